This design comes from an exercise in tuning for small area, a short achievable clock period and few clock cycles on the open sky130 flow, not from production work.
At most, simulation tests tie the RTL to the original design; equivalence was not proved.
Runs are listed by start time; runs that overlapped did not see each other's results, and the first one shown may already differ from the original design.
The series may have gaps, and a smaller design here may also do less where the tests do not look.
Function not checked in runs 3, 5, 6, 11 to 13, 18, 21, 24 and 25: the RTL went through the layout flow alone.

===== design/flow/constraint.sdc =====
create_clock -name core_clock -period 12.5 [get_ports {csi_clockreset_clk}]
set_input_delay 2.5000 -clock core_clock [delete_from_list [all_inputs] [get_ports {csi_clockreset_clk}]]
set_output_delay 2.5000 -clock core_clock [all_outputs]
set_load 0.01 [all_outputs]

===== design/flow/config.mk =====
export PLATFORM = sky130hd
export DESIGN_NAME = processing_element_avalon_interface
export DESIGN_NICKNAME = processing_element_avalon_interface
export VERILOG_FILES = /design/flow/design.v
export SDC_FILE = /design/flow/constraint.sdc
export NUM_CORES = 4
export LEC_CHECK = 0
export CAP_MARGIN = 20
export CORE_MARGIN = 2
export CORE_UTILIZATION = 40
export SLEW_MARGIN = 20

===== design/flow/run.sh =====
#!/bin/bash
# synth_recipe.tcl (not shown) runs the flow's synth.tcl, then flattens the netlist and writes it again
# the make line also repeats each setting of config.mk as NAME=value (left out here)
make -C /OpenROAD-flow-scripts/flow DESIGN_CONFIG=/design/flow/config.mk WORK_HOME=/design/flow/orfs CLKGATE_MAP_FILE= SYNTH_SCRIPT=/design/flow/synth_recipe.tcl finish

===== design/flow/design.v =====
module processing_element_fsm (
    input wire clk,
    input wire rst,
    input wire start,
    input signed [7:0] image_sector_0,
    input signed [7:0] image_sector_1,
    input signed [7:0] image_sector_2,
    input signed [7:0] image_sector_3,
    input signed [7:0] image_sector_4,
    input signed [7:0] image_sector_5,
    input signed [7:0] image_sector_6,
    input signed [7:0] image_sector_7,
    input signed [7:0] image_sector_8,
    input signed [7:0] filter_value_0,
    input signed [7:0] filter_value_1,
    input signed [7:0] filter_value_2,
    input signed [7:0] filter_value_3,
    input signed [7:0] filter_value_4,
    input signed [7:0] filter_value_5,
    input signed [7:0] filter_value_6,
    input signed [7:0] filter_value_7,
    input signed [7:0] filter_value_8,
    output reg signed [31:0] result,
    output reg done
);
    wire signed [15:0] p0 = image_sector_0 * filter_value_0;
    wire signed [15:0] p1 = image_sector_1 * filter_value_1;
    wire signed [15:0] p2 = image_sector_2 * filter_value_2;
    wire signed [15:0] p3 = image_sector_3 * filter_value_3;
    wire signed [15:0] p4 = image_sector_4 * filter_value_4;
    wire signed [15:0] p5 = image_sector_5 * filter_value_5;
    wire signed [15:0] p6 = image_sector_6 * filter_value_6;
    wire signed [15:0] p7 = image_sector_7 * filter_value_7;
    wire signed [15:0] p8 = image_sector_8 * filter_value_8;
    wire signed [19:0] sum1 = p0 + p1;
    wire signed [19:0] sum2 = p2 + p3;
    wire signed [19:0] sum3 = p4 + p5;
    wire signed [19:0] sum4 = p6 + p7;
    wire signed [19:0] sum5 = sum1 + sum2;
    wire signed [19:0] sum6 = sum3 + sum4;
    wire signed [31:0] final_sum = sum5 + sum6 + p8;
    reg [1:0] state;
    parameter IDLE = 2'd0, COMPUTE = 2'd1, DONE = 2'd2;
    always @(posedge clk or posedge rst) begin
        if (rst) begin
            state <= IDLE;
            result <= 0;
            done <= 0;
        end else begin
            case (state)
                IDLE: begin
                    done <= 0;
                    if (start)
                        state <= COMPUTE;
                end
                COMPUTE: begin
                    result <= final_sum;  
                    done <= 1;
                    state <= DONE;
                end
                DONE: begin
                    done <= 1;
                    state <= IDLE;
                end
            endcase
        end
    end
endmodule
module processing_element_avalon_interface (
    input csi_clockreset_clk,
    input csi_clockreset_reset_n,
    input [7:0] avs_s1_address,
    input avs_s1_read,
    input avs_s1_write,
    input [31:0] avs_s1_writedata,
    output reg [31:0] avs_s1_readdata
);
    reg signed [7:0] img_0, img_1, img_2;
    reg signed [7:0] img_3, img_4, img_5;
    reg signed [7:0] img_6, img_7, img_8;
    reg signed [7:0] filt_0, filt_1, filt_2;
    reg signed [7:0] filt_3, filt_4, filt_5;
    reg signed [7:0] filt_6, filt_7, filt_8;
    reg start;
    wire signed [31:0] result;
    wire done;
    processing_element_fsm pe_inst (
        .clk(csi_clockreset_clk),
        .rst(~csi_clockreset_reset_n),
        .start(start),
        .image_sector_0(img_0), .image_sector_1(img_1), .image_sector_2(img_2),
        .image_sector_3(img_3), .image_sector_4(img_4), .image_sector_5(img_5),
        .image_sector_6(img_6), .image_sector_7(img_7), .image_sector_8(img_8),
        .filter_value_0(filt_0), .filter_value_1(filt_1), .filter_value_2(filt_2),
        .filter_value_3(filt_3), .filter_value_4(filt_4), .filter_value_5(filt_5),
        .filter_value_6(filt_6), .filter_value_7(filt_7), .filter_value_8(filt_8),
        .result(result),
        .done(done)
    );
    always @(posedge csi_clockreset_clk) begin
        if (!csi_clockreset_reset_n) begin
            img_0 <= 0; img_1 <= 0; img_2 <= 0;
            img_3 <= 0; img_4 <= 0; img_5 <= 0;
            img_6 <= 0; img_7 <= 0; img_8 <= 0;
            filt_0 <= 0; filt_1 <= 0; filt_2 <= 0;
            filt_3 <= 0; filt_4 <= 0; filt_5 <= 0;
            filt_6 <= 0; filt_7 <= 0; filt_8 <= 0;
            start <= 0;
        end else if (avs_s1_write) begin
            case (avs_s1_address)
                8'd0:  img_0 <= avs_s1_writedata;
                8'd1:  img_1 <= avs_s1_writedata;
                8'd2:  img_2 <= avs_s1_writedata;
                8'd3:  img_3 <= avs_s1_writedata;
                8'd4:  img_4 <= avs_s1_writedata;
                8'd5:  img_5 <= avs_s1_writedata;
                8'd6:  img_6 <= avs_s1_writedata;
                8'd7:  img_7 <= avs_s1_writedata;
                8'd8:  img_8 <= avs_s1_writedata;
                8'd9:  filt_0 <= avs_s1_writedata;
                8'd10: filt_1 <= avs_s1_writedata;
                8'd11: filt_2 <= avs_s1_writedata;
                8'd12: filt_3 <= avs_s1_writedata;
                8'd13: filt_4 <= avs_s1_writedata;
                8'd14: filt_5 <= avs_s1_writedata;
                8'd15: filt_6 <= avs_s1_writedata;
                8'd16: filt_7 <= avs_s1_writedata;
                8'd17: filt_8 <= avs_s1_writedata;
                8'd18: start  <= avs_s1_writedata[0];
            endcase
        end
    end
    always @(*) begin
        case (avs_s1_address)
            8'd30: avs_s1_readdata = result;
            8'd31: avs_s1_readdata = done;
            default: avs_s1_readdata = 32'd0;
        endcase
    end
endmodule

==> impl_metrics.env, run 1 <==
export IMPL_core_area_um2=86900
export IMPL_synth_cell_type_count=69
export IMPL_cp_top_family="adder cells"
export IMPL_min_path_type="flop to flop"
export IMPL_synth_seq_cells=180
export IMPL_htree_levels=4
export IMPL_crit_buf_inv=5
export IMPL_met1_length_um=39800
export IMPL_async_flop_share_pct=19.4
export IMPL_antenna_cells=0
export IMPL_grt_max_degree=78
export IMPL_totalWireLength_um=82600
export IMPL_worst_path_most_repeated_cell="fa_1"
export IMPL_route_met2_wl_um=39500
export IMPL_grt_pass1_wl_um=140000
export IMPL_dp_cells=4863
export IMPL_cts_buffers=17
export IMPL_cts_hold_buf=0
export IMPL_drv_slew=0
export IMPL_fmax_ghz=0.0835
export IMPL_r2r_setup_slack_ns=0.53
export IMPL_slew_headroom_pct=31.1
export IMPL_root_buffer="clkbuf_16"
export IMPL_clkLatencyLatePin_ns=0.51
export IMPL_die_width_um=301
export IMPL_hold_end="start$_SDFFE_PN0P_"
export IMPL_crit_slowest_cell="fa_1"
export IMPL_hold_start="start$_SDFFE_PN0P_"
export IMPL_globalRoute_totalOverflow=0
export IMPL_highest_layer="met4"
export IMPL_port_buffers=50
export IMPL_path_class="flop to flop"
export IMPL_via_per_inst=4.87
export IMPL_grt_usage_pct=19.6
export IMPL_min_period_over_period_pct=95.8
export IMPL_wl_per_cell_um=16.9
export IMPL_arrival_ns=12.37
export IMPL_cts_clk_slew_worst_paths_ns=0.08
export IMPL_finalCriticalPeriod_ns=11.97
export IMPL_die_y_um=301
export IMPL_syn_inst=3708
export IMPL_dp_slack_ns=0.281
export IMPL_routabilityCongestion=0.846
export IMPL_placed_cell_area_um2=37100
export IMPL_synth_area_per_cell_um2=9.48
export IMPL_synth_edff_count=0
export IMPL_setup_slack_ns=0.528
export IMPL_r2r_start="filt_6[1]$_SDFFE_PN0P_"
export IMPL_hpwlAfterDp_um=68000
export IMPL_syn_to_final_growth_pct=8.31
export IMPL_ys_seq_area_share_pct=10.7
export IMPL_cts_buffer_depth=2
export IMPL_path_max_fanout=9
export IMPL_cts_sinks=180
export IMPL_skew_ns=0.0152
export IMPL_max_cap_violations=0
export IMPL_setup_viol=0
export IMPL_finalHoldViolations=0
export IMPL_finalInstanceArea_um2=38100
export IMPL_grt_pass1_vias=25700
export IMPL_status="finished clean"
export IMPL_fp_row_count=108
export IMPL_r2r_end="pe_inst.result[23]$_DFFE_PN0N_"
export IMPL_critPathLaunchType="flop"
export IMPL_finalSetupTns_ns=0
export IMPL_regMostFlops="pe_inst.result"
export IMPL_critPathCaptureType="flop"
export IMPL_drt_iter0_markers=987
export IMPL_slowest_delay_ns=0.56
export IMPL_dieArea_um2=90300
export IMPL_yosysWarnings=2
export IMPL_first_pass_iters=5
export IMPL_vias=23900
export IMPL_fillers=8552
export IMPL_routed_wl_met3_um=2190
export IMPL_r2r_cells=42
export IMPL_ant_nets=0
export IMPL_synth_ff_type="dfxtp_1"
export IMPL_final_cells=4900
export IMPL_crit_required_ns=12.90
export IMPL_cts_tree="done"
export IMPL_start_util_pct=40.5
export IMPL_grt_antenna_before_repair=0
export IMPL_syn_cell_area_um2=35200
export IMPL_layout_drive_gt1_share_pct=5.26
export IMPL_num_io_pins=76
export IMPL_drc=0
export IMPL_min_path_cells=2
export IMPL_largest_register_ffs=32
export IMPL_tightest_slew_ns=1.03
export IMPL_nets=4777
cell families after synthesis:
group / Yosys count / synth area share [%]
muxes: 166 / 4.79
and+or+nand+nor: 965 / 14.6
xor gates and xnor gates: 161 / 4.01
adders and majority gates: 1000 / 50.0
buffers and inverters: 925 / 9.88
AOI/OAI and AO/OA: 311 / 5.99
DFF: 180 / 10.7
how the worst max path moves through the flow:
stage	to	startpoint	depth (start not counted)	slack, ns
after global routing	pe_inst.result[28]$_DFFE_PN0N_	filt_2[1]$_SDFFE_PN0P_	46	-0.03
after global placement	pe_inst.result[28]$_DFFE_PN0N_	filt_0[1]$_SDFFE_PN0P_	46	0.25
after floorplan	pe_inst.result[23]$_DFFE_PN0N_	img_7[7]$_SDFFE_PN0P_	43	0.92
final	pe_inst.result[23]$_DFFE_PN0N_	filt_6[1]$_SDFFE_PN0P_	42	0.53
after detailed placement	pe_inst.result[30]$_DFFE_PN0N_	filt_2[1]$_SDFFE_PN0P_	46	0.28
after CTS	pe_inst.result[30]$_DFFE_PN0N_	filt_2[1]$_SDFFE_PN0P_	46	0.18
placed cells by master, fill, tap and decap left out, types with 45 or more instances in the layout:
cell     netlist  routed
inv_1        819     819
fa_1         675     675
and2_1       351     349
ha_1         325     319
nand2_1      231     231
nor2b_1      156     156
mux2i_1      147     147
nor2_1       132     130
dfxtp_1      145     123
xnor2_1      117     112
a21oi_1       82      76
buf_4          0      59
o21ai_0       48      45
synth_stat cells (5+ instances only):
library cell,instances,area (µm²)
a2111oi_2,5,75.1
a211oi_1,14,105
a21o_1,36,270
a21oi_1,82,410
a31oi_1,7,43.8
and2_1,351,2200
and3_1,8,50.1
clkbuf_1,97,364
dfrtp_1,35,876
dfxtp_1,145,2900
fa_1,675,13500
ha_1,325,4070
inv_1,819,3070
mux2_2,19,214
mux2i_1,147,1470
nand2_1,231,867
nand2b_1,32,200
nand3_1,9,45.0
nand4_1,5,31.3
nor2_1,132,495
nor2b_1,156,976
nor3_1,16,80.1
nor3b_1,7,52.6
o211ai_1,11,82.6
o21a_1,34,255
o21ai_0,48,240
o21ai_1,5,25.0
o21bai_1,14,105
o31a_1,5,43.8
o31ai_1,5,37.5
o41ai_1,5,43.8
or3_1,7,43.8
xnor2_1,117,1020
xor2_1,44,385
area by class of cell:
class / instances / area, µm² / area share [%]
clock buffers: 21 / 493 / 1.29
clock inverters: 10 / 153 / 0.401
inverters: 823 / 3090 / 8.11
multi-input cells: 2603 / 28200 / 74.0
flip-flops and latches: 180 / 3810 / 10.0
well taps: 1155 / 1450 / 3.79
repair buffers: 108 / 908 / 2.38
tightest hold or removal path: cells and delay by family, from the launching register on:
kind / cells / cell delay [ns]
DFF: 1 / 0.32
AOI/OAI and AO/OA: 1 / 0.07
and+or+nand+nor: 1 / 0.05
layer usage:
| metal | vias up | GRT usage, % |
|---|---|---|
| met5 | - | 0 |
| met4 | 0 | 3.62 |
| met3 | 70 | 2.32 |
| met2 | 297 | 32.2 |
| met1 | 12200 | 27.9 |
| li1 | 11300 | - |
through the flow:
stage / utilization [%] / hold slack (ns)
2_1_floorplan: - / 0.443
3_3_place_gp: 42.7 / 0.459
3_5_place_dp: 42.7 / 0.465
4_1_cts: 43.4 / 0.479
5_1_grt: 43.8 / 0.516
6_report: 43.8 / 0.476
what timing repair did:
item | CTS | global route
endpoints found under the setup margin | 0 | 14
setup buffers | 0 | 6
resized for setup | 0 | 74
Testbench counts, summed over its fixed seeds: cycles 43,200.
Power of run 1 is not shown: the default activity estimate is doubtful for this run.
==> inputs of run 2 (changes only) <==
==> design/flow/design.v (replaced) <==
module processing_element_fsm (
    input wire clk,
    input wire rst,
    input wire [8:0] delta,    
    input wire [7:0] other,    
    output wire signed [31:0] result
);
    reg signed [8:0] d_q;
    reg signed [7:0] o_q;
    reg signed [18:0] acc;
    always @(posedge clk) begin
        d_q <= delta;
        o_q <= other;
    end
    always @(posedge clk)
        if (rst) acc <= 19'sd0;
        else acc <= acc + d_q * o_q;
    assign result = {{13{acc[18]}}, acc};
endmodule
module processing_element_avalon_interface (
    input csi_clockreset_clk,
    input csi_clockreset_reset_n,
    input [7:0] avs_s1_address,
    input avs_s1_read,
    input avs_s1_write,
    input [31:0] avs_s1_writedata,
    output reg [31:0] avs_s1_readdata
);
    wire clk = csi_clockreset_clk;
    wire rst = ~csi_clockreset_reset_n;
    wire wen = avs_s1_write & ~rst;
    wire [7:0] a = avs_s1_address;
    reg [7:0] img [0:8];
    reg [7:0] filt [0:8];
    reg start;
    wire [7:0] din = rst ? 8'd0 : avs_s1_writedata[7:0];
    wire [8:0] sel_x, sel_w;
    reg  [7:0] xs, ws;
    integer k;
    genvar i;
    generate
        for (i = 0; i < 9; i = i + 1) begin : g_op
            assign sel_x[i] = wen & (a == i);
            assign sel_w[i] = wen & (a == i + 9);
            always @(posedge clk)
                if (rst | sel_x[i]) img[i] <= din;
            always @(posedge clk)
                if (rst | sel_w[i]) filt[i] <= din;
        end
    endgenerate
    always @(*) begin
        xs = 8'd0;
        ws = 8'd0;
        for (k = 0; k < 9; k = k + 1) begin
            if (sel_x[k] | sel_w[k]) begin
                xs = xs | img[k];
                ws = ws | filt[k];
            end
        end
    end
    wire is_x = |sel_x;
    wire [7:0] old_v   = is_x ? xs : ws;
    wire [7:0] other_v = is_x ? ws : xs;
    wire [8:0] delta = {din[7], din} - {old_v[7], old_v};
    always @(posedge clk)
        if (rst) start <= 1'b0;
        else if (wen & (a == 8'd18)) start <= avs_s1_writedata[0];
    wire signed [31:0] result;
    processing_element_fsm pe_inst (
        .clk(clk),
        .rst(rst),
        .delta(delta),
        .other(other_v),
        .result(result)
    );
    always @(*) begin
        case (a)
            8'd30: avs_s1_readdata = result;
            8'd31: avs_s1_readdata = {31'd0, start};
            default: avs_s1_readdata = 32'd0;
        endcase
    end
endmodule
==> run 2 against run 1 <==
  * Clock-buffer cell count is 4 lower
  * Via count is 71% lower
  * Sequential cell count is 1 higher
  * Worst setup slack better by 4.5 ns
  * Final area is 68% lower
  * Critical endpoint is now avs_s1_readdata[24]
==> impl_metrics.env, run 2 <==
export IMPL_cts_resized=0
export IMPL_grt_pass1_vias=7093
export IMPL_synth_edff_count=144
export IMPL_grt_antenna_before_repair=0
export IMPL_grt_usage_pct=17.9
export IMPL_fmax_ghz=0.134
export IMPL_totalWireLength_um=24200
export IMPL_die_width_um=169
export IMPL_arrival_ns=4.98
export IMPL_dieArea_um2=28400
export IMPL_antenna_cells=0
export IMPL_fp_row_count=60
export IMPL_cts_sinks=181
export IMPL_critPathLaunchType="input pin"
export IMPL_core_area_um2=26800
export IMPL_crit_required_ns=10.00
export IMPL_hold_ws_ns=0.483
export IMPL_port_buffers=50
export IMPL_netlist_area_leader_share_pct=39.9
export IMPL_ys_seq_area_share_pct=46.7
export IMPL_globalRoute_totalOverflow=0
export IMPL_first_pass_iters=6
export IMPL_grt_pass1_wl_um=39100
export IMPL_ys_top_cells_by_area="edfxtp_1 40%, fa_1 12%, dfxtp_1 6.8%"
export IMPL_slew_headroom_pct=33.1
export IMPL_rsz0062_at_grt="no"
export IMPL_nets=1112
export IMPL_synth_common_cells="144 x edfxtp_1, 98 x inv_1, 69 x and2_1"
export IMPL_cts_clk_slew_worst_paths_ns=0.07
export IMPL_fillers=2422
export IMPL_min_path_cells=2
export IMPL_ant_nets=0
export IMPL_synth_top_area_cell="edfxtp_1"
export IMPL_dp_slack_ns=5.01
export IMPL_drt_iter0_markers=606
export IMPL_synth_seq_cells=181
export IMPL_tightest_slew_ns=0.997
export IMPL_cts_tree="done"
export IMPL_max_cap_violations=0
export IMPL_cts_hold_buf=0
export IMPL_hpwlAfterDp_um=16800
export IMPL_finalSetupTns_ns=0
export IMPL_start_util_pct=40.4
export IMPL_final_common_cell="edfxtp_1"
export IMPL_r2r_cells=22
export IMPL_finalCriticalPeriod_ns=7.48
export IMPL_grt_max_degree=40
export IMPL_clkLatencyLatePin_ns=0.43
export IMPL_cts_setup_buffers=0
export IMPL_die_y_um=169
export IMPL_skew_ns=0.0240
export IMPL_htree_levels=4
export IMPL_crit_chain="clkdlybuf4s50_1 -> buf_4 -> nand2_1 -> nor3_1 -> buf_4 -> and2_1 -> clkdlybuf4s50_1"
export IMPL_routabilityCongestion=0.824
export IMPL_slowest_delay_ns=0.62
export IMPL_setup_slack_ns=5.02
export IMPL_synth_ff_type="edfxtp_1"
export IMPL_path_max_fanout=34
export IMPL_status="finished clean"
export IMPL_min_period_over_period_pct=59.8
export IMPL_async_flop_share_pct=0
export IMPL_path_class="input pin to primary output"
export IMPL_syn_to_final_growth_pct=13.4
export IMPL_crit_slowest_cell="clkdlybuf4s50_1"
export IMPL_critPathCaptureType="primary output"
export IMPL_drc=0
export IMPL_cts_buffer_depth=2
export IMPL_multi_input_area_um2=5170
export IMPL_cts_buffers=17
export IMPL_reg_largest_list="filt x72, img x72, pe_inst.acc x19"
export IMPL_via_per_inst=5.34
export IMPL_root_buffer="clkbuf_16"
export IMPL_regArea_um2=5060
export IMPL_synth_cell_type_count=61
export IMPL_yosysWarnings=4
export IMPL_final_cell_mix="144 x edfxtp_1, 98 x inv_1, 69 x and2_1"
export IMPL_drv_slew=0
export IMPL_num_io_pins=76
export IMPL_min_path_type="flop to flop"
export IMPL_setup_viol=0
export IMPL_layout_drive_gt1_share_pct=9.79
export IMPL_synth_area_per_cell_um2=12.1
export IMPL_syn_inst=895
export IMPL_wl_per_cell_um=18.6
export IMPL_yosysMostFrequentCell="edfxtp_1"
export IMPL_finalHoldViolations=0
export IMPL_syn_cell_area_um2=10800
export IMPL_vias=6953
==> run 2: changes by cell type in the layout (fill, tap and decap cells not counted), sizes merged, moves of 92 or more <==
cell and delta:
fa -612, nor2 -94, dfxtp -108, edfxtp +144
ha -268, nor2b -153, nand2 -191, inv -721
and2 -282, xnor2 -92, mux2i -138
==> run 2: worst max-delay path, delay by kind of cell <==
family                 cells  cell delay, ns
and+or+nand+nor            3            0.77
buffers and inverters      4            1.68
==> run 2: logic make-up after synthesis <==
logic type	count (synthesis)	synth area share, %
AND/OR/NAND/NOR	203	10.4
flip-flops	181	46.7
AO/OA/AOI/OAI	171	11.5
buffers and inverters	138	5.60
adder cells (fa/ha/maj)	120	18.2
multiplexers	46	4.68
XOR/XNOR	36	2.91
==> run 2: per-layer routing <==
layer  global-route usage [%]  wire, µm
met5                        0         0
met4                     5.10       354
met3                     2.24       982
met2                     30.3     11700
met1                     24.2     11200
==> run 2: stage by stage <==
| stage | instances | cell area (µm²) | utilization (%) |
|---|---|---|---|
| after global routing | 1301 | 12300 | 45.9 |
| after detailed placement | 1270 | 11700 | 43.7 |
| after global placement | 1270 | 11700 | 43.7 |
| after floorplan | 895 | 10800 | - |
| after CTS | 1301 | 12300 | 45.9 |
| final | 1301 | 12300 | 45.9 |
==> run 2: final timing paths <==
check	start	to	slack [ns]
setup / recovery	avs_s1_address[2]	avs_s1_readdata[24]	5.02
hold / removal	start$_SDFFE_PN0P_	start$_SDFFE_PN0P_	0.48
setup reg to reg	pe_inst.o_q[2]$_DFF_P_	pe_inst.acc[18]$_SDFF_PN0_	6.39
hold reg to reg	start$_SDFFE_PN0P_	start$_SDFFE_PN0P_	0.48
==> run 2: area by class of cell <==
class | instances | area share [%]
multi-input cells | 576 | 42.0
flip-flops and latches | 181 | 41.2
repair buffers | 74 | 5.54
well taps | 341 | 3.47
clock buffers | 17 | 3.46
inverters | 98 | 2.99
clock inverters | 14 | 1.30
Testbench counts for the RTL of run 2, summed over its fixed seeds: cycles 36,800.
Power of run 2 is not shown: the default activity estimate is doubtful for this run.
==> inputs of run 3 (changes only) <==
--- a/design/flow/design.v
+++ b/design/flow/design.v
@@ -30,4 +30,11 @@
     wire rst = ~csi_clockreset_reset_n;
-    wire wen = avs_s1_write & ~rst;
     wire [7:0] a = avs_s1_address;
+    reg       wr_v;
+    reg [4:0] wr_a;
+    reg [7:0] wr_d;
+    always @(posedge clk) begin
+        wr_v <= ~rst & avs_s1_write & (a < 8'd18);
+        wr_a <= a[4:0];
+        wr_d <= avs_s1_writedata[7:0];
+    end
     reg [7:0] img [0:8];
@@ -35,3 +42,4 @@
     reg start;
-    wire [7:0] din = rst ? 8'd0 : avs_s1_writedata[7:0];
+    wire [7:0] din = rst ? 8'd0 : wr_d;
+    wire live = wr_v & ~rst;
     wire [8:0] sel_x, sel_w;
@@ -42,4 +50,4 @@
         for (i = 0; i < 9; i = i + 1) begin : g_op
-            assign sel_x[i] = wen & (a == i);
-            assign sel_w[i] = wen & (a == i + 9);
+            assign sel_x[i] = live & (wr_a == i);
+            assign sel_w[i] = live & (wr_a == i + 9);
             always @(posedge clk)
@@ -63,6 +71,6 @@
     wire [7:0] other_v = is_x ? ws : xs;
-    wire [8:0] delta = {din[7], din} - {old_v[7], old_v};
+    wire [8:0] delta = {wr_d[7], wr_d} - {old_v[7], old_v};
     always @(posedge clk)
         if (rst) start <= 1'b0;
-        else if (wen & (a == 8'd18)) start <= avs_s1_writedata[0];
+        else if (avs_s1_write & (a == 8'd18)) start <= avs_s1_writedata[0];
     wire signed [31:0] result;
==> design/flow/flow/run.sh (new file) <==
#!/bin/bash
# Standard ORFS layout, with repair_timing asked to leave extra setup slack so
# that the fixed input/output paths are built fast. The SDC is the standard flow's own.
set -euo pipefail
bash standard.sh SETUP_SLACK_MARGIN=7 MATCH_CELL_FOOTPRINT=0 \
  "BUFFER_PORTS_ARGS=-buffer_cell sky130_fd_sc_hd__buf_2" finish > standard_flow.log 2>&1
==> design/flow/standard.sh (new file) <==
#!/bin/bash
# synth_recipe.tcl (not shown) runs the flow's synth.tcl, then flattens the netlist and writes it again
# the make line also repeats each setting of config.mk as NAME=value (left out here)
make -C /OpenROAD-flow-scripts/flow DESIGN_CONFIG=/design/flow/config.mk WORK_HOME=/design/flow/orfs CLKGATE_MAP_FILE= SYNTH_SCRIPT=/design/flow/synth_recipe.tcl "${@:-finish}"
removed: design/flow/run.sh
==> run 3 against run 2 <==
  * Still clean
  * Register-to-register slack improved by 0.63 ns
  * Synthesized cell count rose by 11%
  * Final area rose by 9.3%
  * Largest cell class unchanged
==> impl_metrics.env, run 3 <==
export IMPL_tightest_slew_ns=0.920
export IMPL_min_path_type="flop to flop"
export IMPL_via_per_inst=5.28
export IMPL_cts_clk_slew_worst_paths_ns=0.08
export IMPL_skew_ns=0.0229
export IMPL_grt_antenna_before_repair=0
export IMPL_final_cell_mix="144 x edfxtp_1, 96 x inv_1, 67 x and2_1"
export IMPL_max_cap_violations=0
export IMPL_arrival_ns=3.70
export IMPL_first_pass_iters=6
export IMPL_critPathCaptureType="primary output"
export IMPL_min_period_over_period_pct=49.6
export IMPL_yosysMostFrequentCell="edfxtp_1"
export IMPL_path_class="input pin to primary output"
export IMPL_fp_row_count=61
export IMPL_die_y_um=173
export IMPL_finalSetupTns_ns=0
export IMPL_grt_max_degree=50
export IMPL_ys_seq_area_share_pct=46.9
export IMPL_cts_buffer_depth=2
export IMPL_routabilityCongestion=0.795
export IMPL_path_max_fanout=7
export IMPL_nets=1237
export IMPL_routed_wl_met3_um=1110
export IMPL_rsz0062_at_grt="yes"
export IMPL_setup_viol=0
export IMPL_cts_hold_buf=0
export IMPL_syn_inst=993
export IMPL_finalCriticalPeriod_ns=6.20
export IMPL_drv_slew=0
export IMPL_drc=0
export IMPL_root_buffer="clkbuf_16"
export IMPL_layout_drive_gt1_share_pct=20.4
export IMPL_fillers=2573
export IMPL_syn_cell_area_um2=11400
export IMPL_antenna_cells=0
export IMPL_grt_pass1_vias=7763
export IMPL_cts_sinks=195
export IMPL_syn_to_final_growth_pct=18.0
export IMPL_core_area_um2=27900
export IMPL_finalHoldViolations=0
export IMPL_synth_edff_count=144
export IMPL_die_width_um=173
export IMPL_synth_common_cells="144 x edfxtp_1, 98 x inv_1, 73 x and2_1"
export IMPL_ys_top_cells_by_area="edfxtp_1 38%, fa_1 11%, dfxtp_1 9.0%"
export IMPL_wl_per_cell_um=18.5
export IMPL_grt_pass1_wl_um=42300
export IMPL_cts_buffers=17
export IMPL_num_io_pins=76
export IMPL_status="finished clean"
export IMPL_port_buffers=50
export IMPL_slew_headroom_pct=38.2
export IMPL_clkLatencyLatePin_ns=0.44
export IMPL_globalRoute_totalOverflow=0
export IMPL_vias=7735
export IMPL_ant_nets=0
export IMPL_hpwlAfterDp_um=18400
export IMPL_synth_ff_type="edfxtp_1"
export IMPL_dieArea_um2=29800
export IMPL_critPathLaunchType="input pin"
export IMPL_yosysWarnings=4
export IMPL_highest_layer="met4"
export IMPL_fmax_ghz=0.161
export IMPL_synth_cell_type_count=62
export IMPL_synth_top_area_cell="edfxtp_1"
export IMPL_final_common_cell="edfxtp_1"
export IMPL_totalWireLength_um=27100
export IMPL_cts_tree="done"
export IMPL_met1_length_um=11200
export IMPL_synth_seq_cells=195
export IMPL_netlist_area_leader_share_pct=38.0
export IMPL_start_util_pct=40.8
export IMPL_reg_largest_list="filt x72, img x72, pe_inst.acc x19"
export IMPL_async_flop_share_pct=0
export IMPL_synth_area_per_cell_um2=11.5
export IMPL_crit_required_ns=10.00
export IMPL_drt_iter0_markers=580
export IMPL_route_met2_wl_um=14200
export IMPL_grt_usage_pct=18.2
export IMPL_htree_levels=4
[run 3: area by class of cell]
type                            count  area (µm²)  area share, %
Tap cell                          378         473           3.52
Multi-Input combinational cell    651        5700           42.4
Timing Repair Buffer              110         890           6.62
Inverter                           98         368           2.74
Clock buffer                       18         429           3.19
Sequential cell                   195        5380           40.0
Clock inverter                     14         195           1.45
[run 3: path summary, 6_finish.rpt]
path | from | cells after the start | to | slack [ns]
setup / recovery | avs_s1_address[7] | 7 | avs_s1_readdata[25] | 6.30
hold / removal | start$_SDFFE_PN0P_ | 2 | start$_SDFFE_PN0P_ | 0.51
setup reg to reg | pe_inst.o_q[2]$_DFF_P_ | 23 | pe_inst.acc[18]$_SDFF_PN0_ | 7.02
hold reg to reg | start$_SDFFE_PN0P_ | 2 | start$_SDFFE_PN0P_ | 0.51
[run 3: cell families (layout without fill, tap and decap cells)]
logic type | Yosys count | after routing | synth area share, %
compound gates | 205 | 205 | 13.0
xor+xnor | 35 | 35 | 2.76
fa+ha+maj | 120 | 120 | 17.3
buf+inv | 148 | 240 | 5.60
flops | 195 | 195 | 46.9
mux | 37 | 37 | 3.35
simple gates | 253 | 254 | 11.1
[run 3: worst max-delay path: stages]
cell,delay (ns)
buf_6,0.10
nor3_4,0.20
nand3_2,0.15
nor3_4,0.20
buf_12,0.17
and2_4,0.24
buf_6,0.13
[run 3: timing repair]
action | 4_1_cts | 5_1_grt
endpoints found under the setup margin | 45 | 42
pin swaps | 6 | 28
buffers inserted | 15 | 17
gates resized for setup | 37 | 75
gates cloned | 2 | 0
[run 3: per-stage QoR]
step                utilization [%]  instances  hold slack [ns]  cell area, µm²  setup WS [ns]
floorplan                         -        993            0.463           11400           6.54
global placement               43.2       1397            0.480           12100           5.75
detailed placement             43.2       1398            0.504           12100           5.73
CTS                            46.5       1447            0.524           13000           6.28
global route                   48.1       1464            0.555           13400           6.22
finish                         48.1       1464            0.510           13400           6.30
[run 3: layer usage]
layer | vias up | track usage, %
li1 | 3680 | -
met1 | 3832 | 22.2
met2 | 194 | 32.8
met3 | 29 | 3.23
met4 | 0 | 5.37
met5 | - | 0
Power of run 3 is not shown: the default activity estimate is doubtful for this run.
==> inputs of run 4 (changes only) <==
--- a/design/flow/design.v
+++ b/design/flow/design.v
@@ -7,5 +7,5 @@
 );
-    reg signed [8:0] d_q;
-    reg signed [7:0] o_q;
-    reg signed [18:0] acc;
+    reg [8:0] d_q;
+    reg [7:0] o_q;
+    reg [18:0] acc;
     always @(posedge clk) begin
@@ -14,5 +14,20 @@
     end
+    reg [18:0] row;
+    reg [18:0] sum;
+    integer i, j;
+    always @(*) begin
+        sum = acc;
+        for (j = 0; j < 8; j = j + 1) begin
+            row = 19'd0;
+            for (i = 0; i < 9; i = i + 1) begin
+                if ((i == 8) ^ (j == 7)) row[i+j] = ~(d_q[i] & o_q[j]);
+                else row[i+j] = d_q[i] & o_q[j];
+            end
+            sum = sum + row;
+        end
+    end
+    localparam [18:0] K = 19'd459136;
     always @(posedge clk)
-        if (rst) acc <= 19'sd0;
-        else acc <= acc + d_q * o_q;
+        if (rst) acc <= 19'd0;
+        else acc <= sum + K;
     assign result = {{13{acc[18]}}, acc};
@@ -43,3 +58,3 @@
     wire [7:0] din = rst ? 8'd0 : wr_d;
-    wire live = wr_v & ~rst;
+    wire live = wr_v;
     wire [8:0] sel_x, sel_w;
@@ -80,3 +95,3 @@
         .delta(delta),
-        .other(other_v),
+        .other(other_v & {8{~rst}}),
         .result(result)
--- a/design/flow/flow/run.sh
+++ b/design/flow/flow/run.sh
@@ -4,3 +4,3 @@
 set -euo pipefail
-bash standard.sh SETUP_SLACK_MARGIN=7 MATCH_CELL_FOOTPRINT=0 \
+bash standard.sh SETUP_SLACK_MARGIN=8 MATCH_CELL_FOOTPRINT=0 \
   "BUFFER_PORTS_ARGS=-buffer_cell sky130_fd_sc_hd__buf_2" finish > standard_flow.log 2>&1
==> run 4 against run 3 <==
  * Still clean on timing, DRC and antenna
  * Global-route usage down 0.52 points
  * Cell count down 15%
  * Sequential cell count did not move
  * Synthesized cell count down 17%
  * Non-clock buffer count is 12 lower
  * Sequential share of layout area is 3.4 points higher
  * Maximum frequency grew 2.1%
  * Clock-buffer cell count decreased by 1
  * Synthesized area shrank 7.4%
  * Core utilization down 0.23 points
  * Register-to-register slack gained 1.1 ns
  * Worst setup slack better by 0.13 ns
==> impl_metrics.env, run 4 <==
export IMPL_status="finished clean"
export IMPL_cp_top_family="simple AND/OR/NAND/NOR gates"
export IMPL_finalCriticalPeriod_ns=6.07
export IMPL_grt_pass1_vias=6600
export IMPL_grt_pass1_wl_um=37600
export IMPL_max_cap_violations=0
export IMPL_setup_viol=0
export IMPL_drv_slew=0
export IMPL_yosysWarnings=4
export IMPL_layout_drive_gt1_share_pct=23.2
export IMPL_slowest_delay_ns=0.21
export IMPL_crit_buf_inv=4
export IMPL_netlist_area_leader_share_pct=41.0
export IMPL_crit_required_ns=10.00
export IMPL_skew_ns=0.0168
export IMPL_r2r_start="pe_inst.d_q[5]$_DFF_P_"
export IMPL_ys_top_cells_by_area="edfxtp_1 41%, fa_1 11%, dfxtp_1 9.7%"
export IMPL_num_io_pins=76
export IMPL_fmax_ghz=0.165
export IMPL_drt_iter0_markers=497
export IMPL_multi_input_area_um2=5000
export IMPL_min_path_cells=2
export IMPL_cts_buffers=17
export IMPL_r2r_setup_slack_ns=8.07
export IMPL_die_width_um=166
export IMPL_grt_usage_pct=17.7
export IMPL_synth_area_per_cell_um2=12.8
export IMPL_finalHoldViolations=0
export IMPL_final_common_cell="edfxtp_1"
export IMPL_via_per_inst=5.42
export IMPL_final_cells=1239
export IMPL_setup_slack_ns=6.43
export IMPL_cts_hold_buf=0
export IMPL_synth_ff_type="edfxtp_1"
export IMPL_hpwlAfterDp_um=16300
export IMPL_syn_inst=823
export IMPL_reg_largest_list="filt x72, img x72, pe_inst.acc x19"
export IMPL_hold_start="start$_SDFFE_PN0P_"
export IMPL_dp_cells=1184
export IMPL_finalSetupTns_ns=0
export IMPL_wl_per_cell_um=19.8
export IMPL_arrival_ns=3.57
export IMPL_syn_cell_area_um2=10500
export IMPL_path_max_fanout=6
export IMPL_critPathCaptureType="primary output"
export IMPL_slew_headroom_pct=27.0
export IMPL_start_util_pct=40.6
export IMPL_fp_row_count=59
export IMPL_min_period_over_period_pct=48.6
export IMPL_synth_edff_count=144
export IMPL_tightest_slew_ns=1.09
export IMPL_synth_top_area_cell="edfxtp_1"
export IMPL_rsz0062_at_grt="yes"
export IMPL_cts_buffer_depth=2
export IMPL_totalWireLength_um=24600
export IMPL_r2r_cells=14
export IMPL_crit_chain="buf_6 -> nor3_4 -> nand3_4 -> nor3_4 -> buf_6 -> buf_12 -> and2_4 -> buf_6"
export IMPL_grt_antenna_before_repair=0
export IMPL_first_pass_iters=7
export IMPL_cts_clk_slew_worst_paths_ns=0.08
export IMPL_routabilityCongestion=0.755
export IMPL_hold_end="start$_SDFFE_PN0P_"
export IMPL_cts_tree="done"
export IMPL_globalRoute_totalOverflow=0
export IMPL_path_class="input pin to primary output"
export IMPL_die_y_um=166
export IMPL_htree_levels=4
export IMPL_clkLatencyLatePin_ns=0.44
export IMPL_syn_to_final_growth_pct=18.0
export IMPL_antenna_cells=0
export IMPL_regArea_um2=5400
export IMPL_dieArea_um2=27700
export IMPL_dp_slack_ns=6.06
export IMPL_critPathLaunchType="input pin"
export IMPL_synth_seq_cells=195
export IMPL_synth_common_cells="144 x edfxtp_1, 63 x ha_1, 60 x and2_1, 60 x inv_1, 58 x fa_1"
export IMPL_fillers=2343
export IMPL_final_cell_mix="144 x edfxtp_1, 58 x inv_1, 57 x ha_1"
export IMPL_root_buffer="clkbuf_16"
export IMPL_worst_path_most_repeated_cell="buf_6"
export IMPL_synth_cell_type_count=60
export IMPL_nets=1056
export IMPL_cts_sinks=195
export IMPL_core_area_um2=26000
export IMPL_async_flop_share_pct=0
export IMPL_finalInstanceArea_um2=12400
export IMPL_ys_seq_area_share_pct=50.7
export IMPL_vias=6712
export IMPL_min_path_type="flop to flop"
export IMPL_grt_max_degree=41
export IMPL_drc=0
export IMPL_ant_nets=0
export IMPL_placed_cell_area_um2=11200
export IMPL_yosysMostFrequentCell="edfxtp_1"
export IMPL_r2r_end="pe_inst.acc[16]$_SDFF_PN0_"
export IMPL_crit_slowest_cell="nor3_4"
export IMPL_port_buffers=50
## run 4: changes by cell type in the layout (fill, tap and decap cells not counted), moves of 16 or more
cell     change
mux2i_1     -25
and2_1      -21
a21oi_1     -19
and4_1      +18
nand3_1     -20
inv_1       -38
a22o_1      -17
o211a_1     +30
nor2_1      -44
and3_1      +16
## run 4: worst max path at each step
stage	startpoint	endpoint	slack, ns	cells after the start
final	avs_s1_address[7]	avs_s1_readdata[14]	6.43	8
after floorplan	avs_s1_address[5]	avs_s1_readdata[19]	6.58	5
after global routing	avs_s1_address[7]	avs_s1_readdata[14]	6.38	8
after detailed placement	avs_s1_address[5]	avs_s1_readdata[25]	6.06	6
after CTS	avs_s1_address[6]	avs_s1_readdata[14]	6.37	8
after global placement	avs_s1_address[5]	avs_s1_readdata[20]	6.09	6
## run 4: timing repair
item	in CTS	in global routing
resized for setup	45	56
gates cloned	1	0
buffers inserted	8	14
setup endpoints to repair	41	42
pin swaps	17	30
## run 4: kinds of logic (layout without fill, tap and decap cells)
logic type | count (synthesis) | in the layout | share of synthesized area, %
multiplexers | 10 | 10 | 1.07
adder cells (fa/ha/maj) | 121 | 121 | 18.5
buffers and inverters | 109 | 190 | 4.59
flip-flops | 195 | 195 | 50.7
AND/OR/NAND/NOR | 219 | 219 | 12.3
XOR/XNOR | 21 | 21 | 1.74
AO/OA/AOI/OAI | 148 | 148 | 11.1
## run 4: cell type report
class,count,share of cell area [%]
clock inverters,15,1.75
multi-input cells,519,40.2
well taps,335,3.37
repair buffers,98,6.03
clock buffers,17,3.42
flip-flops and latches,195,43.4
inverters,60,1.81
## run 4: metal layers
metal | track usage [%] | vias to the layer above | routed length (µm)
li1 | - | 3165 | -
met1 | 24.4 | 3369 | 11100
met2 | 29.1 | 164 | 12000
met3 | 3.34 | 14 | 1220
met4 | 4.01 | 0 | 261
met5 | 0 | - | 0
## run 4: per-stage QoR
stage	utilization, %	hold WS (ns)
floorplan	-	0.463
global placement	43.1	0.478
detailed placement	43.1	0.494
CTS	46.5	0.515
global route	47.9	0.573
finish	47.9	0.507
## run 4: tightest hold or removal path: cells and delay by family (launching register included)
kind / cells / cell delay [ns]
flip-flops: 1 / 0.33
AND/OR/NAND/NOR: 1 / 0.08
multiplexers: 1 / 0.07
Testbench counts for the RTL of run 4, summed over its fixed seeds: cycles 36,800.
Power of run 4 is not shown: the default activity estimate is doubtful for this run.
==> inputs of run 5 (changes only) <==
--- a/design/flow/design.v
+++ b/design/flow/design.v
@@ -14,21 +14,254 @@
     end
-    reg [18:0] row;
-    reg [18:0] sum;
-    integer i, j;
-    always @(*) begin
-        sum = acc;
-        for (j = 0; j < 8; j = j + 1) begin
-            row = 19'd0;
-            for (i = 0; i < 9; i = i + 1) begin
-                if ((i == 8) ^ (j == 7)) row[i+j] = ~(d_q[i] & o_q[j]);
-                else row[i+j] = d_q[i] & o_q[j];
-            end
-            sum = sum + row;
-        end
-    end
-    localparam [18:0] K = 19'd459136;
+    wire [18:0] sum;
+    pe_mac_tree mac (
+        .d(d_q),
+        .o(o_q),
+        .acc(acc),
+        .sum(sum)
+    );
     always @(posedge clk)
         if (rst) acc <= 19'd0;
-        else acc <= sum + K;
+        else acc <= sum;
     assign result = {{13{acc[18]}}, acc};
+endmodule
+module pe_mac_tree (
+    input  wire [8:0]  d,
+    input  wire [7:0]  o,
+    input  wire [18:0] acc,
+    output wire [18:0] sum
+);
+    wire pp_0_0 = d[0] & o[0];
+    wire pp_0_1 = d[0] & o[1];
+    wire pp_0_2 = d[0] & o[2];
+    wire pp_0_3 = d[0] & o[3];
+    wire pp_0_4 = d[0] & o[4];
+    wire pp_0_5 = d[0] & o[5];
+    wire pp_0_6 = d[0] & o[6];
+    wire pp_0_7 = ~(d[0] & o[7]);
+    wire pp_1_0 = d[1] & o[0];
+    wire pp_1_1 = d[1] & o[1];
+    wire pp_1_2 = d[1] & o[2];
+    wire pp_1_3 = d[1] & o[3];
+    wire pp_1_4 = d[1] & o[4];
+    wire pp_1_5 = d[1] & o[5];
+    wire pp_1_6 = d[1] & o[6];
+    wire pp_1_7 = ~(d[1] & o[7]);
+    wire pp_2_0 = d[2] & o[0];
+    wire pp_2_1 = d[2] & o[1];
+    wire pp_2_2 = d[2] & o[2];
+    wire pp_2_3 = d[2] & o[3];
+    wire pp_2_4 = d[2] & o[4];
+    wire pp_2_5 = d[2] & o[5];
+    wire pp_2_6 = d[2] & o[6];
+    wire pp_2_7 = ~(d[2] & o[7]);
+    wire pp_3_0 = d[3] & o[0];
+    wire pp_3_1 = d[3] & o[1];
+    wire pp_3_2 = d[3] & o[2];
+    wire pp_3_3 = d[3] & o[3];
+    wire pp_3_4 = d[3] & o[4];
+    wire pp_3_5 = d[3] & o[5];
+    wire pp_3_6 = d[3] & o[6];
+    wire pp_3_7 = ~(d[3] & o[7]);
+    wire pp_4_0 = d[4] & o[0];
+    wire pp_4_1 = d[4] & o[1];
+    wire pp_4_2 = d[4] & o[2];
+    wire pp_4_3 = d[4] & o[3];
+    wire pp_4_4 = d[4] & o[4];
+    wire pp_4_5 = d[4] & o[5];
+    wire pp_4_6 = d[4] & o[6];
+    wire pp_4_7 = ~(d[4] & o[7]);
+    wire pp_5_0 = d[5] & o[0];
+    wire pp_5_1 = d[5] & o[1];
+    wire pp_5_2 = d[5] & o[2];
+    wire pp_5_3 = d[5] & o[3];
+    wire pp_5_4 = d[5] & o[4];
+    wire pp_5_5 = d[5] & o[5];
+    wire pp_5_6 = d[5] & o[6];
+    wire pp_5_7 = ~(d[5] & o[7]);
+    wire pp_6_0 = d[6] & o[0];
+    wire pp_6_1 = d[6] & o[1];
+    wire pp_6_2 = d[6] & o[2];
+    wire pp_6_3 = d[6] & o[3];
+    wire pp_6_4 = d[6] & o[4];
+    wire pp_6_5 = d[6] & o[5];
+    wire pp_6_6 = d[6] & o[6];
+    wire pp_6_7 = ~(d[6] & o[7]);
+    wire pp_7_0 = d[7] & o[0];
+    wire pp_7_1 = d[7] & o[1];
+    wire pp_7_2 = d[7] & o[2];
+    wire pp_7_3 = d[7] & o[3];
+    wire pp_7_4 = d[7] & o[4];
+    wire pp_7_5 = d[7] & o[5];
+    wire pp_7_6 = d[7] & o[6];
+    wire pp_7_7 = ~(d[7] & o[7]);
+    wire pp_8_0 = ~(d[8] & o[0]);
+    wire pp_8_1 = ~(d[8] & o[1]);
+    wire pp_8_2 = ~(d[8] & o[2]);
+    wire pp_8_3 = ~(d[8] & o[3]);
+    wire pp_8_4 = ~(d[8] & o[4]);
+    wire pp_8_5 = ~(d[8] & o[5]);
+    wire pp_8_6 = ~(d[8] & o[6]);
+    wire pp_8_7 = d[8] & o[7];
+    wire k1 = ~acc[7];
+    wire k2 = ~acc[7];
+    wire k3 = ~acc[16];
+    wire k4 = ~acc[16];
+    wire k5 = ~acc[16];
+    wire s6, c7;
+    assign {c7, s6} = pp_1_7 + pp_2_6;
+    wire s8, c9;
+    assign {c9, s8} = pp_2_7 + pp_3_6;
+    wire s10, c11;
+    assign {c11, s10} = pp_0_5 + pp_1_4;
+    wire s12, c13;
+    assign {c13, s12} = pp_0_6 + pp_1_5 + pp_2_4;
+    wire s14, c15;
+    assign {c15, s14} = pp_3_3 + pp_4_2;
+    wire s16, c17;
+    assign {c17, s16} = pp_0_7 + pp_1_6 + pp_2_5;
+    wire s18, c19;
+    assign {c19, s18} = pp_3_4 + pp_4_3 + pp_5_2;
+    wire s20, c21;
+    assign {c21, s20} = pp_6_1 + pp_7_0;
+    wire s22, c23;
+    assign {c23, s22} = s6 + pp_3_5 + pp_4_4;
+    wire s24, c25;
+    assign {c25, s24} = pp_5_3 + pp_6_2 + pp_7_1;
+    wire s26, c27;
+    assign {c27, s26} = pp_8_0 + acc[8] + k2;
+    wire s28, c29;
+    assign {c29, s28} = s8 + pp_4_5 + pp_5_4;
+    wire s30, c31;
+    assign {c31, s30} = pp_6_3 + pp_7_2 + pp_8_1;
+    wire s32, c33;
+    assign {c33, s32} = acc[9] + acc[7] + c7;
+    wire s34, c35;
+    assign {c35, s34} = pp_3_7 + pp_4_6 + pp_5_5;
+    wire s36, c37;
+    assign {c37, s36} = pp_6_4 + pp_7_3 + pp_8_2;
+    wire s38, c39;
+    assign {c39, s38} = acc[10] + c9;
+    wire s40, c41;
+    assign {c41, s40} = pp_4_7 + pp_5_6 + pp_6_5;
+    wire s42, c43;
+    assign {c43, s42} = pp_7_4 + pp_8_3;
+    wire s44, c45;
+    assign {c45, s44} = pp_5_7 + pp_6_6;
+    wire s46, c47;
+    assign {c47, s46} = pp_0_3 + pp_1_2;
+    wire s48, c49;
+    assign {c49, s48} = pp_0_4 + pp_1_3 + pp_2_2;
+    wire s50, c51;
+    assign {c51, s50} = pp_3_1 + pp_4_0;
+    wire s52, c53;
+    assign {c53, s52} = s10 + pp_2_3 + pp_3_2;
+    wire s54, c55;
+    assign {c55, s54} = pp_4_1 + pp_5_0 + acc[5];
+    wire s56, c57;
+    assign {c57, s56} = s12 + s14 + pp_5_1;
+    wire s58, c59;
+    assign {c59, s58} = pp_6_0 + acc[6] + c11;
+    wire s60, c61;
+    assign {c61, s60} = s16 + s18 + s20;
+    wire s62, c63;
+    assign {c63, s62} = k1 + c13 + c15;
+    wire s64, c65;
+    assign {c65, s64} = s22 + s24 + s26;
+    wire s66, c67;
+    assign {c67, s66} = c17 + c19 + c21;
+    wire s68, c69;
+    assign {c69, s68} = s28 + s30 + s32;
+    wire s70, c71;
+    assign {c71, s70} = c23 + c25 + c27;
+    wire s72, c73;
+    assign {c73, s72} = s34 + s36 + s38;
+    wire s74, c75;
+    assign {c75, s74} = c29 + c31 + c33;
+    wire s76, c77;
+    assign {c77, s76} = s40 + s42 + acc[11];
+    wire s78, c79;
+    assign {c79, s78} = c35 + c37 + c39;
+    wire s80, c81;
+    assign {c81, s80} = s44 + pp_7_5 + pp_8_4;
+    wire s82, c83;
+    assign {c83, s82} = acc[12] + c41 + c43;
+    wire s84, c85;
+    assign {c85, s84} = pp_6_7 + pp_7_6 + pp_8_5;
+    wire s86, c87;
+    assign {c87, s86} = acc[13] + c45;
+    wire s88, c89;
+    assign {c89, s88} = pp_7_7 + pp_8_6;
+    wire s90, c91;
+    assign {c91, s90} = pp_0_2 + pp_1_1;
+    wire s92, c93;
+    assign {c93, s92} = s46 + pp_2_1 + pp_3_0;
+    wire s94, c95;
+    assign {c95, s94} = s48 + s50 + acc[4];
+    wire s96, c97;
+    assign {c97, s96} = s52 + s54 + c49;
+    wire s98, c99;
+    assign {c99, s98} = s56 + s58 + c53;
+    wire s100, c101;
+    assign {c101, s100} = s60 + s62 + c57;
+    wire s102, c103;
+    assign {c103, s102} = s64 + s66 + c61;
+    wire s104, c105;
+    assign {c105, s104} = s68 + s70 + c65;
+    wire s106, c107;
+    assign {c107, s106} = s72 + s74 + c69;
+    wire s108, c109;
+    assign {c109, s108} = s76 + s78 + c73;
+    wire s110, c111;
+    assign {c111, s110} = s80 + s82 + c77;
+    wire s112, c113;
+    assign {c113, s112} = s84 + s86 + c81;
+    wire s114, c115;
+    assign {c115, s114} = s88 + acc[14] + c85;
+    wire s116, c117;
+    assign {c117, s116} = pp_8_7 + acc[15];
+    wire s118, c119;
+    assign {c119, s118} = pp_0_1 + pp_1_0;
+    wire s120, c121;
+    assign {c121, s120} = s90 + pp_2_0 + acc[2];
+    wire s122, c123;
+    assign {c123, s122} = s92 + acc[3] + c91;
+    wire s124, c125;
+    assign {c125, s124} = s94 + c47 + c93;
+    wire s126, c127;
+    assign {c127, s126} = s96 + c51 + c95;
+    wire s128, c129;
+    assign {c129, s128} = s98 + c55 + c97;
+    wire s130, c131;
+    assign {c131, s130} = s100 + c59 + c99;
+    wire s132, c133;
+    assign {c133, s132} = s102 + c63 + c101;
+    wire s134, c135;
+    assign {c135, s134} = s104 + c67 + c103;
+    wire s136, c137;
+    assign {c137, s136} = s106 + c71 + c105;
+    wire s138, c139;
+    assign {c139, s138} = s108 + c75 + c107;
+    wire s140, c141;
+    assign {c141, s140} = s110 + c79 + c109;
+    wire s142, c143;
+    assign {c143, s142} = s112 + c83 + c111;
+    wire s144, c145;
+    assign {c145, s144} = s114 + c87 + c113;
+    wire s146, c147;
+    assign {c147, s146} = s116 + c89 + c115;
+    wire s148, c149;
+    assign {c149, s148} = k3 + c117;
+    wire s150, c151;
+    assign {c151, s150} = acc[17] + k4;
+    wire s152, c153;
+    assign {c153, s152} = acc[18] + k5;
+    wire [18:0] ra = {s152, s150, s148, s146, s144, s142, s140, s138, s136, s134, s132, s130, s128, s126, s124, s122, s120, s118, pp_0_0};
+    wire [18:0] rb = {c151, c149, c147, c145, c143, c141, c139, c137, c135, c133, c131, c129, c127, c125, c123, c121, c119, acc[1], acc[0]};
+    wire [4:0] rc;
+    assign rc[0] = 1'b0;
+    assign {rc[1], sum[0]} = ra[0] + rb[0] + rc[0];
+    assign {rc[2], sum[1]} = ra[1] + rb[1] + rc[1];
+    assign {rc[3], sum[2]} = ra[2] + rb[2] + rc[2];
+    assign {rc[4], sum[3]} = ra[3] + rb[3] + rc[3];
+    assign sum[18:4] = ra[18:4] + rb[18:4] + rc[4];
 endmodule
--- a/design/flow/flow/run.sh
+++ b/design/flow/flow/run.sh
@@ -4,3 +4,3 @@
 set -euo pipefail
-bash standard.sh SETUP_SLACK_MARGIN=8 MATCH_CELL_FOOTPRINT=0 \
+bash standard.sh SETUP_SLACK_MARGIN=7 MATCH_CELL_FOOTPRINT=0 \
   "BUFFER_PORTS_ARGS=-buffer_cell sky130_fd_sc_hd__buf_2" finish > standard_flow.log 2>&1
==> run 5 against run 4 <==
  * Hold slack worse by 0.0058 ns
  * Core utilization is 1.6 points lower
  * Maximum frequency is 0.82% lower
  * Register-to-register slack worse by 0.45 ns
  * Critical endpoint is now avs_s1_readdata[28]
==> impl_metrics.env, run 5 <==
export IMPL_status="finished clean"
export IMPL_num_io_pins=76
export IMPL_finalCriticalPeriod_ns=6.12
export IMPL_start_util_pct=40.8
export IMPL_fp_row_count=59
export IMPL_synth_cell_type_count=62
export IMPL_drc=0
export IMPL_ys_top_cells_by_area="edfxtp_1 41%, fa_1 12%, dfxtp_1 9.6%"
export IMPL_root_buffer="clkbuf_16"
export IMPL_layout_drive_gt1_share_pct=15.1
export IMPL_drt_iter0_markers=543
export IMPL_fillers=2368
export IMPL_wl_per_cell_um=19.7
export IMPL_min_path_type="flop to flop"
export IMPL_cts_tree="done"
export IMPL_port_buffers=50
export IMPL_grt_max_degree=50
export IMPL_cts_sinks=195
export IMPL_critPathLaunchType="input pin"
export IMPL_yosysWarnings=4
export IMPL_cts_buffers=17
export IMPL_core_area_um2=26100
export IMPL_slew_headroom_pct=29.8
export IMPL_finalSetupTns_ns=0
export IMPL_grt_pass1_vias=6953
export IMPL_path_max_fanout=7
export IMPL_critPathCaptureType="primary output"
export IMPL_hpwlAfterDp_um=16900
export IMPL_r2r_setup_slack_ns=7.62
export IMPL_setup_viol=0
export IMPL_die_width_um=167
export IMPL_multi_input_area_um2=4710
export IMPL_path_class="input pin to primary output"
export IMPL_globalRoute_totalOverflow=0
export IMPL_skew_ns=0.0148
export IMPL_synth_top_area_cell="edfxtp_1"
export IMPL_htree_levels=4
export IMPL_via_per_inst=5.46
export IMPL_max_cap_violations=0
export IMPL_first_pass_iters=5
export IMPL_synth_common_cells="144 x edfxtp_1, 95 x inv_1, 68 x and2_1"
export IMPL_ys_seq_area_share_pct=50.3
export IMPL_hold_ws_ns=0.502
export IMPL_cts_clk_slew_worst_paths_ns=0.08
export IMPL_drv_slew=0
export IMPL_synth_area_per_cell_um2=12.1
export IMPL_dieArea_um2=27900
export IMPL_syn_to_final_growth_pct=13.5
export IMPL_regArea_um2=5350
export IMPL_fmax_ghz=0.163
export IMPL_nets=1067
export IMPL_rsz0062_at_grt="yes"
export IMPL_ant_nets=0
export IMPL_grt_antenna_before_repair=0
export IMPL_synth_ff_type="edfxtp_1"
export IMPL_clkLatencyLatePin_ns=0.44
export IMPL_final_common_cell="edfxtp_1"
export IMPL_syn_inst=882
export IMPL_grt_pass1_wl_um=39600
export IMPL_cts_hold_buf=0
export IMPL_yosysMostFrequentCell="edfxtp_1"
export IMPL_synth_seq_cells=195
export IMPL_cts_buffer_depth=2
export IMPL_arrival_ns=3.62
export IMPL_antenna_cells=0
export IMPL_routabilityCongestion=0.803
export IMPL_netlist_area_leader_share_pct=40.7
export IMPL_totalWireLength_um=25000
export IMPL_reg_largest_list="filt x72, img x72, pe_inst.acc x19"
export IMPL_syn_cell_area_um2=10600
export IMPL_min_period_over_period_pct=49.0
export IMPL_synth_edff_count=144
export IMPL_die_y_um=167
export IMPL_async_flop_share_pct=0
export IMPL_crit_required_ns=10.00
export IMPL_finalHoldViolations=0
export IMPL_vias=6940
export IMPL_grt_usage_pct=18.6
export IMPL_tightest_slew_ns=1.05
export IMPL_final_cell_mix="144 x edfxtp_1, 95 x inv_1, 62 x and2_1, 62 x fa_1, 51 x dfxtp_1"
==> run 5: per-stage QoR <==
step	instance area (µm²)	utilization (%)	instances	worst slack, ns
after floorplan	10700	-	882	6.51
after global placement	11200	42.9	1230	5.86
after detailed placement	11200	42.9	1230	5.80
after CTS	11900	45.8	1268	6.32
after global routing	12100	46.3	1270	6.30
final	12100	46.3	1270	6.38
==> run 5: critical path, cell delays in order <==
cell and delay (ns):
buf_6 0.10, nor3_4 0.22, nand3_4 0.14, nor3_4 0.16, buf_6 0.16, and2_4 0.22
buf_6 0.12
==> run 5: routing by layer <==
metal  vias to the layer above  share of wire, %  wire length (µm)  global-route usage, %
li1                       3248                 -                 -                      -
met1                      3501                45             11300                   25.8
met2                       170                48             12100                   30.2
met3                        21               5.3              1320                   3.45
met4                         0               1.2               301                   4.42
met5                         -                 0                 0                      0
==> run 5: worst paths after layout <==
kind / endpoint / cells past startpoint / start
setup / recovery: avs_s1_readdata[28] / 7 / avs_s1_address[6]
hold / removal: start$_SDFFE_PN0P_ / 2 / start$_SDFFE_PN0P_
setup reg to reg: pe_inst.acc[17]$_SDFF_PN0_ / 14 / pe_inst.o_q[6]$_DFF_P_
hold reg to reg: start$_SDFFE_PN0P_ / 2 / start$_SDFFE_PN0P_
==> run 5: repair_timing <==
action,in CTS,in global routing
endpoints found under the setup margin,32,32
gates cloned,1,0
setup buffers,5,2
pin swaps,4,4
gates resized for setup,19,21
==> run 5: area by class of cell <==
| class | instances | area share (%) |
|---|---|---|
| tap | 335 | 3.47 |
| sequential | 195 | 44.3 |
| timing repair buffer | 78 | 5.10 |
| clock buffer | 17 | 3.53 |
| clock inverter | 15 | 1.60 |
| inverter | 95 | 2.96 |
| multi-input combinational | 535 | 39.1 |
==> run 5: cell families after synthesis <==
| group | Yosys count | share of synthesized area [%] |
|---|---|---|
| simple gates | 264 | 14.6 |
| flops | 195 | 50.3 |
| buf+inv | 153 | 6.47 |
| compound gates | 149 | 10.7 |
| fa+ha+maj | 101 | 16.3 |
| xor+xnor | 14 | 1.15 |
| mux | 6 | 0.565 |
Power of run 5 is not shown: the default activity estimate is doubtful for this run.
==> inputs of run 6 (changes only) <==
==> design/flow/design.v (replaced) <==
module processing_element_fsm (
    input wire clk,
    input wire rst,
    input wire [8:0] delta,    
    input wire [7:0] other,    
    output wire signed [31:0] result
);
    reg [8:0] d_q;
    reg [7:0] o_q;
    reg [18:0] acc;
    always @(posedge clk) begin
        d_q <= delta;
        o_q <= other;
    end
    reg [18:0] row;
    reg [18:0] sum;
    integer i, j;
    always @(*) begin
        sum = acc;
        for (j = 0; j < 8; j = j + 1) begin
            row = 19'd0;
            for (i = 0; i < 9; i = i + 1) begin
                if ((i == 8) ^ (j == 7)) row[i+j] = ~(d_q[i] & o_q[j]);
                else row[i+j] = d_q[i] & o_q[j];
            end
            sum = sum + row;
        end
    end
    localparam [18:0] K = 19'd459136;
    always @(posedge clk)
        if (rst) acc <= 19'd0;
        else acc <= sum + K;
    assign result = {{13{acc[18]}}, acc};
endmodule
module processing_element_avalon_interface (
    input csi_clockreset_clk,
    input csi_clockreset_reset_n,
    input [7:0] avs_s1_address,
    input avs_s1_read,
    input avs_s1_write,
    input [31:0] avs_s1_writedata,
    output reg [31:0] avs_s1_readdata
);
    wire clk = csi_clockreset_clk;
    wire rst = ~csi_clockreset_reset_n;
    wire wen = avs_s1_write & ~rst;
    wire [7:0] a = avs_s1_address;
    reg [7:0] img [0:8];
    reg [7:0] filt [0:8];
    reg start;
    wire [7:0] din = rst ? 8'd0 : avs_s1_writedata[7:0];
    wire [8:0] sel_x, sel_w;
    reg  [7:0] xs, ws;
    integer k;
    genvar i;
    generate
        for (i = 0; i < 9; i = i + 1) begin : g_op
            assign sel_x[i] = wen & (a == i);
            assign sel_w[i] = wen & (a == i + 9);
            always @(posedge clk)
                if (rst | sel_x[i]) img[i] <= din;
            always @(posedge clk)
                if (rst | sel_w[i]) filt[i] <= din;
        end
    endgenerate
    always @(*) begin
        xs = 8'd0;
        ws = 8'd0;
        for (k = 0; k < 9; k = k + 1) begin
            if (sel_x[k] | sel_w[k]) begin
                xs = xs | img[k];
                ws = ws | filt[k];
            end
        end
    end
    wire is_x = |sel_x;
    wire [7:0] old_v   = is_x ? xs : ws;
    wire [7:0] other_v = is_x ? ws : xs;
    wire [8:0] delta = {din[7], din} - {old_v[7], old_v};
    always @(posedge clk)
        if (rst) start <= 1'b0;
        else if (wen & (a == 8'd18)) start <= avs_s1_writedata[0];
    wire signed [31:0] result;
    processing_element_fsm pe_inst (
        .clk(clk),
        .rst(rst),
        .delta(delta),
        .other(other_v),
        .result(result)
    );
    always @(*) begin
        case (a)
            8'd30: avs_s1_readdata = result;
            8'd31: avs_s1_readdata = {31'd0, start};
            default: avs_s1_readdata = 32'd0;
        endcase
    end
endmodule
==> run 6 against run 5 <==
  * Non-clock buffer count increased by 15
  * Worst setup slack lost 0.14 ns
  * Wire length fell by 2.8%
  * Via count shrank 3.3%
  * Sequential cell count shrank 14
  * Cell count down 0.55%
  * Maximum frequency decreased by 2.2%
  * Die area fell by 0.87%
  * Hold slack better by 0.035 ns
  * Clock-buffer cell count did not move
  * Register-to-register slack got worse by 0.28 ns
  * Critical endpoint is now avs_s1_readdata[7]
==> impl_metrics.env, run 6 <==
export IMPL_ys_top_cells_by_area="edfxtp_1 41%, fa_1 11%, ha_1 7.5%"
export IMPL_num_io_pins=76
export IMPL_reg_largest_list="filt x72, img x72, pe_inst.acc x19"
export IMPL_hold_start="start$_SDFFE_PN0P_"
export IMPL_finalCriticalPeriod_ns=6.26
export IMPL_globalRoute_totalOverflow=0
export IMPL_cts_tree="done"
export IMPL_vias=6710
export IMPL_r2r_setup_slack_ns=7.34
export IMPL_synth_cell_type_count=55
export IMPL_min_path_type="flop to flop"
export IMPL_path_class="input pin to primary output"
export IMPL_critPathCaptureType="primary output"
export IMPL_fillers=2325
export IMPL_min_path_cells=2
export IMPL_wl_per_cell_um=19.3
export IMPL_grt_pass1_vias=6879
export IMPL_port_buffers=50
export IMPL_core_area_um2=26000
export IMPL_die_width_um=166
export IMPL_cts_buffers=17
export IMPL_syn_inst=857
export IMPL_start_util_pct=40.6
export IMPL_synth_area_per_cell_um2=12.3
export IMPL_synth_common_cells="144 x edfxtp_1, 86 x nand2_1, 63 x and2_1, 63 x ha_1, 59 x inv_1"
export IMPL_status="finished clean"
export IMPL_layout_drive_gt1_share_pct=21.3
export IMPL_grt_max_degree=49
export IMPL_r2r_end="pe_inst.acc[18]$_SDFF_PN0_"
export IMPL_finalSetupTns_ns=0
export IMPL_root_buffer="clkbuf_16"
export IMPL_synth_ff_type="edfxtp_1"
export IMPL_final_common_cell="edfxtp_1"
export IMPL_ys_seq_area_share_pct=48.1
export IMPL_grt_usage_pct=18.0
export IMPL_max_cap_violations=0
export IMPL_via_per_inst=5.31
export IMPL_routabilityCongestion=0.795
export IMPL_r2r_start="pe_inst.o_q[7]$_DFF_P_"
export IMPL_skew_ns=0.0117
export IMPL_cts_sinks=181
export IMPL_drc=0
export IMPL_final_cell_mix="144 x edfxtp_1, 86 x nand2_1, 63 x ha_1"
export IMPL_grt_pass1_wl_um=38400
export IMPL_cts_clk_slew_worst_paths_ns=0.08
export IMPL_ant_nets=0
export IMPL_syn_to_final_growth_pct=16.9
export IMPL_grt_antenna_before_repair=0
export IMPL_drt_iter0_markers=428
export IMPL_setup_viol=0
export IMPL_die_y_um=166
export IMPL_slew_headroom_pct=38.6
export IMPL_synth_seq_cells=181
export IMPL_dieArea_um2=27700
export IMPL_htree_levels=4
export IMPL_synth_top_area_cell="edfxtp_1"
export IMPL_critPathLaunchType="input pin"
export IMPL_rsz0062_at_grt="yes"
export IMPL_synth_edff_count=144
export IMPL_cts_buffer_depth=2
export IMPL_drv_slew=0
export IMPL_antenna_cells=0
export IMPL_yosysMostFrequentCell="edfxtp_1"
export IMPL_path_max_fanout=6
export IMPL_r2r_cells=17
export IMPL_finalHoldViolations=0
export IMPL_async_flop_share_pct=0
export IMPL_arrival_ns=3.76
export IMPL_tightest_slew_ns=0.920
export IMPL_syn_cell_area_um2=10500
export IMPL_crit_required_ns=10.00
export IMPL_min_period_over_period_pct=50.1
export IMPL_fp_row_count=59
export IMPL_first_pass_iters=5
export IMPL_totalWireLength_um=24300
export IMPL_netlist_area_leader_share_pct=41.0
export IMPL_nets=1080
export IMPL_yosysWarnings=4
export IMPL_hold_end="start$_SDFFE_PN0P_"
export IMPL_hpwlAfterDp_um=16500
export IMPL_clkLatencyLatePin_ns=0.44
export IMPL_fmax_ghz=0.160
## run 6: cell count changes after synthesis, moves of 9 or more
cell      previous run  this run
nand2_1             46        86
inv_1               95        59
mux2i_1              6        42
a22oi_1              5        30
nand4_1             26         1
ha_1                39        63
o211ai_1            23         2
dfxtp_1             51        37
nor4_1              16         5
a221o_1             11         1
o22ai_2              0        10
mux2_2               0         9
## run 6: layer usage
layer  global-route usage (%)  share of wire [%]  vias up
met2                     30.9                 49      160
li1                         -                  -     3183
met4                     7.27                3.9        0
met5                        0                  0        -
met1                     22.7                 43     3325
met3                     2.91                4.0       42
## run 6: per-stage QoR
step	area (µm²)	setup WS [ns]	hold WS, ns	utilization [%]	cells
CTS	12200	6.27	0.541	47.0	1259
floorplan	10600	6.38	0.482	-	857
global placement	11100	4.86	0.518	42.7	1208
detailed placement	11100	4.80	0.523	42.7	1208
finish	12300	6.24	0.537	47.4	1263
global route	12300	6.16	0.594	47.4	1263
## run 6: worst max path at each step
stage,startpoint,end,slack [ns],depth (start not counted)
2_1_floorplan,avs_s1_address[2],avs_s1_readdata[19],6.38,6
4_1_cts,avs_s1_address[6],avs_s1_readdata[15],6.27,9
6_report,avs_s1_address[6],avs_s1_readdata[7],6.24,9
3_3_place_gp,avs_s1_address[2],avs_s1_readdata[18],4.86,6
5_1_grt,avs_s1_address[6],avs_s1_readdata[15],6.16,9
3_5_place_dp,avs_s1_address[2],avs_s1_readdata[30],4.80,6
## run 6: final cells by class
class	instances	area (µm²)	share of cell area (%)
Multi-Input combinational cell	562	5110	41.5
Sequential cell	181	5060	41.1
Timing Repair Buffer	93	890	7.22
Clock buffer	17	425	3.45
Tap cell	335	419	3.40
Inverter	60	225	1.83
Clock inverter	15	183	1.48
## run 6: cell families (layout without fill, tap and decap cells)
family,Yosys count,count (layout),synth area share [%]
buffers and inverters,115,185,5.03
AOI/OAI and AO/OA,153,153,11.1
xor gates and xnor gates,20,20,1.66
adders and majority gates,121,121,18.5
DFF,181,181,48.1
muxes,51,51,4.95
and+or+nand+nor,216,217,10.7
## run 6: timing repair
action / CTS / global route
pin swaps: 8 / 2
cloned: 4 / 1
hold buffers: 0 / 0
resized for setup: 60 / 14
buffers inserted: 15 / 3
endpoints found under the setup margin: 40 / 37
## run 6: worst max-delay path: stages
cell	delay [ns]
buf_6	0.10
nor3_4	0.18
nand4_1	0.13
buf_6	0.16
nor3_4	0.17
buf_12	0.15
clkbuf_16	0.13
and2_4	0.14
buf_6	0.09
Power of run 6 is not shown: the default activity estimate is doubtful for this run.
==> inputs of run 7 (changes only) <==
--- a/design/flow/design.v
+++ b/design/flow/design.v
@@ -45,4 +45,11 @@
     wire rst = ~csi_clockreset_reset_n;
-    wire wen = avs_s1_write & ~rst;
     wire [7:0] a = avs_s1_address;
+    reg       wr_v;
+    reg [4:0] wr_a;
+    reg [7:0] wr_d;
+    always @(posedge clk) begin
+        wr_v <= ~rst & avs_s1_write & (a < 8'd18);
+        wr_a <= a[4:0];
+        wr_d <= avs_s1_writedata[7:0];
+    end
     reg [7:0] img [0:8];
@@ -50,3 +57,4 @@
     reg start;
-    wire [7:0] din = rst ? 8'd0 : avs_s1_writedata[7:0];
+    wire [7:0] din = rst ? 8'd0 : wr_d;
+    wire live = wr_v;
     wire [8:0] sel_x, sel_w;
@@ -57,4 +65,4 @@
         for (i = 0; i < 9; i = i + 1) begin : g_op
-            assign sel_x[i] = wen & (a == i);
-            assign sel_w[i] = wen & (a == i + 9);
+            assign sel_x[i] = live & (wr_a == i);
+            assign sel_w[i] = live & (wr_a == i + 9);
             always @(posedge clk)
@@ -78,6 +86,6 @@
     wire [7:0] other_v = is_x ? ws : xs;
-    wire [8:0] delta = {din[7], din} - {old_v[7], old_v};
+    wire [8:0] delta = {wr_d[7], wr_d} - {old_v[7], old_v};
     always @(posedge clk)
         if (rst) start <= 1'b0;
-        else if (wen & (a == 8'd18)) start <= avs_s1_writedata[0];
+        else if (avs_s1_write & (a == 8'd18)) start <= avs_s1_writedata[0];
     wire signed [31:0] result;
@@ -87,3 +95,3 @@
         .delta(delta),
-        .other(other_v),
+        .other(other_v & {8{~rst}}),
         .result(result)
==> run 7 against run 6 <==
  * Still clean
  * Worst setup slack better by 0.19 ns
  * Via count is 0.76% lower
  * Cell count is 3.4% lower
  * Critical path depth is 1 lower
  * Maximum frequency is 3.2% higher
  * Synthesized area hardly changed
  * Sequential share of layout area is 3.5 points higher
  * Largest cell class is now sequential cells
==> impl_metrics.env, run 7 <==
export IMPL_antenna_cells=0
export IMPL_crit_end="avs_s1_readdata[7]"
export IMPL_yosysWarnings=4
export IMPL_r2r_setup_slack_ns=7.54
export IMPL_status="finished clean"
export IMPL_r2r_end="pe_inst.acc[15]$_SDFF_PN0_"
export IMPL_path_class="input pin to primary output"
export IMPL_crit_required_ns=10.00
export IMPL_clkLatencyLatePin_ns=0.45
export IMPL_die_y_um=166
export IMPL_final_cell_mix="144 x edfxtp_1, 63 x ha_1, 60 x inv_1"
export IMPL_ys_seq_area_share_pct=50.7
export IMPL_finalCriticalPeriod_ns=6.06
export IMPL_die_width_um=166
export IMPL_cts_clk_slew_worst_paths_ns=0.07
export IMPL_r2r_cells=13
export IMPL_vias=6659
export IMPL_slew_headroom_pct=24.8
export IMPL_final_common_cell="edfxtp_1"
export IMPL_rsz0062_at_grt="yes"
export IMPL_grt_antenna_before_repair=0
export IMPL_first_pass_iters=5
export IMPL_dp_cells=1182
export IMPL_syn_to_final_growth_pct=13.7
export IMPL_arrival_ns=3.56
export IMPL_highest_layer="met4"
export IMPL_syn_inst=823
export IMPL_skew_ns=0.0208
export IMPL_finalHoldViolations=0
export IMPL_synth_top_area_cell="edfxtp_1"
export IMPL_final_cells=1220
export IMPL_max_cap_violations=0
export IMPL_fin_util_pct=46.1
export IMPL_num_io_pins=76
export IMPL_routed_wl_met3_um=1050
export IMPL_fp_row_count=59
export IMPL_ant_nets=0
export IMPL_tightest_slew_ns=1.10
export IMPL_met1_length_um=10900
export IMPL_port_buffers=50
export IMPL_cts_buffer_depth=2
export IMPL_totalWireLength_um=23900
export IMPL_synth_cell_type_count=60
export IMPL_core_area_um2=26000
export IMPL_globalRoute_totalOverflow=0
export IMPL_ys_top_cells_by_area="edfxtp_1 41%, fa_1 11%, dfxtp_1 9.7%"
export IMPL_drc=0
export IMPL_synth_seq_cells=195
export IMPL_critPathCaptureType="primary output"
export IMPL_cp_startpoint="avs_s1_address[7]"
export IMPL_drt_iter0_markers=514
export IMPL_dp_slack_ns=6.05
export IMPL_min_period_over_period_pct=48.5
export IMPL_synth_area_per_cell_um2=12.8
export IMPL_path_max_fanout=5
export IMPL_wl_per_cell_um=19.6
export IMPL_cts_buffers=17
export IMPL_cts_tree="done"
export IMPL_synth_edff_count=144
export IMPL_grt_usage_pct=17.8
export IMPL_synth_ff_type="edfxtp_1"
export IMPL_synth_common_cells="144 x edfxtp_1, 63 x ha_1, 60 x and2_1, 60 x inv_1, 58 x fa_1"
export IMPL_grt_pass1_wl_um=38400
export IMPL_setup_viol=0
export IMPL_routabilityCongestion=0.770
export IMPL_yosysMostFrequentCell="edfxtp_1"
export IMPL_drv_slew=0
export IMPL_hpwlAfterDp_um=16200
export IMPL_async_flop_share_pct=0
export IMPL_cts_hold_buf=0
export IMPL_start_util_pct=40.6
export IMPL_htree_levels=4
export IMPL_layout_drive_gt1_share_pct=16.2
export IMPL_fmax_ghz=0.165
export IMPL_nets=1037
export IMPL_min_path_type="flop to flop"
export IMPL_syn_cell_area_um2=10500
export IMPL_r2r_start="pe_inst.o_q[6]$_DFF_P_"
export IMPL_finalSetupTns_ns=0
export IMPL_setup_slack_ns=6.44
export IMPL_reg_largest_list="filt x72, img x72, pe_inst.acc x19"
export IMPL_grt_max_degree=41
export IMPL_via_per_inst=5.46
export IMPL_netlist_area_leader_share_pct=41.0
export IMPL_root_buffer="clkbuf_16"
export IMPL_route_met2_wl_um=11400
export IMPL_grt_pass1_vias=6715
export IMPL_dieArea_um2=27700
export IMPL_critPathLaunchType="input pin"
export IMPL_cts_sinks=195
[run 7: cell types whose count changed in the layout (fill, tap and decap cells not counted), moves of 17 or more]
cell	previous run	this run
mux2i_1	42	3
nand2_1	86	56
o211a_1	0	30
buf_2	17	39
buf_6	33	12
and4_1	0	18
a22o_1	17	0
[run 7: cell type report]
type | instances | area [µm²]
well taps | 335 | 419
clock inverters | 15 | 219
fillers | 2347 | 14000
clock buffers | 17 | 425
repair buffers | 79 | 571
multi-input cells | 519 | 4780
flip-flops and latches | 195 | 5350
inverters | 60 | 225
[run 7: worst min path at each step]
| stage | from | endpoint | slack (ns) | depth (start not counted) |
|---|---|---|---|---|
| 2_1_floorplan | start$_SDFFE_PN0P_ | start$_SDFFE_PN0P_ | 0.46 | 2 |
| 3_3_place_gp | start$_SDFFE_PN0P_ | start$_SDFFE_PN0P_ | 0.48 | 2 |
| 3_5_place_dp | start$_SDFFE_PN0P_ | start$_SDFFE_PN0P_ | 0.50 | 2 |
| 4_1_cts | start$_SDFFE_PN0P_ | start$_SDFFE_PN0P_ | 0.52 | 2 |
| 5_1_grt | start$_SDFFE_PN0P_ | start$_SDFFE_PN0P_ | 0.59 | 2 |
| 6_report | start$_SDFFE_PN0P_ | start$_SDFFE_PN0P_ | 0.51 | 2 |
[run 7: stage by stage]
stage	instance area, µm²	hold slack, ns
finish	12000	0.510
global placement	11200	0.476
floorplan	10600	0.463
detailed placement	11200	0.498
CTS	12000	0.517
global route	12000	0.586
[run 7: what timing repair did]
action                     CTS  global route
pin swaps                    6             3
cloned                       1             0
setup buffers                5             0
setup endpoints to repair   32            32
resized for setup           14             6
[run 7: kinds of logic (layout without fill, tap and decap cells)]
group / after synthesis / after routing / share of synthesized area, %
XOR/XNOR: 21 / 21 / 1.74
flip-flops: 195 / 195 / 50.7
adder cells (fa/ha/maj): 121 / 121 / 18.5
multiplexers: 10 / 10 / 1.07
buffers and inverters: 109 / 171 / 4.59
AND/OR/NAND/NOR: 219 / 219 / 12.3
AO/OA/AOI/OAI: 148 / 148 / 11.1
[run 7: critical path, stage by stage]
cell	delay (ns)
buf_6	0.10
nor3_4	0.22
nand3_4	0.11
nor3_4	0.13
buf_6	0.15
clkbuf_16	0.13
and2_4	0.13
buf_6	0.09
[run 7: metal layers]
metal	track usage, %	vias to the layer above
li1	-	3113
met1	24.9	3321
met2	28.8	188
met3	2.88	37
met4	4.95	0
met5	0	-
Testbench counts for the RTL of run 7, summed over its fixed seeds: cycles 36,800.
Power of run 7 is not shown: the default activity estimate is doubtful for this run.
==> inputs of run 8 (changes only) <==
--- a/design/flow/design.v
+++ b/design/flow/design.v
@@ -14,21 +14,300 @@
     end
-    reg [18:0] row;
-    reg [18:0] sum;
-    integer i, j;
-    always @(*) begin
-        sum = acc;
-        for (j = 0; j < 8; j = j + 1) begin
-            row = 19'd0;
-            for (i = 0; i < 9; i = i + 1) begin
-                if ((i == 8) ^ (j == 7)) row[i+j] = ~(d_q[i] & o_q[j]);
-                else row[i+j] = d_q[i] & o_q[j];
-            end
-            sum = sum + row;
-        end
-    end
-    localparam [18:0] K = 19'd459136;
+    wire [18:0] sum;
+    pe_mac_tree mac (
+        .d(d_q),
+        .o(o_q),
+        .acc(acc),
+        .sum(sum)
+    );
     always @(posedge clk)
         if (rst) acc <= 19'd0;
-        else acc <= sum + K;
+        else acc <= sum;
     assign result = {{13{acc[18]}}, acc};
+endmodule
+module pe_mac_tree (
+    input  wire [8:0]  d,
+    input  wire [7:0]  o,
+    input  wire [18:0] acc,
+    output wire [18:0] sum
+);
+    wire pp_0_0 = d[0] & o[0];
+    wire pp_0_1 = d[0] & o[1];
+    wire pp_0_2 = d[0] & o[2];
+    wire pp_0_3 = d[0] & o[3];
+    wire pp_0_4 = d[0] & o[4];
+    wire pp_0_5 = d[0] & o[5];
+    wire pp_0_6 = d[0] & o[6];
+    wire pp_1_0 = d[1] & o[0];
+    wire pp_1_1 = d[1] & o[1];
+    wire pp_1_2 = d[1] & o[2];
+    wire pp_1_3 = d[1] & o[3];
+    wire pp_1_4 = d[1] & o[4];
+    wire pp_1_5 = d[1] & o[5];
+    wire pp_1_6 = d[1] & o[6];
+    wire pp_2_0 = d[2] & o[0];
+    wire pp_2_1 = d[2] & o[1];
+    wire pp_2_2 = d[2] & o[2];
+    wire pp_2_3 = d[2] & o[3];
+    wire pp_2_4 = d[2] & o[4];
+    wire pp_2_5 = d[2] & o[5];
+    wire pp_2_6 = d[2] & o[6];
+    wire pp_3_0 = d[3] & o[0];
+    wire pp_3_1 = d[3] & o[1];
+    wire pp_3_2 = d[3] & o[2];
+    wire pp_3_3 = d[3] & o[3];
+    wire pp_3_4 = d[3] & o[4];
+    wire pp_3_5 = d[3] & o[5];
+    wire pp_3_6 = d[3] & o[6];
+    wire pp_4_0 = d[4] & o[0];
+    wire pp_4_1 = d[4] & o[1];
+    wire pp_4_2 = d[4] & o[2];
+    wire pp_4_3 = d[4] & o[3];
+    wire pp_4_4 = d[4] & o[4];
+    wire pp_4_5 = d[4] & o[5];
+    wire pp_4_6 = d[4] & o[6];
+    wire pp_5_0 = d[5] & o[0];
+    wire pp_5_1 = d[5] & o[1];
+    wire pp_5_2 = d[5] & o[2];
+    wire pp_5_3 = d[5] & o[3];
+    wire pp_5_4 = d[5] & o[4];
+    wire pp_5_5 = d[5] & o[5];
+    wire pp_5_6 = d[5] & o[6];
+    wire pp_6_0 = d[6] & o[0];
+    wire pp_6_1 = d[6] & o[1];
+    wire pp_6_2 = d[6] & o[2];
+    wire pp_6_3 = d[6] & o[3];
+    wire pp_6_4 = d[6] & o[4];
+    wire pp_6_5 = d[6] & o[5];
+    wire pp_6_6 = d[6] & o[6];
+    wire pp_7_0 = d[7] & o[0];
+    wire pp_7_1 = d[7] & o[1];
+    wire pp_7_2 = d[7] & o[2];
+    wire pp_7_3 = d[7] & o[3];
+    wire pp_7_4 = d[7] & o[4];
+    wire pp_7_5 = d[7] & o[5];
+    wire pp_7_6 = d[7] & o[6];
+    wire pn_0 = o[7] & ~d[0];
+    wire pn_1 = o[7] & ~d[1];
+    wire pn_2 = o[7] & ~d[2];
+    wire pn_3 = o[7] & ~d[3];
+    wire pn_4 = o[7] & ~d[4];
+    wire pn_5 = o[7] & ~d[5];
+    wire pn_6 = o[7] & ~d[6];
+    wire pn_7 = o[7] & ~d[7];
+    wire qn_0 = d[8] & ~o[0];
+    wire qn_1 = d[8] & ~o[1];
+    wire qn_2 = d[8] & ~o[2];
+    wire qn_3 = d[8] & ~o[3];
+    wire qn_4 = d[8] & ~o[4];
+    wire qn_5 = d[8] & ~o[5];
+    wire qn_6 = d[8] & ~o[6];
+    wire sgn = ~(o[7] | d[8]);
+    wire s1, c2;
+    assign {c2, s1} = pp_1_6 + pp_2_5;
+    wire s3, c4;
+    assign {c4, s3} = pp_2_6 + pp_3_5 + pp_4_4;
+    wire s5, c6;
+    assign {c6, s5} = pp_0_5 + pp_1_4;
+    wire s7, c8;
+    assign {c8, s7} = pp_0_6 + pp_1_5 + pp_2_4;
+    wire s9, c10;
+    assign {c10, s9} = pp_3_3 + pp_4_2;
+    wire s11, c12;
+    assign {c12, s11} = s1 + pp_3_4 + pp_4_3;
+    wire s13, c14;
+    assign {c14, s13} = pp_5_2 + pp_6_1 + pp_7_0;
+    wire s15, c16;
+    assign {c16, s15} = pn_0 + o[7];
+    wire s17, c18;
+    assign {c18, s17} = s3 + pp_5_3 + pp_6_2;
+    wire s19, c20;
+    assign {c20, s19} = pp_7_1 + pn_1 + qn_0;
+    wire s21, c22;
+    assign {c22, s21} = d[8] + acc[8] + c2;
+    wire s23, c24;
+    assign {c24, s23} = pp_3_6 + pp_4_5 + pp_5_4;
+    wire s25, c26;
+    assign {c26, s25} = pp_6_3 + pp_7_2 + pn_2;
+    wire s27, c28;
+    assign {c28, s27} = qn_1 + acc[9] + c4;
+    wire s29, c30;
+    assign {c30, s29} = pp_4_6 + pp_5_5 + pp_6_4;
+    wire s31, c32;
+    assign {c32, s31} = pp_7_3 + pn_3 + qn_2;
+    wire s33, c34;
+    assign {c34, s33} = pp_5_6 + pp_6_5 + pp_7_4;
+    wire s35, c36;
+    assign {c36, s35} = pp_0_3 + pp_1_2;
+    wire s37, c38;
+    assign {c38, s37} = pp_0_4 + pp_1_3 + pp_2_2;
+    wire s39, c40;
+    assign {c40, s39} = pp_3_1 + pp_4_0;
+    wire s41, c42;
+    assign {c42, s41} = s5 + pp_2_3 + pp_3_2;
+    wire s43, c44;
+    assign {c44, s43} = pp_4_1 + pp_5_0 + acc[5];
+    wire s45, c46;
+    assign {c46, s45} = s7 + s9 + pp_5_1;
+    wire s47, c48;
+    assign {c48, s47} = pp_6_0 + acc[6] + c6;
+    wire s49, c50;
+    assign {c50, s49} = s11 + s13 + s15;
+    wire s51, c52;
+    assign {c52, s51} = acc[7] + c8 + c10;
+    wire s53, c54;
+    assign {c54, s53} = s17 + s19 + s21;
+    wire s55, c56;
+    assign {c56, s55} = c12 + c14 + c16;
+    wire s57, c58;
+    assign {c58, s57} = s23 + s25 + s27;
+    wire s59, c60;
+    assign {c60, s59} = c18 + c20 + c22;
+    wire s61, c62;
+    assign {c62, s61} = s29 + s31 + acc[10];
+    wire s63, c64;
+    assign {c64, s63} = c24 + c26 + c28;
+    wire s65, c66;
+    assign {c66, s65} = s33 + pn_4 + qn_3;
+    wire s67, c68;
+    assign {c68, s67} = acc[11] + c30 + c32;
+    wire s69, c70;
+    assign {c70, s69} = pp_6_6 + pp_7_5 + pn_5;
+    wire s71, c72;
+    assign {c72, s71} = qn_4 + acc[12] + c34;
+    wire s73, c74;
+    assign {c74, s73} = pp_7_6 + pn_6 + qn_5;
+    wire s75, c76;
+    assign {c76, s75} = pp_0_2 + pp_1_1;
+    wire s77, c78;
+    assign {c78, s77} = s35 + pp_2_1 + pp_3_0;
+    wire s79, c80;
+    assign {c80, s79} = s37 + s39 + acc[4];
+    wire s81, c82;
+    assign {c82, s81} = s41 + s43 + c38;
+    wire s83, c84;
+    assign {c84, s83} = s45 + s47 + c42;
+    wire s85, c86;
+    assign {c86, s85} = s49 + s51 + c46;
+    wire s87, c88;
+    assign {c88, s87} = s53 + s55 + c50;
+    wire s89, c90;
+    assign {c90, s89} = s57 + s59 + c54;
+    wire s91, c92;
+    assign {c92, s91} = s61 + s63 + c58;
+    wire s93, c94;
+    assign {c94, s93} = s65 + s67 + c62;
+    wire s95, c96;
+    assign {c96, s95} = s69 + s71 + c66;
+    wire s97, c98;
+    assign {c98, s97} = s73 + acc[13] + c70;
+    wire s99, c100;
+    assign {c100, s99} = pn_7 + qn_6 + acc[14];
+    wire s101, c102;
+    assign {c102, s101} = sgn + acc[15];
+    wire s103, c104;
+    assign {c104, s103} = pp_0_1 + pp_1_0;
+    wire s105, c106;
+    assign {c106, s105} = s75 + pp_2_0 + acc[2];
+    wire s107, c108;
+    assign {c108, s107} = s77 + acc[3] + c76;
+    wire s109, c110;
+    assign {c110, s109} = s79 + c36 + c78;
+    wire s111, c112;
+    assign {c112, s111} = s81 + c40 + c80;
+    wire s113, c114;
+    assign {c114, s113} = s83 + c44 + c82;
+    wire s115, c116;
+    assign {c116, s115} = s85 + c48 + c84;
+    wire s117, c118;
+    assign {c118, s117} = s87 + c52 + c86;
+    wire s119, c120;
+    assign {c120, s119} = s89 + c56 + c88;
+    wire s121, c122;
+    assign {c122, s121} = s91 + c60 + c90;
+    wire s123, c124;
+    assign {c124, s123} = s93 + c64 + c92;
+    wire s125, c126;
+    assign {c126, s125} = s95 + c68 + c94;
+    wire s127, c128;
+    assign {c128, s127} = s97 + c72 + c96;
+    wire s129, c130;
+    assign {c130, s129} = s99 + c74 + c98;
+    wire s131, c132;
+    assign {c132, s131} = s101 + 1'b1 + c100;
+    wire s133, c134;
+    assign {c134, s133} = acc[16] + 1'b1 + c102;
+    wire s135, c136;
+    assign {c136, s135} = acc[17] + 1'b1;
+    wire s137, c138;
+    assign {c138, s137} = acc[18] + 1'b1;
+    wire [18:0] ra = {s137, s135, s133, s131, s129, s127, s125, s123, s121, s119, s117, s115, s113, s111, s109, s107, s105, s103, pp_0_0};
+    wire [18:0] rb = {c136, c134, c132, c130, c128, c126, c124, c122, c120, c118, c116, c114, c112, c110, c108, c106, c104, acc[1], acc[0]};
+    wire [4:0] rc;
+    assign rc[0] = 1'b0;
+    assign {rc[1], sum[0]} = ra[0] + rb[0] + rc[0];
+    assign {rc[2], sum[1]} = ra[1] + rb[1] + rc[1];
+    assign {rc[3], sum[2]} = ra[2] + rb[2] + rc[2];
+    assign {rc[4], sum[3]} = ra[3] + rb[3] + rc[3];
+    wire [14:0] g0, p0;
+    assign p0 = ra[18:4] ^ rb[18:4];
+    assign g0 = (ra[18:4] & rb[18:4]) | {14'd0, p0[0] & rc[4]};
+    wire bg1 = g0[1] | (p0[1] & g0[0]);
+    wire bp1 = p0[1] & p0[0];
+    wire bg2 = g0[3] | (p0[3] & g0[2]);
+    wire bp2 = p0[3] & p0[2];
+    wire bg3 = g0[5] | (p0[5] & g0[4]);
+    wire bp3 = p0[5] & p0[4];
+    wire bg4 = g0[7] | (p0[7] & g0[6]);
+    wire bp4 = p0[7] & p0[6];
+    wire bg5 = g0[9] | (p0[9] & g0[8]);
+    wire bp5 = p0[9] & p0[8];
+    wire bg6 = g0[11] | (p0[11] & g0[10]);
+    wire bp6 = p0[11] & p0[10];
+    wire bg7 = g0[13] | (p0[13] & g0[12]);
+    wire bp7 = p0[13] & p0[12];
+    wire bg8 = bg2 | (bp2 & bg1);
+    wire bp8 = bp2 & bp1;
+    wire bg9 = bg4 | (bp4 & bg3);
+    wire bp9 = bp4 & bp3;
+    wire bg10 = bg6 | (bp6 & bg5);
+    wire bp10 = bp6 & bp5;
+    wire bg11 = bg9 | (bp9 & bg8);
+    wire bp11 = bp9 & bp8;
+    wire bg12 = bg10 | (bp10 & bg11);
+    wire bp12 = bp10 & bp11;
+    wire bg13 = bg3 | (bp3 & bg8);
+    wire bp13 = bp3 & bp8;
+    wire bg14 = bg5 | (bp5 & bg11);
+    wire bp14 = bp5 & bp11;
+    wire bg15 = bg7 | (bp7 & bg12);
+    wire bp15 = bp7 & bp12;
+    wire bg16 = g0[2] | (p0[2] & bg1);
+    wire bp16 = p0[2] & bp1;
+    wire bg17 = g0[4] | (p0[4] & bg8);
+    wire bp17 = p0[4] & bp8;
+    wire bg18 = g0[6] | (p0[6] & bg13);
+    wire bp18 = p0[6] & bp13;
+    wire bg19 = g0[8] | (p0[8] & bg11);
+    wire bp19 = p0[8] & bp11;
+    wire bg20 = g0[10] | (p0[10] & bg14);
+    wire bp20 = p0[10] & bp14;
+    wire bg21 = g0[12] | (p0[12] & bg12);
+    wire bp21 = p0[12] & bp12;
+    wire bg22 = g0[14] | (p0[14] & bg15);
+    wire bp22 = p0[14] & bp15;
+    assign sum[4] = p0[0] ^ rc[4];
+    assign sum[5] = p0[1] ^ g0[0];
+    assign sum[6] = p0[2] ^ bg1;
+    assign sum[7] = p0[3] ^ bg16;
+    assign sum[8] = p0[4] ^ bg8;
+    assign sum[9] = p0[5] ^ bg17;
+    assign sum[10] = p0[6] ^ bg13;
+    assign sum[11] = p0[7] ^ bg18;
+    assign sum[12] = p0[8] ^ bg11;
+    assign sum[13] = p0[9] ^ bg19;
+    assign sum[14] = p0[10] ^ bg14;
+    assign sum[15] = p0[11] ^ bg20;
+    assign sum[16] = p0[12] ^ bg12;
+    assign sum[17] = p0[13] ^ bg21;
+    assign sum[18] = p0[14] ^ bg15;
 endmodule
==> design/flow/flow/run.sh (replaced) <==
#!/bin/bash
# Standard ORFS layout, with repair_timing asked to leave extra setup slack so
# that the fixed input/output paths are built fast, and a timing-driven
# resynthesis of the slowest logic cones after floorplan. The SDC is the standard flow's own.
set -euo pipefail
here=$(pwd)
bash standard.sh SETUP_SLACK_MARGIN=7 MATCH_CELL_FOOTPRINT=0 \
  "BUFFER_PORTS_ARGS=-buffer_cell sky130_fd_sc_hd__buf_2" \
  POST_FLOORPLAN_TCL=$here/flow/restructure.tcl finish > standard_flow.log 2>&1
==> design/flow/flow/restructure.tcl (new file) <==
# Timing-driven resynthesis of the logic cones on the slowest paths
set lib [lindex $::env(LIB_FILES) 0]
file mkdir $::env(OBJECTS_DIR)/rmp
restructure -liberty_file $lib -target timing -slack_threshold 6.9 -depth_threshold 2 \
  -tielo_port sky130_fd_sc_hd__conb_1/LO -tiehi_port sky130_fd_sc_hd__conb_1/HI \
  -work_dir $::env(OBJECTS_DIR)/rmp -abc_logfile $::env(OBJECTS_DIR)/rmp/abc.log
==> run 8 against run 7 <==
  * Cell count fell by 1.1%
  * First-iteration DRC count fell by 11%
  * Wire length fell by 6.0%
  * Global-route usage rose by 0.073 points
  * Synthesized area fell by 3.7%
  * Critical path depth fell by 1
  * Via count fell by 6.7%
  * Critical endpoint is now avs_s1_readdata[14]
  * Highest routed layer unchanged
==> impl_metrics.env, run 8 <==
export IMPL_status="finished clean"
export IMPL_r2r_setup_slack_ns=7.29
export IMPL_cts_sinks=195
export IMPL_wl_per_cell_um=18.6
export IMPL_crit_required_ns=10.00
export IMPL_min_path_cells=2
export IMPL_port_buffers=50
export IMPL_nets=1007
export IMPL_cp_top_family="simple AND/OR/NAND/NOR gates"
export IMPL_num_io_pins=76
export IMPL_dp_cells=1171
export IMPL_multi_input_area_um2=4350
export IMPL_layout_drive_gt1_share_pct=16.9
export IMPL_hpwlAfterDp_um=15400
export IMPL_drv_slew=0
export IMPL_drc=0
export IMPL_critPathLaunchType="input pin"
export IMPL_r2r_cells=17
export IMPL_start_util_pct=40.5
export IMPL_vias=6215
export IMPL_final_cell_mix="144 x edfxtp_1, 104 x inv_1, 74 x and2_1"
export IMPL_final_cells=1207
export IMPL_synth_edff_count=144
export IMPL_hold_end="start$_SDFFE_PN0P_"
export IMPL_max_cap_violations=0
export IMPL_cts_buffer_depth=2
export IMPL_regArea_um2=5350
export IMPL_root_buffer="clkbuf_16"
export IMPL_drt_iter0_markers=460
export IMPL_reg_largest_list="filt x72, img x72, pe_inst.acc x19"
export IMPL_slowest_delay_ns=0.23
export IMPL_hold_start="start$_SDFFE_PN0P_"
export IMPL_crit_buf_inv=3
export IMPL_globalRoute_totalOverflow=0
export IMPL_path_class="input pin to primary output"
export IMPL_placed_cell_area_um2=10900
export IMPL_first_pass_iters=5
export IMPL_fmax_ghz=0.165
export IMPL_netlist_area_leader_share_pct=42.6
export IMPL_syn_cell_area_um2=10200
export IMPL_tightest_slew_ns=0.982
export IMPL_syn_inst=806
export IMPL_path_max_fanout=8
export IMPL_worst_path_most_repeated_cell="nor3_4"
export IMPL_dieArea_um2=26700
export IMPL_grt_pass1_vias=6213
export IMPL_ys_top_cells_by_area="edfxtp_1 43%, fa_1 13%, dfxtp_1 10%"
export IMPL_synth_cell_type_count=52
export IMPL_crit_slowest_cell="nor3_4"
export IMPL_syn_to_final_growth_pct=14.8
export IMPL_synth_top_area_cell="edfxtp_1"
export IMPL_grt_antenna_before_repair=0
export IMPL_cts_hold_buf=0
export IMPL_fp_row_count=58
export IMPL_antenna_cells=0
export IMPL_htree_levels=4
export IMPL_synth_common_cells="144 x edfxtp_1, 104 x inv_1, 78 x and2_1"
export IMPL_min_period_over_period_pct=48.4
export IMPL_arrival_ns=3.55
export IMPL_yosysWarnings=4
export IMPL_slew_headroom_pct=34.3
export IMPL_r2r_end="pe_inst.acc[15]$_SDFF_PN0_"
export IMPL_die_width_um=163
export IMPL_grt_max_degree=50
export IMPL_core_area_um2=25000
export IMPL_final_common_cell="edfxtp_1"
export IMPL_rsz0062_at_grt="yes"
export IMPL_skew_ns=0.0160
export IMPL_synth_ff_type="edfxtp_1"
export IMPL_routabilityCongestion=0.799
export IMPL_async_flop_share_pct=0
export IMPL_finalCriticalPeriod_ns=6.05
export IMPL_totalWireLength_um=22500
export IMPL_cts_tree="done"
export IMPL_ys_seq_area_share_pct=52.7
export IMPL_synth_seq_cells=195
export IMPL_min_path_type="flop to flop"
export IMPL_finalHoldViolations=0
export IMPL_yosysMostFrequentCell="edfxtp_1"
export IMPL_via_per_inst=5.15
export IMPL_crit_chain="buf_6 -> nor3_4 -> nand3_4 -> nor3_4 -> buf_12 -> and2_1 -> buf_2"
export IMPL_setup_viol=0
export IMPL_finalInstanceArea_um2=11700
export IMPL_finalSetupTns_ns=0
export IMPL_die_y_um=163
export IMPL_fillers=2282
export IMPL_clkLatencyLatePin_ns=0.45
export IMPL_ant_nets=0
export IMPL_grt_usage_pct=17.9
export IMPL_grt_pass1_wl_um=35500
export IMPL_critPathCaptureType="primary output"
export IMPL_synth_area_per_cell_um2=12.6
export IMPL_r2r_start="pe_inst.d_q[3]$_DFF_P_"
export IMPL_cts_clk_slew_worst_paths_ns=0.08
export IMPL_cts_buffers=17
[run 8: area by class of cell]
type                    count  area share (%)
clock buffers              17            3.65
inverters                 106            3.41
flip-flops and latches    195            45.9
well taps                 330            3.54
multi-input cells         469            37.3
clock inverters            15            1.92
repair buffers             75            4.24
[run 8: worst min-delay path, delay by kind of cell, from the launching register on]
kind / cells / cell delay [ns]
flip-flops: 1 / 0.33
multiplexers: 1 / 0.07
AND/OR/NAND/NOR: 1 / 0.10
[run 8: cells by family after synthesis]
family | synth area share, %
compound gates | 10.0
buf+inv | 6.05
flops | 52.7
xor+xnor | 1.12
simple gates | 11.8
mux | 1.17
fa+ha+maj | 17.2
[run 8: what timing repair did]
action                                  CTS  global route
resized for setup                        12             5
endpoints found under the setup margin   33            36
setup buffers                             3             1
pin swaps                                10             1
[run 8: routing by layer]
| layer | track usage, % | up-vias | share of wire, % |
|---|---|---|---|
| met2 | 28.3 | 183 | 46 |
| met4 | 3.50 | 0 | 0.94 |
| met1 | 26.1 | 3099 | 48 |
| li1 | - | 2914 | - |
| met5 | 0 | - | 0 |
| met3 | 3.02 | 19 | 5.0 |
[run 8: metrics by stage]
step           utilization, %  setup slack (ns)  hold slack (ns)
4_1_cts                  46.5              6.47            0.539
5_1_grt                  46.5              6.36            0.576
2_1_floorplan               -              6.54            0.485
6_report                 46.5              6.45            0.530
3_5_place_dp             43.4              5.78            0.520
3_3_place_gp             43.4              5.80            0.504
[run 8: worst max-delay path by stage]
| stage | start | end | slack [ns] | cells after the start |
|---|---|---|---|---|
| 4_1_cts | avs_s1_address[6] | avs_s1_readdata[14] | 6.47 | 7 |
| 3_3_place_gp | avs_s1_address[5] | avs_s1_readdata[31] | 5.80 | 6 |
| 6_report | avs_s1_address[6] | avs_s1_readdata[14] | 6.45 | 7 |
| 5_1_grt | avs_s1_address[6] | avs_s1_readdata[15] | 6.36 | 7 |
| 2_1_floorplan | avs_s1_address[5] | avs_s1_readdata[19] | 6.54 | 5 |
| 3_5_place_dp | avs_s1_address[5] | avs_s1_readdata[21] | 5.78 | 6 |
Testbench counts for the RTL of run 8, summed over its fixed seeds: cycles 36,800.
Power of run 8 is not shown: the default activity estimate is doubtful for this run.
==> inputs of run 9 (changes only) <==
==> design/flow/flow/run.sh (replaced) <==
#!/bin/bash
# Standard ORFS layout, with repair_timing asked to leave extra setup slack so
# that the fixed input/output paths are built fast. The SDC is the standard flow's own.
set -euo pipefail
bash standard.sh SETUP_SLACK_MARGIN=7 MATCH_CELL_FOOTPRINT=0 \
  "BUFFER_PORTS_ARGS=-buffer_cell sky130_fd_sc_hd__buf_2" finish > standard_flow.log 2>&1
removed: design/flow/flow/restructure.tcl
==> run 9 against run 8 <==
  * Still clean
  * Via count did not move
  * Die area did not move
  * Non-clock buffer count did not move
  * Critical path depth did not move
  * Wire length did not move
  * Synthesized area did not move
  * Core utilization did not move
  * Critical endpoint unchanged
  * Hold slack did not move
  * Sequential cell count did not move
==> impl_metrics.env, run 9 <==
export IMPL_critPathLaunchType="input pin"
export IMPL_synth_common_cells="144 x edfxtp_1, 104 x inv_1, 78 x and2_1"
export IMPL_routabilityCongestion=0.799
export IMPL_cts_tree="done"
export IMPL_yosys_area_share_adder_pct=17.2
export IMPL_cts_clk_slew_worst_paths_ns=0.08
export IMPL_grt_max_degree=50
export IMPL_path_class="input pin to primary output"
export IMPL_r2r_start="pe_inst.d_q[3]$_DFF_P_"
export IMPL_wl_per_cell_um=18.6
export IMPL_async_flop_share_pct=0
export IMPL_status="finished clean"
export IMPL_grt_pass1_vias=6213
export IMPL_via_per_inst=5.15
export IMPL_regArea_um2=5350
export IMPL_skew_ns=0.0160
export IMPL_tightest_slew_ns=0.982
export IMPL_finalHoldViolations=0
export IMPL_synth_top_area_cell="edfxtp_1"
export IMPL_layout_drive_gt1_share_pct=16.9
export IMPL_reg_largest_list="filt x72, img x72, pe_inst.acc x19"
export IMPL_min_path_type="flop to flop"
export IMPL_crit_required_ns=10.00
export IMPL_start_util_pct=40.5
export IMPL_totalWireLength_um=22500
export IMPL_synthSimpleGateAreaFrac_pct=11.8
export IMPL_synth_seq_cells=195
export IMPL_synthMuxAreaShare_pct=1.17
export IMPL_finalSetupTns_ns=0
export IMPL_first_pass_iters=5
export IMPL_synth_ff_type="edfxtp_1"
export IMPL_nets=1007
export IMPL_path_max_fanout=8
export IMPL_yosysMostFrequentCell="edfxtp_1"
export IMPL_root_buffer="clkbuf_16"
export IMPL_grt_usage_pct=17.9
export IMPL_netlist_area_leader_share_pct=42.6
export IMPL_cp_startpoint="avs_s1_address[6]"
export IMPL_arrival_ns=3.55
export IMPL_yosysWarnings=4
export IMPL_fmax_ghz=0.165
export IMPL_fp_row_count=58
export IMPL_synth_compound_area_share_pct=10.0
export IMPL_vias=6215
export IMPL_hold_start="start$_SDFFE_PN0P_"
export IMPL_ys_top_cells_by_area="edfxtp_1 43%, fa_1 13%, dfxtp_1 10%"
export IMPL_max_cap_violations=0
export IMPL_synth_area_per_cell_um2=12.6
export IMPL_hpwlAfterDp_um=15400
export IMPL_slew_headroom_pct=34.3
export IMPL_drt_iter0_markers=460
export IMPL_synth_top_family_by_area="adder cells"
export IMPL_die_y_um=163
export IMPL_num_io_pins=76
export IMPL_grt_pass1_wl_um=35500
export IMPL_drc=0
export IMPL_cts_buffers=17
export IMPL_final_common_cell="edfxtp_1"
export IMPL_drv_slew=0
export IMPL_critPathCaptureType="primary output"
export IMPL_syn_inst=806
export IMPL_setup_viol=0
export IMPL_core_area_um2=25000
export IMPL_die_width_um=163
export IMPL_syn_to_final_growth_pct=14.8
export IMPL_synth_edff_count=144
export IMPL_dieArea_um2=26700
export IMPL_rsz0062_at_grt="yes"
export IMPL_synth_xor_area_share_pct=1.12
export IMPL_synth_cell_type_count=52
export IMPL_clkLatencyLatePin_ns=0.45
export IMPL_syn_cell_area_um2=10200
export IMPL_min_period_over_period_pct=48.4
export IMPL_antenna_cells=0
export IMPL_multi_input_area_um2=4350
export IMPL_grt_antenna_before_repair=0
export IMPL_cts_sinks=195
export IMPL_finalCriticalPeriod_ns=6.05
export IMPL_port_buffers=50
export IMPL_final_cell_mix="144 x edfxtp_1, 104 x inv_1, 74 x and2_1"
export IMPL_cts_buffer_depth=2
export IMPL_ys_seq_area_share_pct=52.7
export IMPL_globalRoute_totalOverflow=0
export IMPL_ant_nets=0
export IMPL_htree_levels=4
export IMPL_fillers=2282
[run 9: per-layer routing]
metal	GRT usage, %	vias up	wire, µm
met5	0	-	0
met4	3.50	0	211
met3	3.02	19	1130
met2	28.3	183	10400
met1	26.1	3099	10700
li1	-	2914	-
[run 9: timing repair]
item                                    4_1_cts  5_1_grt
buffers inserted                              3        1
endpoints found under the setup margin       33       36
gates resized for setup                      12        5
hold buffers                                  0        0
cloned                                        0        0
pin swaps                                    10        1
endpoints found under the hold margin         0        0
[run 9: path summary, 6_finish.rpt]
path                                 to  slack, ns  cells after the start
max                 avs_s1_readdata[14]       6.45                      7
min                  start$_SDFFE_PN0P_       0.53                      2
max reg2reg  pe_inst.acc[15]$_SDFF_PN0_       7.29                     17
min reg2reg          start$_SDFFE_PN0P_       0.53                      2
[run 9: critical path, cell delays in order]
cell and delay, ns:
buf_6 0.10, nor3_4 0.23, nand3_4 0.14, nor3_4 0.19, buf_12 0.16, and2_1 0.11, buf_2 0.13
[run 9: layout make-up]
| type | count | share of cell area (%) |
|---|---|---|
| clock buffers | 17 | 3.65 |
| clock inverters | 15 | 1.92 |
| inverters | 106 | 3.41 |
| multi-input cells | 469 | 37.3 |
| flip-flops and latches | 195 | 45.9 |
| well taps | 330 | 3.54 |
| repair buffers | 75 | 4.24 |
[run 9: cells by family after synthesis]
family	Yosys count
adder cells (fa/ha/maj)	99
multiplexers	11
XOR/XNOR	13
buffers and inverters	142
AO/OA/AOI/OAI	141
AND/OR/NAND/NOR	205
flip-flops	195
[run 9: metrics by stage]
step,cell area [µm²],instances,utilization [%],setup WS [ns],hold slack [ns]
final,11700,1207,46.5,6.45,0.530
after floorplan,10300,806,-,6.54,0.485
after global routing,11700,1207,46.5,6.36,0.576
after CTS,11600,1206,46.5,6.47,0.539
after detailed placement,10900,1171,43.4,5.78,0.520
after global placement,10900,1171,43.4,5.80,0.504
Power of run 9 is not shown: the default activity estimate is doubtful for this run.
==> inputs of run 10 (changes only) <==
--- a/design/flow/config.mk
+++ b/design/flow/config.mk
@@ -9,3 +9,3 @@
 export CORE_MARGIN = 2
-export CORE_UTILIZATION = 40
+export CORE_UTILIZATION = 65
 export SLEW_MARGIN = 20
==> run 10 against run 9 <==
  * Register-to-register slack improved by 0.06 ns
  * Highest routed layer unchanged
  * Clock-buffer cell count rose by 1
  * Critical path type unchanged
  * Die area fell by 38%
  * Synthesized cell count did not move
  * Final area fell by 2.1%
==> impl_metrics.env, run 10 <==
export IMPL_status="finished clean"
export IMPL_vias=6246
export IMPL_ant_nets=0
export IMPL_port_buffers=50
export IMPL_fmax_ghz=0.164
export IMPL_dieArea_um2=16600
export IMPL_crit_required_ns=10.00
export IMPL_worst_path_most_repeated_cell="buf_6"
export IMPL_htree_levels=4
export IMPL_hold_end="start$_SDFFE_PN0P_"
export IMPL_final_cell_mix="144 x edfxtp_1, 104 x inv_1, 76 x and2_1"
export IMPL_synth_seq_cells=195
export IMPL_crit_chain="buf_6 -> nor3_4 -> nand3_4 -> buf_6 -> nor4_4 -> buf_2"
export IMPL_synth_common_cells="144 x edfxtp_1, 104 x inv_1, 78 x and2_1"
export IMPL_min_period_over_period_pct=48.7
export IMPL_critPathLaunchType="input pin"
export IMPL_clkLatencyLatePin_ns=0.43
export IMPL_start_util_pct=66.5
export IMPL_synth_edff_count=144
export IMPL_drc=0
export IMPL_cts_buffers=17
export IMPL_syn_inst=806
export IMPL_grt_pass1_wl_um=33800
export IMPL_synth_cell_type_count=52
export IMPL_hpwlAfterDp_um=15100
export IMPL_globalRoute_totalOverflow=0
export IMPL_cts_clk_slew_worst_paths_ns=0.07
export IMPL_ys_top_cells_by_area="edfxtp_1 43%, fa_1 13%, dfxtp_1 10%"
export IMPL_grt_usage_pct=27.5
export IMPL_min_path_cells=2
export IMPL_drv_slew=0
export IMPL_synth_area_per_cell_um2=12.6
export IMPL_wl_per_cell_um=19.8
export IMPL_syn_to_final_growth_pct=12.4
export IMPL_grt_max_degree=50
export IMPL_fillers=1030
export IMPL_skew_ns=0.0149
export IMPL_multi_input_area_um2=4370
export IMPL_r2r_start="pe_inst.d_q[3]$_DFF_P_"
export IMPL_r2r_setup_slack_ns=7.35
export IMPL_synth_top_area_cell="edfxtp_1"
export IMPL_num_io_pins=76
export IMPL_min_path_type="flop to flop"
export IMPL_path_max_fanout=10
export IMPL_hold_start="start$_SDFFE_PN0P_"
export IMPL_grt_pass1_vias=6470
export IMPL_tightest_slew_ns=1.07
export IMPL_regArea_um2=5350
export IMPL_rsz0062_at_grt="yes"
export IMPL_core_area_um2=15300
export IMPL_grt_antenna_before_repair=0
export IMPL_cts_sinks=195
export IMPL_drt_iter0_markers=518
export IMPL_critPathCaptureType="primary output"
export IMPL_yosysMostFrequentCell="edfxtp_1"
export IMPL_ys_seq_area_share_pct=52.7
export IMPL_reg_largest_list="filt x72, img x72, pe_inst.acc x19"
export IMPL_synth_ff_type="edfxtp_1"
export IMPL_syn_cell_area_um2=10200
export IMPL_finalHoldViolations=0
export IMPL_final_common_cell="edfxtp_1"
export IMPL_die_width_um=129
export IMPL_root_buffer="clkbuf_16"
export IMPL_cts_hold_buf=0
export IMPL_crit_slowest_cell="nor4_4"
export IMPL_arrival_ns=3.59
export IMPL_via_per_inst=5.76
export IMPL_max_cap_violations=0
export IMPL_die_y_um=129
export IMPL_yosysWarnings=4
export IMPL_slowest_delay_ns=0.24
export IMPL_totalWireLength_um=21500
export IMPL_routabilityCongestion=0.882
export IMPL_r2r_cells=17
export IMPL_cts_tree="done"
export IMPL_async_flop_share_pct=0
export IMPL_slew_headroom_pct=28.2
export IMPL_netlist_area_leader_share_pct=42.6
export IMPL_cts_buffer_depth=2
export IMPL_r2r_end="pe_inst.acc[15]$_SDFF_PN0_"
export IMPL_antenna_cells=0
export IMPL_path_class="input pin to primary output"
export IMPL_layout_drive_gt1_share_pct=16.0
export IMPL_finalCriticalPeriod_ns=6.09
export IMPL_finalSetupTns_ns=0
export IMPL_setup_viol=0
export IMPL_nets=1004
export IMPL_first_pass_iters=5
export IMPL_fp_row_count=45
run 10: cell counts after synthesis:
Identical to the previous run, type by type.
run 10: layout make-up:
cell class              instances  area share (%)
flip-flops and latches        195            46.9
multi-input cells             470            38.3
repair buffers                 71            3.86
clock buffers                  18            3.76
inverters                     106            3.49
well taps                     211            2.31
clock inverters                14            1.39
run 10: critical path: cells and delay by family:
| family | cells | cell delay [ns] |
|---|---|---|
| AND/OR/NAND/NOR | 3 | 0.62 |
| buffers and inverters | 3 | 0.47 |
run 10: cells by family after synthesis:
family | Yosys count | share of synthesized area [%]
flip-flops | 195 | 52.7
adder cells (fa/ha/maj) | 99 | 17.2
buffers and inverters | 142 | 6.05
AO/OA/AOI/OAI | 141 | 10.0
AND/OR/NAND/NOR | 205 | 11.8
multiplexers | 11 | 1.17
XOR/XNOR | 13 | 1.12
run 10: worst max-delay path by stage:
stage                       from                  end  slack [ns]  cells past startpoint
2_1_floorplan  avs_s1_address[5]  avs_s1_readdata[19]        6.54                      5
3_3_place_gp   avs_s1_address[5]  avs_s1_readdata[31]        5.75                      6
3_5_place_dp   avs_s1_address[5]  avs_s1_readdata[29]        5.68                      6
4_1_cts        avs_s1_address[6]   avs_s1_readdata[1]        6.43                      7
5_1_grt        avs_s1_address[6]  avs_s1_readdata[30]        6.35                      7
6_report       avs_s1_address[6]  avs_s1_readdata[12]        6.41                      6
run 10: layer usage:
layer | up-vias | GRT usage, % | share of wire, %
li1 | 2909 | - | -
met5 | - | 0 | 0
met3 | 34 | 3.78 | 4.1
met4 | 0 | 8.70 | 1.9
met1 | 3139 | 34.1 | 41
met2 | 164 | 50.2 | 53
run 10: timing repair:
item | in CTS | in global routing
buffers inserted | 4 | 3
endpoints found under the setup margin | 32 | 36
resized for setup | 10 | 6
gates cloned | 0 | 1
pin swaps | 9 | 1
hold endpoints to repair | 0 | 0
run 10: metrics by stage:
stage	worst slack (ns)	utilization [%]	cell area [µm²]	std cells	hold slack, ns
4_1_cts	6.43	74.4	11400	1081	0.544
6_report	6.41	74.7	11400	1085	0.544
3_3_place_gp	5.75	70.1	10700	1045	0.509
2_1_floorplan	6.54	-	10300	806	0.485
5_1_grt	6.35	74.7	11400	1085	0.561
3_5_place_dp	5.68	70.1	10700	1045	0.530
Power of run 10 is not shown: the default activity estimate is doubtful for this run.
==> inputs of run 11 (changes only) <==
--- a/design/flow/design.v
+++ b/design/flow/design.v
@@ -105,139 +105,139 @@
     wire s1, c2;
-    assign {c2, s1} = pp_1_6 + pp_2_5;
+    pe_ha us1 (.a(pp_1_6), .b(pp_2_5), .s(s1), .co(c2));
     wire s3, c4;
-    assign {c4, s3} = pp_2_6 + pp_3_5 + pp_4_4;
+    pe_fa us3 (.a(pp_2_6), .b(pp_3_5), .c(pp_4_4), .s(s3), .co(c4));
     wire s5, c6;
-    assign {c6, s5} = pp_0_5 + pp_1_4;
+    pe_ha us5 (.a(pp_0_5), .b(pp_1_4), .s(s5), .co(c6));
     wire s7, c8;
-    assign {c8, s7} = pp_0_6 + pp_1_5 + pp_2_4;
+    pe_fa us7 (.a(pp_0_6), .b(pp_1_5), .c(pp_2_4), .s(s7), .co(c8));
     wire s9, c10;
-    assign {c10, s9} = pp_3_3 + pp_4_2;
+    pe_ha us9 (.a(pp_3_3), .b(pp_4_2), .s(s9), .co(c10));
     wire s11, c12;
-    assign {c12, s11} = s1 + pp_3_4 + pp_4_3;
+    pe_fa us11 (.a(s1), .b(pp_3_4), .c(pp_4_3), .s(s11), .co(c12));
     wire s13, c14;
-    assign {c14, s13} = pp_5_2 + pp_6_1 + pp_7_0;
+    pe_fa us13 (.a(pp_5_2), .b(pp_6_1), .c(pp_7_0), .s(s13), .co(c14));
     wire s15, c16;
-    assign {c16, s15} = pn_0 + o[7];
+    pe_ha us15 (.a(pn_0), .b(o[7]), .s(s15), .co(c16));
     wire s17, c18;
-    assign {c18, s17} = s3 + pp_5_3 + pp_6_2;
+    pe_fa us17 (.a(s3), .b(pp_5_3), .c(pp_6_2), .s(s17), .co(c18));
     wire s19, c20;
-    assign {c20, s19} = pp_7_1 + pn_1 + qn_0;
+    pe_fa us19 (.a(pp_7_1), .b(pn_1), .c(qn_0), .s(s19), .co(c20));
     wire s21, c22;
-    assign {c22, s21} = d[8] + acc[8] + c2;
+    pe_fa us21 (.a(d[8]), .b(acc[8]), .c(c2), .s(s21), .co(c22));
     wire s23, c24;
-    assign {c24, s23} = pp_3_6 + pp_4_5 + pp_5_4;
+    pe_fa us23 (.a(pp_3_6), .b(pp_4_5), .c(pp_5_4), .s(s23), .co(c24));
     wire s25, c26;
-    assign {c26, s25} = pp_6_3 + pp_7_2 + pn_2;
+    pe_fa us25 (.a(pp_6_3), .b(pp_7_2), .c(pn_2), .s(s25), .co(c26));
     wire s27, c28;
-    assign {c28, s27} = qn_1 + acc[9] + c4;
+    pe_fa us27 (.a(qn_1), .b(acc[9]), .c(c4), .s(s27), .co(c28));
     wire s29, c30;
-    assign {c30, s29} = pp_4_6 + pp_5_5 + pp_6_4;
+    pe_fa us29 (.a(pp_4_6), .b(pp_5_5), .c(pp_6_4), .s(s29), .co(c30));
     wire s31, c32;
-    assign {c32, s31} = pp_7_3 + pn_3 + qn_2;
+    pe_fa us31 (.a(pp_7_3), .b(pn_3), .c(qn_2), .s(s31), .co(c32));
     wire s33, c34;
-    assign {c34, s33} = pp_5_6 + pp_6_5 + pp_7_4;
+    pe_fa us33 (.a(pp_5_6), .b(pp_6_5), .c(pp_7_4), .s(s33), .co(c34));
     wire s35, c36;
-    assign {c36, s35} = pp_0_3 + pp_1_2;
+    pe_ha us35 (.a(pp_0_3), .b(pp_1_2), .s(s35), .co(c36));
     wire s37, c38;
-    assign {c38, s37} = pp_0_4 + pp_1_3 + pp_2_2;
+    pe_fa us37 (.a(pp_0_4), .b(pp_1_3), .c(pp_2_2), .s(s37), .co(c38));
     wire s39, c40;
-    assign {c40, s39} = pp_3_1 + pp_4_0;
+    pe_ha us39 (.a(pp_3_1), .b(pp_4_0), .s(s39), .co(c40));
     wire s41, c42;
-    assign {c42, s41} = s5 + pp_2_3 + pp_3_2;
+    pe_fa us41 (.a(s5), .b(pp_2_3), .c(pp_3_2), .s(s41), .co(c42));
     wire s43, c44;
-    assign {c44, s43} = pp_4_1 + pp_5_0 + acc[5];
+    pe_fa us43 (.a(pp_4_1), .b(pp_5_0), .c(acc[5]), .s(s43), .co(c44));
     wire s45, c46;
-    assign {c46, s45} = s7 + s9 + pp_5_1;
+    pe_fa us45 (.a(s7), .b(s9), .c(pp_5_1), .s(s45), .co(c46));
     wire s47, c48;
-    assign {c48, s47} = pp_6_0 + acc[6] + c6;
+    pe_fa us47 (.a(pp_6_0), .b(acc[6]), .c(c6), .s(s47), .co(c48));
     wire s49, c50;
-    assign {c50, s49} = s11 + s13 + s15;
+    pe_fa us49 (.a(s11), .b(s13), .c(s15), .s(s49), .co(c50));
     wire s51, c52;
-    assign {c52, s51} = acc[7] + c8 + c10;
+    pe_fa us51 (.a(acc[7]), .b(c8), .c(c10), .s(s51), .co(c52));
     wire s53, c54;
-    assign {c54, s53} = s17 + s19 + s21;
+    pe_fa us53 (.a(s17), .b(s19), .c(s21), .s(s53), .co(c54));
     wire s55, c56;
-    assign {c56, s55} = c12 + c14 + c16;
+    pe_fa us55 (.a(c12), .b(c14), .c(c16), .s(s55), .co(c56));
     wire s57, c58;
-    assign {c58, s57} = s23 + s25 + s27;
+    pe_fa us57 (.a(s23), .b(s25), .c(s27), .s(s57), .co(c58));
     wire s59, c60;
-    assign {c60, s59} = c18 + c20 + c22;
+    pe_fa us59 (.a(c18), .b(c20), .c(c22), .s(s59), .co(c60));
     wire s61, c62;
-    assign {c62, s61} = s29 + s31 + acc[10];
+    pe_fa us61 (.a(s29), .b(s31), .c(acc[10]), .s(s61), .co(c62));
     wire s63, c64;
-    assign {c64, s63} = c24 + c26 + c28;
+    pe_fa us63 (.a(c24), .b(c26), .c(c28), .s(s63), .co(c64));
     wire s65, c66;
-    assign {c66, s65} = s33 + pn_4 + qn_3;
+    pe_fa us65 (.a(s33), .b(pn_4), .c(qn_3), .s(s65), .co(c66));
     wire s67, c68;
-    assign {c68, s67} = acc[11] + c30 + c32;
+    pe_fa us67 (.a(acc[11]), .b(c30), .c(c32), .s(s67), .co(c68));
     wire s69, c70;
-    assign {c70, s69} = pp_6_6 + pp_7_5 + pn_5;
+    pe_fa us69 (.a(pp_6_6), .b(pp_7_5), .c(pn_5), .s(s69), .co(c70));
     wire s71, c72;
-    assign {c72, s71} = qn_4 + acc[12] + c34;
+    pe_fa us71 (.a(qn_4), .b(acc[12]), .c(c34), .s(s71), .co(c72));
     wire s73, c74;
-    assign {c74, s73} = pp_7_6 + pn_6 + qn_5;
+    pe_fa us73 (.a(pp_7_6), .b(pn_6), .c(qn_5), .s(s73), .co(c74));
     wire s75, c76;
-    assign {c76, s75} = pp_0_2 + pp_1_1;
+    pe_ha us75 (.a(pp_0_2), .b(pp_1_1), .s(s75), .co(c76));
     wire s77, c78;
-    assign {c78, s77} = s35 + pp_2_1 + pp_3_0;
+    pe_fa us77 (.a(s35), .b(pp_2_1), .c(pp_3_0), .s(s77), .co(c78));
     wire s79, c80;
-    assign {c80, s79} = s37 + s39 + acc[4];
+    pe_fa us79 (.a(s37), .b(s39), .c(acc[4]), .s(s79), .co(c80));
     wire s81, c82;
-    assign {c82, s81} = s41 + s43 + c38;
+    pe_fa us81 (.a(s41), .b(s43), .c(c38), .s(s81), .co(c82));
     wire s83, c84;
-    assign {c84, s83} = s45 + s47 + c42;
+    pe_fa us83 (.a(s45), .b(s47), .c(c42), .s(s83), .co(c84));
     wire s85, c86;
-    assign {c86, s85} = s49 + s51 + c46;
+    pe_fa us85 (.a(s49), .b(s51), .c(c46), .s(s85), .co(c86));
     wire s87, c88;
-    assign {c88, s87} = s53 + s55 + c50;
+    pe_fa us87 (.a(s53), .b(s55), .c(c50), .s(s87), .co(c88));
     wire s89, c90;
-    assign {c90, s89} = s57 + s59 + c54;
+    pe_fa us89 (.a(s57), .b(s59), .c(c54), .s(s89), .co(c90));
     wire s91, c92;
-    assign {c92, s91} = s61 + s63 + c58;
+    pe_fa us91 (.a(s61), .b(s63), .c(c58), .s(s91), .co(c92));
     wire s93, c94;
-    assign {c94, s93} = s65 + s67 + c62;
+    pe_fa us93 (.a(s65), .b(s67), .c(c62), .s(s93), .co(c94));
     wire s95, c96;
-    assign {c96, s95} = s69 + s71 + c66;
+    pe_fa us95 (.a(s69), .b(s71), .c(c66), .s(s95), .co(c96));
     wire s97, c98;
-    assign {c98, s97} = s73 + acc[13] + c70;
+    pe_fa us97 (.a(s73), .b(acc[13]), .c(c70), .s(s97), .co(c98));
     wire s99, c100;
-    assign {c100, s99} = pn_7 + qn_6 + acc[14];
+    pe_fa us99 (.a(pn_7), .b(qn_6), .c(acc[14]), .s(s99), .co(c100));
     wire s101, c102;
-    assign {c102, s101} = sgn + acc[15];
+    pe_ha us101 (.a(sgn), .b(acc[15]), .s(s101), .co(c102));
     wire s103, c104;
-    assign {c104, s103} = pp_0_1 + pp_1_0;
+    pe_ha us103 (.a(pp_0_1), .b(pp_1_0), .s(s103), .co(c104));
     wire s105, c106;
-    assign {c106, s105} = s75 + pp_2_0 + acc[2];
+    pe_fa us105 (.a(s75), .b(pp_2_0), .c(acc[2]), .s(s105), .co(c106));
     wire s107, c108;
-    assign {c108, s107} = s77 + acc[3] + c76;
+    pe_fa us107 (.a(s77), .b(acc[3]), .c(c76), .s(s107), .co(c108));
     wire s109, c110;
-    assign {c110, s109} = s79 + c36 + c78;
+    pe_fa us109 (.a(s79), .b(c36), .c(c78), .s(s109), .co(c110));
     wire s111, c112;
-    assign {c112, s111} = s81 + c40 + c80;
+    pe_fa us111 (.a(s81), .b(c40), .c(c80), .s(s111), .co(c112));
     wire s113, c114;
-    assign {c114, s113} = s83 + c44 + c82;
+    pe_fa us113 (.a(s83), .b(c44), .c(c82), .s(s113), .co(c114));
     wire s115, c116;
-    assign {c116, s115} = s85 + c48 + c84;
+    pe_fa us115 (.a(s85), .b(c48), .c(c84), .s(s115), .co(c116));
     wire s117, c118;
-    assign {c118, s117} = s87 + c52 + c86;
+    pe_fa us117 (.a(s87), .b(c52), .c(c86), .s(s117), .co(c118));
     wire s119, c120;
-    assign {c120, s119} = s89 + c56 + c88;
+    pe_fa us119 (.a(s89), .b(c56), .c(c88), .s(s119), .co(c120));
     wire s121, c122;
-    assign {c122, s121} = s91 + c60 + c90;
+    pe_fa us121 (.a(s91), .b(c60), .c(c90), .s(s121), .co(c122));
     wire s123, c124;
-    assign {c124, s123} = s93 + c64 + c92;
+    pe_fa us123 (.a(s93), .b(c64), .c(c92), .s(s123), .co(c124));
     wire s125, c126;
-    assign {c126, s125} = s95 + c68 + c94;
+    pe_fa us125 (.a(s95), .b(c68), .c(c94), .s(s125), .co(c126));
     wire s127, c128;
-    assign {c128, s127} = s97 + c72 + c96;
+    pe_fa us127 (.a(s97), .b(c72), .c(c96), .s(s127), .co(c128));
     wire s129, c130;
-    assign {c130, s129} = s99 + c74 + c98;
+    pe_fa us129 (.a(s99), .b(c74), .c(c98), .s(s129), .co(c130));
     wire s131, c132;
-    assign {c132, s131} = s101 + 1'b1 + c100;
+    pe_fa us131 (.a(s101), .b(1'b1), .c(c100), .s(s131), .co(c132));
     wire s133, c134;
-    assign {c134, s133} = acc[16] + 1'b1 + c102;
+    pe_fa us133 (.a(acc[16]), .b(1'b1), .c(c102), .s(s133), .co(c134));
     wire s135, c136;
-    assign {c136, s135} = acc[17] + 1'b1;
+    pe_ha us135 (.a(acc[17]), .b(1'b1), .s(s135), .co(c136));
     wire s137, c138;
-    assign {c138, s137} = acc[18] + 1'b1;
+    pe_ha us137 (.a(acc[18]), .b(1'b1), .s(s137), .co(c138));
     wire [18:0] ra = {s137, s135, s133, s131, s129, s127, s125, s123, s121, s119, s117, s115, s113, s111, s109, s107, s105, s103, pp_0_0};
@@ -313,2 +313,8 @@
 endmodule
+module pe_fa (input wire a, input wire b, input wire c, output wire s, output wire co);
+    assign {co, s} = a + b + c;
+endmodule
+module pe_ha (input wire a, input wire b, output wire s, output wire co);
+    assign {co, s} = a + b;
+endmodule
 module processing_element_avalon_interface (
--- a/design/flow/config.mk
+++ b/design/flow/config.mk
@@ -9,3 +9,5 @@
 export CORE_MARGIN = 2
-export CORE_UTILIZATION = 65
+export CORE_UTILIZATION = 40
 export SLEW_MARGIN = 20
+export SYNTH_HIERARCHICAL = 1
+export SYNTH_MINIMUM_KEEP_SIZE = 0
==> run 11 against run 10 <==
  * Die area up 62%
  * Core utilization decreased by 28 points
  * Sequential cell count unchanged
  * Final area rose by 3.1%
  * Synthesized area is 0.97% higher
==> impl_metrics.env, run 11 <==
export IMPL_status="finished clean"
export IMPL_synth_top_area_cell="edfxtp_1"
export IMPL_synth_edff_count=144
export IMPL_wl_per_cell_um=18.9
export IMPL_core_area_um2=25200
export IMPL_syn_inst=769
export IMPL_fillers=2233
export IMPL_ys_top_cells_by_area="edfxtp_1 42%, fa_1 14%, dfxtp_1 10%"
export IMPL_cts_buffers=17
export IMPL_critPathCaptureType="primary output"
export IMPL_htree_levels=4
export IMPL_cts_tree="done"
export IMPL_syn_to_final_growth_pct=14.7
export IMPL_final_common_cell="edfxtp_1"
export IMPL_hold_ws_ns=0.501
export IMPL_ys_seq_area_share_pct=52.1
export IMPL_via_per_inst=5.21
export IMPL_fp_row_count=58
export IMPL_setup_viol=0
export IMPL_drt_iter0_markers=553
export IMPL_multi_input_area_um2=4700
export IMPL_dp_slack_ns=5.58
export IMPL_reg_largest_list="filt x72, img x72, pe_inst.acc x19"
export IMPL_netlist_area_leader_share_pct=42.2
export IMPL_cts_buffer_depth=2
export IMPL_die_width_um=164
export IMPL_arrival_ns=3.61
export IMPL_slew_headroom_pct=22.4
export IMPL_synth_cell_type_count=60
export IMPL_synth_seq_cells=195
export IMPL_final_cell_mix="144 x edfxtp_1, 70 x fa_1, 63 x and2_1"
export IMPL_async_flop_share_pct=0
export IMPL_path_class="input pin to primary output"
export IMPL_drv_slew=0
export IMPL_path_max_fanout=16
export IMPL_cts_sinks=195
export IMPL_r2r_setup_slack_ns=7.48
export IMPL_cts_clk_slew_worst_paths_ns=0.08
export IMPL_crit_required_ns=10.00
export IMPL_drc=0
export IMPL_num_io_pins=76
export IMPL_finalHoldViolations=0
export IMPL_finalSetupTns_ns=0
export IMPL_critPathLaunchType="input pin"
export IMPL_start_util_pct=40.7
export IMPL_die_y_um=164
export IMPL_grt_antenna_before_repair=0
export IMPL_cts_hold_buf=0
export IMPL_grt_pass1_wl_um=35100
export IMPL_dp_cells=1137
export IMPL_rsz0062_at_grt="yes"
export IMPL_clkLatencyLatePin_ns=0.45
export IMPL_grt_pass1_vias=6007
export IMPL_yosysMostFrequentCell="edfxtp_1"
export IMPL_first_pass_iters=5
export IMPL_fmax_ghz=0.164
export IMPL_vias=6118
export IMPL_skew_ns=0.0176
export IMPL_synth_area_per_cell_um2=13.3
export IMPL_routabilityCongestion=0.787
export IMPL_dieArea_um2=26900
export IMPL_final_cells=1174
export IMPL_nets=977
export IMPL_setup_slack_ns=6.39
export IMPL_totalWireLength_um=22200
export IMPL_synth_common_cells="144 x edfxtp_1, 93 x and2_1, 70 x fa_1"
export IMPL_hpwlAfterDp_um=15400
export IMPL_min_period_over_period_pct=48.9
export IMPL_finalCriticalPeriod_ns=6.11
export IMPL_layout_drive_gt1_share_pct=20.3
export IMPL_ant_nets=0
export IMPL_synth_ff_type="edfxtp_1"
export IMPL_globalRoute_totalOverflow=0
export IMPL_port_buffers=50
export IMPL_regArea_um2=5350
export IMPL_root_buffer="clkbuf_16"
export IMPL_antenna_cells=0
export IMPL_syn_cell_area_um2=10200
export IMPL_max_cap_violations=0
export IMPL_tightest_slew_ns=1.16
export IMPL_grt_usage_pct=17.5
export IMPL_min_path_type="flop to flop"
export IMPL_grt_max_degree=35
export IMPL_yosysWarnings=10
-- run 11: worst paths after layout --
check	from	to	cells after the start
min	start$_SDFFE_PN0P_	start$_SDFFE_PN0P_	2
max reg2reg	pe_inst.o_q[5]$_DFF_P_	pe_inst.acc[17]$_SDFF_PP0_	14
max	avs_s1_address[7]	avs_s1_readdata[14]	7
min reg2reg	start$_SDFFE_PN0P_	start$_SDFFE_PN0P_	2
-- run 11: kinds of logic (layout without fill, tap and decap cells) --
group                      after synthesis  in the layout  synth area share, %
AOI/OAI and AO/OA                      108            108                 8.56
xor gates and xnor gates                15             15                 1.28
adders and majority gates              102            102                 17.6
buffers and inverters                   71            142                 3.56
DFF                                    195            195                 52.1
muxes                                   12             12                 1.31
other                                    1              4               0.0366
and+or+nand+nor                        265            266                 15.5
-- run 11: modules after synthesis (local to each module, per instance) --
module	cell area, µm²	cells
processing_element_fsm	955	69
pe_fa	20.0	1
pe_ha	12.5	1
pe_mac_tree	1140	150
processing_element_avalon_interface	6860	481
-- run 11: critical path, cell delays in order --
cell and delay [ns]:
buf_6 0.09, nor3_4 0.25, nand3_4 0.15, nor3_4 0.17, buf_12 0.17, and2_4 0.14, buf_2 0.12
-- run 11: final cells by class --
class,count,share of cell area (%)
flip-flops and latches,195,45.5
multi-input cells,507,40.0
repair buffers,76,4.42
clock buffers,17,3.62
well taps,330,3.51
clock inverters,15,1.94
inverters,34,1.09
-- run 11: metal layers --
layer  GRT usage [%]  wire [µm]
met1            25.0      10400
met2            27.9      10300
met3            2.55       1120
met4            5.02        352
met5               0          0
-- run 11: through the flow --
stage	area, µm²	utilization, %
after floorplan	10400	-
after global placement	11000	43.5
after detailed placement	11000	43.6
after CTS	11700	46.6
after global routing	11800	46.7
final	11800	46.7
-- run 11: timing repair --
action                                 CTS  global route
gates resized for setup                 12             1
buffers inserted                         3             1
endpoints found under the hold margin    0             0
cloned                                   1             0
pin swaps                                4             2
setup endpoints to repair               32            32
Power of run 11 is not shown: the default activity estimate is doubtful for this run.
==> inputs of run 12 (changes only) <==
--- a/design/flow/design.v
+++ b/design/flow/design.v
@@ -1,27 +1 @@
-module processing_element_fsm (
-    input wire clk,
-    input wire rst,
-    input wire [8:0] delta,    
-    input wire [7:0] other,    
-    output wire signed [31:0] result
-);
-    reg [8:0] d_q;
-    reg [7:0] o_q;
-    reg [18:0] acc;
-    always @(posedge clk) begin
-        d_q <= delta;
-        o_q <= other;
-    end
-    wire [18:0] sum;
-    pe_mac_tree mac (
-        .d(d_q),
-        .o(o_q),
-        .acc(acc),
-        .sum(sum)
-    );
-    always @(posedge clk)
-        if (rst) acc <= 19'd0;
-        else acc <= sum;
-    assign result = {{13{acc[18]}}, acc};
-endmodule
 module pe_mac_tree (
@@ -375,10 +349,20 @@
         else if (avs_s1_write & (a == 8'd18)) start <= avs_s1_writedata[0];
-    wire signed [31:0] result;
-    processing_element_fsm pe_inst (
-        .clk(clk),
-        .rst(rst),
-        .delta(delta),
-        .other(other_v & {8{~rst}}),
-        .result(result)
+    reg [8:0] d_q;
+    reg [7:0] o_q;
+    reg [18:0] acc;
+    wire [18:0] sum;
+    always @(posedge clk) begin
+        d_q <= delta;
+        o_q <= other_v & {8{~rst}};
+    end
+    pe_mac_tree mac (
+        .d(d_q),
+        .o(o_q),
+        .acc(acc),
+        .sum(sum)
     );
+    always @(posedge clk)
+        if (rst) acc <= 19'd0;
+        else acc <= sum;
+    wire [31:0] result = {{13{acc[18]}}, acc};
     always @(*) begin
==> run 12 against run 11 <==
  * Still clean on timing, DRC and antenna
  * First-iteration DRC count decreased by 22%
  * Worst setup slack improved by 0.014 ns
  * Clock-buffer cell count unchanged
  * Sequential cell count unchanged
  * Final area decreased by 0.13%
  * Register-to-register slack got worse by 0.03 ns
  * Die area about the same
  * Critical path type unchanged
  * Critical endpoint is now avs_s1_readdata[23]
==> impl_metrics.env, run 12 <==
export IMPL_drv_slew=0
export IMPL_cts_buffer_depth=2
export IMPL_min_path_cells=2
export IMPL_synth_edff_count=144
export IMPL_arrival_ns=3.60
export IMPL_grtUsageMet3_pct=2.88
export IMPL_synth_area_per_cell_um2=13.1
export IMPL_hpwlAfterDp_um=15200
export IMPL_slew_headroom_pct=29.4
export IMPL_grt_antenna_before_repair=0
export IMPL_nets=987
export IMPL_grt_usage_pct=17.7
export IMPL_synth_seq_cells=195
export IMPL_finalSetupTns_ns=0
export IMPL_wl_per_cell_um=19.1
export IMPL_grt_pass1_vias=6293
export IMPL_netlist_area_leader_share_pct=42.1
export IMPL_hold_end="start$_SDFFE_PN0P_"
export IMPL_path_class="input pin to primary output"
export IMPL_core_area_um2=25200
export IMPL_globalRoute_totalOverflow=0
export IMPL_hold_start="start$_SDFFE_PN0P_"
export IMPL_r2r_cells=14
export IMPL_antenna_cells=0
export IMPL_r2r_end="acc[17]$_SDFF_PN0_"
export IMPL_syn_inst=783
export IMPL_syn_to_final_growth_pct=14.4
export IMPL_critPathCaptureType="primary output"
export IMPL_grt_max_degree=47
export IMPL_dieArea_um2=26900
export IMPL_max_cap_violations=0
export IMPL_final_cell_mix="144 x edfxtp_1, 100 x and2_1, 70 x fa_1"
export IMPL_port_buffers=50
export IMPL_met2_usage_pct=29.6
export IMPL_cts_tree="done"
export IMPL_min_path_type="flop to flop"
export IMPL_grt_busiest_layer="met2"
export IMPL_min_period_over_period_pct=48.8
export IMPL_use_met1_pct=24.1
export IMPL_layout_drive_gt1_share_pct=15.3
export IMPL_synth_common_cells="144 x edfxtp_1, 101 x and2_1, 70 x fa_1"
export IMPL_fillers=2239
export IMPL_regArea_um2=5350
export IMPL_routabilityCongestion=0.767
export IMPL_critPathLaunchType="input pin"
export IMPL_totalWireLength_um=22600
export IMPL_clkLatencyLatePin_ns=0.45
export IMPL_drc=0
export IMPL_cts_hold_buf=0
export IMPL_grt_pass1_wl_um=35300
export IMPL_tightest_slew_ns=1.05
export IMPL_htree_levels=4
export IMPL_r2r_start="o_q[4]$_DFF_P_"
export IMPL_r2r_setup_slack_ns=7.45
export IMPL_ys_top_cells_by_area="edfxtp_1 42%, fa_1 14%, dfxtp_1 10%"
export IMPL_ys_seq_area_share_pct=52.1
export IMPL_async_flop_share_pct=0
export IMPL_via_per_inst=5.33
export IMPL_status="finished clean"
export IMPL_cts_sinks=195
export IMPL_cts_buffers=17
export IMPL_drt_iter0_markers=429
export IMPL_die_y_um=164
export IMPL_synth_top_area_cell="edfxtp_1"
export IMPL_crit_required_ns=10.00
export IMPL_syn_cell_area_um2=10300
export IMPL_die_width_um=164
export IMPL_finalHoldViolations=0
export IMPL_multi_input_area_um2=4560
export IMPL_vias=6307
export IMPL_fmax_ghz=0.164
export IMPL_num_io_pins=76
export IMPL_synth_cell_type_count=57
export IMPL_yosysWarnings=9
export IMPL_ant_nets=0
export IMPL_start_util_pct=40.7
export IMPL_rsz0062_at_grt="yes"
export IMPL_root_buffer="clkbuf_16"
export IMPL_finalCriticalPeriod_ns=6.10
export IMPL_yosysMostFrequentCell="edfxtp_1"
export IMPL_synth_ff_type="edfxtp_1"
export IMPL_reg_largest_list="filt x72, img x72, acc x19"
export IMPL_fp_row_count=58
export IMPL_first_pass_iters=16
export IMPL_path_max_fanout=7
export IMPL_skew_ns=0.0202
export IMPL_setup_viol=0
export IMPL_final_common_cell="edfxtp_1"
export IMPL_cts_clk_slew_worst_paths_ns=0.09
run 12: cell count changes in the layout (fill, tap and decap cells not counted), moves of 11 or more:
cell       delta
and2_1       +37
nand3_1      +31
and2_4       -28
and3_1       -23
nand2_1      -19
a221o_1      -16
nor4_1       +16
o2111ai_1    +16
o211ai_1     +16
a22o_1       +14
nor2b_1      -12
a222oi_1     -11
run 12: Yosys stat by module, one instance, submodules excluded:
module                               flops+latches  copies in the design
pe_mac_tree                                      0                     1
pe_ha                                            0                    11
pe_fa                                            0                    58
processing_element_avalon_interface            195                     1
run 12: critical path, stage by stage:
cell and delay (ns):
buf_6 0.09, nor3_4 0.19, nand3_2 0.13, nor3_4 0.19
buf_12 0.14, and2_4 0.20, buf_2 0.15
run 12: per-stage QoR:
stage	area (µm²)	worst slack, ns	std cells	util (%)	hold slack [ns]
2_1_floorplan	10300	6.43	786	-	0.463
6_report	11700	6.40	1184	46.6	0.510
5_1_grt	11700	6.31	1184	46.6	0.599
3_5_place_dp	10900	6.01	1147	43.3	0.489
4_1_cts	11700	6.40	1184	46.4	0.512
3_3_place_gp	10900	6.02	1147	43.3	0.472
run 12: per-layer routing:
metal  routed length [µm]  vias up
met5                    0        -
met4                  294        0
met3                 1130       22
met2                11000      165
met1                10100     3168
li1                     -     2952
run 12: area by class of cell:
type	instances	area share (%)
Timing Repair Buffer	80	5.21
Clock inverter	15	1.92
Inverter	42	1.34
Multi-Input combinational cell	505	38.9
Tap cell	330	3.52
Sequential cell	195	45.5
Clock buffer	17	3.62
run 12: logic make-up (layout without fill, tap and decap cells):
| kind of cell | count (synthesis) | after routing | share of synthesized area [%] |
|---|---|---|---|
| mux | 2 | 2 | 0.195 |
| compound gates | 126 | 126 | 9.55 |
| buf+inv | 87 | 154 | 3.99 |
| other cells | 1 | 4 | 0.0366 |
| xor+xnor | 16 | 16 | 1.44 |
| simple gates | 254 | 255 | 15.1 |
| flops | 195 | 195 | 52.1 |
| fa+ha+maj | 102 | 102 | 17.6 |
run 12: worst max path at each step:
stage / cells past startpoint / end / from / slack (ns)
after global placement: 6 / avs_s1_readdata[19] / avs_s1_address[5] / 6.02
after detailed placement: 6 / avs_s1_readdata[31] / avs_s1_address[5] / 6.01
after floorplan: 6 / avs_s1_readdata[19] / avs_s1_address[5] / 6.43
after CTS: 8 / avs_s1_readdata[1] / avs_s1_address[5] / 6.40
final: 7 / avs_s1_readdata[23] / avs_s1_address[5] / 6.40
after global routing: 7 / avs_s1_readdata[23] / avs_s1_address[5] / 6.31
run 12: what timing repair did:
item,in CTS,in global routing
endpoints found under the setup margin,32,32
cloned,2,0
gates resized for setup,8,10
setup buffers,3,0
pin swaps,1,0
Power of run 12 is not shown: the default activity estimate is doubtful for this run.
==> inputs of run 13 (changes only) <==
--- a/design/flow/design.v
+++ b/design/flow/design.v
@@ -293,2 +293,5 @@
 endmodule
+module pe_rd_bit (input wire [7:0] a, input wire v, output wire y);
+    assign y = v & (a == 8'd30);
+endmodule
 module processing_element_avalon_interface (
@@ -367,9 +370,12 @@
     wire [31:0] result = {{13{acc[18]}}, acc};
-    always @(*) begin
-        case (a)
-            8'd30: avs_s1_readdata = result;
-            8'd31: avs_s1_readdata = {31'd0, start};
-            default: avs_s1_readdata = 32'd0;
-        endcase
-    end
+    wire [18:0] rd_sum;
+    genvar b;
+    generate
+        for (b = 0; b < 19; b = b + 1) begin : g_rd
+            pe_rd_bit rd (.a(a), .v(acc[b]), .y(rd_sum[b]));
+        end
+    endgenerate
+    wire rd_done = (a == 8'd31) & start;
+    always @(*)
+        avs_s1_readdata = {{13{rd_sum[18]}}, rd_sum[18:1], rd_sum[0] | rd_done};
 endmodule
==> run 13 against run 12 <==
  * Largest cell class unchanged
  * Die area rose by 1.9%
  * Final area grew 2.1%
  * Register-to-register slack worse by 0.04 ns
  * Hold slack lost 0.012 ns
  * Maximum frequency up 3.4%
  * Clock-buffer cell count unchanged
  * Synthesized cell count fell by 1.8%
==> impl_metrics.env, run 13 <==
export IMPL_totalWireLength_um=23800
export IMPL_num_io_pins=76
export IMPL_synth_common_cells="144 x edfxtp_1, 82 x and2_1, 70 x fa_1"
export IMPL_min_period_over_period_pct=47.2
export IMPL_grt_pass1_wl_um=37400
export IMPL_rsz0062_at_grt="yes"
export IMPL_reg_largest_list="filt x72, img x72, acc x19"
export IMPL_path_max_fanout=7
export IMPL_min_path_type="flop to flop"
export IMPL_crit_required_ns=10.00
export IMPL_synth_seq_cells=195
export IMPL_fp_row_count=59
export IMPL_max_cap_violations=0
export IMPL_routabilityCongestion=0.792
export IMPL_finalCriticalPeriod_ns=5.90
export IMPL_clkLatencyLatePin_ns=0.44
export IMPL_grt_pass1_vias=6535
export IMPL_drt_iter0_markers=528
export IMPL_cp_top_family="simple AND/OR/NAND/NOR gates"
export IMPL_cts_tree="done"
export IMPL_port_buffers=50
export IMPL_ys_seq_area_share_pct=51.1
export IMPL_via_per_inst=5.50
export IMPL_finalHoldViolations=0
export IMPL_yosysMostFrequentCell="edfxtp_1"
export IMPL_core_area_um2=25800
export IMPL_synth_top_area_cell="edfxtp_1"
export IMPL_arrival_ns=3.40
export IMPL_slowest_delay_ns=0.32
export IMPL_tightest_slew_ns=1.04
export IMPL_synth_ff_type="edfxtp_1"
export IMPL_fmax_ghz=0.170
export IMPL_grt_antenna_before_repair=0
export IMPL_r2r_cells=14
export IMPL_wl_per_cell_um=20.4
export IMPL_nets=964
export IMPL_htree_levels=4
export IMPL_grt_max_degree=49
export IMPL_syn_to_final_growth_pct=14.6
export IMPL_status="finished clean"
export IMPL_min_path_cells=2
export IMPL_antenna_cells=0
export IMPL_syn_cell_area_um2=10500
export IMPL_setup_viol=0
export IMPL_finalInstanceArea_um2=12000
export IMPL_dieArea_um2=27500
export IMPL_ant_nets=0
export IMPL_vias=6414
export IMPL_cts_buffers=17
export IMPL_synth_area_per_cell_um2=13.6
export IMPL_synth_edff_count=144
export IMPL_skew_ns=0.0173
export IMPL_root_buffer="clkbuf_16"
export IMPL_fin_util_pct=46.4
export IMPL_syn_inst=769
export IMPL_cts_hold_buf=0
export IMPL_grt_usage_pct=17.7
export IMPL_drv_slew=0
export IMPL_layout_drive_gt1_share_pct=17.3
export IMPL_synth_cell_type_count=64
export IMPL_first_pass_iters=8
export IMPL_crit_buf_inv=2
export IMPL_crit_chain="buf_16 -> nor4bb_4 -> and4_4 -> buf_2"
export IMPL_yosysWarnings=9
export IMPL_cp_depth=4
export IMPL_final_cell_mix="144 x edfxtp_1, 82 x and2_1, 70 x fa_1"
export IMPL_finalSetupTns_ns=0
export IMPL_netlist_area_leader_share_pct=41.3
export IMPL_final_common_cell="edfxtp_1"
export IMPL_hpwlAfterDp_um=15900
export IMPL_critPathLaunchType="input pin"
export IMPL_cts_sinks=195
export IMPL_start_util_pct=40.5
export IMPL_drc=0
export IMPL_die_width_um=166
export IMPL_slew_headroom_pct=30.5
export IMPL_globalRoute_totalOverflow=0
export IMPL_critPathCaptureType="primary output"
export IMPL_path_class="input pin to primary output"
export IMPL_cts_buffer_depth=2
export IMPL_async_flop_share_pct=0
export IMPL_cts_clk_slew_worst_paths_ns=0.07
export IMPL_placed_cell_area_um2=11000
export IMPL_ys_top_cells_by_area="edfxtp_1 41%, fa_1 13%, dfxtp_1 9.8%"
export IMPL_crit_slowest_cell="and4_4"
export IMPL_die_y_um=166
## run 13: tightest hold or removal path, cell delays in order, from the launching register on
cell and delay, ns:
dfxtp_1 0.33, mux2i_1 0.06, nor2_1 0.07
## run 13: what timing repair did
item / 4_1_cts / 5_1_grt
setup endpoints to repair: 32 / 32
resized for setup: 51 / 14
setup buffers: 1 / 1
pin swaps: 10 / 12
cloned: 4 / 2
## run 13: layer usage
metal | up-vias | wire, µm | track usage (%)
met2 | 169 | 11600 | 29.7
met4 | 0 | 665 | 6.24
met5 | - | 0 | 0
met1 | 3253 | 10400 | 23.1
li1 | 2960 | - | -
met3 | 32 | 1030 | 3.27
## run 13: path summary, 6_finish.rpt
path                      startpoint                   to  slack (ns)
setup reg to reg      o_q[5]$_DFF_P_   acc[17]$_SDFF_PN0_        7.41
setup / recovery   avs_s1_address[6]  avs_s1_readdata[18]        6.60
hold / removal    start$_SDFFE_PN0P_   start$_SDFFE_PN0P_        0.50
hold reg to reg   start$_SDFFE_PN0P_   start$_SDFFE_PN0P_        0.50
## run 13: stage by stage
stage          setup WS, ns  std cells  hold WS, ns
5_1_grt                6.55       1166        0.533
3_5_place_dp           6.49       1126        0.480
3_3_place_gp           6.48       1126        0.469
2_1_floorplan          6.80        772        0.452
6_report               6.60       1166        0.498
4_1_cts                6.61       1163        0.500
## run 13: area by class of cell
class	count	area, µm²
flip-flops and latches	195	5350
repair buffers	78	687
clock buffers	17	425
fillers	2332	13900
clock inverters	15	184
inverters	26	97.6
multi-input cells	500	4830
well taps	335	419
## run 13: cell families (layout without fill, tap and decap cells)
logic type | count (synthesis) | in the layout | share of synthesized area (%)
flops | 195 | 195 | 51.1
simple gates | 245 | 246 | 16.0
mux | 4 | 4 | 0.419
buf+inv | 78 | 136 | 4.28
fa+ha+maj | 102 | 102 | 17.2
xor+xnor | 14 | 14 | 1.24
compound gates | 130 | 130 | 9.72
other cells | 1 | 4 | 0.0358
## run 13: per-module statistics from Yosys (local to each module, per instance)
module                               cells  cell area (µm²)  flip-flops and latches
pe_fa                                    1             20.0                       0
pe_mac_tree                            150             1140                       0
pe_ha                                    1             12.5                       0
processing_element_avalon_interface    493             7530                     195
pe_rd_bit                                3             26.3                       0
Power of run 13 is not shown: the default activity estimate is doubtful for this run.
==> inputs of run 14 (changes only) <==
--- a/design/flow/design.v
+++ b/design/flow/design.v
@@ -293,4 +293,28 @@
 endmodule
-module pe_rd_bit (input wire [7:0] a, input wire v, output wire y);
-    assign y = v & (a == 8'd30);
+module pe_mux9 (input wire [8:0] s, input wire [8:0] d, output wire y);
+    wire [2:0] n;
+    pe_aoi222 g0 (.a1(s[0]), .a2(d[0]), .b1(s[1]), .b2(d[1]), .c1(s[2]), .c2(d[2]), .y(n[0]));
+    pe_aoi222 g1 (.a1(s[3]), .a2(d[3]), .b1(s[4]), .b2(d[4]), .c1(s[5]), .c2(d[5]), .y(n[1]));
+    pe_aoi222 g2 (.a1(s[6]), .a2(d[6]), .b1(s[7]), .b2(d[7]), .c1(s[8]), .c2(d[8]), .y(n[2]));
+    assign y = ~&n;
+endmodule
+module pe_aoi222 (
+    input wire a1, input wire a2, input wire b1, input wire b2,
+    input wire c1, input wire c2, output wire y
+);
+    assign y = ~((a1 & a2) | (b1 & b2) | (c1 & c2));
+endmodule
+module pe_dec30 (input wire [7:0] a, output wire h1, output wire h2, output wire is31);
+    assign h1 = &a[4:1];
+    assign h2 = ~(a[7] | a[6] | a[5] | a[0]);
+    assign is31 = (a == 8'd31);
+endmodule
+module pe_and3 (input wire a, input wire b, input wire c, output wire y);
+    assign y = a & b & c;
+endmodule
+module pe_rd0 (
+    input wire a, input wire b, input wire c, input wire d, input wire e,
+    output wire y
+);
+    assign y = (a & b & c) | (d & e);
 endmodule
@@ -322,4 +346,2 @@
     wire [8:0] sel_x, sel_w;
-    reg  [7:0] xs, ws;
-    integer k;
     genvar i;
@@ -335,12 +357,20 @@
     endgenerate
-    always @(*) begin
-        xs = 8'd0;
-        ws = 8'd0;
-        for (k = 0; k < 9; k = k + 1) begin
-            if (sel_x[k] | sel_w[k]) begin
-                xs = xs | img[k];
-                ws = ws | filt[k];
-            end
+    wire [8:0] sel = sel_x | sel_w;
+    wire [7:0] xs, ws;
+    generate
+        for (i = 0; i < 8; i = i + 1) begin : g_mux
+            pe_mux9 mx (
+                .s(sel),
+                .d({img[8][i], img[7][i], img[6][i], img[5][i], img[4][i],
+                    img[3][i], img[2][i], img[1][i], img[0][i]}),
+                .y(xs[i])
+            );
+            pe_mux9 mw (
+                .s(sel),
+                .d({filt[8][i], filt[7][i], filt[6][i], filt[5][i], filt[4][i],
+                    filt[3][i], filt[2][i], filt[1][i], filt[0][i]}),
+                .y(ws[i])
+            );
         end
-    end
+    endgenerate
     wire is_x = |sel_x;
@@ -370,12 +400,13 @@
     wire [31:0] result = {{13{acc[18]}}, acc};
-    wire [18:0] rd_sum;
-    genvar b;
+    wire h1, h2, is31;
+    pe_dec30 dec (.a(a), .h1(h1), .h2(h2), .is31(is31));
+    wire [31:0] rd_bits;
+    pe_rd0 rd0 (.a(h1), .b(h2), .c(result[0]), .d(is31), .e(start), .y(rd_bits[0]));
     generate
-        for (b = 0; b < 19; b = b + 1) begin : g_rd
-            pe_rd_bit rd (.a(a), .v(acc[b]), .y(rd_sum[b]));
+        for (i = 1; i < 32; i = i + 1) begin : g_rd
+            pe_and3 rd (.a(h1), .b(h2), .c(result[i]), .y(rd_bits[i]));
         end
     endgenerate
-    wire rd_done = (a == 8'd31) & start;
     always @(*)
-        avs_s1_readdata = {{13{rd_sum[18]}}, rd_sum[18:1], rd_sum[0] | rd_done};
+        avs_s1_readdata = rd_bits;
 endmodule
==> run 14 against run 13 <==
  * Sequential cell count did not move
  * Worst setup slack got worse by 0.083 ns
  * Final area fell by 7.4%
  * Synthesized cell count fell by 11%
  * Die area fell by 6.7%
  * Synthesized area fell by 6.9%
  * Critical path depth rose by 1
  * Core utilization fell by 0.36 points
  * Wire length fell by 8.2%
  * Via count fell by 6.8%
  * Non-clock buffer count fell by 17
  * Clock skew fell by 0.0036 ns
  * Critical path type unchanged
==> impl_metrics.env, run 14 <==
export IMPL_first_pass_iters=5
export IMPL_crit_chain="buf_2 -> nor4_4 -> buf_12 -> and3_1 -> buf_2"
export IMPL_dieArea_um2=25600
export IMPL_grt_pass1_wl_um=34800
export IMPL_yosysWarnings=9
export IMPL_globalRoute_totalOverflow=0
export IMPL_fillers=2205
export IMPL_reg_largest_list="filt x72, img x72, acc x19"
export IMPL_finalSetupTns_ns=0
export IMPL_grt_usage_pct=17.8
export IMPL_die_y_um=160
export IMPL_synth_area_per_cell_um2=14.2
export IMPL_wl_per_cell_um=19.9
export IMPL_cts_sinks=195
export IMPL_min_path_type="flop to flop"
export IMPL_start_util_pct=40.4
export IMPL_die_width_um=160
export IMPL_synth_cell_type_count=51
export IMPL_synth_edff_count=144
export IMPL_nets=903
export IMPL_vias=5979
export IMPL_netlist_area_leader_share_pct=44.4
export IMPL_async_flop_share_pct=0
export IMPL_ys_top_cells_by_area="edfxtp_1 44%, fa_1 14%, dfxtp_1 10%"
export IMPL_synth_ff_type="edfxtp_1"
export IMPL_dp_slack_ns=6.44
export IMPL_critPathCaptureType="primary output"
export IMPL_totalWireLength_um=21800
export IMPL_final_common_cell="edfxtp_1"
export IMPL_drc=0
export IMPL_synth_common_cells="144 x edfxtp_1, 83 x and2_1, 70 x fa_1"
export IMPL_finalCriticalPeriod_ns=5.98
export IMPL_grt_pass1_vias=6185
export IMPL_min_period_over_period_pct=47.9
export IMPL_syn_cell_area_um2=9740
export IMPL_crit_required_ns=10.00
export IMPL_hpwlAfterDp_um=15000
export IMPL_skew_ns=0.0137
export IMPL_final_cells=1094
export IMPL_finalHoldViolations=0
export IMPL_dp_cells=1060
export IMPL_arrival_ns=3.48
export IMPL_clkLatencyLatePin_ns=0.44
export IMPL_num_io_pins=76
export IMPL_syn_to_final_growth_pct=13.9
export IMPL_antenna_cells=0
export IMPL_layout_drive_gt1_share_pct=14.3
export IMPL_grt_max_degree=56
export IMPL_worst_path_most_repeated_cell="buf_2"
export IMPL_drt_iter0_markers=586
export IMPL_ys_seq_area_share_pct=54.9
export IMPL_path_max_fanout=32
export IMPL_cts_buffers=17
export IMPL_syn_inst=684
export IMPL_rsz0062_at_grt="yes"
export IMPL_fp_row_count=57
export IMPL_cts_buffer_depth=2
export IMPL_cts_clk_slew_worst_paths_ns=0.07
export IMPL_ant_nets=0
export IMPL_synth_seq_cells=195
export IMPL_cts_tree="done"
export IMPL_fin_util_pct=46.0
export IMPL_slew_headroom_pct=32.9
export IMPL_via_per_inst=5.47
export IMPL_cp_top_family="simple AND/OR/NAND/NOR gates"
export IMPL_synth_top_area_cell="edfxtp_1"
export IMPL_yosysMostFrequentCell="edfxtp_1"
export IMPL_htree_levels=4
export IMPL_fmax_ghz=0.167
export IMPL_tightest_slew_ns=0.999
export IMPL_setup_viol=0
export IMPL_slowest_delay_ns=0.32
export IMPL_critPathLaunchType="input pin"
export IMPL_root_buffer="clkbuf_16"
export IMPL_grt_antenna_before_repair=0
export IMPL_routabilityCongestion=0.833
export IMPL_final_cell_mix="144 x edfxtp_1, 83 x and2_1, 70 x fa_1"
export IMPL_max_cap_violations=0
export IMPL_crit_slowest_cell="nor4_4"
export IMPL_path_class="input pin to primary output"
export IMPL_port_buffers=50
export IMPL_core_area_um2=24100
export IMPL_multi_input_area_um2=4310
export IMPL_status="finished clean"
export IMPL_setup_slack_ns=6.52
export IMPL_crit_buf_inv=3
export IMPL_drv_slew=0
export IMPL_regArea_um2=5350
==> run 14: cell count changes after synthesis, moves of 17 or more <==
cell	change
buf_4	-35
a222oi_1	+34
and3_1	+25
and4_1	-20
nor3b_1	-20
nor4bb_1	-19
a22o_1	-18
nand3_1	+18
mux2i_1	+17
==> run 14: final cells by class <==
type / instances / share of cell area, %
multi-input combinational: 458 / 38.8
clock inverter: 15 / 1.47
timing repair buffer: 61 / 3.22
tap: 324 / 3.65
clock buffer: 17 / 3.83
sequential: 195 / 48.2
inverter: 24 / 0.812
==> run 14: worst register-to-register path, cell delays in order, from the launching register on <==
cell and delay [ns]:
dfxtp_1 0.52, and2_1 0.20, fa_1 0.45, fa_1 0.53, fa_1 0.54, fa_1 0.52
fa_1 0.44, ha_1 0.35, a21oi_1 0.29, nor2b_2 0.21, a211o_1 0.19, nand2_1 0.11
fa_1 0.39, xor2_1 0.15, and2_1 0.15
==> run 14: path summary, 6_finish.rpt <==
check | startpoint | endpoint | slack, ns | cells after the start
max | avs_s1_address[6] | avs_s1_readdata[19] | 6.52 | 5
min | start$_SDFFE_PN0P_ | start$_SDFFE_PN0P_ | 0.55 | 2
max reg2reg | o_q[4]$_DFF_P_ | acc[17]$_SDFF_PN0_ | 7.38 | 14
min reg2reg | start$_SDFFE_PN0P_ | start$_SDFFE_PN0P_ | 0.55 | 2
==> run 14: per-stage QoR <==
stage	hold WS, ns	instance area, µm²
after CTS	0.546	11100
final	0.548	11100
after detailed placement	0.538	10500
after floorplan	0.488	9770
after global routing	0.555	11100
after global placement	0.508	10500
==> run 14: repair_timing <==
action                                  CTS  global route
pin swaps                                 1             0
endpoints found under the setup margin   32            32
cloned                                    1             0
buffers inserted                          1             0
hold buffers                              0             0
resized for setup                         2             2
==> run 14: cell families (layout without fill, tap and decap cells) <==
logic type | after synthesis | in the layout | synth area share [%]
and+or+nand+nor | 214 | 215 | 13.2
DFF | 195 | 195 | 54.9
AOI/OAI and AO/OA | 104 | 104 | 8.62
adders and majority gates | 102 | 102 | 18.5
buffers and inverters | 35 | 117 | 1.53
muxes | 20 | 20 | 2.12
xor gates and xnor gates | 13 | 13 | 1.17
other | 1 | 4 | 0.0385
==> run 14: routing by layer <==
metal,GRT usage (%),up-vias,routed length [µm],part of all wire (%)
li1,-,2744,-,-
met1,23.2,3031,9400,43
met2,29.4,175,10400,48
met3,3.58,29,1340,6.2
met4,6.67,0,616,2.8
met5,0,-,0,0
==> run 14: per-module statistics from Yosys (local to each module, per instance), a selection <==
module                               copies in the design  flops+latches  cells
processing_element_avalon_interface                     1            195    365
pe_aoi222                                              48              0      1
pe_mux9                                                16              0      1
pe_mac_tree                                             1              0    150
pe_rd0                                                  1              0      1
pe_dec30                                                1              0      4
pe_ha                                                  11              0      1
pe_fa                                                  58              0      1
Testbench counts for the RTL of run 14, summed over its fixed seeds: cycles 36,800.
Power of run 14 is not shown: the default activity estimate is doubtful for this run.
==> inputs of run 15 (changes only) <==
--- a/design/flow/design.v
+++ b/design/flow/design.v
@@ -306,16 +306,2 @@
 endmodule
-module pe_dec30 (input wire [7:0] a, output wire h1, output wire h2, output wire is31);
-    assign h1 = &a[4:1];
-    assign h2 = ~(a[7] | a[6] | a[5] | a[0]);
-    assign is31 = (a == 8'd31);
-endmodule
-module pe_and3 (input wire a, input wire b, input wire c, output wire y);
-    assign y = a & b & c;
-endmodule
-module pe_rd0 (
-    input wire a, input wire b, input wire c, input wire d, input wire e,
-    output wire y
-);
-    assign y = (a & b & c) | (d & e);
-endmodule
 module processing_element_avalon_interface (
@@ -400,13 +386,9 @@
     wire [31:0] result = {{13{acc[18]}}, acc};
-    wire h1, h2, is31;
-    pe_dec30 dec (.a(a), .h1(h1), .h2(h2), .is31(is31));
-    wire [31:0] rd_bits;
-    pe_rd0 rd0 (.a(h1), .b(h2), .c(result[0]), .d(is31), .e(start), .y(rd_bits[0]));
-    generate
-        for (i = 1; i < 32; i = i + 1) begin : g_rd
-            pe_and3 rd (.a(h1), .b(h2), .c(result[i]), .y(rd_bits[i]));
-        end
-    endgenerate
-    always @(*)
-        avs_s1_readdata = rd_bits;
+    always @(*) begin
+        case (a)
+            8'd30: avs_s1_readdata = result;
+            8'd31: avs_s1_readdata = {31'd0, start};
+            default: avs_s1_readdata = 32'd0;
+        endcase
+    end
 endmodule
==> run 15 against run 14 <==
  * Register-to-register slack better by 0.14 ns
  * Sequential cell count unchanged
  * Final area up 0.26%
  * Critical path type unchanged
  * Highest routed layer unchanged
==> impl_metrics.env, run 15 <==
export IMPL_status="finished clean"
export IMPL_drc=0
export IMPL_antenna_cells=0
export IMPL_min_path_type="flop to flop"
export IMPL_port_buffers=50
export IMPL_first_pass_iters=8
export IMPL_totalWireLength_um=21000
export IMPL_placed_cell_area_um2=10300
export IMPL_drt_iter0_markers=510
export IMPL_htree_levels=4
export IMPL_syn_to_final_growth_pct=14.2
export IMPL_met2_usage_pct=28.1
export IMPL_globalRoute_totalOverflow=0
export IMPL_cts_tree="done"
export IMPL_drv_slew=0
export IMPL_dieArea_um2=25600
export IMPL_rsz0062_at_grt="yes"
export IMPL_path_class="input pin to primary output"
export IMPL_ys_top_cells_by_area="edfxtp_1 44%, fa_1 14%, dfxtp_1 10%"
export IMPL_cts_sinks=195
export IMPL_layout_drive_gt1_share_pct=15.8
export IMPL_die_width_um=160
export IMPL_grt_pass1_wl_um=32800
export IMPL_critPathCaptureType="primary output"
export IMPL_ant_nets=0
export IMPL_max_cap_violations=0
export IMPL_synth_top_area_cell="edfxtp_1"
export IMPL_crit_buf_inv=4
export IMPL_worst_path_most_repeated_cell="nor3_4"
export IMPL_grt_busiest_layer="met2"
export IMPL_fp_row_count=57
export IMPL_num_io_pins=76
export IMPL_yosysWarnings=9
export IMPL_async_flop_share_pct=0
export IMPL_grtUsageMet3_pct=2.70
export IMPL_ys_seq_area_share_pct=54.9
export IMPL_skew_ns=0.0187
export IMPL_synth_edff_count=144
export IMPL_reg_largest_list="filt x72, img x72, acc x19"
export IMPL_arrival_ns=3.65
export IMPL_root_buffer="clkbuf_16"
export IMPL_wl_per_cell_um=19.3
export IMPL_finalCriticalPeriod_ns=6.15
export IMPL_hpwlAfterDp_um=14500
export IMPL_core_area_um2=24100
export IMPL_syn_inst=683
export IMPL_synth_area_per_cell_um2=14.3
export IMPL_synth_cell_type_count=51
export IMPL_min_period_over_period_pct=49.2
export IMPL_finalInstanceArea_um2=11100
export IMPL_syn_cell_area_um2=9740
export IMPL_crit_chain="buf_6 -> nor3_4 -> nand3_2 -> nor3_4 -> buf_4 -> buf_12 -> and2_4 -> buf_2"
export IMPL_cts_buffer_depth=2
export IMPL_via_per_inst=5.34
export IMPL_final_common_cell="edfxtp_1"
export IMPL_synth_common_cells="144 x edfxtp_1, 102 x and2_1, 70 x fa_1"
export IMPL_tightest_slew_ns=0.851
export IMPL_fin_util_pct=46.2
export IMPL_critPathLaunchType="input pin"
export IMPL_routabilityCongestion=0.811
export IMPL_fmax_ghz=0.162
export IMPL_slowest_delay_ns=0.19
export IMPL_synth_ff_type="edfxtp_1"
export IMPL_grt_antenna_before_repair=0
export IMPL_path_max_fanout=10
export IMPL_vias=5795
export IMPL_crit_required_ns=10.00
export IMPL_final_cell_mix="144 x edfxtp_1, 101 x and2_1, 70 x fa_1"
export IMPL_die_y_um=160
export IMPL_slew_headroom_pct=42.9
export IMPL_finalSetupTns_ns=0
export IMPL_grt_usage_pct=16.6
export IMPL_cts_clk_slew_worst_paths_ns=0.08
export IMPL_grt_pass1_vias=5889
export IMPL_crit_slowest_cell="nor3_4"
export IMPL_clkLatencyLatePin_ns=0.43
export IMPL_finalHoldViolations=0
export IMPL_synth_seq_cells=195
export IMPL_start_util_pct=40.4
export IMPL_yosysMostFrequentCell="edfxtp_1"
export IMPL_use_met1_pct=22.4
export IMPL_setup_viol=0
export IMPL_netlist_area_leader_share_pct=44.4
export IMPL_cp_top_family="simple AND/OR/NAND/NOR gates"
export IMPL_cts_buffers=17
export IMPL_nets=894
export IMPL_grt_max_degree=56
## run 15: changes by cell type after synthesis, sizes merged, moves of 2 or more
cell	change
and3	-32
or3	+4
o21a	-2
nand2b	+2
mux2i	-2
buf	+15
nand2	+2
or2b	-2
nor2	+2
and2	+19
nand3b	-2
## run 15: what timing repair did
action,4_1_cts,5_1_grt
gates cloned,0,2
endpoints found under the hold margin,0,0
pin swaps,2,4
hold buffers,0,0
endpoints found under the setup margin,32,32
gates resized for setup,7,1
setup buffers,5,2
## run 15: cell families (layout without fill, tap and decap cells)
logic type | after synthesis | count (layout) | share of synthesized area (%)
compound gates | 99 | 99 | 8.30
flops | 195 | 195 | 54.9
xor+xnor | 15 | 15 | 1.35
buf+inv | 50 | 124 | 2.65
other cells | 1 | 4 | 0.0385
simple gates | 203 | 204 | 12.4
fa+ha+maj | 102 | 102 | 18.5
mux | 18 | 18 | 1.88
## run 15: worst min-delay path, delay by kind of cell, from the launching register on
kind	cells	cell delay (ns)
fa+ha+maj	1	0.12
buf+inv	2	0.09
flops	1	0.32
## run 15: per-layer routing
layer / vias up / part of all wire (%)
li1: 2656 / -
met3: 18 / 4.8
met4: 0 / 1.3
met2: 189 / 50
met1: 2932 / 44
met5: - / 0
## run 15: per-module statistics from Yosys (local to each module, per instance)
module                               copies in the design  flip-flops and latches
pe_mac_tree                                             1                       0
pe_fa                                                  58                       0
pe_ha                                                  11                       0
pe_mux9                                                16                       0
pe_aoi222                                              48                       0
processing_element_avalon_interface                     1                     195
## run 15: worst paths after layout
path / cells past startpoint / slack, ns / startpoint / to
worst max-delay path: 8 / 6.35 / avs_s1_address[7] / avs_s1_readdata[23]
worst min register to register: 3 / 0.58 / wr_d[0]$_DFF_P_ / d_q[0]$_DFF_P_
worst max register to register: 14 / 7.52 / d_q[3]$_DFF_P_ / acc[17]$_SDFF_PN0_
worst min-delay path: 3 / 0.58 / wr_d[0]$_DFF_P_ / d_q[0]$_DFF_P_
## run 15: final cells by class
class / count / area (µm²)
clock buffer: 17 / 425
clock inverter: 15 / 221
fill: 2180 / 13000
inverter: 25 / 93.8
multi-input combinational: 442 / 4200
sequential: 195 / 5350
tap: 324 / 405
timing repair buffer: 67 / 435
## run 15: stage by stage
stage                     std cells  hold slack (ns)  worst slack [ns]
after floorplan                 686            0.485              6.49
after global placement         1044            0.500              6.03
after detailed placement       1044            0.548              5.95
after CTS                      1081            0.556              6.30
after global routing           1085            0.598              6.26
final                          1085            0.579              6.35
Testbench counts for the RTL of run 15, summed over its fixed seeds: cycles 36,800.
Power of run 15 is not shown: the default activity estimate is doubtful for this run.
==> inputs of run 16 (changes only) <==
--- a/design/flow/config.mk
+++ b/design/flow/config.mk
@@ -10,2 +10,4 @@
 export CORE_UTILIZATION = 40
+export CTS_CLUSTER_DIAMETER = 100
+export CTS_CLUSTER_SIZE = 30
 export SLEW_MARGIN = 20
==> run 16 against run 15 <==
  * Still clean
  * Critical path depth stayed put
  * Cell count unchanged
  * Wire length unchanged
  * Critical path type unchanged
  * Largest cell class unchanged
==> impl_metrics.env, run 16 <==
export IMPL_status="finished clean"
export IMPL_async_flop_share_pct=0
export IMPL_finalInstanceArea_um2=11100
export IMPL_netlist_area_leader_share_pct=44.4
export IMPL_port_buffers=50
export IMPL_skew_ns=0.0187
export IMPL_cts_buffer_depth=2
export IMPL_cp_top_family="simple AND/OR/NAND/NOR gates"
export IMPL_reg_largest_list="filt x72, img x72, acc x19"
export IMPL_grt_max_degree=56
export IMPL_globalRoute_totalOverflow=0
export IMPL_core_area_um2=24100
export IMPL_path_max_fanout=10
export IMPL_drc=0
export IMPL_syn_to_final_growth_pct=14.2
export IMPL_synth_area_per_cell_um2=14.3
export IMPL_slowest_delay_ns=0.19
export IMPL_final_cell_mix="144 x edfxtp_1, 101 x and2_1, 70 x fa_1"
export IMPL_r2r_cells=14
export IMPL_crit_required_ns=10.00
export IMPL_r2r_setup_slack_ns=7.52
export IMPL_grt_pass1_vias=5889
export IMPL_syn_cell_area_um2=9740
export IMPL_grt_usage_pct=16.6
export IMPL_finalHoldViolations=0
export IMPL_yosysWarnings=9
export IMPL_hold_start="wr_d[0]$_DFF_P_"
export IMPL_first_pass_iters=8
export IMPL_root_buffer="clkbuf_16"
export IMPL_synth_edff_count=144
export IMPL_drv_slew=0
export IMPL_ant_nets=0
export IMPL_num_io_pins=76
export IMPL_placed_cell_area_um2=10300
export IMPL_htree_levels=4
export IMPL_die_width_um=160
export IMPL_min_path_cells=3
export IMPL_regArea_um2=5350
export IMPL_worst_path_most_repeated_cell="nor3_4"
export IMPL_totalWireLength_um=21000
export IMPL_min_period_over_period_pct=49.2
export IMPL_grt_antenna_before_repair=0
export IMPL_die_y_um=160
export IMPL_crit_buf_inv=4
export IMPL_synth_top_area_cell="edfxtp_1"
export IMPL_cts_tree="done"
export IMPL_cp_startpoint="avs_s1_address[7]"
export IMPL_slew_headroom_pct=42.9
export IMPL_synth_ff_type="edfxtp_1"
export IMPL_crit_chain="buf_6 -> nor3_4 -> nand3_2 -> nor3_4 -> buf_4 -> buf_12 -> and2_4 -> buf_2"
export IMPL_setup_slack_ns=6.35
export IMPL_start_util_pct=40.4
export IMPL_routabilityCongestion=0.811
export IMPL_dp_slack_ns=5.95
export IMPL_synth_cell_type_count=51
export IMPL_setup_viol=0
export IMPL_yosysMostFrequentCell="edfxtp_1"
export IMPL_synth_seq_cells=195
export IMPL_tightest_slew_ns=0.851
export IMPL_nets=894
export IMPL_hold_end="d_q[0]$_DFF_P_"
export IMPL_r2r_start="d_q[3]$_DFF_P_"
export IMPL_wl_per_cell_um=19.3
export IMPL_final_cells=1085
export IMPL_critPathLaunchType="input pin"
export IMPL_synth_common_cells="144 x edfxtp_1, 102 x and2_1, 70 x fa_1"
export IMPL_fmax_ghz=0.162
export IMPL_path_class="input pin to primary output"
export IMPL_antenna_cells=0
export IMPL_r2r_end="acc[17]$_SDFF_PN0_"
export IMPL_via_per_inst=5.34
export IMPL_cts_hold_buf=0
export IMPL_min_path_type="flop to flop"
export IMPL_max_cap_violations=0
export IMPL_clkLatencyLatePin_ns=0.43
export IMPL_finalSetupTns_ns=0
export IMPL_dieArea_um2=25600
export IMPL_fp_row_count=57
export IMPL_final_common_cell="edfxtp_1"
export IMPL_ys_top_cells_by_area="edfxtp_1 44%, fa_1 14%, dfxtp_1 10%"
export IMPL_arrival_ns=3.65
export IMPL_cts_clk_slew_worst_paths_ns=0.08
export IMPL_cts_buffers=17
export IMPL_finalCriticalPeriod_ns=6.15
export IMPL_hpwlAfterDp_um=14500
export IMPL_grt_pass1_wl_um=32800
export IMPL_critPathCaptureType="primary output"
export IMPL_ys_seq_area_share_pct=54.9
export IMPL_syn_inst=683
export IMPL_fillers=2180
export IMPL_crit_slowest_cell="nor3_4"
export IMPL_cts_sinks=195
export IMPL_vias=5795
export IMPL_multi_input_area_um2=4200
export IMPL_dp_cells=1044
export IMPL_drt_iter0_markers=510
export IMPL_rsz0062_at_grt="yes"
export IMPL_layout_drive_gt1_share_pct=15.8
[run 16: cell counts after synthesis]
Identical to the previous run, type by type.
[run 16: layout make-up]
| class | instances | share of cell area [%] |
|---|---|---|
| Clock buffer | 17 | 3.82 |
| Clock inverter | 15 | 1.99 |
| Inverter | 25 | 0.843 |
| Multi-Input combinational cell | 442 | 37.7 |
| Sequential cell | 195 | 48.0 |
| Tap cell | 324 | 3.64 |
| Timing Repair Buffer | 67 | 3.91 |
[run 16: cell families (layout without fill, tap and decap cells)]
| kind of cell | after synthesis | in the layout | share of synthesized area, % |
|---|---|---|---|
| AO/OA/AOI/OAI | 99 | 99 | 8.30 |
| adder cells (fa/ha/maj) | 102 | 102 | 18.5 |
| other | 1 | 4 | 0.0385 |
| flip-flops | 195 | 195 | 54.9 |
| AND/OR/NAND/NOR | 203 | 204 | 12.4 |
| multiplexers | 18 | 18 | 1.88 |
| XOR/XNOR | 15 | 15 | 1.35 |
| buffers and inverters | 50 | 124 | 2.65 |
[run 16: worst reg2reg max path, stage by stage, from the launching register on]
cell	delay, ns
dfxtp_1	0.49
and2_1	0.20
fa_1	0.45
fa_1	0.53
fa_1	0.53
fa_1	0.52
fa_1	0.44
ha_1	0.35
a21oi_1	0.22
nor2b_2	0.19
a211o_1	0.17
nand2_1	0.10
fa_1	0.39
xor2_1	0.15
and2_1	0.15
[run 16: modules after synthesis (local to each module, per instance)]
module / flip-flops and latches / cells
pe_fa: 0 / 1
pe_mac_tree: 0 / 150
processing_element_avalon_interface: 195 / 400
pe_ha: 0 / 1
pe_aoi222: 0 / 1
pe_mux9: 0 / 1
[run 16: worst max-delay path by stage]
stage | to | slack [ns] | cells after the start
final | avs_s1_readdata[23] | 6.35 | 8
after global routing | avs_s1_readdata[27] | 6.26 | 8
after detailed placement | avs_s1_readdata[27] | 5.95 | 6
after floorplan | avs_s1_readdata[19] | 6.49 | 6
after global placement | avs_s1_readdata[18] | 6.03 | 6
after CTS | avs_s1_readdata[27] | 6.30 | 7
[run 16: through the flow]
stage | hold slack [ns] | utilization [%]
after global placement | 0.500 | 42.9
after global routing | 0.598 | 46.2
after floorplan | 0.485 | -
after detailed placement | 0.548 | 42.9
final | 0.579 | 46.2
after CTS | 0.556 | 46.0
[run 16: timing repair]
| action | in CTS | in global routing |
|---|---|---|
| setup buffers | 5 | 2 |
| gates resized for setup | 7 | 1 |
| gates cloned | 0 | 2 |
| pin swaps | 2 | 4 |
| endpoints found under the setup margin | 32 | 32 |
[run 16: layer usage]
metal,vias up,share of wire [%],global-route usage [%]
met1,2932,44,22.4
met3,18,4.8,2.70
li1,2656,-,-
met4,0,1.3,4.30
met5,-,0,0
met2,189,50,28.1
Power of run 16 is not shown: the default activity estimate is doubtful for this run.
==> inputs of run 17 (changes only) <==
--- a/design/flow/config.mk
+++ b/design/flow/config.mk
@@ -10,4 +10,4 @@
 export CORE_UTILIZATION = 40
-export CTS_CLUSTER_DIAMETER = 100
-export CTS_CLUSTER_SIZE = 30
+export CTS_BUF_LIST = sky130_fd_sc_hd__clkbuf_8
+export CTS_CLUSTER_SIZE = 10
 export SLEW_MARGIN = 20
==> run 17 against run 16 <==
  * Clock skew is 0.0064 ns higher
  * Via count decreased by 0.86%
  * Wire length is 0.14% lower
  * Synthesized area is the same
  * Sequential share of layout area grew 0.84 points
  * Sequential cell count unchanged
  * Critical path depth unchanged
  * Global-route usage rose by 0.057 points
  * First-iteration DRC count is 7.8% higher
  * Highest routed layer unchanged
==> impl_metrics.env, run 17 <==
export IMPL_status="finished clean"
export IMPL_crit_required_ns=10.00
export IMPL_ys_top_cells_by_area="edfxtp_1 44%, fa_1 14%, dfxtp_1 10%"
export IMPL_netlist_area_leader_share_pct=44.4
export IMPL_vias=5745
export IMPL_dieArea_um2=25600
export IMPL_drv_slew=0
export IMPL_slew_headroom_pct=44.3
export IMPL_grt_usage_pct=16.7
export IMPL_globalRoute_totalOverflow=0
export IMPL_hpwlAfterDp_um=14500
export IMPL_path_max_fanout=10
export IMPL_synth_ff_type="edfxtp_1"
export IMPL_critPathCaptureType="primary output"
export IMPL_synth_top_area_cell="edfxtp_1"
export IMPL_grt_pass1_wl_um=32900
export IMPL_min_path_type="flop to flop"
export IMPL_dp_slack_ns=5.95
export IMPL_via_per_inst=5.29
export IMPL_synth_seq_cells=195
export IMPL_num_io_pins=76
export IMPL_wl_per_cell_um=19.3
export IMPL_synth_cell_type_count=51
export IMPL_nets=894
export IMPL_cts_clk_slew_worst_paths_ns=0.12
export IMPL_drc=0
export IMPL_cts_buffer_depth=2
export IMPL_totalWireLength_um=21000
export IMPL_syn_inst=683
export IMPL_clkLatencyLatePin_ns=0.47
export IMPL_finalCriticalPeriod_ns=6.15
export IMPL_final_common_cell="edfxtp_1"
export IMPL_skew_ns=0.0251
export IMPL_tightest_slew_ns=0.830
export IMPL_grt_pass1_vias=5883
export IMPL_first_pass_iters=7
export IMPL_start_util_pct=40.4
export IMPL_fp_row_count=57
export IMPL_root_buffer="clkbuf_8"
export IMPL_syn_cell_area_um2=9740
export IMPL_ys_seq_area_share_pct=54.9
export IMPL_htree_levels=4
export IMPL_final_cell_mix="144 x edfxtp_1, 101 x and2_1, 70 x fa_1"
export IMPL_async_flop_share_pct=0
export IMPL_grt_antenna_before_repair=0
export IMPL_min_period_over_period_pct=49.2
export IMPL_ant_nets=0
export IMPL_yosysMostFrequentCell="edfxtp_1"
export IMPL_worst_path_most_repeated_cell="nor3_4"
export IMPL_cts_buffers=17
export IMPL_cp_top_family="simple AND/OR/NAND/NOR gates"
export IMPL_port_buffers=50
export IMPL_drt_iter0_markers=550
export IMPL_synth_area_per_cell_um2=14.3
export IMPL_arrival_ns=3.65
export IMPL_fillers=2197
export IMPL_cts_sinks=195
export IMPL_rsz0062_at_grt="yes"
export IMPL_fmax_ghz=0.162
export IMPL_die_y_um=160
export IMPL_cts_tree="done"
export IMPL_slowest_delay_ns=0.19
export IMPL_finalHoldViolations=0
export IMPL_core_area_um2=24100
export IMPL_crit_chain="buf_6 -> nor3_4 -> nand3_2 -> nor3_4 -> buf_4 -> buf_12 -> and2_4 -> buf_2"
export IMPL_yosysWarnings=9
export IMPL_setup_slack_ns=6.35
export IMPL_antenna_cells=0
export IMPL_reg_largest_list="filt x72, img x72, acc x19"
export IMPL_setup_viol=0
export IMPL_synth_common_cells="144 x edfxtp_1, 102 x and2_1, 70 x fa_1"
export IMPL_routabilityCongestion=0.811
export IMPL_crit_slowest_cell="nor3_4"
export IMPL_critPathLaunchType="input pin"
export IMPL_die_width_um=160
export IMPL_synth_edff_count=144
export IMPL_layout_drive_gt1_share_pct=15.8
export IMPL_finalSetupTns_ns=0
export IMPL_max_cap_violations=0
export IMPL_crit_buf_inv=4
export IMPL_path_class="input pin to primary output"
export IMPL_grt_max_degree=56
export IMPL_syn_to_final_growth_pct=12.2
run 17: changes by cell type in the layout (fill, tap and decap cells not counted):
cell	before	now
clkbuf_16	18	1
clkbuf_8	0	17
run 17: routing by layer:
| metal | vias up | track usage [%] | part of all wire (%) |
|---|---|---|---|
| met4 | 0 | 4.18 | 1.3 |
| li1 | 2646 | - | - |
| met3 | 18 | 2.75 | 4.9 |
| met5 | - | 0 | 0 |
| met2 | 162 | 28.3 | 50 |
| met1 | 2919 | 22.5 | 43 |
run 17: worst paths after layout:
| path | endpoint | from | slack, ns | depth (start not counted) |
|---|---|---|---|---|
| setup / recovery | avs_s1_readdata[23] | avs_s1_address[7] | 6.35 | 8 |
| hold / removal | d_q[0]$_DFF_P_ | wr_d[0]$_DFF_P_ | 0.59 | 3 |
| setup reg to reg | acc[17]$_SDFF_PN0_ | d_q[3]$_DFF_P_ | 7.51 | 14 |
| hold reg to reg | d_q[0]$_DFF_P_ | wr_d[0]$_DFF_P_ | 0.59 | 3 |
run 17: metrics by stage:
stage,hold slack (ns),util (%),instances,cell area (µm²)
floorplan,0.485,-,686,9770
global placement,0.500,42.9,1044,10300
detailed placement,0.548,42.9,1044,10300
CTS,0.561,45.2,1081,10900
global route,0.603,45.4,1085,10900
finish,0.586,45.4,1085,10900
run 17: final cells by class:
cell class | instances | area, µm² | area share (%)
clock inverters | 15 | 221 | 2.03
repair buffers | 67 | 435 | 3.98
inverters | 25 | 93.8 | 0.858
well taps | 324 | 405 | 3.71
multi-input cells | 442 | 4200 | 38.4
flip-flops and latches | 195 | 5350 | 48.9
clock buffers | 17 | 234 | 2.14
run 17: cell families after synthesis:
group           synth area share [%]
compound gates                  8.30
xor+xnor                        1.35
fa+ha+maj                       18.5
buf+inv                         2.65
flops                           54.9
mux                             1.88
other cells                   0.0385
simple gates                    12.4
run 17: repair_timing:
| action | CTS | global route |
|---|---|---|
| cloned | 0 | 2 |
| pin swaps | 2 | 4 |
| resized for setup | 7 | 1 |
| hold buffers | 0 | 0 |
| buffers inserted | 5 | 2 |
| endpoints found under the setup margin | 32 | 32 |
run 17: worst reg2reg max path: cells and delay by family, from the launching register on:
kind	cells	cell delay, ns
and+or+nand+nor	4	0.64
adders and majority gates	7	3.21
xor gates and xnor gates	1	0.15
AOI/OAI and AO/OA	2	0.39
DFF	1	0.51
run 17: per-module statistics from Yosys, one instance, submodules excluded:
module	area [µm²]	flops+latches	copies in the design
processing_element_avalon_interface	6750	195	1
pe_mac_tree	1140	0	1
pe_fa	20.0	0	58
pe_ha	12.5	0	11
pe_aoi222	10.0	0	48
pe_mux9	5.00	0	16
Power of run 17 is not shown: the default activity estimate is doubtful for this run.
==> inputs of run 18 (changes only) <==
--- a/design/flow/design.v
+++ b/design/flow/design.v
@@ -306,2 +306,16 @@
 endmodule
+module pe_dec30 (input wire [7:0] a, output wire h1, output wire h2, output wire is31);
+    assign h1 = &a[4:1];
+    assign h2 = ~(a[7] | a[6] | a[5] | a[0]);
+    assign is31 = (a == 8'd31);
+endmodule
+module pe_and3 (input wire a, input wire b, input wire c, output wire y);
+    assign y = a & b & c;
+endmodule
+module pe_rd0 (
+    input wire a, input wire b, input wire c, input wire d, input wire e,
+    output wire y
+);
+    assign y = (a & b & c) | (d & e);
+endmodule
 module processing_element_avalon_interface (
@@ -386,9 +400,17 @@
     wire [31:0] result = {{13{acc[18]}}, acc};
-    always @(*) begin
-        case (a)
-            8'd30: avs_s1_readdata = result;
-            8'd31: avs_s1_readdata = {31'd0, start};
-            default: avs_s1_readdata = 32'd0;
-        endcase
-    end
+    wire [3:0] h1, h2, is31;
+    wire [31:0] rd_bits;
+    generate
+        for (i = 0; i < 4; i = i + 1) begin : g_dec
+            pe_dec30 dec (.a(a), .h1(h1[i]), .h2(h2[i]), .is31(is31[i]));
+        end
+    endgenerate
+    pe_rd0 rd0 (.a(h1[0]), .b(h2[0]), .c(result[0]), .d(is31[0]), .e(start), .y(rd_bits[0]));
+    generate
+        for (i = 1; i < 32; i = i + 1) begin : g_rd
+            pe_and3 rd (.a(h1[i/8]), .b(h2[i/8]), .c(result[i]), .y(rd_bits[i]));
+        end
+    endgenerate
+    always @(*)
+        avs_s1_readdata = rd_bits;
 endmodule
--- a/design/flow/config.mk
+++ b/design/flow/config.mk
@@ -10,4 +10,2 @@
 export CORE_UTILIZATION = 40
-export CTS_BUF_LIST = sky130_fd_sc_hd__clkbuf_8
-export CTS_CLUSTER_SIZE = 10
 export SLEW_MARGIN = 20
==> run 18 against run 17 <==
  * Worst setup slack better by 0.30 ns
  * Sequential share of layout area shrank 2.7 points
  * Highest routed layer unchanged
  * Critical path type unchanged
  * Synthesized cell count up 1.0%
  * Clock skew is 0.0091 ns lower
  * Wire length is 8.8% higher
  * Still clean on timing, DRC and antenna
  * Clock-buffer cell count did not move
  * Critical endpoint is now avs_s1_readdata[13]
  * Synthesized area rose by 0.53%
  * Largest cell class unchanged
  * Hold slack worse by 0.033 ns
  * Non-clock buffer count up 10
==> impl_metrics.env, run 18 <==
export IMPL_slowest_delay_ns=0.27
export IMPL_max_cap_violations=0
export IMPL_syn_inst=690
export IMPL_finalCriticalPeriod_ns=5.85
export IMPL_drc=0
export IMPL_reg_largest_list="filt x72, img x72, acc x19"
export IMPL_cts_clk_slew_worst_paths_ns=0.08
export IMPL_rsz0062_at_grt="yes"
export IMPL_drv_slew=0
export IMPL_tightest_slew_ns=0.867
export IMPL_cp_top_family="simple AND/OR/NAND/NOR gates"
export IMPL_critPathCaptureType="primary output"
export IMPL_dp_cells=1078
export IMPL_finalSetupTns_ns=0
export IMPL_fp_row_count=57
export IMPL_crit_slowest_cell="nor4_4"
export IMPL_arrival_ns=3.35
export IMPL_grt_usage_pct=18.1
export IMPL_grt_max_degree=56
export IMPL_die_width_um=160
export IMPL_path_class="input pin to primary output"
export IMPL_root_buffer="clkbuf_16"
export IMPL_finalInstanceArea_um2=11600
export IMPL_critPathLaunchType="input pin"
export IMPL_ant_nets=0
export IMPL_clkLatencyLatePin_ns=0.44
export IMPL_final_cells=1115
export IMPL_hpwlAfterDp_um=16000
export IMPL_finalHoldViolations=0
export IMPL_grt_pass1_vias=6398
export IMPL_yosysWarnings=9
export IMPL_cts_buffers=17
export IMPL_num_io_pins=76
export IMPL_vias=6194
export IMPL_crit_required_ns=10.00
export IMPL_synth_area_per_cell_um2=14.2
export IMPL_min_path_type="flop to flop"
export IMPL_drt_iter0_markers=677
export IMPL_cts_hold_buf=0
export IMPL_die_y_um=160
export IMPL_min_period_over_period_pct=46.8
export IMPL_antenna_cells=0
export IMPL_htree_levels=4
export IMPL_grt_antenna_before_repair=0
export IMPL_syn_cell_area_um2=9790
export IMPL_slew_headroom_pct=42.2
export IMPL_final_cell_mix="144 x edfxtp_1, 83 x and2_1, 70 x fa_1"
export IMPL_port_buffers=50
export IMPL_path_max_fanout=8
export IMPL_globalRoute_totalOverflow=0
export IMPL_start_util_pct=40.5
export IMPL_layout_drive_gt1_share_pct=18.6
export IMPL_fmax_ghz=0.171
export IMPL_dp_slack_ns=6.34
export IMPL_setup_viol=0
export IMPL_syn_to_final_growth_pct=18.2
export IMPL_fillers=2047
export IMPL_totalWireLength_um=22800
export IMPL_skew_ns=0.0160
export IMPL_core_area_um2=24200
export IMPL_crit_buf_inv=3
export IMPL_wl_per_cell_um=20.4
export IMPL_first_pass_iters=6
export IMPL_cts_sinks=195
export IMPL_crit_chain="buf_12 -> nor4_4 -> buf_6 -> and3_4 -> buf_6"
export IMPL_cts_tree="done"
export IMPL_nets=924
export IMPL_grt_pass1_wl_um=35800
export IMPL_routabilityCongestion=0.827
export IMPL_dieArea_um2=25800
export IMPL_placed_cell_area_um2=10600
export IMPL_status="finished clean"
export IMPL_worst_path_most_repeated_cell="buf_6"
export IMPL_cts_buffer_depth=2
export IMPL_final_common_cell="edfxtp_1"
export IMPL_via_per_inst=5.56
export IMPL_setup_slack_ns=6.65
run 18: changes by cell type in the layout (fill, tap and decap cells not counted), moves of 14 or more:
cell	before	now
clkbuf_8	17	0
and3_1	3	17
buf_6	6	22
clkbuf_16	1	17
and3_4	0	17
and2_1	101	83
buf_2	48	25
buf_4	11	25
run 18: timing repair:
item | 4_1_cts | 5_1_grt
setup endpoints to repair | 32 | 32
setup buffers | 4 | 1
resized for setup | 38 | 26
endpoints found under the hold margin | 0 | 0
pin swaps | 9 | 9
run 18: metal layers:
layer	GRT usage, %	vias to the layer above	share of wire [%]
li1	-	2797	-
met2	30.8	229	49
met4	5.86	0	1.9
met3	2.61	35	5.9
met5	0	-	0
met1	24.1	3133	43
run 18: cell type report:
cell class                 count  area (µm²)  share of cell area (%)
sequential                   195        5350                    46.2
multi-input combinational    463        4470                    38.6
timing repair buffer          77         656                    5.67
clock buffer                  17         425                    3.68
tap                          324         405                    3.50
clock inverter                15         183                    1.58
inverter                      24        90.1                   0.778
run 18: worst paths after layout:
kind | startpoint | to | slack [ns] | cells past startpoint
setup / recovery | avs_s1_address[6] | avs_s1_readdata[13] | 6.65 | 5
hold / removal | start$_SDFFE_PN0P_ | start$_SDFFE_PN0P_ | 0.55 | 2
setup reg to reg | o_q[5]$_DFF_P_ | acc[17]$_SDFF_PN0_ | 7.37 | 14
hold reg to reg | start$_SDFFE_PN0P_ | start$_SDFFE_PN0P_ | 0.55 | 2
run 18: tightest hold or removal path, stage by stage (launching register included):
cell     delay [ns]
dfxtp_1        0.33
mux2i_1        0.13
nor2b_1        0.06
run 18: stage by stage:
step | hold WS, ns | util (%)
after detailed placement | 0.545 | 44.0
after global routing | 0.593 | 47.9
after CTS | 0.562 | 47.2
after floorplan | 0.488 | -
after global placement | 0.539 | 44.0
final | 0.553 | 47.9
Power of run 18 is not shown: the default activity estimate is doubtful for this run.
==> inputs of run 19 (changes only) <==
--- a/design/flow/design.v
+++ b/design/flow/design.v
@@ -400,13 +400,9 @@
     wire [31:0] result = {{13{acc[18]}}, acc};
-    wire [3:0] h1, h2, is31;
+    wire h1, h2, is31;
+    pe_dec30 dec (.a(a), .h1(h1), .h2(h2), .is31(is31));
     wire [31:0] rd_bits;
-    generate
-        for (i = 0; i < 4; i = i + 1) begin : g_dec
-            pe_dec30 dec (.a(a), .h1(h1[i]), .h2(h2[i]), .is31(is31[i]));
-        end
-    endgenerate
-    pe_rd0 rd0 (.a(h1[0]), .b(h2[0]), .c(result[0]), .d(is31[0]), .e(start), .y(rd_bits[0]));
+    pe_rd0 rd0 (.a(h1), .b(h2), .c(result[0]), .d(is31), .e(start), .y(rd_bits[0]));
     generate
         for (i = 1; i < 32; i = i + 1) begin : g_rd
-            pe_and3 rd (.a(h1[i/8]), .b(h2[i/8]), .c(result[i]), .y(rd_bits[i]));
+            pe_and3 rd (.a(h1), .b(h2), .c(result[i]), .y(rd_bits[i]));
         end
--- a/design/flow/flow/run.sh
+++ b/design/flow/flow/run.sh
@@ -4,3 +4,3 @@
 set -euo pipefail
-bash standard.sh SETUP_SLACK_MARGIN=7 MATCH_CELL_FOOTPRINT=0 \
+bash standard.sh SETUP_SLACK_MARGIN=6.5 MATCH_CELL_FOOTPRINT=0 \
   "BUFFER_PORTS_ARGS=-buffer_cell sky130_fd_sc_hd__buf_2" finish > standard_flow.log 2>&1
--- a/design/flow/config.mk
+++ b/design/flow/config.mk
@@ -10,2 +10,4 @@
 export CORE_UTILIZATION = 40
+export CTS_BUF_LIST = sky130_fd_sc_hd__clkbuf_8
+export CTS_CLUSTER_SIZE = 10
 export SLEW_MARGIN = 20
==> run 19 against run 18 <==
  * Maximum frequency fell by 3.1%
  * Core utilization fell by 1.4 points
  * Cell count fell by 0.99%
  * Hold slack improved by 0.038 ns
  * Sequential cell count did not move
  * Wire length fell by 0.18%
  * First-iteration DRC count fell by 29%
==> impl_metrics.env, run 19 <==
export IMPL_r2r_cells=14
export IMPL_path_class="input pin to primary output"
export IMPL_hold_start="wr_d[1]$_DFF_P_"
export IMPL_r2r_setup_slack_ns=7.38
export IMPL_totalWireLength_um=22800
export IMPL_synth_common_cells="144 x edfxtp_1, 83 x and2_1, 70 x fa_1"
export IMPL_yosysWarnings=9
export IMPL_synth_edff_count=144
export IMPL_yosysMostFrequentCell="edfxtp_1"
export IMPL_netlist_area_leader_share_pct=44.4
export IMPL_synth_seq_cells=195
export IMPL_die_width_um=160
export IMPL_nets=913
export IMPL_regArea_um2=5350
export IMPL_crit_required_ns=10.00
export IMPL_first_pass_iters=6
export IMPL_vias=6033
export IMPL_htree_levels=4
export IMPL_critPathLaunchType="input pin"
export IMPL_reg_largest_list="filt x72, img x72, acc x19"
export IMPL_rsz0062_at_grt="yes"
export IMPL_wl_per_cell_um=20.6
export IMPL_multi_input_area_um2=4360
export IMPL_ys_top_cells_by_area="edfxtp_1 44%, fa_1 14%, dfxtp_1 10%"
export IMPL_drv_slew=0
export IMPL_fmax_ghz=0.166
export IMPL_slew_headroom_pct=42.5
export IMPL_start_util_pct=40.4
export IMPL_grt_max_degree=56
export IMPL_num_io_pins=76
export IMPL_syn_inst=684
export IMPL_finalCriticalPeriod_ns=6.04
export IMPL_cts_sinks=195
export IMPL_max_cap_violations=0
export IMPL_hpwlAfterDp_um=15000
export IMPL_grt_usage_pct=17.8
export IMPL_r2r_end="acc[17]$_SDFF_PN0_"
export IMPL_synth_top_area_cell="edfxtp_1"
export IMPL_dieArea_um2=25600
export IMPL_min_path_type="flop to flop"
export IMPL_fillers=2166
export IMPL_path_max_fanout=8
export IMPL_cts_clk_slew_worst_paths_ns=0.11
export IMPL_arrival_ns=3.54
export IMPL_min_period_over_period_pct=48.3
export IMPL_r2r_start="o_q[5]$_DFF_P_"
export IMPL_final_common_cell="edfxtp_1"
export IMPL_drc=0
export IMPL_drt_iter0_markers=484
export IMPL_cts_tree="done"
export IMPL_syn_to_final_growth_pct=14.9
export IMPL_fp_row_count=57
export IMPL_port_buffers=50
export IMPL_async_flop_share_pct=0
export IMPL_core_area_um2=24100
export IMPL_layout_drive_gt1_share_pct=16.7
export IMPL_clkLatencyLatePin_ns=0.47
export IMPL_critPathCaptureType="primary output"
export IMPL_hold_end="d_q[1]$_DFF_P_"
export IMPL_root_buffer="clkbuf_8"
export IMPL_ant_nets=0
export IMPL_status="finished clean"
export IMPL_final_cell_mix="144 x edfxtp_1, 83 x and2_1, 70 x fa_1"
export IMPL_die_y_um=160
export IMPL_antenna_cells=0
export IMPL_min_path_cells=1
export IMPL_grt_pass1_vias=6236
export IMPL_synth_cell_type_count=51
export IMPL_synth_area_per_cell_um2=14.2
export IMPL_syn_cell_area_um2=9740
export IMPL_synth_ff_type="edfxtp_1"
export IMPL_tightest_slew_ns=0.862
export IMPL_skew_ns=0.0166
export IMPL_routabilityCongestion=0.836
export IMPL_grt_antenna_before_repair=0
export IMPL_cts_buffers=17
export IMPL_finalSetupTns_ns=0
export IMPL_grt_pass1_wl_um=34900
export IMPL_setup_viol=0
export IMPL_ys_seq_area_share_pct=54.9
export IMPL_cts_buffer_depth=2
export IMPL_via_per_inst=5.46
export IMPL_globalRoute_totalOverflow=0
export IMPL_cts_hold_buf=0
export IMPL_finalHoldViolations=0
-- run 19: cell count changes in the layout (fill, tap and decap cells not counted), moves of 3 or more --
cell	change
and3_1	+4
and3_4	-4
buf_2	+10
buf_4	-10
buf_6	-6
clkbuf_16	-15
clkbuf_8	+17
inv_12	-4
nor4_4	-3
o21ai_0	-7
o21ai_1	+7
-- run 19: cell families after synthesis --
group / Yosys count / share of synthesized area (%)
adder cells (fa/ha/maj): 102 / 18.5
buffers and inverters: 35 / 1.53
AND/OR/NAND/NOR: 214 / 13.2
AO/OA/AOI/OAI: 104 / 8.62
XOR/XNOR: 13 / 1.17
flip-flops: 195 / 54.9
other: 1 / 0.0385
multiplexers: 20 / 2.12
-- run 19: cell type report --
type	count	share of cell area, %
Tap cell	324	3.62
Clock buffer	17	2.09
Multi-Input combinational cell	458	38.9
Timing Repair Buffer	71	5.12
Inverter	24	0.805
Sequential cell	195	47.8
Clock inverter	15	1.68
-- run 19: how the worst max path moves through the flow --
stage                                  from  slack, ns  depth (start not counted)                   to
after CTS                 avs_s1_address[0]       6.49                          5  avs_s1_readdata[17]
after global routing      avs_s1_address[6]       6.43                          6  avs_s1_readdata[21]
after detailed placement  avs_s1_address[0]       6.43                          5  avs_s1_readdata[17]
final                     avs_s1_address[6]       6.46                          6   avs_s1_readdata[0]
after floorplan           avs_s1_address[0]       6.54                          2   avs_s1_readdata[0]
after global placement    avs_s1_address[0]       6.46                          5  avs_s1_readdata[17]
-- run 19: per-module statistics from Yosys, one instance, submodules excluded --
module                               times used  flops+latches  cells  cell area [µm²]
pe_and3                                      31              0      1             6.26
pe_mux9                                      16              0      1             5.00
pe_aoi222                                    48              0      1             10.0
pe_dec30                                      1              0      4             28.8
pe_mac_tree                                   1              0    150             1140
processing_element_avalon_interface           1            195    365             6510
pe_ha                                        11              0      1             12.5
pe_rd0                                        1              0      1             10.0
pe_fa                                        58              0      1             20.0
-- run 19: metrics by stage --
stage | hold slack (ns) | utilization, % | cells | worst slack [ns] | cell area (µm²)
floorplan | 0.486 | - | 687 | 6.54 | 9770
global placement | 0.501 | 43.5 | 1065 | 6.46 | 10500
detailed placement | 0.532 | 43.5 | 1065 | 6.43 | 10500
CTS | 0.554 | 45.4 | 1100 | 6.49 | 10900
global route | 0.627 | 46.4 | 1104 | 6.43 | 11200
finish | 0.591 | 46.4 | 1104 | 6.46 | 11200
-- run 19: what timing repair did --
| item | 4_1_cts | 5_1_grt |
|---|---|---|
| gates resized for setup | 2 | 35 |
| pin swaps | 1 | 2 |
| gates cloned | 1 | 3 |
| endpoints found under the setup margin | 32 | 32 |
| setup buffers | 2 | 1 |
-- run 19: routing by layer --
layer  vias up  wire, µm  track usage, %
met1      3065      9570            23.1
met5         -         0               0
li1       2757         -               -
met4         0       577            6.18
met3        30      1200            2.96
met2       181     11400            30.5
-- run 19: critical path, stage by stage --
cell and delay, ns:
buf_8 0.10, nor4_4 0.27, buf_6 0.19, clkbuf_16 0.18, a32o_1 0.16, buf_2 0.13
Testbench counts for the RTL of run 19, summed over its fixed seeds: cycles 36,800.
Power of run 19 is not shown: the default activity estimate is doubtful for this run.
==> inputs of run 20 (changes only) <==
--- a/design/flow/flow/run.sh
+++ b/design/flow/flow/run.sh
@@ -4,3 +4,3 @@
 set -euo pipefail
-bash standard.sh SETUP_SLACK_MARGIN=6.5 MATCH_CELL_FOOTPRINT=0 \
+bash standard.sh SETUP_SLACK_MARGIN=7 MATCH_CELL_FOOTPRINT=0 \
   "BUFFER_PORTS_ARGS=-buffer_cell sky130_fd_sc_hd__buf_2" finish > standard_flow.log 2>&1
==> run 20 against run 19 <==
  * Still clean on timing, DRC and antenna
  * Clock-buffer cell count stayed put
  * Clock skew is 0.0099 ns higher
  * Cell count is 0.91% lower
  * Core utilization is 1.2 points lower
  * Hold slack worse by 0.045 ns
==> impl_metrics.env, run 20 <==
export IMPL_layout_drive_gt1_share_pct=14.3
export IMPL_ant_nets=0
export IMPL_synth_ff_type="edfxtp_1"
export IMPL_r2r_setup_slack_ns=7.36
export IMPL_yosysMostFrequentCell="edfxtp_1"
export IMPL_tightest_slew_ns=0.998
export IMPL_die_width_um=160
export IMPL_dieArea_um2=25600
export IMPL_reg_largest_list="filt x72, img x72, acc x19"
export IMPL_root_buffer="clkbuf_8"
export IMPL_fp_row_count=57
export IMPL_slew_headroom_pct=33.0
export IMPL_finalSetupTns_ns=0
export IMPL_dp_cells=1060
export IMPL_cts_hold_buf=0
export IMPL_routabilityCongestion=0.833
export IMPL_synth_common_cells="144 x edfxtp_1, 83 x and2_1, 70 x fa_1"
export IMPL_hold_ws_ns=0.546
export IMPL_clkLatencyLatePin_ns=0.47
export IMPL_drt_iter0_markers=480
export IMPL_netlist_area_leader_share_pct=44.4
export IMPL_setup_slack_ns=6.52
export IMPL_port_buffers=50
export IMPL_crit_slowest_cell="nor4_4"
export IMPL_fillers=2236
export IMPL_hpwlAfterDp_um=15000
export IMPL_grt_pass1_wl_um=34800
export IMPL_grt_pass1_vias=6207
export IMPL_synth_edff_count=144
export IMPL_grt_usage_pct=17.7
export IMPL_critPathLaunchType="input pin"
export IMPL_path_class="input pin to primary output"
export IMPL_status="finished clean"
export IMPL_slowest_delay_ns=0.32
export IMPL_antenna_cells=0
export IMPL_async_flop_share_pct=0
export IMPL_vias=5945
export IMPL_finalHoldViolations=0
export IMPL_cts_tree="done"
export IMPL_cts_buffers=17
export IMPL_worst_path_most_repeated_cell="buf_2"
export IMPL_cts_clk_slew_worst_paths_ns=0.10
export IMPL_synth_top_area_cell="edfxtp_1"
export IMPL_met1_length_um=9490
export IMPL_critPathCaptureType="primary output"
export IMPL_final_cell_mix="144 x edfxtp_1, 83 x and2_1, 70 x fa_1"
export IMPL_grt_antenna_before_repair=0
export IMPL_syn_inst=684
export IMPL_cts_buffer_depth=2
export IMPL_start_util_pct=40.4
export IMPL_first_pass_iters=5
export IMPL_yosysWarnings=9
export IMPL_ys_top_cells_by_area="edfxtp_1 44%, fa_1 14%, dfxtp_1 10%"
export IMPL_totalWireLength_um=21700
export IMPL_max_cap_violations=0
export IMPL_core_area_um2=24100
export IMPL_syn_to_final_growth_pct=12.0
export IMPL_min_path_type="flop to flop"
export IMPL_drc=0
export IMPL_min_period_over_period_pct=47.9
export IMPL_htree_levels=4
export IMPL_nets=903
export IMPL_via_per_inst=5.43
export IMPL_wl_per_cell_um=19.8
export IMPL_ys_seq_area_share_pct=54.9
export IMPL_skew_ns=0.0265
export IMPL_setup_viol=0
export IMPL_drv_slew=0
export IMPL_crit_required_ns=10.00
export IMPL_num_io_pins=76
export IMPL_routed_wl_met3_um=1120
export IMPL_globalRoute_totalOverflow=0
export IMPL_path_max_fanout=32
export IMPL_die_y_um=160
export IMPL_final_cells=1094
export IMPL_grt_max_degree=56
export IMPL_synth_area_per_cell_um2=14.2
export IMPL_rsz0062_at_grt="yes"
export IMPL_highest_layer="met4"
export IMPL_route_met2_wl_um=10500
export IMPL_synth_cell_type_count=51
export IMPL_final_common_cell="edfxtp_1"
export IMPL_dp_slack_ns=6.44
export IMPL_finalCriticalPeriod_ns=5.98
export IMPL_arrival_ns=3.48
export IMPL_syn_cell_area_um2=9740
export IMPL_crit_chain="buf_2 -> nor4_4 -> buf_12 -> and3_1 -> buf_2"
export IMPL_fmax_ghz=0.167
export IMPL_synth_seq_cells=195
export IMPL_cts_sinks=195
run 20: cell counts after synthesis:
No cell type changed its count.
run 20: repair_timing:
action	4_1_cts	5_1_grt
setup endpoints to repair	32	32
setup buffers	1	0
cloned	1	0
resized for setup	2	2
hold endpoints to repair	0	0
pin swaps	1	0
run 20: path summary, 6_finish.rpt:
path | startpoint | end | cells after the start
setup reg to reg | o_q[4]$_DFF_P_ | acc[17]$_SDFF_PN0_ | 14
hold reg to reg | start$_SDFFE_PN0P_ | start$_SDFFE_PN0P_ | 2
setup / recovery | avs_s1_address[6] | avs_s1_readdata[19] | 5
hold / removal | start$_SDFFE_PN0P_ | start$_SDFFE_PN0P_ | 2
run 20: modules after synthesis, one instance, submodules excluded:
module / flip-flops and latches / cell area, µm² / copies in the design
processing_element_avalon_interface: 195 / 6510 / 1
pe_mac_tree: 0 / 1140 / 1
pe_dec30: 0 / 28.8 / 1
pe_fa: 0 / 20.0 / 58
pe_ha: 0 / 12.5 / 11
pe_aoi222: 0 / 10.0 / 48
pe_rd0: 0 / 10.0 / 1
pe_and3: 0 / 6.26 / 31
pe_mux9: 0 / 5.00 / 16
run 20: final cells by class:
| cell class | instances | area [µm²] | area share (%) |
|---|---|---|---|
| clock buffer | 17 | 234 | 2.15 |
| clock inverter | 15 | 163 | 1.49 |
| inverter | 24 | 90.1 | 0.826 |
| multi-input combinational | 458 | 4310 | 39.5 |
| sequential | 195 | 5350 | 49.0 |
| tap | 324 | 405 | 3.72 |
| timing repair buffer | 61 | 358 | 3.28 |
run 20: metal layers:
metal  vias up  global-route usage, %
li1       2740                      -
met1      3024                   23.2
met2       155                   29.5
met3        26                   3.66
met4         0                   5.90
met5         -                      0
run 20: cell families (layout without fill, tap and decap cells):
kind of cell | Yosys count | in the layout | share of synthesized area [%]
xor+xnor | 13 | 13 | 1.17
compound gates | 104 | 104 | 8.62
mux | 20 | 20 | 2.12
buf+inv | 35 | 117 | 1.53
flops | 195 | 195 | 54.9
fa+ha+maj | 102 | 102 | 18.5
other cells | 1 | 4 | 0.0385
simple gates | 214 | 215 | 13.2
run 20: metrics by stage:
step | cell area (µm²) | utilization, %
after floorplan | 9770 | -
after global placement | 10500 | 43.4
after detailed placement | 10500 | 43.4
after CTS | 10900 | 45.2
after global routing | 10900 | 45.2
final | 10900 | 45.2
run 20: worst max-delay path: cells and delay by family:
family	cells	cell delay, ns
simple gates	2	0.49
buf+inv	3	0.46
Power of run 20 is not shown: the default activity estimate is doubtful for this run.
==> inputs of run 21 (changes only) <==
--- a/design/flow/design.v
+++ b/design/flow/design.v
@@ -400,9 +400,13 @@
     wire [31:0] result = {{13{acc[18]}}, acc};
-    wire h1, h2, is31;
-    pe_dec30 dec (.a(a), .h1(h1), .h2(h2), .is31(is31));
+    wire [3:0] h1, h2, is31;
     wire [31:0] rd_bits;
-    pe_rd0 rd0 (.a(h1), .b(h2), .c(result[0]), .d(is31), .e(start), .y(rd_bits[0]));
+    generate
+        for (i = 0; i < 4; i = i + 1) begin : g_dec
+            pe_dec30 dec (.a(a), .h1(h1[i]), .h2(h2[i]), .is31(is31[i]));
+        end
+    endgenerate
+    pe_rd0 rd0 (.a(h1[0]), .b(h2[0]), .c(result[0]), .d(is31[0]), .e(start), .y(rd_bits[0]));
     generate
         for (i = 1; i < 32; i = i + 1) begin : g_rd
-            pe_and3 rd (.a(h1), .b(h2), .c(result[i]), .y(rd_bits[i]));
+            pe_and3 rd (.a(h1[i/8]), .b(h2[i/8]), .c(result[i]), .y(rd_bits[i]));
         end
--- a/design/flow/flow/run.sh
+++ b/design/flow/flow/run.sh
@@ -4,3 +4,3 @@
 set -euo pipefail
-bash standard.sh SETUP_SLACK_MARGIN=7 MATCH_CELL_FOOTPRINT=0 \
+bash standard.sh SETUP_SLACK_MARGIN=6.7 MATCH_CELL_FOOTPRINT=0 \
   "BUFFER_PORTS_ARGS=-buffer_cell sky130_fd_sc_hd__buf_2" finish > standard_flow.log 2>&1
==> run 21 against run 20 <==
  * Die area is 0.53% higher
  * Hold slack worse by 0.0027 ns
  * Wire length is 0.97% higher
  * Non-clock buffer count is 6 higher
  * Critical endpoint is now avs_s1_readdata[15]
==> impl_metrics.env, run 21 <==
export IMPL_status="finished clean"
export IMPL_syn_cell_area_um2=9790
export IMPL_totalWireLength_um=21900
export IMPL_dieArea_um2=25800
export IMPL_tightest_slew_ns=0.870
export IMPL_htree_levels=4
export IMPL_critPathLaunchType="input pin"
export IMPL_slew_headroom_pct=42.0
export IMPL_finalHoldViolations=0
export IMPL_die_width_um=160
export IMPL_finalCriticalPeriod_ns=5.87
export IMPL_setup_slack_ns=6.63
export IMPL_drc=0
export IMPL_crit_buf_inv=3
export IMPL_placed_cell_area_um2=10500
export IMPL_grt_usage_pct=17.5
export IMPL_cts_buffer_depth=2
export IMPL_first_pass_iters=7
export IMPL_path_class="input pin to primary output"
export IMPL_max_cap_violations=0
export IMPL_cts_clk_slew_worst_paths_ns=0.10
export IMPL_finalInstanceArea_um2=11200
export IMPL_skew_ns=0.0256
export IMPL_grt_pass1_vias=6152
export IMPL_core_area_um2=24200
export IMPL_regArea_um2=5350
export IMPL_dp_slack_ns=6.00
export IMPL_fmax_ghz=0.170
export IMPL_wl_per_cell_um=19.8
export IMPL_dp_cells=1069
export IMPL_vias=5948
export IMPL_cp_top_family="simple AND/OR/NAND/NOR gates"
export IMPL_cts_hold_buf=0
export IMPL_via_per_inst=5.38
export IMPL_r2r_cells=14
export IMPL_crit_slowest_cell="nor4_4"
export IMPL_rsz0062_at_grt="yes"
export IMPL_start_util_pct=40.5
export IMPL_critPathCaptureType="primary output"
export IMPL_crit_required_ns=10.00
export IMPL_final_common_cell="edfxtp_1"
export IMPL_num_io_pins=76
export IMPL_finalSetupTns_ns=0
export IMPL_final_cells=1105
export IMPL_ant_nets=0
export IMPL_grt_pass1_wl_um=34200
export IMPL_worst_path_most_repeated_cell="buf_6"
export IMPL_setup_viol=0
export IMPL_port_buffers=50
export IMPL_min_path_cells=2
export IMPL_r2r_start="o_q[5]$_DFF_P_"
export IMPL_fp_row_count=57
export IMPL_r2r_setup_slack_ns=7.46
export IMPL_clkLatencyLatePin_ns=0.48
export IMPL_synth_area_per_cell_um2=14.2
export IMPL_cts_buffers=17
export IMPL_cts_tree="done"
export IMPL_hold_start="start$_SDFFE_PN0P_"
export IMPL_syn_to_final_growth_pct=14.4
export IMPL_nets=914
export IMPL_path_max_fanout=8
export IMPL_die_y_um=160
export IMPL_layout_drive_gt1_share_pct=16.5
export IMPL_drt_iter0_markers=669
export IMPL_grt_max_degree=56
export IMPL_arrival_ns=3.37
export IMPL_yosysWarnings=9
export IMPL_cts_sinks=195
export IMPL_hpwlAfterDp_um=15900
export IMPL_antenna_cells=0
export IMPL_drv_slew=0
export IMPL_min_path_type="flop to flop"
export IMPL_crit_chain="buf_12 -> nor4_4 -> buf_6 -> and3_4 -> buf_6"
export IMPL_multi_input_area_um2=4440
export IMPL_reg_largest_list="filt x72, img x72, acc x19"
export IMPL_root_buffer="clkbuf_8"
export IMPL_globalRoute_totalOverflow=0
export IMPL_grt_antenna_before_repair=0
export IMPL_min_period_over_period_pct=47.0
export IMPL_slowest_delay_ns=0.28
export IMPL_final_cell_mix="144 x edfxtp_1, 83 x and2_1, 70 x fa_1"
export IMPL_syn_inst=690
export IMPL_fillers=2117
export IMPL_hold_end="start$_SDFFE_PN0P_"
export IMPL_routabilityCongestion=0.824
export IMPL_r2r_end="acc[17]$_SDFF_PN0_"
[run 21: layout make-up]
cell class,instances,share of cell area (%)
timing repair buffer,67,4.61
inverter,24,0.804
tap,324,3.62
clock inverter,15,1.56
clock buffer,17,2.09
sequential,195,47.7
multi-input combinational,463,39.6
[run 21: worst max path at each step]
stage                       from                  end  cells after the start
6_report       avs_s1_address[5]  avs_s1_readdata[15]                      5
5_1_grt        avs_s1_address[5]  avs_s1_readdata[24]                      4
4_1_cts        avs_s1_address[6]  avs_s1_readdata[14]                      5
3_5_place_dp   avs_s1_address[0]  avs_s1_readdata[19]                      4
3_3_place_gp   avs_s1_address[0]  avs_s1_readdata[17]                      4
2_1_floorplan  avs_s1_address[0]  avs_s1_readdata[10]                      2
[run 21: worst register-to-register path: stages, from the launching register on]
cell     delay [ns]
dfxtp_1        0.49
and2_1         0.20
fa_1           0.46
fa_1           0.52
fa_1           0.52
fa_1           0.53
fa_1           0.44
ha_1           0.35
a21oi_1        0.28
nor2b_2        0.20
a211o_1        0.17
nand2_1        0.10
fa_1           0.39
xor2_1         0.15
and2_1         0.15
[run 21: metal layers]
metal  track usage, %  up-vias  routed length [µm]
li1                 -     2769                   -
met1             22.7     2991                9490
met2             28.7      164               10600
met3             4.29       24                1270
met4             6.76        0                 539
met5                0        -                   0
[run 21: what timing repair did]
| action | in CTS | in global routing |
|---|---|---|
| gates resized for setup | 23 | 26 |
| setup endpoints to repair | 32 | 32 |
| setup buffers | 4 | 0 |
| pin swaps | 6 | 8 |
[run 21: metrics by stage]
stage | util [%] | hold slack (ns)
after detailed placement | 43.5 | 0.522
after global routing | 46.3 | 0.592
after floorplan | - | 0.486
after global placement | 43.5 | 0.503
final | 46.3 | 0.543
after CTS | 45.8 | 0.543
Power of run 21 is not shown: the default activity estimate is doubtful for this run.
==> inputs of run 22 (changes only) <==
--- a/design/flow/design.v
+++ b/design/flow/design.v
@@ -400,13 +400,9 @@
     wire [31:0] result = {{13{acc[18]}}, acc};
-    wire [3:0] h1, h2, is31;
+    wire h1, h2, is31;
+    pe_dec30 dec (.a(a), .h1(h1), .h2(h2), .is31(is31));
     wire [31:0] rd_bits;
-    generate
-        for (i = 0; i < 4; i = i + 1) begin : g_dec
-            pe_dec30 dec (.a(a), .h1(h1[i]), .h2(h2[i]), .is31(is31[i]));
-        end
-    endgenerate
-    pe_rd0 rd0 (.a(h1[0]), .b(h2[0]), .c(result[0]), .d(is31[0]), .e(start), .y(rd_bits[0]));
+    pe_rd0 rd0 (.a(h1), .b(h2), .c(result[0]), .d(is31), .e(start), .y(rd_bits[0]));
     generate
         for (i = 1; i < 32; i = i + 1) begin : g_rd
-            pe_and3 rd (.a(h1[i/8]), .b(h2[i/8]), .c(result[i]), .y(rd_bits[i]));
+            pe_and3 rd (.a(h1), .b(h2), .c(result[i]), .y(rd_bits[i]));
         end
==> design/flow/flow/run.sh (replaced) <==
#!/bin/bash
# Standard ORFS layout, with repair_timing asked to leave extra setup slack so
# that the fixed input/output paths are built fast, and a clock tree of
# clkbuf_8 leaves without dummy loads. The SDC is the standard flow's own.
set -euo pipefail
bash standard.sh SETUP_SLACK_MARGIN=7 MATCH_CELL_FOOTPRINT=0 \
  "BUFFER_PORTS_ARGS=-buffer_cell sky130_fd_sc_hd__buf_2" \
  "CTS_ARGS=-sink_clustering_enable -repair_clock_nets -sink_clustering_size 10 -buf_list sky130_fd_sc_hd__clkbuf_8 -dont_use_dummy_load" \
  finish > standard_flow.log 2>&1
==> run 22 against run 21 <==
  * Still clean on timing, DRC and antenna
  * Clock skew grew 0.0078 ns
  * Synthesized cell count shrank 0.87%
  * Sequential cell count is the same
  * Synthesized area shrank 0.54%
  * Hold slack is essentially flat
  * Wire length shrank 1.2%
  * Maximum frequency shrank 1.9%
  * Critical endpoint is now avs_s1_readdata[19]
  * Highest routed layer unchanged
==> impl_metrics.env, run 22 <==
export IMPL_tightest_slew_ns=1.03
export IMPL_num_io_pins=76
export IMPL_hold_start="start$_SDFFE_PN0P_"
export IMPL_max_cap_violations=0
export IMPL_fmax_ghz=0.167
export IMPL_synth_ff_type="edfxtp_1"
export IMPL_crit_slowest_cell="nor4_4"
export IMPL_grt_usage_pct=17.6
export IMPL_root_buffer="clkbuf_8"
export IMPL_use_met1_pct=22.9
export IMPL_slew_headroom_pct=31.1
export IMPL_dieArea_um2=25600
export IMPL_min_path_cells=2
export IMPL_grt_max_degree=56
export IMPL_drv_slew=0
export IMPL_routabilityCongestion=0.833
export IMPL_die_y_um=160
export IMPL_r2r_cells=14
export IMPL_cp_top_family="simple AND/OR/NAND/NOR gates"
export IMPL_globalRoute_totalOverflow=0
export IMPL_core_area_um2=24100
export IMPL_port_buffers=50
export IMPL_drc=0
export IMPL_die_width_um=160
export IMPL_hpwlAfterDp_um=15000
export IMPL_min_period_over_period_pct=47.9
export IMPL_cts_buffer_depth=2
export IMPL_arrival_ns=3.48
export IMPL_hold_ws_ns=0.543
export IMPL_totalWireLength_um=21600
export IMPL_ant_nets=0
export IMPL_yosysWarnings=9
export IMPL_met2_usage_pct=29.5
export IMPL_grt_pass1_wl_um=34600
export IMPL_r2r_end="acc[17]$_SDFF_PN0_"
export IMPL_r2r_setup_slack_ns=7.39
export IMPL_placed_cell_area_um2=10500
export IMPL_ys_top_cells_by_area="edfxtp_1 44%, fa_1 14%, dfxtp_1 10%"
export IMPL_via_per_inst=5.50
export IMPL_wl_per_cell_um=20.0
export IMPL_reg_largest_list="filt x72, img x72, acc x19"
export IMPL_async_flop_share_pct=0
export IMPL_finalHoldViolations=0
export IMPL_path_class="input pin to primary output"
export IMPL_status="finished clean"
export IMPL_dp_slack_ns=6.44
export IMPL_critPathCaptureType="primary output"
export IMPL_cts_tree="done"
export IMPL_synth_seq_cells=195
export IMPL_final_cell_mix="144 x edfxtp_1, 83 x and2_1, 70 x fa_1"
export IMPL_start_util_pct=40.4
export IMPL_grt_busiest_layer="met2"
export IMPL_synth_area_per_cell_um2=14.2
export IMPL_crit_required_ns=10.00
export IMPL_synth_edff_count=144
export IMPL_cts_clk_slew_worst_paths_ns=0.08
export IMPL_fp_row_count=57
export IMPL_layout_drive_gt1_share_pct=12.6
export IMPL_setup_viol=0
export IMPL_worst_path_most_repeated_cell="buf_2"
export IMPL_final_common_cell="edfxtp_1"
export IMPL_syn_cell_area_um2=9740
export IMPL_skew_ns=0.0334
export IMPL_cts_sinks=195
export IMPL_clkLatencyLatePin_ns=0.46
export IMPL_hold_end="start$_SDFFE_PN0P_"
export IMPL_rsz0062_at_grt="yes"
export IMPL_htree_levels=4
export IMPL_critPathLaunchType="input pin"
export IMPL_nets=903
export IMPL_syn_inst=684
export IMPL_grtUsageMet3_pct=3.69
export IMPL_fillers=2249
export IMPL_yosysMostFrequentCell="edfxtp_1"
export IMPL_finalCriticalPeriod_ns=5.98
export IMPL_finalInstanceArea_um2=10700
export IMPL_syn_to_final_growth_pct=10.3
export IMPL_crit_buf_inv=3
export IMPL_crit_chain="buf_2 -> nor4_4 -> buf_12 -> and3_1 -> buf_2"
export IMPL_synth_cell_type_count=51
export IMPL_cts_buffers=17
export IMPL_synth_top_area_cell="edfxtp_1"
export IMPL_path_max_fanout=32
export IMPL_netlist_area_leader_share_pct=44.4
export IMPL_slowest_delay_ns=0.32
export IMPL_setup_slack_ns=6.52
export IMPL_vias=5937
export IMPL_min_path_type="flop to flop"
export IMPL_r2r_start="o_q[4]$_DFF_P_"
export IMPL_ys_seq_area_share_pct=54.9
export IMPL_finalSetupTns_ns=0
export IMPL_grt_antenna_before_repair=0
export IMPL_first_pass_iters=5
export IMPL_cts_hold_buf=0
export IMPL_antenna_cells=0
export IMPL_synth_common_cells="144 x edfxtp_1, 83 x and2_1, 70 x fa_1"
export IMPL_drt_iter0_markers=576
export IMPL_grt_pass1_vias=6186
## run 22: kinds of logic (layout without fill, tap and decap cells)
logic type      Yosys count  in the layout  share of synthesized area (%)
buf+inv                  35            102                           1.53
compound gates          104            104                           8.62
mux                      20             20                           2.12
xor+xnor                 13             13                           1.17
simple gates            214            215                           13.2
fa+ha+maj               102            102                           18.5
other cells               1              4                         0.0385
flops                   195            195                           54.9
## run 22: routing by layer
metal	share of wire [%]	wire length (µm)
met2	48	10400
met3	5.2	1130
met4	2.6	570
met5	0	0
met1	44	9480
## run 22: how the worst max path moves through the flow
| stage | from | to | cells after the start |
|---|---|---|---|
| final | avs_s1_address[6] | avs_s1_readdata[19] | 5 |
| after global routing | avs_s1_address[6] | avs_s1_readdata[29] | 5 |
| after CTS | avs_s1_address[6] | avs_s1_readdata[0] | 5 |
| after detailed placement | avs_s1_address[6] | avs_s1_readdata[1] | 5 |
| after global placement | avs_s1_address[6] | avs_s1_readdata[16] | 5 |
| after floorplan | avs_s1_address[6] | avs_s1_readdata[10] | 2 |
## run 22: cell type report
class                   count  area (µm²)  share of cell area, %
clock buffers              17         234                   2.18
inverters                  24        90.1                  0.839
multi-input cells         458        4310                   40.1
flip-flops and latches    195        5350                   49.8
well taps                 324         405                   3.77
repair buffers             61         358                   3.33
## run 22: Yosys stat by module (local to each module, per instance)
| module | area (µm²) | cells | copies in the design |
|---|---|---|---|
| pe_fa | 20.0 | 1 | 58 |
| processing_element_avalon_interface | 6510 | 365 | 1 |
| pe_and3 | 6.26 | 1 | 31 |
| pe_aoi222 | 10.0 | 1 | 48 |
| pe_mux9 | 5.00 | 1 | 16 |
| pe_ha | 12.5 | 1 | 11 |
| pe_rd0 | 10.0 | 1 | 1 |
| pe_dec30 | 28.8 | 4 | 1 |
| pe_mac_tree | 1140 | 150 | 1 |
## run 22: worst reg2reg max path, stage by stage, from the launching register on
cell,delay [ns]
dfxtp_1,0.51
and2_1,0.20
fa_1,0.45
fa_1,0.53
fa_1,0.54
fa_1,0.52
fa_1,0.44
ha_1,0.35
a21oi_1,0.30
nor2b_2,0.21
a211o_1,0.19
nand2_1,0.11
fa_1,0.39
xor2_1,0.15
and2_1,0.15
## run 22: timing repair
action	4_1_cts	5_1_grt
cloned	1	0
resized for setup	2	2
pin swaps	1	0
setup endpoints to repair	32	32
setup buffers	1	0
## run 22: per-stage QoR
step,cells,utilization [%]
floorplan,687,-
CTS,1079,44.5
detailed placement,1060,43.4
global route,1079,44.6
global placement,1060,43.4
finish,1079,44.6
Testbench counts for the RTL of run 22, summed over its fixed seeds: cycles 36,800.
Power of run 22 is not shown: the default activity estimate is doubtful for this run.
==> inputs of run 23 (changes only) <==
==> design/flow/flow/run.sh (replaced) <==
#!/bin/bash
# Standard ORFS layout, with repair_timing asked to leave extra setup slack so
# that the fixed input/output paths are built fast, and a clock tree of
# small leaves without dummy loads. The SDC is the standard flow's own.
set -euo pipefail
bash standard.sh SETUP_SLACK_MARGIN=7 MATCH_CELL_FOOTPRINT=0 \
  "BUFFER_PORTS_ARGS=-buffer_cell sky130_fd_sc_hd__buf_2" \
  "CTS_ARGS=-sink_clustering_enable -repair_clock_nets -sink_clustering_size 8 -buf_list {sky130_fd_sc_hd__clkbuf_4 sky130_fd_sc_hd__clkbuf_8} -dont_use_dummy_load" \
  finish > standard_flow.log 2>&1
==> run 23 against run 22 <==
  * Core utilization did not move
  * Wire length is the same
  * Synthesized cell count unchanged
  * Still clean
  * Final area is the same
  * Non-clock buffer count is the same
  * Critical path type unchanged
  * Clock-buffer cell count did not move
  * First-iteration DRC count is the same
  * Hold slack stayed put
==> impl_metrics.env, run 23 <==
export IMPL_critPathLaunchType="input pin"
export IMPL_start_util_pct=40.4
export IMPL_grt_max_degree=56
export IMPL_cts_clk_slew_worst_paths_ns=0.08
export IMPL_placed_cell_area_um2=10500
export IMPL_drc=0
export IMPL_tightest_slew_ns=1.03
export IMPL_port_buffers=50
export IMPL_wl_per_cell_um=20.0
export IMPL_setup_viol=0
export IMPL_fp_row_count=57
export IMPL_synth_edff_count=144
export IMPL_synth_seq_cells=195
export IMPL_dieArea_um2=25600
export IMPL_grt_pass1_wl_um=34600
export IMPL_cts_buffers=17
export IMPL_finalHoldViolations=0
export IMPL_fmax_ghz=0.167
export IMPL_syn_cell_area_um2=9740
export IMPL_reg_largest_list="filt x72, img x72, acc x19"
export IMPL_finalSetupTns_ns=0
export IMPL_async_flop_share_pct=0
export IMPL_finalCriticalPeriod_ns=5.98
export IMPL_vias=5937
export IMPL_yosysMostFrequentCell="edfxtp_1"
export IMPL_hpwlAfterDp_um=15000
export IMPL_cts_buffer_depth=2
export IMPL_critPathCaptureType="primary output"
export IMPL_synth_top_area_cell="edfxtp_1"
export IMPL_die_width_um=160
export IMPL_ys_seq_area_share_pct=54.9
export IMPL_cts_hold_buf=0
export IMPL_grt_usage_pct=17.6
export IMPL_skew_ns=0.0334
export IMPL_antenna_cells=0
export IMPL_r2r_start="o_q[4]$_DFF_P_"
export IMPL_arrival_ns=3.48
export IMPL_final_cell_mix="144 x edfxtp_1, 83 x and2_1, 70 x fa_1"
export IMPL_netlist_area_leader_share_pct=44.4
export IMPL_slew_headroom_pct=31.1
export IMPL_drt_iter0_markers=576
export IMPL_totalWireLength_um=21600
export IMPL_final_common_cell="edfxtp_1"
export IMPL_globalRoute_totalOverflow=0
export IMPL_core_area_um2=24100
export IMPL_clkLatencyLatePin_ns=0.46
export IMPL_max_cap_violations=0
export IMPL_first_pass_iters=5
export IMPL_crit_required_ns=10.00
export IMPL_finalInstanceArea_um2=10700
export IMPL_min_period_over_period_pct=47.9
export IMPL_syn_inst=684
export IMPL_grt_antenna_before_repair=0
export IMPL_path_class="input pin to primary output"
export IMPL_ys_top_cells_by_area="edfxtp_1 44%, fa_1 14%, dfxtp_1 10%"
export IMPL_path_max_fanout=32
export IMPL_syn_to_final_growth_pct=10.3
export IMPL_routabilityCongestion=0.833
export IMPL_drv_slew=0
export IMPL_fillers=2249
export IMPL_rsz0062_at_grt="yes"
export IMPL_num_io_pins=76
export IMPL_status="finished clean"
export IMPL_synth_cell_type_count=51
export IMPL_cts_tree="done"
export IMPL_grt_pass1_vias=6186
export IMPL_fin_util_pct=44.6
export IMPL_r2r_setup_slack_ns=7.39
export IMPL_hold_start="start$_SDFFE_PN0P_"
export IMPL_htree_levels=4
export IMPL_yosysWarnings=9
export IMPL_nets=903
export IMPL_synth_common_cells="144 x edfxtp_1, 83 x and2_1, 70 x fa_1"
export IMPL_layout_drive_gt1_share_pct=12.6
export IMPL_cp_startpoint="avs_s1_address[6]"
export IMPL_die_y_um=160
export IMPL_cts_sinks=195
export IMPL_min_path_type="flop to flop"
export IMPL_via_per_inst=5.50
export IMPL_synth_area_per_cell_um2=14.2
export IMPL_synth_ff_type="edfxtp_1"
export IMPL_ant_nets=0
export IMPL_root_buffer="clkbuf_8"
run 23: through the flow:
step,setup slack [ns],hold slack [ns],instances
floorplan,6.54,0.488,687
global placement,6.47,0.508,1060
detailed placement,6.44,0.538,1060
CTS,6.50,0.548,1079
global route,6.46,0.557,1079
finish,6.52,0.543,1079
run 23: logic make-up (layout without fill, tap and decap cells):
| group | count (synthesis) | in the layout | share of synthesized area (%) |
|---|---|---|---|
| compound gates | 104 | 104 | 8.62 |
| xor+xnor | 13 | 13 | 1.17 |
| fa+ha+maj | 102 | 102 | 18.5 |
| buf+inv | 35 | 102 | 1.53 |
| flops | 195 | 195 | 54.9 |
| mux | 20 | 20 | 2.12 |
| other cells | 1 | 4 | 0.0385 |
| simple gates | 214 | 215 | 13.2 |
run 23: critical path, cell delays in order:
cell and delay (ns):
buf_2 0.13, nor4_4 0.32, buf_12 0.20, and3_1 0.17, buf_2 0.13
run 23: worst paths after layout:
path	cells past startpoint	endpoint
setup / recovery	5	avs_s1_readdata[19]
hold / removal	2	start$_SDFFE_PN0P_
setup reg to reg	14	acc[17]$_SDFF_PN0_
hold reg to reg	2	start$_SDFFE_PN0P_
run 23: layer usage:
layer / global-route usage [%] / up-vias / wire length, µm
li1: - / 2721 / -
met1: 22.9 / 3011 / 9480
met2: 29.5 / 175 / 10400
met3: 3.69 / 30 / 1130
met4: 5.77 / 0 / 570
met5: 0 / - / 0
run 23: per-module statistics from Yosys (local to each module, per instance):
module,cells inside,copies in the design,cell area [µm²]
pe_mac_tree,150,1,1140
pe_aoi222,1,48,10.0
pe_ha,1,11,12.5
pe_mux9,1,16,5.00
processing_element_avalon_interface,365,1,6510
pe_rd0,1,1,10.0
pe_and3,1,31,6.26
pe_dec30,4,1,28.8
pe_fa,1,58,20.0
run 23: what timing repair did:
item	in CTS	in global routing
pin swaps	1	0
buffers inserted	1	0
gates cloned	1	0
resized for setup	2	2
endpoints found under the setup margin	32	32
run 23: area by class of cell:
type	count	area (µm²)	share of cell area (%)
Clock buffer	17	234	2.18
Sequential cell	195	5350	49.8
Multi-Input combinational cell	458	4310	40.1
Timing Repair Buffer	61	358	3.33
Inverter	24	90.1	0.839
Tap cell	324	405	3.77
Power of run 23 is not shown: the default activity estimate is doubtful for this run.
==> inputs of run 24 (changes only) <==
--- a/design/flow/design.v
+++ b/design/flow/design.v
@@ -306,15 +306,19 @@
 endmodule
-module pe_dec30 (input wire [7:0] a, output wire h1, output wire h2, output wire is31);
+module pe_dec30 (
+    input wire [7:0] a,
+    output wire h1, output wire h2, output wire h3, output wire is31
+);
     assign h1 = &a[4:1];
-    assign h2 = ~(a[7] | a[6] | a[5] | a[0]);
+    assign h2 = ~(a[7] | a[6]);
+    assign h3 = ~(a[5] | a[0]);
     assign is31 = (a == 8'd31);
 endmodule
-module pe_and3 (input wire a, input wire b, input wire c, output wire y);
-    assign y = a & b & c;
+module pe_and4 (input wire a, input wire b, input wire c, input wire d, output wire y);
+    assign y = a & b & c & d;
 endmodule
 module pe_rd0 (
-    input wire a, input wire b, input wire c, input wire d, input wire e,
+    input wire a, input wire b, input wire c, input wire d, input wire e, input wire f,
     output wire y
 );
-    assign y = (a & b & c) | (d & e);
+    assign y = (a & b & c & d) | (e & f);
 endmodule
@@ -400,9 +404,9 @@
     wire [31:0] result = {{13{acc[18]}}, acc};
-    wire h1, h2, is31;
-    pe_dec30 dec (.a(a), .h1(h1), .h2(h2), .is31(is31));
+    wire h1, h2, h3, is31;
+    pe_dec30 dec (.a(a), .h1(h1), .h2(h2), .h3(h3), .is31(is31));
     wire [31:0] rd_bits;
-    pe_rd0 rd0 (.a(h1), .b(h2), .c(result[0]), .d(is31), .e(start), .y(rd_bits[0]));
+    pe_rd0 rd0 (.a(h1), .b(h2), .c(h3), .d(result[0]), .e(is31), .f(start), .y(rd_bits[0]));
     generate
         for (i = 1; i < 32; i = i + 1) begin : g_rd
-            pe_and3 rd (.a(h1), .b(h2), .c(result[i]), .y(rd_bits[i]));
+            pe_and4 rd (.a(h1), .b(h2), .c(h3), .d(result[i]), .y(rd_bits[i]));
         end
==> design/flow/flow/run.sh (replaced) <==
#!/bin/bash
# Standard ORFS layout, with repair_timing asked to leave extra setup slack so
# that the fixed input/output paths are built fast, and a clock tree of
# clkbuf_8 leaves without dummy loads. The SDC is the standard flow's own.
set -euo pipefail
bash standard.sh SETUP_SLACK_MARGIN=7 MATCH_CELL_FOOTPRINT=0 \
  "BUFFER_PORTS_ARGS=-buffer_cell sky130_fd_sc_hd__buf_2" \
  "CTS_ARGS=-sink_clustering_enable -repair_clock_nets -sink_clustering_size 10 -buf_list sky130_fd_sc_hd__clkbuf_8 -dont_use_dummy_load" \
  finish > standard_flow.log 2>&1
==> run 24 against run 23 <==
  * Via count increased by 4.5%
  * Sequential share of layout area is 1.4 points lower
  * Core utilization increased by 1.2 points
  * Register-to-register slack barely moved
  * Critical path depth did not move
  * Final area increased by 3.0%
  * Clock skew fell by 0.0024 ns
  * Largest cell class unchanged
  * Highest routed layer unchanged
==> impl_metrics.env, run 24 <==
export IMPL_setup_slack_ns=6.65
export IMPL_layout_drive_gt1_share_pct=14.1
export IMPL_first_pass_iters=4
export IMPL_placed_cell_area_um2=10500
export IMPL_max_cap_violations=0
export IMPL_r2r_setup_slack_ns=7.40
export IMPL_htree_levels=4
export IMPL_rsz0062_at_grt="yes"
export IMPL_drv_slew=0
export IMPL_routabilityCongestion=0.832
export IMPL_cts_clk_slew_worst_paths_ns=0.08
export IMPL_ys_top_cells_by_area="edfxtp_1 44%, fa_1 14%, dfxtp_1 10%"
export IMPL_final_cell_mix="144 x edfxtp_1, 83 x and2_1, 70 x fa_1"
export IMPL_grt_antenna_before_repair=0
export IMPL_path_max_fanout=16
export IMPL_root_buffer="clkbuf_8"
export IMPL_reg_largest_list="filt x72, img x72, acc x19"
export IMPL_synth_ff_type="edfxtp_1"
export IMPL_totalWireLength_um=23800
export IMPL_wl_per_cell_um=21.8
export IMPL_antenna_cells=0
export IMPL_die_width_um=161
export IMPL_hpwlAfterDp_um=15500
export IMPL_finalInstanceArea_um2=11100
export IMPL_synth_area_per_cell_um2=14.3
export IMPL_cts_tree="done"
export IMPL_fmax_ghz=0.171
export IMPL_globalRoute_totalOverflow=0
export IMPL_status="finished clean"
export IMPL_fp_row_count=57
export IMPL_arrival_ns=3.35
export IMPL_dp_slack_ns=6.24
export IMPL_synth_top_area_cell="edfxtp_1"
export IMPL_core_area_um2=24200
export IMPL_syn_to_final_growth_pct=12.7
export IMPL_min_path_type="flop to flop"
export IMPL_r2r_start="o_q[4]$_DFF_P_"
export IMPL_synth_seq_cells=195
export IMPL_r2r_cells=14
export IMPL_min_period_over_period_pct=46.8
export IMPL_num_io_pins=76
export IMPL_tightest_slew_ns=0.901
export IMPL_via_per_inst=5.67
export IMPL_port_buffers=50
export IMPL_async_flop_share_pct=0
export IMPL_finalHoldViolations=0
export IMPL_cts_buffer_depth=2
export IMPL_setup_viol=0
export IMPL_final_common_cell="edfxtp_1"
export IMPL_min_path_cells=3
export IMPL_grt_usage_pct=19.2
export IMPL_die_y_um=161
export IMPL_drt_iter0_markers=624
export IMPL_slew_headroom_pct=39.9
export IMPL_syn_inst=686
export IMPL_yosysWarnings=9
export IMPL_ys_seq_area_share_pct=54.4
export IMPL_cts_buffers=17
export IMPL_crit_required_ns=10.00
export IMPL_syn_cell_area_um2=9820
export IMPL_skew_ns=0.0309
export IMPL_netlist_area_leader_share_pct=44.0
export IMPL_vias=6204
export IMPL_critPathCaptureType="primary output"
export IMPL_ant_nets=0
export IMPL_grt_max_degree=56
export IMPL_cts_sinks=195
export IMPL_hold_end="d_q[0]$_DFF_P_"
export IMPL_yosysMostFrequentCell="edfxtp_1"
export IMPL_synth_cell_type_count=51
export IMPL_critPathLaunchType="input pin"
export IMPL_finalSetupTns_ns=0
export IMPL_r2r_end="acc[17]$_SDFF_PN0_"
export IMPL_finalCriticalPeriod_ns=5.85
export IMPL_start_util_pct=40.6
export IMPL_drc=0
export IMPL_path_class="input pin to primary output"
export IMPL_hold_start="wr_d[0]$_DFF_P_"
export IMPL_fillers=2114
export IMPL_synth_common_cells="144 x edfxtp_1, 83 x and2_1, 70 x fa_1"
export IMPL_grt_pass1_wl_um=37300
export IMPL_clkLatencyLatePin_ns=0.47
export IMPL_cts_hold_buf=0
export IMPL_final_cells=1095
export IMPL_synth_edff_count=144
export IMPL_dp_cells=1062
export IMPL_grt_pass1_vias=6515
export IMPL_dieArea_um2=25800
export IMPL_nets=919
## run 24: cell types whose count changed after synthesis, moves of 2 or more
cell | previous run | this run
nor2_1 | 12 | 14
and3_1 | 34 | 2
and4_1 | 0 | 32
nand2_1 | 11 | 13
## run 24: critical path: stages
cell and delay (ns):
buf_12 0.11, and4_4 0.25, buf_12 0.15, and4_1 0.20
buf_2 0.13
## run 24: layer usage
| metal | track usage (%) | wire length [µm] | up-vias |
|---|---|---|---|
| li1 | - | - | 2792 |
| met1 | 24.0 | 9790 | 3161 |
| met2 | 31.6 | 11500 | 212 |
| met3 | 4.57 | 1540 | 39 |
| met4 | 9.30 | 1020 | 0 |
| met5 | 0 | 0 | - |
## run 24: cell families after synthesis
family	count (synthesis)	synth area share (%)
XOR/XNOR	13	1.16
AND/OR/NAND/NOR	217	14.0
AO/OA/AOI/OAI	103	8.45
buffers and inverters	35	1.52
flip-flops	195	54.4
multiplexers	20	2.10
adder cells (fa/ha/maj)	102	18.3
other	1	0.0382
## run 24: what timing repair did
| action | CTS | global route |
|---|---|---|
| setup buffers | 9 | 1 |
| resized for setup | 40 | 8 |
| endpoints found under the setup margin | 32 | 32 |
| pin swaps | 23 | 5 |
| cloned | 5 | 1 |
## run 24: Yosys stat by module (local to each module, per instance), a selection
module	area, µm²	flops+latches	cells	copies in the design
processing_element_avalon_interface	6510	195	365	1
pe_ha	12.5	0	1	11
pe_mac_tree	1140	0	150	1
pe_and4	8.76	0	1	31
pe_fa	20.0	0	1	58
pe_rd0	13.8	0	3	1
## run 24: worst max-delay path by stage
stage / start / end / slack [ns] / depth (start not counted)
floorplan: avs_s1_address[1] / avs_s1_readdata[0] / 6.84 / 4
global placement: avs_s1_address[7] / avs_s1_readdata[0] / 6.27 / 6
detailed placement: avs_s1_address[7] / avs_s1_readdata[0] / 6.24 / 6
CTS: avs_s1_address[3] / avs_s1_readdata[15] / 6.66 / 5
global route: avs_s1_address[3] / avs_s1_readdata[5] / 6.62 / 5
finish: avs_s1_address[3] / avs_s1_readdata[28] / 6.65 / 5
## run 24: layout make-up
type                            count  area, µm²  share of cell area [%]
Multi-Input combinational cell    463       4410                    39.9
Timing Repair Buffer               72        578                    5.23
Tap cell                          324        405                    3.66
Sequential cell                   195       5350                    48.3
Inverter                           24       90.1                   0.814
Clock buffer                       17        234                    2.11
## run 24: metrics by stage
stage	utilization, %	hold slack (ns)
final	45.8	0.564
after global routing	45.8	0.599
after CTS	45.6	0.563
after detailed placement	43.5	0.533
after global placement	43.5	0.501
after floorplan	-	0.486
Power of run 24 is not shown: the default activity estimate is doubtful for this run.
==> inputs of run 25 (changes only) <==
--- a/design/flow/flow/run.sh
+++ b/design/flow/flow/run.sh
@@ -5,3 +5,3 @@
 set -euo pipefail
-bash standard.sh SETUP_SLACK_MARGIN=7 MATCH_CELL_FOOTPRINT=0 \
+bash standard.sh SETUP_SLACK_MARGIN=6.75 MATCH_CELL_FOOTPRINT=0 \
   "BUFFER_PORTS_ARGS=-buffer_cell sky130_fd_sc_hd__buf_2" \
==> run 25 against run 24 <==
  * Still clean
  * Maximum frequency shrank 0.49%
  * Critical path depth unchanged
  * Wire length is 1.7% lower
  * Die area unchanged
  * Clock-buffer cell count is the same
  * Highest routed layer unchanged
  * Sequential cell count stayed put
  * Cell count grew 0.27%
  * Critical path type unchanged
  * Global-route usage down 0.26 points
  * Worst setup slack worse by 0.029 ns
  * Sequential share of layout area is 0.10 points higher
==> impl_metrics.env, run 25 <==
export IMPL_synthSimpleGateAreaFrac_pct=14.0
export IMPL_async_flop_share_pct=0
export IMPL_synth_compound_area_share_pct=8.45
export IMPL_finalCriticalPeriod_ns=5.88
export IMPL_antenna_cells=0
export IMPL_nets=922
export IMPL_cts_buffer_depth=2
export IMPL_final_common_cell="edfxtp_1"
export IMPL_netlist_area_leader_share_pct=44.0
export IMPL_syn_cell_area_um2=9820
export IMPL_num_io_pins=76
export IMPL_arrival_ns=3.38
export IMPL_cp_top_family="simple AND/OR/NAND/NOR gates"
export IMPL_slowest_delay_ns=0.31
export IMPL_max_cap_violations=0
export IMPL_die_y_um=161
export IMPL_first_pass_iters=6
export IMPL_port_buffers=50
export IMPL_hpwlAfterDp_um=15100
export IMPL_cts_clk_slew_worst_paths_ns=0.08
export IMPL_drc=0
export IMPL_grt_pass1_vias=6393
export IMPL_start_util_pct=40.6
export IMPL_critPathLaunchType="input pin"
export IMPL_synth_ff_type="edfxtp_1"
export IMPL_yosysMostFrequentCell="edfxtp_1"
export IMPL_ant_nets=0
export IMPL_dieArea_um2=25800
export IMPL_crit_required_ns=10.00
export IMPL_synth_seq_cells=195
export IMPL_fp_row_count=57
export IMPL_grt_pass1_wl_um=37000
export IMPL_ys_top_cells_by_area="edfxtp_1 44%, fa_1 14%, dfxtp_1 10%"
export IMPL_synth_xor_area_share_pct=1.16
export IMPL_via_per_inst=5.59
export IMPL_final_cells=1098
export IMPL_synth_area_per_cell_um2=14.3
export IMPL_die_width_um=161
export IMPL_synth_top_family_by_area="adder cells"
export IMPL_finalHoldViolations=0
export IMPL_layout_drive_gt1_share_pct=14.2
export IMPL_ys_seq_area_share_pct=54.4
export IMPL_cts_tree="done"
export IMPL_crit_chain="buf_12 -> and4_4 -> clkbuf_16 -> and4_1 -> buf_2"
export IMPL_setup_viol=0
export IMPL_finalSetupTns_ns=0
export IMPL_core_area_um2=24200
export IMPL_synth_edff_count=144
export IMPL_rsz0062_at_grt="yes"
export IMPL_crit_buf_inv=3
export IMPL_syn_to_final_growth_pct=12.4
export IMPL_wl_per_cell_um=21.3
export IMPL_yosys_area_share_adder_pct=18.3
export IMPL_synth_cell_type_count=51
export IMPL_r2r_setup_slack_ns=7.35
export IMPL_critPathCaptureType="primary output"
export IMPL_min_period_over_period_pct=47.1
export IMPL_skew_ns=0.0399
export IMPL_cts_buffers=17
export IMPL_syn_inst=686
export IMPL_drt_iter0_markers=697
export IMPL_slew_headroom_pct=43.5
export IMPL_vias=6135
export IMPL_globalRoute_totalOverflow=0
export IMPL_grt_usage_pct=19.0
export IMPL_fmax_ghz=0.170
export IMPL_crit_slowest_cell="and4_4"
export IMPL_drv_slew=0
export IMPL_final_cell_mix="144 x edfxtp_1, 83 x and2_1, 70 x fa_1"
export IMPL_htree_levels=4
export IMPL_min_path_type="flop to flop"
export IMPL_clkLatencyLatePin_ns=0.47
export IMPL_routabilityCongestion=0.816
export IMPL_synth_top_area_cell="edfxtp_1"
export IMPL_path_class="input pin to primary output"
export IMPL_dp_cells=1067
export IMPL_path_max_fanout=8
export IMPL_regArea_um2=5350
export IMPL_synthMuxAreaShare_pct=2.10
export IMPL_root_buffer="clkbuf_8"
export IMPL_multi_input_area_um2=4390
export IMPL_grt_antenna_before_repair=0
export IMPL_cts_sinks=195
export IMPL_reg_largest_list="filt x72, img x72, acc x19"
export IMPL_fillers=2127
export IMPL_yosysWarnings=9
export IMPL_totalWireLength_um=23400
export IMPL_synth_common_cells="144 x edfxtp_1, 83 x and2_1, 70 x fa_1"
export IMPL_status="finished clean"
export IMPL_tightest_slew_ns=0.842
export IMPL_grt_max_degree=56
run 25: cell counts after synthesis:
No cell type changed its count.
run 25: cells by family after synthesis:
group           Yosys count
buf+inv                  35
mux                      20
flops                   195
other cells               1
xor+xnor                 13
fa+ha+maj               102
compound gates          103
simple gates            217
run 25: layer usage:
layer | vias up | part of all wire (%) | global-route usage, %
met3 | 29 | 5.8 | 3.15
met2 | 196 | 49 | 32.1
li1 | 2791 | - | -
met4 | 0 | 2.9 | 6.35
met1 | 3119 | 42 | 25.0
met5 | - | 0 | 0
run 25: worst paths after layout:
| path | from | to | cells after the start |
|---|---|---|---|
| max reg2reg | d_q[2]$_DFF_P_ | acc[17]$_SDFF_PN0_ | 14 |
| min | start$_SDFFE_PN0P_ | start$_SDFFE_PN0P_ | 2 |
| min reg2reg | start$_SDFFE_PN0P_ | start$_SDFFE_PN0P_ | 2 |
| max | avs_s1_address[3] | avs_s1_readdata[17] | 5 |
run 25: what timing repair did:
item / in CTS / in global routing
gates resized for setup: 22 / 5
pin swaps: 13 / 3
gates cloned: 4 / 0
setup buffers: 8 / 2
setup endpoints to repair: 32 / 32
hold buffers: 0 / 0
run 25: worst register-to-register path: stages, from the launching register on:
cell and delay, ns:
dfxtp_1 0.40, and2_1 0.22, fa_1 0.51, fa_1 0.52, fa_1 0.53, fa_1 0.52
fa_1 0.44, ha_1 0.35, a21oi_1 0.33, nor2b_2 0.21, a211o_1 0.19, nand2_1 0.11
fa_1 0.40, xor2_1 0.15, and2_1 0.15
run 25: area by class of cell:
class                      count  share of cell area [%]
timing repair buffer          76                    5.17
inverter                      24                   0.816
tap                          324                    3.67
clock buffer                  17                    2.12
multi-input combinational    462                    39.8
sequential                   195                    48.4
run 25: per-module statistics from Yosys, one instance, submodules excluded:
module | flip-flops and latches | area (µm²) | times used | cells
pe_and4 | 0 | 8.76 | 31 | 1
pe_aoi222 | 0 | 10.0 | 48 | 1
pe_dec30 | 0 | 26.3 | 1 | 4
pe_fa | 0 | 20.0 | 58 | 1
pe_ha | 0 | 12.5 | 11 | 1
pe_mac_tree | 0 | 1140 | 1 | 150
pe_mux9 | 0 | 5.00 | 16 | 1
pe_rd0 | 0 | 13.8 | 1 | 3
processing_element_avalon_interface | 195 | 6510 | 1 | 365
run 25: through the flow:
step | hold slack [ns] | worst slack, ns | utilization (%) | area, µm²
2_1_floorplan | 0.486 | 6.83 | - | 9850
3_3_place_gp | 0.497 | 6.38 | 43.7 | 10600
3_5_place_dp | 0.529 | 6.31 | 43.7 | 10600
4_1_cts | 0.546 | 6.60 | 45.5 | 11000
5_1_grt | 0.583 | 6.59 | 45.7 | 11000
6_report | 0.539 | 6.62 | 45.7 | 11000
Power of run 25 is not shown: the default activity estimate is doubtful for this run.
==> inputs of run 26 (changes only) <==
--- a/design/flow/design.v
+++ b/design/flow/design.v
@@ -306,19 +306,15 @@
 endmodule
-module pe_dec30 (
-    input wire [7:0] a,
-    output wire h1, output wire h2, output wire h3, output wire is31
-);
+module pe_dec30 (input wire [7:0] a, output wire h1, output wire h2, output wire is31);
     assign h1 = &a[4:1];
-    assign h2 = ~(a[7] | a[6]);
-    assign h3 = ~(a[5] | a[0]);
+    assign h2 = ~(a[7] | a[6] | a[5] | a[0]);
     assign is31 = (a == 8'd31);
 endmodule
-module pe_and4 (input wire a, input wire b, input wire c, input wire d, output wire y);
-    assign y = a & b & c & d;
+module pe_and3 (input wire a, input wire b, input wire c, output wire y);
+    assign y = a & b & c;
 endmodule
 module pe_rd0 (
-    input wire a, input wire b, input wire c, input wire d, input wire e, input wire f,
+    input wire a, input wire b, input wire c, input wire d, input wire e,
     output wire y
 );
-    assign y = (a & b & c & d) | (e & f);
+    assign y = (a & b & c) | (d & e);
 endmodule
@@ -382,3 +378,13 @@
     wire [7:0] other_v = is_x ? ws : xs;
-    wire [8:0] delta = {wr_d[7], wr_d} - {old_v[7], old_v};
+    wire [8:0] sa = {wr_d[7], wr_d};
+    wire [8:0] sb = ~{old_v[7], old_v};
+    wire [4:0] sc;
+    wire [8:0] delta;
+    assign sc[0] = 1'b1;
+    generate
+        for (i = 0; i < 4; i = i + 1) begin : g_sub
+            pe_fa fa (.a(sa[i]), .b(sb[i]), .c(sc[i]), .s(delta[i]), .co(sc[i+1]));
+        end
+    endgenerate
+    assign delta[8:4] = sa[8:4] + sb[8:4] + sc[4];
     always @(posedge clk)
@@ -404,9 +410,9 @@
     wire [31:0] result = {{13{acc[18]}}, acc};
-    wire h1, h2, h3, is31;
-    pe_dec30 dec (.a(a), .h1(h1), .h2(h2), .h3(h3), .is31(is31));
+    wire h1, h2, is31;
+    pe_dec30 dec (.a(a), .h1(h1), .h2(h2), .is31(is31));
     wire [31:0] rd_bits;
-    pe_rd0 rd0 (.a(h1), .b(h2), .c(h3), .d(result[0]), .e(is31), .f(start), .y(rd_bits[0]));
+    pe_rd0 rd0 (.a(h1), .b(h2), .c(result[0]), .d(is31), .e(start), .y(rd_bits[0]));
     generate
         for (i = 1; i < 32; i = i + 1) begin : g_rd
-            pe_and4 rd (.a(h1), .b(h2), .c(h3), .d(result[i]), .y(rd_bits[i]));
+            pe_and3 rd (.a(h1), .b(h2), .c(result[i]), .y(rd_bits[i]));
         end
==> design/flow/flow/run.sh (replaced) <==
#!/bin/bash
# Standard ORFS layout, with repair_timing asked to leave extra setup slack so
# that the fixed input/output paths are built fast, and a clock tree of
# clkbuf_8 leaves without dummy loads. The SDC is the standard flow's own.
set -euo pipefail
bash standard.sh SETUP_SLACK_MARGIN=7 MATCH_CELL_FOOTPRINT=0 \
  "BUFFER_PORTS_ARGS=-buffer_cell sky130_fd_sc_hd__buf_2" \
  "CTS_ARGS=-sink_clustering_enable -repair_clock_nets -sink_clustering_size 20 -sink_clustering_max_diameter 80 -buf_list sky130_fd_sc_hd__clkbuf_8 -dont_use_dummy_load" \
  finish > standard_flow.log 2>&1
==> run 26 against run 25 <==
  * Still clean
  * Hold slack improved by 0.031 ns
  * Synthesized area decreased by 1.4%
  * Non-clock buffer count decreased by 12
  * Global-route usage decreased by 1.1 points
  * Die area decreased by 1.4%
==> impl_metrics.env, run 26 <==
export IMPL_finalHoldViolations=0
export IMPL_drt_iter0_markers=653
export IMPL_core_area_um2=23600
export IMPL_synth_compound_area_share_pct=8.70
export IMPL_critPathLaunchType="input pin"
export IMPL_tightest_slew_ns=0.939
export IMPL_ys_seq_area_share_pct=55.2
export IMPL_synth_common_cells="144 x edfxtp_1, 84 x and2_1, 75 x fa_1"
export IMPL_grt_antenna_before_repair=0
export IMPL_r2r_start="o_q[5]$_DFF_P_"
export IMPL_hpwlAfterDp_um=14700
export IMPL_dp_cells=1054
export IMPL_multi_input_area_um2=4200
export IMPL_regArea_um2=5350
export IMPL_synth_area_per_cell_um2=14.2
export IMPL_synth_seq_cells=195
export IMPL_slew_headroom_pct=37.0
export IMPL_finalSetupTns_ns=0
export IMPL_hold_start="wr_d[2]$_DFF_P_"
export IMPL_path_max_fanout=32
export IMPL_path_class="input pin to primary output"
export IMPL_fp_row_count=56
export IMPL_cp_startpoint="avs_s1_address[6]"
export IMPL_synth_xor_area_share_pct=0.905
export IMPL_yosysWarnings=9
export IMPL_totalWireLength_um=21600
export IMPL_crit_required_ns=10.00
export IMPL_fmax_ghz=0.167
export IMPL_setup_viol=0
export IMPL_synth_ff_type="edfxtp_1"
export IMPL_first_pass_iters=5
export IMPL_final_common_cell="edfxtp_1"
export IMPL_synthSimpleGateAreaFrac_pct=13.2
export IMPL_min_period_over_period_pct=47.8
export IMPL_synth_top_area_cell="edfxtp_1"
export IMPL_grt_pass1_wl_um=34600
export IMPL_grt_max_degree=65
export IMPL_routabilityCongestion=0.799
export IMPL_drv_slew=0
export IMPL_cts_sinks=195
export IMPL_netlist_area_leader_share_pct=44.7
export IMPL_dieArea_um2=25500
export IMPL_synth_top_family_by_area="adder cells"
export IMPL_cts_clk_slew_worst_paths_ns=0.07
export IMPL_cts_tree="done"
export IMPL_status="finished clean"
export IMPL_min_path_type="flop to flop"
export IMPL_final_cell_mix="144 x edfxtp_1, 84 x and2_1, 75 x fa_1"
export IMPL_fin_util_pct=45.1
export IMPL_via_per_inst=5.38
export IMPL_rsz0062_at_grt="yes"
export IMPL_async_flop_share_pct=0
export IMPL_reg_largest_list="filt x72, img x72, acc x19"
export IMPL_cts_buffers=17
export IMPL_synth_edff_count=144
export IMPL_finalCriticalPeriod_ns=5.97
export IMPL_htree_levels=4
export IMPL_yosys_area_share_adder_pct=19.0
export IMPL_skew_ns=0.0291
export IMPL_syn_inst=684
export IMPL_syn_cell_area_um2=9680
export IMPL_layout_drive_gt1_share_pct=12.7
export IMPL_die_y_um=160
export IMPL_start_util_pct=41.0
export IMPL_critPathCaptureType="primary output"
export IMPL_fillers=2123
export IMPL_globalRoute_totalOverflow=0
export IMPL_nets=903
export IMPL_root_buffer="clkbuf_8"
export IMPL_yosysMostFrequentCell="edfxtp_1"
export IMPL_ys_top_cells_by_area="edfxtp_1 45%, fa_1 16%, dfxtp_1 11%"
export IMPL_syn_to_final_growth_pct=10.1
export IMPL_vias=5778
export IMPL_clkLatencyLatePin_ns=0.45
export IMPL_synth_cell_type_count=52
export IMPL_die_width_um=160
export IMPL_antenna_cells=0
export IMPL_final_cells=1074
export IMPL_cts_hold_buf=0
export IMPL_num_io_pins=76
export IMPL_grt_pass1_vias=6019
export IMPL_port_buffers=50
export IMPL_drc=0
export IMPL_cts_buffer_depth=2
export IMPL_grt_usage_pct=17.8
export IMPL_max_cap_violations=0
export IMPL_synthMuxAreaShare_pct=1.12
export IMPL_wl_per_cell_um=20.1
export IMPL_ant_nets=0
export IMPL_arrival_ns=3.47
[run 26: cell types whose count changed after synthesis, moves of 5 or more]
cell,delta
nand2_1,+8
nand3_1,+5
nor2b_1,-6
mux2i_1,-12
fa_1,+5
o21ai_1,+22
o21ai_0,-19
and4_1,-32
ha_1,-5
and3_1,+33
[run 26: layout make-up]
| type | count | area share, % |
|---|---|---|
| clock buffer | 17 | 2.19 |
| inverter | 26 | 0.915 |
| tap | 319 | 3.74 |
| multi-input combinational | 453 | 39.4 |
| sequential | 195 | 50.1 |
| timing repair buffer | 64 | 3.57 |
[run 26: metal layers]
layer	part of all wire, %	track usage (%)	routed length [µm]	vias up
met5	0	0	0	-
met4	1.2	3.97	264	0
met3	4.0	3.13	857	13
met2	51	30.8	11000	131
met1	44	23.7	9520	2938
li1	-	-	-	2696
[run 26: cell families (layout without fill, tap and decap cells)]
family	Yosys count	count (layout)
buffers and inverters	40	107
AOI/OAI and AO/OA	104	104
muxes	10	10
adders and majority gates	102	102
other	2	5
xor gates and xnor gates	10	10
DFF	195	195
and+or+nand+nor	221	222
[run 26: per-stage QoR]
stage,area [µm²],hold WS [ns],setup slack [ns]
after CTS,10700,0.573,6.49
final,10700,0.569,6.53
after floorplan,9710,0.472,6.54
after global routing,10700,0.591,6.45
after detailed placement,10400,0.549,6.42
after global placement,10400,0.485,6.48
[run 26: critical path, cell delays in order]
cell and delay [ns]:
buf_2 0.13, nor4_4 0.32, buf_12 0.20, and3_1 0.17, buf_2 0.13
[run 26: per-module statistics from Yosys, one instance, submodules excluded, a selection]
module                               flops+latches  cell area (µm²)  cells
processing_element_avalon_interface            195             6360    359
pe_mux9                                          0             5.00      1
pe_aoi222                                        0             10.0      1
pe_and3                                          0             6.26      1
pe_mac_tree                                      0             1150    152
pe_rd0                                           0             10.0      1
pe_dec30                                         0             28.8      4
pe_ha                                            0             12.5      1
[run 26: path summary, 6_finish.rpt]
kind                         endpoint  slack [ns]  cells past startpoint
setup / recovery  avs_s1_readdata[27]        6.53                      5
hold / removal         d_q[2]$_DFF_P_        0.57                      1
setup reg to reg   acc[17]$_SDFF_PN0_        7.36                     14
hold reg to reg        d_q[2]$_DFF_P_        0.57                      1
[run 26: timing repair]
action                     in CTS  in global routing
pin swaps                       1                  0
setup buffers                   2                  0
cloned                          1                  0
gates resized for setup         2                  2
setup endpoints to repair      32                 32
Testbench counts for the RTL of run 26, summed over its fixed seeds: cycles 36,800.
Power of run 26 is not shown: the default activity estimate is doubtful for this run.
==> inputs of run 27 (changes only) <==
--- a/design/flow/flow/run.sh
+++ b/design/flow/flow/run.sh
@@ -7,3 +7,3 @@
   "BUFFER_PORTS_ARGS=-buffer_cell sky130_fd_sc_hd__buf_2" \
-  "CTS_ARGS=-sink_clustering_enable -repair_clock_nets -sink_clustering_size 20 -sink_clustering_max_diameter 80 -buf_list sky130_fd_sc_hd__clkbuf_8 -dont_use_dummy_load" \
+  "CTS_ARGS=-sink_clustering_enable -repair_clock_nets -sink_clustering_size 16 -sink_clustering_max_diameter 60 -sink_clustering_levels 1 -buf_list sky130_fd_sc_hd__clkbuf_8 -dont_use_dummy_load" \
   finish > standard_flow.log 2>&1
==> run 27 against run 26 <==
  * Worst setup slack unchanged
  * Global-route usage unchanged
  * Via count unchanged
  * Wire length unchanged
  * Critical path depth unchanged
  * First-iteration DRC count unchanged
  * Synthesized cell count unchanged
  * Clock-buffer cell count unchanged
  * Cell count unchanged
  * Sequential cell count unchanged
==> impl_metrics.env, run 27 <==
export IMPL_synth_common_cells="144 x edfxtp_1, 84 x and2_1, 75 x fa_1"
export IMPL_vias=5778
export IMPL_antenna_cells=0
export IMPL_syn_inst=684
export IMPL_syn_to_final_growth_pct=10.1
export IMPL_die_width_um=160
export IMPL_cts_tree="done"
export IMPL_synth_ff_type="edfxtp_1"
export IMPL_crit_slowest_cell="nor4_4"
export IMPL_critPathLaunchType="input pin"
export IMPL_use_met1_pct=23.7
export IMPL_hold_start="wr_d[2]$_DFF_P_"
export IMPL_ant_nets=0
export IMPL_drt_iter0_markers=653
export IMPL_globalRoute_totalOverflow=0
export IMPL_grtUsageMet3_pct=3.13
export IMPL_finalSetupTns_ns=0
export IMPL_synthMuxAreaShare_pct=1.12
export IMPL_htree_levels=4
export IMPL_layout_drive_gt1_share_pct=12.7
export IMPL_netlist_area_leader_share_pct=44.7
export IMPL_synth_xor_area_share_pct=0.905
export IMPL_routabilityCongestion=0.799
export IMPL_grt_pass1_vias=6019
export IMPL_slowest_delay_ns=0.32
export IMPL_wl_per_cell_um=20.1
export IMPL_critPathCaptureType="primary output"
export IMPL_dieArea_um2=25500
export IMPL_drv_slew=0
export IMPL_path_class="input pin to primary output"
export IMPL_reg_largest_list="filt x72, img x72, acc x19"
export IMPL_min_period_over_period_pct=47.8
export IMPL_grt_pass1_wl_um=34600
export IMPL_finalHoldViolations=0
export IMPL_r2r_setup_slack_ns=7.36
export IMPL_core_area_um2=23600
export IMPL_yosysWarnings=9
export IMPL_r2r_cells=14
export IMPL_grt_antenna_before_repair=0
export IMPL_grt_max_degree=65
export IMPL_cts_hold_buf=0
export IMPL_cp_startpoint="avs_s1_address[6]"
export IMPL_r2r_start="o_q[5]$_DFF_P_"
export IMPL_met2_usage_pct=30.8
export IMPL_cts_buffers=17
export IMPL_max_cap_violations=0
export IMPL_crit_buf_inv=3
export IMPL_totalWireLength_um=21600
export IMPL_fp_row_count=56
export IMPL_crit_chain="buf_2 -> nor4_4 -> buf_12 -> and3_1 -> buf_2"
export IMPL_hold_ws_ns=0.569
export IMPL_synth_top_area_cell="edfxtp_1"
export IMPL_worst_path_most_repeated_cell="buf_2"
export IMPL_clkLatencyLatePin_ns=0.45
export IMPL_skew_ns=0.0291
export IMPL_min_path_type="flop to flop"
export IMPL_grt_usage_pct=17.8
export IMPL_grt_busiest_layer="met2"
export IMPL_start_util_pct=41.0
export IMPL_synthSimpleGateAreaFrac_pct=13.2
export IMPL_first_pass_iters=5
export IMPL_via_per_inst=5.38
export IMPL_r2r_end="acc[17]$_SDFF_PN0_"
export IMPL_synth_seq_cells=195
export IMPL_ys_seq_area_share_pct=55.2
export IMPL_die_y_um=160
export IMPL_status="finished clean"
export IMPL_rsz0062_at_grt="yes"
export IMPL_min_path_cells=1
export IMPL_synth_top_family_by_area="adder cells"
export IMPL_crit_required_ns=10.00
export IMPL_hpwlAfterDp_um=14700
export IMPL_arrival_ns=3.47
export IMPL_synth_cell_type_count=52
export IMPL_synth_area_per_cell_um2=14.2
export IMPL_final_common_cell="edfxtp_1"
export IMPL_yosysMostFrequentCell="edfxtp_1"
export IMPL_synth_compound_area_share_pct=8.70
export IMPL_ys_top_cells_by_area="edfxtp_1 45%, fa_1 16%, dfxtp_1 11%"
export IMPL_fmax_ghz=0.167
export IMPL_cts_buffer_depth=2
export IMPL_nets=903
export IMPL_slew_headroom_pct=37.0
export IMPL_cts_clk_slew_worst_paths_ns=0.07
export IMPL_setup_viol=0
export IMPL_hold_end="d_q[2]$_DFF_P_"
export IMPL_port_buffers=50
export IMPL_num_io_pins=76
export IMPL_syn_cell_area_um2=9680
export IMPL_synth_edff_count=144
export IMPL_cts_sinks=195
export IMPL_tightest_slew_ns=0.939
export IMPL_fillers=2123
export IMPL_async_flop_share_pct=0
export IMPL_finalCriticalPeriod_ns=5.97
export IMPL_yosys_area_share_adder_pct=19.0
export IMPL_cp_top_family="simple AND/OR/NAND/NOR gates"
export IMPL_drc=0
export IMPL_path_max_fanout=32
export IMPL_final_cell_mix="144 x edfxtp_1, 84 x and2_1, 75 x fa_1"
export IMPL_root_buffer="clkbuf_8"
[run 27: cell counts after synthesis]
No cell type changed its count.
[run 27: Yosys stat by module, one instance, submodules excluded]
module / flip-flops and latches / copies in the design / cells / cell area (µm²)
pe_and3: 0 / 31 / 1 / 6.26
pe_mac_tree: 0 / 1 / 152 / 1150
pe_mux9: 0 / 16 / 1 / 5.00
pe_fa: 0 / 62 / 1 / 20.0
pe_dec30: 0 / 1 / 4 / 28.8
pe_ha: 0 / 11 / 1 / 12.5
pe_rd0: 0 / 1 / 1 / 10.0
processing_element_avalon_interface: 195 / 1 / 359 / 6360
pe_aoi222: 0 / 48 / 1 / 10.0
[run 27: area by class of cell]
class / instances / area [µm²] / area share (%)
repair buffers: 64 / 380 / 3.57
inverters: 26 / 97.6 / 0.915
well taps: 319 / 399 / 3.74
clock buffers: 17 / 234 / 2.19
flip-flops and latches: 195 / 5350 / 50.1
multi-input cells: 453 / 4200 / 39.4
[run 27: worst max-delay path by stage]
| stage | cells past startpoint | to |
|---|---|---|
| floorplan | 2 | avs_s1_readdata[10] |
| CTS | 5 | avs_s1_readdata[27] |
| global route | 5 | avs_s1_readdata[31] |
| global placement | 5 | avs_s1_readdata[17] |
| finish | 5 | avs_s1_readdata[27] |
| detailed placement | 5 | avs_s1_readdata[27] |
[run 27: per-stage QoR]
| step | area, µm² | std cells | util [%] | setup slack, ns |
|---|---|---|---|---|
| after global routing | 10700 | 1074 | 45.1 | 6.45 |
| after CTS | 10700 | 1074 | 45.1 | 6.49 |
| after global placement | 10400 | 1054 | 43.9 | 6.48 |
| final | 10700 | 1074 | 45.1 | 6.53 |
| after floorplan | 9710 | 687 | - | 6.54 |
| after detailed placement | 10400 | 1054 | 43.9 | 6.42 |
[run 27: cell families after synthesis]
family / after synthesis
simple gates: 221
xor+xnor: 10
other cells: 2
fa+ha+maj: 102
mux: 10
flops: 195
compound gates: 104
buf+inv: 40
[run 27: what timing repair did]
| action | 4_1_cts | 5_1_grt |
|---|---|---|
| buffers inserted | 2 | 0 |
| resized for setup | 2 | 2 |
| gates cloned | 1 | 0 |
| pin swaps | 1 | 0 |
| endpoints found under the setup margin | 32 | 32 |
[run 27: per-layer routing]
layer / up-vias / part of all wire, %
met1: 2938 / 44
met3: 13 / 4.0
li1: 2696 / -
met2: 131 / 51
met4: 0 / 1.2
met5: - / 0
Power of run 27 is not shown: the default activity estimate is doubtful for this run.
==> inputs of run 28 (changes only) <==
--- a/design/flow/flow/run.sh
+++ b/design/flow/flow/run.sh
@@ -7,3 +7,3 @@
   "BUFFER_PORTS_ARGS=-buffer_cell sky130_fd_sc_hd__buf_2" \
-  "CTS_ARGS=-sink_clustering_enable -repair_clock_nets -sink_clustering_size 16 -sink_clustering_max_diameter 60 -sink_clustering_levels 1 -buf_list sky130_fd_sc_hd__clkbuf_8 -dont_use_dummy_load" \
+  "CTS_ARGS=-sink_clustering_enable -repair_clock_nets -sink_clustering_size 10 -buf_list sky130_fd_sc_hd__clkbuf_8 -dont_use_dummy_load" \
   finish > standard_flow.log 2>&1
==> run 28 against run 27 <==
  * Register-to-register slack about the same
  * Synthesized cell count is the same
  * Cell count unchanged
  * Final area is the same
  * Synthesized area unchanged
  * Die area did not move
  * Maximum frequency did not move
  * Hold slack did not move
  * Core utilization unchanged
  * Still clean on timing, DRC and antenna
==> impl_metrics.env, run 28 <==
export IMPL_finalInstanceArea_um2=10700
export IMPL_synth_top_area_cell="edfxtp_1"
export IMPL_drt_iter0_markers=653
export IMPL_min_path_cells=1
export IMPL_syn_inst=684
export IMPL_worst_path_most_repeated_cell="buf_2"
export IMPL_final_common_cell="edfxtp_1"
export IMPL_core_area_um2=23600
export IMPL_crit_required_ns=10.00
export IMPL_finalCriticalPeriod_ns=5.97
export IMPL_yosysMostFrequentCell="edfxtp_1"
export IMPL_dieArea_um2=25500
export IMPL_hpwlAfterDp_um=14700
export IMPL_port_buffers=50
export IMPL_num_io_pins=76
export IMPL_arrival_ns=3.47
export IMPL_path_class="input pin to primary output"
export IMPL_setup_viol=0
export IMPL_syn_cell_area_um2=9680
export IMPL_antenna_cells=0
export IMPL_finalHoldViolations=0
export IMPL_totalWireLength_um=21600
export IMPL_regArea_um2=5350
export IMPL_root_buffer="clkbuf_8"
export IMPL_via_per_inst=5.38
export IMPL_grt_antenna_before_repair=0
export IMPL_wl_per_cell_um=20.1
export IMPL_yosysWarnings=9
export IMPL_r2r_setup_slack_ns=7.36
export IMPL_path_max_fanout=32
export IMPL_tightest_slew_ns=0.939
export IMPL_status="finished clean"
export IMPL_min_path_type="flop to flop"
export IMPL_first_pass_iters=5
export IMPL_synth_common_cells="144 x edfxtp_1, 84 x and2_1, 75 x fa_1"
export IMPL_fillers=2123
export IMPL_critPathCaptureType="primary output"
export IMPL_final_cells=1074
export IMPL_r2r_cells=14
export IMPL_crit_slowest_cell="nor4_4"
export IMPL_min_period_over_period_pct=47.8
export IMPL_reg_largest_list="filt x72, img x72, acc x19"
export IMPL_netlist_area_leader_share_pct=44.7
export IMPL_multi_input_area_um2=4200
export IMPL_clkLatencyLatePin_ns=0.45
export IMPL_drv_slew=0
export IMPL_drc=0
export IMPL_synth_area_per_cell_um2=14.2
export IMPL_grt_pass1_vias=6019
export IMPL_routabilityCongestion=0.799
export IMPL_critPathLaunchType="input pin"
export IMPL_async_flop_share_pct=0
export IMPL_ys_seq_area_share_pct=55.2
export IMPL_synth_edff_count=144
export IMPL_grt_pass1_wl_um=34600
export IMPL_placed_cell_area_um2=10400
export IMPL_layout_drive_gt1_share_pct=12.7
export IMPL_slowest_delay_ns=0.32
export IMPL_cts_buffers=17
export IMPL_synth_seq_cells=195
export IMPL_r2r_start="o_q[5]$_DFF_P_"
export IMPL_globalRoute_totalOverflow=0
export IMPL_grt_usage_pct=17.8
export IMPL_crit_chain="buf_2 -> nor4_4 -> buf_12 -> and3_1 -> buf_2"
export IMPL_hold_end="d_q[2]$_DFF_P_"
export IMPL_hold_start="wr_d[2]$_DFF_P_"
export IMPL_cts_sinks=195
export IMPL_final_cell_mix="144 x edfxtp_1, 84 x and2_1, 75 x fa_1"
export IMPL_finalSetupTns_ns=0
export IMPL_r2r_end="acc[17]$_SDFF_PN0_"
export IMPL_hold_ws_ns=0.569
export IMPL_skew_ns=0.0291
export IMPL_dp_cells=1054
export IMPL_fmax_ghz=0.167
export IMPL_die_y_um=160
export IMPL_max_cap_violations=0
export IMPL_synth_ff_type="edfxtp_1"
export IMPL_cts_buffer_depth=2
export IMPL_htree_levels=4
export IMPL_syn_to_final_growth_pct=10.1
export IMPL_synth_cell_type_count=52
export IMPL_die_width_um=160
export IMPL_cts_clk_slew_worst_paths_ns=0.07
export IMPL_nets=903
export IMPL_start_util_pct=41.0
export IMPL_vias=5778
export IMPL_grt_max_degree=65
export IMPL_cts_tree="done"
export IMPL_ant_nets=0
export IMPL_slew_headroom_pct=37.0
export IMPL_rsz0062_at_grt="yes"
export IMPL_fp_row_count=56
export IMPL_ys_top_cells_by_area="edfxtp_1 45%, fa_1 16%, dfxtp_1 11%"
[run 28: cell counts in the layout (fill, tap and decap cells not counted)]
No cell type changed its count.
[run 28: kinds of logic after synthesis]
group	Yosys count	share of synthesized area [%]
AND/OR/NAND/NOR	221	13.2
adder cells (fa/ha/maj)	102	19.0
buffers and inverters	40	1.77
XOR/XNOR	10	0.905
multiplexers	10	1.12
other	2	0.0776
flip-flops	195	55.2
AO/OA/AOI/OAI	104	8.70
[run 28: final cells by class]
class                           count  area share (%)
Sequential cell                   195            50.1
Multi-Input combinational cell    453            39.4
Tap cell                          319            3.74
Timing Repair Buffer               64            3.57
Clock buffer                       17            2.19
Inverter                           26           0.915
[run 28: modules after synthesis (local to each module, per instance)]
module	cell area, µm²	copies in the design	cells inside	flip-flops and latches
pe_aoi222	10.0	48	1	0
pe_and3	6.26	31	1	0
pe_rd0	10.0	1	1	0
pe_fa	20.0	62	1	0
pe_dec30	28.8	1	4	0
processing_element_avalon_interface	6360	1	359	195
pe_mac_tree	1150	1	152	0
pe_mux9	5.00	16	1	0
pe_ha	12.5	11	1	0
[run 28: critical path, delay by kind of cell]
family | cells | cell delay [ns]
buffers and inverters | 3 | 0.46
AND/OR/NAND/NOR | 2 | 0.49
[run 28: stage by stage]
stage | util (%) | setup WS [ns]
global placement | 43.9 | 6.48
detailed placement | 43.9 | 6.42
global route | 45.1 | 6.45
CTS | 45.1 | 6.49
finish | 45.1 | 6.53
floorplan | - | 6.54
[run 28: worst max-delay path by stage]
stage                 startpoint                   to  slack [ns]  cells past startpoint
2_1_floorplan  avs_s1_address[6]  avs_s1_readdata[10]        6.54                      2
3_3_place_gp   avs_s1_address[6]  avs_s1_readdata[17]        6.48                      5
3_5_place_dp   avs_s1_address[6]  avs_s1_readdata[27]        6.42                      5
4_1_cts        avs_s1_address[6]  avs_s1_readdata[27]        6.49                      5
5_1_grt        avs_s1_address[6]  avs_s1_readdata[31]        6.45                      5
6_report       avs_s1_address[6]  avs_s1_readdata[27]        6.53                      5
[run 28: routing by layer]
metal	global-route usage, %	up-vias	wire (µm)
li1	-	2696	-
met1	23.7	2938	9520
met2	30.8	131	11000
met3	3.13	13	857
met4	3.97	0	264
met5	0	-	0
[run 28: repair_timing]
action,CTS,global route
resized for setup,2,2
endpoints found under the hold margin,0,0
cloned,1,0
hold buffers,0,0
pin swaps,1,0
setup endpoints to repair,32,32
buffers inserted,2,0
Power of run 28 is not shown: the default activity estimate is doubtful for this run.
==> inputs of run 29 (changes only) <==
--- a/design/flow/config.mk
+++ b/design/flow/config.mk
@@ -12,2 +12,3 @@
 export CTS_CLUSTER_SIZE = 10
+export PLACE_DENSITY = 0.75
 export SLEW_MARGIN = 20
==> run 29 against run 28 <==
  * Critical path depth did not move
  * Via count rose by 0.43%
  * Wire length fell by 4.7%
  * Core utilization barely moved
  * Clock skew fell by 0.00086 ns
  * Cell count fell by 0.19%
  * Global-route usage fell by 1.1 points
  * Non-clock buffer count fell by 2
  * Clock-buffer cell count did not move
  * Sequential share of layout area barely moved
  * Final area barely moved
  * Synthesized cell count did not move
  * Critical path type unchanged
==> impl_metrics.env, run 29 <==
export IMPL_vias=5803
export IMPL_drv_slew=0
export IMPL_max_cap_violations=0
export IMPL_met1_length_um=8930
export IMPL_tightest_slew_ns=0.918
export IMPL_grt_usage_pct=16.8
export IMPL_yosysMostFrequentCell="edfxtp_1"
export IMPL_slew_headroom_pct=38.4
export IMPL_critPathLaunchType="input pin"
export IMPL_finalHoldViolations=0
export IMPL_ant_nets=0
export IMPL_nets=901
export IMPL_synth_seq_cells=195
export IMPL_ys_top_cells_by_area="edfxtp_1 45%, fa_1 16%, dfxtp_1 11%"
export IMPL_globalRoute_totalOverflow=0
export IMPL_syn_cell_area_um2=9680
export IMPL_synth_top_area_cell="edfxtp_1"
export IMPL_reg_largest_list="filt x72, img x72, acc x19"
export IMPL_crit_required_ns=10.00
export IMPL_num_io_pins=76
export IMPL_grt_antenna_before_repair=0
export IMPL_via_per_inst=5.41
export IMPL_path_class="input pin to primary output"
export IMPL_hpwlAfterDp_um=14100
export IMPL_layout_drive_gt1_share_pct=12.6
export IMPL_slowest_delay_ns=0.32
export IMPL_htree_levels=4
export IMPL_cp_top_family="simple AND/OR/NAND/NOR gates"
export IMPL_cts_buffer_depth=2
export IMPL_synth_cell_type_count=52
export IMPL_drt_iter0_markers=621
export IMPL_path_max_fanout=32
export IMPL_final_cells=1072
export IMPL_crit_buf_inv=3
export IMPL_synth_edff_count=144
export IMPL_yosysWarnings=9
export IMPL_cts_sinks=195
export IMPL_async_flop_share_pct=0
export IMPL_final_cell_mix="144 x edfxtp_1, 84 x and2_1, 75 x fa_1"
export IMPL_setup_viol=0
export IMPL_grt_pass1_wl_um=33000
export IMPL_route_met2_wl_um=10200
export IMPL_netlist_area_leader_share_pct=44.7
export IMPL_final_common_cell="edfxtp_1"
export IMPL_routed_wl_met3_um=1140
export IMPL_cts_buffers=17
export IMPL_status="finished clean"
export IMPL_fmax_ghz=0.168
export IMPL_min_path_type="flop to flop"
export IMPL_first_pass_iters=7
export IMPL_crit_slowest_cell="nor4_4"
export IMPL_totalWireLength_um=20600
export IMPL_syn_to_final_growth_pct=10.0
export IMPL_syn_inst=684
export IMPL_crit_chain="buf_2 -> nor4_4 -> buf_12 -> and3_1 -> buf_2"
export IMPL_ys_seq_area_share_pct=55.2
export IMPL_cts_tree="done"
export IMPL_worst_path_most_repeated_cell="buf_2"
export IMPL_finalSetupTns_ns=0
export IMPL_min_period_over_period_pct=47.7
export IMPL_antenna_cells=0
export IMPL_clkLatencyLatePin_ns=0.46
export IMPL_grt_pass1_vias=5869
export IMPL_critPathCaptureType="primary output"
export IMPL_core_area_um2=23600
export IMPL_grt_max_degree=65
export IMPL_port_buffers=50
export IMPL_dp_cells=1052
export IMPL_wl_per_cell_um=19.2
export IMPL_finalCriticalPeriod_ns=5.96
export IMPL_r2r_start="o_q[5]$_DFF_P_"
export IMPL_skew_ns=0.0282
export IMPL_arrival_ns=3.46
export IMPL_synth_area_per_cell_um2=14.2
export IMPL_routabilityCongestion=0.787
export IMPL_hold_start="start$_SDFFE_PN0P_"
export IMPL_rsz0062_at_grt="yes"
export IMPL_cp_startpoint="avs_s1_address[6]"
export IMPL_start_util_pct=41.0
export IMPL_synth_common_cells="144 x edfxtp_1, 84 x and2_1, 75 x fa_1"
export IMPL_drc=0
export IMPL_dieArea_um2=25500
export IMPL_highest_layer="met4"
export IMPL_die_width_um=160
export IMPL_fp_row_count=56
export IMPL_cts_clk_slew_worst_paths_ns=0.09
export IMPL_synth_ff_type="edfxtp_1"
export IMPL_root_buffer="clkbuf_8"
export IMPL_die_y_um=160
-- run 29: modules after synthesis, one instance, submodules excluded, a selection --
module	cells inside	flip-flops and latches	cell area, µm²	copies in the design
processing_element_avalon_interface	359	195	6360	1
pe_and3	1	0	6.26	31
pe_rd0	1	0	10.0	1
pe_mux9	1	0	5.00	16
pe_mac_tree	152	0	1150	1
pe_ha	1	0	12.5	11
-- run 29: final timing paths --
| kind | to | slack, ns | depth (start not counted) |
|---|---|---|---|
| worst max-delay path | avs_s1_readdata[26] | 6.54 | 5 |
| worst min-delay path | start$_SDFFE_PN0P_ | 0.53 | 2 |
| worst max register to register | acc[17]$_SDFF_PN0_ | 7.33 | 13 |
| worst min register to register | start$_SDFFE_PN0P_ | 0.53 | 2 |
-- run 29: kinds of logic after synthesis --
group	share of synthesized area [%]
XOR/XNOR	0.905
AND/OR/NAND/NOR	13.2
adder cells (fa/ha/maj)	19.0
buffers and inverters	1.77
AO/OA/AOI/OAI	8.70
other	0.0776
flip-flops	55.2
multiplexers	1.12
-- run 29: per-stage QoR --
step / cell area (µm²) / worst slack (ns) / hold WS, ns / utilization (%)
global route: 10700 / 6.46 / 0.554 / 45.1
finish: 10700 / 6.54 / 0.532 / 45.1
floorplan: 9710 / 6.54 / 0.472 / -
global placement: 10400 / 6.46 / 0.486 / 43.9
detailed placement: 10400 / 6.43 / 0.511 / 43.9
CTS: 10600 / 6.50 / 0.525 / 45.1
-- run 29: layout make-up --
cell class / count / area (µm²)
inverters: 26 / 97.6
well taps: 319 / 399
repair buffers: 62 / 365
flip-flops and latches: 195 / 5350
multi-input cells: 453 / 4210
fillers: 2118 / 13000
clock buffers: 17 / 234
-- run 29: timing repair --
item                                    CTS  global route
resized for setup                         2             2
hold buffers                              0             0
endpoints found under the setup margin   32            32
cloned                                    1             0
setup buffers                             2             0
pin swaps                                 1             0
-- run 29: per-layer routing --
layer,GRT usage [%],up-vias
li1,-,2688
met1,22.3,2923
met2,28.1,173
met3,3.02,19
met4,5.25,0
met5,0,-
-- run 29: tightest hold or removal path: stages, from the launching register on --
cell and delay [ns]:
dfxtp_1 0.33, o211ai_1 0.09, o31ai_1 0.08
Power of run 29 is not shown: the default activity estimate is doubtful for this run.
==> inputs of run 30 (changes only) <==
--- a/design/flow/config.mk
+++ b/design/flow/config.mk
@@ -9,6 +9,5 @@
 export CORE_MARGIN = 2
-export CORE_UTILIZATION = 40
+export CORE_UTILIZATION = 50
 export CTS_BUF_LIST = sky130_fd_sc_hd__clkbuf_8
 export CTS_CLUSTER_SIZE = 10
-export PLACE_DENSITY = 0.75
 export SLEW_MARGIN = 20
==> run 30 against run 29 <==
  * Synthesized area stayed put
  * Maximum frequency decreased by 0.43%
  * Still clean on timing, DRC and antenna
  * First-iteration DRC count fell by 14%
  * Largest cell class unchanged
  * Core utilization increased by 13 points
  * Sequential cell count is the same
==> impl_metrics.env, run 30 <==
export IMPL_fp_row_count=50
export IMPL_rsz0062_at_grt="yes"
export IMPL_cts_buffers=17
export IMPL_ys_top_cells_by_area="edfxtp_1 45%, fa_1 16%, dfxtp_1 11%"
export IMPL_start_util_pct=51.4
export IMPL_syn_to_final_growth_pct=12.9
export IMPL_nets=909
export IMPL_synthSimpleGateAreaFrac_pct=13.2
export IMPL_layout_drive_gt1_share_pct=15.8
export IMPL_grt_max_degree=65
export IMPL_cts_tree="done"
export IMPL_status="finished clean"
export IMPL_crit_buf_inv=4
export IMPL_port_buffers=50
export IMPL_yosysWarnings=9
export IMPL_vias=5836
export IMPL_grt_usage_pct=23.0
export IMPL_cp_startpoint="avs_s1_address[5]"
export IMPL_synth_cell_type_count=52
export IMPL_grt_pass1_wl_um=34600
export IMPL_finalHoldViolations=0
export IMPL_synth_xor_area_share_pct=0.905
export IMPL_num_io_pins=76
export IMPL_die_width_um=143
export IMPL_tightest_slew_ns=1.04
export IMPL_crit_slowest_cell="nor4_4"
export IMPL_yosys_area_share_adder_pct=19.0
export IMPL_reg_largest_list="filt x72, img x72, acc x19"
export IMPL_core_area_um2=18800
export IMPL_synth_top_family_by_area="adder cells"
export IMPL_ant_nets=0
export IMPL_synth_area_per_cell_um2=14.2
export IMPL_antenna_cells=0
export IMPL_grt_antenna_before_repair=0
export IMPL_hpwlAfterDp_um=14400
export IMPL_syn_inst=684
export IMPL_ys_seq_area_share_pct=55.2
export IMPL_cts_buffer_depth=2
export IMPL_skew_ns=0.0415
export IMPL_min_period_over_period_pct=47.9
export IMPL_worst_path_most_repeated_cell="buf_6"
export IMPL_slowest_delay_ns=0.27
export IMPL_routabilityCongestion=0.808
export IMPL_setup_viol=0
export IMPL_async_flop_share_pct=0
export IMPL_grt_pass1_vias=5914
export IMPL_synth_seq_cells=195
export IMPL_globalRoute_totalOverflow=0
export IMPL_cts_clk_slew_worst_paths_ns=0.09
export IMPL_final_common_cell="edfxtp_1"
export IMPL_die_y_um=143
export IMPL_r2r_start="wr_a[3]$_DFF_P_"
export IMPL_finalCriticalPeriod_ns=5.99
export IMPL_clkLatencyLatePin_ns=0.46
export IMPL_synth_common_cells="144 x edfxtp_1, 84 x and2_1, 75 x fa_1"
export IMPL_max_cap_violations=0
export IMPL_htree_levels=4
export IMPL_yosysMostFrequentCell="edfxtp_1"
export IMPL_slew_headroom_pct=30.8
export IMPL_drt_iter0_markers=535
export IMPL_crit_chain="buf_12 -> nor4_4 -> buf_6 -> clkbuf_16 -> and3_4 -> buf_6"
export IMPL_min_path_type="flop to flop"
export IMPL_synth_ff_type="edfxtp_1"
export IMPL_dieArea_um2=20500
export IMPL_final_cell_mix="144 x edfxtp_1, 84 x and2_1, 75 x fa_1"
export IMPL_hold_start="start$_SDFFE_PN0P_"
export IMPL_path_max_fanout=8
export IMPL_drc=0
export IMPL_crit_required_ns=10.00
export IMPL_synth_compound_area_share_pct=8.70
export IMPL_fmax_ghz=0.167
export IMPL_cts_sinks=195
export IMPL_arrival_ns=3.49
export IMPL_root_buffer="clkbuf_8"
export IMPL_synth_edff_count=144
export IMPL_totalWireLength_um=22200
export IMPL_syn_cell_area_um2=9680
export IMPL_wl_per_cell_um=21.7
export IMPL_first_pass_iters=6
export IMPL_netlist_area_leader_share_pct=44.7
export IMPL_path_class="input pin to primary output"
export IMPL_critPathCaptureType="primary output"
export IMPL_synthMuxAreaShare_pct=1.12
export IMPL_cp_top_family="buffers and inverters"
export IMPL_drv_slew=0
export IMPL_via_per_inst=5.72
export IMPL_synth_top_area_cell="edfxtp_1"
export IMPL_critPathLaunchType="input pin"
export IMPL_finalSetupTns_ns=0
run 30: cell counts after synthesis:
Identical to the previous run, type by type.
run 30: through the flow:
step                std cells  hold slack [ns]  cell area, µm²  util (%)  setup WS (ns)
floorplan                 687            0.472            9710         -           6.54
global route             1021            0.549           10900      58.0           6.45
finish                   1021            0.526           10900      58.0           6.51
CTS                      1020            0.523           10800      57.1           6.54
global placement          992            0.500           10300      54.6           5.95
detailed placement        992            0.510           10300      54.6           5.85
run 30: worst min-delay path, stage by stage, from the launching register on:
cell,delay (ns)
dfxtp_1,0.33
o211ai_1,0.09
o31ai_1,0.07
run 30: modules after synthesis, one instance, submodules excluded, excerpt:
module	flip-flops and latches	cells	times used	cell area, µm²
pe_and3	0	1	31	6.26
pe_ha	0	1	11	12.5
pe_mac_tree	0	152	1	1150
pe_mux9	0	1	16	5.00
pe_rd0	0	1	1	10.0
processing_element_avalon_interface	195	359	1	6360
run 30: final timing paths:
path                               to  slack, ns  cells past startpoint
setup / recovery  avs_s1_readdata[27]       6.51                      6
hold reg to reg    start$_SDFFE_PN0P_       0.53                      2
setup reg to reg       d_q[8]$_DFF_P_       7.40                     17
hold / removal     start$_SDFFE_PN0P_       0.53                      2
run 30: repair_timing:
item / 4_1_cts / 5_1_grt
pin swaps: 3 / 2
gates resized for setup: 24 / 31
hold buffers: 0 / 0
gates cloned: 3 / 0
endpoints found under the hold margin: 0 / 0
setup endpoints to repair: 32 / 32
buffers inserted: 8 / 1
run 30: routing by layer:
layer / vias up / routed length [µm] / track usage, %
met4: 0 / 408 / 7.03
met3: 18 / 923 / 4.23
li1: 2714 / - / -
met1: 2982 / 9780 / 31.2
met2: 122 / 11000 / 37.8
met5: - / 0 / 0
run 30: cell type report:
| type | count | area, µm² |
|---|---|---|
| clock buffers | 17 | 234 |
| fillers | 1504 | 7900 |
| repair buffers | 69 | 611 |
| multi-input cells | 454 | 4320 |
| inverters | 26 | 97.6 |
| flip-flops and latches | 195 | 5350 |
| well taps | 260 | 325 |
run 30: logic make-up (layout without fill, tap and decap cells):
group,Yosys count,count (layout)
other,2,5
AOI/OAI and AO/OA,104,104
and+or+nand+nor,221,223
buffers and inverters,40,112
adders and majority gates,102,102
DFF,195,195
muxes,10,10
xor gates and xnor gates,10,10
Power of run 30 is not shown: the default activity estimate is doubtful for this run.

[re-timing with driven ports]
How much do the figures lean on ideal ports? The routed layouts below were timed once more, with nothing changed but the port constraints. Step 1 (the two cells are an assumption about what drives the block):
set clk [get_ports {csi_clockreset_clk}]
set_driving_cell -lib_cell sky130_fd_sc_hd__clkbuf_16 $clk
set_driving_cell -lib_cell sky130_fd_sc_hd__buf_2 [delete_from_list [all_inputs] $clk]
Step 2 times the ports against the registers' clock, not the clock port: input delays grow and output delays shrink by t, the midpoint of the rising clock arrivals with the driver on. Slacks: ideal ports / drivers / drivers and shift; pairs: ideal ports / drivers.
| run | shift t [ns] | setup WS [ns] | worst setup path at the end |
|---|---|---|---|
| run 1 | 0.559 | 0.528 / 0.528 / 0.528 | register to register |
| run 2 | 0.471 | 5.023 / 5.001 / 5.001 | input to output |
| run 3 | 0.478 | 6.302 / 6.265 / 6.265 | input to output |
| run 4 | 0.477 | 6.429 / 6.396 / 6.396 | input to output |
| run 5 | 0.482 | 6.379 / 6.348 / 6.348 | input to output |
| run 6 | 0.481 | 6.243 / 6.212 / 6.212 | input to output |
| run 7 | 0.479 | 6.436 / 6.403 / 6.403 | input to output |
| run 8 | 0.481 | 6.448 / 6.415 / 6.415 | input to output |
| run 9 | 0.481 | 6.448 / 6.415 / 6.415 | input to output |
| run 10 | 0.470 | 6.415 / 6.375 / 6.375 | input to output |
| run 11 | 0.487 | 6.387 / 6.355 / 6.355 | input to output |
| run 12 | 0.487 | 6.401 / 6.369 / 6.369 | input to output |
| run 13 | 0.472 | 6.601 / 6.471 / 6.471 | input to output |
| run 14 | 0.477 | 6.517 / 6.483 / 6.483 | input to output |
| run 15 | 0.468 | 6.345 / 6.308 / 6.308 | input to output |
| run 16 | 0.468 | 6.345 / 6.308 / 6.308 | input to output |
| run 17 | 0.498 | 6.345 / 6.308 / 6.308 | input to output |
| run 18 | 0.477 | 6.647 / 6.592 / 6.592 | input to output |
| run 19 | 0.496 | 6.459 / 6.421 / 6.421 | input to output |
| run 20 | 0.500 | 6.516 / 6.482 / 6.482 | input to output |
| run 21 | 0.510 | 6.629 / 6.580 / 6.580 | input to output |
| run 22 | 0.481 | 6.518 / 6.482 / 6.482 | input to output |
| run 23 | 0.481 | 6.518 / 6.482 / 6.482 | input to output |
| run 24 | 0.488 | 6.647 / 6.584 / 6.584 | input to output |
| run 25 | 0.488 | 6.618 / 6.544 / 6.544 | input to output |
| run 26 | 0.479 | 6.529 / 6.508 / 6.508 | input to output |
| run 27 | 0.479 | 6.529 / 6.508 / 6.508 | input to output |
| run 28 | 0.479 | 6.529 / 6.508 / 6.508 | input to output |
| run 29 | 0.489 | 6.536 / 6.516 / 6.516 | input to output |
| run 30 | 0.478 | 6.510 / 6.452 / 6.452 | input to output |
After both steps every run listed still meets setup and hold. For run 13, which loses most, drivers alone change the setup slack by -0.130 ns; drivers and shift together by -0.130 ns.
